Source: an optimization exercise on an open RTL-to-GDS flow (aim: small area). Production flows keep margins and buffers that such runs may drop. Function was checked by simulation only, so behaviour that the tests miss may differ from the original. The runs stand in the order in which they began. Some may have run side by side, so a run need not build on the results above it, and the first need not be the original design. The series may have gaps, and a smaller design here may also do less where the tests do not look. No activity file was given, so power comes from the tool's default toggle rates.

<file path="flow/log_lut.hex">
00
01
02
03
04
05
06
07
08
09
0b
0b
0c
0d
0e
0f
10
11
12
13
14
15
15
16
17
18
19
19
1a
1b
1c
1c
1d
1e
1f
1f
20
21
21
22
23
23
24
25
25
26
26
27
28
28
29
29
2a
2b
2b
2c
2c
2d
2d
2e
2e
2f
2f
30
30
31
31
32
32
33
33
34
34
35
35
36
36
37
37
38
38
39
39
39
3a
3a
3b
3b
3c
3c
3c
3d
3d
3e
3e
3f
3f
3f
40
40
40
41
41
42
42
42
43
43
43
44
44
45
45
45
46
46
46
47
47
47
48
48
48
49
49
49
4a
4a
4a
4b
4b
4b
4c
4c
4c
4d
4d
4d
4e
4e
4e
4e
4f
4f
4f
50
50
50
51
51
51
51
52
52
52
53
53
53
53
54
54
54
55
55
55
55
56
56
56
56
57
57
57
57
58
58
58
58
59
59
59
59
5a
5a
5a
5a
5b
5b
5b
5b
5c
5c
5c
5c
5d
5d
5d
5d
5e
5e
5e
5e
5e
5f
5f
5f
5f
60
60
60
60
61
61
61
61
61
62
62
62
62
62
63
63
63
63
64
64
64
64
64
65
65
65
65
65
66
66
66
66
66
67
67
67
67
67
68
68
68
68
68
69
69
69
69
69
69
6a
6a
6a
6a
6a
6b
6b
6b
6b
6b
6c
6c
6c
6c
6c
6c
6d
6d
6d
6d
6d
6d
6e
6e
6e
6e
6e
6f
6f
6f
6f
6f
6f
70
70
70
70
70
70
71
71
71
71
71
71
72
72
72
72
72
72
73
73
73
73
73
73
73
74
74
74
74
74
74
75
75
75
75
75
75
75
76
76
76
76
76
76
77
77
77
77
77
77
77
78
78
78
78
78
78
78
79
79
79
79
79
79
79
7a
7a
7a
7a
7a
7a
7a
7b
7b
7b
7b
7b
7b
7b
7c
7c
7c
7c
7c
7c
7c
7d
7d
7d
7d
7d
7d
7d
7d
7e
7e
7e
7e
7e
7e
7e
7f
7f
7f
7f
7f
7f
7f
7f
80
80
80
80
80
80
80
80
81
81
81
81
81
81
81
81
82
82
82
82
82
82
82
82
83
83
83
83
83
83
83
83
83
84
84
84
84
84
84
84
84
85
85
85
85
85
85
85
85
85
86
86
86
86
86
86
86
86
87
87
87
87
87
87
87
87
87
88
88
88
88
88
88
88
88
88
89
89
89
89
89
89
89
89
89
89
8a
8a
8a
8a
8a
8a
8a
8a
8a
8b
8b
8b
8b
8b
8b
8b
8b
8b
8b
8c
8c
8c
8c
8c
8c
8c
8c
8c
8d
8d
8d
8d
8d
8d
8d
8d
8d
8d
8e
8e
8e
8e
8e
8e
8e
8e
8e
8e
8f
8f
8f
8f
8f
8f
8f
8f
8f
8f
8f
90
90
90
90
90
90
90
90
90
90
91
91
91
91
91
91
91
91
91
91
91
92
92
92
92
92
92
92
92
92
92
93
93
93
93
93
93
93
93
93
93
93
94
94
94
94
94
94
94
94
94
94
94
94
95
95
95
95
95
95
95
95
95
95
95
96
96
96
96
96
96
96
96
96
96
96
96
97
97
97
97
97
97
97
97
97
97
97
98
98
98
98
98
98
98
98
98
98
98
98
99
99
99
99
99
99
99
99
99
99
99
99
99
9a
9a
9a
9a
9a
9a
9a
9a
9a
9a
9a
9a
9b
9b
9b
9b
9b
9b
9b
9b
9b
9b
9b
9b
9b
9c
9c
9c
9c
9c
9c
9c
9c
9c
9c
9c
9c
9c
9d
9d
9d
9d
9d
9d
9d
9d
9d
9d
9d
9d
9d
9e
9e
9e
9e
9e
9e
9e
9e
9e
9e
9e
9e
9e
9f
9f
9f
9f
9f
9f
9f
9f
9f
9f
9f
9f
9f
9f
a0
a0
a0
a0
a0
a0
a0
a0
a0
a0
a0
a0
a0
a0
a1
a1
a1
a1
a1
a1
a1
a1
a1
a1
a1
a1
a1
a1
a2
a2
a2
a2
a2
a2
a2
a2
a2
a2
a2
a2
a2
a2
a3
a3
a3
a3
a3
a3
a3
a3
a3
a3
a3
a3
a3
a3
a3
a4
a4
a4
a4
a4
a4
a4
a4
a4
a4
a4
a4
a4
a4
a5
a5
a5
a5
a5
a5
a5
a5
a5
a5
a5
a5
a5
a5
a5
a5
a6
a6
a6
a6
a6
a6
a6
a6
a6
a6
a6
a6
a6
a6
a6
a7
a7
a7
a7
a7
a7
a7
a7
a7
a7
a7
a7
a7
a7
a7
a7
a8
a8
a8
a8
a8
a8
a8
a8
a8
a8
a8
a8
a8
a8
a8
a9
a9
a9
a9
a9
a9
a9
a9
a9
a9
a9
a9
a9
a9
a9
a9
a9
aa
aa
aa
aa
aa
aa
aa
aa
aa
aa
aa
aa
aa
aa
aa
aa
ab
ab
ab
ab
ab
ab
ab
ab
ab
ab
ab
ab
ab
ab
ab
ab
ab
ac
ac
ac
ac
ac
ac
ac
ac
ac
ac
ac
ac
ac
ac
ac
ac
ac
ad
ad
ad
ad
ad
ad
ad
ad
ad
ad
ad
ad
ad
ad
ad
ad
ad
ae
ae
ae
ae
ae
ae
ae
ae
ae
ae
ae
ae
ae
ae
ae
ae
ae
ae
af
af
af
af
af
af
af
af
af
af
af
af
af
af
af
af
af
af
b0
b0
b0
b0
b0
b0
b0
b0
b0
b0
b0
b0
b0
b0
b0
b0
b0
b0
b1
b1
b1
b1
b1
b1
b1
b1
b1
b1
b1
b1
b1
b1
b1
b1
b1
b1
b1
b2
b2
b2
b2
b2
b2
b2
b2
b2
b2
b2
b2
b2
b2
b2
b2
b2
b2
b2
b3
b3
b3
b3
b3
b3
b3
b3
b3
b3
b3
b3
b3
b3
b3
b3
b3
b3
b3
b4
b4
b4
b4
b4
b4
b4
b4
b4
b4
b4
b4
b4
b4
b4
b4
b4
b4
b4
b4
b5
b5
b5
b5
b5
b5
b5
b5
b5
b5
b5
b5
b5
b5
b5
b5
b5
b5
b5
b5
b6
b6
b6
b6
b6
b6
b6
b6
b6
b6
b6
b6
b6
b6
b6
b6
b6
b6
b6
b6
b7
b7
b7
b7
b7
b7
b7
b7
b7
b7
b7
b7
b7
b7
b7
b7
b7
b7
b7
b7
b7
b8
b8
b8
b8
b8
b8
b8
b8
b8
b8
b8
b8
b8
b8
b8
b8
b8
b8
b8
b8
b8
b9
b9
b9
b9
b9
b9
b9
b9
b9
b9
b9
b9
b9
b9
b9
b9
b9
b9
b9
b9
b9
b9
ba
ba
ba
ba
ba
ba
ba
ba
ba
ba
ba
ba
ba
ba
ba
ba
ba
ba
ba
ba
ba
bb
bb
bb
bb
bb
bb
bb
bb
bb
bb
bb
bb
bb
bb
bb
bb
bb
bb
bb
bb
bb
bb
bb
bc
bc
bc
bc
bc
bc
bc
bc
bc
bc
bc
bc
bc
bc
bc
bc
bc
bc
bc
bc
bc
bc
bd
bd
bd
bd
bd
bd
bd
bd
bd
bd
bd
bd
bd
bd
bd
bd
bd
bd
bd
bd
bd
bd
bd
be
be
be
be
be
be
be
be
be
be
be
be
be
be
be
be
be
be
be
be
be
be
be
be
bf
bf
bf
bf
bf
bf
bf
bf
bf
bf
bf
bf
bf
bf
bf
bf
bf
bf
bf
bf
bf
bf
bf
bf
c0
c0
c0
c0
c0
c0
c0
c0
c0
c0
c0
c0
c0
c0
c0
c0
c0
c0
c0
c0
c0
c0
c0
c0
c1
c1
c1
c1
c1
c1
c1
c1
c1
c1
c1
c1
c1
c1
c1
c1
c1
c1
c1
c1
c1
c1
c1
c1
c1
c2
c2
c2
c2
c2
c2
c2
c2
c2
c2
c2
c2
c2
c2
c2
c2
c2
c2
c2
c2
c2
c2
c2
c2
c2
c3
c3
c3
c3
c3
c3
c3
c3
c3
c3
c3
c3
c3
c3
c3
c3
c3
c3
c3
c3
c3
c3
c3
c3
c3
c4
c4
c4
c4
c4
c4
c4
c4
c4
c4
c4
c4
c4
c4
c4
c4
c4
c4
c4
c4
c4
c4
c4
c4
c4
c4
c5
c5
c5
c5
c5
c5
c5
c5
c5
c5
c5
c5
c5
c5
c5
c5
c5
c5
c5
c5
c5
c5
c5
c5
c5
c5
c5
c6
c6
c6
c6
c6
c6
c6
c6
c6
c6
c6
c6
c6
c6
c6
c6
c6
c6
c6
c6
c6
c6
c6
c6
c6
c6
c6
c7
c7
c7
c7
c7
c7
c7
c7
c7
c7
c7
c7
c7
c7
c7
c7
c7
c7
c7
c7
c7
c7
c7
c7
c7
c7
c7
c8
c8
c8
c8
c8
c8
c8
c8
c8
c8
c8
c8
c8
c8
c8
c8
c8
c8
c8
c8
c8
c8
c8
c8
c8
c8
c8
c8
c9
c9
c9
c9
c9
c9
c9
c9
c9
c9
c9
c9
c9
c9
c9
c9
c9
c9
c9
c9
c9
c9
c9
c9
c9
c9
c9
c9
c9
ca
ca
ca
ca
ca
ca
ca
ca
ca
ca
ca
ca
ca
ca
ca
ca
ca
ca
ca
ca
ca
ca
ca
ca
ca
ca
ca
ca
ca
cb
cb
cb
cb
cb
cb
cb
cb
cb
cb
cb
cb
cb
cb
cb
cb
cb
cb
cb
cb
cb
cb
cb
cb
cb
cb
cb
cb
cb
cc
cc
cc
cc
cc
cc
cc
cc
cc
cc
cc
cc
cc
cc
cc
cc
cc
cc
cc
cc
cc
cc
cc
cc
cc
cc
cc
cc
cc
cc
cd
cd
cd
cd
cd
cd
cd
cd
cd
cd
cd
cd
cd
cd
cd
cd
cd
cd
cd
cd
cd
cd
cd
cd
cd
cd
cd
cd
cd
cd
ce
ce
ce
ce
ce
ce
ce
ce
ce
ce
ce
ce
ce
ce
ce
ce
ce
ce
ce
ce
ce
ce
ce
ce
ce
ce
ce
ce
ce
ce
ce
cf
cf
cf
cf
cf
cf
cf
cf
cf
cf
cf
cf
cf
cf
cf
cf
cf
cf
cf
cf
cf
cf
cf
cf
cf
cf
cf
cf
cf
cf
cf
cf
d0
d0
d0
d0
d0
d0
d0
d0
d0
d0
d0
d0
d0
d0
d0
d0
d0
d0
d0
d0
d0
d0
d0
d0
d0
d0
d0
d0
d0
d0
d0
d0
d1
d1
d1
d1
d1
d1
d1
d1
d1
d1
d1
d1
d1
d1
d1
d1
d1
d1
d1
d1
d1
d1
d1
d1
d1
d1
d1
d1
d1
d1
d1
d1
d1
d2
d2
d2
d2
d2
d2
d2
d2
d2
d2
d2
d2
d2
d2
d2
d2
d2
d2
d2
d2
d2
d2
d2
d2
d2
d2
d2
d2
d2
d2
d2
d2
d2
d3
d3
d3
d3
d3
d3
d3
d3
d3
d3
d3
d3
d3
d3
d3
d3
d3
d3
d3
d3
d3
d3
d3
d3
d3
d3
d3
d3
d3
d3
d3
d3
d3
d3
d4
d4
d4
d4
d4
d4
d4
d4
d4
d4
d4
d4
d4
d4
d4
d4
d4
d4
d4
d4
d4
d4
d4
d4
d4
d4
d4
d4
d4
d4
d4
d4
d4
d4
d4
d5
d5
d5
d5
d5
d5
d5
d5
d5
d5
d5
d5
d5
d5
d5
d5
d5
d5
d5
d5
d5
d5
d5
d5
d5
d5
d5
d5
d5
d5
d5
d5
d5
d5
d5
d6
d6
d6
d6
d6
d6
d6
d6
d6
d6
d6
d6
d6
d6
d6
d6
d6
d6
d6
d6
d6
d6
d6
d6
d6
d6
d6
d6
d6
d6
d6
d6
d6
d6
d6
d7
d7
d7
d7
d7
d7
d7
d7
d7
d7
d7
d7
d7
d7
d7
d7
d7
d7
d7
d7
d7
d7
d7
d7
d7
d7
d7
d7
d7
d7
d7
d7
d7
d7
d7
d7
d7
d8
d8
d8
d8
d8
d8
d8
d8
d8
d8
d8
d8
d8
d8
d8
d8
d8
d8
d8
d8
d8
d8
d8
d8
d8
d8
d8
d8
d8
d8
d8
d8
d8
d8
d8
d8
d8
d9
d9
d9
d9
d9
d9
d9
d9
d9
d9
d9
d9
d9
d9
d9
d9
d9
d9
d9
d9
d9
d9
d9
d9
d9
d9
d9
d9
d9
d9
d9
d9
d9
d9
d9
d9
d9
da
da
da
da
da
da
da
da
da
da
da
da
da
da
da
da
da
da
da
da
da
da
da
da
da
da
da
da
da
da
da
da
da
da
da
da
da
da
da
db
db
db
db
db
db
db
db
db
db
db
db
db
db
db
db
db
db
db
db
db
db
db
db
db
db
db
db
db
db
db
db
db
db
db
db
db
db
db
dc
dc
dc
dc
dc
dc
dc
dc
dc
dc
dc
dc
dc
dc
dc
dc
dc
dc
dc
dc
dc
dc
dc
dc
dc
dc
dc
dc
dc
dc
dc
dc
dc
dc
dc
dc
dc
dc
dc
dd
dd
dd
dd
dd
dd
dd
dd
dd
dd
dd
dd
dd
dd
dd
dd
dd
dd
dd
dd
dd
dd
dd
dd
dd
dd
dd
dd
dd
dd
dd
dd
dd
dd
dd
dd
dd
dd
dd
dd
dd
de
de
de
de
de
de
de
de
de
de
de
de
de
de
de
de
de
de
de
de
de
de
de
de
de
de
de
de
de
de
de
de
de
de
de
de
de
de
de
de
de
df
df
df
df
df
df
df
df
df
df
df
df
df
df
df
df
df
df
df
df
df
df
df
df
df
df
df
df
df
df
df
df
df
df
df
df
df
df
df
df
df
df
e0
e0
e0
e0
e0
e0
e0
e0
e0
e0
e0
e0
e0
e0
e0
e0
e0
e0
e0
e0
e0
e0
e0
e0
e0
e0
e0
e0
e0
e0
e0
e0
e0
e0
e0
e0
e0
e0
e0
e0
e0
e0
e1
e1
e1
e1
e1
e1
e1
e1
e1
e1
e1
e1
e1
e1
e1
e1
e1
e1
e1
e1
e1
e1
e1
e1
e1
e1
e1
e1
e1
e1
e1
e1
e1
e1
e1
e1
e1
e1
e1
e1
e1
e1
e1
e1
e2
e2
e2
e2
e2
e2
e2
e2
e2
e2
e2
e2
e2
e2
e2
e2
e2
e2
e2
e2
e2
e2
e2
e2
e2
e2
e2
e2
e2
e2
e2
e2
e2
e2
e2
e2
e2
e2
e2
e2
e2
e2
e2
e2
e3
e3
e3
e3
e3
e3
e3
e3
e3
e3
e3
e3
e3
e3
e3
e3
e3
e3
e3
e3
e3
e3
e3
e3
e3
e3
e3
e3
e3
e3
e3
e3
e3
e3
e3
e3
e3
e3
e3
e3
e3
e3
e3
e3
e3
e4
e4
e4
e4
e4
e4
e4
e4
e4
e4
e4
e4
e4
e4
e4
e4
e4
e4
e4
e4
e4
e4
e4
e4
e4
e4
e4
e4
e4
e4
e4
e4
e4
e4
e4
e4
e4
e4
e4
e4
e4
e4
e4
e4
e4
e5
e5
e5
e5
e5
e5
e5
e5
e5
e5
e5
e5
e5
e5
e5
e5
e5
e5
e5
e5
e5
e5
e5
e5
e5
e5
e5
e5
e5
e5
e5
e5
e5
e5
e5
e5
e5
e5
e5
e5
e5
e5
e5
e5
e5
e5
e5
e6
e6
e6
e6
e6
e6
e6
e6
e6
e6
e6
e6
e6
e6
e6
e6
e6
e6
e6
e6
e6
e6
e6
e6
e6
e6
e6
e6
e6
e6
e6
e6
e6
e6
e6
e6
e6
e6
e6
e6
e6
e6
e6
e6
e6
e6
e6
e7
e7
e7
e7
e7
e7
e7
e7
e7
e7
e7
e7
e7
e7
e7
e7
e7
e7
e7
e7
e7
e7
e7
e7
e7
e7
e7
e7
e7
e7
e7
e7
e7
e7
e7
e7
e7
e7
e7
e7
e7
e7
e7
e7
e7
e7
e7
e7
e8
e8
e8
e8
e8
e8
e8
e8
e8
e8
e8
e8
e8
e8
e8
e8
e8
e8
e8
e8
e8
e8
e8
e8
e8
e8
e8
e8
e8
e8
e8
e8
e8
e8
e8
e8
e8
e8
e8
e8
e8
e8
e8
e8
e8
e8
e8
e8
e8
e9
e9
e9
e9
e9
e9
e9
e9
e9
e9
e9
e9
e9
e9
e9
e9
e9
e9
e9
e9
e9
e9
e9
e9
e9
e9
e9
e9
e9
e9
e9
e9
e9
e9
e9
e9
e9
e9
e9
e9
e9
e9
e9
e9
e9
e9
e9
e9
e9
e9
ea
ea
ea
ea
ea
ea
ea
ea
ea
ea
ea
ea
ea
ea
ea
ea
ea
ea
ea
ea
ea
ea
ea
ea
ea
ea
ea
ea
ea
ea
ea
ea
ea
ea
ea
ea
ea
ea
ea
ea
ea
ea
ea
ea
ea
ea
ea
ea
ea
ea
ea
eb
eb
eb
eb
eb
eb
eb
eb
eb
eb
eb
eb
eb
eb
eb
eb
eb
eb
eb
eb
eb
eb
eb
eb
eb
eb
eb
eb
eb
eb
eb
eb
eb
eb
eb
eb
eb
eb
eb
eb
eb
eb
eb
eb
eb
eb
eb
eb
eb
eb
eb
eb
ec
ec
ec
ec
ec
ec
ec
ec
ec
ec
ec
ec
ec
ec
ec
ec
ec
ec
ec
ec
ec
ec
ec
ec
ec
ec
ec
ec
ec
ec
ec
ec
ec
ec
ec
ec
ec
ec
ec
ec
ec
ec
ec
ec
ec
ec
ec
ec
ec
ec
ec
ec
ed
ed
ed
ed
ed
ed
ed
ed
ed
ed
ed
ed
ed
ed
ed
ed
ed
ed
ed
ed
ed
ed
ed
ed
ed
ed
ed
ed
ed
ed
ed
ed
ed
ed
ed
ed
ed
ed
ed
ed
ed
ed
ed
ed
ed
ed
ed
ed
ed
ed
ed
ed
ed
ed
ee
ee
ee
ee
ee
ee
ee
ee
ee
ee
ee
ee
ee
ee
ee
ee
ee
ee
ee
ee
ee
ee
ee
ee
ee
ee
ee
ee
ee
ee
ee
ee
ee
ee
ee
ee
ee
ee
ee
ee
ee
ee
ee
ee
ee
ee
ee
ee
ee
ee
ee
ee
ee
ee
ef
ef
ef
ef
ef
ef
ef
ef
ef
ef
ef
ef
ef
ef
ef
ef
ef
ef
ef
ef
ef
ef
ef
ef
ef
ef
ef
ef
ef
ef
ef
ef
ef
ef
ef
ef
ef
ef
ef
ef
ef
ef
ef
ef
ef
ef
ef
ef
ef
ef
ef
ef
ef
ef
ef
ef
f0
f0
f0
f0
f0
f0
f0
f0
f0
f0
f0
f0
f0
f0
f0
f0
f0
f0
f0
f0
f0
f0
f0
f0
f0
f0
f0
f0
f0
f0
f0
f0
f0
f0
f0
f0
f0
f0
f0
f0
f0
f0
f0
f0
f0
f0
f0
f0
f0
f0
f0
f0
f0
f0
f0
f0
f1
f1
f1
f1
f1
f1
f1
f1
f1
f1
f1
f1
f1
f1
f1
f1
f1
f1
f1
f1
f1
f1
f1
f1
f1
f1
f1
f1
f1
f1
f1
f1
f1
f1
f1
f1
f1
f1
f1
f1
f1
f1
f1
f1
f1
f1
f1
f1
f1
f1
f1
f1
f1
f1
f1
f1
f1
f1
f2
f2
f2
f2
f2
f2
f2
f2
f2
f2
f2
f2
f2
f2
f2
f2
f2
f2
f2
f2
f2
f2
f2
f2
f2
f2
f2
f2
f2
f2
f2
f2
f2
f2
f2
f2
f2
f2
f2
f2
f2
f2
f2
f2
f2
f2
f2
f2
f2
f2
f2
f2
f2
f2
f2
f2
f2
f2
f3
f3
f3
f3
f3
f3
f3
f3
f3
f3
f3
f3
f3
f3
f3
f3
f3
f3
f3
f3
f3
f3
f3
f3
f3
f3
f3
f3
f3
f3
f3
f3
f3
f3
f3
f3
f3
f3
f3
f3
f3
f3
f3
f3
f3
f3
f3
f3
f3
f3
f3
f3
f3
f3
f3
f3
f3
f3
f3
f3
f4
f4
f4
f4
f4
f4
f4
f4
f4
f4
f4
f4
f4
f4
f4
f4
f4
f4
f4
f4
f4
f4
f4
f4
f4
f4
f4
f4
f4
f4
f4
f4
f4
f4
f4
f4
f4
f4
f4
f4
f4
f4
f4
f4
f4
f4
f4
f4
f4
f4
f4
f4
f4
f4
f4
f4
f4
f4
f4
f4
f5
f5
f5
f5
f5
f5
f5
f5
f5
f5
f5
f5
f5
f5
f5
f5
f5
f5
f5
f5
f5
f5
f5
f5
f5
f5
f5
f5
f5
f5
f5
f5
f5
f5
f5
f5
f5
f5
f5
f5
f5
f5
f5
f5
f5
f5
f5
f5
f5
f5
f5
f5
f5
f5
f5
f5
f5
f5
f5
f5
f5
f5
f6
f6
f6
f6
f6
f6
f6
f6
f6
f6
f6
f6
f6
f6
f6
f6
f6
f6
f6
f6
f6
f6
f6
f6
f6
f6
f6
f6
f6
f6
f6
f6
f6
f6
f6
f6
f6
f6
f6
f6
f6
f6
f6
f6
f6
f6
f6
f6
f6
f6
f6
f6
f6
f6
f6
f6
f6
f6
f6
f6
f6
f6
f7
f7
f7
f7
f7
f7
f7
f7
f7
f7
f7
f7
f7
f7
f7
f7
f7
f7
f7
f7
f7
f7
f7
f7
f7
f7
f7
f7
f7
f7
f7
f7
f7
f7
f7
f7
f7
f7
f7
f7
f7
f7
f7
f7
f7
f7
f7
f7
f7
f7
f7
f7
f7
f7
f7
f7
f7
f7
f7
f7
f7
f7
f7
f7
f8
f8
f8
f8
f8
f8
f8
f8
f8
f8
f8
f8
f8
f8
f8
f8
f8
f8
f8
f8
f8
f8
f8
f8
f8
f8
f8
f8
f8
f8
f8
f8
f8
f8
f8
f8
f8
f8
f8
f8
f8
f8
f8
f8
f8
f8
f8
f8
f8
f8
f8
f8
f8
f8
f8
f8
f8
f8
f8
f8
f8
f8
f8
f8
f8
f9
f9
f9
f9
f9
f9
f9
f9
f9
f9
f9
f9
f9
f9
f9
f9
f9
f9
f9
f9
f9
f9
f9
f9
f9
f9
f9
f9
f9
f9
f9
f9
f9
f9
f9
f9
f9
f9
f9
f9
f9
f9
f9
f9
f9
f9
f9
f9
f9
f9
f9
f9
f9
f9
f9
f9
f9
f9
f9
f9
f9
f9
f9
f9
f9
f9
fa
fa
fa
fa
fa
fa
fa
fa
fa
fa
fa
fa
fa
fa
fa
fa
fa
fa
fa
fa
fa
fa
fa
fa
fa
fa
fa
fa
fa
fa
fa
fa
fa
fa
fa
fa
fa
fa
fa
fa
fa
fa
fa
fa
fa
fa
fa
fa
fa
fa
fa
fa
fa
fa
fa
fa
fa
fa
fa
fa
fa
fa
fa
fa
fa
fa
fa
fb
fb
fb
fb
fb
fb
fb
fb
fb
fb
fb
fb
fb
fb
fb
fb
fb
fb
fb
fb
fb
fb
fb
fb
fb
fb
fb
fb
fb
fb
fb
fb
fb
fb
fb
fb
fb
fb
fb
fb
fb
fb
fb
fb
fb
fb
fb
fb
fb
fb
fb
fb
fb
fb
fb
fb
fb
fb
fb
fb
fb
fb
fb
fb
fb
fb
fb
fb
fb
fc
fc
fc
fc
fc
fc
fc
fc
fc
fc
fc
fc
fc
fc
fc
fc
fc
fc
fc
fc
fc
fc
fc
fc
fc
fc
fc
fc
fc
fc
fc
fc
fc
fc
fc
fc
fc
fc
fc
fc
fc
fc
fc
fc
fc
fc
fc
fc
fc
fc
fc
fc
fc
fc
fc
fc
fc
fc
fc
fc
fc
fc
fc
fc
fc
fc
fc
fc
fc
fd
fd
fd
fd
fd
fd
fd
fd
fd
fd
fd
fd
fd
fd
fd
fd
fd
fd
fd
fd
fd
fd
fd
fd
fd
fd
fd
fd
fd
fd
fd
fd
fd
fd
fd
fd
fd
fd
fd
fd
fd
fd
fd
fd
fd
fd
fd
fd
fd
fd
fd
fd
fd
fd
fd
fd
fd
fd
fd
fd
fd
fd
fd
fd
fd
fd
fd
fd
fd
fd
fd
fe
fe
fe
fe
fe
fe
fe
fe
fe
fe
fe
fe
fe
fe
fe
fe
fe
fe
fe
fe
fe
fe
fe
fe
fe
fe
fe
fe
fe
fe
fe
fe
fe
fe
fe
fe
fe
fe
fe
fe
fe
fe
fe
fe
fe
fe
fe
fe
fe
fe
fe
fe
fe
fe
fe
fe
fe
fe
fe
fe
fe
fe
fe
fe
fe
fe
fe
fe
fe
fe
fe
fe
ff
</file>
<file path="flow/run.sh">
#!/bin/bash
# synth_recipe.tcl (not shown) runs the flow's synth.tcl, then flattens the netlist and writes it again
# the make line also repeats each setting of config.mk as NAME=value (left out here)
make -C /OpenROAD-flow-scripts/flow DESIGN_CONFIG=/design/flow/config.mk WORK_HOME=/design/flow/orfs CLKGATE_MAP_FILE= SYNTH_SCRIPT=/design/flow/synth_recipe.tcl finish
</file>
<file path="flow/config.mk">
export PLATFORM = sky130hd
export DESIGN_NAME = hispi_rx
export DESIGN_NICKNAME = hispi_rx
export VERILOG_FILES = /design/flow/design.v
export SDC_FILE = /design/flow/constraint.sdc
export NUM_CORES = 4
export LEC_CHECK = 0
export CAP_MARGIN = 20
export CORE_MARGIN = 2
export CORE_UTILIZATION = 40
export SLEW_MARGIN = 20
export SYNTH_MEMORY_MAX_BITS = 131072
</file>
<file path="flow/constraint.sdc">
create_clock -name core_clock -period 10.0 [get_ports {clk}]
set_input_delay 2.0000 -clock core_clock [delete_from_list [all_inputs] [get_ports {clk}]]
set_output_delay 2.0000 -clock core_clock [all_outputs]
set_load 0.01 [all_outputs]
</file>
<file path="flow/design.v">
module hispi_rx(
	input [47:0] data_in,
	output [63:0] data_out,
	output data_valid,
	output frame_start,
	input clk,
	input rst
);
reg [11:0] hispimodule00;
reg [11:0] hispimodule01;
reg [11:0] hispimodule02;
reg [11:0] hispimodule03;
wire [11:0] hispimodule0;
wire [11:0] hispimodule1;
wire [11:0] hispimodule2;
wire [11:0] hispimodule3;
reg [59:0] hispimodule0_data;
reg [5:0] hispimodule0_word_offset;
reg [5:0] hispimodule0_bit_offset;
reg hispimodule0_aligned;
reg [59:0] hispimodule1_data0;
reg [5:0] hispimodule1_word_offset;
reg [5:0] hispimodule1_bit_offset;
reg hispimodule1_aligned;
reg [59:0] hispimodule2_data;
reg [5:0] hispimodule2_word_offset;
reg [5:0] hispimodule2_bit_offset;
reg hispimodule2_aligned;
reg [59:0] hispimodule3_data;
reg [5:0] hispimodule3_word_offset;
reg [5:0] hispimodule3_bit_offset;
reg hispimodule3_aligned;
reg hispimodule1_frame_start;
reg hispimodule1_data_valid;
reg hispimodule1_data_actual_valid;
reg [7:0] hispimodule1_hispimodule10;
reg [7:0] hispimodule1_hispimodule11;
reg [7:0] hispimodule1_hispimodule12;
reg [7:0] hispimodule1_hispimodule13;
reg hispimodule1_found_frame_start;
reg [5:0] hispimodule1_padding_counter;
reg [23:0] hispimodule1_data1;
reg [23:0] hispimodule1_data2;
reg [23:0] hispimodule1_data3;
reg [23:0] hispimodule1_data4;
wire [7:0] hispimodule1_out0;
wire [11:0] hispimodule1_logarithmizer0_in_data;
wire [7:0] hispimodule1_logarithmizer0_out_data;
wire [11:0] hispimodule1_logarithmizer0_adr;
wire [7:0] hispimodule1_logarithmizer0_dat_r;
wire [7:0] hispimodule1_out1;
wire [11:0] hispimodule1_logarithmizer1_in_data;
wire [7:0] hispimodule1_logarithmizer1_out_data;
wire [11:0] hispimodule1_logarithmizer1_adr;
wire [7:0] hispimodule1_logarithmizer1_dat_r;
wire [7:0] hispimodule1_out2;
wire [11:0] hispimodule1_logarithmizer2_in_data;
wire [7:0] hispimodule1_logarithmizer2_out_data;
wire [11:0] hispimodule1_logarithmizer2_adr;
wire [7:0] hispimodule1_logarithmizer2_dat_r;
wire [7:0] hispimodule1_out3;
wire [11:0] hispimodule1_logarithmizer3_in_data;
wire [7:0] hispimodule1_logarithmizer3_out_data;
wire [11:0] hispimodule1_logarithmizer3_adr;
wire [7:0] hispimodule1_logarithmizer3_dat_r;
wire [31:0] data_out_1;
wire [83:0] hispimodule0_ext;
assign hispimodule0_ext = {24'd0, hispimodule0_data};
wire [83:0] hispimodule1_ext;
assign hispimodule1_ext = {24'd0, hispimodule1_data0};
wire [83:0] hispimodule2_ext;
assign hispimodule2_ext = {24'd0, hispimodule2_data};
wire [83:0] hispimodule3_ext;
assign hispimodule3_ext = {24'd0, hispimodule3_data};
reg [67:0] hispimodule2_double_in;
reg [1:0] hispimodule2_counter;
reg [3:0] state;
reg [3:0] next_state;
reg hispimodule1_found_frame_start_next_value;
reg hispimodule1_found_frame_start_next_value_ce;
reg [1:0] next_value0;
reg next_value_ce0;
reg [1:0] next_value1;
reg next_value_ce1;
reg [1:0] next_value2;
reg next_value_ce2;
reg [1:0] next_value3;
reg next_value_ce3;
reg [1:0] next_value4;
reg next_value_ce4;
reg [1:0] next_value5;
reg next_value_ce5;
reg [1:0] next_value6;
reg next_value_ce6;
reg [1:0] next_value7;
reg next_value_ce7;
assign data_out_1 = {hispimodule1_hispimodule13, hispimodule1_hispimodule12, hispimodule1_hispimodule11, hispimodule1_hispimodule10};
always @(*) begin
	hispimodule1_data_valid <= 1'd0;
	if (hispimodule1_data_actual_valid) begin
		hispimodule1_data_valid <= 1'd1;
	end else begin
		if ((hispimodule1_padding_counter != 1'd0)) begin
			hispimodule1_data_valid <= 1'd1;
		end else begin
			hispimodule1_data_valid <= 1'd0;
		end
	end
end
assign hispimodule1_logarithmizer0_in_data = hispimodule0_ext[(hispimodule0_bit_offset + (4'd12 * (hispimodule0_word_offset + 1'd0)))+:12];
assign hispimodule1_out0 = hispimodule1_logarithmizer0_out_data;
assign hispimodule1_logarithmizer1_in_data = hispimodule1_ext[(hispimodule1_bit_offset + (4'd12 * (hispimodule1_word_offset + 1'd0)))+:12];
assign hispimodule1_out1 = hispimodule1_logarithmizer1_out_data;
assign hispimodule1_logarithmizer2_in_data = hispimodule2_ext[(hispimodule2_bit_offset + (4'd12 * (hispimodule2_word_offset + 1'd0)))+:12];
assign hispimodule1_out2 = hispimodule1_logarithmizer2_out_data;
assign hispimodule1_logarithmizer3_in_data = hispimodule3_ext[(hispimodule3_bit_offset + (4'd12 * (hispimodule3_word_offset + 1'd0)))+:12];
assign hispimodule1_out3 = hispimodule1_logarithmizer3_out_data;
always @(*) begin
	hispimodule1_frame_start <= 1'd0;
	hispimodule1_data_actual_valid <= 1'd0;
	hispimodule1_hispimodule10 <= 8'd0;
	hispimodule1_hispimodule11 <= 8'd0;
	hispimodule1_hispimodule12 <= 8'd0;
	hispimodule1_hispimodule13 <= 8'd0;
	next_state <= 4'd0;
	hispimodule1_found_frame_start_next_value <= 1'd0;
	hispimodule1_found_frame_start_next_value_ce <= 1'd0;
	next_value0 <= 2'd0;
	next_value_ce0 <= 1'd0;
	next_value1 <= 2'd0;
	next_value_ce1 <= 1'd0;
	next_value2 <= 2'd0;
	next_value_ce2 <= 1'd0;
	next_value3 <= 2'd0;
	next_value_ce3 <= 1'd0;
	next_value4 <= 2'd0;
	next_value_ce4 <= 1'd0;
	next_value5 <= 2'd0;
	next_value_ce5 <= 1'd0;
	next_value6 <= 2'd0;
	next_value_ce6 <= 1'd0;
	next_value7 <= 2'd0;
	next_value_ce7 <= 1'd0;
	next_state <= state;
	case (state)
		1'd1: begin
			if ((hispimodule0_ext[(hispimodule0_bit_offset + (4'd12 * (hispimodule0_word_offset + 1'd1)))+:36] == 12'd4095)) begin
				next_state <= 2'd2;
			end
		end
		2'd2: begin
			next_state <= 2'd3;
		end
		2'd3: begin
			next_state <= 3'd4;
		end
		3'd4: begin
			next_state <= 3'd5;
		end
		3'd5: begin
			case (hispimodule0_ext[(hispimodule0_bit_offset + (4'd12 * (hispimodule0_word_offset + 1'd0)))+:12])
				1'd1: begin
					next_state <= 4'd8;
				end
				2'd3: begin
					hispimodule1_found_frame_start_next_value <= 1'd1;
					hispimodule1_found_frame_start_next_value_ce <= 1'd1;
					next_state <= 4'd8;
				end
				3'd5: begin
					next_state <= 3'd6;
				end
				3'd7: begin
					next_state <= 3'd6;
				end
				4'd9: begin
					next_state <= 1'd1;
				end
				5'd17: begin
					next_state <= 1'd1;
				end
				5'd19: begin
					hispimodule1_found_frame_start_next_value <= 1'd1;
					hispimodule1_found_frame_start_next_value_ce <= 1'd1;
					next_state <= 1'd1;
				end
				default: begin
					next_state <= 1'd1;
				end
			endcase
		end
		3'd6: begin
			next_value0 <= hispimodule0_ext[(hispimodule0_bit_offset + (4'd12 * (hispimodule0_word_offset + 1'd0)))+:12];
			next_value_ce0 <= 1'd1;
			next_value1 <= hispimodule1_ext[(hispimodule1_bit_offset + (4'd12 * (hispimodule1_word_offset + 1'd0)))+:12];
			next_value_ce1 <= 1'd1;
			next_value2 <= hispimodule2_ext[(hispimodule2_bit_offset + (4'd12 * (hispimodule2_word_offset + 1'd0)))+:12];
			next_value_ce2 <= 1'd1;
			next_value3 <= hispimodule3_ext[(hispimodule3_bit_offset + (4'd12 * (hispimodule3_word_offset + 1'd0)))+:12];
			next_value_ce3 <= 1'd1;
			next_state <= 3'd7;
		end
		3'd7: begin
			next_value4 <= hispimodule0_ext[(hispimodule0_bit_offset + (4'd12 * (hispimodule0_word_offset + 1'd0)))+:12];
			next_value_ce4 <= 1'd1;
			next_value5 <= hispimodule1_ext[(hispimodule1_bit_offset + (4'd12 * (hispimodule1_word_offset + 1'd0)))+:12];
			next_value_ce5 <= 1'd1;
			next_value6 <= hispimodule2_ext[(hispimodule2_bit_offset + (4'd12 * (hispimodule2_word_offset + 1'd0)))+:12];
			next_value_ce6 <= 1'd1;
			next_value7 <= hispimodule3_ext[(hispimodule3_bit_offset + (4'd12 * (hispimodule3_word_offset + 1'd0)))+:12];
			next_value_ce7 <= 1'd1;
			next_state <= 1'd1;
		end
		4'd8: begin
			hispimodule1_data_actual_valid <= 1'd1;
			hispimodule1_frame_start <= hispimodule1_found_frame_start;
			hispimodule1_found_frame_start_next_value <= 1'd0;
			hispimodule1_found_frame_start_next_value_ce <= 1'd1;
			hispimodule1_hispimodule10 <= hispimodule1_out0;
			hispimodule1_hispimodule11 <= hispimodule1_out1;
			hispimodule1_hispimodule12 <= hispimodule1_out2;
			hispimodule1_hispimodule13 <= hispimodule1_out3;
			if ((hispimodule0_ext[(hispimodule0_bit_offset + (4'd12 * (hispimodule0_word_offset + 1'd1)))+:36] == 12'd4095)) begin
				next_state <= 2'd2;
			end
		end
		default: begin
			if ((((hispimodule0_aligned & hispimodule1_aligned) & hispimodule2_aligned) & hispimodule3_aligned)) begin
				next_state <= 1'd1;
			end
		end
	endcase
end
assign hispimodule1_logarithmizer0_adr = hispimodule1_logarithmizer0_in_data;
assign hispimodule1_logarithmizer0_out_data = hispimodule1_logarithmizer0_dat_r;
assign hispimodule1_logarithmizer1_adr = hispimodule1_logarithmizer1_in_data;
assign hispimodule1_logarithmizer1_out_data = hispimodule1_logarithmizer1_dat_r;
assign hispimodule1_logarithmizer2_adr = hispimodule1_logarithmizer2_in_data;
assign hispimodule1_logarithmizer2_out_data = hispimodule1_logarithmizer2_dat_r;
assign hispimodule1_logarithmizer3_adr = hispimodule1_logarithmizer3_in_data;
assign hispimodule1_logarithmizer3_out_data = hispimodule1_logarithmizer3_dat_r;
assign data_out = {hispimodule2_double_in[65:34], hispimodule2_double_in[31:0]};
assign data_valid = ((hispimodule2_double_in[32] | hispimodule2_double_in[66]) & hispimodule2_counter[0]);
assign frame_start = (hispimodule2_double_in[33] | hispimodule2_double_in[67]);
assign hispimodule0 = hispimodule00;
assign hispimodule1 = hispimodule01;
assign hispimodule2 = hispimodule02;
assign hispimodule3 = hispimodule03;
always @(posedge clk) begin
	hispimodule0_data[47:0] <= hispimodule0_data[59:12];
	hispimodule0_data[59:48] <= hispimodule0;
	hispimodule1_data0[47:0] <= hispimodule1_data0[59:12];
	hispimodule1_data0[59:48] <= hispimodule1;
	hispimodule2_data[47:0] <= hispimodule2_data[59:12];
	hispimodule2_data[59:48] <= hispimodule2;
	hispimodule3_data[47:0] <= hispimodule3_data[59:12];
	hispimodule3_data[59:48] <= hispimodule3;
	if ((hispimodule0_data[35:0] == 12'd4095)) begin
		hispimodule0_bit_offset <= 1'd0;
	end
	if ((hispimodule0_data[36:1] == 12'd4095)) begin
		hispimodule0_bit_offset <= 1'd1;
	end
	if ((hispimodule0_data[37:2] == 12'd4095)) begin
		hispimodule0_bit_offset <= 2'd2;
	end
	if ((hispimodule0_data[38:3] == 12'd4095)) begin
		hispimodule0_bit_offset <= 2'd3;
	end
	if ((hispimodule0_data[39:4] == 12'd4095)) begin
		hispimodule0_bit_offset <= 3'd4;
	end
	if ((hispimodule0_data[40:5] == 12'd4095)) begin
		hispimodule0_bit_offset <= 3'd5;
	end
	if ((hispimodule0_data[41:6] == 12'd4095)) begin
		hispimodule0_bit_offset <= 3'd6;
	end
	if ((hispimodule0_data[42:7] == 12'd4095)) begin
		hispimodule0_bit_offset <= 3'd7;
	end
	if ((hispimodule0_data[43:8] == 12'd4095)) begin
		hispimodule0_bit_offset <= 4'd8;
	end
	if ((hispimodule0_data[44:9] == 12'd4095)) begin
		hispimodule0_bit_offset <= 4'd9;
	end
	if ((hispimodule0_data[45:10] == 12'd4095)) begin
		hispimodule0_bit_offset <= 4'd10;
	end
	if ((hispimodule0_data[46:11] == 12'd4095)) begin
		hispimodule0_bit_offset <= 4'd11;
	end
	if ((hispimodule1_data0[35:0] == 12'd4095)) begin
		hispimodule1_bit_offset <= 1'd0;
	end
	if ((hispimodule1_data0[36:1] == 12'd4095)) begin
		hispimodule1_bit_offset <= 1'd1;
	end
	if ((hispimodule1_data0[37:2] == 12'd4095)) begin
		hispimodule1_bit_offset <= 2'd2;
	end
	if ((hispimodule1_data0[38:3] == 12'd4095)) begin
		hispimodule1_bit_offset <= 2'd3;
	end
	if ((hispimodule1_data0[39:4] == 12'd4095)) begin
		hispimodule1_bit_offset <= 3'd4;
	end
	if ((hispimodule1_data0[40:5] == 12'd4095)) begin
		hispimodule1_bit_offset <= 3'd5;
	end
	if ((hispimodule1_data0[41:6] == 12'd4095)) begin
		hispimodule1_bit_offset <= 3'd6;
	end
	if ((hispimodule1_data0[42:7] == 12'd4095)) begin
		hispimodule1_bit_offset <= 3'd7;
	end
	if ((hispimodule1_data0[43:8] == 12'd4095)) begin
		hispimodule1_bit_offset <= 4'd8;
	end
	if ((hispimodule1_data0[44:9] == 12'd4095)) begin
		hispimodule1_bit_offset <= 4'd9;
	end
	if ((hispimodule1_data0[45:10] == 12'd4095)) begin
		hispimodule1_bit_offset <= 4'd10;
	end
	if ((hispimodule1_data0[46:11] == 12'd4095)) begin
		hispimodule1_bit_offset <= 4'd11;
	end
	if ((hispimodule2_data[35:0] == 12'd4095)) begin
		hispimodule2_bit_offset <= 1'd0;
	end
	if ((hispimodule2_data[36:1] == 12'd4095)) begin
		hispimodule2_bit_offset <= 1'd1;
	end
	if ((hispimodule2_data[37:2] == 12'd4095)) begin
		hispimodule2_bit_offset <= 2'd2;
	end
	if ((hispimodule2_data[38:3] == 12'd4095)) begin
		hispimodule2_bit_offset <= 2'd3;
	end
	if ((hispimodule2_data[39:4] == 12'd4095)) begin
		hispimodule2_bit_offset <= 3'd4;
	end
	if ((hispimodule2_data[40:5] == 12'd4095)) begin
		hispimodule2_bit_offset <= 3'd5;
	end
	if ((hispimodule2_data[41:6] == 12'd4095)) begin
		hispimodule2_bit_offset <= 3'd6;
	end
	if ((hispimodule2_data[42:7] == 12'd4095)) begin
		hispimodule2_bit_offset <= 3'd7;
	end
	if ((hispimodule2_data[43:8] == 12'd4095)) begin
		hispimodule2_bit_offset <= 4'd8;
	end
	if ((hispimodule2_data[44:9] == 12'd4095)) begin
		hispimodule2_bit_offset <= 4'd9;
	end
	if ((hispimodule2_data[45:10] == 12'd4095)) begin
		hispimodule2_bit_offset <= 4'd10;
	end
	if ((hispimodule2_data[46:11] == 12'd4095)) begin
		hispimodule2_bit_offset <= 4'd11;
	end
	if ((hispimodule3_data[35:0] == 12'd4095)) begin
		hispimodule3_bit_offset <= 1'd0;
	end
	if ((hispimodule3_data[36:1] == 12'd4095)) begin
		hispimodule3_bit_offset <= 1'd1;
	end
	if ((hispimodule3_data[37:2] == 12'd4095)) begin
		hispimodule3_bit_offset <= 2'd2;
	end
	if ((hispimodule3_data[38:3] == 12'd4095)) begin
		hispimodule3_bit_offset <= 2'd3;
	end
	if ((hispimodule3_data[39:4] == 12'd4095)) begin
		hispimodule3_bit_offset <= 3'd4;
	end
	if ((hispimodule3_data[40:5] == 12'd4095)) begin
		hispimodule3_bit_offset <= 3'd5;
	end
	if ((hispimodule3_data[41:6] == 12'd4095)) begin
		hispimodule3_bit_offset <= 3'd6;
	end
	if ((hispimodule3_data[42:7] == 12'd4095)) begin
		hispimodule3_bit_offset <= 3'd7;
	end
	if ((hispimodule3_data[43:8] == 12'd4095)) begin
		hispimodule3_bit_offset <= 4'd8;
	end
	if ((hispimodule3_data[44:9] == 12'd4095)) begin
		hispimodule3_bit_offset <= 4'd9;
	end
	if ((hispimodule3_data[45:10] == 12'd4095)) begin
		hispimodule3_bit_offset <= 4'd10;
	end
	if ((hispimodule3_data[46:11] == 12'd4095)) begin
		hispimodule3_bit_offset <= 4'd11;
	end
	hispimodule0_word_offset <= 1'd1;
	hispimodule0_aligned <= 1'd1;
	if ((hispimodule0_ext[(hispimodule0_bit_offset + 4'd12)+:36] == 12'd4095)) begin
		if ((hispimodule1_ext[(hispimodule1_bit_offset + 1'd0)+:36] == 12'd4095)) begin
			hispimodule1_word_offset <= 1'd0;
			hispimodule1_aligned <= 1'd1;
		end
		if ((hispimodule1_ext[(hispimodule1_bit_offset + 4'd12)+:36] == 12'd4095)) begin
			hispimodule1_word_offset <= 1'd1;
			hispimodule1_aligned <= 1'd1;
		end
		if ((hispimodule1_ext[(hispimodule1_bit_offset + 5'd24)+:36] == 12'd4095)) begin
			hispimodule1_word_offset <= 2'd2;
			hispimodule1_aligned <= 1'd1;
		end
	end
	if ((hispimodule0_ext[(hispimodule0_bit_offset + 4'd12)+:36] == 12'd4095)) begin
		if ((hispimodule2_ext[(hispimodule2_bit_offset + 1'd0)+:36] == 12'd4095)) begin
			hispimodule2_word_offset <= 1'd0;
			hispimodule2_aligned <= 1'd1;
		end
		if ((hispimodule2_ext[(hispimodule2_bit_offset + 4'd12)+:36] == 12'd4095)) begin
			hispimodule2_word_offset <= 1'd1;
			hispimodule2_aligned <= 1'd1;
		end
		if ((hispimodule2_ext[(hispimodule2_bit_offset + 5'd24)+:36] == 12'd4095)) begin
			hispimodule2_word_offset <= 2'd2;
			hispimodule2_aligned <= 1'd1;
		end
	end
	if ((hispimodule0_ext[(hispimodule0_bit_offset + 4'd12)+:36] == 12'd4095)) begin
		if ((hispimodule3_ext[(hispimodule3_bit_offset + 1'd0)+:36] == 12'd4095)) begin
			hispimodule3_word_offset <= 1'd0;
			hispimodule3_aligned <= 1'd1;
		end
		if ((hispimodule3_ext[(hispimodule3_bit_offset + 4'd12)+:36] == 12'd4095)) begin
			hispimodule3_word_offset <= 1'd1;
			hispimodule3_aligned <= 1'd1;
		end
		if ((hispimodule3_ext[(hispimodule3_bit_offset + 5'd24)+:36] == 12'd4095)) begin
			hispimodule3_word_offset <= 2'd2;
			hispimodule3_aligned <= 1'd1;
		end
	end
	if (hispimodule1_data_valid) begin
		if (((hispimodule1_padding_counter + 1'd1) < 6'd32)) begin
			hispimodule1_padding_counter <= (hispimodule1_padding_counter + 1'd1);
		end else begin
			hispimodule1_padding_counter <= 1'd0;
		end
	end
	state <= next_state;
	if (hispimodule1_found_frame_start_next_value_ce) begin
		hispimodule1_found_frame_start <= hispimodule1_found_frame_start_next_value;
	end
	if (next_value_ce0) begin
		hispimodule1_data1[1:0] <= next_value0;
	end
	if (next_value_ce1) begin
		hispimodule1_data2[1:0] <= next_value1;
	end
	if (next_value_ce2) begin
		hispimodule1_data3[1:0] <= next_value2;
	end
	if (next_value_ce3) begin
		hispimodule1_data4[1:0] <= next_value3;
	end
	if (next_value_ce4) begin
		hispimodule1_data1[3:2] <= next_value4;
	end
	if (next_value_ce5) begin
		hispimodule1_data2[3:2] <= next_value5;
	end
	if (next_value_ce6) begin
		hispimodule1_data3[3:2] <= next_value6;
	end
	if (next_value_ce7) begin
		hispimodule1_data4[3:2] <= next_value7;
	end
	if (hispimodule1_data_valid) begin
		if ((hispimodule2_counter == 2'd2)) begin
			hispimodule2_counter <= 1'd0;
		end else begin
			hispimodule2_counter[0] <= (~hispimodule2_counter[0]);
		end
	end else begin
		hispimodule2_counter <= 2'd2;
	end
	hispimodule2_double_in[65:34] <= data_out_1;
	hispimodule2_double_in[66] <= hispimodule1_data_valid;
	hispimodule2_double_in[67] <= hispimodule1_frame_start;
	hispimodule2_double_in[33:0] <= hispimodule2_double_in[67:34];
	if (rst) begin
		hispimodule0_data <= 60'd1152921504606846975;
		hispimodule0_word_offset <= 6'd0;
		hispimodule0_bit_offset <= 6'd0;
		hispimodule0_aligned <= 1'd0;
		hispimodule1_data0 <= 60'd1152921504606846975;
		hispimodule1_word_offset <= 6'd0;
		hispimodule1_bit_offset <= 6'd0;
		hispimodule1_aligned <= 1'd0;
		hispimodule2_data <= 60'd1152921504606846975;
		hispimodule2_word_offset <= 6'd0;
		hispimodule2_bit_offset <= 6'd0;
		hispimodule2_aligned <= 1'd0;
		hispimodule3_data <= 60'd1152921504606846975;
		hispimodule3_word_offset <= 6'd0;
		hispimodule3_bit_offset <= 6'd0;
		hispimodule3_aligned <= 1'd0;
		hispimodule1_found_frame_start <= 1'd0;
		hispimodule1_padding_counter <= 6'd0;
		hispimodule1_data1 <= 24'd16777215;
		hispimodule1_data2 <= 24'd16777215;
		hispimodule1_data3 <= 24'd16777215;
		hispimodule1_data4 <= 24'd16777215;
		hispimodule2_double_in <= 68'd0;
		hispimodule2_counter <= 2'd1;
		state <= 4'd0;
	end
end
always @(posedge clk) begin
	hispimodule00[0] <= (~data_in[0]);
	hispimodule00[1] <= (~data_in[4]);
	hispimodule00[2] <= (~data_in[8]);
	hispimodule00[3] <= (~data_in[12]);
	hispimodule00[4] <= (~data_in[16]);
	hispimodule00[5] <= (~data_in[20]);
	hispimodule00[6] <= (~data_in[24]);
	hispimodule00[7] <= (~data_in[28]);
	hispimodule00[8] <= (~data_in[32]);
	hispimodule00[9] <= (~data_in[36]);
	hispimodule00[10] <= (~data_in[40]);
	hispimodule00[11] <= (~data_in[44]);
	hispimodule01[0] <= (~data_in[1]);
	hispimodule01[1] <= (~data_in[5]);
	hispimodule01[2] <= (~data_in[9]);
	hispimodule01[3] <= (~data_in[13]);
	hispimodule01[4] <= (~data_in[17]);
	hispimodule01[5] <= (~data_in[21]);
	hispimodule01[6] <= (~data_in[25]);
	hispimodule01[7] <= (~data_in[29]);
	hispimodule01[8] <= (~data_in[33]);
	hispimodule01[9] <= (~data_in[37]);
	hispimodule01[10] <= (~data_in[41]);
	hispimodule01[11] <= (~data_in[45]);
	hispimodule02[0] <= (~data_in[2]);
	hispimodule02[1] <= (~data_in[6]);
	hispimodule02[2] <= (~data_in[10]);
	hispimodule02[3] <= (~data_in[14]);
	hispimodule02[4] <= (~data_in[18]);
	hispimodule02[5] <= (~data_in[22]);
	hispimodule02[6] <= (~data_in[26]);
	hispimodule02[7] <= (~data_in[30]);
	hispimodule02[8] <= (~data_in[34]);
	hispimodule02[9] <= (~data_in[38]);
	hispimodule02[10] <= (~data_in[42]);
	hispimodule02[11] <= (~data_in[46]);
	hispimodule03[0] <= (~data_in[3]);
	hispimodule03[1] <= (~data_in[7]);
	hispimodule03[2] <= (~data_in[11]);
	hispimodule03[3] <= (~data_in[15]);
	hispimodule03[4] <= (~data_in[19]);
	hispimodule03[5] <= (~data_in[23]);
	hispimodule03[6] <= (~data_in[27]);
	hispimodule03[7] <= (~data_in[31]);
	hispimodule03[8] <= (~data_in[35]);
	hispimodule03[9] <= (~data_in[39]);
	hispimodule03[10] <= (~data_in[43]);
	hispimodule03[11] <= (~data_in[47]);
	if (rst) begin
		hispimodule00 <= 12'd0;
		hispimodule01 <= 12'd0;
		hispimodule02 <= 12'd0;
		hispimodule03 <= 12'd0;
	end
end
reg [7:0] mem[0:4095];
assign hispimodule1_logarithmizer0_dat_r = mem[hispimodule1_logarithmizer0_adr];
initial begin
	$readmemh("log_lut.hex", mem);
end
reg [7:0] mem_1[0:4095];
assign hispimodule1_logarithmizer1_dat_r = mem_1[hispimodule1_logarithmizer1_adr];
initial begin
	$readmemh("log_lut.hex", mem_1);
end
reg [7:0] mem_2[0:4095];
assign hispimodule1_logarithmizer2_dat_r = mem_2[hispimodule1_logarithmizer2_adr];
initial begin
	$readmemh("log_lut.hex", mem_2);
end
reg [7:0] mem_3[0:4095];
assign hispimodule1_logarithmizer3_dat_r = mem_3[hispimodule1_logarithmizer3_adr];
initial begin
	$readmemh("log_lut.hex", mem_3);
end
endmodule
</file>
==> summary.txt, run 1 <==
register area share after synthesis: 17.0%
peak clock frequency supported by timing: 148 MHz
startpoint of the worst-slack reg-to-reg timing path: hispimodule3_bit_offset[2]
Worst Hold Path Cells: 1
core footprint: 116000 um2
worst reg2reg path depth: 20
met1 track demand over resource: 44.5%
Starting Density: 40.2%
share of Yosys cell area claimed by the top area cell type: 17.0%
Die Area: 119000 um2
power density over the cells: 87.6 nW/um2
final RePlAce weighted congestion: 1.05
Yosys reg bits: 394
TritonCTS clock tree: done
Post-Syn Area: 46500 um2
total via count after detailed routing: 50900
largest cells by area after synthesis: sky130_fd_sc_hd__dfxtp_1, sky130_fd_sc_hd__mux4_2, sky130_fd_sc_hd__nand2_1, sky130_fd_sc_hd__a21oi_1, sky130_fd_sc_hd__o21ai_0
synthesized instance count: 5980
Yosys warning total: 1
filler-free cell count of the finished design: 7189
largest net degree at the start of global routing: 113
number of top-level design ports: 116
global-route wire length before repair: 301000 um
met2 track utilization from global routing: 47.4%
initial antenna violation count: 4
Layout Cell Area excl Fill: 49200 um2
library cell used as clock root buffer: sky130_fd_sc_hd__clkbuf_16
Bufs on Longest Clock Path: 3
Placed Instance Area: 47500 um2
most used flip-flop cell after synthesis: sky130_fd_sc_hd__dfxtp_1
Hold Crit Endpoint: hispimodule0_data[53]
buffer and inverter count on the worst path: 6
clock skew after layout: 0.0362 ns
horizontal die dimension: 345 um
leading cell type by number of instances after synthesis: sky130_fd_sc_hd__nand2_1
TNS Setup: 0 ns
Resize count post-CTS: 0
Slowest Stage Delay on Critical Path: 1.00 ns
fraction of final layout cells sized beyond drive strength 1: 17.4%
estimated wirelength of the detail-placed design: 137000 um
overall fraction of global-route tracks in use: 31.8%
net total in the final layout: 5755
detailed-routing iteration count for the pre-antenna-repair pass: 10
worst slew pin tran: 1.27 ns
commonest cells in the netlist: sky130_fd_sc_hd__nand2_1, sky130_fd_sc_hd__nor2_1, sky130_fd_sc_hd__a21oi_1
number of placed cells counting well taps: 7095
total CTS buffers: 50
category of the most critical setup path: flop to flop
mean instance size in the synthesized netlist: 7.78 um2
post-route ant nets: 0
number of library cell types mapped by synthesis: 115
critical path endpoint category: flop
endpoint of the lowest-slack register-to-register path: hispimodule2_double_in[58]
number of H-tree levels: 2
peak supply drop: 0.192 mV
wire length after detailed routing: 199000 um
cell at the slowest stage of the critical path: sky130_fd_sc_hd__ha_2
Via-to-Cell Ratio: 7.08
critical path data required time: 10.52 ns
post-synth top area cell: sky130_fd_sc_hd__dfxtp_1
time the worst path needs with I/O delays and setup: 6.77 ns
DRC Markers: 0
Iteration-0 DRC Markers: 8366
status: complete, no violations
maxcap violations: 0
arrival time reported for the critical path endpoint: 7.29 ns
Syn-to-layout area delta: 5.87%
overall overflow remaining after global route: 0
die height: 345 um
number of global-route vias before repair: 46600
number of port buffers: 115
Largest delay share family, worst path: compound AO/OA/AOI/OAI gates
routing layer with the top usage in global route: met2
ordered cell list for the critical path: buf_4 -> ha_2 -> inv_1 -> buf_4 -> mux4_2 -> o221ai_1 -> o21ai_0 -> a22o_1 -> inv_1 -> ha_1 -> inv_1 -> nor3_2 -> buf_4 -> nand2_1 -> o2bb2ai_1 -> nand2_1 -> a2111oi_0 -> o21ai_0 -> a41oi_1 -> a311oi_1
worst-path maximum fanout: 36
cts hold-fix bufs: 0
setup bufs post-CTS: 0
worst setup slack for register-to-register paths: 3.23 ns
Final Hold Vio Count: 0
# clock sinks: 394
class of the worst hold path: flop to flop
relative slew slack: 14.9%
leakage power: 0.0162 uW
portion of the clock cycle consumed by the worst path in the final layout: 67.7%
worst hold path startpoint: hispimodule00[5]
met3 track utilization from global routing: 6.16%
startpoint kind of the worst setup timing path: flop
number of enable flip-flop cells after synthesis: 0
fill cell total of the finished layout: 11800
clock input transition at the sequential cells of the worst setup and hold paths: 0.06 ns
setup repair after global routing missed its margin: false
fraction of the core area covered by cells at the end of the flow: 42.6%
worst-skew pair later-pin latency: 0.67 ns
routed wire length per instance: 27.7 um
share of synthesized flip-flops with an asynchronous set or reset: 0%
total count of max-transition violations in the final report: 0
number of rows in the core area: 125
total setup violations reported at the end of the flow: 0
power breakdown:
part	total [uW]	switching, uW	internal, uW
clock network	1940	820	1120
registers	1720	94.3	1620
logic	660	402	259
final cells by class:
type | instances | area (um2) | share of cell area [%]
clock inverter | 34 | 439 | 0.892
multi-input combinational | 4840 | 35200 | 71.5
timing repair buffer | 240 | 2110 | 4.29
sequential | 394 | 7920 | 16.1
inverter | 98 | 370 | 0.752
antenna | 1 | 2.50 | 0.00508
tap | 1524 | 1910 | 3.87
clock buffer | 58 | 1310 | 2.66
stage by stage:
step	power (uW)	setup slack, ns	hold slack [ns]
2_1_floorplan	2150	4.63	0.389
3_3_place_gp	2380	3.12	0.392
3_5_place_dp	2380	3.47	0.392
4_1_cts	4350	3.45	0.403
5_1_grt	4480	2.88	0.406
6_report	4310	3.23	0.401
worst max path at each step:
stage	cells past startpoint	startpoint	to
floorplan	19	hispimodule0_aligned	hispimodule2_double_in[35]
global placement	21	hispimodule1_bit_offset[2]	hispimodule2_double_in[42]
detailed placement	20	hispimodule3_bit_offset[2]	hispimodule2_double_in[58]
CTS	21	hispimodule3_word_offset[0]	hispimodule2_double_in[59]
global route	20	hispimodule3_bit_offset[2]	hispimodule2_double_in[58]
finish	20	hispimodule3_bit_offset[2]	hispimodule2_double_in[58]
registers in the layout, summed over array words and instances, names as in the netlist, 2 cells and up:
register and count:
hispimodule00 12, hispimodule01 12, hispimodule02 12, hispimodule03 12
hispimodule0_bit_offset 4, hispimodule0_data 60, hispimodule1_bit_offset 4, hispimodule1_data0 60
hispimodule1_padding_counter 5, hispimodule1_word_offset 2, hispimodule2_bit_offset 4, hispimodule2_counter 2
hispimodule2_data 60, hispimodule2_double_in 68, hispimodule2_word_offset 2, hispimodule3_bit_offset 4
hispimodule3_data 60, hispimodule3_word_offset 2, state 4
layer usage:
metal,share of wire [%],up-vias
met1,41,24300
met2,43,3839
met4,5.2,2
met3,12,725
met5,0.0065,-
li1,-,22100
layout by cell type (no fill, tap or decap), types with 84 or more instances in the layout:
cell type,count
sky130_fd_sc_hd__nor4_1,84
sky130_fd_sc_hd__mux4_2,306
sky130_fd_sc_hd__nand2_1,671
sky130_fd_sc_hd__or2_2,246
sky130_fd_sc_hd__nor3_1,157
sky130_fd_sc_hd__o21ai_0,417
sky130_fd_sc_hd__buf_4,124
sky130_fd_sc_hd__a31oi_1,95
sky130_fd_sc_hd__a211oi_1,88
sky130_fd_sc_hd__nand3_1,179
sky130_fd_sc_hd__dfxtp_1,386
sky130_fd_sc_hd__clkdlybuf4s50_1,114
sky130_fd_sc_hd__a21oi_1,464
sky130_fd_sc_hd__nor2_1,529
sky130_fd_sc_hd__mux2_2,102
sky130_fd_sc_hd__mux2i_1,200
kinds of logic after synthesis:
group / Yosys count / share of synthesized area [%]
adders and majority gates: 83 / 2.29
buffers and inverters: 746 / 7.90
xor gates and xnor gates: 16 / 0.317
DFF: 394 / 17.0
and+or+nand+nor: 2272 / 23.8
muxes: 633 / 22.7
AOI/OAI and AO/OA: 1836 / 26.1
==> run 2: changes to the inputs <==
==> flow/design.v (replaced) <==
module hispi_rx(
	input [47:0] data_in,
	output [63:0] data_out,
	output data_valid,
	output frame_start,
	input clk,
	input rst
);
wire [11:0] nw0, nw1, nw2, nw3;
genvar k;
generate for (k = 0; k < 12; k = k + 1) begin : g_split
	assign nw0[k] = data_in[4*k+0];
	assign nw1[k] = data_in[4*k+1];
	assign nw2[k] = data_in[4*k+2];
	assign nw3[k] = data_in[4*k+3];
end endgenerate
reg [47:12] ns0;
reg [47:0] ns1, ns2, ns3;
wire [59:12] d0 = ~{nw0, ns0};
wire [59:0] d1 = ~{nw1, ns1};
wire [59:0] d2 = ~{nw2, ns2};
wire [59:0] d3 = ~{nw3, ns3};
function [4:0] match_hi;
	input [59:24] d;
	integer q, j;
	reg m;
	reg [3:0] b;
	reg v;
	begin
		v = 1'b0;
		b = 4'd0;
		for (q = 24; q < 36; q = q + 1) begin
			m = 1'b1;
			for (j = q; j < q + 12; j = j + 1) m = m & d[j];
			for (j = q + 12; j < 60; j = j + 1) m = m & ~d[j];
			if (m) begin
				v = 1'b1;
				b = b | (q - 24);
			end
		end
		match_hi = {v, b};
	end
endfunction
function zero_prefix;
	input [11:0] w;
	input [3:0] b;
	integer j;
	begin
		zero_prefix = 1'b1;
		for (j = 0; j < 12; j = j + 1)
			if (j < b && w[j]) zero_prefix = 1'b0;
	end
endfunction
wire [4:0] g2_0 = match_hi(d0[59:24]);
wire [4:0] g2_1 = match_hi(d1[59:24]);
wire [4:0] g2_2 = match_hi(d2[59:24]);
wire [4:0] g2_3 = match_hi(d3[59:24]);
reg [4:0] r2_0, r2_1, r2_2, r2_3;    
reg [4:0] r1_0, r1_1, r1_2, r1_3;    
wire [4:0] g1_0 = {r2_0[4] & zero_prefix(d0[59:48], r2_0[3:0]), r2_0[3:0]};
wire [4:0] g1_1 = {r2_1[4] & zero_prefix(d1[59:48], r2_1[3:0]), r2_1[3:0]};
wire [4:0] g1_2 = {r2_2[4] & zero_prefix(d2[59:48], r2_2[3:0]), r2_2[3:0]};
wire [4:0] g1_3 = {r2_3[4] & zero_prefix(d3[59:48], r2_3[3:0]), r2_3[3:0]};
wire [4:0] g0_0 = r1_0, g0_1 = r1_1, g0_2 = r1_2, g0_3 = r1_3;
reg [3:0] bo0, bo1, bo2, bo3;
reg [1:0] wo1, wo2, wo3;
reg al1, al2, al3;
wire a0 = g1_0[4] & (g1_0[3:0] == bo0);
wire s0 = g2_0[4] & (g2_0[3:0] == bo0);
reg [3:0] state;
reg ffs;
reg [4:0] pc;
reg [31:0] h;
reg hfs;
wire in_pix = (state == 4'd8);
wire [11:0] code = d0[bo0 + 12 +: 12];
wire [11:0] px0 = d0[bo0 + 12 +: 12];
wire [11:0] px1 = d1[bo1 + 12 * wo1 +: 12];
wire [11:0] px2 = d2[bo2 + 12 * wo2 +: 12];
wire [11:0] px3 = d3[bo3 + 12 * wo3 +: 12];
reg [7:0] lut [0:4095];
initial $readmemh("log_lut.hex", lut);
wire [31:0] grp = in_pix ? {lut[px3], lut[px2], lut[px1], lut[px0]} : 32'd0;
wire gfs = in_pix & ffs;
wire dv = in_pix | (pc != 5'd0);
assign data_out = {grp, h};
assign frame_start = gfs | hfs;
assign data_valid = pc[0];
always @(posedge clk) begin
	ns0 <= {nw0, ns0[47:24]};
	ns1 <= {nw1, ns1[47:12]};
	ns2 <= {nw2, ns2[47:12]};
	ns3 <= {nw3, ns3[47:12]};
	r2_0 <= g2_0; r2_1 <= g2_1; r2_2 <= g2_2; r2_3 <= g2_3;
	r1_0 <= g1_0; r1_1 <= g1_1; r1_2 <= g1_2; r1_3 <= g1_3;
	if (g0_0[4]) bo0 <= g0_0[3:0];
	if (g0_1[4]) bo1 <= g0_1[3:0];
	if (g0_2[4]) bo2 <= g0_2[3:0];
	if (g0_3[4]) bo3 <= g0_3[3:0];
	if (a0) begin
		if (g0_1[4] && g0_1[3:0] == bo1) begin wo1 <= 2'd0; al1 <= 1'b1; end
		if (g1_1[4] && g1_1[3:0] == bo1) begin wo1 <= 2'd1; al1 <= 1'b1; end
		if (g2_1[4] && g2_1[3:0] == bo1) begin wo1 <= 2'd2; al1 <= 1'b1; end
		if (g0_2[4] && g0_2[3:0] == bo2) begin wo2 <= 2'd0; al2 <= 1'b1; end
		if (g1_2[4] && g1_2[3:0] == bo2) begin wo2 <= 2'd1; al2 <= 1'b1; end
		if (g2_2[4] && g2_2[3:0] == bo2) begin wo2 <= 2'd2; al2 <= 1'b1; end
		if (g0_3[4] && g0_3[3:0] == bo3) begin wo3 <= 2'd0; al3 <= 1'b1; end
		if (g1_3[4] && g1_3[3:0] == bo3) begin wo3 <= 2'd1; al3 <= 1'b1; end
		if (g2_3[4] && g2_3[3:0] == bo3) begin wo3 <= 2'd2; al3 <= 1'b1; end
	end
	case (state)
		4'd0: if (al1 & al2 & al3) state <= 4'd1;
		4'd1: if (s0) state <= 4'd2;
		4'd2: state <= 4'd3;
		4'd3: state <= 4'd4;
		4'd4: state <= 4'd5;
		4'd5: begin
			case (code)
				12'h001: state <= 4'd8;
				12'h003: begin ffs <= 1'b1; state <= 4'd8; end
				12'h005, 12'h007: state <= 4'd6;
				12'h013: begin ffs <= 1'b1; state <= 4'd1; end
				default: state <= 4'd1;
			endcase
		end
		4'd6: state <= 4'd7;
		4'd7: state <= 4'd1;
		4'd8: begin
			ffs <= 1'b0;
			if (s0) state <= 4'd2;
		end
		default: if (al1 & al2 & al3) state <= 4'd1;
	endcase
	if (dv) pc <= pc + 5'd1;
	h <= grp;
	hfs <= gfs;
	if (rst) begin
		ns0[47:24] <= {12'hfff, 12'h000};
		ns1[47:24] <= {12'hfff, 12'h000};
		ns2[47:24] <= {12'hfff, 12'h000};
		ns3[47:24] <= {12'hfff, 12'h000};
		r2_0[4] <= 1'b0; r2_1[4] <= 1'b0; r2_2[4] <= 1'b0; r2_3[4] <= 1'b0;
		r1_0[4] <= 1'b0; r1_1[4] <= 1'b0; r1_2[4] <= 1'b0; r1_3[4] <= 1'b0;
		bo0 <= 4'd0; bo1 <= 4'd0; bo2 <= 4'd0; bo3 <= 4'd0;
		wo1 <= 2'd0; wo2 <= 2'd0; wo3 <= 2'd0;
		al1 <= 1'b0; al2 <= 1'b0; al3 <= 1'b0;
		state <= 4'd0;
		ffs <= 1'b0;
		pc <= 5'd0;
	end
end
endmodule
--- a/flow/config.mk
+++ b/flow/config.mk
@@ -7,2 +7,3 @@
 export LEC_CHECK = 0
+export ABC_AREA = 1
 export CAP_MARGIN = 20
==> run 2 against run 1 <==
Still clean on timing, DRC and antenna. Total power is 6.3% lower. Synthesized cell count grew 6.9%. Count of clock-buffer cells in the layout decreased by 4. Clock skew down 0.011 ns. Sequential power decreased by 27%. Sequential cell count is 106 lower. Non-clock buffer count shrank 26. Wire length fell by 21%. Clock power is 25% lower. Cell area decreased by 24%. Fmax shrank 29%. Global-route usage increased by 2.5 points. Critical path type is now primary input to primary output. Highest routed layer unchanged.
==> summary.txt, run 2 <==
status: complete, no violations
register area share after synthesis: 16.7% (-0.24 points)
largest registers in the final layout: ns1 (48), ns2 (48), ns3 (48)
die height: 298 um (-14%)
post-synth top area cell: sky130_fd_sc_hd__nand2_1
CP dominant cell by count: sky130_fd_sc_hd__nand2_1
largest net degree at the start of global routing: 80 (-29%)
time the worst path needs with I/O delays and setup: 9.51 ns (+2.74 ns)
initial antenna violation count: 2 (-2)
worst-path maximum fanout: 21 (-42%)
overall overflow remaining after global route: 0 (unchanged)
maxcap violations: 0 (unchanged)
post-route ant nets: 0 (unchanged)
critical path data required time: 8.00 ns (-2.52 ns)
synthesized-area fraction occupied by and/or/nand/nor cells: 50.2% (+26 points)
dominant combinational cell family by area after synthesis: simple AND/OR/NAND/NOR gates
total CTS buffers: 39 (-22%)
startpoint of the worst-slack reg-to-reg timing path: wo1[0]
global-route wire length before repair: 244000 um (-19%)
amount of wire on met3 after detailed routing: 16400 um (-30%)
Slowest Stage Delay on Critical Path: 0.68 ns (-0.32 ns)
mean instance size in the synthesized netlist: 5.39 um2 (-31%)
power density over the cells: 108 nW/um2 (+24%)
Yosys reg bits: 288 (-27%)
commonest cells in the netlist: sky130_fd_sc_hd__nand2_1, sky130_fd_sc_hd__nand3_1, sky130_fd_sc_hd__nor2_1
Syn-to-layout area delta: 8.27%
routed wire length per instance: 21.2 um (-24%)
relative slew slack: 27.1% (+12 points)
WL met2: 68300 um (-19%)
Starting Density: 40.4% (+0.24 points)
largest cells by area after synthesis: sky130_fd_sc_hd__nand2_1, sky130_fd_sc_hd__dfxtp_1, sky130_fd_sc_hd__nand3_1, sky130_fd_sc_hd__nor2_1, sky130_fd_sc_hd__o21ai_0
endpoint of the lowest-slack register-to-register path: h[8]
leakage power: 0.0177 uW (+9.0%)
buffer and inverter count on the worst path: 4 (-2)
worst-skew pair later-pin latency: 0.62 ns (-0.05 ns)
overall fraction of global-route tracks in use: 34.3% (+2.5 points)
most used flip-flop cell after synthesis: sky130_fd_sc_hd__dfxtp_1
Total Power: 4040 uW (-6.3%)
cell at the slowest stage of the critical path: sky130_fd_sc_hd__clkdlybuf4s50_1
clock input transition at the sequential cells of the worst setup and hold paths: 0.05 ns (about the same)
number of antenna diodes: 0 (-1)
Die Area: 88600 um2 (-26%)
worst hold path startpoint: ns2[18]
setup repair after global routing missed its margin: false
number of global-route vias before repair: 42200 (-9.4%)
total routed wire length on the met1 layer: 63900 um (-21%)
clock skew after layout: 0.0249 ns (-0.0113 ns)
total setup violations reported at the end of the flow: 0 (unchanged)
Hold Crit Endpoint: ns2[6]
leading cell type by number of instances after synthesis: sky130_fd_sc_hd__nand2_1
most frequent standard cell in the layout excluding fill and tap cells: sky130_fd_sc_hd__nand2_1
portion of the clock cycle consumed by the worst path in the final layout: 95.1% (+27 points)
number of enable flip-flop cells after synthesis: 0 (unchanged)
net total in the final layout: 6419 (+12%)
library cell used as clock root buffer: sky130_fd_sc_hd__clkbuf_16
number of H-tree levels: 2 (unchanged)
setup bufs post-CTS: 0 (unchanged)
startpoint kind of the worst setup timing path: primary input
Iteration-0 DRC Markers: 6249 (-25%)
number of library cell types mapped by synthesis: 69 (-40%)
number of port buffers: 115 (unchanged)
arrival time reported for the critical path endpoint: 7.51 ns (+0.22 ns)
Post-Syn Area: 34500 um2 (-26%)
Yosys warning total: 1 (unchanged)
Via-to-Cell Ratio: 6.07 (-14%)
peak supply drop: 0.126 mV (-35%)
estimated wirelength of the detail-placed design: 117000 um (-15%)
total count of max-transition violations in the final report: 0 (unchanged)
synthesized instance count: 6395 (+6.9%)
cts hold-fix bufs: 0 (unchanged)
fraction of final layout cells sized beyond drive strength 1: 5.34% (-12 points)
Largest delay share family, worst path: simple AND/OR/NAND/NOR gates
TritonCTS clock tree: done
core footprint: 85300 um2 (-26%)
number of rows in the core area: 107 (-14%)
most frequent cells in the layout: sky130_fd_sc_hd__nand2_1, sky130_fd_sc_hd__nand3_1, sky130_fd_sc_hd__nor2_1, sky130_fd_sc_hd__inv_1, sky130_fd_sc_hd__o21ai_0
share of synthesized flip-flops with an asynchronous set or reset: 0% (unchanged)
number of top-level design ports: 116 (unchanged)
worst reg2reg path depth: 30 (+50%)
Final Hold Vio Count: 0 (unchanged)
total via count after detailed routing: 45300 (-11%)
compound-gate portion of the synthesized area: 18.2% (-7.8 points)
area share of xor/xnor cells in the synthesized design: 0.860% (+0.54 points)
worst setup slack for register-to-register paths: 3.67 ns (+0.44 ns)
mux contribution to synthesized area: 0.203% (-23 points)
critical path endpoint category: primary output
# clock sinks: 288 (-27%)
category of the most critical setup path: primary input to primary output
TNS Setup: 0 ns (unchanged)
DRC Markers: 0 (unchanged)
final RePlAce weighted congestion: 1.07 (+2.7%)
share of Yosys cell area claimed by the top area cell type: 22.4% (+5.4 points)
Worst Hold Path Cells: 0 (-1)
detailed-routing iteration count for the pre-antenna-repair pass: 7 (-3)
post-synthesis share of cell area spent on full adders, half adders and majority gates: 2.68% (+0.39 points)
wire length after detailed routing: 158000 um (-21%)
horizontal die dimension: 298 um (-14%)
uppermost signal routing layer after detailed routing: met5
class of the worst hold path: flop to flop
worst slew pin tran: 1.09 ns (-0.179 ns)
peak clock frequency supported by timing: 105 MHz (-29%)
Bufs on Longest Clock Path: 3 (unchanged)
run 2: report_power, final:
| group | switching (uW) | total, uW | internal, uW |
|---|---|---|---|
| Combinational | 969 | 1340 | 372 |
| Clock | 586 | 1450 | 863 |
| Sequential | 54.8 | 1250 | 1200 |
| Total | 1610 | 4040 | 2430 |
run 2: cells by family after synthesis:
| group | after synthesis |
|---|---|
| multiplexers | 7 |
| AO/OA/AOI/OAI | 1110 |
| adder cells (fa/ha/maj) | 72 |
| AND/OR/NAND/NOR | 4008 |
| XOR/XNOR | 33 |
| flip-flops | 288 |
| buffers and inverters | 877 |
run 2: layout make-up:
class,count,area (um2)
clock buffer,54,1110
clock inverter,14,214
fill,9539,47900
inverter,524,1970
multi-input combinational,5230,24900
sequential,288,5780
tap,1144,1430
timing repair buffer,214,1910
run 2: repair_timing:
item / 4_1_cts / 5_1_grt
endpoints found under the setup margin: 0 / 2
endpoints found under the hold margin: 0 / 0
gates resized for setup: 0 / 1
run 2: worst register-to-register path, delay by kind of cell, from the launching register on:
| kind | cells | cell delay [ns] |
|---|---|---|
| fa+ha+maj | 3 | 1.00 |
| buf+inv | 8 | 1.62 |
| flops | 1 | 0.40 |
| simple gates | 19 | 3.23 |
run 2: worst max-delay path by stage:
stage | from | to | slack [ns] | cells after the start
after detailed placement | data_in[45] | data_out[40] | 0.76 | 27
after global placement | data_in[45] | data_out[40] | 0.79 | 27
after global routing | wo1[0] | data_out[40] | 0.23 | 31
after CTS | wo1[0] | data_out[40] | 0.55 | 29
final | data_in[45] | data_out[40] | 0.49 | 27
after floorplan | data_in[9] | data_out[40] | 3.50 | 24
run 2: per-layer routing:
metal | GRT usage (%) | up-vias
met5 | 0 | -
met4 | 18.6 | 4
met3 | 6.69 | 630
met2 | 53.5 | 2871
met1 | 44.4 | 20600
li1 | - | 21200
run 2: per-stage QoR:
step,setup slack [ns],hold WS (ns),instance area [um2],std cells,util [%]
6_report,0.494,0.355,37300,7468,43.8
3_3_place_gp,0.788,0.340,36000,7399,42.2
3_5_place_dp,0.757,0.346,36000,7399,42.2
2_1_floorplan,3.50,0.329,34500,6395,-
4_1_cts,0.549,0.356,37300,7467,43.7
5_1_grt,0.226,0.363,37300,7468,43.8
==> run 3: changes to the inputs <==
--- a/flow/design.v
+++ b/flow/design.v
@@ -24,19 +24,18 @@
 	input [59:24] d;
-	integer q, j;
-	reg m;
-	reg [3:0] b;
-	reg v;
+	reg [48:36] zs;    
+	reg [35:24] suf;   
+	reg [46:36] pre;   
+	reg [11:0] m;
+	integer k;
 	begin
-		v = 1'b0;
-		b = 4'd0;
-		for (q = 24; q < 36; q = q + 1) begin
-			m = 1'b1;
-			for (j = q; j < q + 12; j = j + 1) m = m & d[j];
-			for (j = q + 12; j < 60; j = j + 1) m = m & ~d[j];
-			if (m) begin
-				v = 1'b1;
-				b = b | (q - 24);
-			end
-		end
-		match_hi = {v, b};
+		zs[48] = ~|d[59:48];
+		for (k = 47; k >= 36; k = k - 1) zs[k] = zs[k+1] & ~d[k];
+		suf[35] = d[35];
+		for (k = 34; k >= 24; k = k - 1) suf[k] = suf[k+1] & d[k];
+		pre[36] = d[36];
+		for (k = 37; k <= 46; k = k + 1) pre[k] = pre[k-1] & d[k];
+		m[0] = suf[24] & zs[36];
+		for (k = 1; k < 12; k = k + 1) m[k] = suf[24+k] & pre[35+k] & zs[36+k];
+		match_hi = {|m, m[8] | m[9] | m[10] | m[11], m[4] | m[5] | m[6] | m[7],
+			m[2] | m[3] | m[6] | m[7] | m[10] | m[11], m[1] | m[3] | m[5] | m[7] | m[9] | m[11]};
 	end
@@ -75,10 +74,26 @@
 wire in_pix = (state == 4'd8);
-wire [11:0] code = d0[bo0 + 12 +: 12];
-wire [11:0] px0 = d0[bo0 + 12 +: 12];
-wire [11:0] px1 = d1[bo1 + 12 * wo1 +: 12];
-wire [11:0] px2 = d2[bo2 + 12 * wo2 +: 12];
-wire [11:0] px3 = d3[bo3 + 12 * wo3 +: 12];
-reg [7:0] lut [0:4095];
-initial $readmemh("log_lut.hex", lut);
-wire [31:0] grp = in_pix ? {lut[px3], lut[px2], lut[px1], lut[px0]} : 32'd0;
+wire [14:0] sh0a = (bo0[3:2] == 2'd0) ? d0[26:12] : (bo0[3:2] == 2'd1) ? d0[30:16] : d0[34:20];
+wire [11:0] px0 = sh0a[bo0[1:0] +: 12];
+wire [11:0] code = px0;
+function [11:0] pick;
+	input [46:0] d;
+	input [1:0] wo;
+	input [3:0] bo;
+	reg [22:0] w;
+	reg [14:0] s;
+	begin
+		w = (wo == 2'd0) ? d[22:0] : (wo == 2'd1) ? d[34:12] : d[46:24];
+		s = (bo[3:2] == 2'd0) ? w[14:0] : (bo[3:2] == 2'd1) ? w[18:4] : w[22:8];
+		pick = s[bo[1:0] +: 12];
+	end
+endfunction
+wire [11:0] px1 = pick(d1[46:0], wo1, bo1);
+wire [11:0] px2 = pick(d2[46:0], wo2, bo2);
+wire [11:0] px3 = pick(d3[46:0], wo3, bo3);
+wire [7:0] y0, y1, y2, y3;
+hispi_rx_log lg0 (.x(px0), .y(y0));
+hispi_rx_log lg1 (.x(px1), .y(y1));
+hispi_rx_log lg2 (.x(px2), .y(y2));
+hispi_rx_log lg3 (.x(px3), .y(y3));
+wire [31:0] grp = in_pix ? {y3, y2, y1, y0} : 32'd0;
 wire gfs = in_pix & ffs;
@@ -152 +167,1228 @@
 endmodule
+module hispi_rx_log(input [11:0] x, output [7:0] y);
+wire [7:0] g;
+wire n_new_n100;
+wire n_new_n101;
+wire n_new_n102;
+wire n_new_n103;
+wire n_new_n104;
+wire n_new_n105;
+wire n_new_n106;
+wire n_new_n107;
+wire n_new_n108;
+wire n_new_n109;
+wire n_new_n110;
+wire n_new_n111;
+wire n_new_n112;
+wire n_new_n113;
+wire n_new_n114;
+wire n_new_n115;
+wire n_new_n116;
+wire n_new_n117;
+wire n_new_n118;
+wire n_new_n119;
+wire n_new_n120;
+wire n_new_n121;
+wire n_new_n122;
+wire n_new_n123;
+wire n_new_n124;
+wire n_new_n125;
+wire n_new_n126;
+wire n_new_n127;
+wire n_new_n128;
+wire n_new_n129;
+wire n_new_n130;
+wire n_new_n132;
+wire n_new_n133;
+wire n_new_n134;
+wire n_new_n135;
+wire n_new_n136;
+wire n_new_n137;
+wire n_new_n138;
+wire n_new_n139;
+wire n_new_n140;
+wire n_new_n141;
+wire n_new_n142;
+wire n_new_n143;
+wire n_new_n144;
+wire n_new_n145;
+wire n_new_n146;
+wire n_new_n147;
+wire n_new_n148;
+wire n_new_n149;
+wire n_new_n150;
+wire n_new_n151;
+wire n_new_n152;
+wire n_new_n153;
+wire n_new_n154;
+wire n_new_n155;
+wire n_new_n156;
+wire n_new_n157;
+wire n_new_n158;
+wire n_new_n159;
+wire n_new_n160;
+wire n_new_n161;
+wire n_new_n162;
+wire n_new_n163;
+wire n_new_n164;
+wire n_new_n165;
+wire n_new_n166;
+wire n_new_n167;
+wire n_new_n168;
+wire n_new_n169;
+wire n_new_n170;
+wire n_new_n171;
+wire n_new_n172;
+wire n_new_n173;
+wire n_new_n174;
+wire n_new_n175;
+wire n_new_n176;
+wire n_new_n177;
+wire n_new_n178;
+wire n_new_n179;
+wire n_new_n180;
+wire n_new_n181;
+wire n_new_n182;
+wire n_new_n183;
+wire n_new_n184;
+wire n_new_n185;
+wire n_new_n186;
+wire n_new_n187;
+wire n_new_n188;
+wire n_new_n189;
+wire n_new_n190;
+wire n_new_n191;
+wire n_new_n192;
+wire n_new_n193;
+wire n_new_n194;
+wire n_new_n195;
+wire n_new_n196;
+wire n_new_n197;
+wire n_new_n198;
+wire n_new_n200;
+wire n_new_n201;
+wire n_new_n202;
+wire n_new_n203;
+wire n_new_n204;
+wire n_new_n205;
+wire n_new_n206;
+wire n_new_n207;
+wire n_new_n208;
+wire n_new_n209;
+wire n_new_n21;
+wire n_new_n210;
+wire n_new_n211;
+wire n_new_n212;
+wire n_new_n213;
+wire n_new_n214;
+wire n_new_n215;
+wire n_new_n216;
+wire n_new_n217;
+wire n_new_n218;
+wire n_new_n219;
+wire n_new_n22;
+wire n_new_n220;
+wire n_new_n221;
+wire n_new_n222;
+wire n_new_n223;
+wire n_new_n224;
+wire n_new_n225;
+wire n_new_n226;
+wire n_new_n227;
+wire n_new_n228;
+wire n_new_n229;
+wire n_new_n23;
+wire n_new_n230;
+wire n_new_n231;
+wire n_new_n232;
+wire n_new_n233;
+wire n_new_n234;
+wire n_new_n235;
+wire n_new_n236;
+wire n_new_n237;
+wire n_new_n238;
+wire n_new_n239;
+wire n_new_n24;
+wire n_new_n240;
+wire n_new_n241;
+wire n_new_n242;
+wire n_new_n243;
+wire n_new_n244;
+wire n_new_n245;
+wire n_new_n246;
+wire n_new_n247;
+wire n_new_n248;
+wire n_new_n249;
+wire n_new_n25;
+wire n_new_n250;
+wire n_new_n251;
+wire n_new_n252;
+wire n_new_n253;
+wire n_new_n254;
+wire n_new_n255;
+wire n_new_n256;
+wire n_new_n257;
+wire n_new_n258;
+wire n_new_n259;
+wire n_new_n26;
+wire n_new_n260;
+wire n_new_n261;
+wire n_new_n262;
+wire n_new_n263;
+wire n_new_n264;
+wire n_new_n265;
+wire n_new_n266;
+wire n_new_n267;
+wire n_new_n268;
+wire n_new_n269;
+wire n_new_n27;
+wire n_new_n270;
+wire n_new_n271;
+wire n_new_n272;
+wire n_new_n273;
+wire n_new_n274;
+wire n_new_n275;
+wire n_new_n276;
+wire n_new_n277;
+wire n_new_n278;
+wire n_new_n279;
+wire n_new_n28;
+wire n_new_n280;
+wire n_new_n281;
+wire n_new_n282;
+wire n_new_n283;
+wire n_new_n284;
+wire n_new_n285;
+wire n_new_n286;
+wire n_new_n287;
+wire n_new_n288;
+wire n_new_n289;
+wire n_new_n29;
+wire n_new_n290;
+wire n_new_n291;
+wire n_new_n292;
+wire n_new_n293;
+wire n_new_n294;
+wire n_new_n295;
+wire n_new_n296;
+wire n_new_n297;
+wire n_new_n298;
+wire n_new_n299;
+wire n_new_n30;
+wire n_new_n300;
+wire n_new_n301;
+wire n_new_n302;
+wire n_new_n303;
+wire n_new_n304;
+wire n_new_n306;
+wire n_new_n307;
+wire n_new_n308;
+wire n_new_n309;
+wire n_new_n310;
+wire n_new_n311;
+wire n_new_n312;
+wire n_new_n313;
+wire n_new_n314;
+wire n_new_n315;
+wire n_new_n316;
+wire n_new_n317;
+wire n_new_n318;
+wire n_new_n319;
+wire n_new_n32;
+wire n_new_n320;
+wire n_new_n321;
+wire n_new_n322;
+wire n_new_n323;
+wire n_new_n324;
+wire n_new_n325;
+wire n_new_n326;
+wire n_new_n327;
+wire n_new_n328;
+wire n_new_n329;
+wire n_new_n33;
+wire n_new_n330;
+wire n_new_n331;
+wire n_new_n332;
+wire n_new_n333;
+wire n_new_n334;
+wire n_new_n335;
+wire n_new_n336;
+wire n_new_n337;
+wire n_new_n338;
+wire n_new_n339;
+wire n_new_n34;
+wire n_new_n340;
+wire n_new_n341;
+wire n_new_n342;
+wire n_new_n343;
+wire n_new_n344;
+wire n_new_n345;
+wire n_new_n346;
+wire n_new_n347;
+wire n_new_n348;
+wire n_new_n349;
+wire n_new_n35;
+wire n_new_n350;
+wire n_new_n351;
+wire n_new_n352;
+wire n_new_n353;
+wire n_new_n354;
+wire n_new_n355;
+wire n_new_n356;
+wire n_new_n357;
+wire n_new_n358;
+wire n_new_n359;
+wire n_new_n36;
+wire n_new_n360;
+wire n_new_n361;
+wire n_new_n362;
+wire n_new_n363;
+wire n_new_n364;
+wire n_new_n365;
+wire n_new_n366;
+wire n_new_n367;
+wire n_new_n368;
+wire n_new_n369;
+wire n_new_n37;
+wire n_new_n370;
+wire n_new_n371;
+wire n_new_n372;
+wire n_new_n373;
+wire n_new_n374;
+wire n_new_n375;
+wire n_new_n376;
+wire n_new_n377;
+wire n_new_n378;
+wire n_new_n379;
+wire n_new_n38;
+wire n_new_n380;
+wire n_new_n381;
+wire n_new_n382;
+wire n_new_n383;
+wire n_new_n384;
+wire n_new_n385;
+wire n_new_n386;
+wire n_new_n387;
+wire n_new_n388;
+wire n_new_n389;
+wire n_new_n39;
+wire n_new_n390;
+wire n_new_n391;
+wire n_new_n392;
+wire n_new_n393;
+wire n_new_n394;
+wire n_new_n395;
+wire n_new_n396;
+wire n_new_n397;
+wire n_new_n398;
+wire n_new_n399;
+wire n_new_n40;
+wire n_new_n400;
+wire n_new_n401;
+wire n_new_n402;
+wire n_new_n403;
+wire n_new_n404;
+wire n_new_n405;
+wire n_new_n406;
+wire n_new_n407;
+wire n_new_n408;
+wire n_new_n409;
+wire n_new_n41;
+wire n_new_n410;
+wire n_new_n411;
+wire n_new_n412;
+wire n_new_n413;
+wire n_new_n414;
+wire n_new_n415;
+wire n_new_n416;
+wire n_new_n417;
+wire n_new_n418;
+wire n_new_n419;
+wire n_new_n42;
+wire n_new_n420;
+wire n_new_n421;
+wire n_new_n422;
+wire n_new_n423;
+wire n_new_n424;
+wire n_new_n425;
+wire n_new_n426;
+wire n_new_n427;
+wire n_new_n428;
+wire n_new_n429;
+wire n_new_n43;
+wire n_new_n430;
+wire n_new_n431;
+wire n_new_n432;
+wire n_new_n433;
+wire n_new_n434;
+wire n_new_n435;
+wire n_new_n436;
+wire n_new_n437;
+wire n_new_n438;
+wire n_new_n44;
+wire n_new_n440;
+wire n_new_n441;
+wire n_new_n442;
+wire n_new_n443;
+wire n_new_n444;
+wire n_new_n445;
+wire n_new_n446;
+wire n_new_n447;
+wire n_new_n448;
+wire n_new_n449;
+wire n_new_n45;
+wire n_new_n450;
+wire n_new_n451;
+wire n_new_n452;
+wire n_new_n453;
+wire n_new_n454;
+wire n_new_n455;
+wire n_new_n456;
+wire n_new_n457;
+wire n_new_n458;
+wire n_new_n459;
+wire n_new_n46;
+wire n_new_n460;
+wire n_new_n461;
+wire n_new_n462;
+wire n_new_n463;
+wire n_new_n464;
+wire n_new_n465;
+wire n_new_n466;
+wire n_new_n467;
+wire n_new_n468;
+wire n_new_n469;
+wire n_new_n47;
+wire n_new_n470;
+wire n_new_n471;
+wire n_new_n472;
+wire n_new_n473;
+wire n_new_n474;
+wire n_new_n475;
+wire n_new_n476;
+wire n_new_n477;
+wire n_new_n478;
+wire n_new_n479;
+wire n_new_n48;
+wire n_new_n480;
+wire n_new_n481;
+wire n_new_n482;
+wire n_new_n483;
+wire n_new_n484;
+wire n_new_n485;
+wire n_new_n486;
+wire n_new_n487;
+wire n_new_n488;
+wire n_new_n489;
+wire n_new_n49;
+wire n_new_n490;
+wire n_new_n491;
+wire n_new_n492;
+wire n_new_n493;
+wire n_new_n494;
+wire n_new_n495;
+wire n_new_n496;
+wire n_new_n497;
+wire n_new_n498;
+wire n_new_n499;
+wire n_new_n50;
+wire n_new_n500;
+wire n_new_n501;
+wire n_new_n502;
+wire n_new_n503;
+wire n_new_n504;
+wire n_new_n505;
+wire n_new_n506;
+wire n_new_n507;
+wire n_new_n508;
+wire n_new_n509;
+wire n_new_n51;
+wire n_new_n510;
+wire n_new_n511;
+wire n_new_n512;
+wire n_new_n513;
+wire n_new_n514;
+wire n_new_n515;
+wire n_new_n516;
+wire n_new_n517;
+wire n_new_n518;
+wire n_new_n519;
+wire n_new_n52;
+wire n_new_n520;
+wire n_new_n521;
+wire n_new_n522;
+wire n_new_n523;
+wire n_new_n524;
+wire n_new_n525;
+wire n_new_n526;
+wire n_new_n527;
+wire n_new_n528;
+wire n_new_n529;
+wire n_new_n53;
+wire n_new_n530;
+wire n_new_n531;
+wire n_new_n532;
+wire n_new_n533;
+wire n_new_n534;
+wire n_new_n535;
+wire n_new_n536;
+wire n_new_n537;
+wire n_new_n538;
+wire n_new_n539;
+wire n_new_n540;
+wire n_new_n541;
+wire n_new_n542;
+wire n_new_n543;
+wire n_new_n544;
+wire n_new_n545;
+wire n_new_n546;
+wire n_new_n547;
+wire n_new_n548;
+wire n_new_n549;
+wire n_new_n55;
+wire n_new_n550;
+wire n_new_n551;
+wire n_new_n552;
+wire n_new_n553;
+wire n_new_n554;
+wire n_new_n555;
+wire n_new_n556;
+wire n_new_n557;
+wire n_new_n558;
+wire n_new_n559;
+wire n_new_n56;
+wire n_new_n560;
+wire n_new_n561;
+wire n_new_n562;
+wire n_new_n563;
+wire n_new_n564;
+wire n_new_n565;
+wire n_new_n566;
+wire n_new_n567;
+wire n_new_n568;
+wire n_new_n569;
+wire n_new_n57;
+wire n_new_n570;
+wire n_new_n571;
+wire n_new_n572;
+wire n_new_n573;
+wire n_new_n574;
+wire n_new_n575;
+wire n_new_n576;
+wire n_new_n577;
+wire n_new_n578;
+wire n_new_n579;
+wire n_new_n58;
+wire n_new_n580;
+wire n_new_n581;
+wire n_new_n582;
+wire n_new_n583;
+wire n_new_n584;
+wire n_new_n585;
+wire n_new_n586;
+wire n_new_n587;
+wire n_new_n588;
+wire n_new_n589;
+wire n_new_n59;
+wire n_new_n590;
+wire n_new_n591;
+wire n_new_n592;
+wire n_new_n593;
+wire n_new_n594;
+wire n_new_n595;
+wire n_new_n596;
+wire n_new_n597;
+wire n_new_n598;
+wire n_new_n599;
+wire n_new_n60;
+wire n_new_n600;
+wire n_new_n601;
+wire n_new_n602;
+wire n_new_n603;
+wire n_new_n604;
+wire n_new_n605;
+wire n_new_n606;
+wire n_new_n607;
+wire n_new_n608;
+wire n_new_n609;
+wire n_new_n61;
+wire n_new_n610;
+wire n_new_n611;
+wire n_new_n612;
+wire n_new_n613;
+wire n_new_n614;
+wire n_new_n615;
+wire n_new_n616;
+wire n_new_n617;
+wire n_new_n618;
+wire n_new_n619;
+wire n_new_n62;
+wire n_new_n620;
+wire n_new_n621;
+wire n_new_n622;
+wire n_new_n623;
+wire n_new_n624;
+wire n_new_n625;
+wire n_new_n626;
+wire n_new_n627;
+wire n_new_n628;
+wire n_new_n629;
+wire n_new_n63;
+wire n_new_n630;
+wire n_new_n631;
+wire n_new_n64;
+wire n_new_n65;
+wire n_new_n66;
+wire n_new_n67;
+wire n_new_n68;
+wire n_new_n69;
+wire n_new_n70;
+wire n_new_n71;
+wire n_new_n72;
+wire n_new_n73;
+wire n_new_n74;
+wire n_new_n75;
+wire n_new_n76;
+wire n_new_n77;
+wire n_new_n78;
+wire n_new_n79;
+wire n_new_n80;
+wire n_new_n81;
+wire n_new_n82;
+wire n_new_n83;
+wire n_new_n84;
+wire n_new_n85;
+wire n_new_n87;
+wire n_new_n88;
+wire n_new_n89;
+wire n_new_n90;
+wire n_new_n91;
+wire n_new_n92;
+wire n_new_n93;
+wire n_new_n94;
+wire n_new_n95;
+wire n_new_n96;
+wire n_new_n97;
+wire n_new_n98;
+wire n_new_n99;
+assign n_new_n21 = (x[8] & x[7]);
+assign n_new_n22 = (x[6] & n_new_n21);
+assign n_new_n23 = (~x[10] & ~x[9]);
+assign n_new_n24 = (x[2] & x[1]);
+assign n_new_n25 = (x[3] & n_new_n24);
+assign n_new_n26 = (~x[5] & ~x[4]);
+assign n_new_n27 = (~n_new_n25 & n_new_n26);
+assign n_new_n28 = (n_new_n21 & ~n_new_n27);
+assign n_new_n29 = (~x[11] & n_new_n23);
+assign n_new_n30 = (~n_new_n22 & n_new_n29);
+assign g[7] = ~((~n_new_n28 & n_new_n30));
+assign n_new_n32 = (x[10] & x[9]);
+assign n_new_n33 = (~x[2] & ~x[1]);
+assign n_new_n34 = (x[3] & ~n_new_n33);
+assign n_new_n35 = (~x[2] & ~x[0]);
+assign n_new_n36 = (n_new_n34 & ~n_new_n35);
+assign n_new_n37 = (~x[4] & ~n_new_n36);
+assign n_new_n38 = (x[5] & ~n_new_n37);
+assign n_new_n39 = (~x[7] & ~x[6]);
+assign n_new_n40 = (~n_new_n38 & n_new_n39);
+assign n_new_n41 = (x[10] & x[8]);
+assign n_new_n42 = (~n_new_n40 & n_new_n41);
+assign n_new_n43 = (~x[3] & ~x[2]);
+assign n_new_n44 = (~x[4] & n_new_n43);
+assign n_new_n45 = (~x[1] & n_new_n44);
+assign n_new_n46 = (x[5] & ~n_new_n45);
+assign n_new_n47 = (x[6] & n_new_n46);
+assign n_new_n48 = (~x[8] & ~x[7]);
+assign n_new_n49 = (~x[10] & n_new_n48);
+assign n_new_n50 = (~n_new_n47 & n_new_n49);
+assign n_new_n51 = (~n_new_n42 & ~n_new_n50);
+assign n_new_n52 = (~x[9] & ~n_new_n51);
+assign n_new_n53 = (~x[11] & ~n_new_n32);
+assign g[6] = (~n_new_n52 & n_new_n53);
+assign n_new_n55 = (x[5] & ~n_new_n44);
+assign n_new_n56 = (n_new_n39 & ~n_new_n55);
+assign n_new_n57 = (x[8] & ~x[6]);
+assign n_new_n58 = (x[1] & x[0]);
+assign n_new_n59 = (x[3] & x[2]);
+assign n_new_n60 = (n_new_n58 & n_new_n59);
+assign n_new_n61 = (~x[8] & ~x[5]);
+assign n_new_n62 = (~x[4] & n_new_n61);
+assign n_new_n63 = (~n_new_n60 & n_new_n62);
+assign n_new_n64 = (x[6] & ~n_new_n48);
+assign n_new_n65 = (~n_new_n63 & n_new_n64);
+assign n_new_n66 = (~n_new_n56 & ~n_new_n57);
+assign n_new_n67 = (~n_new_n65 & n_new_n66);
+assign n_new_n68 = (n_new_n23 & ~n_new_n67);
+assign n_new_n69 = (x[7] & x[6]);
+assign n_new_n70 = (x[4] & x[3]);
+assign n_new_n71 = (n_new_n24 & n_new_n70);
+assign n_new_n72 = (~x[5] & ~n_new_n71);
+assign n_new_n73 = (n_new_n69 & ~n_new_n72);
+assign n_new_n74 = (~x[10] & x[9]);
+assign n_new_n75 = (~x[8] & n_new_n74);
+assign n_new_n76 = (~n_new_n73 & n_new_n75);
+assign n_new_n77 = (~n_new_n68 & ~n_new_n76);
+assign n_new_n78 = (~x[11] & ~n_new_n77);
+assign n_new_n79 = (x[8] & ~n_new_n39);
+assign n_new_n80 = (x[5] & x[4]);
+assign n_new_n81 = (x[8] & n_new_n80);
+assign n_new_n82 = (~n_new_n43 & n_new_n81);
+assign n_new_n83 = (n_new_n23 & ~n_new_n79);
+assign n_new_n84 = (~n_new_n82 & n_new_n83);
+assign n_new_n85 = (x[11] & ~n_new_n84);
+assign g[5] = (~n_new_n78 & ~n_new_n85);
+assign n_new_n87 = (x[4] & n_new_n34);
+assign n_new_n88 = (~n_new_n35 & n_new_n87);
+assign n_new_n89 = (~x[5] & ~n_new_n88);
+assign n_new_n90 = (n_new_n22 & ~n_new_n89);
+assign n_new_n91 = (x[0] & n_new_n71);
+assign n_new_n92 = (n_new_n39 & n_new_n61);
+assign n_new_n93 = (~n_new_n91 & n_new_n92);
+assign n_new_n94 = (n_new_n74 & ~n_new_n93);
+assign n_new_n95 = (~n_new_n90 & n_new_n94);
+assign n_new_n96 = (x[8] & n_new_n32);
+assign n_new_n97 = (~x[3] & ~x[0]);
+assign n_new_n98 = (~x[3] & ~n_new_n24);
+assign n_new_n99 = (~n_new_n97 & ~n_new_n98);
+assign n_new_n100 = (~x[4] & ~n_new_n99);
+assign n_new_n101 = (x[5] & ~n_new_n100);
+assign n_new_n102 = (n_new_n32 & n_new_n69);
+assign n_new_n103 = (n_new_n101 & n_new_n102);
+assign n_new_n104 = (~x[1] & ~x[0]);
+assign n_new_n105 = (n_new_n43 & n_new_n104);
+assign n_new_n106 = (x[4] & ~n_new_n105);
+assign n_new_n107 = (~x[5] & ~n_new_n106);
+assign n_new_n108 = (~x[6] & n_new_n107);
+assign n_new_n109 = (x[7] & ~n_new_n108);
+assign n_new_n110 = (~x[4] & ~x[3]);
+assign n_new_n111 = (~x[0] & n_new_n33);
+assign n_new_n112 = (n_new_n110 & n_new_n111);
+assign n_new_n113 = (x[5] & ~n_new_n112);
+assign n_new_n114 = (x[8] & ~n_new_n113);
+assign n_new_n115 = (x[5] & n_new_n91);
+assign n_new_n116 = (~x[8] & ~n_new_n115);
+assign n_new_n117 = (~n_new_n114 & ~n_new_n116);
+assign n_new_n118 = (n_new_n39 & ~n_new_n62);
+assign n_new_n119 = (~n_new_n117 & n_new_n118);
+assign n_new_n120 = (~n_new_n109 & ~n_new_n119);
+assign n_new_n121 = (~n_new_n21 & n_new_n23);
+assign n_new_n122 = (~n_new_n120 & n_new_n121);
+assign n_new_n123 = (~x[11] & ~n_new_n96);
+assign n_new_n124 = (~n_new_n103 & n_new_n123);
+assign n_new_n125 = (~n_new_n95 & n_new_n124);
+assign n_new_n126 = (~n_new_n122 & n_new_n125);
+assign n_new_n127 = (~x[8] & n_new_n39);
+assign n_new_n128 = (~x[9] & n_new_n127);
+assign n_new_n129 = (x[11] & x[10]);
+assign n_new_n130 = (~n_new_n128 & n_new_n129);
+assign g[4] = (~n_new_n126 & ~n_new_n130);
+assign n_new_n132 = (x[3] & ~n_new_n111);
+assign n_new_n133 = (x[7] & n_new_n81);
+assign n_new_n134 = (n_new_n132 & n_new_n133);
+assign n_new_n135 = (x[10] & ~n_new_n134);
+assign n_new_n136 = (n_new_n80 & n_new_n99);
+assign n_new_n137 = (~x[8] & ~n_new_n136);
+assign n_new_n138 = (x[8] & x[5]);
+assign n_new_n139 = (x[4] & ~n_new_n43);
+assign n_new_n140 = (x[8] & n_new_n139);
+assign n_new_n141 = (~x[7] & ~n_new_n138);
+assign n_new_n142 = (~n_new_n140 & n_new_n141);
+assign n_new_n143 = (~n_new_n137 & n_new_n142);
+assign n_new_n144 = (~x[8] & x[7]);
+assign n_new_n145 = (~x[10] & ~n_new_n144);
+assign n_new_n146 = (~n_new_n143 & n_new_n145);
+assign n_new_n147 = (x[9] & ~n_new_n135);
+assign n_new_n148 = (~n_new_n146 & n_new_n147);
+assign n_new_n149 = (n_new_n21 & ~n_new_n107);
+assign n_new_n150 = (x[2] & x[0]);
+assign n_new_n151 = (n_new_n98 & ~n_new_n150);
+assign n_new_n152 = (x[4] & ~n_new_n151);
+assign n_new_n153 = (x[5] & n_new_n152);
+assign n_new_n154 = (x[7] & n_new_n153);
+assign n_new_n155 = (x[5] & n_new_n70);
+assign n_new_n156 = (~x[8] & ~n_new_n155);
+assign n_new_n157 = (~x[4] & ~n_new_n60);
+assign n_new_n158 = (~x[5] & n_new_n157);
+assign n_new_n159 = (n_new_n156 & ~n_new_n158);
+assign n_new_n160 = (n_new_n142 & ~n_new_n159);
+assign n_new_n161 = (n_new_n23 & ~n_new_n149);
+assign n_new_n162 = (~n_new_n154 & n_new_n161);
+assign n_new_n163 = (~n_new_n160 & n_new_n162);
+assign n_new_n164 = (x[10] & ~x[9]);
+assign n_new_n165 = (n_new_n48 & ~n_new_n136);
+assign n_new_n166 = (~n_new_n134 & n_new_n164);
+assign n_new_n167 = (~n_new_n165 & n_new_n166);
+assign n_new_n168 = (x[6] & ~n_new_n167);
+assign n_new_n169 = (~n_new_n148 & n_new_n168);
+assign n_new_n170 = (~n_new_n163 & n_new_n169);
+assign n_new_n171 = (~n_new_n21 & ~n_new_n48);
+assign n_new_n172 = (n_new_n74 & n_new_n171);
+assign n_new_n173 = (x[10] & n_new_n48);
+assign n_new_n174 = (~x[5] & ~n_new_n110);
+assign n_new_n175 = (x[4] & n_new_n132);
+assign n_new_n176 = (n_new_n174 & ~n_new_n175);
+assign n_new_n177 = (n_new_n48 & ~n_new_n80);
+assign n_new_n178 = (~n_new_n176 & n_new_n177);
+assign n_new_n179 = (~x[4] & ~n_new_n25);
+assign n_new_n180 = (x[5] & ~n_new_n179);
+assign n_new_n181 = (~x[8] & ~n_new_n180);
+assign n_new_n182 = (x[7] & ~n_new_n181);
+assign n_new_n183 = (~x[10] & ~n_new_n178);
+assign n_new_n184 = (~n_new_n182 & n_new_n183);
+assign n_new_n185 = (~x[9] & ~n_new_n173);
+assign n_new_n186 = (~n_new_n184 & n_new_n185);
+assign n_new_n187 = (~x[6] & ~n_new_n172);
+assign n_new_n188 = (~n_new_n186 & n_new_n187);
+assign n_new_n189 = (~n_new_n170 & ~n_new_n188);
+assign n_new_n190 = (~x[11] & ~n_new_n189);
+assign n_new_n191 = (n_new_n32 & ~n_new_n92);
+assign n_new_n192 = (~x[6] & n_new_n61);
+assign n_new_n193 = (~n_new_n71 & n_new_n192);
+assign n_new_n194 = (x[9] & ~n_new_n48);
+assign n_new_n195 = (~n_new_n193 & n_new_n194);
+assign n_new_n196 = (~x[10] & ~n_new_n195);
+assign n_new_n197 = (x[11] & ~n_new_n191);
+assign n_new_n198 = (~n_new_n196 & n_new_n197);
+assign g[3] = ~((~n_new_n190 & ~n_new_n198));
+assign n_new_n200 = (~n_new_n44 & ~n_new_n91);
+assign n_new_n201 = (n_new_n61 & ~n_new_n200);
+assign n_new_n202 = (~x[8] & x[5]);
+assign n_new_n203 = (~n_new_n71 & n_new_n202);
+assign n_new_n204 = (n_new_n138 & ~n_new_n157);
+assign n_new_n205 = (~n_new_n203 & ~n_new_n204);
+assign n_new_n206 = (~n_new_n201 & n_new_n205);
+assign n_new_n207 = (x[7] & ~n_new_n206);
+assign n_new_n208 = (x[8] & ~x[7]);
+assign n_new_n209 = (~x[4] & ~n_new_n34);
+assign n_new_n210 = (~x[5] & n_new_n209);
+assign n_new_n211 = (~n_new_n33 & n_new_n155);
+assign n_new_n212 = (~n_new_n210 & ~n_new_n211);
+assign n_new_n213 = (n_new_n208 & ~n_new_n212);
+assign n_new_n214 = (x[4] & ~n_new_n98);
+assign n_new_n215 = (~n_new_n97 & n_new_n214);
+assign n_new_n216 = (x[5] & n_new_n48);
+assign n_new_n217 = (~n_new_n209 & n_new_n216);
+assign n_new_n218 = (~n_new_n215 & n_new_n217);
+assign n_new_n219 = (~x[4] & n_new_n59);
+assign n_new_n220 = (~n_new_n43 & n_new_n48);
+assign n_new_n221 = (~n_new_n219 & n_new_n220);
+assign n_new_n222 = (n_new_n72 & n_new_n221);
+assign n_new_n223 = (~n_new_n218 & ~n_new_n222);
+assign n_new_n224 = (~n_new_n213 & n_new_n223);
+assign n_new_n225 = (~n_new_n207 & n_new_n224);
+assign n_new_n226 = (~x[6] & ~n_new_n225);
+assign n_new_n227 = (~x[5] & ~n_new_n70);
+assign n_new_n228 = (~n_new_n100 & n_new_n227);
+assign n_new_n229 = (n_new_n59 & ~n_new_n104);
+assign n_new_n230 = (~x[4] & ~n_new_n229);
+assign n_new_n231 = (x[5] & ~n_new_n230);
+assign n_new_n232 = (n_new_n48 & ~n_new_n231);
+assign n_new_n233 = (~n_new_n228 & n_new_n232);
+assign n_new_n234 = (n_new_n80 & n_new_n208);
+assign n_new_n235 = (~n_new_n113 & n_new_n144);
+assign n_new_n236 = (n_new_n81 & n_new_n99);
+assign n_new_n237 = (x[6] & ~n_new_n234);
+assign n_new_n238 = (~n_new_n236 & n_new_n237);
+assign n_new_n239 = (~n_new_n235 & n_new_n238);
+assign n_new_n240 = (~n_new_n233 & n_new_n239);
+assign n_new_n241 = (~n_new_n226 & ~n_new_n240);
+assign n_new_n242 = (n_new_n23 & ~n_new_n241);
+assign n_new_n243 = (~x[7] & x[6]);
+assign n_new_n244 = (x[8] & ~n_new_n38);
+assign n_new_n245 = (~x[4] & ~n_new_n59);
+assign n_new_n246 = (x[5] & ~n_new_n245);
+assign n_new_n247 = (~x[8] & n_new_n246);
+assign n_new_n248 = (n_new_n243 & ~n_new_n247);
+assign n_new_n249 = (~n_new_n244 & n_new_n248);
+assign n_new_n250 = (~n_new_n21 & ~n_new_n127);
+assign n_new_n251 = (~n_new_n249 & n_new_n250);
+assign n_new_n252 = (n_new_n32 & ~n_new_n251);
+assign n_new_n253 = (n_new_n61 & n_new_n179);
+assign n_new_n254 = (x[6] & n_new_n171);
+assign n_new_n255 = (~n_new_n253 & n_new_n254);
+assign n_new_n256 = (n_new_n27 & n_new_n57);
+assign n_new_n257 = (~n_new_n39 & ~n_new_n256);
+assign n_new_n258 = (~x[4] & n_new_n98);
+assign n_new_n259 = (x[5] & ~n_new_n258);
+assign n_new_n260 = (~x[8] & n_new_n259);
+assign n_new_n261 = (~n_new_n257 & ~n_new_n260);
+assign n_new_n262 = (n_new_n164 & ~n_new_n255);
+assign n_new_n263 = (~n_new_n261 & n_new_n262);
+assign n_new_n264 = (x[6] & ~n_new_n208);
+assign n_new_n265 = (~x[4] & ~n_new_n132);
+assign n_new_n266 = (~x[5] & n_new_n265);
+assign n_new_n267 = (~x[7] & ~n_new_n266);
+assign n_new_n268 = (n_new_n264 & ~n_new_n267);
+assign n_new_n269 = (~x[5] & ~n_new_n215);
+assign n_new_n270 = (n_new_n208 & ~n_new_n269);
+assign n_new_n271 = (~x[5] & ~n_new_n152);
+assign n_new_n272 = (x[8] & ~n_new_n271);
+assign n_new_n273 = (x[5] & ~n_new_n265);
+assign n_new_n274 = (x[7] & ~n_new_n273);
+assign n_new_n275 = (~n_new_n272 & n_new_n274);
+assign n_new_n276 = (~x[6] & ~n_new_n270);
+assign n_new_n277 = (~n_new_n275 & n_new_n276);
+assign n_new_n278 = (n_new_n74 & ~n_new_n268);
+assign n_new_n279 = (~n_new_n277 & n_new_n278);
+assign n_new_n280 = (~n_new_n252 & ~n_new_n263);
+assign n_new_n281 = (~n_new_n279 & n_new_n280);
+assign n_new_n282 = (~n_new_n242 & n_new_n281);
+assign n_new_n283 = (~x[11] & ~n_new_n282);
+assign n_new_n284 = (n_new_n43 & ~n_new_n58);
+assign n_new_n285 = (~x[4] & n_new_n284);
+assign n_new_n286 = (x[5] & ~n_new_n285);
+assign n_new_n287 = (n_new_n22 & n_new_n286);
+assign n_new_n288 = (~x[8] & n_new_n108);
+assign n_new_n289 = (~n_new_n287 & ~n_new_n288);
+assign n_new_n290 = (~x[10] & ~n_new_n289);
+assign n_new_n291 = (x[5] & ~n_new_n110);
+assign n_new_n292 = (n_new_n39 & ~n_new_n291);
+assign n_new_n293 = (n_new_n41 & ~n_new_n292);
+assign n_new_n294 = (~x[9] & ~n_new_n49);
+assign n_new_n295 = (~n_new_n293 & n_new_n294);
+assign n_new_n296 = (~n_new_n290 & n_new_n295);
+assign n_new_n297 = (x[8] & n_new_n291);
+assign n_new_n298 = (x[6] & n_new_n297);
+assign n_new_n299 = (~n_new_n21 & ~n_new_n298);
+assign n_new_n300 = (n_new_n74 & ~n_new_n299);
+assign n_new_n301 = (x[9] & n_new_n42);
+assign n_new_n302 = (x[11] & ~n_new_n300);
+assign n_new_n303 = (~n_new_n301 & n_new_n302);
+assign n_new_n304 = (~n_new_n296 & n_new_n303);
+assign g[2] = ~((~n_new_n283 & ~n_new_n304));
+assign n_new_n306 = (~x[5] & ~n_new_n214);
+assign n_new_n307 = (~n_new_n231 & ~n_new_n306);
+assign n_new_n308 = (n_new_n208 & ~n_new_n307);
+assign n_new_n309 = (~n_new_n214 & n_new_n259);
+assign n_new_n310 = (~n_new_n209 & n_new_n227);
+assign n_new_n311 = (n_new_n144 & ~n_new_n310);
+assign n_new_n312 = (~n_new_n309 & n_new_n311);
+assign n_new_n313 = (~n_new_n99 & ~n_new_n111);
+assign n_new_n314 = (n_new_n230 & ~n_new_n313);
+assign n_new_n315 = (~n_new_n36 & n_new_n139);
+assign n_new_n316 = (x[5] & ~n_new_n315);
+assign n_new_n317 = (~n_new_n314 & n_new_n316);
+assign n_new_n318 = (x[2] & n_new_n70);
+assign n_new_n319 = (~x[5] & ~n_new_n318);
+assign n_new_n320 = (x[4] & ~x[0]);
+assign n_new_n321 = (n_new_n24 & ~n_new_n320);
+assign n_new_n322 = (~n_new_n33 & ~n_new_n70);
+assign n_new_n323 = (~n_new_n321 & n_new_n322);
+assign n_new_n324 = (n_new_n319 & ~n_new_n323);
+assign n_new_n325 = (n_new_n48 & ~n_new_n324);
+assign n_new_n326 = (~n_new_n317 & n_new_n325);
+assign n_new_n327 = (n_new_n21 & ~n_new_n72);
+assign n_new_n328 = (~x[6] & ~n_new_n327);
+assign n_new_n329 = (~n_new_n308 & n_new_n328);
+assign n_new_n330 = (~n_new_n312 & n_new_n329);
+assign n_new_n331 = (~n_new_n326 & n_new_n330);
+assign n_new_n332 = (~x[3] & n_new_n33);
+assign n_new_n333 = (x[4] & ~n_new_n332);
+assign n_new_n334 = (~n_new_n100 & ~n_new_n333);
+assign n_new_n335 = (n_new_n203 & ~n_new_n334);
+assign n_new_n336 = (n_new_n37 & ~n_new_n284);
+assign n_new_n337 = (n_new_n139 & ~n_new_n229);
+assign n_new_n338 = (n_new_n61 & ~n_new_n337);
+assign n_new_n339 = (~n_new_n336 & n_new_n338);
+assign n_new_n340 = (n_new_n46 & ~n_new_n91);
+assign n_new_n341 = (~x[5] & n_new_n100);
+assign n_new_n342 = (x[8] & ~n_new_n340);
+assign n_new_n343 = (~n_new_n341 & n_new_n342);
+assign n_new_n344 = (~n_new_n335 & ~n_new_n339);
+assign n_new_n345 = (~n_new_n343 & n_new_n344);
+assign n_new_n346 = (n_new_n243 & ~n_new_n345);
+assign n_new_n347 = (x[8] & n_new_n55);
+assign n_new_n348 = (n_new_n227 & ~n_new_n258);
+assign n_new_n349 = (~x[8] & ~n_new_n348);
+assign n_new_n350 = (~n_new_n38 & n_new_n349);
+assign n_new_n351 = (n_new_n69 & ~n_new_n347);
+assign n_new_n352 = (~n_new_n350 & n_new_n351);
+assign n_new_n353 = (~x[10] & ~n_new_n352);
+assign n_new_n354 = (~n_new_n331 & n_new_n353);
+assign n_new_n355 = (~n_new_n346 & n_new_n354);
+assign n_new_n356 = (~x[5] & n_new_n44);
+assign n_new_n357 = (~n_new_n58 & n_new_n356);
+assign n_new_n358 = (n_new_n22 & ~n_new_n357);
+assign n_new_n359 = (n_new_n87 & n_new_n202);
+assign n_new_n360 = (~n_new_n35 & n_new_n69);
+assign n_new_n361 = (n_new_n359 & n_new_n360);
+assign n_new_n362 = (x[8] & ~n_new_n319);
+assign n_new_n363 = (n_new_n243 & ~n_new_n253);
+assign n_new_n364 = (~n_new_n362 & n_new_n363);
+assign n_new_n365 = (~n_new_n45 & n_new_n202);
+assign n_new_n366 = (~x[6] & n_new_n171);
+assign n_new_n367 = (~n_new_n365 & n_new_n366);
+assign n_new_n368 = (x[10] & ~n_new_n358);
+assign n_new_n369 = (~n_new_n361 & ~n_new_n367);
+assign n_new_n370 = (n_new_n368 & n_new_n369);
+assign n_new_n371 = (~n_new_n364 & n_new_n370);
+assign n_new_n372 = (~x[9] & ~n_new_n371);
+assign n_new_n373 = (~n_new_n355 & n_new_n372);
+assign n_new_n374 = (~x[7] & ~n_new_n61);
+assign n_new_n375 = (~n_new_n82 & n_new_n374);
+assign n_new_n376 = (x[6] & ~n_new_n21);
+assign n_new_n377 = (x[7] & ~n_new_n211);
+assign n_new_n378 = (~n_new_n357 & n_new_n377);
+assign n_new_n379 = (~n_new_n375 & n_new_n376);
+assign n_new_n380 = (~n_new_n378 & n_new_n379);
+assign n_new_n381 = (~n_new_n151 & n_new_n234);
+assign n_new_n382 = (~n_new_n62 & ~n_new_n236);
+assign n_new_n383 = (x[7] & ~n_new_n382);
+assign n_new_n384 = (~n_new_n43 & n_new_n80);
+assign n_new_n385 = (n_new_n48 & ~n_new_n384);
+assign n_new_n386 = (~n_new_n210 & n_new_n385);
+assign n_new_n387 = (~x[6] & ~n_new_n381);
+assign n_new_n388 = (~n_new_n386 & n_new_n387);
+assign n_new_n389 = (~n_new_n383 & n_new_n388);
+assign n_new_n390 = (n_new_n74 & ~n_new_n380);
+assign n_new_n391 = (~n_new_n389 & n_new_n390);
+assign n_new_n392 = (n_new_n144 & n_new_n291);
+assign n_new_n393 = (n_new_n202 & n_new_n333);
+assign n_new_n394 = (n_new_n39 & ~n_new_n297);
+assign n_new_n395 = (~n_new_n393 & n_new_n394);
+assign n_new_n396 = (~n_new_n105 & n_new_n133);
+assign n_new_n397 = (~n_new_n69 & ~n_new_n392);
+assign n_new_n398 = (~n_new_n396 & n_new_n397);
+assign n_new_n399 = (~n_new_n395 & n_new_n398);
+assign n_new_n400 = (n_new_n32 & ~n_new_n399);
+assign n_new_n401 = (~x[11] & ~n_new_n400);
+assign n_new_n402 = (~n_new_n391 & n_new_n401);
+assign n_new_n403 = (~n_new_n373 & n_new_n402);
+assign n_new_n404 = (n_new_n26 & n_new_n105);
+assign n_new_n405 = (x[8] & ~n_new_n404);
+assign n_new_n406 = (n_new_n39 & ~n_new_n405);
+assign n_new_n407 = (~n_new_n116 & n_new_n406);
+assign n_new_n408 = (n_new_n57 & n_new_n210);
+assign n_new_n409 = (~x[8] & n_new_n113);
+assign n_new_n410 = (n_new_n69 & n_new_n409);
+assign n_new_n411 = (n_new_n264 & ~n_new_n357);
+assign n_new_n412 = (~x[7] & ~n_new_n411);
+assign n_new_n413 = (~n_new_n408 & ~n_new_n410);
+assign n_new_n414 = (~n_new_n412 & n_new_n413);
+assign n_new_n415 = (~x[9] & ~n_new_n414);
+assign n_new_n416 = (~x[10] & ~n_new_n407);
+assign n_new_n417 = (~n_new_n415 & n_new_n416);
+assign n_new_n418 = (~x[8] & ~n_new_n286);
+assign n_new_n419 = (x[9] & ~n_new_n236);
+assign n_new_n420 = (~n_new_n418 & n_new_n419);
+assign n_new_n421 = (x[7] & ~x[6]);
+assign n_new_n422 = (x[8] & ~n_new_n46);
+assign n_new_n423 = (~n_new_n393 & ~n_new_n422);
+assign n_new_n424 = (~x[9] & ~n_new_n423);
+assign n_new_n425 = (~n_new_n420 & n_new_n421);
+assign n_new_n426 = (~n_new_n424 & n_new_n425);
+assign n_new_n427 = (x[10] & ~n_new_n48);
+assign n_new_n428 = (~n_new_n22 & n_new_n427);
+assign n_new_n429 = (~n_new_n426 & n_new_n428);
+assign n_new_n430 = (~n_new_n417 & ~n_new_n429);
+assign n_new_n431 = (x[8] & ~x[5]);
+assign n_new_n432 = (~n_new_n333 & n_new_n431);
+assign n_new_n433 = (~x[8] & n_new_n421);
+assign n_new_n434 = (~n_new_n264 & ~n_new_n433);
+assign n_new_n435 = (n_new_n74 & ~n_new_n434);
+assign n_new_n436 = (~n_new_n432 & n_new_n435);
+assign n_new_n437 = (x[11] & ~n_new_n436);
+assign n_new_n438 = (~n_new_n430 & n_new_n437);
+assign g[1] = ~((~n_new_n403 & ~n_new_n438));
+assign n_new_n440 = (~n_new_n58 & ~n_new_n104);
+assign n_new_n441 = (~n_new_n214 & ~n_new_n440);
+assign n_new_n442 = (~n_new_n24 & ~n_new_n33);
+assign n_new_n443 = (~n_new_n150 & n_new_n442);
+assign n_new_n444 = (x[4] & n_new_n443);
+assign n_new_n445 = (~x[4] & ~n_new_n35);
+assign n_new_n446 = (x[3] & ~n_new_n445);
+assign n_new_n447 = (~n_new_n444 & n_new_n446);
+assign n_new_n448 = (~n_new_n441 & ~n_new_n447);
+assign n_new_n449 = (n_new_n61 & ~n_new_n448);
+assign n_new_n450 = (~x[3] & n_new_n443);
+assign n_new_n451 = (x[0] & ~n_new_n442);
+assign n_new_n452 = (~n_new_n35 & ~n_new_n451);
+assign n_new_n453 = (x[3] & ~n_new_n452);
+assign n_new_n454 = (~x[4] & ~n_new_n450);
+assign n_new_n455 = (~n_new_n453 & n_new_n454);
+assign n_new_n456 = (~x[2] & x[0]);
+assign n_new_n457 = (n_new_n70 & n_new_n456);
+assign n_new_n458 = (n_new_n202 & ~n_new_n457);
+assign n_new_n459 = (~n_new_n444 & n_new_n458);
+assign n_new_n460 = (~n_new_n455 & n_new_n459);
+assign n_new_n461 = (x[4] & ~n_new_n284);
+assign n_new_n462 = (n_new_n101 & ~n_new_n461);
+assign n_new_n463 = (~x[4] & ~n_new_n151);
+assign n_new_n464 = (n_new_n89 & ~n_new_n463);
+assign n_new_n465 = (x[8] & ~n_new_n462);
+assign n_new_n466 = (~n_new_n464 & n_new_n465);
+assign n_new_n467 = (~n_new_n449 & ~n_new_n460);
+assign n_new_n468 = (~n_new_n466 & n_new_n467);
+assign n_new_n469 = (n_new_n39 & ~n_new_n468);
+assign n_new_n470 = (~n_new_n36 & ~n_new_n151);
+assign n_new_n471 = (x[4] & ~n_new_n470);
+assign n_new_n472 = (n_new_n132 & ~n_new_n451);
+assign n_new_n473 = (n_new_n463 & ~n_new_n472);
+assign n_new_n474 = (~n_new_n471 & ~n_new_n473);
+assign n_new_n475 = (n_new_n202 & ~n_new_n474);
+assign n_new_n476 = (~n_new_n24 & ~n_new_n111);
+assign n_new_n477 = (~x[3] & ~n_new_n476);
+assign n_new_n478 = (x[4] & n_new_n61);
+assign n_new_n479 = (~n_new_n477 & n_new_n478);
+assign n_new_n480 = (~n_new_n453 & n_new_n479);
+assign n_new_n481 = (~n_new_n443 & ~n_new_n456);
+assign n_new_n482 = (n_new_n62 & ~n_new_n481);
+assign n_new_n483 = (x[5] & ~n_new_n215);
+assign n_new_n484 = (~n_new_n265 & n_new_n483);
+assign n_new_n485 = (n_new_n89 & ~n_new_n230);
+assign n_new_n486 = (x[8] & ~n_new_n484);
+assign n_new_n487 = (~n_new_n485 & n_new_n486);
+assign n_new_n488 = (n_new_n243 & ~n_new_n482);
+assign n_new_n489 = (~n_new_n480 & n_new_n488);
+assign n_new_n490 = (~n_new_n475 & n_new_n489);
+assign n_new_n491 = (~n_new_n487 & n_new_n490);
+assign n_new_n492 = (~n_new_n306 & ~n_new_n483);
+assign n_new_n493 = (~n_new_n258 & ~n_new_n492);
+assign n_new_n494 = (x[8] & ~n_new_n493);
+assign n_new_n495 = (n_new_n179 & ~n_new_n313);
+assign n_new_n496 = (~n_new_n315 & ~n_new_n495);
+assign n_new_n497 = (n_new_n61 & ~n_new_n496);
+assign n_new_n498 = (~n_new_n34 & n_new_n202);
+assign n_new_n499 = (~n_new_n332 & n_new_n498);
+assign n_new_n500 = (n_new_n421 & ~n_new_n499);
+assign n_new_n501 = (~n_new_n497 & n_new_n500);
+assign n_new_n502 = (~n_new_n494 & n_new_n501);
+assign n_new_n503 = (n_new_n37 & ~n_new_n332);
+assign n_new_n504 = (~n_new_n229 & n_new_n461);
+assign n_new_n505 = (n_new_n61 & ~n_new_n504);
+assign n_new_n506 = (~n_new_n503 & n_new_n505);
+assign n_new_n507 = (~x[4] & ~n_new_n98);
+assign n_new_n508 = (n_new_n202 & ~n_new_n507);
+assign n_new_n509 = (x[8] & n_new_n174);
+assign n_new_n510 = (~n_new_n508 & ~n_new_n509);
+assign n_new_n511 = (~n_new_n87 & ~n_new_n510);
+assign n_new_n512 = (x[8] & n_new_n231);
+assign n_new_n513 = (~n_new_n506 & ~n_new_n512);
+assign n_new_n514 = (~n_new_n511 & n_new_n513);
+assign n_new_n515 = (n_new_n69 & ~n_new_n514);
+assign n_new_n516 = (~x[10] & ~n_new_n491);
+assign n_new_n517 = (~n_new_n502 & ~n_new_n515);
+assign n_new_n518 = (n_new_n516 & n_new_n517);
+assign n_new_n519 = (~n_new_n469 & n_new_n518);
+assign n_new_n520 = (~n_new_n153 & ~n_new_n357);
+assign n_new_n521 = (n_new_n208 & ~n_new_n520);
+assign n_new_n522 = (~n_new_n55 & n_new_n144);
+assign n_new_n523 = (~n_new_n327 & ~n_new_n522);
+assign n_new_n524 = (~n_new_n521 & n_new_n523);
+assign n_new_n525 = (x[6] & ~n_new_n524);
+assign n_new_n526 = (n_new_n243 & n_new_n365);
+assign n_new_n527 = (~x[5] & ~n_new_n461);
+assign n_new_n528 = (n_new_n39 & ~n_new_n359);
+assign n_new_n529 = (~n_new_n527 & n_new_n528);
+assign n_new_n530 = (~x[5] & n_new_n245);
+assign n_new_n531 = (n_new_n137 & ~n_new_n530);
+assign n_new_n532 = (~n_new_n297 & n_new_n421);
+assign n_new_n533 = (~n_new_n531 & n_new_n532);
+assign n_new_n534 = (x[10] & ~n_new_n526);
+assign n_new_n535 = (~n_new_n529 & n_new_n534);
+assign n_new_n536 = (~n_new_n533 & n_new_n535);
+assign n_new_n537 = (~n_new_n525 & n_new_n536);
+assign n_new_n538 = (~x[9] & ~n_new_n537);
+assign n_new_n539 = (~n_new_n519 & n_new_n538);
+assign n_new_n540 = (~n_new_n341 & ~n_new_n431);
+assign n_new_n541 = (~n_new_n140 & ~n_new_n540);
+assign n_new_n542 = (n_new_n69 & ~n_new_n541);
+assign n_new_n543 = (n_new_n192 & n_new_n209);
+assign n_new_n544 = (n_new_n257 & ~n_new_n543);
+assign n_new_n545 = (n_new_n208 & ~n_new_n341);
+assign n_new_n546 = (n_new_n48 & ~n_new_n271);
+assign n_new_n547 = (~n_new_n544 & ~n_new_n545);
+assign n_new_n548 = (~n_new_n546 & n_new_n547);
+assign n_new_n549 = (n_new_n265 & n_new_n431);
+assign n_new_n550 = (~n_new_n63 & n_new_n243);
+assign n_new_n551 = (~n_new_n549 & n_new_n550);
+assign n_new_n552 = (~n_new_n542 & ~n_new_n551);
+assign n_new_n553 = (~n_new_n548 & n_new_n552);
+assign n_new_n554 = (n_new_n32 & ~n_new_n553);
+assign n_new_n555 = (~x[5] & ~n_new_n139);
+assign n_new_n556 = (~n_new_n71 & n_new_n273);
+assign n_new_n557 = (~n_new_n555 & ~n_new_n556);
+assign n_new_n558 = (n_new_n48 & ~n_new_n557);
+assign n_new_n559 = (~n_new_n259 & ~n_new_n356);
+assign n_new_n560 = (n_new_n21 & ~n_new_n559);
+assign n_new_n561 = (~n_new_n285 & n_new_n319);
+assign n_new_n562 = (x[5] & n_new_n214);
+assign n_new_n563 = (~n_new_n561 & ~n_new_n562);
+assign n_new_n564 = (n_new_n144 & ~n_new_n563);
+assign n_new_n565 = (x[5] & ~n_new_n150);
+assign n_new_n566 = (n_new_n258 & n_new_n565);
+assign n_new_n567 = (~n_new_n174 & n_new_n208);
+assign n_new_n568 = (~n_new_n566 & n_new_n567);
+assign n_new_n569 = (~x[6] & ~n_new_n568);
+assign n_new_n570 = (~n_new_n560 & n_new_n569);
+assign n_new_n571 = (~n_new_n564 & n_new_n570);
+assign n_new_n572 = (~n_new_n558 & n_new_n571);
+assign n_new_n573 = (~n_new_n62 & ~n_new_n247);
+assign n_new_n574 = (~n_new_n512 & n_new_n573);
+assign n_new_n575 = (~n_new_n549 & n_new_n574);
+assign n_new_n576 = (x[7] & ~n_new_n575);
+assign n_new_n577 = (~n_new_n286 & ~n_new_n356);
+assign n_new_n578 = (n_new_n208 & ~n_new_n577);
+assign n_new_n579 = (~n_new_n246 & n_new_n546);
+assign n_new_n580 = (x[6] & ~n_new_n578);
+assign n_new_n581 = (~n_new_n579 & n_new_n580);
+assign n_new_n582 = (~n_new_n576 & n_new_n581);
+assign n_new_n583 = (~n_new_n572 & ~n_new_n582);
+assign n_new_n584 = (n_new_n74 & ~n_new_n583);
+assign n_new_n585 = (~x[11] & ~n_new_n554);
+assign n_new_n586 = (~n_new_n584 & n_new_n585);
+assign n_new_n587 = (~n_new_n539 & n_new_n586);
+assign n_new_n588 = (~x[8] & n_new_n155);
+assign n_new_n589 = (n_new_n243 & ~n_new_n588);
+assign n_new_n590 = (~n_new_n347 & n_new_n589);
+assign n_new_n591 = (~n_new_n138 & ~n_new_n246);
+assign n_new_n592 = (n_new_n69 & ~n_new_n591);
+assign n_new_n593 = (n_new_n61 & n_new_n110);
+assign n_new_n594 = (n_new_n39 & ~n_new_n593);
+assign n_new_n595 = (x[10] & ~n_new_n594);
+assign n_new_n596 = (~n_new_n590 & n_new_n595);
+assign n_new_n597 = (~n_new_n592 & n_new_n596);
+assign n_new_n598 = (n_new_n72 & n_new_n127);
+assign n_new_n599 = (n_new_n208 & ~n_new_n210);
+assign n_new_n600 = (n_new_n81 & ~n_new_n98);
+assign n_new_n601 = (~n_new_n156 & ~n_new_n600);
+assign n_new_n602 = (x[7] & ~n_new_n601);
+assign n_new_n603 = (~x[6] & ~n_new_n599);
+assign n_new_n604 = (~n_new_n602 & n_new_n603);
+assign n_new_n605 = (~n_new_n71 & n_new_n431);
+assign n_new_n606 = (n_new_n376 & ~n_new_n605);
+assign n_new_n607 = (~n_new_n217 & n_new_n606);
+assign n_new_n608 = (~n_new_n604 & ~n_new_n607);
+assign n_new_n609 = (~x[10] & ~n_new_n598);
+assign n_new_n610 = (~n_new_n608 & n_new_n609);
+assign n_new_n611 = (~x[9] & ~n_new_n597);
+assign n_new_n612 = (~n_new_n610 & n_new_n611);
+assign n_new_n613 = (~n_new_n63 & n_new_n69);
+assign n_new_n614 = (~n_new_n82 & n_new_n118);
+assign n_new_n615 = (n_new_n362 & n_new_n421);
+assign n_new_n616 = (n_new_n181 & n_new_n243);
+assign n_new_n617 = (n_new_n74 & ~n_new_n613);
+assign n_new_n618 = (~n_new_n614 & n_new_n617);
+assign n_new_n619 = (~n_new_n615 & n_new_n618);
+assign n_new_n620 = (~n_new_n616 & n_new_n619);
+assign n_new_n621 = (n_new_n60 & n_new_n81);
+assign n_new_n622 = (~n_new_n260 & ~n_new_n621);
+assign n_new_n623 = (n_new_n69 & ~n_new_n622);
+assign n_new_n624 = (~x[7] & ~n_new_n81);
+assign n_new_n625 = (~n_new_n409 & n_new_n624);
+assign n_new_n626 = (~n_new_n39 & ~n_new_n625);
+assign n_new_n627 = (~n_new_n623 & n_new_n626);
+assign n_new_n628 = (n_new_n32 & ~n_new_n627);
+assign n_new_n629 = (x[11] & ~n_new_n620);
+assign n_new_n630 = (~n_new_n628 & n_new_n629);
+assign n_new_n631 = (~n_new_n612 & n_new_n630);
+assign g[0] = ~((~n_new_n587 & ~n_new_n631));
+assign y[7] = g[7];
+assign y[6] = y[7] ^ g[6];
+assign y[5] = y[6] ^ g[5];
+assign y[4] = y[5] ^ g[4];
+assign y[3] = y[4] ^ g[3];
+assign y[2] = y[3] ^ g[2];
+assign y[1] = y[2] ^ g[1];
+assign y[0] = y[1] ^ g[0];
+endmodule
removed: flow/log_lut.hex
==> run 3 against run 2 <==
Critical path depth is 1 higher. First-iteration DRC count down 49%. Via count fell by 38%. Clock skew is 0.0047 ns higher. Non-clock buffer count is 82 lower. Sequential power rose by 3%. Clock power shrank 9.7%.
==> summary.txt, run 3 <==
mux contribution to synthesized area: 0.347% (+0.14 points)
setup repair after global routing missed its margin: false
Bufs on Longest Clock Path: 3 (unchanged)
power share of the sequential group: 34.4% (+3.4 points)
largest cells by area after synthesis: sky130_fd_sc_hd__dfxtp_1, sky130_fd_sc_hd__nand2_1, sky130_fd_sc_hd__nand3_1, sky130_fd_sc_hd__inv_1, sky130_fd_sc_hd__nor2_1
share of synthesized flip-flops with an asynchronous set or reset: 0% (unchanged)
worst-path maximum fanout: 26 (+24%)
most frequent standard cell in the layout excluding fill and tap cells: sky130_fd_sc_hd__nand2_1
power share of the combinational group: 30.6% (-2.6 points)
Placed Instance Area: 25200 um2 (-30%)
critical path data required time: 8.00 ns (about the same)
share of total power consumed by net switching: 36.5% (-3.3 points)
relative slew slack: 34.0% (+6.8 points)
dominant combinational cell family by area after synthesis: simple AND/OR/NAND/NOR gates
worst slew pin tran: 0.989 ns (-0.104 ns)
overall overflow remaining after global route: 0 (unchanged)
maxcap violations: 0 (unchanged)
horizontal die dimension: 248 um (-17%)
clock skew after layout: 0.0297 ns (+0.00475 ns)
time the worst path needs with I/O delays and setup: 8.40 ns (-1.10 ns)
synthesized-area fraction occupied by and/or/nand/nor cells: 44.3% (-6.0 points)
TNS Setup: 0 ns (unchanged)
final RePlAce weighted congestion: 1.01 (-6.3%)
Iteration-0 DRC Markers: 3176 (-49%)
switching power: 1370 uW (-15%)
Post-Place Worst Slack: 2.39 ns (+1.64 ns)
power density over the cells: 142 nW/um2 (+31%)
synthesized instance count: 3984 (-38%)
largest net degree at the start of global routing: 72 (-10%)
routed wire length per instance: 19.9 um (-6.1%)
number of global-route vias before repair: 26300 (-38%)
register area share after synthesis: 24.2% (+7.5 points)
post-synthesis share of cell area spent on full adders, half adders and majority gates: 2.00% (-0.68 points)
TritonCTS clock tree: done
Syn-to-layout area delta: 10.9%
final setup slack of the worst path: 1.60 ns (+1.10 ns)
most frequent cells in the layout: sky130_fd_sc_hd__nand2_1, sky130_fd_sc_hd__nand3_1, sky130_fd_sc_hd__inv_1, sky130_fd_sc_hd__nor2_1, sky130_fd_sc_hd__dfxtp_1
largest registers in the final layout: ns1 (48), ns2 (48), ns3 (48)
number of antenna diodes: 0 (unchanged)
overall fraction of global-route tracks in use: 30.5% (-3.9 points)
Via-to-Cell Ratio: 5.82 (-4.2%)
leading cell type by number of instances after synthesis: sky130_fd_sc_hd__nand2_1
category of the most critical setup path: flop to primary output
post-synth top area cell: sky130_fd_sc_hd__dfxtp_1
initial antenna violation count: 0 (-2)
fraction of the core area covered by cells at the end of the flow: 44.8% (+0.98 points)
detailed-routing iteration count for the pre-antenna-repair pass: 9 (+2)
fraction of final layout cells sized beyond drive strength 1: 8.61% (+3.3 points)
CP dominant cell by count: sky130_fd_sc_hd__nand2_1
Layout Cell Area excl Fill: 26400 um2 (-29%)
met2 track utilization from global routing: 49.3% (-4.2 points)
die height: 248 um (-17%)
total count of max-transition violations in the final report: 0 (unchanged)
total via count after detailed routing: 27900 (-38%)
Final Hold Vio Count: 0 (unchanged)
# clock sinks: 288 (unchanged)
area share of xor/xnor cells in the synthesized design: 1.10% (+0.24 points)
number of library cell types mapped by synthesis: 73 (+5.8%)
leakage power: 0.0119 uW (-33%)
core footprint: 58900 um2 (-31%)
cell at the slowest stage of the critical path: sky130_fd_sc_hd__dfxtp_1
DRC Markers: 0 (unchanged)
setup bufs post-CTS: 0 (unchanged)
number of enable flip-flop cells after synthesis: 0 (unchanged)
clock input transition at the sequential cells of the worst setup and hold paths: 0.06 ns (about the same)
Yosys reg bits: 288 (unchanged)
most used flip-flop cell after synthesis: sky130_fd_sc_hd__dfxtp_1
routing layer with the top usage in global route: met2
commonest cells in the netlist: sky130_fd_sc_hd__nand2_1, sky130_fd_sc_hd__nand3_1, sky130_fd_sc_hd__inv_1
Post-Syn Area: 23800 um2 (-31%)
share of Yosys cell area claimed by the top area cell type: 24.2% (+1.8 points)
number of top-level design ports: 116 (unchanged)
Starting Density: 40.4% (-0.067 points)
worst-skew pair later-pin latency: 0.57 ns (-0.05 ns)
portion of the clock cycle consumed by the worst path in the final layout: 84.0% (-11 points)
Yosys warning total: 1 (unchanged)
cts hold-fix bufs: 0 (unchanged)
library cell used as clock root buffer: sky130_fd_sc_hd__clkbuf_16
number of port buffers: 115 (unchanged)
startpoint kind of the worst setup timing path: flop
number of H-tree levels: 2 (unchanged)
Die Area: 61400 um2 (-31%)
Clock Power Share: 35.0% (-0.8 points)
mean instance size in the synthesized netlist: 5.97 um2 (+11%)
wire length after detailed routing: 95800 um (-40%)
critical path endpoint category: primary output
class of the worst hold path: flop to flop
met3 track utilization from global routing: 4.24% (-2.5 points)
peak supply drop: 0.184 mV (+46%)
compound-gate portion of the synthesized area: 17.4% (-0.80 points)
number of rows in the core area: 89 (-17%)
status: complete, no violations
internal power contribution: 2370 uW (-2.4%)
arrival time reported for the critical path endpoint: 6.40 ns (-1.11 ns)
peak clock frequency supported by timing: 119 MHz (+13%)
total CTS buffers: 35 (-10%)
post-route ant nets: 0 (unchanged)
total setup violations reported at the end of the flow: 0 (unchanged)
estimated wirelength of the detail-placed design: 73500 um (-37%)
global-route wire length before repair: 148000 um (-39%)
met1 track demand over resource: 39.3% (-5.1 points)
net total in the final layout: 4094 (-36%)
Resize count post-CTS: 0 (unchanged)
Total Power: 3740 uW (-7.5%)
Slowest Stage Delay on Critical Path: 0.93 ns (+0.25 ns)
-- run 3: changes by cell type after synthesis, moves of 17 or more --
| cell | delta |
|---|---|
| sky130_fd_sc_hd__nand2_2 | +52 |
| sky130_fd_sc_hd__ha_1 | -31 |
| sky130_fd_sc_hd__nand2_1 | -918 |
| sky130_fd_sc_hd__nor2_1 | -177 |
| sky130_fd_sc_hd__o21ai_1 | -69 |
| sky130_fd_sc_hd__buf_1 | -17 |
| sky130_fd_sc_hd__buf_4 | -30 |
| sky130_fd_sc_hd__inv_1 | -89 |
| sky130_fd_sc_hd__nand3_1 | -630 |
| sky130_fd_sc_hd__buf_2 | -103 |
| sky130_fd_sc_hd__a21oi_1 | -107 |
| sky130_fd_sc_hd__clkbuf_1 | -58 |
| sky130_fd_sc_hd__o211ai_1 | -66 |
| sky130_fd_sc_hd__o21ai_0 | -192 |
-- run 3: critical path, delay by kind of cell, from the launching register on --
family	cells	cell delay [ns]
flops	1	0.93
fa+ha+maj	1	0.54
simple gates	22	2.56
compound gates	1	0.18
buf+inv	4	1.61
-- run 3: worst paths after layout --
check	start	end	slack (ns)	cells past startpoint
hold / removal	ns2[23]	ns2[11]	0.35	0
hold reg to reg	ns2[23]	ns2[11]	0.35	0
setup / recovery	wo3[1]	data_out[56]	1.60	28
setup reg to reg	wo3[1]	h[24]	4.62	27
-- run 3: cell type report --
| type | count | area [um2] |
|---|---|---|
| clock buffer | 49 | 968 |
| clock inverter | 14 | 211 |
| fill | 6411 | 32500 |
| inverter | 441 | 1660 |
| multi-input combinational | 3108 | 15500 |
| sequential | 288 | 5770 |
| tap | 773 | 967 |
| timing repair buffer | 132 | 1280 |
-- run 3: power groups by stage --
stage / logic (uW) / clock network [uW] / registers (uW)
finish: 1150 / 1310 / 1290
global route: 1250 / 1380 / 1290
CTS: 1120 / 1340 / 1290
detailed placement: 1110 / 0 / 1310
global placement: 1140 / 0 / 1310
floorplan: 705 / 0 / 1300
-- run 3: kinds of logic after synthesis --
logic type | count (synthesis)
xor+xnor | 30
buf+inv | 588
simple gates | 2344
mux | 7
flops | 288
fa+ha+maj | 38
compound gates | 689
-- run 3: through the flow --
| step | cells | hold slack (ns) |
|---|---|---|
| 2_1_floorplan | 3984 | 0.331 |
| 3_3_place_gp | 4742 | 0.333 |
| 3_5_place_dp | 4742 | 0.338 |
| 4_1_cts | 4805 | 0.351 |
| 5_1_grt | 4805 | 0.360 |
| 6_report | 4805 | 0.352 |
-- run 3: per-layer routing --
metal  share of wire, %  wire (um)
met5                  0          0
met1                 42      39700
met2                 45      43000
met4                5.5       5280
met3                8.0       7700
==> run 4: changes to the inputs <==
==> flow/flow/run.sh (new file) <==
#!/bin/bash
# Layout flow: the standard flow, with one change in synthesis: ABC maps the
# logic with an area-oriented script (flow/abc_area.script) instead of ORFS's
# abc_area.script. Everything else (registers, later steps) is the standard flow.
set -euo pipefail
W=$(pwd)
cp flow/abc_area.script "$W/abc_area.script"
cat > "$W/own_synth.tcl" <<TCL
# Use the flow's own ABC script; every other synthesis step is synth_recipe.tcl's.
proc abc {args} {
  set i [lsearch -exact \$args -script]
  if { \$i >= 0 } { lset args [expr {\$i + 1}] $W/abc_area.script }
  yosys abc {*}\$args
}
source $W/synth_recipe.tcl
TCL
sed "s#SYNTH_SCRIPT=[^ ]*#SYNTH_SCRIPT=$W/own_synth.tcl#" standard.sh > own_standard.sh
grep -q "SYNTH_SCRIPT=$W/own_synth.tcl" own_standard.sh
bash own_standard.sh synth > synth.log 2>&1
bash own_standard.sh finish > finish.log 2>&1
test -f out/final.def
==> flow/flow/abc_area.script (new file) <==
strash
dch
amap
==> flow/standard.sh (new file) <==
#!/bin/bash
# synth_recipe.tcl (not shown) runs the flow's synth.tcl, then flattens the netlist and writes it again
# the make line also repeats each setting of config.mk as NAME=value (left out here)
make -C /OpenROAD-flow-scripts/flow DESIGN_CONFIG=/design/flow/config.mk WORK_HOME=/design/flow/orfs CLKGATE_MAP_FILE= SYNTH_SCRIPT=/design/flow/synth_recipe.tcl "${@:-finish}"
removed: flow/run.sh
==> run 4 against run 3 <==
Area after synthesis decreased by 15%. Clock skew decreased by 0.0086 ns. Die area decreased by 15%. Total power decreased by 1.6%. First-iteration DRC count increased by 28%. Worst setup slack got worse by 0.94 ns. Fmax decreased by 10%. Worst hold slack improved by 0.0037 ns. Largest cell class unchanged. Largest power group unchanged.
==> summary.txt, run 4 <==
TNS Setup: 0 ns (unchanged)
TritonCTS clock tree: done
commonest cells in the netlist: sky130_fd_sc_hd__nor2_1, sky130_fd_sc_hd__clkinv_1, sky130_fd_sc_hd__dfxtp_1
overall fraction of global-route tracks in use: 32.5% (+2.0 points)
startpoint kind of the worst setup timing path: flop
Iteration-0 DRC Markers: 4063 (+28%)
estimated wirelength of the detail-placed design: 67800 um (-7.8%)
worst slew pin tran: 1.15 ns (+0.165 ns)
most used flip-flop cell after synthesis: sky130_fd_sc_hd__dfxtp_1
number of top-level design ports: 116 (unchanged)
Starting Density: 40.4% (+0.077 points)
post-route ant nets: 0 (unchanged)
global-route wire length before repair: 138000 um (-6.7%)
status: complete, no violations
filler-free cell count of the finished design: 3973 (-17%)
cts hold-fix bufs: 0 (unchanged)
mean instance size in the synthesized netlist: 6.68 um2 (+12%)
Yosys reg bits: 288 (unchanged)
category of the most critical setup path: flop to primary output
power density over the cells: 151 nW/um2 (+6.7%)
worst-path maximum fanout: 26 (unchanged)
number of rows in the core area: 82 (-7.9%)
total via count after detailed routing: 25900 (-7.2%)
number of port buffers: 115 (unchanged)
Syn-to-layout area delta: 20.1%
number of antenna diodes: 0 (unchanged)
Die Area: 52400 um2 (-15%)
largest net degree at the start of global routing: 84 (+17%)
net total in the final layout: 3364 (-18%)
core footprint: 50100 um2 (-15%)
Bufs on Longest Clock Path: 3 (unchanged)
DRC Markers: 0 (unchanged)
peak clock frequency supported by timing: 107 MHz (-10%)
total setup violations reported at the end of the flow: 0 (unchanged)
number of global-route vias before repair: 24300 (-7.8%)
Final Hold Vio Count: 0 (unchanged)
leading cell type by number of instances after synthesis: sky130_fd_sc_hd__nor2_1
overall overflow remaining after global route: 0 (unchanged)
Via-to-Cell Ratio: 6.53 (+12%)
total count of max-transition violations in the final report: 0 (unchanged)
register area share after synthesis: 28.5% (+4.2 points)
largest cells by area after synthesis: sky130_fd_sc_hd__dfxtp_1, sky130_fd_sc_hd__nor2_1, sky130_fd_sc_hd__clkinv_1, sky130_fd_sc_hd__o21ai_0, sky130_fd_sc_hd__a21oi_1
number of library cell types mapped by synthesis: 50 (-32%)
share of Yosys cell area claimed by the top area cell type: 28.5% (+4.2 points)
time the worst path needs with I/O delays and setup: 9.34 ns (+0.943 ns)
arrival time reported for the critical path endpoint: 7.34 ns (+0.94 ns)
# clock sinks: 288 (unchanged)
number of H-tree levels: 2 (unchanged)
most frequent cells in the layout: sky130_fd_sc_hd__nor2_1, sky130_fd_sc_hd__clkinv_1, sky130_fd_sc_hd__dfxtp_1, sky130_fd_sc_hd__nand2_1, sky130_fd_sc_hd__o21ai_0
clock skew after layout: 0.0211 ns (-0.00856 ns)
critical path endpoint category: primary output
class of the worst hold path: flop to flop
Slowest Stage Delay on Critical Path: 0.67 ns (-0.26 ns)
final RePlAce weighted congestion: 1.06 (+4.9%)
portion of the clock cycle consumed by the worst path in the final layout: 93.4% (+9.4 points)
fill cell total of the finished layout: 5195 (-19%)
clock input transition at the sequential cells of the worst setup and hold paths: 0.06 ns (about the same)
Yosys warning total: 1 (unchanged)
peak supply drop: 0.141 mV (-23%)
leakage power: 0.00844 uW (-29%)
routed wire length per instance: 22.4 um (+12%)
share of synthesized flip-flops with an asynchronous set or reset: 0% (unchanged)
setup repair after global routing missed its margin: false
setup bufs post-CTS: 0 (unchanged)
detailed-routing iteration count for the pre-antenna-repair pass: 10 (+1)
total CTS buffers: 34 (-2.9%)
worst-skew pair later-pin latency: 0.55 ns (-0.02 ns)
die height: 229 um (-7.6%)
number of placed cells counting well taps: 3912 (-18%)
most frequent standard cell in the layout excluding fill and tap cells: sky130_fd_sc_hd__nor2_1
maxcap violations: 0 (unchanged)
synthesized instance count: 3031 (-24%)
Post-Syn Area: 20200 um2 (-15%)
post-synth top area cell: sky130_fd_sc_hd__dfxtp_1
largest registers in the final layout: ns1 (48), ns2 (48), ns3 (48)
relative slew slack: 22.3% (-12 points)
wire length after detailed routing: 89000 um (-7.1%)
CP dominant cell by count: sky130_fd_sc_hd__nor2_1
critical path data required time: 8.00 ns (about the same)
number of enable flip-flop cells after synthesis: 0 (unchanged)
fraction of final layout cells sized beyond drive strength 1: 5.54% (-3.1 points)
horizontal die dimension: 229 um (-7.6%)
cell at the slowest stage of the critical path: sky130_fd_sc_hd__dfxtp_2
library cell used as clock root buffer: sky130_fd_sc_hd__clkbuf_16
initial antenna violation count: 0 (unchanged)
## run 4: kinds of logic (layout without fill, tap and decap cells)
| kind of cell | after synthesis | after routing | share of synthesized area, % |
|---|---|---|---|
| compound gates | 975 | 975 | 33.0 |
| fa+ha+maj | 38 | 38 | 2.35 |
| buf+inv | 343 | 613 | 6.36 |
| flops | 288 | 288 | 28.5 |
| simple gates | 1387 | 1387 | 29.9 |
## run 4: path summary, 6_finish.rpt
check             slack (ns)    start  depth (start not counted)           end
hold reg to reg         0.36  ns1[23]                          0       ns1[11]
setup / recovery        0.66   wo1[1]                         28  data_out[40]
hold / removal          0.36  ns1[23]                          0       ns1[11]
setup reg to reg        3.69   wo1[1]                         28          h[8]
## run 4: where the power goes
| part | leakage (uW) | switching [uW] | internal (uW) |
|---|---|---|---|
| clock network | 0.000588 | 521 | 807 |
| registers | 0.00239 | 57.5 | 1240 |
| logic | 0.00547 | 680 | 380 |
| total | 0.00844 | 1260 | 2420 |
## run 4: routing by layer
layer	track usage (%)	up-vias	routed length, um
li1	-	11700	-
met1	45.1	12000	37600
met2	49.0	1857	37800
met3	7.25	318	10100
met4	12.1	0	3460
met5	0	-	0
## run 4: worst max-delay path, delay by kind of cell (launching register included)
kind | cells | cell delay [ns]
compound gates | 11 | 2.84
buf+inv | 2 | 1.04
flops | 1 | 0.67
simple gates | 15 | 2.22
## run 4: through the flow
step / instance area (um2) / utilization (%) / total power, uW / hold slack, ns / setup slack, ns
6_report: 24300 / 48.6 / 3680 / 0.355 / 0.655
5_1_grt: 24300 / 48.6 / 3830 / 0.359 / 0.0217
4_1_cts: 24200 / 48.4 / 3670 / 0.356 / 0.0292
3_5_place_dp: 23000 / 45.9 / 2330 / 0.341 / 0.490
3_3_place_gp: 23000 / 45.9 / 2350 / 0.338 / 0.711
2_1_floorplan: 20200 / - / 1880 / 0.330 / 1.35
## run 4: layout make-up
type	instances	area, um2	share of cell area (%)
Multi-Input combinational cell	2400	13300	54.8
Clock buffer	44	938	3.86
Timing Repair Buffer	209	1870	7.67
Sequential cell	288	5770	23.7
Clock inverter	17	277	1.14
Tap cell	672	841	3.46
Inverter	343	1300	5.34
## run 4: what timing repair did
item                                    in CTS  in global routing
pin swaps                                    0                  0
hold endpoints to repair                     0                  0
endpoints found under the setup margin       2                  9
gates resized for setup                      4                 27
gates cloned                                 0                  0
==> run 5: changes to the inputs <==
==> flow/flow/run.sh (replaced) <==
#!/bin/bash
# Layout flow: the standard flow (standard.sh) with these changes:
#  - synthesis: ABC maps the logic with flow/abc_area.script (area-oriented
#    amap) instead of ORFS's abc_area.script, and Yosys's extract_fa is
#    skipped; registers come out exactly as in the standard synthesis;
#  - CTS: no dummy loads, clkbuf_8 clock buffers;
#  - port buffers: every input and output port still gets a buffer,
#    sky130_fd_sc_hd__buf_1.
# Each tool's output goes to a log file in this folder (and ORFS's own logs
# under orfs/logs).
set -euo pipefail
W=$(pwd)
cp flow/abc_area.script "$W/own_abc.script"
cat > "$W/own_synth.tcl" <<TCL
proc abc {args} {
  set i [lsearch -exact \$args -script]
  if { \$i >= 0 } { lset args [expr {\$i + 1}] $W/own_abc.script }
  yosys abc {*}\$args
}
proc extract_fa {args} { puts "extract_fa skipped" }
source $W/synth_recipe.tcl
TCL
cp config.mk own_config.mk
cat >> own_config.mk <<'MK'
export CTS_ARGS = -sink_clustering_enable -repair_clock_nets -dont_use_dummy_load -buf_list sky130_fd_sc_hd__clkbuf_8
export BUFFER_PORTS_ARGS = -buffer_cell sky130_fd_sc_hd__buf_1
MK
sed -e "s#SYNTH_SCRIPT=[^ ]*#SYNTH_SCRIPT=$W/own_synth.tcl#" \
    -e "s#DESIGN_CONFIG=[^ ]*#DESIGN_CONFIG=$W/own_config.mk#" standard.sh > own_standard.sh
grep -q "SYNTH_SCRIPT=$W/own_synth.tcl" own_standard.sh
grep -q "DESIGN_CONFIG=$W/own_config.mk" own_standard.sh
bash own_standard.sh synth > synth.log 2>&1
bash own_standard.sh finish > finish.log 2>&1
test -f out/final.def
==> flow/flow/abc_area.script (replaced) <==
strash
ifraig
dc2
dch
amap
==> run 5 against run 4 <==
Critical path depth grew 1. Clock power decreased by 35%. Largest power group is now sequential cells. Register-to-register slack worse by 0.28 ns. Cell count down 2.6%. Area after synthesis down 3.1%. Highest routed layer unchanged.
==> summary.txt, run 5 <==
status: complete, no violations
leakage power: 0.00764 uW (-9.5%)
initial antenna violation count: 1 (+1)
worst reg2reg path depth: 28 (unchanged)
Post-Syn Area: 19600 um2 (-3.1%)
portion of the clock cycle consumed by the worst path in the final layout: 92.6% (-0.80 points)
fraction of the core area covered by cells at the end of the flow: 45.8% (-2.8 points)
most used flip-flop cell after synthesis: sky130_fd_sc_hd__dfxtp_1
register area share after synthesis: 29.4% (+0.90 points)
worst-skew pair later-pin latency: 0.65 ns (+0.10 ns)
setup bufs post-CTS: 0 (unchanged)
Worst Hold Path Cells: 0 (unchanged)
total CTS buffers: 49 (+44%)
most frequent standard cell in the layout excluding fill and tap cells: sky130_fd_sc_hd__nor2_1
worst slew pin tran: 1.01 ns (-0.149 ns)
Syn-to-layout area delta: 13.5%
time the worst path needs with I/O delays and setup: 9.26 ns (-0.0800 ns)
routed wire length per instance: 22.2 um (-0.75%)
power share of the sequential group: 42.4% (+7.2 points)
Clock Power Share: 29.4% (-6.7 points)
critical path endpoint category: primary output
worst-path maximum fanout: 24 (-7.7%)
library cell used as clock root buffer: sky130_fd_sc_hd__clkbuf_8
global-route wire length before repair: 133000 um (-4.0%)
startpoint of the worst-slack reg-to-reg timing path: bo2[3]
Die Area: 50900 um2 (-3.0%)
Resize count post-CTS: 0 (-4)
total count of max-transition violations in the final report: 0 (unchanged)
Yosys reg bits: 288 (unchanged)
synthesized instance count: 2991 (-1.3%)
number of global-route vias before repair: 23600 (-2.9%)
overall fraction of global-route tracks in use: 32.8% (+0.27 points)
peak clock frequency supported by timing: 108 MHz (+0.86%)
setup repair after global routing missed its margin: false
post-synthesis share of cell area spent on full adders, half adders and majority gates: 0% (-2.3 points)
cts hold-fix bufs: 0 (unchanged)
switching power: 1060 uW (-16%)
number of library cell types mapped by synthesis: 50 (unchanged)
class of the worst hold path: flop to flop
# clock sinks: 288 (unchanged)
wire length after detailed routing: 86000 um (-3.3%)
relative slew slack: 31.2% (+9.0 points)
Final Hold Vio Count: 0 (unchanged)
peak supply drop: 0.142 mV (+1.1%)
number of H-tree levels: 2 (unchanged)
number of antenna diodes: 0 (unchanged)
Starting Density: 40.3% (-0.097 points)
core footprint: 48600 um2 (-2.8%)
TritonCTS clock tree: done
maxcap violations: 0 (unchanged)
commonest cells in the netlist: sky130_fd_sc_hd__nor2_1, sky130_fd_sc_hd__clkinv_1, sky130_fd_sc_hd__dfxtp_1
Hold Crit Endpoint: ns3[10]
clock skew after layout: 0.0746 ns (+0.0535 ns)
power density over the cells: 132 nW/um2 (-13%)
arrival time reported for the critical path endpoint: 7.26 ns (-0.08 ns)
worst setup slack for register-to-register paths: 3.41 ns (-0.28 ns)
compound-gate portion of the synthesized area: 32.0% (-0.95 points)
synthesized-area fraction occupied by and/or/nand/nor cells: 32.2% (+2.4 points)
total setup violations reported at the end of the flow: 0 (unchanged)
final RePlAce weighted congestion: 1.04 (-1.2%)
share of synthesized flip-flops with an asynchronous set or reset: 0% (unchanged)
number of placed cells counting well taps: 3821 (-2.3%)
worst hold path startpoint: ns3[22]
TNS Setup: 0 ns (unchanged)
fraction of final layout cells sized beyond drive strength 1: 4.68% (-0.87 points)
horizontal die dimension: 226 um (-1.5%)
Yosys warning total: 1 (unchanged)
estimated wirelength of the detail-placed design: 64500 um (-4.9%)
dominant combinational cell family by area after synthesis: simple AND/OR/NAND/NOR gates
post-route ant nets: 0 (unchanged)
area share of xor/xnor cells in the synthesized design: 0% (unchanged)
number of top-level design ports: 116 (unchanged)
Bufs on Longest Clock Path: 3 (unchanged)
share of total power consumed by net switching: 36.0% (+1.8 points)
cell at the slowest stage of the critical path: sky130_fd_sc_hd__nand2_1
most frequent cells in the layout: sky130_fd_sc_hd__nor2_1, sky130_fd_sc_hd__clkinv_1, sky130_fd_sc_hd__dfxtp_1, sky130_fd_sc_hd__nand2_1, sky130_fd_sc_hd__o21ai_0
number of port buffers: 115 (unchanged)
startpoint kind of the worst setup timing path: flop
DRC Markers: 0 (unchanged)
largest cells by area after synthesis: sky130_fd_sc_hd__dfxtp_1, sky130_fd_sc_hd__nor2_1, sky130_fd_sc_hd__clkinv_1, sky130_fd_sc_hd__o21ai_0, sky130_fd_sc_hd__nand2_1
category of the most critical setup path: flop to primary output
number of enable flip-flop cells after synthesis: 0 (unchanged)
Slowest Stage Delay on Critical Path: 0.65 ns (-0.02 ns)
fill cell total of the finished layout: 5162 (-0.64%)
net total in the final layout: 3301 (-1.9%)
internal power contribution: 1880 uW (-22%)
Via-to-Cell Ratio: 6.56 (+0.49%)
largest registers in the final layout: ns1 (48), ns2 (48), ns3 (48)
mean instance size in the synthesized netlist: 6.56 um2 (-1.8%)
filler-free cell count of the finished design: 3871 (-2.6%)
die height: 226 um (-1.5%)
power share of the combinational group: 28.2% (-0.6 points)
overall overflow remaining after global route: 0 (unchanged)
detailed-routing iteration count for the pre-antenna-repair pass: 11 (+1)
total via count after detailed routing: 25400 (-2.1%)
CP dominant cell by count: sky130_fd_sc_hd__nor2_1
Iteration-0 DRC Markers: 3540 (-13%)
share of Yosys cell area claimed by the top area cell type: 29.4% (+0.90 points)
mux contribution to synthesized area: 0% (unchanged)
Total Power: 2940 uW (-20%)
clock input transition at the sequential cells of the worst setup and hold paths: 0.06 ns (about the same)
number of rows in the core area: 81 (-1.2%)
post-synth top area cell: sky130_fd_sc_hd__dfxtp_1
critical path data required time: 8.00 ns (about the same)
leading cell type by number of instances after synthesis: sky130_fd_sc_hd__nor2_1
endpoint of the lowest-slack register-to-register path: h[16]
largest net degree at the start of global routing: 78 (-7.1%)
## run 5: changes by cell type after synthesis, moves of 11 or more
| cell | change |
|---|---|
| sky130_fd_sc_hd__a21oi_1 | -27 |
| sky130_fd_sc_hd__nor3_1 | +11 |
| sky130_fd_sc_hd__a211oi_1 | +11 |
| sky130_fd_sc_hd__o22ai_1 | -18 |
| sky130_fd_sc_hd__nor2_1 | +70 |
| sky130_fd_sc_hd__ha_1 | -38 |
| sky130_fd_sc_hd__o21ai_0 | -20 |
| sky130_fd_sc_hd__or2_0 | -11 |
## run 5: critical path: cells and delay by family, from the launching register on
kind | cells | cell delay [ns]
and+or+nand+nor | 12 | 2.15
buffers and inverters | 6 | 1.54
AOI/OAI and AO/OA | 11 | 2.50
DFF | 1 | 0.42
## run 5: area by class of cell
class / count / area, um2 / area share (%)
clock buffer: 49 / 674 / 3.03
inverter: 333 / 1250 / 5.61
multi-input combinational: 2370 / 12600 / 56.7
sequential: 288 / 5770 / 25.9
tap: 622 / 778 / 3.49
timing repair buffer: 209 / 1160 / 5.21
## run 5: per-stage QoR
step                      hold WS (ns)  setup WS, ns  area [um2]
after CTS                        0.336         0.613       22200
final                            0.341         0.735       22300
after floorplan                  0.330          1.07       19600
after detailed placement         0.342          1.32       21600
after global placement           0.352          1.30       21600
after global routing             0.356        0.0272       22300
## run 5: cell families (layout without fill, tap and decap cells)
logic type,after synthesis,count (layout)
buffers and inverters,333,591
and+or+nand+nor,1461,1461
AOI/OAI and AO/OA,909,909
DFF,288,288
## run 5: metal layers
layer / share of wire (%) / vias up / global-route usage (%)
li1: - / 11600 / -
met2: 44 / 1719 / 51.8
met1: 41 / 11800 / 42.7
met4: 4.5 / 0 / 14.8
met5: 0 / - / 0
met3: 10 / 348 / 7.03
## run 5: worst max-delay path by stage
stage / depth (start not counted) / start / end / slack (ns)
2_1_floorplan: 26 / wo3[1] / data_out[56] / 1.07
3_3_place_gp: 28 / wo1[1] / data_out[40] / 1.30
3_5_place_dp: 29 / wo2[1] / data_out[48] / 1.32
4_1_cts: 29 / wo2[1] / data_out[48] / 0.61
5_1_grt: 29 / bo2[3] / data_out[48] / 0.03
6_report: 29 / bo2[3] / data_out[48] / 0.74
## run 5: power groups by stage
stage	sequential (uW)	clock, uW	combinational [uW]
floorplan	1250	0	515
global placement	1270	0	807
detailed placement	1270	0	787
CTS	1250	892	791
global route	1250	940	888
finish	1250	864	829
==> run 6: changes to the inputs <==
--- a/flow/design.v
+++ b/flow/design.v
@@ -52,6 +52,16 @@
 endfunction
-wire [4:0] g2_0 = match_hi(d0[59:24]);
-wire [4:0] g2_1 = match_hi(d1[59:24]);
-wire [4:0] g2_2 = match_hi(d2[59:24]);
-wire [4:0] g2_3 = match_hi(d3[59:24]);
+reg [1:0] post_rst;
+function [4:0] match_now;
+	input [59:24] d;
+	input [1:0] pr;
+	begin
+		if (pr[0]) match_now = {~|d[59:48], 4'd0};
+		else if (pr[1]) match_now = 5'd0;
+		else match_now = match_hi(d);
+	end
+endfunction
+wire [4:0] g2_0 = match_now(d0[59:24], post_rst);
+wire [4:0] g2_1 = match_now(d1[59:24], post_rst);
+wire [4:0] g2_2 = match_now(d2[59:24], post_rst);
+wire [4:0] g2_3 = match_now(d3[59:24], post_rst);
 reg [4:0] r2_0, r2_1, r2_2, r2_3;    
@@ -151,7 +161,5 @@
 	hfs <= gfs;
+	post_rst <= {post_rst[0], 1'b0};
 	if (rst) begin
-		ns0[47:24] <= {12'hfff, 12'h000};
-		ns1[47:24] <= {12'hfff, 12'h000};
-		ns2[47:24] <= {12'hfff, 12'h000};
-		ns3[47:24] <= {12'hfff, 12'h000};
+		post_rst <= 2'b01;
 		r2_0[4] <= 1'b0; r2_1[4] <= 1'b0; r2_2[4] <= 1'b0; r2_3[4] <= 1'b0;
==> run 6 against run 5 <==
Die area is 0.85% lower. Clock skew is 0.0091 ns lower. Count of clock-buffer cells in the layout stayed put. Critical path type unchanged. Sequential power hardly changed. Still clean. Largest power group unchanged. Worst hold slack worse by 0.0082 ns. Combinational power is 19% lower.
==> summary.txt, run 6 <==
status: complete, no violations
worst-path maximum fanout: 23 (-4.2%)
TritonCTS clock tree: done
share of synthesized flip-flops with an asynchronous set or reset: 0% (unchanged)
maxcap violations: 0 (unchanged)
mean instance size in the synthesized netlist: 6.70 um2 (+2.0%)
most frequent cells in the layout: sky130_fd_sc_hd__nor2_1, sky130_fd_sc_hd__clkinv_1, sky130_fd_sc_hd__dfxtp_1, sky130_fd_sc_hd__nand2_1, sky130_fd_sc_hd__o21ai_0
number of rows in the core area: 80 (-1.2%)
Clock Power Share: 30.7% (+1.3 points)
TNS Setup: 0 ns (unchanged)
net total in the final layout: 3202 (-3.0%)
Syn-to-layout area delta: 12.9%
peak clock frequency supported by timing: 108 MHz (about the same)
worst setup slack for register-to-register paths: 3.34 ns (-0.07 ns)
global-route wire length before repair: 134000 um (+1.1%)
cell at the slowest stage of the critical path: sky130_fd_sc_hd__dfxtp_1
detailed-routing iteration count for the pre-antenna-repair pass: 10 (-1)
Bufs on Longest Clock Path: 3 (unchanged)
critical path data required time: 8.00 ns (about the same)
share of Yosys cell area claimed by the top area cell type: 29.8% (+0.46 points)
number of global-route vias before repair: 23900 (+1.2%)
horizontal die dimension: 225 um (-0.42%)
number of H-tree levels: 2 (unchanged)
buffer and inverter count on the worst path: 3 (-3)
peak supply drop: 0.0723 mV (-49%)
Starting Density: 40.7% (+0.32 points)
power share of the sequential group: 45.1% (+2.7 points)
commonest cells in the netlist: sky130_fd_sc_hd__nor2_1, sky130_fd_sc_hd__clkinv_1, sky130_fd_sc_hd__dfxtp_1
number of library cell types mapped by synthesis: 57 (+14%)
clock input transition at the sequential cells of the worst setup and hold paths: 0.06 ns (about the same)
time the worst path needs with I/O delays and setup: 9.26 ns (-0.00412 ns)
most frequent standard cell in the layout excluding fill and tap cells: sky130_fd_sc_hd__nor2_1
portion of the clock cycle consumed by the worst path in the final layout: 92.6% (about the same)
largest registers in the final layout: ns1 (48), ns2 (48), ns3 (48)
final RePlAce weighted congestion: 1.03 (-1.4%)
critical path endpoint category: primary output
Post-Syn Area: 19500 um2 (-0.86%)
CP dominant cell by count: sky130_fd_sc_hd__nor2_1
worst-skew pair later-pin latency: 0.60 ns (-0.05 ns)
number of port buffers: 115 (unchanged)
setup repair after global routing missed its margin: false
die height: 225 um (-0.42%)
Die Area: 50400 um2 (-0.85%)
Iteration-0 DRC Markers: 3828 (+8.1%)
Yosys reg bits: 290 (+0.69%)
power share of the combinational group: 24.2% (-4.0 points)
# clock sinks: 290 (+0.69%)
initial antenna violation count: 2 (+1)
total setup violations reported at the end of the flow: 0 (unchanged)
Via-to-Cell Ratio: 6.66 (+1.4%)
estimated wirelength of the detail-placed design: 64900 um (+0.62%)
switching power: 931 uW (-12%)
fraction of final layout cells sized beyond drive strength 1: 4.29% (-0.39 points)
largest net degree at the start of global routing: 46 (-41%)
class of the worst hold path: flop to flop
internal power contribution: 1830 uW (-2.5%)
overall overflow remaining after global route: 0 (unchanged)
largest cells by area after synthesis: sky130_fd_sc_hd__dfxtp_1, sky130_fd_sc_hd__nor2_1, sky130_fd_sc_hd__clkinv_1, sky130_fd_sc_hd__o21ai_0, sky130_fd_sc_hd__a21oi_1
Worst Hold Slack: 0.333 ns (-0.00821 ns)
clock skew after layout: 0.0654 ns (-0.00914 ns)
total via count after detailed routing: 25100 (-1.3%)
leakage power: 0.00747 uW (-2.2%)
post-synth top area cell: sky130_fd_sc_hd__dfxtp_1
Total Power: 2770 uW (-6.0%)
startpoint kind of the worst setup timing path: flop
overall fraction of global-route tracks in use: 33.1% (+0.34 points)
worst hold path startpoint: ns1[23]
total count of max-transition violations in the final report: 0 (unchanged)
post-route ant nets: 0 (unchanged)
setup bufs post-CTS: 0 (unchanged)
Largest delay share family, worst path: compound AO/OA/AOI/OAI gates
most used flip-flop cell after synthesis: sky130_fd_sc_hd__dfxtp_1
Final Hold Vio Count: 0 (unchanged)
wire length after detailed routing: 86100 um (about the same)
library cell used as clock root buffer: sky130_fd_sc_hd__clkbuf_8
relative slew slack: 26.2% (-5.0 points)
arrival time reported for the critical path endpoint: 7.26 ns (about the same)
startpoint of the worst-slack reg-to-reg timing path: wo1[1]
core footprint: 47800 um2 (-1.6%)
fill cell total of the finished layout: 5083 (-1.5%)
Yosys warning total: 1 (unchanged)
DRC Markers: 0 (unchanged)
leading cell type by number of instances after synthesis: sky130_fd_sc_hd__nor2_1
register area share after synthesis: 29.8% (+0.46 points)
worst slew pin tran: 1.11 ns (+0.102 ns)
routed wire length per instance: 22.9 um (+2.8%)
Slowest Stage Delay on Critical Path: 0.82 ns (+0.17 ns)
number of top-level design ports: 116 (unchanged)
power density over the cells: 126 nW/um2 (-4.7%)
total CTS buffers: 49 (unchanged)
share of total power consumed by net switching: 33.7% (-2.3 points)
synthesized instance count: 2906 (-2.8%)
number of enable flip-flop cells after synthesis: 0 (unchanged)
CP startpoint: wo1[1]
category of the most critical setup path: flop to primary output
run 6: changes by cell type in the layout (fill, tap and decap cells not counted), sizes merged, moves of 12 or more:
cell | previous run | this run
nor3 | 152 | 139
clkinv | 333 | 306
o22a | 28 | 44
nand2 | 212 | 191
buf | 208 | 194
nor2 | 826 | 794
nor4 | 50 | 37
nor2b | 29 | 15
or2 | 48 | 22
or3 | 56 | 44
run 6: logic make-up (layout without fill, tap and decap cells):
family / count (synthesis) / in the layout / synth area share [%]
other: 0 / 2 / 0
buffers and inverters: 306 / 550 / 5.90
AND/OR/NAND/NOR: 1352 / 1352 / 30.0
AO/OA/AOI/OAI: 958 / 958 / 34.3
flip-flops: 290 / 290 / 29.8
run 6: area by class of cell:
class	instances	area, um2	area share (%)
clock buffers	49	674	3.07
well taps	615	769	3.50
repair buffers	195	1030	4.71
diodes	2	5.00	0.0228
inverters	306	1150	5.23
multi-input cells	2310	12500	57.0
flip-flops and latches	290	5810	26.4
run 6: power groups by stage:
stage	logic (uW)	clock network [uW]	registers, uW
floorplan	417	0	1250
global placement	654	0	1270
detailed placement	635	0	1270
CTS	639	872	1250
global route	718	917	1250
finish	669	849	1250
run 6: worst reg2reg max path, stage by stage (launching register included):
cell and delay, ns:
sky130_fd_sc_hd__dfxtp_1 0.82, sky130_fd_sc_hd__nor2_1 0.08, sky130_fd_sc_hd__buf_4 0.23, sky130_fd_sc_hd__a222oi_1 0.56
sky130_fd_sc_hd__nor2_1 0.10, sky130_fd_sc_hd__nor3_1 0.29, sky130_fd_sc_hd__nor2_1 0.07, sky130_fd_sc_hd__o32ai_1 0.76
sky130_fd_sc_hd__clkinv_1 0.49, sky130_fd_sc_hd__nor3_1 0.70, sky130_fd_sc_hd__nor3_1 0.19, sky130_fd_sc_hd__a21oi_1 0.21
sky130_fd_sc_hd__o21ai_0 0.10, sky130_fd_sc_hd__nand3_1 0.11, sky130_fd_sc_hd__o41ai_1 0.11, sky130_fd_sc_hd__a21oi_1 0.26
sky130_fd_sc_hd__nor2_1 0.09, sky130_fd_sc_hd__a21oi_1 0.21, sky130_fd_sc_hd__nor2_1 0.08, sky130_fd_sc_hd__a21oi_1 0.20
sky130_fd_sc_hd__nor2_1 0.08, sky130_fd_sc_hd__a21oi_1 0.19, sky130_fd_sc_hd__nor2_1 0.07, sky130_fd_sc_hd__a21oi_1 0.19
sky130_fd_sc_hd__and2_0 0.17, sky130_fd_sc_hd__nor2_1 0.04, sky130_fd_sc_hd__nor2b_1 0.13
run 6: final timing paths:
kind                        to  cells after the start
hold reg to reg        ns1[11]                      0
setup / recovery  data_out[40]                     27
hold / removal         ns1[11]                      0
setup reg to reg          h[8]                     26
run 6: per-layer routing:
layer	part of all wire, %	vias to the layer above	GRT usage [%]
li1	-	11400	-
met1	40	11600	42.5
met2	45	1724	54.3
met5	0	-	0
met4	5.4	0	16.3
met3	9.4	382	4.79
run 6: timing repair:
| action | CTS | global route |
|---|---|---|
| gates resized for setup | 0 | 2 |
| hold buffers | 0 | 0 |
| endpoints found under the setup margin | 0 | 2 |
run 6: through the flow:
stage                     area (um2)  std cells  utilization, %  worst slack, ns
after global routing           22000       3767            45.9            0.141
after detailed placement       21300       3716            44.5             1.46
after CTS                      22000       3765            45.9            0.801
after floorplan                19500       2906               -             1.37
final                          22000       3767            45.9            0.739
after global placement         21300       3716            44.5             1.58
==> run 7: changes to the inputs <==
==> flow/design.v (replaced) <==
module hispi_rx(
	input [47:0] data_in,
	output [63:0] data_out,
	output data_valid,
	output frame_start,
	input clk,
	input rst
);
wire [11:0] nw0, nw1, nw2, nw3;
genvar k;
generate for (k = 0; k < 12; k = k + 1) begin : g_split
	assign nw0[k] = data_in[4*k+0];
	assign nw1[k] = data_in[4*k+1];
	assign nw2[k] = data_in[4*k+2];
	assign nw3[k] = data_in[4*k+3];
end endgenerate
reg [47:12] ns0;
reg [47:0] ns1, ns2, ns3;
wire [59:12] d0 = ~{nw0, ns0};
wire [59:0] d1 = ~{nw1, ns1};
wire [59:0] d2 = ~{nw2, ns2};
wire [59:0] d3 = ~{nw3, ns3};
function [4:0] match_hi;
	input [59:24] d;
	reg [48:36] zs;    
	reg [35:24] suf;   
	reg [46:36] pre;   
	reg [11:0] m;
	integer k;
	begin
		zs[48] = ~|d[59:48];
		for (k = 47; k >= 36; k = k - 1) zs[k] = zs[k+1] & ~d[k];
		suf[35] = d[35];
		for (k = 34; k >= 24; k = k - 1) suf[k] = suf[k+1] & d[k];
		pre[36] = d[36];
		for (k = 37; k <= 46; k = k + 1) pre[k] = pre[k-1] & d[k];
		m[0] = suf[24] & zs[36];
		for (k = 1; k < 12; k = k + 1) m[k] = suf[24+k] & pre[35+k] & zs[36+k];
		match_hi = {|m, m[8] | m[9] | m[10] | m[11], m[4] | m[5] | m[6] | m[7],
			m[2] | m[3] | m[6] | m[7] | m[10] | m[11], m[1] | m[3] | m[5] | m[7] | m[9] | m[11]};
	end
endfunction
function zero_prefix;
	input [11:0] w;
	input [3:0] b;
	integer j;
	begin
		zero_prefix = 1'b1;
		for (j = 0; j < 12; j = j + 1)
			if (j < b && w[j]) zero_prefix = 1'b0;
	end
endfunction
reg [1:0] post_rst;
function [4:0] match_now;
	input [59:24] d;
	input [1:0] pr;
	begin
		if (pr[0]) match_now = {~|d[59:48], 4'd0};
		else if (pr[1]) match_now = 5'd0;
		else match_now = match_hi(d);
	end
endfunction
wire [4:0] g2_0 = match_now(d0[59:24], post_rst);
wire [4:0] g2_1 = match_now(d1[59:24], post_rst);
wire [4:0] g2_2 = match_now(d2[59:24], post_rst);
wire [4:0] g2_3 = match_now(d3[59:24], post_rst);
reg [4:0] r2_0, r2_1, r2_2, r2_3;    
reg [4:0] r1_0, r1_1, r1_2, r1_3;    
wire [4:0] g1_0 = {r2_0[4] & zero_prefix(d0[59:48], r2_0[3:0]), r2_0[3:0]};
wire [4:0] g1_1 = {r2_1[4] & zero_prefix(d1[59:48], r2_1[3:0]), r2_1[3:0]};
wire [4:0] g1_2 = {r2_2[4] & zero_prefix(d2[59:48], r2_2[3:0]), r2_2[3:0]};
wire [4:0] g1_3 = {r2_3[4] & zero_prefix(d3[59:48], r2_3[3:0]), r2_3[3:0]};
wire [4:0] g0_0 = r1_0, g0_1 = r1_1, g0_2 = r1_2, g0_3 = r1_3;
reg [3:0] bo0, bo1, bo2, bo3;
reg [1:0] wo1, wo2, wo3;
reg al1, al2, al3;
wire a0 = g1_0[4] & (g1_0[3:0] == bo0);
wire s0 = g2_0[4] & (g2_0[3:0] == bo0);
reg [3:0] state;
reg ffs;
reg [4:0] pc;
reg [31:0] h;
reg hfs;
wire in_pix = (state == 4'd8);
wire [14:0] sh0a = (bo0[3:2] == 2'd0) ? d0[26:12] : (bo0[3:2] == 2'd1) ? d0[30:16] : d0[34:20];
wire [11:0] px0 = sh0a[bo0[1:0] +: 12];
wire [11:0] code = px0;
function [11:0] pick;
	input [46:0] d;
	input [1:0] wo;
	input [3:0] bo;
	reg [22:0] w;
	reg [14:0] s;
	begin
		w = (wo == 2'd0) ? d[22:0] : (wo == 2'd1) ? d[34:12] : d[46:24];
		s = (bo[3:2] == 2'd0) ? w[14:0] : (bo[3:2] == 2'd1) ? w[18:4] : w[22:8];
		pick = s[bo[1:0] +: 12];
	end
endfunction
wire [11:0] px1 = pick(d1[46:0], wo1, bo1);
wire [11:0] px2 = pick(d2[46:0], wo2, bo2);
wire [11:0] px3 = pick(d3[46:0], wo3, bo3);
wire [7:0] y0, y1, y2, y3;
hispi_rx_log lg0 (.x(px0), .y(y0));
hispi_rx_log lg1 (.x(px1), .y(y1));
hispi_rx_log lg2 (.x(px2), .y(y2));
hispi_rx_log lg3 (.x(px3), .y(y3));
wire [31:0] grp = in_pix ? {y3, y2, y1, y0} : 32'd0;
wire gfs = in_pix & ffs;
wire dv = in_pix | (pc != 5'd0);
assign data_out = {grp, h};
assign frame_start = gfs | hfs;
assign data_valid = pc[0];
always @(posedge clk) begin
	ns0 <= {nw0, ns0[47:24]};
	ns1 <= {nw1, ns1[47:12]};
	ns2 <= {nw2, ns2[47:12]};
	ns3 <= {nw3, ns3[47:12]};
	r2_0 <= g2_0; r2_1 <= g2_1; r2_2 <= g2_2; r2_3 <= g2_3;
	r1_0 <= g1_0; r1_1 <= g1_1; r1_2 <= g1_2; r1_3 <= g1_3;
	if (g0_0[4]) bo0 <= g0_0[3:0];
	if (g0_1[4]) bo1 <= g0_1[3:0];
	if (g0_2[4]) bo2 <= g0_2[3:0];
	if (g0_3[4]) bo3 <= g0_3[3:0];
	if (a0) begin
		if (g0_1[4] && g0_1[3:0] == bo1) begin wo1 <= 2'd0; al1 <= 1'b1; end
		if (g1_1[4] && g1_1[3:0] == bo1) begin wo1 <= 2'd1; al1 <= 1'b1; end
		if (g2_1[4] && g2_1[3:0] == bo1) begin wo1 <= 2'd2; al1 <= 1'b1; end
		if (g0_2[4] && g0_2[3:0] == bo2) begin wo2 <= 2'd0; al2 <= 1'b1; end
		if (g1_2[4] && g1_2[3:0] == bo2) begin wo2 <= 2'd1; al2 <= 1'b1; end
		if (g2_2[4] && g2_2[3:0] == bo2) begin wo2 <= 2'd2; al2 <= 1'b1; end
		if (g0_3[4] && g0_3[3:0] == bo3) begin wo3 <= 2'd0; al3 <= 1'b1; end
		if (g1_3[4] && g1_3[3:0] == bo3) begin wo3 <= 2'd1; al3 <= 1'b1; end
		if (g2_3[4] && g2_3[3:0] == bo3) begin wo3 <= 2'd2; al3 <= 1'b1; end
	end
	case (state)
		4'd0: if (al1 & al2 & al3) state <= 4'd1;
		4'd1: if (s0) state <= 4'd2;
		4'd2: state <= 4'd3;
		4'd3: state <= 4'd4;
		4'd4: state <= 4'd5;
		4'd5: begin
			case (code)
				12'h001: state <= 4'd8;
				12'h003: begin ffs <= 1'b1; state <= 4'd8; end
				12'h005, 12'h007: state <= 4'd6;
				12'h013: begin ffs <= 1'b1; state <= 4'd1; end
				default: state <= 4'd1;
			endcase
		end
		4'd6: state <= 4'd7;
		4'd7: state <= 4'd1;
		4'd8: begin
			ffs <= 1'b0;
			if (s0) state <= 4'd2;
		end
		default: if (al1 & al2 & al3) state <= 4'd1;
	endcase
	if (dv) pc <= pc + 5'd1;
	h <= grp;
	hfs <= gfs;
	post_rst <= {post_rst[0], 1'b0};
	if (rst) begin
		post_rst <= 2'b01;
		r2_0[4] <= 1'b0; r2_1[4] <= 1'b0; r2_2[4] <= 1'b0; r2_3[4] <= 1'b0;
		r1_0[4] <= 1'b0; r1_1[4] <= 1'b0; r1_2[4] <= 1'b0; r1_3[4] <= 1'b0;
		bo0 <= 4'd0; bo1 <= 4'd0; bo2 <= 4'd0; bo3 <= 4'd0;
		wo1 <= 2'd0; wo2 <= 2'd0; wo3 <= 2'd0;
		al1 <= 1'b0; al2 <= 1'b0; al3 <= 1'b0;
		state <= 4'd0;
		ffs <= 1'b0;
		pc <= 5'd0;
	end
end
endmodule
module hispi_rx_log(input [11:0] x, output [7:0] y);
wire [7:0] g;
wire n_new_n100;
wire n_new_n101;
wire n_new_n102;
wire n_new_n103;
wire n_new_n104;
wire n_new_n105;
wire n_new_n106;
wire n_new_n107;
wire n_new_n108;
wire n_new_n109;
wire n_new_n110;
wire n_new_n111;
wire n_new_n112;
wire n_new_n113;
wire n_new_n114;
wire n_new_n115;
wire n_new_n116;
wire n_new_n117;
wire n_new_n118;
wire n_new_n119;
wire n_new_n120;
wire n_new_n121;
wire n_new_n122;
wire n_new_n123;
wire n_new_n124;
wire n_new_n125;
wire n_new_n126;
wire n_new_n127;
wire n_new_n128;
wire n_new_n129;
wire n_new_n130;
wire n_new_n131;
wire n_new_n132;
wire n_new_n133;
wire n_new_n134;
wire n_new_n135;
wire n_new_n136;
wire n_new_n137;
wire n_new_n138;
wire n_new_n139;
wire n_new_n140;
wire n_new_n141;
wire n_new_n142;
wire n_new_n143;
wire n_new_n144;
wire n_new_n145;
wire n_new_n146;
wire n_new_n148;
wire n_new_n149;
wire n_new_n150;
wire n_new_n151;
wire n_new_n152;
wire n_new_n153;
wire n_new_n154;
wire n_new_n155;
wire n_new_n156;
wire n_new_n157;
wire n_new_n158;
wire n_new_n159;
wire n_new_n160;
wire n_new_n161;
wire n_new_n162;
wire n_new_n163;
wire n_new_n164;
wire n_new_n165;
wire n_new_n166;
wire n_new_n167;
wire n_new_n168;
wire n_new_n169;
wire n_new_n170;
wire n_new_n171;
wire n_new_n172;
wire n_new_n173;
wire n_new_n174;
wire n_new_n175;
wire n_new_n176;
wire n_new_n177;
wire n_new_n178;
wire n_new_n179;
wire n_new_n180;
wire n_new_n181;
wire n_new_n182;
wire n_new_n183;
wire n_new_n184;
wire n_new_n185;
wire n_new_n186;
wire n_new_n187;
wire n_new_n188;
wire n_new_n189;
wire n_new_n190;
wire n_new_n191;
wire n_new_n192;
wire n_new_n193;
wire n_new_n194;
wire n_new_n195;
wire n_new_n196;
wire n_new_n197;
wire n_new_n198;
wire n_new_n199;
wire n_new_n200;
wire n_new_n201;
wire n_new_n202;
wire n_new_n204;
wire n_new_n205;
wire n_new_n206;
wire n_new_n207;
wire n_new_n208;
wire n_new_n209;
wire n_new_n21;
wire n_new_n210;
wire n_new_n211;
wire n_new_n212;
wire n_new_n213;
wire n_new_n214;
wire n_new_n215;
wire n_new_n216;
wire n_new_n217;
wire n_new_n218;
wire n_new_n219;
wire n_new_n22;
wire n_new_n220;
wire n_new_n221;
wire n_new_n222;
wire n_new_n223;
wire n_new_n224;
wire n_new_n225;
wire n_new_n226;
wire n_new_n227;
wire n_new_n228;
wire n_new_n229;
wire n_new_n23;
wire n_new_n230;
wire n_new_n231;
wire n_new_n232;
wire n_new_n233;
wire n_new_n234;
wire n_new_n235;
wire n_new_n236;
wire n_new_n237;
wire n_new_n238;
wire n_new_n239;
wire n_new_n24;
wire n_new_n240;
wire n_new_n241;
wire n_new_n242;
wire n_new_n243;
wire n_new_n244;
wire n_new_n245;
wire n_new_n246;
wire n_new_n247;
wire n_new_n248;
wire n_new_n249;
wire n_new_n25;
wire n_new_n250;
wire n_new_n251;
wire n_new_n252;
wire n_new_n253;
wire n_new_n254;
wire n_new_n255;
wire n_new_n256;
wire n_new_n257;
wire n_new_n258;
wire n_new_n259;
wire n_new_n26;
wire n_new_n260;
wire n_new_n261;
wire n_new_n262;
wire n_new_n263;
wire n_new_n264;
wire n_new_n265;
wire n_new_n266;
wire n_new_n267;
wire n_new_n268;
wire n_new_n269;
wire n_new_n27;
wire n_new_n270;
wire n_new_n271;
wire n_new_n272;
wire n_new_n273;
wire n_new_n274;
wire n_new_n275;
wire n_new_n276;
wire n_new_n277;
wire n_new_n278;
wire n_new_n279;
wire n_new_n28;
wire n_new_n280;
wire n_new_n281;
wire n_new_n282;
wire n_new_n283;
wire n_new_n284;
wire n_new_n285;
wire n_new_n286;
wire n_new_n287;
wire n_new_n288;
wire n_new_n289;
wire n_new_n29;
wire n_new_n290;
wire n_new_n291;
wire n_new_n293;
wire n_new_n294;
wire n_new_n295;
wire n_new_n296;
wire n_new_n297;
wire n_new_n298;
wire n_new_n299;
wire n_new_n30;
wire n_new_n300;
wire n_new_n301;
wire n_new_n302;
wire n_new_n303;
wire n_new_n304;
wire n_new_n305;
wire n_new_n306;
wire n_new_n307;
wire n_new_n308;
wire n_new_n309;
wire n_new_n310;
wire n_new_n311;
wire n_new_n312;
wire n_new_n313;
wire n_new_n314;
wire n_new_n315;
wire n_new_n316;
wire n_new_n317;
wire n_new_n318;
wire n_new_n319;
wire n_new_n32;
wire n_new_n320;
wire n_new_n321;
wire n_new_n322;
wire n_new_n323;
wire n_new_n324;
wire n_new_n325;
wire n_new_n326;
wire n_new_n327;
wire n_new_n328;
wire n_new_n329;
wire n_new_n33;
wire n_new_n330;
wire n_new_n331;
wire n_new_n332;
wire n_new_n333;
wire n_new_n334;
wire n_new_n335;
wire n_new_n336;
wire n_new_n337;
wire n_new_n338;
wire n_new_n339;
wire n_new_n34;
wire n_new_n340;
wire n_new_n341;
wire n_new_n342;
wire n_new_n343;
wire n_new_n344;
wire n_new_n345;
wire n_new_n346;
wire n_new_n347;
wire n_new_n348;
wire n_new_n349;
wire n_new_n35;
wire n_new_n350;
wire n_new_n351;
wire n_new_n352;
wire n_new_n353;
wire n_new_n354;
wire n_new_n355;
wire n_new_n356;
wire n_new_n357;
wire n_new_n358;
wire n_new_n359;
wire n_new_n36;
wire n_new_n360;
wire n_new_n361;
wire n_new_n362;
wire n_new_n363;
wire n_new_n364;
wire n_new_n365;
wire n_new_n366;
wire n_new_n367;
wire n_new_n368;
wire n_new_n369;
wire n_new_n37;
wire n_new_n370;
wire n_new_n371;
wire n_new_n372;
wire n_new_n373;
wire n_new_n374;
wire n_new_n375;
wire n_new_n376;
wire n_new_n377;
wire n_new_n378;
wire n_new_n379;
wire n_new_n38;
wire n_new_n380;
wire n_new_n381;
wire n_new_n382;
wire n_new_n383;
wire n_new_n384;
wire n_new_n385;
wire n_new_n386;
wire n_new_n387;
wire n_new_n388;
wire n_new_n389;
wire n_new_n39;
wire n_new_n390;
wire n_new_n391;
wire n_new_n392;
wire n_new_n393;
wire n_new_n394;
wire n_new_n395;
wire n_new_n396;
wire n_new_n397;
wire n_new_n398;
wire n_new_n399;
wire n_new_n40;
wire n_new_n400;
wire n_new_n401;
wire n_new_n402;
wire n_new_n403;
wire n_new_n404;
wire n_new_n405;
wire n_new_n406;
wire n_new_n407;
wire n_new_n408;
wire n_new_n409;
wire n_new_n41;
wire n_new_n410;
wire n_new_n412;
wire n_new_n413;
wire n_new_n414;
wire n_new_n415;
wire n_new_n416;
wire n_new_n417;
wire n_new_n418;
wire n_new_n419;
wire n_new_n42;
wire n_new_n420;
wire n_new_n421;
wire n_new_n422;
wire n_new_n423;
wire n_new_n424;
wire n_new_n425;
wire n_new_n426;
wire n_new_n427;
wire n_new_n428;
wire n_new_n429;
wire n_new_n43;
wire n_new_n430;
wire n_new_n431;
wire n_new_n432;
wire n_new_n433;
wire n_new_n434;
wire n_new_n435;
wire n_new_n436;
wire n_new_n437;
wire n_new_n438;
wire n_new_n439;
wire n_new_n44;
wire n_new_n440;
wire n_new_n441;
wire n_new_n442;
wire n_new_n443;
wire n_new_n444;
wire n_new_n445;
wire n_new_n446;
wire n_new_n447;
wire n_new_n448;
wire n_new_n449;
wire n_new_n45;
wire n_new_n450;
wire n_new_n451;
wire n_new_n452;
wire n_new_n453;
wire n_new_n454;
wire n_new_n455;
wire n_new_n456;
wire n_new_n457;
wire n_new_n458;
wire n_new_n459;
wire n_new_n46;
wire n_new_n460;
wire n_new_n461;
wire n_new_n462;
wire n_new_n463;
wire n_new_n464;
wire n_new_n465;
wire n_new_n466;
wire n_new_n467;
wire n_new_n468;
wire n_new_n469;
wire n_new_n47;
wire n_new_n470;
wire n_new_n471;
wire n_new_n472;
wire n_new_n473;
wire n_new_n474;
wire n_new_n475;
wire n_new_n476;
wire n_new_n477;
wire n_new_n478;
wire n_new_n479;
wire n_new_n48;
wire n_new_n480;
wire n_new_n481;
wire n_new_n482;
wire n_new_n483;
wire n_new_n484;
wire n_new_n485;
wire n_new_n486;
wire n_new_n487;
wire n_new_n488;
wire n_new_n489;
wire n_new_n49;
wire n_new_n490;
wire n_new_n491;
wire n_new_n492;
wire n_new_n493;
wire n_new_n494;
wire n_new_n495;
wire n_new_n496;
wire n_new_n497;
wire n_new_n498;
wire n_new_n499;
wire n_new_n50;
wire n_new_n500;
wire n_new_n501;
wire n_new_n502;
wire n_new_n503;
wire n_new_n504;
wire n_new_n505;
wire n_new_n506;
wire n_new_n507;
wire n_new_n508;
wire n_new_n509;
wire n_new_n51;
wire n_new_n510;
wire n_new_n511;
wire n_new_n512;
wire n_new_n513;
wire n_new_n514;
wire n_new_n515;
wire n_new_n516;
wire n_new_n517;
wire n_new_n518;
wire n_new_n519;
wire n_new_n52;
wire n_new_n520;
wire n_new_n521;
wire n_new_n522;
wire n_new_n523;
wire n_new_n524;
wire n_new_n525;
wire n_new_n526;
wire n_new_n527;
wire n_new_n528;
wire n_new_n529;
wire n_new_n53;
wire n_new_n530;
wire n_new_n531;
wire n_new_n532;
wire n_new_n533;
wire n_new_n534;
wire n_new_n535;
wire n_new_n536;
wire n_new_n537;
wire n_new_n538;
wire n_new_n539;
wire n_new_n54;
wire n_new_n540;
wire n_new_n541;
wire n_new_n542;
wire n_new_n543;
wire n_new_n544;
wire n_new_n545;
wire n_new_n546;
wire n_new_n547;
wire n_new_n548;
wire n_new_n549;
wire n_new_n55;
wire n_new_n550;
wire n_new_n551;
wire n_new_n552;
wire n_new_n553;
wire n_new_n554;
wire n_new_n555;
wire n_new_n556;
wire n_new_n557;
wire n_new_n558;
wire n_new_n559;
wire n_new_n56;
wire n_new_n560;
wire n_new_n561;
wire n_new_n562;
wire n_new_n563;
wire n_new_n564;
wire n_new_n565;
wire n_new_n566;
wire n_new_n567;
wire n_new_n568;
wire n_new_n569;
wire n_new_n570;
wire n_new_n571;
wire n_new_n572;
wire n_new_n573;
wire n_new_n574;
wire n_new_n575;
wire n_new_n576;
wire n_new_n577;
wire n_new_n58;
wire n_new_n59;
wire n_new_n60;
wire n_new_n61;
wire n_new_n62;
wire n_new_n63;
wire n_new_n64;
wire n_new_n65;
wire n_new_n66;
wire n_new_n67;
wire n_new_n68;
wire n_new_n69;
wire n_new_n70;
wire n_new_n71;
wire n_new_n72;
wire n_new_n73;
wire n_new_n74;
wire n_new_n75;
wire n_new_n76;
wire n_new_n77;
wire n_new_n78;
wire n_new_n79;
wire n_new_n80;
wire n_new_n81;
wire n_new_n82;
wire n_new_n83;
wire n_new_n84;
wire n_new_n86;
wire n_new_n87;
wire n_new_n88;
wire n_new_n89;
wire n_new_n90;
wire n_new_n91;
wire n_new_n92;
wire n_new_n93;
wire n_new_n94;
wire n_new_n95;
wire n_new_n96;
wire n_new_n97;
wire n_new_n98;
wire n_new_n99;
assign n_new_n21 = (~x[10] & ~x[9]);
assign n_new_n22 = (~x[11] & n_new_n21);
assign n_new_n23 = (x[8] & x[7]);
assign n_new_n24 = (x[2] & x[1]);
assign n_new_n25 = (x[3] & n_new_n24);
assign n_new_n26 = (~x[5] & ~x[4]);
assign n_new_n27 = (~n_new_n25 & n_new_n26);
assign n_new_n28 = (x[8] & ~x[6]);
assign n_new_n29 = (n_new_n27 & n_new_n28);
assign n_new_n30 = (n_new_n23 & ~n_new_n29);
assign g[7] = ~((n_new_n22 & ~n_new_n30));
assign n_new_n32 = (~x[4] & ~x[3]);
assign n_new_n33 = (x[5] & ~n_new_n32);
assign n_new_n34 = (~x[2] & ~x[1]);
assign n_new_n35 = (x[3] & ~n_new_n34);
assign n_new_n36 = (~x[3] & n_new_n34);
assign n_new_n37 = (x[5] & ~n_new_n36);
assign n_new_n38 = (~n_new_n35 & n_new_n37);
assign n_new_n39 = (~n_new_n33 & ~n_new_n38);
assign n_new_n40 = (x[6] & ~n_new_n39);
assign n_new_n41 = (~x[8] & ~x[7]);
assign n_new_n42 = (n_new_n21 & n_new_n41);
assign n_new_n43 = (~n_new_n40 & n_new_n42);
assign n_new_n44 = (x[1] & x[0]);
assign n_new_n45 = (~x[2] & ~n_new_n44);
assign n_new_n46 = (x[3] & ~n_new_n45);
assign n_new_n47 = (~x[4] & ~n_new_n46);
assign n_new_n48 = (x[8] & x[5]);
assign n_new_n49 = (~n_new_n47 & n_new_n48);
assign n_new_n50 = (~x[7] & ~x[6]);
assign n_new_n51 = (x[8] & ~n_new_n50);
assign n_new_n52 = (~n_new_n49 & ~n_new_n51);
assign n_new_n53 = (x[10] & ~n_new_n52);
assign n_new_n54 = (x[10] & x[9]);
assign n_new_n55 = (~x[11] & ~n_new_n54);
assign n_new_n56 = (~n_new_n53 & n_new_n55);
assign g[6] = (~n_new_n43 & n_new_n56);
assign n_new_n58 = (x[6] & ~n_new_n27);
assign n_new_n59 = (~x[0] & n_new_n26);
assign n_new_n60 = (n_new_n58 & ~n_new_n59);
assign n_new_n61 = (x[7] & n_new_n60);
assign n_new_n62 = (~x[3] & ~x[2]);
assign n_new_n63 = (~x[4] & n_new_n62);
assign n_new_n64 = (x[5] & ~n_new_n63);
assign n_new_n65 = (n_new_n50 & ~n_new_n64);
assign n_new_n66 = (~x[8] & ~n_new_n65);
assign n_new_n67 = (~n_new_n61 & n_new_n66);
assign n_new_n68 = (~x[11] & ~n_new_n67);
assign n_new_n69 = (~x[8] & ~x[5]);
assign n_new_n70 = (x[4] & x[3]);
assign n_new_n71 = (n_new_n24 & n_new_n70);
assign n_new_n72 = (n_new_n69 & ~n_new_n71);
assign n_new_n73 = (~n_new_n41 & ~n_new_n72);
assign n_new_n74 = (x[9] & n_new_n73);
assign n_new_n75 = (n_new_n68 & n_new_n74);
assign n_new_n76 = (x[8] & ~x[7]);
assign n_new_n77 = (x[5] & x[4]);
assign n_new_n78 = (~n_new_n62 & n_new_n77);
assign n_new_n79 = (n_new_n76 & n_new_n78);
assign n_new_n80 = (n_new_n21 & ~n_new_n51);
assign n_new_n81 = (~n_new_n79 & n_new_n80);
assign n_new_n82 = (~n_new_n68 & n_new_n81);
assign n_new_n83 = (~x[11] & x[10]);
assign n_new_n84 = (~n_new_n82 & ~n_new_n83);
assign g[5] = ~((~n_new_n75 & n_new_n84));
assign n_new_n86 = (x[2] & n_new_n44);
assign n_new_n87 = (~x[3] & ~n_new_n86);
assign n_new_n88 = (~x[8] & ~x[4]);
assign n_new_n89 = (n_new_n87 & n_new_n88);
assign n_new_n90 = (~n_new_n69 & ~n_new_n89);
assign n_new_n91 = (n_new_n68 & n_new_n90);
assign n_new_n92 = (~x[8] & n_new_n50);
assign n_new_n93 = (~x[9] & n_new_n92);
assign n_new_n94 = (x[10] & ~n_new_n93);
assign n_new_n95 = (~n_new_n91 & n_new_n94);
assign n_new_n96 = (~n_new_n25 & n_new_n88);
assign n_new_n97 = (~n_new_n69 & ~n_new_n96);
assign n_new_n98 = (~x[7] & x[6]);
assign n_new_n99 = (n_new_n97 & n_new_n98);
assign n_new_n100 = (~n_new_n44 & n_new_n63);
assign n_new_n101 = (n_new_n99 & n_new_n100);
assign n_new_n102 = (x[3] & n_new_n77);
assign n_new_n103 = (~n_new_n34 & n_new_n102);
assign n_new_n104 = (~n_new_n26 & n_new_n50);
assign n_new_n105 = (~n_new_n103 & n_new_n104);
assign n_new_n106 = (~n_new_n101 & ~n_new_n105);
assign n_new_n107 = (x[2] & n_new_n70);
assign n_new_n108 = (~x[7] & ~n_new_n88);
assign n_new_n109 = (~x[6] & ~x[5]);
assign n_new_n110 = (~n_new_n108 & n_new_n109);
assign n_new_n111 = (~n_new_n107 & n_new_n110);
assign n_new_n112 = (~n_new_n79 & ~n_new_n111);
assign n_new_n113 = (n_new_n44 & n_new_n107);
assign n_new_n114 = (~n_new_n98 & ~n_new_n113);
assign n_new_n115 = (n_new_n112 & n_new_n114);
assign n_new_n116 = (n_new_n106 & ~n_new_n115);
assign n_new_n117 = (~x[0] & n_new_n36);
assign n_new_n118 = (x[7] & x[4]);
assign n_new_n119 = (~n_new_n117 & n_new_n118);
assign n_new_n120 = (n_new_n116 & ~n_new_n119);
assign n_new_n121 = (~x[1] & ~x[0]);
assign n_new_n122 = (~x[2] & n_new_n121);
assign n_new_n123 = (n_new_n32 & n_new_n122);
assign n_new_n124 = (n_new_n48 & ~n_new_n123);
assign n_new_n125 = (n_new_n81 & ~n_new_n124);
assign n_new_n126 = (~n_new_n120 & n_new_n125);
assign n_new_n127 = (n_new_n55 & ~n_new_n126);
assign n_new_n128 = (~n_new_n95 & ~n_new_n127);
assign n_new_n129 = (~x[4] & n_new_n122);
assign n_new_n130 = (x[4] & ~n_new_n62);
assign n_new_n131 = (n_new_n87 & ~n_new_n130);
assign n_new_n132 = (x[2] & ~n_new_n121);
assign n_new_n133 = (~x[4] & ~n_new_n132);
assign n_new_n134 = (n_new_n46 & ~n_new_n133);
assign n_new_n135 = (~n_new_n131 & ~n_new_n134);
assign n_new_n136 = (~n_new_n129 & ~n_new_n135);
assign n_new_n137 = (~x[5] & ~n_new_n136);
assign n_new_n138 = (~x[5] & ~n_new_n130);
assign n_new_n139 = (x[6] & ~n_new_n138);
assign n_new_n140 = (n_new_n23 & n_new_n139);
assign n_new_n141 = (~n_new_n137 & n_new_n140);
assign n_new_n142 = (~x[10] & x[9]);
assign n_new_n143 = (n_new_n50 & n_new_n69);
assign n_new_n144 = (~n_new_n113 & n_new_n143);
assign n_new_n145 = (n_new_n142 & ~n_new_n144);
assign n_new_n146 = (~n_new_n141 & n_new_n145);
assign g[4] = ~((~n_new_n128 & ~n_new_n146));
assign n_new_n148 = (~x[8] & ~x[6]);
assign n_new_n149 = (x[4] & ~n_new_n36);
assign n_new_n150 = (n_new_n148 & ~n_new_n149);
assign n_new_n151 = (~n_new_n119 & ~n_new_n150);
assign n_new_n152 = (n_new_n33 & ~n_new_n151);
assign n_new_n153 = (x[3] & ~n_new_n122);
assign n_new_n154 = (x[8] & x[6]);
assign n_new_n155 = (n_new_n153 & n_new_n154);
assign n_new_n156 = (n_new_n152 & n_new_n155);
assign n_new_n157 = (~x[11] & ~n_new_n156);
assign n_new_n158 = (~n_new_n138 & n_new_n154);
assign n_new_n159 = (~n_new_n23 & ~n_new_n158);
assign n_new_n160 = (n_new_n157 & n_new_n159);
assign n_new_n161 = (x[9] & ~n_new_n160);
assign n_new_n162 = (x[10] & ~n_new_n143);
assign n_new_n163 = (x[7] & x[6]);
assign n_new_n164 = (~x[10] & ~n_new_n163);
assign n_new_n165 = (~n_new_n73 & n_new_n164);
assign n_new_n166 = (~n_new_n162 & ~n_new_n165);
assign n_new_n167 = (~n_new_n157 & ~n_new_n166);
assign n_new_n168 = (~n_new_n148 & ~n_new_n154);
assign n_new_n169 = (~n_new_n87 & ~n_new_n168);
assign n_new_n170 = (n_new_n26 & ~n_new_n35);
assign n_new_n171 = (n_new_n76 & ~n_new_n170);
assign n_new_n172 = (~n_new_n76 & ~n_new_n77);
assign n_new_n173 = (~n_new_n171 & ~n_new_n172);
assign n_new_n174 = (~n_new_n169 & n_new_n173);
assign n_new_n175 = (~n_new_n87 & n_new_n174);
assign n_new_n176 = (n_new_n41 & ~n_new_n175);
assign n_new_n177 = (~n_new_n54 & ~n_new_n176);
assign n_new_n178 = (~n_new_n167 & n_new_n177);
assign n_new_n179 = (~n_new_n161 & n_new_n178);
assign n_new_n180 = (x[9] & n_new_n167);
assign n_new_n181 = (~n_new_n21 & ~n_new_n180);
assign n_new_n182 = (~n_new_n179 & n_new_n181);
assign n_new_n183 = (x[4] & ~n_new_n153);
assign n_new_n184 = (x[3] & n_new_n26);
assign n_new_n185 = (n_new_n50 & ~n_new_n184);
assign n_new_n186 = (~n_new_n183 & n_new_n185);
assign n_new_n187 = (~n_new_n60 & ~n_new_n186);
assign n_new_n188 = (~x[3] & ~n_new_n132);
assign n_new_n189 = (n_new_n77 & ~n_new_n188);
assign n_new_n190 = (~x[8] & ~n_new_n189);
assign n_new_n191 = (~n_new_n187 & n_new_n190);
assign n_new_n192 = (x[7] & ~x[6]);
assign n_new_n193 = (n_new_n97 & n_new_n192);
assign n_new_n194 = (~x[5] & n_new_n163);
assign n_new_n195 = (~n_new_n119 & n_new_n194);
assign n_new_n196 = (~x[8] & x[3]);
assign n_new_n197 = (n_new_n98 & ~n_new_n196);
assign n_new_n198 = (~n_new_n138 & n_new_n197);
assign n_new_n199 = (n_new_n22 & ~n_new_n198);
assign n_new_n200 = (~n_new_n195 & n_new_n199);
assign n_new_n201 = (~n_new_n193 & n_new_n200);
assign n_new_n202 = (~n_new_n191 & n_new_n201);
assign g[3] = ~((~n_new_n182 & ~n_new_n202));
assign n_new_n204 = (~x[8] & x[5]);
assign n_new_n205 = (~n_new_n136 & n_new_n204);
assign n_new_n206 = (~n_new_n70 & n_new_n98);
assign n_new_n207 = (~n_new_n154 & ~n_new_n206);
assign n_new_n208 = (~n_new_n77 & ~n_new_n207);
assign n_new_n209 = (~n_new_n89 & n_new_n208);
assign n_new_n210 = (~n_new_n205 & n_new_n209);
assign n_new_n211 = (n_new_n163 & n_new_n204);
assign n_new_n212 = (~n_new_n117 & n_new_n211);
assign n_new_n213 = (n_new_n21 & ~n_new_n212);
assign n_new_n214 = (~n_new_n174 & n_new_n213);
assign n_new_n215 = (~n_new_n210 & n_new_n214);
assign n_new_n216 = (x[8] & x[4]);
assign n_new_n217 = (~n_new_n88 & ~n_new_n216);
assign n_new_n218 = (x[5] & ~n_new_n217);
assign n_new_n219 = (~n_new_n48 & ~n_new_n69);
assign n_new_n220 = (x[7] & ~n_new_n88);
assign n_new_n221 = (n_new_n86 & n_new_n220);
assign n_new_n222 = (~n_new_n219 & n_new_n221);
assign n_new_n223 = (~n_new_n218 & ~n_new_n222);
assign n_new_n224 = (~x[6] & n_new_n35);
assign n_new_n225 = (~n_new_n223 & n_new_n224);
assign n_new_n226 = (~x[8] & x[7]);
assign n_new_n227 = (~x[6] & n_new_n226);
assign n_new_n228 = (~x[5] & ~n_new_n63);
assign n_new_n229 = (n_new_n227 & ~n_new_n228);
assign n_new_n230 = (x[3] & x[2]);
assign n_new_n231 = (n_new_n88 & n_new_n230);
assign n_new_n232 = (~n_new_n62 & n_new_n143);
assign n_new_n233 = (~n_new_n231 & n_new_n232);
assign n_new_n234 = (~n_new_n229 & ~n_new_n233);
assign n_new_n235 = (~n_new_n25 & ~n_new_n234);
assign n_new_n236 = (~n_new_n225 & ~n_new_n235);
assign n_new_n237 = (n_new_n215 & n_new_n236);
assign n_new_n238 = (n_new_n88 & ~n_new_n153);
assign n_new_n239 = (~x[5] & n_new_n238);
assign n_new_n240 = (x[4] & ~n_new_n87);
assign n_new_n241 = (n_new_n109 & ~n_new_n240);
assign n_new_n242 = (~x[7] & ~n_new_n148);
assign n_new_n243 = (~n_new_n241 & n_new_n242);
assign n_new_n244 = (~n_new_n239 & n_new_n243);
assign n_new_n245 = (x[4] & ~n_new_n188);
assign n_new_n246 = (~x[5] & ~n_new_n245);
assign n_new_n247 = (~n_new_n69 & ~n_new_n238);
assign n_new_n248 = (~n_new_n246 & n_new_n247);
assign n_new_n249 = (n_new_n192 & ~n_new_n248);
assign n_new_n250 = (n_new_n142 & ~n_new_n249);
assign n_new_n251 = (~n_new_n244 & n_new_n250);
assign n_new_n252 = (x[10] & ~x[9]);
assign n_new_n253 = (~n_new_n23 & ~n_new_n41);
assign n_new_n254 = (n_new_n58 & n_new_n253);
assign n_new_n255 = (~n_new_n50 & ~n_new_n76);
assign n_new_n256 = (~x[3] & ~n_new_n24);
assign n_new_n257 = (n_new_n88 & n_new_n256);
assign n_new_n258 = (n_new_n204 & ~n_new_n257);
assign n_new_n259 = (~n_new_n255 & ~n_new_n258);
assign n_new_n260 = (~n_new_n29 & ~n_new_n259);
assign n_new_n261 = (~n_new_n254 & n_new_n260);
assign n_new_n262 = (n_new_n252 & ~n_new_n261);
assign n_new_n263 = (x[6] & n_new_n49);
assign n_new_n264 = (x[6] & x[5]);
assign n_new_n265 = (~x[4] & ~n_new_n230);
assign n_new_n266 = (n_new_n264 & ~n_new_n265);
assign n_new_n267 = (~n_new_n253 & ~n_new_n266);
assign n_new_n268 = (n_new_n54 & ~n_new_n267);
assign n_new_n269 = (~n_new_n263 & n_new_n268);
assign n_new_n270 = (~n_new_n262 & ~n_new_n269);
assign n_new_n271 = (~n_new_n251 & n_new_n270);
assign n_new_n272 = (~n_new_n237 & n_new_n271);
assign n_new_n273 = (~x[11] & ~n_new_n272);
assign n_new_n274 = (n_new_n23 & ~n_new_n39);
assign n_new_n275 = (~n_new_n150 & ~n_new_n274);
assign n_new_n276 = (~x[9] & ~n_new_n275);
assign n_new_n277 = (~n_new_n100 & n_new_n163);
assign n_new_n278 = (n_new_n276 & n_new_n277);
assign n_new_n279 = (x[9] & n_new_n52);
assign n_new_n280 = (~n_new_n119 & n_new_n165);
assign n_new_n281 = (~n_new_n33 & n_new_n50);
assign n_new_n282 = (x[8] & n_new_n252);
assign n_new_n283 = (~n_new_n281 & n_new_n282);
assign n_new_n284 = (~n_new_n32 & n_new_n264);
assign n_new_n285 = (~x[7] & n_new_n142);
assign n_new_n286 = (~n_new_n284 & n_new_n285);
assign n_new_n287 = (x[11] & ~n_new_n286);
assign n_new_n288 = (~n_new_n283 & n_new_n287);
assign n_new_n289 = (~n_new_n280 & n_new_n288);
assign n_new_n290 = (~n_new_n279 & n_new_n289);
assign n_new_n291 = (~n_new_n278 & n_new_n290);
assign g[2] = (~n_new_n273 & ~n_new_n291);
assign n_new_n293 = (n_new_n76 & n_new_n109);
assign n_new_n294 = (n_new_n123 & n_new_n293);
assign n_new_n295 = (~x[8] & ~n_new_n50);
assign n_new_n296 = (n_new_n142 & ~n_new_n295);
assign n_new_n297 = (~n_new_n294 & n_new_n296);
assign n_new_n298 = (~n_new_n23 & ~n_new_n47);
assign n_new_n299 = (n_new_n64 & ~n_new_n298);
assign n_new_n300 = (n_new_n240 & n_new_n299);
assign n_new_n301 = (x[5] & ~n_new_n100);
assign n_new_n302 = (n_new_n148 & ~n_new_n301);
assign n_new_n303 = (x[10] & ~n_new_n41);
assign n_new_n304 = (~n_new_n302 & n_new_n303);
assign n_new_n305 = (~n_new_n300 & n_new_n304);
assign n_new_n306 = (~n_new_n276 & n_new_n305);
assign n_new_n307 = (~n_new_n297 & ~n_new_n306);
assign n_new_n308 = (x[7] & n_new_n154);
assign n_new_n309 = (n_new_n41 & n_new_n116);
assign n_new_n310 = (~n_new_n308 & ~n_new_n309);
assign n_new_n311 = (~x[10] & ~x[5]);
assign n_new_n312 = (~n_new_n149 & n_new_n311);
assign n_new_n313 = (~n_new_n310 & ~n_new_n312);
assign n_new_n314 = (~n_new_n307 & ~n_new_n313);
assign n_new_n315 = (~x[8] & n_new_n163);
assign n_new_n316 = (n_new_n21 & ~n_new_n315);
assign n_new_n317 = (~n_new_n215 & ~n_new_n316);
assign n_new_n318 = (n_new_n255 & ~n_new_n317);
assign n_new_n319 = (x[11] & ~n_new_n318);
assign n_new_n320 = (~n_new_n314 & n_new_n319);
assign n_new_n321 = (x[11] & ~n_new_n170);
assign n_new_n322 = (~x[8] & ~n_new_n70);
assign n_new_n323 = (~x[5] & ~n_new_n71);
assign n_new_n324 = (x[8] & n_new_n323);
assign n_new_n325 = (~n_new_n322 & ~n_new_n324);
assign n_new_n326 = (~n_new_n35 & n_new_n88);
assign n_new_n327 = (~n_new_n258 & n_new_n326);
assign n_new_n328 = (n_new_n77 & ~n_new_n256);
assign n_new_n329 = (~x[6] & ~n_new_n328);
assign n_new_n330 = (~n_new_n327 & n_new_n329);
assign n_new_n331 = (~n_new_n325 & n_new_n330);
assign n_new_n332 = (n_new_n32 & ~n_new_n45);
assign n_new_n333 = (n_new_n62 & ~n_new_n332);
assign n_new_n334 = (x[4] & ~n_new_n132);
assign n_new_n335 = (n_new_n46 & ~n_new_n334);
assign n_new_n336 = (~x[5] & ~n_new_n335);
assign n_new_n337 = (~n_new_n333 & n_new_n336);
assign n_new_n338 = (x[5] & ~x[4]);
assign n_new_n339 = (~x[7] & ~n_new_n87);
assign n_new_n340 = (n_new_n338 & n_new_n339);
assign n_new_n341 = (~n_new_n25 & ~n_new_n36);
assign n_new_n342 = (n_new_n33 & ~n_new_n341);
assign n_new_n343 = (~x[7] & ~n_new_n342);
assign n_new_n344 = (~n_new_n340 & n_new_n343);
assign n_new_n345 = (~n_new_n337 & n_new_n344);
assign n_new_n346 = (~n_new_n331 & ~n_new_n345);
assign n_new_n347 = (~n_new_n321 & ~n_new_n346);
assign n_new_n348 = (n_new_n318 & n_new_n347);
assign n_new_n349 = (n_new_n163 & ~n_new_n257);
assign n_new_n350 = (n_new_n70 & ~n_new_n174);
assign n_new_n351 = (n_new_n349 & ~n_new_n350);
assign n_new_n352 = (~n_new_n39 & ~n_new_n113);
assign n_new_n353 = (n_new_n154 & ~n_new_n174);
assign n_new_n354 = (~n_new_n352 & n_new_n353);
assign n_new_n355 = (~n_new_n351 & ~n_new_n354);
assign n_new_n356 = (~n_new_n299 & ~n_new_n355);
assign n_new_n357 = (~x[8] & ~n_new_n136);
assign n_new_n358 = (n_new_n33 & ~n_new_n133);
assign n_new_n359 = (x[8] & n_new_n358);
assign n_new_n360 = (n_new_n216 & ~n_new_n256);
assign n_new_n361 = (~x[5] & ~n_new_n360);
assign n_new_n362 = (n_new_n50 & ~n_new_n361);
assign n_new_n363 = (~n_new_n359 & n_new_n362);
assign n_new_n364 = (~n_new_n357 & n_new_n363);
assign n_new_n365 = (x[1] & ~n_new_n70);
assign n_new_n366 = (x[2] & ~n_new_n365);
assign n_new_n367 = (x[4] & ~x[0]);
assign n_new_n368 = (x[2] & ~n_new_n367);
assign n_new_n369 = (n_new_n365 & ~n_new_n368);
assign n_new_n370 = (n_new_n143 & ~n_new_n369);
assign n_new_n371 = (~n_new_n366 & n_new_n370);
assign n_new_n372 = (n_new_n21 & ~n_new_n371);
assign n_new_n373 = (~n_new_n364 & n_new_n372);
assign n_new_n374 = (~n_new_n356 & n_new_n373);
assign n_new_n375 = (n_new_n48 & n_new_n245);
assign n_new_n376 = (n_new_n50 & n_new_n375);
assign n_new_n377 = (~n_new_n92 & ~n_new_n163);
assign n_new_n378 = (~n_new_n170 & ~n_new_n377);
assign n_new_n379 = (~n_new_n154 & ~n_new_n378);
assign n_new_n380 = (~n_new_n78 & ~n_new_n379);
assign n_new_n381 = (~x[3] & n_new_n45);
assign n_new_n382 = (~n_new_n35 & n_new_n163);
assign n_new_n383 = (~n_new_n381 & n_new_n382);
assign n_new_n384 = (n_new_n26 & n_new_n227);
assign n_new_n385 = (n_new_n41 & n_new_n264);
assign n_new_n386 = (n_new_n142 & ~n_new_n385);
assign n_new_n387 = (~n_new_n384 & n_new_n386);
assign n_new_n388 = (~n_new_n383 & n_new_n387);
assign n_new_n389 = (~n_new_n380 & n_new_n388);
assign n_new_n390 = (~n_new_n376 & n_new_n389);
assign n_new_n391 = (~n_new_n300 & n_new_n390);
assign n_new_n392 = (~n_new_n100 & ~n_new_n107);
assign n_new_n393 = (n_new_n154 & n_new_n392);
assign n_new_n394 = (~n_new_n227 & ~n_new_n393);
assign n_new_n395 = (n_new_n39 & ~n_new_n394);
assign n_new_n396 = (~n_new_n58 & ~n_new_n76);
assign n_new_n397 = (~n_new_n254 & ~n_new_n396);
assign n_new_n398 = (~n_new_n45 & n_new_n163);
assign n_new_n399 = (n_new_n102 & n_new_n398);
assign n_new_n400 = (n_new_n252 & ~n_new_n399);
assign n_new_n401 = (~n_new_n397 & n_new_n400);
assign n_new_n402 = (~n_new_n395 & n_new_n401);
assign n_new_n403 = (n_new_n54 & ~n_new_n163);
assign n_new_n404 = (~n_new_n281 & n_new_n403);
assign n_new_n405 = (~n_new_n152 & n_new_n404);
assign n_new_n406 = (~x[11] & ~n_new_n405);
assign n_new_n407 = (~n_new_n402 & n_new_n406);
assign n_new_n408 = (~n_new_n391 & n_new_n407);
assign n_new_n409 = (~n_new_n374 & n_new_n408);
assign n_new_n410 = (~n_new_n348 & ~n_new_n409);
assign g[1] = (~n_new_n320 & n_new_n410);
assign n_new_n412 = (x[6] & ~n_new_n64);
assign n_new_n413 = (~x[9] & x[5]);
assign n_new_n414 = (~x[3] & ~n_new_n413);
assign n_new_n415 = (n_new_n322 & ~n_new_n414);
assign n_new_n416 = (x[9] & ~x[4]);
assign n_new_n417 = (~n_new_n415 & ~n_new_n416);
assign n_new_n418 = (~n_new_n412 & n_new_n417);
assign n_new_n419 = (~x[7] & ~n_new_n418);
assign n_new_n420 = (x[5] & n_new_n349);
assign n_new_n421 = (~n_new_n50 & ~n_new_n420);
assign n_new_n422 = (~x[9] & n_new_n88);
assign n_new_n423 = (~n_new_n230 & n_new_n422);
assign n_new_n424 = (~n_new_n421 & ~n_new_n423);
assign n_new_n425 = (~n_new_n419 & ~n_new_n424);
assign n_new_n426 = (~n_new_n117 & n_new_n385);
assign n_new_n427 = (~n_new_n23 & ~n_new_n426);
assign n_new_n428 = (x[9] & ~n_new_n113);
assign n_new_n429 = (~n_new_n427 & n_new_n428);
assign n_new_n430 = (x[10] & ~n_new_n429);
assign n_new_n431 = (~n_new_n425 & n_new_n430);
assign n_new_n432 = (~n_new_n60 & n_new_n226);
assign n_new_n433 = (~n_new_n99 & n_new_n112);
assign n_new_n434 = (~n_new_n432 & n_new_n433);
assign n_new_n435 = (n_new_n142 & ~n_new_n434);
assign n_new_n436 = (x[8] & ~n_new_n171);
assign n_new_n437 = (n_new_n329 & n_new_n436);
assign n_new_n438 = (~n_new_n69 & ~n_new_n326);
assign n_new_n439 = (x[6] & ~n_new_n438);
assign n_new_n440 = (~x[7] & ~n_new_n168);
assign n_new_n441 = (~n_new_n323 & n_new_n440);
assign n_new_n442 = (n_new_n102 & n_new_n226);
assign n_new_n443 = (n_new_n316 & ~n_new_n442);
assign n_new_n444 = (~n_new_n441 & n_new_n443);
assign n_new_n445 = (~n_new_n439 & n_new_n444);
assign n_new_n446 = (~n_new_n437 & n_new_n445);
assign n_new_n447 = (x[11] & ~n_new_n446);
assign n_new_n448 = (~n_new_n435 & n_new_n447);
assign n_new_n449 = (~n_new_n431 & n_new_n448);
assign n_new_n450 = (~n_new_n267 & ~n_new_n332);
assign n_new_n451 = (~n_new_n50 & n_new_n246);
assign n_new_n452 = (~x[6] & n_new_n138);
assign n_new_n453 = (~n_new_n139 & ~n_new_n452);
assign n_new_n454 = (~n_new_n451 & ~n_new_n453);
assign n_new_n455 = (n_new_n33 & ~n_new_n71);
assign n_new_n456 = (~n_new_n129 & n_new_n455);
assign n_new_n457 = (~n_new_n454 & ~n_new_n456);
assign n_new_n458 = (~n_new_n450 & ~n_new_n457);
assign n_new_n459 = (~n_new_n204 & ~n_new_n458);
assign n_new_n460 = (n_new_n35 & ~n_new_n459);
assign n_new_n461 = (n_new_n32 & ~n_new_n69);
assign n_new_n462 = (~n_new_n36 & n_new_n69);
assign n_new_n463 = (~n_new_n461 & ~n_new_n462);
assign n_new_n464 = (n_new_n62 & n_new_n367);
assign n_new_n465 = (~n_new_n335 & ~n_new_n464);
assign n_new_n466 = (~n_new_n463 & n_new_n465);
assign n_new_n467 = (~n_new_n132 & n_new_n338);
assign n_new_n468 = (n_new_n163 & ~n_new_n467);
assign n_new_n469 = (~n_new_n466 & n_new_n468);
assign n_new_n470 = (~n_new_n460 & n_new_n469);
assign n_new_n471 = (~n_new_n24 & n_new_n184);
assign n_new_n472 = (n_new_n227 & ~n_new_n471);
assign n_new_n473 = (~n_new_n38 & n_new_n472);
assign n_new_n474 = (~n_new_n137 & n_new_n473);
assign n_new_n475 = (~n_new_n34 & n_new_n245);
assign n_new_n476 = (n_new_n337 & n_new_n475);
assign n_new_n477 = (~n_new_n121 & n_new_n149);
assign n_new_n478 = (n_new_n45 & ~n_new_n477);
assign n_new_n479 = (n_new_n33 & ~n_new_n132);
assign n_new_n480 = (~n_new_n478 & n_new_n479);
assign n_new_n481 = (n_new_n44 & ~n_new_n461);
assign n_new_n482 = (~x[4] & x[2]);
assign n_new_n483 = (~x[5] & ~x[3]);
assign n_new_n484 = (~n_new_n482 & ~n_new_n483);
assign n_new_n485 = (~n_new_n121 & ~n_new_n484);
assign n_new_n486 = (~n_new_n481 & n_new_n485);
assign n_new_n487 = (~x[4] & ~x[1]);
assign n_new_n488 = (~n_new_n59 & n_new_n487);
assign n_new_n489 = (~n_new_n64 & n_new_n488);
assign n_new_n490 = (n_new_n92 & ~n_new_n489);
assign n_new_n491 = (~n_new_n486 & n_new_n490);
assign n_new_n492 = (~n_new_n480 & n_new_n491);
assign n_new_n493 = (~n_new_n476 & n_new_n492);
assign n_new_n494 = (n_new_n21 & ~n_new_n493);
assign n_new_n495 = (~n_new_n474 & n_new_n494);
assign n_new_n496 = (~n_new_n86 & ~n_new_n122);
assign n_new_n497 = (n_new_n69 & ~n_new_n496);
assign n_new_n498 = (n_new_n133 & ~n_new_n456);
assign n_new_n499 = (~x[3] & x[0]);
assign n_new_n500 = (n_new_n69 & n_new_n499);
assign n_new_n501 = (~n_new_n46 & ~n_new_n500);
assign n_new_n502 = (x[4] & ~n_new_n501);
assign n_new_n503 = (~n_new_n34 & ~n_new_n86);
assign n_new_n504 = (n_new_n88 & ~n_new_n503);
assign n_new_n505 = (~n_new_n188 & ~n_new_n504);
assign n_new_n506 = (~n_new_n502 & n_new_n505);
assign n_new_n507 = (~n_new_n498 & n_new_n506);
assign n_new_n508 = (~n_new_n497 & ~n_new_n507);
assign n_new_n509 = (~n_new_n87 & ~n_new_n112);
assign n_new_n510 = (n_new_n98 & ~n_new_n461);
assign n_new_n511 = (~n_new_n509 & n_new_n510);
assign n_new_n512 = (~n_new_n508 & n_new_n511);
assign n_new_n513 = (~x[7] & n_new_n132);
assign n_new_n514 = (n_new_n256 & ~n_new_n513);
assign n_new_n515 = (n_new_n106 & n_new_n514);
assign n_new_n516 = (~n_new_n69 & ~n_new_n148);
assign n_new_n517 = (~n_new_n217 & n_new_n516);
assign n_new_n518 = (n_new_n515 & n_new_n517);
assign n_new_n519 = (~x[5] & ~n_new_n46);
assign n_new_n520 = (x[7] & ~n_new_n87);
assign n_new_n521 = (~n_new_n381 & ~n_new_n520);
assign n_new_n522 = (~n_new_n519 & n_new_n521);
assign n_new_n523 = (x[4] & ~n_new_n522);
assign n_new_n524 = (n_new_n28 & ~n_new_n340);
assign n_new_n525 = (~n_new_n523 & n_new_n524);
assign n_new_n526 = (~n_new_n515 & n_new_n525);
assign n_new_n527 = (~n_new_n518 & ~n_new_n526);
assign n_new_n528 = (~n_new_n512 & n_new_n527);
assign n_new_n529 = (n_new_n495 & n_new_n528);
assign n_new_n530 = (~n_new_n470 & n_new_n529);
assign n_new_n531 = (~n_new_n44 & ~n_new_n453);
assign n_new_n532 = (~n_new_n106 & ~n_new_n531);
assign n_new_n533 = (~n_new_n193 & n_new_n375);
assign n_new_n534 = (n_new_n33 & ~n_new_n240);
assign n_new_n535 = (n_new_n193 & ~n_new_n375);
assign n_new_n536 = (~n_new_n534 & n_new_n535);
assign n_new_n537 = (~n_new_n533 & ~n_new_n536);
assign n_new_n538 = (~n_new_n532 & n_new_n537);
assign n_new_n539 = (~x[9] & ~n_new_n538);
assign n_new_n540 = (n_new_n109 & n_new_n265);
assign n_new_n541 = (~n_new_n154 & ~n_new_n412);
assign n_new_n542 = (~n_new_n324 & ~n_new_n541);
assign n_new_n543 = (~n_new_n540 & ~n_new_n542);
assign n_new_n544 = (x[7] & ~n_new_n543);
assign n_new_n545 = (n_new_n40 & n_new_n41);
assign n_new_n546 = (x[10] & ~n_new_n545);
assign n_new_n547 = (~n_new_n544 & n_new_n546);
assign n_new_n548 = (~n_new_n539 & n_new_n547);
assign n_new_n549 = (n_new_n338 & n_new_n514);
assign n_new_n550 = (x[8] & ~n_new_n228);
assign n_new_n551 = (~n_new_n549 & n_new_n550);
assign n_new_n552 = (n_new_n69 & n_new_n392);
assign n_new_n553 = (n_new_n329 & ~n_new_n552);
assign n_new_n554 = (x[7] & ~n_new_n553);
assign n_new_n555 = (~n_new_n551 & ~n_new_n554);
assign n_new_n556 = (~n_new_n458 & n_new_n555);
assign n_new_n557 = (~n_new_n60 & ~n_new_n155);
assign n_new_n558 = (x[7] & ~n_new_n231);
assign n_new_n559 = (~n_new_n358 & n_new_n558);
assign n_new_n560 = (~n_new_n557 & n_new_n559);
assign n_new_n561 = (x[9] & ~n_new_n560);
assign n_new_n562 = (~n_new_n556 & n_new_n561);
assign n_new_n563 = (~n_new_n548 & ~n_new_n562);
assign n_new_n564 = (~n_new_n530 & n_new_n563);
assign n_new_n565 = (n_new_n27 & ~n_new_n339);
assign n_new_n566 = (~x[8] & n_new_n246);
assign n_new_n567 = (~n_new_n565 & ~n_new_n566);
assign n_new_n568 = (x[6] & ~n_new_n520);
assign n_new_n569 = (~n_new_n170 & n_new_n227);
assign n_new_n570 = (~n_new_n568 & ~n_new_n569);
assign n_new_n571 = (~n_new_n567 & n_new_n570);
assign n_new_n572 = (n_new_n557 & ~n_new_n571);
assign n_new_n573 = (n_new_n138 & n_new_n308);
assign n_new_n574 = (n_new_n54 & ~n_new_n573);
assign n_new_n575 = (~n_new_n572 & n_new_n574);
assign n_new_n576 = (~x[11] & ~n_new_n575);
assign n_new_n577 = (~n_new_n564 & n_new_n576);
assign g[0] = ~((~n_new_n449 & ~n_new_n577));
assign y[7] = g[7];
assign y[6] = y[7] ^ g[6];
assign y[5] = y[6] ^ g[5];
assign y[4] = y[5] ^ g[4];
assign y[3] = y[4] ^ g[3];
assign y[2] = y[3] ^ g[2];
assign y[1] = y[2] ^ g[1];
assign y[0] = y[1] ^ g[0];
endmodule
==> flow/flow/run.sh (replaced) <==
#!/bin/bash
# Layout flow: the standard flow (standard.sh) with these changes:
#  - synthesis: ABC maps the logic with area-oriented scripts (flow/abc*.script)
#    instead of ORFS's abc_area.script, and Yosys's extract_fa is skipped.
#    The synthesis is run once per script and the one with the smallest cell
#    area is kept. Registers come out exactly as in the standard synthesis
#    (ABC only maps the logic between them).
#  - CTS: no dummy loads, clkbuf_8 clock buffers;
#  - port buffers: every input and output port still gets a buffer,
#    sky130_fd_sc_hd__buf_1.
# Each tool's output goes to a log file in this folder (and ORFS's own logs
# under orfs*/logs).
set -euo pipefail
W=$(pwd)
cp config.mk own_config.mk
cat >> own_config.mk <<'MK'
export CTS_ARGS = -sink_clustering_enable -repair_clock_nets -dont_use_dummy_load -buf_list sky130_fd_sc_hd__clkbuf_8
export BUFFER_PORTS_ARGS = -buffer_cell sky130_fd_sc_hd__buf_1
MK
# own_synth_<n>.tcl: synth_recipe.tcl with ABC script <n> and no extract_fa
mk_synth() {
  cat > "$W/own_synth_$1.tcl" <<TCL
proc abc {args} {
  set i [lsearch -exact \$args -script]
  if { \$i >= 0 } { lset args [expr {\$i + 1}] $W/flow/abc$1.script }
  yosys abc {*}\$args
}
proc extract_fa {args} { puts "extract_fa skipped" }
source $W/synth_recipe.tcl
TCL
}
# own_standard_<n>.sh: standard.sh with that synthesis, in work home $2
mk_std() {
  sed -e "s#SYNTH_SCRIPT=[^ ]*#SYNTH_SCRIPT=$W/own_synth_$1.tcl#" \
      -e "s#DESIGN_CONFIG=[^ ]*#DESIGN_CONFIG=$W/own_config.mk#" \
      -e "s#WORK_HOME=[^ ]*#WORK_HOME=$2#" standard.sh > "own_standard_$1.sh"
  grep -q "SYNTH_SCRIPT=$W/own_synth_$1.tcl" "own_standard_$1.sh"
  grep -q "WORK_HOME=$2 " "own_standard_$1.sh"
}
best=""; best_area=""
for f in flow/abc*.script; do
  n=$(basename "$f" .script); n=${n#abc}
  mk_synth "$n"
  mk_std "$n" "$W/orfs_try$n"
  bash "own_standard_$n.sh" synth > "synth_try$n.log" 2>&1 &
done
wait
for f in flow/abc*.script; do
  n=$(basename "$f" .script); n=${n#abc}
  st="$W/orfs_try$n/reports/sky130hd/hispi_rx/base/synth_stat.txt"
  a=$(grep -m1 "Chip area for module" "$st" | awk '{print $NF}') || continue
  echo "script $n: area $a" >> synth_choice.log
  if [[ -z "$best" ]] || awk -v a="$a" -v b="$best_area" 'BEGIN{exit !(a < b)}'; then
    best=$n; best_area=$a
  fi
done
echo "chosen: script $best ($best_area)" >> synth_choice.log
mk_std "$best" "$W/orfs"
cp "own_standard_$best.sh" own_standard.sh
bash own_standard.sh synth > synth.log 2>&1
bash own_standard.sh finish > finish.log 2>&1
test -f out/final.def
==> flow/flow/abc1.script (new file) <==
strash
ifraig
dc2
dch
amap
==> flow/flow/abc2.script (new file) <==
strash
dc2
dc2
dch
amap
==> flow/flow/abc3.script (new file) <==
strash
dc2
dch
amap
==> flow/flow/abc4.script (new file) <==
strash
dch
amap
==> flow/flow/abc5.script (new file) <==
strash
dc2
dch
amap
strash
dc2
dch
amap
==> flow/flow/abc6.script (new file) <==
strash
&get -n
&dch -f
&nf -R 1000 -p -a
&put
removed: flow/flow/abc_area.script
==> run 7 against run 6 <==
Cell area shrank 2.6%. Sequential cell count is the same. Global-route usage grew 0.47 points. Non-clock buffer count grew 7. Critical endpoint is now data_out[48]. Highest routed layer is now met5.
==> summary.txt, run 7 <==
largest net degree at the start of global routing: 43 (-6.5%)
startpoint kind of the worst setup timing path: flop
worst-path maximum fanout: 18 (-22%)
power density over the cells: 135 nW/um2 (+7.4%)
most frequent cells in the layout: sky130_fd_sc_hd__nor2_1, sky130_fd_sc_hd__clkinv_1, sky130_fd_sc_hd__dfxtp_1, sky130_fd_sc_hd__nand2_1, sky130_fd_sc_hd__nor3_1
global-route wire length before repair: 132000 um (-1.6%)
initial antenna violation count: 1 (-1)
most used flip-flop cell after synthesis: sky130_fd_sc_hd__dfxtp_1
Hold Crit Endpoint: r1_1[3]
commonest cells in the netlist: sky130_fd_sc_hd__nor2_1, sky130_fd_sc_hd__clkinv_1, sky130_fd_sc_hd__dfxtp_1
total count of max-transition violations in the final report: 0 (unchanged)
net total in the final layout: 3115 (-2.7%)
clock input transition at the sequential cells of the worst setup and hold paths: 0.06 ns (about the same)
met1 track demand over resource: 45.3% (+2.7 points)
largest registers in the final layout: ns1 (48), ns2 (48), ns3 (48)
worst slew pin tran: 1.03 ns (-0.0777 ns)
mean instance size in the synthesized netlist: 6.70 um2 (about the same)
number of library cell types mapped by synthesis: 58 (+1.8%)
final setup slack of the worst path: 0.479 ns (-0.260 ns)
worst reg2reg path depth: 18 (-31%)
final RePlAce weighted congestion: 1.07 (+4.1%)
number of top-level design ports: 116 (unchanged)
routed wire length per instance: 23.4 um (+2.6%)
number of placed cells counting well taps: 3620 (-2.6%)
post-synth top area cell: sky130_fd_sc_hd__dfxtp_1
library cell used as clock root buffer: sky130_fd_sc_hd__clkbuf_8
met2 track utilization from global routing: 50.5% (-3.9 points)
overall fraction of global-route tracks in use: 33.6% (+0.47 points)
number of rows in the core area: 79 (-1.3%)
Die Area: 48900 um2 (-3.1%)
total CTS buffers: 47 (-4.1%)
status: complete, no violations
post-route ant nets: 0 (unchanged)
class of the worst hold path: flop to flop
met3 track utilization from global routing: 8.84% (+4.0 points)
fraction of final layout cells sized beyond drive strength 1: 4.93% (+0.64 points)
routing layer with the top usage in global route: met2
Bufs on Longest Clock Path: 3 (unchanged)
number of port buffers: 115 (unchanged)
number of global-route vias before repair: 22600 (-5.1%)
Worst Hold Path Cells: 0 (unchanged)
critical path data required time: 8.00 ns (about the same)
arrival time reported for the critical path endpoint: 7.52 ns (+0.26 ns)
most frequent standard cell in the layout excluding fill and tap cells: sky130_fd_sc_hd__nor2_1
horizontal die dimension: 221 um (-1.6%)
peak supply drop: 0.122 mV (+69%)
register area share after synthesis: 30.8% (+0.97 points)
worst-skew pair later-pin latency: 0.65 ns (+0.05 ns)
worst hold path startpoint: r2_1[3]
Starting Density: 40.5% (-0.19 points)
relative slew slack: 30.5% (+4.3 points)
Yosys warning total: 1 (unchanged)
synthesized instance count: 2814 (-3.2%)
worst setup slack for register-to-register paths: 3.06 ns (-0.28 ns)
leading cell type by number of instances after synthesis: sky130_fd_sc_hd__nor2_1
Iteration-0 DRC Markers: 4276 (+12%)
overall overflow remaining after global route: 0 (unchanged)
die height: 221 um (-1.6%)
Yosys reg bits: 290 (unchanged)
setup repair after global routing missed its margin: false
Post-Syn Area: 18800 um2 (-3.2%)
filler-free cell count of the finished design: 3670 (-2.6%)
peak clock frequency supported by timing: 105 MHz (-2.7%)
wire length after detailed routing: 86000 um (about the same)
# clock sinks: 290 (unchanged)
leakage power: 0.00734 uW (-1.8%)
number of H-tree levels: 2 (unchanged)
number of antenna diodes: 0 (-2)
Via-to-Cell Ratio: 6.65 (-0.12%)
share of synthesized flip-flops with an asynchronous set or reset: 0% (unchanged)
DRC Markers: 0 (unchanged)
total via count after detailed routing: 24400 (-2.7%)
Final Hold Vio Count: 0 (unchanged)
category of the most critical setup path: flop to primary output
TritonCTS clock tree: done
critical path endpoint category: primary output
Syn-to-layout area delta: 13.6%
time the worst path needs with I/O delays and setup: 9.52 ns (+0.260 ns)
share of Yosys cell area claimed by the top area cell type: 30.8% (+0.97 points)
Post-Place Worst Slack: 0.712 ns (-0.748 ns)
Worst Hold Slack: 0.349 ns (+0.0166 ns)
maxcap violations: 0 (unchanged)
TNS Setup: 0 ns (unchanged)
startpoint of the worst-slack reg-to-reg timing path: bo2[0]
total setup violations reported at the end of the flow: 0 (unchanged)
estimated wirelength of the detail-placed design: 66000 um (+1.7%)
cts hold-fix bufs: 0 (unchanged)
number of enable flip-flop cells after synthesis: 0 (unchanged)
largest cells by area after synthesis: sky130_fd_sc_hd__dfxtp_1, sky130_fd_sc_hd__nor2_1, sky130_fd_sc_hd__clkinv_1, sky130_fd_sc_hd__nor3_1, sky130_fd_sc_hd__o21ai_0
clock skew after layout: 0.103 ns (+0.0373 ns)
portion of the clock cycle consumed by the worst path in the final layout: 95.2% (+2.6 points)
endpoint of the lowest-slack register-to-register path: h[16]
core footprint: 46600 um2 (-2.7%)
detailed-routing iteration count for the pre-antenna-repair pass: 10 (unchanged)
## run 7: logic make-up (layout without fill, tap and decap cells)
family | count (synthesis) | count (layout) | share of synthesized area, %
AND/OR/NAND/NOR | 1346 | 1346 | 30.9
AO/OA/AOI/OAI | 863 | 863 | 32.0
buffers and inverters | 315 | 564 | 6.27
flip-flops | 290 | 290 | 30.8
## run 7: report_power, final
group	internal [uW]	switching (uW)
logic	233	544
clock network	412	415
registers	1240	51.7
total	1880	1010
## run 7: worst max-delay path by stage
stage,from,to,depth (start not counted)
final,bo2[0],data_out[48],19
after global routing,bo2[0],data_out[48],26
after CTS,wo1[1],data_out[40],31
after detailed placement,wo1[1],data_out[40],31
after global placement,bo2[0],data_out[48],26
after floorplan,wo3[1],data_out[56],28
## run 7: routing by layer
layer  share of wire, %  vias to the layer above  routed length, um
met4                5.0                        2               4300
li1                   -                    10900                  -
met2                 42                     1838              36200
met5              0.015                        -                 13
met3                 12                      381              10400
met1                 41                    11200              35000
## run 7: layout make-up
type | instances | area [um2]
tap | 607 | 759
inverter | 315 | 1200
multi-input combinational | 2209 | 11900
fill | 4880 | 25200
clock buffer | 47 | 647
timing repair buffer | 202 | 1080
sequential | 290 | 5810
## run 7: metrics by stage
| stage | power [uW] | utilization (%) | cell area [um2] |
|---|---|---|---|
| 2_1_floorplan | 1760 | - | 18800 |
| 3_3_place_gp | 2070 | 44.4 | 20700 |
| 3_5_place_dp | 2050 | 44.4 | 20700 |
| 4_1_cts | 2880 | 45.8 | 21300 |
| 5_1_grt | 3020 | 46.0 | 21400 |
| 6_report | 2890 | 46.0 | 21400 |
## run 7: what timing repair did
action | in CTS | in global routing
endpoints found under the hold margin | 0 | 0
endpoints found under the setup margin | 0 | 8
resized for setup | 0 | 13
buffers inserted | 0 | 2
## run 7: worst max-delay path: stages (launching register included)
cell                        delay [ns]
sky130_fd_sc_hd__dfxtp_1          0.74
sky130_fd_sc_hd__clkinv_1         0.65
sky130_fd_sc_hd__o22a_1           0.38
sky130_fd_sc_hd__o22ai_1          0.21
sky130_fd_sc_hd__clkinv_1         0.36
sky130_fd_sc_hd__nor2_1           0.70
sky130_fd_sc_hd__clkinv_1         0.54
sky130_fd_sc_hd__nor2_1           0.61
sky130_fd_sc_hd__clkinv_1         0.24
sky130_fd_sc_hd__a21oi_1          0.19
sky130_fd_sc_hd__nor2_1           0.05
sky130_fd_sc_hd__a21oi_1          0.20
sky130_fd_sc_hd__a2111oi_0        0.14
sky130_fd_sc_hd__a2111oi_0        0.91
sky130_fd_sc_hd__nor3_1           0.16
sky130_fd_sc_hd__o21ai_0          0.32
sky130_fd_sc_hd__nor2_1           0.08
sky130_fd_sc_hd__nand2b_1         0.16
sky130_fd_sc_hd__nor2b_1          0.14
sky130_fd_sc_hd__buf_1            0.16
==> run 8: changes to the inputs <==
--- a/flow/flow/run.sh
+++ b/flow/flow/run.sh
@@ -7,3 +7,3 @@
 #    (ABC only maps the logic between them).
-#  - CTS: no dummy loads, clkbuf_8 clock buffers;
+#  - CTS: no dummy loads, clkbuf_16 clock buffers, clusters of up to 20 sinks;
 #  - port buffers: every input and output port still gets a buffer,
@@ -16,3 +16,3 @@
 cat >> own_config.mk <<'MK'
-export CTS_ARGS = -sink_clustering_enable -repair_clock_nets -dont_use_dummy_load -buf_list sky130_fd_sc_hd__clkbuf_8
+export CTS_ARGS = -sink_clustering_enable -repair_clock_nets -dont_use_dummy_load -buf_list sky130_fd_sc_hd__clkbuf_16 -sink_clustering_size 20 -sink_clustering_max_diameter 100
 export BUFFER_PORTS_ARGS = -buffer_cell sky130_fd_sc_hd__buf_1
--- a/flow/config.mk
+++ b/flow/config.mk
@@ -11,2 +11,3 @@
 export CORE_UTILIZATION = 40
+export GPL_TIMING_DRIVEN = 0
 export SLEW_MARGIN = 20
==> run 8 against run 7 <==
Still clean. Worst hold slack got worse by 0.074 ns. Combinational power about the same. Clock power down 11%. Clock skew is 0.0089 ns higher. Sequential share of layout area is 0.054 points higher. Synthesized cell count is the same. Count of clock-buffer cells in the layout down 27. Sequential power about the same. Fmax down 1.2%. Cell area barely moved. Die area stayed put. Cell count is 1.9% lower. Largest cell class unchanged.
==> summary.txt, run 8 <==
share of synthesized flip-flops with an asynchronous set or reset: 0% (unchanged)
leading cell type by number of instances after synthesis: sky130_fd_sc_hd__nor2_1
number of port buffers: 115 (unchanged)
commonest cells in the netlist: sky130_fd_sc_hd__nor2_1, sky130_fd_sc_hd__clkinv_1, sky130_fd_sc_hd__dfxtp_1
mean instance size in the synthesized netlist: 6.70 um2 (unchanged)
power share of the combinational group: 27.7% (+0.9 points)
estimated wirelength of the detail-placed design: 63000 um (-4.5%)
Post-Syn Area: 18800 um2 (unchanged)
arrival time reported for the critical path endpoint: 7.64 ns (+0.12 ns)
most frequent standard cell in the layout excluding fill and tap cells: sky130_fd_sc_hd__nor2_1
number of library cell types mapped by synthesis: 58 (unchanged)
cell at the slowest stage of the critical path: sky130_fd_sc_hd__dfxtp_1
global-route wire length before repair: 127000 um (-3.4%)
largest cells by area after synthesis: sky130_fd_sc_hd__dfxtp_1, sky130_fd_sc_hd__nor2_1, sky130_fd_sc_hd__clkinv_1, sky130_fd_sc_hd__nor3_1, sky130_fd_sc_hd__o21ai_0
total setup violations reported at the end of the flow: 0 (unchanged)
worst-skew pair later-pin latency: 0.57 ns (-0.08 ns)
horizontal die dimension: 221 um (unchanged)
power share of the sequential group: 45.9% (+1.3 points)
die height: 221 um (unchanged)
total count of max-transition violations in the final report: 0 (unchanged)
area share of xor/xnor cells in the synthesized design: 0% (unchanged)
Die Area: 48900 um2 (unchanged)
share of total power consumed by net switching: 34.9% (about the same)
Sequential cell area: 5820 um2 (+0.15%)
overall fraction of global-route tracks in use: 32.2% (-1.4 points)
library cell used as clock root buffer: sky130_fd_sc_hd__clkbuf_16
# clock sinks: 290 (unchanged)
time the worst path needs with I/O delays and setup: 9.64 ns (+0.119 ns)
TritonCTS clock tree: done
number of placed cells counting well taps: 3561 (-1.6%)
number of enable flip-flop cells after synthesis: 0 (unchanged)
critical path endpoint category: primary output
share of Yosys cell area claimed by the top area cell type: 30.8% (unchanged)
register area share after synthesis: 30.8% (unchanged)
relative slew slack: 19.5% (-11 points)
Yosys warning total: 1 (unchanged)
compound-gate portion of the synthesized area: 32.0% (unchanged)
post-synth top area cell: sky130_fd_sc_hd__dfxtp_1
number of H-tree levels: 1 (-1)
dominant combinational cell family by area after synthesis: compound AO/OA/AOI/OAI gates
worst slew pin tran: 1.19 ns (+0.165 ns)
final RePlAce weighted congestion: 1.02 (-4.7%)
DRC Markers: 0 (unchanged)
peak supply drop: 0.162 mV (+33%)
most used flip-flop cell after synthesis: sky130_fd_sc_hd__dfxtp_1
ordered cell list for the critical path: clkinv_1 -> o22ai_2 -> clkinv_1 -> nor2_2 -> clkinv_1 -> nor2_1 -> clkinv_1 -> o32a_1 -> o32a_1 -> a2111oi_0 -> o32a_1 -> nand2_1 -> o21ai_1 -> o21ai_0 -> nor2_1 -> nand2b_1 -> nor2b_1 -> buf_1
CP startpoint: bo2[1]
clock input transition at the sequential cells of the worst setup and hold paths: 0.09 ns (+0.03 ns)
Final Hold Vio Count: 0 (unchanged)
Slowest Stage Delay on Critical Path: 0.87 ns (-0.04 ns)
post-route ant nets: 0 (unchanged)
power density over the cells: 131 nW/um2 (-3.2%)
filler-free cell count of the finished design: 3599 (-1.9%)
leakage power: 0.00716 uW (-2.5%)
worst-path maximum fanout: 19 (+1)
post-synthesis share of cell area spent on full adders, half adders and majority gates: 0% (unchanged)
portion of the clock cycle consumed by the worst path in the final layout: 96.4% (+1.2 points)
synthesized-area fraction occupied by and/or/nand/nor cells: 30.9% (unchanged)
core footprint: 46600 um2 (unchanged)
number of rows in the core area: 79 (unchanged)
Yosys reg bits: 290 (unchanged)
peak clock frequency supported by timing: 104 MHz (-1.2%)
category of the most critical setup path: flop to primary output
most frequent cells in the layout: sky130_fd_sc_hd__nor2_1, sky130_fd_sc_hd__clkinv_1, sky130_fd_sc_hd__dfxtp_1, sky130_fd_sc_hd__nand2_1, sky130_fd_sc_hd__nor3_1
Worst Hold Slack: 0.275 ns (-0.0743 ns)
maxcap violations: 0 (unchanged)
startpoint kind of the worst setup timing path: flop
clock skew after layout: 0.112 ns (+0.00887 ns)
internal power contribution: 1820 uW (-3.3%)
overall overflow remaining after global route: 0 (unchanged)
Starting Density: 40.5% (unchanged)
Bufs on Longest Clock Path: 3 (unchanged)
buffer and inverter count on the worst path: 5 (unchanged)
status: complete, no violations
net total in the final layout: 3044 (-2.3%)
Syn-to-layout area delta: 13.5% (about the same)
switching power: 976 uW (-3.4%)
number of global-route vias before repair: 21900 (-3.3%)
Iteration-0 DRC Markers: 4002 (-6.4%)
fill cell total of the finished layout: 4805 (-1.5%)
CP dominant cell by count: sky130_fd_sc_hd__clkinv_1
largest registers in the final layout: ns1 (48), ns2 (48), ns3 (48)
total CTS buffers: 20 (-57%)
detailed-routing iteration count for the pre-antenna-repair pass: 9 (-1)
total via count after detailed routing: 24200 (-0.92%)
number of top-level design ports: 116 (unchanged)
routed wire length per instance: 23.1 um (-1.3%)
largest net degree at the start of global routing: 39 (-9.3%)
critical path data required time: 8.00 ns (about the same)
class of the worst hold path: flop to flop
Clock Power Share: 26.4% (-2.2 points)
initial antenna violation count: 0 (-1)
area of the multi-input gates: 12200 um2 (+2.6%)
worst hold path startpoint: ns1[44]
mux contribution to synthesized area: 0% (unchanged)
synthesized instance count: 2814 (unchanged)
number of antenna diodes: 0 (unchanged)
cts hold-fix bufs: 0 (unchanged)
startpoint of the worst-slack reg-to-reg timing path: wo3[1]
worst setup slack for register-to-register paths: 2.89 ns (-0.17 ns)
Largest delay share family, worst path: compound AO/OA/AOI/OAI gates
wire length after detailed routing: 83300 um (-3.2%)
Via-to-Cell Ratio: 6.72 (+1.0%)
fraction of final layout cells sized beyond drive strength 1: 4.68% (-0.25 points)
[run 8: layout make-up]
type                       count  share of cell area [%]
sequential                   290                    27.2
tap                          607                    3.55
clock buffer                  20                    2.34
timing repair buffer         158                    4.05
inverter                     315                    5.76
multi-input combinational   2209                    57.1
[run 8: metrics by stage]
step	TNS (ns)	instance area, um2	utilization [%]	setup slack [ns]	total power [uW]
2_1_floorplan	0	18800	-	1.61	1760
6_report	0	21400	45.9	0.359	2800
3_5_place_dp	-0.101	20500	44.0	-0.101	2040
3_3_place_gp	-20.25	20000	43.0	-2.01	2030
4_1_cts	0	21000	45.2	0.00565	2770
5_1_grt	-0.0366	21400	45.9	-0.0366	2920
[run 8: worst register-to-register path: cells and delay by family, from the launching register on]
kind / cells / cell delay (ns)
AO/OA/AOI/OAI: 10 / 2.82
AND/OR/NAND/NOR: 13 / 2.26
buffers and inverters: 6 / 1.15
flip-flops: 1 / 0.70
[run 8: cells by family after synthesis]
family                 after synthesis
AO/OA/AOI/OAI                      863
buffers and inverters              315
flip-flops                         290
AND/OR/NAND/NOR                   1346
[run 8: worst paths after layout]
check | to | cells after the start
worst max-delay path | data_out[48] | 18
worst min-delay path | ns1[32] | 0
worst min register to register | ns1[32] | 0
worst max register to register | h[24] | 29
[run 8: power groups by stage]
stage	logic, uW	registers (uW)	clock network [uW]
floorplan	440	1320	0
global placement	725	1310	0
finish	775	1280	738
CTS	730	1280	760
global route	827	1290	799
detailed placement	727	1310	0
[run 8: repair_timing]
action / 4_1_cts / 5_1_grt
pin swaps: 0 / 14
gates resized for setup: 13 / 52
setup buffers: 0 / 17
setup endpoints to repair: 7 / 12
[run 8: metal layers]
metal | up-vias | GRT usage [%] | wire length, um
met5 | - | 0 | 0
met4 | 0 | 14.5 | 4710
met3 | 424 | 4.85 | 8630
met2 | 1777 | 50.3 | 35800
met1 | 11200 | 43.7 | 34100
li1 | 10800 | - | -
==> run 9: changes to the inputs <==
--- a/flow/flow/run.sh
+++ b/flow/flow/run.sh
@@ -7,3 +7,3 @@
 #    (ABC only maps the logic between them).
-#  - CTS: no dummy loads, clkbuf_16 clock buffers, clusters of up to 20 sinks;
+#  - CTS: no dummy loads, clkbuf_8 clock buffers;
 #  - port buffers: every input and output port still gets a buffer,
@@ -16,3 +16,3 @@
 cat >> own_config.mk <<'MK'
-export CTS_ARGS = -sink_clustering_enable -repair_clock_nets -dont_use_dummy_load -buf_list sky130_fd_sc_hd__clkbuf_16 -sink_clustering_size 20 -sink_clustering_max_diameter 100
+export CTS_ARGS = -sink_clustering_enable -repair_clock_nets -dont_use_dummy_load -buf_list sky130_fd_sc_hd__clkbuf_8
 export BUFFER_PORTS_ARGS = -buffer_cell sky130_fd_sc_hd__buf_1
--- a/flow/config.mk
+++ b/flow/config.mk
@@ -10,4 +10,3 @@
 export CORE_MARGIN = 2
-export CORE_UTILIZATION = 40
-export GPL_TIMING_DRIVEN = 0
+export CORE_UTILIZATION = 50
 export SLEW_MARGIN = 20
==> run 9 against run 8 <==
Non-clock buffer count increased by 40. Area after synthesis unchanged. Wire length increased by 5.0%. Sequential share of layout area increased by 0.16 points. Fmax increased by 1.4%. Combinational power about the same. Worst setup slack improved by 0.13 ns. Via count increased by 5.6%. Worst hold slack improved by 0.031 ns. Critical path depth increased by 12. First-iteration DRC count increased by 32%.
==> summary.txt, run 9 <==
total count of max-transition violations in the final report: 0 (unchanged)
status: complete, no violations
Largest delay share family, worst path: compound AO/OA/AOI/OAI gates
Sequential cell area: 5820 um2 (unchanged)
Bufs on Longest Clock Path: 3 (unchanged)
critical path data required time: 8.00 ns (about the same)
global-route wire length before repair: 132000 um (+3.9%)
peak supply drop: 0.160 mV (-1.2%)
Iteration-0 DRC Markers: 5292 (+32%)
worst hold path startpoint: ns1[39]
largest cells by area after synthesis: sky130_fd_sc_hd__dfxtp_1, sky130_fd_sc_hd__nor2_1, sky130_fd_sc_hd__clkinv_1, sky130_fd_sc_hd__nor3_1, sky130_fd_sc_hd__o21ai_0
die height: 198 um (-10%)
most frequent standard cell in the layout excluding fill and tap cells: sky130_fd_sc_hd__nor2_1
Via-to-Cell Ratio: 7.15 (+6.4%)
number of antenna diodes: 0 (unchanged)
Layout Cell Area excl Fill: 21300 um2 (-0.57%)
Yosys warning total: 1 (unchanged)
cell at the slowest stage of the critical path: sky130_fd_sc_hd__o32ai_1
DRC Markers: 0 (unchanged)
maxcap violations: 0 (unchanged)
Syn-to-layout area delta: 12.8%
routed wire length per instance: 24.5 um (+5.9%)
overall overflow remaining after global route: 0 (unchanged)
total CTS buffers: 47 (+140%)
number of library cell types mapped by synthesis: 58 (unchanged)
core footprint: 37400 um2 (-20%)
final RePlAce weighted congestion: 1.17 (+14%)
setup repair after global routing missed its margin: false
startpoint of the worst-slack reg-to-reg timing path: wo3[1]
number of placed cells counting well taps: 3516 (-1.3%)
relative slew slack: 16.6% (-2.9 points)
wire length after detailed routing: 87500 um (+5.0%)
worst-skew pair later-pin latency: 0.64 ns (+0.07 ns)
post-route ant nets: 0 (unchanged)
number of rows in the core area: 71 (-10%)
largest net degree at the start of global routing: 39 (unchanged)
worst setup slack for register-to-register paths: 3.06 ns (+0.17 ns)
number of top-level design ports: 116 (unchanged)
CP startpoint: wo3[1]
TritonCTS clock tree: done
overall fraction of global-route tracks in use: 43.0% (+11 points)
clock skew after layout: 0.0986 ns (-0.0130 ns)
share of Yosys cell area claimed by the top area cell type: 30.8% (unchanged)
Yosys reg bits: 290 (unchanged)
Slowest Stage Delay on Critical Path: 1.00 ns (+0.13 ns)
commonest cells in the netlist: sky130_fd_sc_hd__nor2_1, sky130_fd_sc_hd__clkinv_1, sky130_fd_sc_hd__dfxtp_1
worst slew pin tran: 1.23 ns (+0.0398 ns)
number of global-route vias before repair: 23500 (+7.5%)
Final Hold Vio Count: 0 (unchanged)
mean instance size in the synthesized netlist: 6.70 um2 (unchanged)
register area share after synthesis: 30.8% (unchanged)
Crit path depth: 30 (+12)
most used flip-flop cell after synthesis: sky130_fd_sc_hd__dfxtp_1
number of H-tree levels: 2 (+1)
# clock sinks: 290 (unchanged)
CP dominant cell by count: sky130_fd_sc_hd__nor2_1
Die Area: 39300 um2 (-20%)
power density over the cells: 137 nW/um2 (+4.8%)
detailed-routing iteration count for the pre-antenna-repair pass: 19 (+10)
portion of the clock cycle consumed by the worst path in the final layout: 95.1% (-1.3 points)
leakage power: 0.00732 uW (+2.3%)
largest registers in the final layout: ns1 (48), ns2 (48), ns3 (48)
filler-free cell count of the finished design: 3570 (-0.81%)
most frequent cells in the layout: sky130_fd_sc_hd__nor2_1, sky130_fd_sc_hd__clkinv_1, sky130_fd_sc_hd__dfxtp_1, sky130_fd_sc_hd__nand2_1, sky130_fd_sc_hd__nor3_1
critical path endpoint category: primary output
buffer and inverter count on the worst path: 4 (-1)
Post-Syn Area: 18800 um2 (unchanged)
number of port buffers: 115 (unchanged)
Placed Instance Area: 20500 um2 (about the same)
time the worst path needs with I/O delays and setup: 9.51 ns (-0.133 ns)
total setup violations reported at the end of the flow: 0 (unchanged)
initial antenna violation count: 0 (unchanged)
fraction of final layout cells sized beyond drive strength 1: 4.97% (+0.29 points)
total via count after detailed routing: 25500 (+5.6%)
share of synthesized flip-flops with an asynchronous set or reset: 0% (unchanged)
startpoint kind of the worst setup timing path: flop
endpoint of the lowest-slack register-to-register path: h[24]
peak clock frequency supported by timing: 105 MHz (+1.4%)
worst reg2reg path depth: 29 (unchanged)
estimated wirelength of the detail-placed design: 63100 um (about the same)
crit path to: data_out[56]
library cell used as clock root buffer: sky130_fd_sc_hd__clkbuf_8
clock input transition at the sequential cells of the worst setup and hold paths: 0.06 ns (-0.03 ns)
post-synth top area cell: sky130_fd_sc_hd__dfxtp_1
horizontal die dimension: 198 um (-10%)
class of the worst hold path: flop to flop
number of enable flip-flop cells after synthesis: 0 (unchanged)
net total in the final layout: 3111 (+2.2%)
arrival time reported for the critical path endpoint: 7.51 ns (-0.13 ns)
area of the multi-input gates: 11900 um2 (-2.5%)
fill cell total of the finished layout: 3389 (-29%)
Starting Density: 50.4% (+9.9 points)
worst-path maximum fanout: 25 (+6)
synthesized instance count: 2814 (unchanged)
leading cell type by number of instances after synthesis: sky130_fd_sc_hd__nor2_1
category of the most critical setup path: flop to primary output
TNS Setup: 0 ns (unchanged)
-- run 9: how the worst min path moves through the flow --
stage	slack [ns]	cells past startpoint	end
floorplan	0.33	0	ns1[11]
global placement	0.34	0	ns1[35]
detailed placement	0.34	0	ns3[11]
CTS	0.31	0	ns1[27]
global route	0.31	0	ns1[27]
finish	0.31	0	ns1[27]
-- run 9: layout make-up --
class / count / area share [%]
clock buffer: 47 / 3.04
tap: 511 / 3.01
sequential: 290 / 27.3
inverter: 315 / 5.61
multi-input combinational: 2209 / 56.0
timing repair buffer: 198 / 4.97
-- run 9: repair_timing --
action	CTS	global route
gates resized for setup	0	24
setup buffers	0	7
setup endpoints to repair	0	11
hold buffers	0	0
-- run 9: metrics by stage --
stage / hold WS, ns / total power (uW) / worst slack (ns) / utilization (%)
floorplan: 0.330 / 1760 / 1.61 / -
CTS: 0.310 / 2870 / 0.00427 / 56.5
global placement: 0.340 / 2050 / 0.754 / 54.8
detailed placement: 0.344 / 2040 / 0.658 / 54.8
global route: 0.307 / 3020 / 0.0542 / 56.9
finish: 0.306 / 2920 / 0.492 / 56.9
-- run 9: per-layer routing --
metal	vias up	GRT usage (%)	routed length, um
li1	10900	-	-
met1	11300	51.7	29800
met2	2589	69.3	38300
met3	703	10.9	12200
met4	0	25.5	7050
met5	-	0	0
-- run 9: worst reg2reg max path, delay by kind of cell (launching register included) --
| family | cells | cell delay, ns |
|---|---|---|
| AND/OR/NAND/NOR | 13 | 1.94 |
| buffers and inverters | 3 | 0.58 |
| flip-flops | 1 | 0.63 |
| AO/OA/AOI/OAI | 13 | 3.55 |
-- run 9: cell families after synthesis --
group                  share of synthesized area [%]
buffers and inverters                           6.27
AND/OR/NAND/NOR                                 30.9
AO/OA/AOI/OAI                                   32.0
flip-flops                                      30.8
-- run 9: where the power goes --
part,internal (uW),switching [uW]
registers,1240,57.9
clock network,412,432
logic,232,545
total,1880,1030
==> run 10: changes to the inputs <==
--- a/flow/config.mk
+++ b/flow/config.mk
@@ -10,3 +10,4 @@
 export CORE_MARGIN = 2
-export CORE_UTILIZATION = 50
+export CORE_UTILIZATION = 60
+export SETUP_SLACK_MARGIN = 0.3
 export SLEW_MARGIN = 20
==> run 10 against run 9 <==
Critical path type unchanged. Critical endpoint is now data_out[40]. Synthesized cell count did not move. Clock skew up 0.0071 ns. Total power fell by 0.79%. Sequential share of layout area rose by 0.32 points. Count of clock-buffer cells in the layout stayed put.
==> summary.txt, run 10 <==
status: complete, no violations
category of the most critical setup path: flop to primary output
largest cells by area after synthesis: sky130_fd_sc_hd__dfxtp_1, sky130_fd_sc_hd__nor2_1, sky130_fd_sc_hd__clkinv_1, sky130_fd_sc_hd__nor3_1, sky130_fd_sc_hd__o21ai_0
mux contribution to synthesized area: 0% (unchanged)
power density over the cells: 138 nW/um2 (+0.39%)
# clock sinks: 290 (unchanged)
time the worst path needs with I/O delays and setup: 9.33 ns (-0.175 ns)
number of library cell types mapped by synthesis: 58 (unchanged)
Iteration-0 DRC Markers: 5765 (+8.9%)
Slowest Stage Delay on Critical Path: 0.56 ns (-0.44 ns)
overall overflow remaining after global route: 0 (unchanged)
TNS Setup: 0 ns (unchanged)
most used flip-flop cell after synthesis: sky130_fd_sc_hd__dfxtp_1
dominant combinational cell family by area after synthesis: compound AO/OA/AOI/OAI gates
leading cell type by number of instances after synthesis: sky130_fd_sc_hd__nor2_1
relative slew slack: 24.8% (+8.2 points)
die height: 181 um (-8.5%)
share of synthesized flip-flops with an asynchronous set or reset: 0% (unchanged)
leakage power: 0.00722 uW (-1.3%)
most frequent standard cell in the layout excluding fill and tap cells: sky130_fd_sc_hd__nor2_1
initial antenna violation count: 1 (+1)
DRC Markers: 0 (unchanged)
wire length after detailed routing: 77000 um (-12%)
global-route wire length before repair: 121000 um (-8.7%)
Die Area: 32800 um2 (-16%)
area share of xor/xnor cells in the synthesized design: 0% (unchanged)
most frequent cells in the layout: sky130_fd_sc_hd__nor2_1, sky130_fd_sc_hd__clkinv_1, sky130_fd_sc_hd__dfxtp_1, sky130_fd_sc_hd__nand2_1, sky130_fd_sc_hd__nor3_1
number of global-route vias before repair: 23300 (-0.85%)
critical path endpoint category: primary output
arrival time reported for the critical path endpoint: 7.33 ns (-0.18 ns)
worst-path maximum fanout: 21 (-16%)
core footprint: 30700 um2 (-18%)
total CTS buffers: 47 (unchanged)
final RePlAce weighted congestion: 1.26 (+8.1%)
detailed-routing iteration count for the pre-antenna-repair pass: 20 (+1)
peak supply drop: 0.177 mV (+11%)
largest net degree at the start of global routing: 43 (+10%)
number of enable flip-flop cells after synthesis: 0 (unchanged)
total setup violations reported at the end of the flow: 0 (unchanged)
overall fraction of global-route tracks in use: 45.0% (+2.1 points)
largest registers in the final layout: ns1 (48), ns2 (48), ns3 (48)
Post-Syn Area: 18800 um2 (unchanged)
final setup slack of the worst path: 0.667 ns (+0.175 ns)
critical path data required time: 8.00 ns (about the same)
estimated wirelength of the detail-placed design: 55000 um (-13%)
worst-skew pair later-pin latency: 0.66 ns (+0.02 ns)
number of port buffers: 115 (unchanged)
setup repair after global routing missed its margin: true
horizontal die dimension: 181 um (-8.5%)
routed wire length per instance: 22.4 um (-8.5%)
startpoint kind of the worst setup timing path: flop
clock input transition at the sequential cells of the worst setup and hold paths: 0.06 ns (about the same)
Yosys reg bits: 290 (unchanged)
post-route ant nets: 0 (unchanged)
Yosys warning total: 1 (unchanged)
worst slew pin tran: 1.12 ns (-0.118 ns)
Starting Density: 61.3% (+11 points)
total count of max-transition violations in the final report: 0 (unchanged)
net total in the final layout: 3092 (-0.61%)
compound-gate portion of the synthesized area: 32.0% (unchanged)
commonest cells in the netlist: sky130_fd_sc_hd__nor2_1, sky130_fd_sc_hd__clkinv_1, sky130_fd_sc_hd__dfxtp_1
number of H-tree levels: 2 (unchanged)
library cell used as clock root buffer: sky130_fd_sc_hd__clkbuf_8
cell at the slowest stage of the critical path: sky130_fd_sc_hd__o22ai_1
Final Hold Vio Count: 0 (unchanged)
number of antenna diodes: 0 (unchanged)
clock skew after layout: 0.106 ns (+0.00715 ns)
synthesized-area fraction occupied by and/or/nand/nor cells: 30.9% (unchanged)
class of the worst hold path: flop to flop
CP dominant cell by count: sky130_fd_sc_hd__nor2_1
register area share after synthesis: 30.8% (unchanged)
Syn-to-layout area delta: 11.5%
Bufs on Longest Clock Path: 3 (unchanged)
number of rows in the core area: 64 (-9.9%)
Post-Place Worst Slack: 0.905 ns (+0.247 ns)
synthesized instance count: 2814 (unchanged)
TritonCTS clock tree: done
peak clock frequency supported by timing: 107 MHz (+1.9%)
total via count after detailed routing: 25300 (-0.69%)
post-synth top area cell: sky130_fd_sc_hd__dfxtp_1
share of Yosys cell area claimed by the top area cell type: 30.8% (unchanged)
portion of the clock cycle consumed by the worst path in the final layout: 93.3% (-1.7 points)
post-synthesis share of cell area spent on full adders, half adders and majority gates: 0% (unchanged)
number of top-level design ports: 116 (unchanged)
mean instance size in the synthesized netlist: 6.70 um2 (unchanged)
maxcap violations: 0 (unchanged)
fraction of final layout cells sized beyond drive strength 1: 4.70% (-0.26 points)
Via-to-Cell Ratio: 7.37 (+3.2%)
run 10: cell count changes in the layout (fill, tap and decap cells not counted), moves of 2 or more:
cell                         change
sky130_fd_sc_hd__buf_4          -20
sky130_fd_sc_hd__clkinvlp_4      +7
sky130_fd_sc_hd__clkinv_1        -8
sky130_fd_sc_hd__nor3_1          -2
sky130_fd_sc_hd__nor3_2          +2
sky130_fd_sc_hd__o22ai_1         -2
sky130_fd_sc_hd__nor2_4          -2
sky130_fd_sc_hd__o22ai_2         +2
run 10: power by group:
group	leakage, uW	switching [uW]	internal [uW]
combinational	0.00448	522	227
sequential	0.00241	53.1	1240
clock	0.000338	442	413
run 10: cell families after synthesis:
family                 count (synthesis)
and+or+nand+nor                     1346
AOI/OAI and AO/OA                    863
buffers and inverters                315
DFF                                  290
run 10: final timing paths:
check / depth (start not counted) / start / to / slack (ns)
min: 0 / ns3[19] / ns3[7] / 0.30
max: 34 / wo1[1] / data_out[40] / 0.67
max reg2reg: 33 / wo1[1] / h[8] / 3.25
min reg2reg: 0 / ns3[19] / ns3[7] / 0.30
run 10: layer usage:
metal  vias to the layer above  GRT usage, %  share of wire, %
met5                         -             0             0.016
met4                         2          27.4               8.2
li1                      10900             -                 -
met3                       790          16.2                16
met2                      2596          67.8                41
met1                     11000          55.0                35
run 10: final cells by class:
type	instances	area [um2]
well taps	396	495
multi-input cells	2209	11900
fillers	2595	9740
repair buffers	178	906
inverters	315	1220
flip-flops and latches	290	5810
repair inverters	1	5.00
clock buffers	47	647
run 10: metrics by stage:
stage	instance area [um2]	hold WS (ns)	instances	power (uW)	util (%)
4_1_cts	20900	0.302	3430	2840	67.8
3_5_place_dp	20200	0.342	3383	2000	65.7
2_1_floorplan	18800	0.330	2814	1760	-
3_3_place_gp	20200	0.340	3383	2000	65.7
5_1_grt	21000	0.316	3436	2990	68.3
6_report	21000	0.299	3436	2890	68.3
run 10: what timing repair did:
| item | in CTS | in global routing |
|---|---|---|
| setup endpoints to repair | 2 | 10 |
| resized for setup | 2 | 30 |
| gates cloned | 0 | 1 |
| setup buffers | 0 | 5 |
| pin swaps | 0 | 3 |
| hold buffers | 0 | 0 |
run 10: worst max-delay path, delay by kind of cell (launching register included):
family,cells,cell delay [ns]
buffers and inverters,7,1.56
flip-flops,1,0.44
AND/OR/NAND/NOR,15,2.00
AO/OA/AOI/OAI,12,2.72
==> run 11: changes to the inputs <==
==> flow/flow/abc7.script (new file) <==
strash
ifraig
dc2
dch
amap
mfs3 -ae
==> flow/flow/abc8.script (new file) <==
strash
dch
amap
mfs3 -ae
==> flow/flow/abc9.script (new file) <==
strash
dc2
dc2
dch
amap
mfs3 -ae
--- a/flow/config.mk
+++ b/flow/config.mk
@@ -10,4 +10,3 @@
 export CORE_MARGIN = 2
-export CORE_UTILIZATION = 60
-export SETUP_SLACK_MARGIN = 0.3
+export CORE_UTILIZATION = 40
 export SLEW_MARGIN = 20
==> run 11 against run 10 <==
Critical path type unchanged. Critical path depth down 6. Clock skew down 0.064 ns. Critical endpoint unchanged. Cell count up 2.5%. First-iteration DRC count down 35%. Sequential share of layout area down 0.22 points. Count of clock-buffer cells in the layout up 2. Area after synthesis down 0.76%. Still clean on timing, DRC and antenna.
==> summary.txt, run 11 <==
final setup slack of the worst path: 0.724 ns (+0.0573 ns)
number of rows in the core area: 79 (+23%)
class of the worst hold path: flop to flop
fraction of the core area covered by cells at the end of the flow: 45.7% (-23 points)
clock input transition at the sequential cells of the worst setup and hold paths: 0.06 ns (about the same)
total count of max-transition violations in the final report: 0 (unchanged)
Iteration-0 DRC Markers: 3768 (-35%)
area share of xor/xnor cells in the synthesized design: 0.234% (+0.23 points)
number of port buffers: 115 (unchanged)
post-synth top area cell: sky130_fd_sc_hd__dfxtp_1
Slowest Stage Delay on Critical Path: 0.56 ns (about the same)
arrival time reported for the critical path endpoint: 7.28 ns (-0.05 ns)
fraction of final layout cells sized beyond drive strength 1: 4.63% (-0.071 points)
total setup violations reported at the end of the flow: 0 (unchanged)
library cell used as clock root buffer: sky130_fd_sc_hd__clkbuf_8
critical path endpoint category: primary output
maxcap violations: 0 (unchanged)
status: complete, no violations
commonest cells in the netlist: sky130_fd_sc_hd__nor2_1, sky130_fd_sc_hd__dfxtp_1, sky130_fd_sc_hd__clkinv_1
mux contribution to synthesized area: 0% (unchanged)
estimated wirelength of the detail-placed design: 61500 um (+12%)
TNS Setup: 0 ns (unchanged)
Die Area: 48500 um2 (+48%)
relative slew slack: 26.6% (+1.8 points)
peak clock frequency supported by timing: 108 MHz (+0.62%)
Syn-to-layout area delta: 13.2%
worst-path maximum fanout: 12 (-43%)
Yosys reg bits: 290 (unchanged)
dominant combinational cell family by area after synthesis: compound AO/OA/AOI/OAI gates
CP startpoint: bo1[2]
number of library cell types mapped by synthesis: 62 (+6.9%)
cts hold-fix bufs: 0 (unchanged)
number of enable flip-flop cells after synthesis: 0 (unchanged)
category of the most critical setup path: flop to primary output
startpoint kind of the worst setup timing path: flop
wire length after detailed routing: 81500 um (+5.8%)
startpoint of the worst-slack reg-to-reg timing path: bo1[2]
cell at the slowest stage of the critical path: sky130_fd_sc_hd__o22ai_1
overall overflow remaining after global route: 0 (unchanged)
DRC Markers: 0 (unchanged)
synthesized-area fraction occupied by and/or/nand/nor cells: 29.9% (-1.0 points)
synthesized instance count: 2675 (-4.9%)
register area share after synthesis: 31.0% (+0.23 points)
critical path data required time: 8.00 ns (about the same)
Sequential cell area: 5810 um2 (-0.11%)
Post-Syn Area: 18700 um2 (-0.76%)
total CTS buffers: 49 (+4.3%)
peak supply drop: 0.147 mV (-17%)
Yosys warning total: 1 (unchanged)
portion of the clock cycle consumed by the worst path in the final layout: 92.8% (-0.57 points)
largest cells by area after synthesis: sky130_fd_sc_hd__dfxtp_1, sky130_fd_sc_hd__nor2_1, sky130_fd_sc_hd__clkinv_1, sky130_fd_sc_hd__a21oi_1, sky130_fd_sc_hd__a222oi_1
overall fraction of global-route tracks in use: 32.5% (-13 points)
area of the multi-input gates: 12000 um2 (+0.20%)
TritonCTS clock tree: done
core footprint: 46400 um2 (+51%)
buffer and inverter count on the worst path: 4 (-3)
# clock sinks: 290 (unchanged)
power density over the cells: 136 nW/um2 (-1.0%)
worst slew pin tran: 1.10 ns (-0.0192 ns)
final RePlAce weighted congestion: 1.06 (-16%)
setup repair after global routing missed its margin: false
number of global-route vias before repair: 22100 (-5.4%)
worst hold path startpoint: ns1[38]
leading cell type by number of instances after synthesis: sky130_fd_sc_hd__nor2_1
horizontal die dimension: 220 um (+22%)
total via count after detailed routing: 23500 (-7.1%)
Largest delay share family, worst path: compound AO/OA/AOI/OAI gates
time the worst path needs with I/O delays and setup: 9.28 ns (-0.0573 ns)
fill cell total of the finished layout: 4806 (+85%)
most frequent cells in the layout: sky130_fd_sc_hd__nor2_1, sky130_fd_sc_hd__dfxtp_1, sky130_fd_sc_hd__clkinv_1, sky130_fd_sc_hd__nand2_1, sky130_fd_sc_hd__a21oi_1
die height: 220 um (+22%)
Post-Place Worst Slack: 1.24 ns (+0.339 ns)
compound-gate portion of the synthesized area: 33.7% (+1.6 points)
Starting Density: 40.3% (-21 points)
share of Yosys cell area claimed by the top area cell type: 31.0% (+0.23 points)
routed wire length per instance: 23.1 um (+3.2%)
detailed-routing iteration count for the pre-antenna-repair pass: 8 (-60%)
Via-to-Cell Ratio: 6.68 (-9.4%)
post-synthesis share of cell area spent on full adders, half adders and majority gates: 0% (unchanged)
mean instance size in the synthesized netlist: 6.99 um2 (+4.4%)
leakage power: 0.00710 uW (-1.8%)
net total in the final layout: 2966 (-4.1%)
largest registers in the final layout: ns1 (48), ns2 (48), ns3 (48)
clock skew after layout: 0.0419 ns (-0.0638 ns)
global-route wire length before repair: 125000 um (+3.1%)
largest net degree at the start of global routing: 46 (+7.0%)
initial antenna violation count: 2 (+1)
number of top-level design ports: 116 (unchanged)
Final Hold Vio Count: 0 (unchanged)
number of H-tree levels: 2 (unchanged)
CP dominant cell by count: sky130_fd_sc_hd__nor2_1
most used flip-flop cell after synthesis: sky130_fd_sc_hd__dfxtp_1
worst-skew pair later-pin latency: 0.61 ns (-0.05 ns)
most frequent standard cell in the layout excluding fill and tap cells: sky130_fd_sc_hd__nor2_1
share of synthesized flip-flops with an asynchronous set or reset: 0% (unchanged)
Bufs on Longest Clock Path: 3 (unchanged)
post-route ant nets: 0 (unchanged)
==> run 11: what timing repair did <==
action | CTS | global route
gates resized for setup | 0 | 8
setup buffers | 0 | 0
endpoints found under the setup margin | 0 | 6
==> run 11: worst register-to-register path: stages, from the launching register on <==
cell	delay [ns]
sky130_fd_sc_hd__dfxtp_1	0.43
sky130_fd_sc_hd__clkinv_1	0.20
sky130_fd_sc_hd__nor2_2	0.38
sky130_fd_sc_hd__clkinv_1	0.37
sky130_fd_sc_hd__o22ai_1	0.25
sky130_fd_sc_hd__a21oi_1	0.12
sky130_fd_sc_hd__nor2_1	0.11
sky130_fd_sc_hd__a21oi_1	0.07
sky130_fd_sc_hd__o22ai_1	0.56
sky130_fd_sc_hd__clkinv_1	0.29
sky130_fd_sc_hd__nor2_1	0.35
sky130_fd_sc_hd__nor2_1	0.20
sky130_fd_sc_hd__nor2b_1	0.43
sky130_fd_sc_hd__or2_0	0.34
sky130_fd_sc_hd__nand2_1	0.14
sky130_fd_sc_hd__a211oi_1	0.41
sky130_fd_sc_hd__nor2_1	0.09
sky130_fd_sc_hd__a21oi_1	0.19
sky130_fd_sc_hd__o21ai_0	0.19
sky130_fd_sc_hd__o21ai_0	0.36
sky130_fd_sc_hd__nor2_1	0.09
sky130_fd_sc_hd__a21oi_1	0.21
sky130_fd_sc_hd__nor2_1	0.08
sky130_fd_sc_hd__a21oi_1	0.20
sky130_fd_sc_hd__nor2_1	0.07
sky130_fd_sc_hd__a21oi_1	0.20
sky130_fd_sc_hd__xnor2_1	0.14
sky130_fd_sc_hd__nor2_1	0.07
==> run 11: layer usage <==
metal | GRT usage, % | routed length, um | vias to the layer above
met5 | 0 | 9 | -
met4 | 16.4 | 4480 | 2
met3 | 7.78 | 9810 | 404
met2 | 49.7 | 34600 | 1730
met1 | 42.5 | 32600 | 10800
li1 | - | - | 10600
==> run 11: final cells by class <==
cell class / instances / share of cell area (%)
multi-input cells: 2127 / 56.5
diodes: 1 / 0.0118
repair buffers: 190 / 4.71
well taps: 607 / 3.59
clock buffers: 49 / 3.19
flip-flops and latches: 290 / 27.4
inverters: 258 / 4.59
==> run 11: cells by family after synthesis <==
group / after synthesis
flip-flops: 290
AO/OA/AOI/OAI: 890
XOR/XNOR: 5
buffers and inverters: 258
AND/OR/NAND/NOR: 1232
==> run 11: worst paths after layout <==
| kind | slack, ns | to | depth (start not counted) |
|---|---|---|---|
| worst max-delay path | 0.72 | data_out[40] | 28 |
| worst min-delay path | 0.34 | ns1[26] | 0 |
| worst min register to register | 0.34 | ns1[26] | 0 |
| worst max register to register | 3.36 | h[8] | 27 |
==> run 11: report_power, final <==
part | internal (uW) | leakage [uW] | switching (uW)
clock | 429 | 0.000352 | 434
combinational | 231 | 0.00434 | 514
sequential | 1230 | 0.00241 | 49.9
==> run 11: through the flow <==
step                      instance area [um2]  hold slack, ns  total power (uW)  cells
after global routing                    21200           0.361              3020   3521
after detailed placement                20500           0.342              2010   3472
after CTS                               21100           0.334              2870   3521
after floorplan                         18700           0.324              1740   2675
after global placement                  20500           0.338              2020   3472
final                                   21200           0.341              2880   3522
==> run 12: changes to the inputs <==
--- a/flow/design.v
+++ b/flow/design.v
@@ -76,4 +76,8 @@
 reg al1, al2, al3;
-wire a0 = g1_0[4] & (g1_0[3:0] == bo0);
-wire s0 = g2_0[4] & (g2_0[3:0] == bo0);
+wire eq0 = ((({4{g1_0[4]}} & g1_0[3:0]) | ({4{g2_0[4]}} & g2_0[3:0])) == bo0);
+wire a0 = g1_0[4] & eq0;
+wire s0 = g2_0[4] & eq0;
+wire [3:0] gb1 = ({4{g0_1[4]}} & g0_1[3:0]) | ({4{g1_1[4]}} & g1_1[3:0]) | ({4{g2_1[4]}} & g2_1[3:0]);
+wire [3:0] gb2 = ({4{g0_2[4]}} & g0_2[3:0]) | ({4{g1_2[4]}} & g1_2[3:0]) | ({4{g2_2[4]}} & g2_2[3:0]);
+wire [3:0] gb3 = ({4{g0_3[4]}} & g0_3[3:0]) | ({4{g1_3[4]}} & g1_3[3:0]) | ({4{g2_3[4]}} & g2_3[3:0]);
 reg [3:0] state;
@@ -124,13 +128,5 @@
 	if (g0_3[4]) bo3 <= g0_3[3:0];
-	if (a0) begin
-		if (g0_1[4] && g0_1[3:0] == bo1) begin wo1 <= 2'd0; al1 <= 1'b1; end
-		if (g1_1[4] && g1_1[3:0] == bo1) begin wo1 <= 2'd1; al1 <= 1'b1; end
-		if (g2_1[4] && g2_1[3:0] == bo1) begin wo1 <= 2'd2; al1 <= 1'b1; end
-		if (g0_2[4] && g0_2[3:0] == bo2) begin wo2 <= 2'd0; al2 <= 1'b1; end
-		if (g1_2[4] && g1_2[3:0] == bo2) begin wo2 <= 2'd1; al2 <= 1'b1; end
-		if (g2_2[4] && g2_2[3:0] == bo2) begin wo2 <= 2'd2; al2 <= 1'b1; end
-		if (g0_3[4] && g0_3[3:0] == bo3) begin wo3 <= 2'd0; al3 <= 1'b1; end
-		if (g1_3[4] && g1_3[3:0] == bo3) begin wo3 <= 2'd1; al3 <= 1'b1; end
-		if (g2_3[4] && g2_3[3:0] == bo3) begin wo3 <= 2'd2; al3 <= 1'b1; end
-	end
+	if (a0 && (g0_1[4] | g1_1[4] | g2_1[4]) && gb1 == bo1) begin wo1 <= {g2_1[4], g1_1[4]}; al1 <= 1'b1; end
+	if (a0 && (g0_2[4] | g1_2[4] | g2_2[4]) && gb2 == bo2) begin wo2 <= {g2_2[4], g1_2[4]}; al2 <= 1'b1; end
+	if (a0 && (g0_3[4] | g1_3[4] | g2_3[4]) && gb3 == bo3) begin wo3 <= {g2_3[4], g1_3[4]}; al3 <= 1'b1; end
 	case (state)
==> run 12 against run 11 <==
Clock skew up 0.036 ns. Count of clock-buffer cells in the layout unchanged. Sequential cell count unchanged. Global-route usage rose by 3.7 points. Largest power group unchanged. Fmax is 2.4% lower. Largest cell class unchanged. Register-to-register slack got worse by 0.22 ns.
==> summary.txt, run 12 <==
status: complete, no violations
DRC Markers: 0 (unchanged)
Via-to-Cell Ratio: 6.70 (+0.32%)
leading cell type by number of instances after synthesis: sky130_fd_sc_hd__nor2_1
buffer and inverter count on the worst path: 4 (unchanged)
register area share after synthesis: 31.3% (+0.26 points)
largest registers in the final layout: ns1 (48), ns2 (48), ns3 (48)
class of the worst hold path: flop to flop
post-synth top area cell: sky130_fd_sc_hd__dfxtp_1
net total in the final layout: 3051 (+2.9%)
number of library cell types mapped by synthesis: 61 (-1.6%)
Yosys warning total: 1 (unchanged)
compound-gate portion of the synthesized area: 31.7% (-1.9 points)
estimated wirelength of the detail-placed design: 67800 um (+10%)
detailed-routing iteration count for the pre-antenna-repair pass: 10 (+2)
Largest delay share family, worst path: compound AO/OA/AOI/OAI gates
clock skew after layout: 0.0775 ns (+0.0356 ns)
setup repair after global routing missed its margin: false
Total Power: 2820 uW (-2.4%)
worst-path maximum fanout: 24 (+12)
area share of xor/xnor cells in the synthesized design: 0.236% (+0.0020 points)
maxcap violations: 0 (unchanged)
portion of the clock cycle consumed by the worst path in the final layout: 95.0% (+2.3 points)
fraction of final layout cells sized beyond drive strength 1: 6.54% (+1.9 points)
library cell used as clock root buffer: sky130_fd_sc_hd__clkbuf_8
critical path endpoint category: primary output
die height: 219 um (-0.41%)
largest net degree at the start of global routing: 42 (-8.7%)
area of the multi-input gates: 11900 um2 (-0.32%)
Slowest Stage Delay on Critical Path: 0.62 ns (+0.06 ns)
cts hold-fix bufs: 0 (unchanged)
number of port buffers: 115 (unchanged)
peak clock frequency supported by timing: 105 MHz (-2.4%)
critical path data required time: 8.00 ns (about the same)
total setup violations reported at the end of the flow: 0 (unchanged)
total count of max-transition violations in the final report: 0 (unchanged)
largest cells by area after synthesis: sky130_fd_sc_hd__dfxtp_1, sky130_fd_sc_hd__nor2_1, sky130_fd_sc_hd__clkinv_1, sky130_fd_sc_hd__nor3_1, sky130_fd_sc_hd__a222oi_1
synthesized-area fraction occupied by and/or/nand/nor cells: 32.0% (+2.1 points)
time the worst path needs with I/O delays and setup: 9.50 ns (+0.225 ns)
Yosys reg bits: 290 (unchanged)
overall fraction of global-route tracks in use: 36.1% (+3.7 points)
most frequent standard cell in the layout excluding fill and tap cells: sky130_fd_sc_hd__nor2_1
Syn-to-layout area delta: 15.7%
clock input transition at the sequential cells of the worst setup and hold paths: 0.06 ns (about the same)
commonest cells in the netlist: sky130_fd_sc_hd__nor2_1, sky130_fd_sc_hd__dfxtp_1, sky130_fd_sc_hd__clkinv_1
fill cell total of the finished layout: 4736 (-1.5%)
Die Area: 48100 um2 (-0.81%)
TritonCTS clock tree: done
worst slew pin tran: 0.995 ns (-0.103 ns)
peak supply drop: 0.156 mV (+5.9%)
startpoint kind of the worst setup timing path: flop
number of H-tree levels: 2 (unchanged)
number of enable flip-flop cells after synthesis: 0 (unchanged)
leakage power: 0.00738 uW (+4.0%)
mean instance size in the synthesized netlist: 6.87 um2 (-1.7%)
total CTS buffers: 49 (unchanged)
initial antenna violation count: 0 (-2)
number of antenna diodes: 0 (-1)
Iteration-0 DRC Markers: 3857 (+2.4%)
number of placed cells counting well taps: 3545 (+2.1%)
worst-skew pair later-pin latency: 0.63 ns (+0.02 ns)
routed wire length per instance: 24.8 um (+7.1%)
Post-Syn Area: 18500 um2 (-0.83%)
share of synthesized flip-flops with an asynchronous set or reset: 0% (unchanged)
relative slew slack: 33.6% (+7.0 points)
number of global-route vias before repair: 22900 (+3.6%)
most frequent cells in the layout: sky130_fd_sc_hd__nor2_1, sky130_fd_sc_hd__dfxtp_1, sky130_fd_sc_hd__clkinv_1, sky130_fd_sc_hd__nand2_1, sky130_fd_sc_hd__nor3_1
cell at the slowest stage of the critical path: sky130_fd_sc_hd__a222oi_1
post-synthesis share of cell area spent on full adders, half adders and majority gates: 0% (unchanged)
Final Hold Vio Count: 0 (unchanged)
total via count after detailed routing: 24100 (+2.5%)
number of rows in the core area: 78 (-1.3%)
dominant combinational cell family by area after synthesis: simple AND/OR/NAND/NOR gates
arrival time reported for the critical path endpoint: 7.50 ns (+0.22 ns)
final setup slack of the worst path: 0.499 ns (-0.225 ns)
mux contribution to synthesized area: 0.0607% (+0.061 points)
overall overflow remaining after global route: 0 (unchanged)
category of the most critical setup path: flop to primary output
# clock sinks: 290 (unchanged)
Sequential cell area: 5810 um2 (about the same)
global-route wire length before repair: 135000 um (+8.4%)
most used flip-flop cell after synthesis: sky130_fd_sc_hd__dfxtp_1
Starting Density: 40.7% (+0.35 points)
core footprint: 45600 um2 (-1.7%)
Bufs on Longest Clock Path: 3 (unchanged)
Layout Cell Area excl Fill: 21500 um2 (+1.4%)
Placed Instance Area: 20700 um2 (+1.3%)
power density over the cells: 131 nW/um2 (-3.7%)
Post-Place Worst Slack: 0.973 ns (-0.270 ns)
number of top-level design ports: 116 (unchanged)
post-route ant nets: 0 (unchanged)
synthesized instance count: 2700 (+0.93%)
horizontal die dimension: 219 um (-0.41%)
wire length after detailed routing: 89100 um (+9.4%)
filler-free cell count of the finished design: 3599 (+2.2%)
final RePlAce weighted congestion: 1.08 (+1.7%)
TNS Setup: 0 ns (unchanged)
share of Yosys cell area claimed by the top area cell type: 31.3% (+0.26 points)
## run 12: cell types whose count changed in the layout (fill, tap and decap cells not counted), moves of 14 or more
cell,before,now
sky130_fd_sc_hd__nor2_1,621,688
sky130_fd_sc_hd__buf_4,75,134
sky130_fd_sc_hd__nor3_1,115,159
sky130_fd_sc_hd__o22ai_1,101,71
sky130_fd_sc_hd__clkinv_1,257,230
sky130_fd_sc_hd__a211oi_1,23,46
sky130_fd_sc_hd__nand2_1,172,188
sky130_fd_sc_hd__a21oi_1,165,150
sky130_fd_sc_hd__o21ai_0,139,153
## run 12: through the flow
| stage | util (%) | hold slack [ns] |
|---|---|---|
| 6_report | 47.1 | 0.324 |
| 5_1_grt | 47.1 | 0.334 |
| 4_1_cts | 47.0 | 0.318 |
| 3_5_place_dp | 45.5 | 0.332 |
| 3_3_place_gp | 45.5 | 0.338 |
| 2_1_floorplan | - | 0.324 |
## run 12: worst register-to-register path: cells and delay by family (launching register included)
| kind | cells | cell delay, ns |
|---|---|---|
| compound gates | 14 | 3.45 |
| simple gates | 9 | 1.41 |
| buf+inv | 3 | 0.80 |
| flops | 1 | 0.60 |
| xor+xnor | 2 | 0.41 |
## run 12: cell families after synthesis
kind of cell / after synthesis
AND/OR/NAND/NOR: 1331
AO/OA/AOI/OAI: 840
flip-flops: 290
buffers and inverters: 232
XOR/XNOR: 5
multiplexers: 1
other: 1
## run 12: repair_timing
item,4_1_cts,5_1_grt
setup endpoints to repair,0,8
gates resized for setup,0,7
setup buffers,0,5
## run 12: metal layers
layer  vias up  global-route usage, %  part of all wire [%]
met5         -                      0                     0
li1      10700                      -                     -
met2      1881                   58.2                    44
met3       521                   7.73                    11
met4         0                   21.4                   7.1
met1     11000                   44.3                    37
## run 12: cell type report
type                       instances  area share [%]
multi-input combinational       2179            55.5
sequential                       290            27.1
timing repair buffer             249            6.70
inverter                         232            4.09
tap                              600            3.50
clock buffer                      49            3.14
## run 12: final timing paths
check / from / slack, ns / depth (start not counted) / endpoint
max reg2reg: wo2[1] / 3.14 / 28 / h[16]
min: ns1[23] / 0.32 / 0 / ns1[11]
min reg2reg: ns1[23] / 0.32 / 0 / ns1[11]
max: wo2[1] / 0.50 / 29 / data_out[48]
## run 12: power by group
part           leakage (uW)  switching (uW)  internal [uW]  total (uW)
combinational       0.00462             483            222         704
clock              0.000352             435            429         864
sequential          0.00241            44.2           1200        1250
total               0.00738             962           1850        2820
==> run 13: changes to the inputs <==
--- a/flow/config.mk
+++ b/flow/config.mk
@@ -10,3 +10,5 @@
 export CORE_MARGIN = 2
-export CORE_UTILIZATION = 40
+export CORE_UTILIZATION = 55
+export GPL_TIMING_DRIVEN = 0
+export SETUP_SLACK_MARGIN = 0.2
 export SLEW_MARGIN = 20
==> run 13 against run 12 <==
Still clean. Count of clock-buffer cells in the layout decreased by 2. First-iteration DRC count increased by 32%. Cell count decreased by 7.3%. Non-clock buffer count decreased by 110. Worst hold slack improved by 0.0044 ns. Clock power decreased by 2.8%. Core utilization increased by 16 points. Via count decreased by 0.25%. Critical path type unchanged. Critical endpoint is now data_out[40]. Largest power group unchanged.
==> summary.txt, run 13 <==
Post-Syn Area: 18500 um2 (unchanged)
library cell used as clock root buffer: sky130_fd_sc_hd__clkbuf_8
clock skew after layout: 0.0654 ns (-0.0121 ns)
Yosys reg bits: 290 (unchanged)
cts hold-fix bufs: 0 (unchanged)
worst slew pin tran: 1.09 ns (+0.0931 ns)
cell at the slowest stage of the critical path: sky130_fd_sc_hd__nor3b_1
number of placed cells counting well taps: 3275 (-7.6%)
most used flip-flop cell after synthesis: sky130_fd_sc_hd__dfxtp_1
ordered cell list for the critical path: clkinv_1 -> nand2_1 -> clkinvlp_4 -> a222oi_1 -> clkinv_1 -> a222oi_1 -> o22ai_1 -> a21oi_4 -> clkinv_1 -> nor2_1 -> nor2_1 -> nor2_1 -> a21oi_1 -> o21ai_0 -> clkinv_1 -> nor4_1 -> nor3b_1 -> o21ai_0 -> a21oi_1 -> o21ai_0 -> xor2_1 -> nor2_1 -> buf_1
total via count after detailed routing: 24100 (-0.25%)
Die Area: 35200 um2 (-27%)
area of the multi-input gates: 12300 um2 (+3.2%)
maxcap violations: 0 (unchanged)
post-route ant nets: 0 (unchanged)
class of the worst hold path: flop to flop
setup repair after global routing missed its margin: true
share of synthesized flip-flops with an asynchronous set or reset: 0% (unchanged)
detailed-routing iteration count for the pre-antenna-repair pass: 10 (unchanged)
Final Hold Vio Count: 0 (unchanged)
fill cell total of the finished layout: 3003 (-37%)
most frequent standard cell in the layout excluding fill and tap cells: sky130_fd_sc_hd__nor2_1
number of enable flip-flop cells after synthesis: 0 (unchanged)
initial antenna violation count: 3 (+3)
portion of the clock cycle consumed by the worst path in the final layout: 95.9% (+0.84 points)
horizontal die dimension: 188 um (-14%)
register area share after synthesis: 31.3% (unchanged)
final RePlAce weighted congestion: 1.14 (+5.5%)
number of library cell types mapped by synthesis: 61 (unchanged)
time the worst path needs with I/O delays and setup: 9.59 ns (+0.0844 ns)
share of Yosys cell area claimed by the top area cell type: 31.3% (unchanged)
leakage power: 0.00693 uW (-6.1%)
worst-path maximum fanout: 23 (-4.2%)
Via-to-Cell Ratio: 7.21 (+7.6%)
Yosys warning total: 1 (unchanged)
Starting Density: 55.6% (+15 points)
Iteration-0 DRC Markers: 5102 (+32%)
clock input transition at the sequential cells of the worst setup and hold paths: 0.06 ns (about the same)
DRC Markers: 0 (unchanged)
# clock sinks: 290 (unchanged)
synthesized instance count: 2700 (unchanged)
largest cells by area after synthesis: sky130_fd_sc_hd__dfxtp_1, sky130_fd_sc_hd__nor2_1, sky130_fd_sc_hd__clkinv_1, sky130_fd_sc_hd__nor3_1, sky130_fd_sc_hd__a222oi_1
post-synth top area cell: sky130_fd_sc_hd__dfxtp_1
Post-Place Worst Slack: 0.0830 ns (-0.890 ns)
largest registers in the final layout: ns1 (48), ns2 (48), ns3 (48)
Slowest Stage Delay on Critical Path: 0.56 ns (-0.06 ns)
number of global-route vias before repair: 22000 (-3.9%)
mean instance size in the synthesized netlist: 6.87 um2 (unchanged)
leading cell type by number of instances after synthesis: sky130_fd_sc_hd__nor2_1
Syn-to-layout area delta: 12.9%
critical path data required time: 8.00 ns (about the same)
number of H-tree levels: 2 (unchanged)
commonest cells in the netlist: sky130_fd_sc_hd__nor2_1, sky130_fd_sc_hd__dfxtp_1, sky130_fd_sc_hd__clkinv_1
total CTS buffers: 47 (-4.1%)
core footprint: 33400 um2 (-27%)
startpoint kind of the worst setup timing path: flop
routed wire length per instance: 23.4 um (-5.7%)
arrival time reported for the critical path endpoint: 7.59 ns (+0.09 ns)
number of rows in the core area: 67 (-14%)
buffer and inverter count on the worst path: 6 (+2)
largest net degree at the start of global routing: 27 (-36%)
number of top-level design ports: 116 (unchanged)
final setup slack of the worst path: 0.414 ns (-0.0844 ns)
Bufs on Longest Clock Path: 3 (unchanged)
total setup violations reported at the end of the flow: 0 (unchanged)
filler-free cell count of the finished design: 3338 (-7.3%)
most frequent cells in the layout: sky130_fd_sc_hd__nor2_1, sky130_fd_sc_hd__dfxtp_1, sky130_fd_sc_hd__clkinv_1, sky130_fd_sc_hd__nand2_1, sky130_fd_sc_hd__nor3_1
estimated wirelength of the detail-placed design: 55800 um (-18%)
Largest delay share family, worst path: compound AO/OA/AOI/OAI gates
power density over the cells: 131 nW/um2 (-0.47%)
Sequential cell area: 5820 um2 (+0.15%)
wire length after detailed routing: 78000 um (-12%)
overall overflow remaining after global route: 0 (unchanged)
status: complete, no violations
overall fraction of global-route tracks in use: 41.9% (+5.8 points)
fraction of final layout cells sized beyond drive strength 1: 5.33% (-1.2 points)
net total in the final layout: 2940 (-3.6%)
category of the most critical setup path: flop to primary output
TritonCTS clock tree: done
total count of max-transition violations in the final report: 0 (unchanged)
global-route wire length before repair: 120000 um (-12%)
critical path endpoint category: primary output
die height: 188 um (-14%)
relative slew slack: 27.5% (-6.1 points)
peak clock frequency supported by timing: 104 MHz (-0.88%)
worst-skew pair later-pin latency: 0.63 ns (about the same)
peak supply drop: 0.164 mV (+5.1%)
number of port buffers: 115 (unchanged)
run 13: per-layer routing:
| layer | up-vias | GRT usage, % | routed length (um) |
|---|---|---|---|
| li1 | 10500 | - | - |
| met2 | 2231 | 66.1 | 33700 |
| met4 | 2 | 24.1 | 5860 |
| met3 | 603 | 11.2 | 10600 |
| met1 | 10700 | 51.7 | 27800 |
| met5 | - | 0 | 13 |
run 13: final timing paths:
check / from / to / slack, ns / cells after the start
setup / recovery: wo1[1] / data_out[40] / 0.41 / 23
hold / removal: ns3[13] / ns3[1] / 0.33 / 0
setup reg to reg: wo1[1] / h[8] / 3.05 / 23
hold reg to reg: ns3[13] / ns3[1] / 0.33 / 0
run 13: worst register-to-register path: stages (launching register included):
cell	delay [ns]
sky130_fd_sc_hd__dfxtp_4	0.50
sky130_fd_sc_hd__clkinv_1	0.19
sky130_fd_sc_hd__nand2_1	0.24
sky130_fd_sc_hd__clkinvlp_4	0.30
sky130_fd_sc_hd__a222oi_1	0.48
sky130_fd_sc_hd__clkinv_1	0.18
sky130_fd_sc_hd__a222oi_1	0.49
sky130_fd_sc_hd__o22ai_1	0.24
sky130_fd_sc_hd__a21oi_4	0.46
sky130_fd_sc_hd__clkinv_1	0.41
sky130_fd_sc_hd__nor2_1	0.54
sky130_fd_sc_hd__nor2_1	0.26
sky130_fd_sc_hd__nor2_1	0.20
sky130_fd_sc_hd__a21oi_1	0.05
sky130_fd_sc_hd__o21ai_0	0.12
sky130_fd_sc_hd__clkinv_1	0.19
sky130_fd_sc_hd__nor4_1	0.41
sky130_fd_sc_hd__nor3b_1	0.56
sky130_fd_sc_hd__o21ai_0	0.23
sky130_fd_sc_hd__nor2_1	0.12
sky130_fd_sc_hd__a21oi_1	0.07
sky130_fd_sc_hd__o21ai_0	0.28
sky130_fd_sc_hd__xor2_1	0.17
sky130_fd_sc_hd__nor2_1	0.07
run 13: logic make-up after synthesis:
group | share of synthesized area (%)
xor+xnor | 0.236
mux | 0.0607
flops | 31.3
other cells | 0.0202
compound gates | 31.7
buf+inv | 4.70
simple gates | 32.0
run 13: area by class of cell:
type                            count  share of cell area [%]
Antenna cell                        2                  0.0239
Clock buffer                       47                    3.09
Inverter                          232                    4.45
Multi-Input combinational cell   2179                    58.7
Sequential cell                   290                    27.8
Tap cell                          448                    2.68
Timing Repair Buffer              139                    3.22
Timing Repair inverter              1                  0.0239
run 13: metrics by stage:
stage | area (um2) | utilization (%) | hold slack [ns] | power (uW) | TNS (ns)
finish | 20900 | 62.7 | 0.329 | 2730 | 0
CTS | 20500 | 61.5 | 0.325 | 2680 | 0
global route | 20900 | 62.7 | 0.332 | 2830 | 0
floorplan | 18600 | - | 0.324 | 1660 | 0
detailed placement | 19800 | 59.4 | 0.342 | 1850 | 0
global placement | 19500 | 58.6 | 0.337 | 1850 | -5.25
run 13: where the power goes:
part	internal [uW]	switching (uW)	total, uW
clock network	412	428	840
logic	195	454	649
registers	1200	41.2	1240
run 13: timing repair:
item                                    CTS  global route
pin swaps                                 1             6
buffers inserted                          0            13
gates cloned                              0             1
endpoints found under the setup margin   12            14
resized for setup                        15            66
==> run 14: changes to the inputs <==
--- a/flow/config.mk
+++ b/flow/config.mk
@@ -10,5 +10,4 @@
 export CORE_MARGIN = 2
-export CORE_UTILIZATION = 55
+export CORE_UTILIZATION = 40
 export GPL_TIMING_DRIVEN = 0
-export SETUP_SLACK_MARGIN = 0.2
 export SLEW_MARGIN = 20
==> run 14 against run 13 <==
Cell count increased by 5.0%. Sequential power about the same. Cell area increased by 1.5%. Via count decreased by 3.4%. Register-to-register slack improved by 0.02 ns. Critical path type unchanged.
==> summary.txt, run 14 <==
status: complete, no violations
Post-Syn Area: 18500 um2 (unchanged)
estimated wirelength of the detail-placed design: 63300 um (+13%)
number of global-route vias before repair: 21900 (-0.49%)
die height: 219 um (+17%)
core footprint: 45600 um2 (+37%)
peak supply drop: 0.0994 mV (-39%)
post-synth top area cell: sky130_fd_sc_hd__dfxtp_1
global-route wire length before repair: 127000 um (+6.3%)
detailed-routing iteration count for the pre-antenna-repair pass: 10 (unchanged)
filler-free cell count of the finished design: 3504 (+5.0%)
relative slew slack: 23.5% (-4.0 points)
worst hold path startpoint: ns1[25]
commonest cells in the netlist: sky130_fd_sc_hd__nor2_1, sky130_fd_sc_hd__dfxtp_1, sky130_fd_sc_hd__clkinv_1
arrival time reported for the critical path endpoint: 7.61 ns (+0.02 ns)
startpoint of the worst-slack reg-to-reg timing path: wo1[1]
fraction of the core area covered by cells at the end of the flow: 46.6% (-16 points)
initial antenna violation count: 2 (-1)
number of H-tree levels: 2 (unchanged)
clock input transition at the sequential cells of the worst setup and hold paths: 0.06 ns (about the same)
largest net degree at the start of global routing: 37 (+37%)
largest cells by area after synthesis: sky130_fd_sc_hd__dfxtp_1, sky130_fd_sc_hd__nor2_1, sky130_fd_sc_hd__clkinv_1, sky130_fd_sc_hd__nor3_1, sky130_fd_sc_hd__a222oi_1
register area share after synthesis: 31.3% (unchanged)
mean instance size in the synthesized netlist: 6.87 um2 (unchanged)
number of rows in the core area: 78 (+16%)
largest registers in the final layout: ns1 (48), ns2 (48), ns3 (48)
total via count after detailed routing: 23200 (-3.4%)
power density over the cells: 130 nW/um2 (-0.59%)
fraction of final layout cells sized beyond drive strength 1: 5.96% (+0.63 points)
portion of the clock cycle consumed by the worst path in the final layout: 96.1% (+0.24 points)
Starting Density: 40.7% (-15 points)
TNS Setup: 0 ns (unchanged)
Slowest Stage Delay on Critical Path: 0.70 ns (+0.14 ns)
Via-to-Cell Ratio: 6.63 (-8.0%)
DRC Markers: 0 (unchanged)
most frequent standard cell in the layout excluding fill and tap cells: sky130_fd_sc_hd__nor2_1
Die Area: 48100 um2 (+37%)
worst-skew pair later-pin latency: 0.63 ns (about the same)
Total Power: 2760 uW (+0.92%)
share of synthesized flip-flops with an asynchronous set or reset: 0% (unchanged)
startpoint kind of the worst setup timing path: flop
total count of max-transition violations in the final report: 0 (unchanged)
most frequent cells in the layout: sky130_fd_sc_hd__nor2_1, sky130_fd_sc_hd__dfxtp_1, sky130_fd_sc_hd__clkinv_1, sky130_fd_sc_hd__nand2_1, sky130_fd_sc_hd__nor3_1
# clock sinks: 290 (unchanged)
critical path data required time: 8.00 ns (about the same)
Final Hold Vio Count: 0 (unchanged)
cell at the slowest stage of the critical path: sky130_fd_sc_hd__clkinv_1
final RePlAce weighted congestion: 1.04 (-8.5%)
CP dominant cell by count: sky130_fd_sc_hd__nor2_1
CP startpoint: wo1[1]
Iteration-0 DRC Markers: 3382 (-34%)
Worst Hold Slack: 0.322 ns (-0.00639 ns)
total CTS buffers: 49 (+4.3%)
number of port buffers: 115 (unchanged)
TritonCTS clock tree: done
clock skew after layout: 0.0987 ns (+0.0332 ns)
number of top-level design ports: 116 (unchanged)
routed wire length per instance: 23.9 um (+2.1%)
Yosys reg bits: 290 (unchanged)
most used flip-flop cell after synthesis: sky130_fd_sc_hd__dfxtp_1
share of Yosys cell area claimed by the top area cell type: 31.3% (unchanged)
category of the most critical setup path: flop to primary output
wire length after detailed routing: 83600 um (+7.2%)
Yosys warning total: 1 (unchanged)
horizontal die dimension: 219 um (+17%)
maxcap violations: 0 (unchanged)
number of library cell types mapped by synthesis: 61 (unchanged)
time the worst path needs with I/O delays and setup: 9.61 ns (+0.0237 ns)
worst slew pin tran: 1.15 ns (+0.0601 ns)
Bufs on Longest Clock Path: 3 (unchanged)
library cell used as clock root buffer: sky130_fd_sc_hd__clkbuf_8
peak clock frequency supported by timing: 104 MHz (-0.25%)
overall overflow remaining after global route: 0 (unchanged)
critical path endpoint category: primary output
class of the worst hold path: flop to flop
net total in the final layout: 2955 (+0.51%)
total setup violations reported at the end of the flow: 0 (unchanged)
setup repair after global routing missed its margin: false
leakage power: 0.00702 uW (+1.2%)
number of placed cells counting well taps: 3432 (+4.8%)
buffer and inverter count on the worst path: 5 (-1)
Largest delay share family, worst path: compound AO/OA/AOI/OAI gates
Syn-to-layout area delta: 14.6%
worst-path maximum fanout: 23 (unchanged)
overall fraction of global-route tracks in use: 33.7% (-8.2 points)
number of enable flip-flop cells after synthesis: 0 (unchanged)
post-route ant nets: 0 (unchanged)
leading cell type by number of instances after synthesis: sky130_fd_sc_hd__nor2_1
cts hold-fix bufs: 0 (unchanged)
synthesized instance count: 2700 (unchanged)
run 14: cell counts after synthesis:
Identical to the previous run, type by type.
run 14: area by class of cell:
type                            count  area (um2)
Fill cell                        4676       24300
Multi-Input combinational cell   2179       12300
Sequential cell                   290        5820
Inverter                          232         922
Timing Repair Buffer              152         800
Tap cell                          600         751
Clock buffer                       49         674
Timing Repair inverter              1        5.00
Antenna cell                        1        2.50
run 14: power breakdown:
group | switching [uW] | internal, uW | total, uW
sequential | 38.1 | 1200 | 1240
combinational | 471 | 199 | 670
clock | 419 | 428 | 847
total | 928 | 1830 | 2760
run 14: path summary, 6_finish.rpt:
check	depth (start not counted)	to	slack (ns)
setup / recovery	26	data_out[40]	0.39
hold reg to reg	0	ns1[13]	0.32
setup reg to reg	25	h[8]	3.07
hold / removal	0	ns1[13]	0.32
run 14: logic make-up after synthesis:
kind of cell	synth area share [%]
AO/OA/AOI/OAI	31.7
XOR/XNOR	0.236
flip-flops	31.3
multiplexers	0.0607
buffers and inverters	4.70
other	0.0202
AND/OR/NAND/NOR	32.0
run 14: layer usage:
| metal | routed length [um] | share of wire [%] | vias up | track usage (%) |
|---|---|---|---|---|
| li1 | - | - | 10500 | - |
| met2 | 37100 | 44 | 1647 | 54.1 |
| met3 | 8630 | 10 | 415 | 6.75 |
| met1 | 32600 | 39 | 10700 | 42.4 |
| met5 | 13 | 0.016 | - | 0 |
| met4 | 5270 | 6.3 | 2 | 18.3 |
run 14: metrics by stage:
| stage | setup WS, ns | instance area, um2 |
|---|---|---|
| final | 0.391 | 21200 |
| after floorplan | 1.91 | 18600 |
| after detailed placement | 0.000244 | 20100 |
| after CTS | 0.0518 | 20800 |
| after global routing | 0.00506 | 21200 |
| after global placement | -1.39 | 19700 |
run 14: what timing repair did:
action,in CTS,in global routing
gates cloned,0,1
resized for setup,13,63
pin swaps,2,9
setup endpoints to repair,10,13
buffers inserted,1,20
==> run 15: changes to the inputs <==
--- a/flow/flow/run.sh
+++ b/flow/flow/run.sh
@@ -7,3 +7,3 @@
 #    (ABC only maps the logic between them).
-#  - CTS: no dummy loads, clkbuf_8 clock buffers;
+#  - CTS: no dummy loads, clkbuf_16 clock buffers, clusters of up to 20 sinks;
 #  - port buffers: every input and output port still gets a buffer,
@@ -16,3 +16,3 @@
 cat >> own_config.mk <<'MK'
-export CTS_ARGS = -sink_clustering_enable -repair_clock_nets -dont_use_dummy_load -buf_list sky130_fd_sc_hd__clkbuf_8
+export CTS_ARGS = -sink_clustering_enable -repair_clock_nets -dont_use_dummy_load -buf_list sky130_fd_sc_hd__clkbuf_16 -sink_clustering_size 20 -sink_clustering_max_diameter 100
 export BUFFER_PORTS_ARGS = -buffer_cell sky130_fd_sc_hd__buf_1
==> run 15 against run 14 <==
Total power down 4.6%. Clock skew shrank 0.070 ns. Global-route usage down 0.14 points. Critical path type unchanged. Largest power group unchanged. Clock power shrank 14%. Synthesized cell count is the same. Sequential share of layout area rose by 0.45 points. Largest cell class unchanged. Cell count down 1.3%. Worst setup slack better by 0.084 ns. Cell area shrank 1.6%.
==> summary.txt, run 15 <==
status: complete, no violations
share of total power consumed by net switching: 34.2% (+0.55 points)
Yosys reg bits: 290 (unchanged)
Slowest Stage Delay on Critical Path: 0.70 ns (about the same)
number of rows in the core area: 78 (unchanged)
net total in the final layout: 2910 (-1.5%)
time the worst path needs with I/O delays and setup: 9.52 ns (-0.0845 ns)
cell at the slowest stage of the critical path: sky130_fd_sc_hd__o22ai_2
Iteration-0 DRC Markers: 3532 (+4.4%)
category of the most critical setup path: flop to primary output
worst-path maximum fanout: 23 (unchanged)
startpoint of the worst-slack reg-to-reg timing path: wo2[1]
Bufs on Longest Clock Path: 3 (unchanged)
power share of the combinational group: 25.4% (+1.1 points)
internal power contribution: 1730 uW (-5.4%)
Syn-to-layout area delta: 12.8%
worst setup slack for register-to-register paths: 3.13 ns (+0.06 ns)
number of H-tree levels: 1 (-1)
total CTS buffers: 19 (-61%)
final RePlAce weighted congestion: 1.04 (unchanged)
core footprint: 45600 um2 (unchanged)
share of Yosys cell area claimed by the top area cell type: 31.3% (unchanged)
TNS Setup: 0 ns (unchanged)
overall overflow remaining after global route: 0 (unchanged)
power share of the sequential group: 47.0% (+2.0 points)
startpoint kind of the worst setup timing path: flop
Via-to-Cell Ratio: 6.67 (+0.57%)
arrival time reported for the critical path endpoint: 7.52 ns (-0.09 ns)
global-route wire length before repair: 127000 um (-0.24%)
clock input transition at the sequential cells of the worst setup and hold paths: 0.09 ns (+0.03 ns)
Yosys warning total: 1 (unchanged)
Worst Hold Slack: 0.347 ns (+0.0251 ns)
Hold Crit Endpoint: ns1[3]
fraction of final layout cells sized beyond drive strength 1: 4.30% (-1.7 points)
initial antenna violation count: 2 (unchanged)
Post-Syn Area: 18500 um2 (unchanged)
CP dominant cell by count: sky130_fd_sc_hd__nor2_1
commonest cells in the netlist: sky130_fd_sc_hd__nor2_1, sky130_fd_sc_hd__dfxtp_1, sky130_fd_sc_hd__clkinv_1
portion of the clock cycle consumed by the worst path in the final layout: 95.2% (-0.84 points)
number of top-level design ports: 116 (unchanged)
wire length after detailed routing: 83700 um (+0.12%)
worst slew pin tran: 1.17 ns (+0.0206 ns)
setup repair after global routing missed its margin: false
most frequent cells in the layout: sky130_fd_sc_hd__nor2_1, sky130_fd_sc_hd__dfxtp_1, sky130_fd_sc_hd__clkinv_1, sky130_fd_sc_hd__nand2_1, sky130_fd_sc_hd__nor3_1
DRC Markers: 0 (unchanged)
Worst Hold Path Cells: 0 (unchanged)
mean instance size in the synthesized netlist: 6.87 um2 (unchanged)
total count of max-transition violations in the final report: 0 (unchanged)
number of port buffers: 115 (unchanged)
Total Power: 2630 uW (-4.6%)
number of global-route vias before repair: 21600 (-1.4%)
most frequent standard cell in the layout excluding fill and tap cells: sky130_fd_sc_hd__nor2_1
fill cell total of the finished layout: 4703 (+0.58%)
number of library cell types mapped by synthesis: 61 (unchanged)
buffer and inverter count on the worst path: 6 (+1)
post-synth top area cell: sky130_fd_sc_hd__dfxtp_1
Post-Place Worst Slack: 0.000244 ns (unchanged)
estimated wirelength of the detail-placed design: 63300 um (unchanged)
total via count after detailed routing: 23100 (-0.75%)
final setup slack of the worst path: 0.475 ns (+0.0845 ns)
largest registers in the final layout: ns1 (48), ns2 (48), ns3 (48)
maxcap violations: 0 (unchanged)
largest cells by area after synthesis: sky130_fd_sc_hd__dfxtp_1, sky130_fd_sc_hd__nor2_1, sky130_fd_sc_hd__clkinv_1, sky130_fd_sc_hd__nor3_1, sky130_fd_sc_hd__a222oi_1
critical path data required time: 8.00 ns (about the same)
largest net degree at the start of global routing: 37 (unchanged)
switching power: 900 uW (-3.0%)
TritonCTS clock tree: done
class of the worst hold path: flop to flop
post-route ant nets: 0 (unchanged)
number of enable flip-flop cells after synthesis: 0 (unchanged)
Starting Density: 40.7% (unchanged)
total setup violations reported at the end of the flow: 0 (unchanged)
routed wire length per instance: 24.2 um (+1.5%)
leading cell type by number of instances after synthesis: sky130_fd_sc_hd__nor2_1
Sequential cell area: 5820 um2 (about the same)
worst reg2reg path depth: 25 (unchanged)
Clock Power Share: 27.6% (-3.1 points)
critical path endpoint category: primary output
share of synthesized flip-flops with an asynchronous set or reset: 0% (unchanged)
horizontal die dimension: 219 um (unchanged)
clock skew after layout: 0.0289 ns (-0.0698 ns)
power density over the cells: 126 nW/um2 (-3.0%)
# clock sinks: 290 (unchanged)
area of the multi-input gates: 12300 um2 (-0.17%)
die height: 219 um (unchanged)
Largest delay share family, worst path: compound AO/OA/AOI/OAI gates
Die Area: 48100 um2 (unchanged)
endpoint of the lowest-slack register-to-register path: h[16]
synthesized instance count: 2700 (unchanged)
overall fraction of global-route tracks in use: 33.6% (-0.14 points)
peak supply drop: 0.119 mV (+19%)
library cell used as clock root buffer: sky130_fd_sc_hd__clkbuf_16
relative slew slack: 22.1% (-1.4 points)
worst-skew pair later-pin latency: 0.55 ns (-0.08 ns)
leakage power: 0.00683 uW (-2.7%)
most used flip-flop cell after synthesis: sky130_fd_sc_hd__dfxtp_1
worst hold path startpoint: ns1[15]
number of antenna diodes: 0 (-1)
Final Hold Vio Count: 0 (unchanged)
register area share after synthesis: 31.3% (unchanged)
detailed-routing iteration count for the pre-antenna-repair pass: 9 (-1)
peak clock frequency supported by timing: 105 MHz (+0.89%)
==> run 15: cell counts after synthesis <==
No cell type changed its count.
==> run 15: worst reg2reg max path: stages, from the launching register on <==
cell                         delay, ns
sky130_fd_sc_hd__dfxtp_4          0.52
sky130_fd_sc_hd__clkinv_1         0.15
sky130_fd_sc_hd__nand2_1          0.13
sky130_fd_sc_hd__clkinv_2         0.26
sky130_fd_sc_hd__a222oi_1         0.56
sky130_fd_sc_hd__buf_4            0.20
sky130_fd_sc_hd__nor2_1           0.04
sky130_fd_sc_hd__a211oi_1         0.31
sky130_fd_sc_hd__o22ai_1          0.22
sky130_fd_sc_hd__a21oi_4          0.55
sky130_fd_sc_hd__clkinvlp_4       0.37
sky130_fd_sc_hd__nor2_2           0.32
sky130_fd_sc_hd__nor3_1           0.11
sky130_fd_sc_hd__or2_0            0.39
sky130_fd_sc_hd__a21oi_1          0.27
sky130_fd_sc_hd__nor4b_2          0.44
sky130_fd_sc_hd__o21ai_0          0.15
sky130_fd_sc_hd__mux2_1           0.33
sky130_fd_sc_hd__o32ai_1          0.35
sky130_fd_sc_hd__nor2b_1          0.14
sky130_fd_sc_hd__o22ai_2          0.22
sky130_fd_sc_hd__nor2_1           0.06
sky130_fd_sc_hd__a21oi_1          0.20
sky130_fd_sc_hd__xor2_1           0.24
sky130_fd_sc_hd__xnor2_1          0.14
sky130_fd_sc_hd__nor2_1           0.07
==> run 15: area by class of cell <==
class                      count  share of cell area, %
inverter                     232                   4.39
timing repair inverter         1                 0.0239
sequential                   290                   27.8
tap                          600                   3.59
multi-input combinational   2179                   58.6
clock buffer                  19                   2.27
timing repair buffer         137                   3.28
==> run 15: cell families (layout without fill, tap and decap cells) <==
group                     after synthesis  count (layout)  share of synthesized area, %
muxes                                   1               1                        0.0607
xor gates and xnor gates                5               5                         0.236
buffers and inverters                 232             389                          4.70
and+or+nand+nor                      1331            1331                          32.0
DFF                                   290             290                          31.3
other                                   1               2                        0.0202
AOI/OAI and AO/OA                     840             840                          31.7
==> run 15: power by group through the flow <==
stage / Combinational, uW / Clock [uW] / Sequential, uW
finish: 667 / 727 / 1240
floorplan: 405 / 0 / 1250
detailed placement: 621 / 0 / 1260
CTS: 626 / 743 / 1240
global route: 711 / 778 / 1240
global placement: 626 / 0 / 1260
==> run 15: worst max-delay path by stage <==
stage / startpoint / end / slack, ns / cells after the start
5_1_grt: wo1[1] / data_out[40] / 0.008 / 31
4_1_cts: wo3[1] / data_out[56] / 0.04 / 29
3_5_place_dp: wo2[1] / data_out[48] / 0.0002 / 25
6_report: wo1[1] / data_out[40] / 0.48 / 28
2_1_floorplan: wo1[1] / data_out[40] / 1.91 / 26
3_3_place_gp: wo2[1] / data_out[48] / -1.39 / 21
==> run 15: routing by layer <==
metal | share of wire (%) | GRT usage [%] | vias to the layer above
met5 | 0.013 | 0 | -
met4 | 6.1 | 17.0 | 2
met3 | 9.9 | 6.13 | 384
met2 | 45 | 54.4 | 1608
met1 | 39 | 42.6 | 10600
li1 | - | - | 10400
==> run 15: metrics by stage <==
step	cells	utilization [%]	cell area, um2
floorplan	2701	-	18600
global placement	3416	43.3	19700
detailed placement	3432	44.1	20100
CTS	3452	45.3	20600
global route	3458	45.9	20900
finish	3458	45.9	20900
==> run 15: what timing repair did <==
| item | 4_1_cts | 5_1_grt |
|---|---|---|
| resized for setup | 12 | 56 |
| pin swaps | 2 | 8 |
| hold buffers | 0 | 0 |
| buffers inserted | 1 | 5 |
| setup endpoints to repair | 10 | 11 |
| gates cloned | 0 | 1 |
==> run 16: changes to the inputs <==
--- a/flow/design.v
+++ b/flow/design.v
@@ -74,4 +74,4 @@
 reg [3:0] bo0, bo1, bo2, bo3;
-reg [1:0] wo1, wo2, wo3;
-reg al1, al2, al3;
+reg [1:0] wo1, wo2, wo3;    
+wire al1 = (wo1 != 2'd3), al2 = (wo2 != 2'd3), al3 = (wo3 != 2'd3);
 wire eq0 = ((({4{g1_0[4]}} & g1_0[3:0]) | ({4{g2_0[4]}} & g2_0[3:0])) == bo0);
@@ -128,5 +128,5 @@
 	if (g0_3[4]) bo3 <= g0_3[3:0];
-	if (a0 && (g0_1[4] | g1_1[4] | g2_1[4]) && gb1 == bo1) begin wo1 <= {g2_1[4], g1_1[4]}; al1 <= 1'b1; end
-	if (a0 && (g0_2[4] | g1_2[4] | g2_2[4]) && gb2 == bo2) begin wo2 <= {g2_2[4], g1_2[4]}; al2 <= 1'b1; end
-	if (a0 && (g0_3[4] | g1_3[4] | g2_3[4]) && gb3 == bo3) begin wo3 <= {g2_3[4], g1_3[4]}; al3 <= 1'b1; end
+	if (a0 && (g0_1[4] | g1_1[4] | g2_1[4]) && gb1 == bo1) wo1 <= {g2_1[4], g1_1[4]};
+	if (a0 && (g0_2[4] | g1_2[4] | g2_2[4]) && gb2 == bo2) wo2 <= {g2_2[4], g1_2[4]};
+	if (a0 && (g0_3[4] | g1_3[4] | g2_3[4]) && gb3 == bo3) wo3 <= {g2_3[4], g1_3[4]};
 	case (state)
@@ -163,4 +163,3 @@
 		bo0 <= 4'd0; bo1 <= 4'd0; bo2 <= 4'd0; bo3 <= 4'd0;
-		wo1 <= 2'd0; wo2 <= 2'd0; wo3 <= 2'd0;
-		al1 <= 1'b0; al2 <= 1'b0; al3 <= 1'b0;
+		wo1 <= 2'd3; wo2 <= 2'd3; wo3 <= 2'd3;
 		state <= 4'd0;
==> run 16 against run 15 <==
Cell area shrank 0.76%. Fmax down 1.3%. Core utilization is 0.25 points lower. Die area fell by 0.26%. Global-route usage is 0.44 points lower. Worst setup slack worse by 0.12 ns. Register-to-register slack worse by 0.16 ns. Critical path depth increased by 2. Area after synthesis down 0.26%. Sequential share of layout area fell by 0.11 points. Wire length down 1.9%. Combinational power up 13%. Critical path type unchanged. Highest routed layer is now met4.
==> summary.txt, run 16 <==
leakage power: 0.00677 uW (-0.91%)
class of the worst hold path: flop to flop
horizontal die dimension: 219 um (-0.13%)
largest net degree at the start of global routing: 32 (-14%)
final RePlAce weighted congestion: 1.05 (+0.76%)
area share of xor/xnor cells in the synthesized design: 0.331% (+0.095 points)
clock input transition at the sequential cells of the worst setup and hold paths: 0.08 ns (about the same)
total CTS buffers: 19 (unchanged)
Post-Place Worst Slack: 0.299 ns (+0.299 ns)
core footprint: 45500 um2 (-0.21%)
cell at the slowest stage of the critical path: sky130_fd_sc_hd__clkinvlp_4
total via count after detailed routing: 23000 (-0.12%)
worst setup slack for register-to-register paths: 2.97 ns (-0.16 ns)
most frequent cells in the layout: sky130_fd_sc_hd__nor2_1, sky130_fd_sc_hd__dfxtp_1, sky130_fd_sc_hd__clkinv_1, sky130_fd_sc_hd__nand2_1, sky130_fd_sc_hd__o21ai_0
critical path endpoint category: primary output
Post-Syn Area: 18500 um2 (-0.26%)
arrival time reported for the critical path endpoint: 7.65 ns (+0.13 ns)
# clock sinks: 287 (-1.0%)
overall fraction of global-route tracks in use: 33.1% (-0.44 points)
dominant combinational cell family by area after synthesis: compound AO/OA/AOI/OAI gates
time the worst path needs with I/O delays and setup: 9.65 ns (+0.123 ns)
share of Yosys cell area claimed by the top area cell type: 31.1% (-0.24 points)
TritonCTS clock tree: done
relative slew slack: 19.7% (-2.4 points)
synthesized instance count: 2661 (-1.4%)
CP dominant cell by count: sky130_fd_sc_hd__nor2_1
number of top-level design ports: 116 (unchanged)
most frequent standard cell in the layout excluding fill and tap cells: sky130_fd_sc_hd__nor2_1
portion of the clock cycle consumed by the worst path in the final layout: 96.5% (+1.2 points)
Clock Power Share: 26.5% (-1.1 points)
power share of the sequential group: 46.0% (-1.0 points)
number of global-route vias before repair: 21500 (-0.50%)
post-route ant nets: 0 (unchanged)
estimated wirelength of the detail-placed design: 62400 um (-1.3%)
worst-skew pair later-pin latency: 0.56 ns (about the same)
worst slew pin tran: 1.20 ns (+0.0357 ns)
CP startpoint: wo2[0]
startpoint of the worst-slack reg-to-reg timing path: wo2[0]
maxcap violations: 0 (unchanged)
detailed-routing iteration count for the pre-antenna-repair pass: 7 (-2)
mux contribution to synthesized area: 0% (-0.061 points)
leading cell type by number of instances after synthesis: sky130_fd_sc_hd__nor2_1
compound-gate portion of the synthesized area: 32.6% (+0.91 points)
net total in the final layout: 2872 (-1.3%)
peak clock frequency supported by timing: 104 MHz (-1.3%)
final setup slack of the worst path: 0.352 ns (-0.123 ns)
peak supply drop: 0.112 mV (-5.5%)
status: complete, no violations
startpoint kind of the worst setup timing path: flop
largest registers in the final layout: ns1 (48), ns2 (48), ns3 (48)
total count of max-transition violations in the final report: 0 (unchanged)
wire length after detailed routing: 82100 um (-1.9%)
Slowest Stage Delay on Critical Path: 0.65 ns (-0.05 ns)
DRC Markers: 0 (unchanged)
largest cells by area after synthesis: sky130_fd_sc_hd__dfxtp_1, sky130_fd_sc_hd__nor2_1, sky130_fd_sc_hd__clkinv_1, sky130_fd_sc_hd__a222oi_1, sky130_fd_sc_hd__o21ai_0
post-synthesis share of cell area spent on full adders, half adders and majority gates: 0% (unchanged)
setup repair after global routing missed its margin: false
Iteration-0 DRC Markers: 3576 (+1.2%)
number of antenna diodes: 0 (unchanged)
number of H-tree levels: 1 (unchanged)
mean instance size in the synthesized netlist: 6.95 um2 (+1.2%)
share of total power consumed by net switching: 35.1% (+0.95 points)
internal power contribution: 1780 uW (+2.5%)
Yosys warning total: 1 (unchanged)
global-route wire length before repair: 125000 um (-1.4%)
register area share after synthesis: 31.1% (-0.24 points)
worst reg2reg path depth: 29 (+16%)
Total Power: 2740 uW (+4.0%)
Starting Density: 40.7% (about the same)
Worst Hold Path Cells: 0 (unchanged)
number of library cell types mapped by synthesis: 56 (-8.2%)
library cell used as clock root buffer: sky130_fd_sc_hd__clkbuf_16
switching power: 962 uW (+6.9%)
power density over the cells: 132 nW/um2 (+4.8%)
routed wire length per instance: 24.0 um (-0.85%)
Yosys reg bits: 287 (-1.0%)
share of synthesized flip-flops with an asynchronous set or reset: 0% (unchanged)
Via-to-Cell Ratio: 6.74 (+0.99%)
category of the most critical setup path: flop to primary output
die height: 219 um (-0.13%)
worst-path maximum fanout: 19 (-17%)
fraction of final layout cells sized beyond drive strength 1: 3.76% (-0.54 points)
overall overflow remaining after global route: 0 (unchanged)
number of enable flip-flop cells after synthesis: 0 (unchanged)
commonest cells in the netlist: sky130_fd_sc_hd__nor2_1, sky130_fd_sc_hd__dfxtp_1, sky130_fd_sc_hd__clkinv_1
Syn-to-layout area delta: 12.2%
power share of the combinational group: 27.5% (+2.1 points)
Final Hold Vio Count: 0 (unchanged)
initial antenna violation count: 0 (-2)
clock skew after layout: 0.0460 ns (+0.0171 ns)
Bufs on Longest Clock Path: 3 (unchanged)
total setup violations reported at the end of the flow: 0 (unchanged)
number of rows in the core area: 78 (unchanged)
Die Area: 48000 um2 (-0.26%)
post-synth top area cell: sky130_fd_sc_hd__dfxtp_1
most used flip-flop cell after synthesis: sky130_fd_sc_hd__dfxtp_1
critical path data required time: 8.00 ns (about the same)
crit path to: data_out[48]
number of port buffers: 115 (unchanged)
synthesized-area fraction occupied by and/or/nand/nor cells: 31.2% (-0.77 points)
endpoint of the lowest-slack register-to-register path: h[16]
==> run 16: changes by cell type after synthesis, sizes merged, moves of 7 or more <==
cell / before / now
a2111oi: 21 / 14
a211oi: 46 / 28
or3: 36 / 46
o22a: 39 / 50
o21a: 25 / 41
nor3: 161 / 130
nor2b: 48 / 62
o22ai: 74 / 98
a21oi: 150 / 138
nor2: 689 / 639
==> run 16: cell type report <==
| class | instances | area, um2 |
|---|---|---|
| Tap cell | 600 | 751 |
| Multi-Input combinational cell | 2140 | 12200 |
| Clock buffer | 19 | 475 |
| Inverter | 236 | 921 |
| Timing Repair Buffer | 138 | 683 |
| Fill cell | 4661 | 24700 |
| Sequential cell | 287 | 5750 |
==> run 16: power groups by stage <==
| stage | Combinational (uW) | Clock [uW] | Sequential, uW |
|---|---|---|---|
| floorplan | 445 | 0 | 1280 |
| global placement | 717 | 0 | 1280 |
| detailed placement | 714 | 0 | 1280 |
| CTS | 717 | 740 | 1260 |
| global route | 805 | 786 | 1270 |
| finish | 753 | 726 | 1260 |
==> run 16: worst min-delay path by stage <==
stage                       start  endpoint
final                     r2_1[3]   r1_1[3]
after global routing      ns0[47]   ns0[35]
after CTS                 ns0[47]   ns0[35]
after detailed placement  r2_3[3]   r1_3[3]
after global placement    ns1[23]   ns1[11]
after floorplan           ns3[23]   ns3[11]
==> run 16: cells by family (layout without fill, tap and decap cells) <==
group | Yosys count | after routing
flip-flops | 287 | 287
AND/OR/NAND/NOR | 1276 | 1278
XOR/XNOR | 7 | 7
AO/OA/AOI/OAI | 855 | 855
buffers and inverters | 236 | 393
==> run 16: what timing repair did <==
| action | in CTS | in global routing |
|---|---|---|
| hold buffers | 0 | 0 |
| endpoints found under the setup margin | 4 | 13 |
| buffers inserted | 0 | 7 |
| cloned | 0 | 2 |
| resized for setup | 8 | 33 |
| pin swaps | 0 | 3 |
==> run 16: metrics by stage <==
stage / std cells / TNS (ns) / utilization, % / hold WS [ns] / area [um2]
2_1_floorplan: 2661 / 0 / - / 0.330 / 18500
3_3_place_gp: 3376 / -27.09 / 43.3 / 0.337 / 19700
3_5_place_dp: 3392 / 0 / 44.1 / 0.343 / 20000
4_1_cts: 3411 / 0 / 45.2 / 0.350 / 20600
5_1_grt: 3420 / 0 / 45.6 / 0.359 / 20800
6_report: 3420 / 0 / 45.6 / 0.351 / 20800
==> run 16: worst max-delay path: cells and delay by family, from the launching register on <==
| kind | cells | cell delay [ns] |
|---|---|---|
| xor gates and xnor gates | 1 | 0.10 |
| AOI/OAI and AO/OA | 12 | 3.05 |
| and+or+nand+nor | 13 | 2.03 |
| DFF | 1 | 0.55 |
| buffers and inverters | 4 | 1.33 |
==> run 16: layer usage <==
metal / up-vias / track usage, % / wire length (um)
li1: 10400 / - / -
met1: 10700 / 42.6 / 33000
met2: 1573 / 54.0 / 36600
met3: 356 / 5.36 / 7810
met4: 0 / 16.0 / 4660
met5: - / 0 / 0

==> re-timing with driven ports <==
The flow's constraints put no driver on any port. The routed layouts listed below were extracted and timed again, unchanged, in two steps. Step 1 sets driving cells, clkbuf_16 on the clock port and buf_2 on the other inputs (assumed; they add their load-dependent delay and slew). Step 2 moves the port delays by t, midway between the first and last clock arrival at a register: inputs arrive t later, outputs are due t later. That takes back most of the time a late clock gives input paths. Slacks: ideal ports / drivers / drivers and shift; pairs: ideal ports / drivers.
run | t (ns) | setup slack, ns | worst register clock-pin slew, ns | pins driven straight from the clock port
run 1 | 0.738 | 3.234 / 3.234 / 3.234 | 0.08 / 0.08 | 1
run 2 | 0.675 | 0.494 / 0.444 / 0.444 | 0.06 / 0.06 | 1
run 3 | 0.613 | 1.598 / 1.537 / 2.150 | 0.07 / 0.07 | 1
run 4 | 0.606 | 0.655 / 0.592 / 1.198 | 0.07 / 0.07 | 1
run 5 | 0.665 | 0.735 / 0.681 / 1.346 | 0.06 / 0.06 | 1
run 6 | 0.626 | 0.739 / 0.685 / 1.311 | 0.06 / 0.06 | 1
run 7 | 0.656 | 0.479 / 0.422 / 1.079 | 0.06 / 0.06 | 1
run 8 | 0.570 | 0.359 / 0.301 / 0.870 | 0.09 / 0.09 | 1
run 9 | 0.643 | 0.492 / 0.445 / 1.088 | 0.06 / 0.06 | 1
run 10 | 0.654 | 0.667 / 0.618 / 1.272 | 0.08 / 0.08 | 1
run 11 | 0.647 | 0.724 / 0.666 / 1.312 | 0.07 / 0.07 | 1
run 12 | 0.649 | 0.499 / 0.445 / 1.094 | 0.06 / 0.06 | 1
run 13 | 0.647 | 0.414 / 0.363 / 1.011 | 0.06 / 0.06 | 1
run 14 | 0.639 | 0.391 / 0.337 / 0.977 | 0.06 / 0.06 | 1
run 15 | 0.596 | 0.475 / 0.416 / 1.012 | 0.09 / 0.09 | 1
run 16 | 0.598 | 0.352 / 0.293 / 0.891 | 0.08 / 0.08 | 1
After both steps setup and hold are still met in every run listed. For run 2, which loses most, drivers alone change the setup slack by -0.050 ns; drivers and shift together by -0.050 ns.
